From an optimization exercise on the open Yosys and OpenROAD flow, aimed at small area and a short achievable clock period; shortcuts taken in it are not production practice. Where RTL was checked, it was by simulation tests only, not by an equivalence proof against the original. Order is by start time. A run may have started before the one above it ended, and the first run may already hold edits. Not every run is shown, and edits may drop behaviour that the tests do not exercise. Only the layout flow was run in runs 5 to 9, 13, 14, 16, 19 and 29 to 31; the RTL was not checked for function there. The flow treats the clock pin as an ideal source. Dropping or thinning the clock tree relies on that and would not hold on a real chip.

### design/flow/run.sh
#!/bin/bash
# synth_recipe.tcl (not shown) runs the flow's synth.tcl, then flattens the netlist and writes it again
# the make line also repeats each setting of config.mk as NAME=value (left out here)
make -C /OpenROAD-flow-scripts/flow DESIGN_CONFIG=/design/flow/config.mk WORK_HOME=/design/flow/orfs CLKGATE_MAP_FILE= SYNTH_SCRIPT=/design/flow/synth_recipe.tcl finish
### design/flow/config.mk
export PLATFORM = sky130hd
export DESIGN_NAME = fifo
export DESIGN_NICKNAME = fifo
export VERILOG_FILES = /design/flow/design.v
export SDC_FILE = /design/flow/constraint.sdc
export NUM_CORES = 4
export LEC_CHECK = 0
export CAP_MARGIN = 20
export CORE_MARGIN = 2
export CORE_UTILIZATION = 40
export SLEW_MARGIN = 20
### design/flow/constraint.sdc
create_clock -name core_clock -period 3.0 [get_ports {clk}]
set_input_delay 0.6000 -clock core_clock [delete_from_list [all_inputs] [get_ports {clk}]]
set_output_delay 0.6000 -clock core_clock [all_outputs]
set_load 0.01 [all_outputs]
### design/flow/design.v
`timescale 1ns/1ps
module fifo #(
    parameter N = 32,
    parameter depth = 3  
)(
    input wire clk,
    input wire reset,
    input wire wr_en,
    input wire rd_en,
    input [N-1:0] din,
    output reg [N-1:0] dout, 
    output wire full,
    output wire empty
);
    reg [depth-1:0] wr_ptr, rd_ptr;
    localparam DEPTH = 2**depth;
    reg [N-1:0] mem [0:(DEPTH)-1];
    reg [depth:0] count;
    always @(posedge clk or posedge reset) begin
        if(reset) begin
            count <= 0;
            wr_ptr <= 0;
            rd_ptr <= 0;
            dout <= 0;
        end
        else begin
            if (wr_en && !full) begin
                mem[wr_ptr] <= din;
                wr_ptr <= wr_ptr + 1'b1;
            end
            if (rd_en && !empty) begin
                dout <= mem[rd_ptr];
                rd_ptr <= rd_ptr + 1'b1;
            end
            case({(rd_en && !empty), (wr_en && !full)})
                2'b10: count <= count - 1'b1;  
                2'b01: count <= count + 1'b1;  
                default: count <= count;       
            endcase
        end    
    end
    assign full = (count == DEPTH);
    assign empty = (count == 1'b0);
endmodule
==> impl_metrics.py, run 1 <==
metrics = {
    "logic_synthesis": {
        "synth_top_family_by_area": "compound AO/OA/AOI/OAI gates",
        "synthAdderAreaFrac_pct": 1.82,
        "yosys.area.top_type": "edfxtp_1",
        "synthArstFlopShare_pct": 14.1,
        "syn_nets": 715,
        "synthMuxAreaShare_pct": 2.52,
        "yosysWarningCount": 2,
        "ys_ff_latch": 298,
        "synth-seq-area-share_pct": 76.4,
        "yosys.area_share.simple_pct": 4.42,
        "synth-edff-count": 256,
        "synthTopCellsByArea": "edfxtp_1, dfrtp_1, a221oi_1, o31ai_1, mux2_2",
        "yosys.area.top_type_share_pct": 67.2,
        "synth-compound-area-share_pct": 11.7,
        "synth_flop_cell": "edfxtp_1",
        "syn-cell-area_sq_um": 11400,
        "netlist_instances": 663,
        "synth_xor_area_share_pct": 0.306,
        "syn_avg_cell_area_sq_um": 17.3,
        "ys_types": 39,
    },
    "cells_and_area": {
        "layout_commonest_cell": "edfxtp_1",
        "most-common-layout-cells": "edfxtp_1, clkdlybuf4s50_1, dfrtp_1",
        "layout.cells.non_filler": 1142,
        "drive_above_1_share_pct": 12.7,
        "area_delta_synth_final_pct": 18.2,
        "nets": 793,
        "antenna_cells": 0,
        "fill_cells": 2366,
    },
    "sta": {
        "hold_viol": 0,
        "drv_slew": 0,
        "period_share_pct": 89.1,
        "tns_ns": 0,
        "setup_viol": 0,
        "fin_crit_ns": 2.67,
        "fmax_mhz": 374,
        "slew_headroom_pct": 49.7,
        "grt_setup_unrepaired": "no",
        "finClkSkew_ns": 0.0111,
        "worst_slew_pin_slew_ns": 0.755,
    },
    "detailed_routing": {
        "drc": 0,
        "vias_per_cell": 5.51,
        "wl_per_cell_um": 22.0,
        "dr.pass1.iters": 5,
        "ant_nets": 0,
        "wl_mm": 25.2,
        "drt-initial-drc-count": 590,
        "vias": 6296,
    },
    "global_route": {
        "met2_usage_pct": 29.2,
        "antenna_found_initial": 0,
        "grt_pass1_wl_mm": 38.6,
        "grt_max_degree": 69,
        "grt_pass1_vias": 6559,
        "met3_usage_pct": 2.42,
        "grt_usage_pct": 16.5,
        "globalRoute.totalOverflow": 0,
        "met1_usage_pct": 21.6,
        "top_usage_layer": "met2",
    },
    "worst_setup_path": {
        "rr_startpoint": "count[0]",
        "cp-startpoint": "count[0]",
        "endpoint": "count[3]",
        "required_ns": 3.41,
        "ff2ff_path_depth": 10,
        "startpoint_type": "flop",
        "path_class": "reg -> reg",
        "reg2reg_slack_ns": 0.33,
        "critical_path.endpoint_type": "flop",
        "critPathMaxFanout": 7,
        "arrival_ns": 3.09,
        "r2r_end": "count[3]",
    },
    "floorplan": {
        "core_sq_um": 27900,
        "ioPinCount": 70,
        "dieArea_sq_um": 30000,
        "floorplan.initialDensity_pct": 40.9,
        "die_h_um": 173,
        "chipWidth_um": 173,
        "num_rows": 61,
    },
    "clocking": {
        "cts_root_buffer": "clkbuf_16",
        "insertion_delay_ns": 0.54,
        "cts_buffers": 30,
        "hold_buffers": 0,
        "cts_buffer_depth": 3,
        "cts_tree": "built",
        "h-tree-depth": 1,
        "cts-resized-gates": 0,
        "post_cts_buffers": 0,
        "clock-sinks": 298,
        "clk_pin_slew_ns": 0.06,
    },
    "place": {
        "io_buffers": 69,
        "gp_congestion": 0.769,
        "dp.cells": 1087,
        "hpwl_mm": 13.5,
    },
    "run": {
        "cap_violations": 0,
    },
    "hold_path": {
        "hold_path_class": "reg -> reg",
    },
    "run_status": {
        "status": "no timing/DRC/antenna violations",
    },
}
## layout make-up
cell class,count,area [sq um],area share (%)
flip-flops and latches,298,8740,64.7
multi-input cells,309,2390,17.7
clock buffers,47,876,6.48
repair buffers,93,971,7.18
clock inverters,8,37.5,0.278
inverters,9,33.8,0.250
well taps,378,473,3.50
## how the worst min path moves through the flow
| stage | from | endpoint | depth (start not counted) |
|---|---|---|---|
| after global routing | dout[26] | dout[26] | 2 |
| after floorplan | rd_ptr[0] | rd_ptr[0] | 1 |
| after global placement | dout[27] | dout[27] | 2 |
| after CTS | dout[14] | dout[14] | 2 |
| after detailed placement | dout[14] | dout[14] | 2 |
| final | dout[14] | dout[14] | 2 |
## per-layer routing
layer,wire [um],share of wire [%]
met1,10800,43
met2,12700,50
met3,1290,5.1
met4,342,1.4
met5,0,0
## sequential cells by signal (all words and copies together), names as in the netlist
register  cells
count         4
wr_ptr        3
rd_ptr        3
dout         32
mem         256
## worst max-delay path: stages (launching register included)
cell     delay [ns]
dfrtp_1        0.45
nor3_1         0.28
a21bo_2        0.25
inv_1          0.06
ha_1           0.22
inv_1          0.18
ha_1           0.28
a21o_1         0.20
a21oi_1        0.24
mux2i_1        0.27
o31ai_1        0.10
## synth_stat cells (4+ instances only)
master and instances:
buf_2 22, o21ai_0 4, o31ai_1 33, edfxtp_1 256, o211a_1 17, nor3b_1 5
buf_4 8, a221oi_1 30, a22oi_1 22, a22o_1 19, buf_6 7, nand2_1 37
nor3_1 5, and2_1 7, inv_1 8, mux2_2 22, ha_1 15, dfrtp_1 42
clkbuf_1 10, and3_1 11, nor2_1 33, a222oi_1 21, xnor2_1 4, a21oi_1 6
## kinds of logic (layout without fill, tap and decap cells)
family                     after synthesis  after routing
adders and majority gates               16             16
AOI/OAI and AO/OA                      159            159
xor gates and xnor gates                 4              4
muxes                                   25             25
and+or+nand+nor                        105            105
buffers and inverters                   56            157
DFF                                    298            298
## through the flow
stage,setup WS (ns),hold slack (ns),cell area [sq um],util [%]
floorplan,0.222,0.498,11400,-
global placement,0.172,0.464,12600,45.1
detailed placement,0.0799,0.466,12600,45.1
CTS,0.408,0.479,13500,48.4
global route,0.0972,0.513,13500,48.4
finish,0.327,0.475,13500,48.4
Power of run 1 is not shown: the default activity estimate is doubtful for this run.
==> run 2, diff against run 1 <==
==> design/flow/design.v (replaced) <==
`timescale 1ns/1ps
module fifo #(
    parameter N = 32,
    parameter depth = 3  
)(
    input wire clk,
    input wire reset,
    input wire wr_en,
    input wire rd_en,
    input [N-1:0] din,
    output reg [N-1:0] dout,
    output reg full,
    output reg empty
);
    localparam DEPTH = 2**depth;
    reg [depth-1:0] wr_ptr, rd_ptr;
    reg [N-1:0] mem [0:DEPTH-1];
    wire wr_fire = wr_en & ~full;
    wire rd_fire = rd_en & ~empty;
    wire [depth-1:0] wr_ptr_inc = wr_ptr + 1'b1;
    wire [depth-1:0] rd_ptr_inc = rd_ptr + 1'b1;
    wire [DEPTH-1:0] wr_sel = {{(DEPTH-1){1'b0}}, 1'b1} << wr_ptr;
    wire [DEPTH-1:0] rd_sel = {{(DEPTH-1){1'b0}}, 1'b1} << rd_ptr;
    wire [DEPTH-1:0] rsel = rd_sel & {DEPTH{rd_fire}};
    wire hold = ~rd_fire;
    wire [N-1:0] dout_nx;
    wire [N-1:0] g0, g1, g2;
    genvar b;
    generate
        for (b = 0; b < N; b = b + 1) begin : rd
            fifo_aoi222 u0 (.a1(rsel[0]), .a2(mem[0][b]), .b1(rsel[1]), .b2(mem[1][b]),
                            .c1(rsel[2]), .c2(mem[2][b]), .y(g0[b]));
            fifo_aoi222 u1 (.a1(rsel[3]), .a2(mem[3][b]), .b1(rsel[4]), .b2(mem[4][b]),
                            .c1(rsel[5]), .c2(mem[5][b]), .y(g1[b]));
            fifo_aoi222 u2 (.a1(rsel[6]), .a2(mem[6][b]), .b1(rsel[7]), .b2(mem[7][b]),
                            .c1(hold),    .c2(dout[b]),   .y(g2[b]));
            fifo_nand3 u3 (.a(g0[b]), .b(g1[b]), .c(g2[b]), .y(dout_nx[b]));
        end
    endgenerate
    integer i;
    always @(posedge clk) begin
        for (i = 0; i < DEPTH; i = i + 1)
            if (wr_fire & wr_sel[i])
                mem[i] <= din;
    end
    always @(posedge clk or posedge reset) begin
        if (reset) begin
            wr_ptr <= 0;
            rd_ptr <= 0;
            dout   <= 0;
            full   <= 1'b0;
            empty  <= 1'b1;
        end else begin
            if (wr_fire)
                wr_ptr <= wr_ptr_inc;
            if (rd_fire)
                rd_ptr <= rd_ptr_inc;
            dout <= dout_nx;
            full  <= ~rd_fire & (full  | (wr_fire & (wr_ptr_inc == rd_ptr)));
            empty <= ~wr_fire & (empty | (rd_fire & (rd_ptr_inc == wr_ptr)));
        end
    end
endmodule
module fifo_aoi222 (
    input wire a1, a2, b1, b2, c1, c2,
    output wire y
);
    assign y = ~((a1 & a2) | (b1 & b2) | (c1 & c2));
endmodule
module fifo_nand3 (
    input wire a, b, c,
    output wire y
);
    assign y = ~(a & b & c);
endmodule
--- a/design/flow/config.mk
+++ b/design/flow/config.mk
@@ -9,3 +9,5 @@
 export CORE_MARGIN = 2
 export CORE_UTILIZATION = 40
 export SLEW_MARGIN = 20
+export SYNTH_HIERARCHICAL = 1
+export SYNTH_MINIMUM_KEEP_SIZE = 0
==> run 2 against run 1 <==
Effect of this change:
- routed wire length is 7.2% lower
- setup slack better by 0.42 ns
- design area is 5.7% lower
- non-clock buffer count is 6 lower
- global-route usage is 0.89 points higher
- clock-buffer cell count is 10 lower
- largest cell class unchanged
==> impl_metrics.py, run 2 <==
metrics = {
    "logic_synthesis": {
        "syn_nets": 531,
        "synth.most_common_cell": "edfxtp_1",
        "synth-seq-area-share_pct": 84.6,
        "synth_flop_cell": "edfxtp_1",
        "yosys.area.top_type": "edfxtp_1",
        "ys_types": 21,
        "synthArstFlopShare_pct": 13.5,
        "syn_avg_cell_area_sq_um": 21.3,
        "ys_ff_latch": 296,
        "netlist_instances": 483,
        "syn-cell-area_sq_um": 10300,
        "synthTopCellsByArea": "edfxtp_1, dfrtp_1, a222oi_1, nand3_1, ha_1",
        "yosys.area.top_type_share_pct": 74.9,
        "yosysWarningCount": 9,
        "synthTopCellsByCount": "edfxtp_1, a222oi_1, dfrtp_1",
        "synth-edff-count": 256,
    },
    "clocking": {
        "cts_buffer_depth": 3,
        "clk_pin_slew_ns": 0.06,
        "cts_root_buffer": "clkbuf_16",
        "h-tree-depth": 1,
        "hold_buffers": 0,
        "insertion_delay_ns": 0.55,
        "cts_tree": "built",
        "clock-sinks": 296,
        "post_cts_buffers": 0,
        "cts_buffers": 30,
        "cts-resized-gates": 0,
    },
    "place": {
        "hpwl_mm": 11.8,
        "dp.cells": 898,
        "io_buffers": 69,
        "gp_congestion": 0.721,
    },
    "floorplan": {
        "die_h_um": 164,
        "core_sq_um": 25200,
        "dieArea_sq_um": 27000,
        "floorplan.initialDensity_pct": 40.8,
        "chipWidth_um": 164,
        "num_rows": 58,
        "ioPinCount": 70,
    },
    "cells_and_area": {
        "nets": 648,
        "fill_cells": 1970,
        "fin_util_pct": 50.6,
        "area_delta_synth_final_pct": 24.1,
        "layout.cells.non_filler": 954,
        "reg_top3": "mem x256, dout x32",
        "largest_reg_flops": 256,
        "antenna_cells": 0,
        "layout_commonest_cell": "edfxtp_1",
        "most-common-layout-cells": "edfxtp_1, a222oi_1, clkdlybuf4s50_1",
        "drive_above_1_share_pct": 11.5,
        "regMostFlops": "mem",
    },
    "detailed_routing": {
        "drt-initial-drc-count": 746,
        "ant_nets": 0,
        "dr.pass1.iters": 8,
        "wl_per_cell_um": 24.5,
        "wl_mm": 23.3,
        "vias_per_cell": 5.85,
        "drc": 0,
        "vias": 5577,
    },
    "global_route": {
        "grt_pass1_vias": 5719,
        "globalRoute.totalOverflow": 0,
        "grt_usage_pct": 17.4,
        "antenna_found_initial": 1,
        "grt_max_degree": 33,
        "grt_pass1_wl_mm": 34.6,
    },
    "worst_setup_path": {
        "path_cells": "clkdlybuf4s50_1",
        "rr_startpoint": "rd_ptr[0]",
        "arrival_ns": 1.66,
        "ff2ff_path_depth": 6,
        "path_depth": 1,
        "critical_path.endpoint_type": "primary output",
        "critical_path.slowest_cell": "dfstp_2",
        "critPathMaxFanout": 3,
        "path_class": "reg -> out",
        "cp-startpoint": "empty",
        "required_ns": 2.40,
        "slowest_delay_ns": 0.57,
        "path_buf_inv": 1,
        "startpoint_type": "flop",
        "crit_family": "flip-flops",
    },
    "sta": {
        "finClkSkew_ns": 0.0221,
        "fmax_mhz": 443,
        "setup_viol": 0,
        "slew_headroom_pct": 63.7,
        "fin_crit_ns": 2.26,
        "grt_setup_unrepaired": "no",
        "tns_ns": 0,
        "worst_slew_pin_slew_ns": 0.544,
        "hold_viol": 0,
        "drv_slew": 0,
        "period_share_pct": 75.2,
    },
    "run": {
        "cap_violations": 0,
    },
    "hold_path": {
        "hold_path_class": "in -> async",
    },
    "run_status": {
        "status": "no timing/DRC/antenna violations",
    },
}
-- run 2: cell count changes in the layout (fill, tap and decap cells not counted), moves of 19 or more --
cell / before / now
a222oi_1: 21 / 96
nand2_1: 37 / 3
o31ai_1: 33 / 0
nand3_1: 0 / 32
a221oi_1: 30 / 0
nor2_1: 33 / 3
a22oi_1: 22 / 0
mux2_2: 22 / 0
a22o_1: 19 / 0
-- run 2: logic make-up after synthesis --
group,share of synthesized area (%)
AND/OR/NAND/NOR,3.06
AO/OA/AOI/OAI,9.72
adder cells (fa/ha/maj),1.46
XOR/XNOR,0.670
flip-flops,84.6
buffers and inverters,0.475
-- run 2: metal layers --
metal  vias to the layer above  GRT usage, %  routed length [um]
met2                       250          30.0               11700
li1                       2414             -                   -
met3                        38          2.95                1840
met4                         2          3.87                 466
met1                      2873          23.3                9310
met5                         -             0                  16
-- run 2: per-module statistics from Yosys, one instance, submodules excluded --
module       times used  cells inside  flip-flops and latches  area (sq um)
fifo                  1           355                     296          9150
fifo_aoi222          96             1                       0          10.0
fifo_nand3           32             1                       0          5.00
-- run 2: path summary, 6_finish.rpt --
path	end	slack, ns
worst min register to register	dout[27]	0.47
min in group core_clock	dout[27]	0.47
worst max-delay path	empty	0.74
max in group asynchronous	dout[0]	2.01
worst max register to register	dout[5]	0.97
worst min-delay path	dout[8]	0.42
-- run 2: area by class of cell --
| cell class | count | area, sq um | area share, % |
|---|---|---|---|
| timing repair buffer | 87 | 1000 | 7.85 |
| sequential | 296 | 8690 | 68.2 |
| inverter | 8 | 30.0 | 0.236 |
| clock buffer | 37 | 797 | 6.25 |
| tap | 330 | 413 | 3.24 |
| clock inverter | 19 | 282 | 2.21 |
| multi-input combinational | 177 | 1530 | 12.0 |
-- run 2: stage by stage --
step	hold WS, ns	worst slack, ns	area (sq um)
after floorplan	0.447	0.884	10300
after global placement	0.453	0.621	11700
after detailed placement	0.460	0.511	11700
after CTS	0.423	0.716	12700
after global routing	0.452	0.694	12700
final	0.417	0.743	12700
Power of run 2 is not shown: the default activity estimate is doubtful for this run.
==> run 3, diff against run 2 <==
--- a/design/flow/config.mk
+++ b/design/flow/config.mk
@@ -8,6 +8,8 @@
 export CAP_MARGIN = 20
 export CORE_MARGIN = 2
 export CORE_UTILIZATION = 40
+export CTS_BUF_LIST = sky130_fd_sc_hd__clkbuf_4 sky130_fd_sc_hd__clkbuf_8
+export CTS_CLUSTER_SIZE = 30
 export SLEW_MARGIN = 20
 export SYNTH_HIERARCHICAL = 1
 export SYNTH_MINIMUM_KEEP_SIZE = 0
==> run 3 against run 2 <==
Effect of this change:
- hold slack gained 0.015 ns
- still clean
- design area shrank 1.2%
- global-route usage is 0.22 points higher
- non-clock buffer count unchanged
- largest cell class unchanged
- critical path depth stayed put
- clock skew decreased by 0.0051 ns
- core utilization is 0.63 points lower
- register-to-register slack barely moved
- first-iteration DRC count rose by 3.8%
- critical endpoint unchanged
- final cell count grew 2.7%
- clock-buffer cell count up 33
- via count rose by 0.45%
==> impl_metrics.py, run 3 <==
metrics = {
    "sta": {
        "fmax_mhz": 444,
        "grt_setup_unrepaired": "no",
        "setup_viol": 0,
        "period_share_pct": 75.2,
        "slew_headroom_pct": 62.8,
        "worst_slew_pin_slew_ns": 0.558,
        "fin_crit_ns": 2.25,
        "drv_slew": 0,
        "hold_viol": 0,
        "tns_ns": 0,
        "finClkSkew_ns": 0.0170,
    },
    "worst_setup_path": {
        "path_depth": 1,
        "path_class": "reg -> out",
        "startpoint_type": "flop",
        "reg2reg_slack_ns": 0.98,
        "path_cells": "clkdlybuf4s50_1",
        "required_ns": 2.40,
        "arrival_ns": 1.65,
        "cp-startpoint": "empty",
        "ff2ff_path_depth": 6,
        "path_buf_inv": 1,
        "crit_family": "flip-flops",
        "critical_path.slowest_cell": "dfstp_2",
        "r2r_end": "dout[9]",
        "slowest_delay_ns": 0.57,
        "critPathMaxFanout": 3,
        "rr_startpoint": "rd_ptr[0]",
        "critical_path.endpoint_type": "primary output",
    },
    "floorplan": {
        "die_h_um": 164,
        "dieArea_sq_um": 27000,
        "num_rows": 58,
        "ioPinCount": 70,
        "core_sq_um": 25200,
        "chipWidth_um": 164,
        "floorplan.initialDensity_pct": 40.8,
    },
    "detailed_routing": {
        "vias_per_cell": 5.72,
        "dr.pass1.iters": 7,
        "vias": 5602,
        "drt-initial-drc-count": 774,
        "wl_per_cell_um": 23.9,
        "dr_wl_met3_mm": 1.92,
        "wl_mm": 23.4,
        "drt-met1-wl_mm": 9.28,
        "met2_length_mm": 11.8,
        "drc": 0,
        "highest_layer": "met5",
        "ant_nets": 0,
    },
    "logic_synthesis": {
        "yosysWarningCount": 9,
        "ys_types": 21,
        "synthArstFlopShare_pct": 13.5,
        "synthTopCellsByCount": "edfxtp_1, a222oi_1, dfrtp_1",
        "yosys.area.top_type_share_pct": 74.9,
        "synth.most_common_cell": "edfxtp_1",
        "synth-seq-area-share_pct": 84.6,
        "synthTopCellsByArea": "edfxtp_1, dfrtp_1, a222oi_1, nand3_1, ha_1",
        "syn-cell-area_sq_um": 10300,
        "syn_nets": 531,
        "synth-edff-count": 256,
        "netlist_instances": 483,
        "yosys.area.top_type": "edfxtp_1",
        "syn_avg_cell_area_sq_um": 21.3,
        "ys_ff_latch": 296,
        "synth_flop_cell": "edfxtp_1",
    },
    "place": {
        "gp_congestion": 0.721,
        "io_buffers": 69,
        "hpwl_mm": 11.8,
    },
    "cells_and_area": {
        "antenna_cells": 0,
        "largest_reg_flops": 256,
        "most-common-layout-cells": "edfxtp_1, a222oi_1, clkdlybuf4s50_1",
        "reg_top3": "mem x256, dout x32",
        "fill_cells": 1990,
        "nets": 663,
        "layout_commonest_cell": "edfxtp_1",
        "regMostFlops": "mem",
        "area_delta_synth_final_pct": 22.5,
        "drive_above_1_share_pct": 15.7,
    },
    "run": {
        "cap_violations": 0,
    },
    "global_route": {
        "grt_pass1_wl_mm": 34.7,
        "grt_max_degree": 33,
        "grt_pass1_vias": 5885,
        "grt_usage_pct": 17.6,
        "globalRoute.totalOverflow": 0,
        "antenna_found_initial": 1,
    },
    "run_status": {
        "status": "no timing/DRC/antenna violations",
    },
    "clocking": {
        "cts_root_buffer": "clkbuf_8",
        "cts-resized-gates": 0,
        "post_cts_buffers": 0,
        "clock-sinks": 296,
        "cts_buffers": 45,
        "h-tree-depth": 2,
        "clk_pin_slew_ns": 0.06,
        "cts_buffer_depth": 3,
        "cts_tree": "built",
        "hold_buffers": 0,
        "insertion_delay_ns": 0.55,
    },
    "hold_path": {
        "hold_path_class": "in -> async",
    },
}
-- run 3: cell types whose count changed in the layout (fill, tap and decap cells not counted) --
cell,change
bufinv_16,-6
clkbuf_16,-30
clkbuf_4,+20
clkbuf_8,+48
clkinv_1,+1
clkinv_4,-1
clkinv_8,-1
inv_6,+1
clkinvlp_4,-1
clkbuf_1,-5
-- run 3: Yosys stat by module (local to each module, per instance) --
module / area [sq um] / times used
fifo: 9150 / 1
fifo_aoi222: 10.0 / 96
fifo_nand3: 5.00 / 32
-- run 3: cells by family after synthesis --
| logic type | share of synthesized area [%] |
|---|---|
| DFF | 84.6 |
| buffers and inverters | 0.475 |
| adders and majority gates | 1.46 |
| xor gates and xnor gates | 0.670 |
| and+or+nand+nor | 3.06 |
| AOI/OAI and AO/OA | 9.72 |
-- run 3: worst max path at each step --
stage / end / slack [ns]
final: empty / 0.75
after global routing: empty / 0.67
after CTS: empty / 0.70
after detailed placement: dout[10] / 0.51
after global placement: dout[15] / 0.62
after floorplan: mem[1][0] / 0.88
-- run 3: per-layer routing --
layer / global-route usage [%] / vias up
met1: 22.6 / 2841
met5: 0 / -
met2: 30.1 / 273
met3: 3.91 / 40
li1: - / 2446
met4: 5.30 / 2
-- run 3: through the flow --
stage	std cells	setup slack, ns	util, %	hold slack (ns)	area, sq um
after floorplan	483	0.884	-	0.447	10300
after global placement	898	0.621	46.3	0.453	11700
after detailed placement	898	0.511	46.3	0.460	11700
after CTS	980	0.697	50.0	0.418	12600
after global routing	980	0.671	50.0	0.438	12600
final	980	0.745	50.0	0.432	12600
-- run 3: cell type report --
cell class | count | area, sq um | area share [%]
clock inverter | 12 | 81.3 | 0.646
sequential | 296 | 8690 | 69.0
timing repair buffer | 87 | 1000 | 7.95
inverter | 8 | 30.0 | 0.239
tap | 330 | 413 | 3.28
multi-input combinational | 177 | 1530 | 12.2
clock buffer | 70 | 838 | 6.66
Power of run 3 is not shown: the default activity estimate is doubtful for this run.
==> run 4, diff against run 3 <==
--- a/design/flow/config.mk
+++ b/design/flow/config.mk
@@ -8,8 +8,7 @@
 export CAP_MARGIN = 20
 export CORE_MARGIN = 2
 export CORE_UTILIZATION = 40
-export CTS_BUF_LIST = sky130_fd_sc_hd__clkbuf_4 sky130_fd_sc_hd__clkbuf_8
-export CTS_CLUSTER_SIZE = 30
+export SETUP_SLACK_MARGIN = 1.3
 export SLEW_MARGIN = 20
 export SYNTH_HIERARCHICAL = 1
 export SYNTH_MINIMUM_KEEP_SIZE = 0
==> run 4 against run 3 <==
Effect of this change:
- die area did not move
- design area rose by 6.9%
- setup slack improved by 0.26 ns
- critical endpoint is now dout[20]
- hold slack got worse by 0.018 ns
- maximum frequency rose by 13%
- clock skew fell by 0.0086 ns
- first-iteration DRC count rose by 38%
- non-clock buffer count rose by 63
- routed wire length rose by 32%
- final cell count rose by 4.8%
- synthesized area did not move
==> impl_metrics.py, run 4 <==
metrics = {
    "logic_synthesis": {
        "syn_nets": 531,
        "yosys.area.top_type": "edfxtp_1",
        "synthArstFlopShare_pct": 13.5,
        "synthTopCellsByCount": "edfxtp_1, a222oi_1, dfrtp_1",
        "ys_ff_latch": 296,
        "ys_types": 21,
        "synth-edff-count": 256,
        "synth.most_common_cell": "edfxtp_1",
        "syn-cell-area_sq_um": 10300,
        "netlist_instances": 483,
        "yosys.area.top_type_share_pct": 74.9,
        "syn_avg_cell_area_sq_um": 21.3,
        "synth_flop_cell": "edfxtp_1",
        "synthTopCellsByArea": "edfxtp_1, dfrtp_1, a222oi_1, nand3_1, ha_1",
        "yosysWarningCount": 9,
        "synth-seq-area-share_pct": 84.6,
    },
    "sta": {
        "period_share_pct": 66.6,
        "slew_headroom_pct": 66.6,
        "worst_slew_pin_slew_ns": 0.501,
        "drv_slew": 0,
        "tns_ns": 0,
        "hold_viol": 0,
        "finClkSkew_ns": 0.00842,
        "setup_viol": 0,
        "fin_crit_ns": 2.00,
        "fmax_mhz": 501,
        "grt_setup_unrepaired": "yes",
    },
    "global_route": {
        "grt_usage_pct": 23.0,
        "antenna_found_initial": 2,
        "globalRoute.totalOverflow": 0,
        "met1_usage_pct": 30.7,
        "met2_usage_pct": 37.7,
        "grt_pass1_vias": 6349,
        "grt_pass1_wl_mm": 43.4,
        "top_usage_layer": "met2",
        "met3_usage_pct": 5.33,
        "grt_max_degree": 33,
    },
    "cells_and_area": {
        "most-common-layout-cells": "edfxtp_1, a222oi_1, buf_4",
        "nets": 722,
        "largest_reg_flops": 256,
        "layout_commonest_cell": "edfxtp_1",
        "multi_input_area_sq_um": 1750,
        "area_delta_synth_final_pct": 31.0,
        "drive_above_1_share_pct": 28.7,
        "seq_area_sq_um": 8690,
        "fill_cells": 1934,
        "reg_top3": "mem x256, dout x32",
        "regMostFlops": "mem",
    },
    "worst_setup_path": {
        "critical_path.endpoint_type": "flop",
        "crit_family": "flip-flops",
        "startpoint_type": "flop",
        "rr_startpoint": "empty",
        "reg2reg_slack_ns": 1.00,
        "r2r_end": "dout[20]",
        "path_depth": 7,
        "slowest_delay_ns": 0.56,
        "path_cells": "nor2b_4 -> buf_6 -> and3_4 -> buf_12 -> buf_16 -> a222oi_1 -> nand3_1",
        "critical_path.slowest_cell": "dfstp_2",
        "path_buf_inv": 3,
        "path_class": "reg -> reg",
        "required_ns": 3.39,
        "critPathMaxFanout": 8,
        "ff2ff_path_depth": 7,
        "arrival_ns": 2.38,
    },
    "detailed_routing": {
        "vias": 6258,
        "wl_mm": 30.9,
        "wl_per_cell_um": 30.0,
        "drt-initial-drc-count": 1071,
        "drc": 0,
        "ant_nets": 0,
        "dr.pass1.iters": 6,
        "vias_per_cell": 6.09,
    },
    "floorplan": {
        "die_h_um": 164,
        "ioPinCount": 70,
        "dieArea_sq_um": 27000,
        "chipWidth_um": 164,
        "num_rows": 58,
        "core_sq_um": 25200,
        "floorplan.initialDensity_pct": 40.8,
    },
    "place": {
        "io_buffers": 69,
        "hpwl_mm": 12.2,
        "gp_congestion": 0.693,
    },
    "clocking": {
        "clock-sinks": 296,
        "cts_root_buffer": "clkbuf_16",
        "cts_buffers": 29,
        "cts_tree": "built",
        "insertion_delay_ns": 0.53,
        "clk_pin_slew_ns": 0.06,
        "h-tree-depth": 1,
        "cts_buffer_depth": 3,
    },
    "hold_path": {
        "hold_path_class": "in -> async",
    },
    "run": {
        "cap_violations": 0,
    },
    "run_status": {
        "status": "no timing/DRC/antenna violations",
    },
}
## run 4: cell counts after synthesis
No cell type changed its count.
## run 4: layout make-up
cell class	instances	area share, %
antenna	1	0.0186
clock buffer	41	5.95
clock inverter	12	1.01
inverter	8	0.251
multi-input combinational	189	13.0
sequential	296	64.6
tap	330	3.07
timing repair buffer	150	12.1
## run 4: per-module statistics from Yosys, one instance, submodules excluded
| module | area [sq um] | flops+latches |
|---|---|---|
| fifo | 9150 | 296 |
| fifo_aoi222 | 10.0 | 0 |
| fifo_nand3 | 5.00 | 0 |
## run 4: cell families after synthesis
group	synth area share, %
AOI/OAI and AO/OA	9.72
buffers and inverters	0.475
xor gates and xnor gates	0.670
adders and majority gates	1.46
and+or+nand+nor	3.06
DFF	84.6
## run 4: repair_timing
item                                    CTS  global route
endpoints found under the setup margin  262           158
resized for setup                       176             8
gates cloned                             22             1
buffers inserted                         37            21
hold buffers                              0             0
pin swaps                                86            24
## run 4: worst max path at each step
stage,end,startpoint,slack [ns]
floorplan,dout[0],rd_en,1.30
finish,dout[20],empty,1.00
global route,dout[8],empty,1.02
detailed placement,dout[19],rd_en,0.44
CTS,dout[19],empty,1.13
global placement,dout[19],rd_en,0.54
## run 4: per-stage QoR
| stage | setup slack [ns] | cell area [sq um] | hold slack [ns] | std cells | utilization [%] |
|---|---|---|---|---|---|
| 3_5_place_dp | 0.440 | 11600 | 0.458 | 892 | 46.1 |
| 6_report | 1.00 | 13400 | 0.414 | 1027 | 53.4 |
| 3_3_place_gp | 0.537 | 11600 | 0.451 | 892 | 46.1 |
| 5_1_grt | 1.02 | 13400 | 0.444 | 1026 | 53.4 |
| 2_1_floorplan | 1.30 | 10300 | 0.447 | 483 | - |
| 4_1_cts | 1.13 | 13100 | 0.424 | 1004 | 52.1 |
## run 4: routing by layer
layer  routed length [um]  vias to the layer above
met1                11200                     3146
li1                     -                     2594
met3                 4040                       73
met5                   16                        -
met2                14800                      443
met4                  866                        2
Power of run 4 is not shown: the default activity estimate is doubtful for this run.
==> run 5, diff against run 4 <==
--- a/design/flow/design.v
+++ b/design/flow/design.v
@@ -17,11 +17,11 @@
     reg [N-1:0] mem [0:DEPTH-1];
     wire wr_fire = wr_en & ~full;
     wire rd_fire = rd_en & ~empty;
-    wire [depth-1:0] wr_ptr_inc = wr_ptr + 1'b1;
-    wire [depth-1:0] rd_ptr_inc = rd_ptr + 1'b1;
-    wire [DEPTH-1:0] wr_sel = {{(DEPTH-1){1'b0}}, 1'b1} << wr_ptr;
-    wire [DEPTH-1:0] rd_sel = {{(DEPTH-1){1'b0}}, 1'b1} << rd_ptr;
-    wire [DEPTH-1:0] rsel = rd_sel & {DEPTH{rd_fire}};
+    wire [depth-1:0] wr_ptr_inc = {wr_ptr[2] ^ (wr_ptr[1] & wr_ptr[0]), wr_ptr[1] ^ wr_ptr[0], ~wr_ptr[0]};
+    wire [depth-1:0] rd_ptr_inc = {rd_ptr[2] ^ (rd_ptr[1] & rd_ptr[0]), rd_ptr[1] ^ rd_ptr[0], ~rd_ptr[0]};
+    wire [DEPTH-1:0] wsel, rsel;
+    fifo_dec3 u_wdec (.en(wr_fire), .p(wr_ptr), .y(wsel));
+    fifo_dec3 u_rdec (.en(rd_fire), .p(rd_ptr), .y(rsel));
     wire hold = ~rd_fire;
     wire [N-1:0] dout_nx;
     wire [N-1:0] g0, g1, g2;
@@ -40,7 +40,7 @@
     integer i;
     always @(posedge clk) begin
         for (i = 0; i < DEPTH; i = i + 1)
-            if (wr_fire & wr_sel[i])
+            if (wsel[i])
                 mem[i] <= din;
     end
     always @(posedge clk or posedge reset) begin
@@ -73,3 +73,10 @@
 );
     assign y = ~(a & b & c);
 endmodule
+module fifo_dec3 (
+    input wire en,
+    input wire [2:0] p,
+    output wire [7:0] y
+);
+    assign y = {8{en}} & (8'd1 << p);
+endmodule
==> design/flow/flow/run.sh (new file) <==
#!/bin/bash
# Own layout flow: the standard synthesis unchanged, then the standard ORFS
# layout with smaller port buffers and without the delay and oversized buffer cells.
set -euo pipefail

bash standard.sh synth > synth.log 2>&1

platform_dont_use="sky130_fd_sc_hd__probe_p_8 sky130_fd_sc_hd__probec_p_8 sky130_fd_sc_hd__lpflow_bleeder_1 sky130_fd_sc_hd__lpflow_clkbufkapwr_1 sky130_fd_sc_hd__lpflow_clkbufkapwr_16 sky130_fd_sc_hd__lpflow_clkbufkapwr_2 sky130_fd_sc_hd__lpflow_clkbufkapwr_4 sky130_fd_sc_hd__lpflow_clkbufkapwr_8 sky130_fd_sc_hd__lpflow_clkinvkapwr_1 sky130_fd_sc_hd__lpflow_clkinvkapwr_16 sky130_fd_sc_hd__lpflow_clkinvkapwr_2 sky130_fd_sc_hd__lpflow_clkinvkapwr_4 sky130_fd_sc_hd__lpflow_clkinvkapwr_8 sky130_fd_sc_hd__lpflow_decapkapwr_12 sky130_fd_sc_hd__lpflow_decapkapwr_3 sky130_fd_sc_hd__lpflow_decapkapwr_4 sky130_fd_sc_hd__lpflow_decapkapwr_6 sky130_fd_sc_hd__lpflow_decapkapwr_8 sky130_fd_sc_hd__lpflow_inputiso0n_1 sky130_fd_sc_hd__lpflow_inputiso0p_1 sky130_fd_sc_hd__lpflow_inputiso1n_1 sky130_fd_sc_hd__lpflow_inputiso1p_1 sky130_fd_sc_hd__lpflow_inputisolatch_1 sky130_fd_sc_hd__lpflow_isobufsrc_1 sky130_fd_sc_hd__lpflow_isobufsrc_16 sky130_fd_sc_hd__lpflow_isobufsrc_2 sky130_fd_sc_hd__lpflow_isobufsrc_4 sky130_fd_sc_hd__lpflow_isobufsrc_8 sky130_fd_sc_hd__lpflow_isobufsrckapwr_16 sky130_fd_sc_hd__lpflow_lsbuf_lh_hl_isowell_tap_1 sky130_fd_sc_hd__lpflow_lsbuf_lh_hl_isowell_tap_2 sky130_fd_sc_hd__lpflow_lsbuf_lh_hl_isowell_tap_4 sky130_fd_sc_hd__lpflow_lsbuf_lh_isowell_4 sky130_fd_sc_hd__lpflow_lsbuf_lh_isowell_tap_1 sky130_fd_sc_hd__lpflow_lsbuf_lh_isowell_tap_2 sky130_fd_sc_hd__lpflow_lsbuf_lh_isowell_tap_4"
extra_dont_use="sky130_fd_sc_hd__clkdlybuf4s* sky130_fd_sc_hd__dlygate* sky130_fd_sc_hd__dlymetal* sky130_fd_sc_hd__buf_12 sky130_fd_sc_hd__buf_16 sky130_fd_sc_hd__bufinv_*"

bash standard.sh \
  "BUFFER_PORTS_ARGS=-buffer_cell sky130_fd_sc_hd__buf_2" \
  "DONT_USE_CELLS=$platform_dont_use $extra_dont_use" \
  finish > layout.log 2>&1
==> design/flow/standard.sh (new file) <==
#!/bin/bash
# synth_recipe.tcl (not shown) runs the flow's synth.tcl, then flattens the netlist and writes it again
# the make line also repeats each setting of config.mk as NAME=value (left out here)
make -C /OpenROAD-flow-scripts/flow DESIGN_CONFIG=/design/flow/config.mk WORK_HOME=/design/flow/orfs CLKGATE_MAP_FILE= SYNTH_SCRIPT=/design/flow/synth_recipe.tcl "${@:-finish}"
removed: design/flow/run.sh
==> run 5 against run 4 <==
Effect of this change:
- still clean
- global-route usage shrank 1.9 points
- via count down 3.7%
- hold slack lost 0.27 ns
- synthesized area decreased by 0.56%
- clock-buffer cell count decreased by 1
- setup slack better by 0.061 ns
- clock skew grew 0.0013 ns
- flip-flop and latch count stayed put
- first-iteration DRC count shrank 6.7%
- critical path type unchanged
- critical endpoint is now dout[15]
- highest routed layer is now met4
==> impl_metrics.py, run 5 <==
metrics = {
    "logic_synthesis": {
        "yosys.area.top_type_share_pct": 75.3,
        "syn-cell-area_sq_um": 10200,
        "synthTopCellsByCount": "edfxtp_1, a222oi_1, dfrtp_1",
        "synthArstFlopShare_pct": 13.5,
        "yosys.area.top_type": "edfxtp_1",
        "synth.most_common_cell": "edfxtp_1",
        "synth-edff-count": 256,
        "synthTopCellsByArea": "edfxtp_1, dfrtp_1, a222oi_1, nand3_1, xnor2_1",
        "synth-seq-area-share_pct": 85.1,
        "yosysWarningCount": 9,
        "syn_avg_cell_area_sq_um": 21.6,
        "netlist_instances": 472,
        "syn_nets": 510,
        "ys_types": 19,
        "ys_ff_latch": 296,
        "synth_flop_cell": "edfxtp_1",
    },
    "cells_and_area": {
        "drive_above_1_share_pct": 27.9,
        "regMostFlops": "mem",
        "fill_cells": 2020,
        "layout_commonest_cell": "edfxtp_1",
        "seq_area_sq_um": 8690,
        "multi_input_area_sq_um": 1580,
        "nets": 696,
        "largest_reg_flops": 256,
        "reg_top3": "mem x256, dout x32",
        "most-common-layout-cells": "edfxtp_1, a222oi_1, buf_2",
        "area_delta_synth_final_pct": 27.1,
        "final_area_sq_um": 13000,
    },
    "sta": {
        "fmax_mhz": 516,
        "hold_viol": 0,
        "drv_slew": 0,
        "period_share_pct": 64.6,
        "worst_slew_pin_slew_ns": 0.689,
        "grt_setup_unrepaired": "yes",
        "tns_ns": 0,
        "slew_headroom_pct": 53.9,
        "setup_viol": 0,
        "finClkSkew_ns": 0.00968,
        "fin_crit_ns": 1.94,
    },
    "worst_setup_path": {
        "path_cells": "nand2b_4 -> inv_6 -> buf_1 -> nor4b_4 -> clkbuf_2 -> buf_8 -> a222oi_1 -> nand3_1",
        "startpoint_type": "flop",
        "path_buf_inv": 4,
        "slowest_delay_ns": 0.57,
        "critical_path.endpoint_type": "flop",
        "path_class": "reg -> reg",
        "ff2ff_path_depth": 8,
        "cp-startpoint": "empty",
        "arrival_ns": 2.42,
        "reg2reg_slack_ns": 1.06,
        "crit_family": "simple AND/OR/NAND/NOR gates",
        "required_ns": 3.49,
        "critPathMaxFanout": 8,
        "r2r_end": "dout[15]",
        "critical_path.slowest_cell": "nor4b_4",
        "rr_startpoint": "empty",
    },
    "place": {
        "hpwl_mm": 13.3,
        "post_dp_cell_area_sq_um": 11200,
        "io_buffers": 69,
        "gp_congestion": 0.727,
    },
    "global_route": {
        "globalRoute.totalOverflow": 0,
        "top_usage_layer": "met2",
        "grt_max_degree": 37,
        "grt_pass1_wl_mm": 40.6,
        "met3_usage_pct": 4.34,
        "met2_usage_pct": 33.6,
        "met1_usage_pct": 30.1,
        "grt_usage_pct": 21.0,
        "grt_pass1_vias": 6065,
        "antenna_found_initial": 1,
    },
    "clocking": {
        "insertion_delay_ns": 0.55,
        "h-tree-depth": 1,
        "cts_buffer_depth": 3,
        "cts_tree": "built",
        "clk_pin_slew_ns": 0.07,
        "cts_buffers": 30,
        "clock-sinks": 296,
        "cts_root_buffer": "clkbuf_16",
    },
    "floorplan": {
        "core_sq_um": 25100,
        "ioPinCount": 70,
        "die_h_um": 164,
        "dieArea_sq_um": 26800,
        "floorplan.initialDensity_pct": 40.7,
        "num_rows": 58,
        "chipWidth_um": 164,
    },
    "run_status": {
        "status": "no timing/DRC/antenna violations",
    },
    "detailed_routing": {
        "dr.pass1.iters": 7,
        "ant_nets": 0,
        "wl_per_cell_um": 27.7,
        "drc": 0,
        "wl_mm": 28.0,
        "vias_per_cell": 5.96,
        "drt-initial-drc-count": 999,
        "vias": 6028,
    },
    "run": {
        "cap_violations": 0,
    },
    "hold_path": {
        "hold_path_class": "in -> async",
    },
}
-- run 5: Yosys stat by module (local to each module, per instance) --
module       cells  flops+latches  copies in the design  area (sq um)
fifo_aoi222      1              0                    96          10.0
fifo           328            296                     1          8900
fifo_dec3        8              0                     2          95.1
fifo_nand3       1              0                    32          5.00
-- run 5: layout make-up --
| type | count | share of cell area, % |
|---|---|---|
| inverters | 3 | 0.145 |
| clock buffers | 40 | 7.13 |
| well taps | 330 | 3.18 |
| multi-input cells | 172 | 12.1 |
| repair buffers | 155 | 9.91 |
| diodes | 1 | 0.0193 |
| clock inverters | 14 | 0.540 |
| flip-flops and latches | 296 | 66.9 |
-- run 5: worst max path at each step --
stage                endpoint  depth (start not counted)  slack (ns)
floorplan           mem[0][0]                          3        0.74
global placement      dout[8]                          7        0.51
detailed placement    dout[3]                          7        0.44
CTS                     empty                          2        1.08
global route         dout[17]                          8        0.99
finish               dout[15]                          8        1.06
-- run 5: worst register-to-register path: cells and delay by family (launching register included) --
kind	cells	cell delay, ns
AND/OR/NAND/NOR	3	0.82
buffers and inverters	4	0.57
flip-flops	1	0.37
AO/OA/AOI/OAI	1	0.11
-- run 5: stage by stage --
step / std cells / worst slack (ns) / hold WS [ns] / utilization (%)
final: 1011 / 1.06 / 0.148 / 51.7
after global routing: 1010 / 0.992 / 0.184 / 51.7
after CTS: 992 / 1.08 / 0.156 / 51.1
after detailed placement: 892 / 0.445 / 0.457 / 44.6
after global placement: 892 / 0.507 / 0.452 / 44.6
after floorplan: 472 / 0.737 / 0.447 / -
-- run 5: kinds of logic after synthesis --
kind of cell	after synthesis	synth area share (%)
compound gates	98	9.56
xor+xnor	10	0.931
fa+ha+maj	2	0.245
buf+inv	4	0.159
flops	296	85.1
simple gates	62	4.02
-- run 5: metal layers --
layer	wire length (um)	vias to the layer above
met3	3070	51
met1	11300	3092
met4	552	0
met2	13100	341
li1	-	2544
met5	0	-
-- run 5: repair_timing --
action                                 4_1_cts  5_1_grt
gates resized for setup                     49       38
hold buffers                                 0        0
endpoints found under the hold margin        0        0
pin swaps                                   65       46
setup endpoints to repair                  233       96
gates cloned                                12        0
buffers inserted                            34       18
Power of run 5 is not shown: the default activity estimate is doubtful for this run.
==> run 6, diff against run 5 <==
==> design/flow/run.sh (new file) <==
#!/bin/bash
# synth_recipe.tcl (not shown) runs the flow's synth.tcl, then flattens the netlist and writes it again
# the make line also repeats each setting of config.mk as NAME=value (left out here)
make -C /OpenROAD-flow-scripts/flow DESIGN_CONFIG=/design/flow/config.mk WORK_HOME=/design/flow/orfs CLKGATE_MAP_FILE= SYNTH_SCRIPT=/design/flow/synth_recipe.tcl finish
--- a/design/flow/config.mk
+++ b/design/flow/config.mk
@@ -7,7 +7,8 @@
 export LEC_CHECK = 0
 export CAP_MARGIN = 20
 export CORE_MARGIN = 2
-export CORE_UTILIZATION = 40
+export CORE_UTILIZATION = 65
+export CTS_BUF_LIST = sky130_fd_sc_hd__clkbuf_8 sky130_fd_sc_hd__clkbuf_16
 export SETUP_SLACK_MARGIN = 1.3
 export SLEW_MARGIN = 20
 export SYNTH_HIERARCHICAL = 1
removed: design/flow/flow/run.sh
removed: design/flow/standard.sh
==> run 6 against run 5 <==
Effect of this change:
- setup slack lost 0.019 ns
- critical path type unchanged
- die area shrank 38%
- still clean on timing, DRC and antenna
- non-clock buffer count shrank 47
- via count shrank 3.6%
==> impl_metrics.py, run 6 <==
metrics = {
    "logic_synthesis": {
        "yosysWarningCount": 9,
        "synthArstFlopShare_pct": 13.5,
        "syn_avg_cell_area_sq_um": 21.6,
        "ys_ff_latch": 296,
        "synth-edff-count": 256,
        "syn_nets": 510,
        "synthTopCellsByArea": "edfxtp_1, dfrtp_1, a222oi_1, nand3_1, xnor2_1",
        "synthTopCellsByCount": "edfxtp_1, a222oi_1, dfrtp_1",
        "syn-cell-area_sq_um": 10200,
        "ys_types": 19,
        "yosys.area.top_type": "edfxtp_1",
        "synth.most_common_cell": "edfxtp_1",
        "synth-seq-area-share_pct": 85.1,
        "netlist_instances": 472,
        "synth_flop_cell": "edfxtp_1",
        "yosys.area.top_type_share_pct": 75.3,
    },
    "detailed_routing": {
        "drc": 0,
        "wl_per_cell_um": 28.2,
        "vias": 5813,
        "wl_mm": 23.8,
        "vias_per_cell": 6.90,
        "dr.pass1.iters": 6,
        "drt-initial-drc-count": 879,
        "ant_nets": 0,
    },
    "floorplan": {
        "ioPinCount": 70,
        "core_sq_um": 15300,
        "chipWidth_um": 129,
        "dieArea_sq_um": 16700,
        "die_h_um": 129,
        "num_rows": 45,
        "floorplan.initialDensity_pct": 66.9,
    },
    "place": {
        "io_buffers": 69,
        "dp.cells": 772,
        "hpwl_mm": 11.3,
        "post_dp_cell_area_sq_um": 11500,
        "gp_congestion": 0.725,
    },
    "sta": {
        "slew_headroom_pct": 56.8,
        "tns_ns": 0,
        "finClkSkew_ns": 0.00622,
        "period_share_pct": 65.2,
        "setup_viol": 0,
        "drv_slew": 0,
        "fin_crit_ns": 1.96,
        "hold_slack_ns": 0.465,
        "fmax_mhz": 511,
        "worst_slew_pin_slew_ns": 0.648,
        "hold_viol": 0,
        "grt_setup_unrepaired": "yes",
    },
    "cells_and_area": {
        "area_delta_synth_final_pct": 22.6,
        "largest_reg_flops": 256,
        "regMostFlops": "mem",
        "seq_area_sq_um": 8690,
        "layout.cells.non_filler": 842,
        "drive_above_1_share_pct": 21.6,
        "most-common-layout-cells": "edfxtp_1, a222oi_1, dfrtp_1",
        "final_area_sq_um": 12500,
        "fill_cells": 765,
        "antenna_cells": 0,
        "nets": 647,
        "reg_top3": "mem x256, dout x32",
        "layout_commonest_cell": "edfxtp_1",
        "multi_input_area_sq_um": 1560,
    },
    "global_route": {
        "grt_usage_pct": 28.6,
        "globalRoute.totalOverflow": 0,
        "antenna_found_initial": 0,
        "grt_pass1_wl_mm": 34.4,
        "grt_max_degree": 41,
        "grt_pass1_vias": 5845,
    },
    "clocking": {
        "insertion_delay_ns": 0.53,
        "cts_root_buffer": "clkbuf_16",
        "clk_pin_slew_ns": 0.06,
        "cts_buffer_depth": 3,
        "cts_buffers": 28,
        "h-tree-depth": 1,
        "clock-sinks": 296,
        "hold_buffers": 0,
        "cts_tree": "built",
    },
    "worst_setup_path": {
        "path_class": "reg -> reg",
        "critPathMaxFanout": 10,
        "required_ns": 3.38,
        "rr_startpoint": "empty",
        "cp-startpoint": "empty",
        "critical_path.endpoint_type": "flop",
        "arrival_ns": 2.33,
        "startpoint_type": "flop",
    },
    "run": {
        "cap_violations": 0,
    },
    "hold_path": {
        "hold_path_class": "reg -> reg",
        "hold_start": "mem[1][4]",
    },
    "run_status": {
        "status": "no timing/DRC/antenna violations",
    },
}
-- run 6: cells by family after synthesis --
family | count (synthesis) | share of synthesized area, %
compound gates | 98 | 9.56
xor+xnor | 10 | 0.931
fa+ha+maj | 2 | 0.245
buf+inv | 4 | 0.159
flops | 296 | 85.1
simple gates | 62 | 4.02
-- run 6: per-layer routing --
metal  track usage [%]  vias up  part of all wire, %
li1                  -     2445                    -
met5                 0        -                    0
met1              39.2     2907                   37
met4              9.08        0                  1.6
met3              5.95       36                   12
met2              47.2      425                   49
-- run 6: final timing paths --
kind                             to  slack (ns)  cells after the start
max                        dout[10]        1.04                      6
min                         dout[4]        0.46                      2
max reg2reg                dout[10]        1.04                      6
min reg2reg                 dout[4]        0.46                      2
max in group asynchronous  dout[29]        1.99                      3
min in group asynchronous  dout[15]        0.58                      3
-- run 6: final cells by class --
cell class,count,share of cell area (%)
Sequential cell,296,69.4
Multi-Input combinational cell,172,12.5
Timing Repair Buffer,108,8.83
Clock buffer,32,6.12
Tap cell,211,2.11
Clock inverter,20,0.929
Inverter,3,0.170
-- run 6: metrics by stage --
step                      utilization, %  setup WS (ns)
after floorplan                        -          0.737
after CTS                           81.2           1.18
after global routing                82.1           1.01
final                               82.1           1.04
after detailed placement            75.0          0.372
after global placement              75.0          0.423
-- run 6: critical path: stages (launching register included) --
cell      delay (ns)
dfstp_2         0.54
nand2b_4        0.15
inv_8           0.05
and4b_4         0.24
buf_12          0.17
a222oi_1        0.48
nand3_1         0.16
-- run 6: repair_timing --
| item | CTS | global route |
|---|---|---|
| resized for setup | 161 | 9 |
| pin swaps | 54 | 32 |
| setup buffers | 8 | 3 |
| setup endpoints to repair | 165 | 90 |
| gates cloned | 3 | 4 |
-- run 6: per-module statistics from Yosys, one instance, submodules excluded --
module	cells inside	flip-flops and latches	cell area (sq um)	times used
fifo_dec3	8	0	95.1	2
fifo_aoi222	1	0	10.0	96
fifo	328	296	8900	1
fifo_nand3	1	0	5.00	32
Power of run 6 is not shown: the default activity estimate is doubtful for this run.
==> run 7, diff against run 6 <==
--- a/design/flow/design.v
+++ b/design/flow/design.v
@@ -15,14 +15,16 @@
     localparam DEPTH = 2**depth;
     reg [depth-1:0] wr_ptr, rd_ptr;
     reg [N-1:0] mem [0:DEPTH-1];
-    wire wr_fire = wr_en & ~full;
-    wire rd_fire = rd_en & ~empty;
+    reg nfull, nempty;
+    wire wr_fire_n = ~(wr_en & nfull);
+    wire rd_fire_n = ~(rd_en & nempty);
+    wire wr_fire = ~wr_fire_n;
+    wire rd_fire = ~rd_fire_n;
     wire [depth-1:0] wr_ptr_inc = {wr_ptr[2] ^ (wr_ptr[1] & wr_ptr[0]), wr_ptr[1] ^ wr_ptr[0], ~wr_ptr[0]};
     wire [depth-1:0] rd_ptr_inc = {rd_ptr[2] ^ (rd_ptr[1] & rd_ptr[0]), rd_ptr[1] ^ rd_ptr[0], ~rd_ptr[0]};
     wire [DEPTH-1:0] wsel, rsel;
-    fifo_dec3 u_wdec (.en(wr_fire), .p(wr_ptr), .y(wsel));
-    fifo_dec3 u_rdec (.en(rd_fire), .p(rd_ptr), .y(rsel));
-    wire hold = ~rd_fire;
+    fifo_dec3 u_wdec (.en_n(wr_fire_n), .p(wr_ptr), .y(wsel));
+    fifo_dec3 u_rdec (.en_n(rd_fire_n), .p(rd_ptr), .y(rsel));
     wire [N-1:0] dout_nx;
     wire [N-1:0] g0, g1, g2;
     genvar b;
@@ -33,7 +35,7 @@
             fifo_aoi222 u1 (.a1(rsel[3]), .a2(mem[3][b]), .b1(rsel[4]), .b2(mem[4][b]),
                             .c1(rsel[5]), .c2(mem[5][b]), .y(g1[b]));
             fifo_aoi222 u2 (.a1(rsel[6]), .a2(mem[6][b]), .b1(rsel[7]), .b2(mem[7][b]),
-                            .c1(hold),    .c2(dout[b]),   .y(g2[b]));
+                            .c1(rd_fire_n), .c2(dout[b]), .y(g2[b]));
             fifo_nand3 u3 (.a(g0[b]), .b(g1[b]), .c(g2[b]), .y(dout_nx[b]));
         end
     endgenerate
@@ -43,6 +45,8 @@
             if (wsel[i])
                 mem[i] <= din;
     end
+    wire full_nx  = rd_fire_n & (~nfull  | (wr_fire & (wr_ptr_inc == rd_ptr)));
+    wire empty_nx = wr_fire_n & (~nempty | (rd_fire & (rd_ptr_inc == wr_ptr)));
     always @(posedge clk or posedge reset) begin
         if (reset) begin
             wr_ptr <= 0;
@@ -50,14 +54,18 @@
             dout   <= 0;
             full   <= 1'b0;
             empty  <= 1'b1;
+            nfull  <= 1'b1;
+            nempty <= 1'b0;
         end else begin
             if (wr_fire)
                 wr_ptr <= wr_ptr_inc;
             if (rd_fire)
                 rd_ptr <= rd_ptr_inc;
-            dout <= dout_nx;
-            full  <= ~rd_fire & (full  | (wr_fire & (wr_ptr_inc == rd_ptr)));
-            empty <= ~wr_fire & (empty | (rd_fire & (rd_ptr_inc == wr_ptr)));
+            dout   <= dout_nx;
+            full   <= full_nx;
+            empty  <= empty_nx;
+            nfull  <= ~full_nx;
+            nempty <= ~empty_nx;
         end
     end
 endmodule
@@ -74,9 +82,42 @@
     assign y = ~(a & b & c);
 endmodule
 module fifo_dec3 (
-    input wire en,
+    input wire en_n,
     input wire [2:0] p,
     output wire [7:0] y
 );
-    assign y = {8{en}} & (8'd1 << p);
+    wire [2:0] pn;
+    wire [3:0] lo_n;
+    fifo_inv  i0 (.a(p[0]), .y(pn[0]));
+    fifo_inv  i1 (.a(p[1]), .y(pn[1]));
+    fifo_inv  i2 (.a(p[2]), .y(pn[2]));
+    fifo_nand2 l0 (.a(pn[0]), .b(pn[1]), .y(lo_n[0]));
+    fifo_nand2 l1 (.a(p[0]),  .b(pn[1]), .y(lo_n[1]));
+    fifo_nand2 l2 (.a(pn[0]), .b(p[1]),  .y(lo_n[2]));
+    fifo_nand2 l3 (.a(p[0]),  .b(p[1]),  .y(lo_n[3]));
+    genvar k;
+    generate
+        for (k = 0; k < 4; k = k + 1) begin : o
+            fifo_nor3 lo (.a(en_n), .b(lo_n[k]), .c(p[2]),  .y(y[k]));
+            fifo_nor3 hi (.a(en_n), .b(lo_n[k]), .c(pn[2]), .y(y[k+4]));
+        end
+    endgenerate
 endmodule
+module fifo_nand2 (
+    input wire a, b,
+    output wire y
+);
+    assign y = ~(a & b);
+endmodule
+module fifo_nor3 (
+    input wire a, b, c,
+    output wire y
+);
+    assign y = ~(a | b | c);
+endmodule
+module fifo_inv (
+    input wire a,
+    output wire y
+);
+    assign y = ~a;
+endmodule
==> design/flow/config.mk (replaced) <==
export PLATFORM = sky130hd
export DESIGN_NAME = fifo
export DESIGN_NICKNAME = fifo
export VERILOG_FILES = /design/flow/design.v
export SDC_FILE = /design/flow/constraint.sdc
export NUM_CORES = 4
export LEC_CHECK = 0
export CAP_MARGIN = 20
export CORE_MARGIN = 2
export CORE_UTILIZATION = 40
export SETUP_SLACK_MARGIN = 1.2
export SLEW_MARGIN = 20
export SYNTH_HIERARCHICAL = 1
export SYNTH_MINIMUM_KEEP_SIZE = 0
==> run 7 against run 6 <==
Effect of this change:
- hold slack improved by 0.0013 ns
- maximum frequency increased by 10%
- via count decreased by 1.7%
- global-route usage decreased by 11 points
- core utilization decreased by 31 points
- non-clock buffer count decreased by 6
- clock-buffer cell count increased by 15
- setup slack improved by 0.18 ns
- synthesized area increased by 0.98%
- sequential share of layout area decreased by 0.93 points
- critical path depth decreased by 5
- critical path type is now reg -> out
- critical endpoint is now dout[19]
- largest cell class unchanged
==> impl_metrics.py, run 7 <==
metrics = {
    "global_route": {
        "top_usage_layer": "met2",
        "grt_pass1_vias": 5878,
        "met2_usage_pct": 30.5,
        "grt_pass1_wl_mm": 36.1,
        "antenna_found_initial": 0,
        "met3_usage_pct": 2.51,
        "met1_usage_pct": 24.6,
        "globalRoute.totalOverflow": 0,
        "grt_usage_pct": 18.1,
        "grt_max_degree": 43,
    },
    "worst_setup_path": {
        "r2r_end": "dout[31]",
        "reg2reg_slack_ns": 1.28,
        "critical_path.slowest_cell": "dfrtp_1",
        "path_cells": "clkdlybuf4s15_1",
        "path_buf_inv": 1,
        "arrival_ns": 1.17,
        "critPathMaxFanout": 2,
        "ff2ff_path_depth": 5,
        "path_class": "reg -> out",
        "required_ns": 2.40,
        "crit_family": "flip-flops",
        "startpoint_type": "flop",
        "rr_startpoint": "rd_ptr[2]",
        "critical_path.endpoint_type": "primary output",
        "slowest_delay_ns": 0.39,
    },
    "sta": {
        "finClkSkew_ns": 0.0160,
        "worst_slew_pin_slew_ns": 0.707,
        "hold_viol": 0,
        "slew_headroom_pct": 52.9,
        "fmax_mhz": 564,
        "period_share_pct": 59.1,
        "setup_viol": 0,
        "grt_setup_unrepaired": "no",
        "drv_slew": 0,
        "fin_crit_ns": 1.77,
        "tns_ns": 0,
    },
    "detailed_routing": {
        "ant_nets": 0,
        "drt-initial-drc-count": 846,
        "vias": 5715,
        "vias_per_cell": 5.90,
        "wl_mm": 24.1,
        "drc": 0,
        "wl_per_cell_um": 24.9,
        "dr.pass1.iters": 7,
    },
    "floorplan": {
        "num_rows": 58,
        "dieArea_sq_um": 27100,
        "die_h_um": 165,
        "chipWidth_um": 165,
        "floorplan.initialDensity_pct": 40.8,
        "ioPinCount": 70,
        "core_sq_um": 25300,
    },
    "place": {
        "dp.cells": 904,
        "hpwl_mm": 12.3,
        "io_buffers": 69,
        "gp_congestion": 0.728,
    },
    "logic_synthesis": {
        "syn-cell-area_sq_um": 10300,
        "yosys.area.top_type_share_pct": 74.5,
        "syn_avg_cell_area_sq_um": 21.4,
        "ys_ff_latch": 298,
        "netlist_instances": 482,
        "synthTopCellsByArea": "edfxtp_1, dfrtp_1, a222oi_1, nand3_1, nor3_2",
        "synth-edff-count": 256,
        "syn_nets": 520,
        "synth-seq-area-share_pct": 84.8,
        "synth_flop_cell": "edfxtp_1",
        "yosys.area.top_type": "edfxtp_1",
        "synthArstFlopShare_pct": 14.1,
        "yosysWarningCount": 9,
        "synthTopCellsByCount": "edfxtp_1, a222oi_1, dfrtp_1",
        "ys_types": 17,
        "synth.most_common_cell": "edfxtp_1",
    },
    "clocking": {
        "cts_buffers": 29,
        "clock-sinks": 298,
        "cts_root_buffer": "clkbuf_16",
        "hold_buffers": 0,
        "clk_pin_slew_ns": 0.06,
        "cts_tree": "built",
        "cts_buffer_depth": 3,
        "h-tree-depth": 1,
        "insertion_delay_ns": 0.55,
    },
    "cells_and_area": {
        "fill_cells": 2064,
        "area_delta_synth_final_pct": 23.9,
        "regMostFlops": "mem",
        "layout_commonest_cell": "edfxtp_1",
        "layout.cells.non_filler": 969,
        "seq_area_sq_um": 8750,
        "most-common-layout-cells": "edfxtp_1, a222oi_1, dfrtp_1",
        "largest_reg_flops": 256,
        "drive_above_1_share_pct": 20.2,
        "reg_top3": "mem x256, dout x32",
        "nets": 654,
        "fin_util_pct": 50.6,
        "antenna_cells": 0,
        "multi_input_area_sq_um": 1690,
    },
    "hold_path": {
        "hold_start": "mem[1][21]",
        "hold-path-cell-count": 2,
        "hold_path_class": "reg -> reg",
        "holdPathEnd": "dout[21]",
    },
    "run_status": {
        "status": "no timing/DRC/antenna violations",
    },
    "run": {
        "cap_violations": 0,
    },
}
-- run 7: cell count changes after synthesis, moves of 3 or more --
cell      delta
nor3_2      +16
and4b_2      -4
and4bb_1     -4
inv_1        +4
xnor2_1      -3
-- run 7: per-module statistics from Yosys (local to each module, per instance), excerpt --
| module | cells | times used | flops+latches | area (sq um) |
|---|---|---|---|---|
| fifo | 324 | 1 | 298 | 8980 |
| fifo_aoi222 | 1 | 96 | 0 | 10.0 |
| fifo_nor3 | 1 | 16 | 0 | 10.0 |
| fifo_nand3 | 1 | 32 | 0 | 5.00 |
| fifo_inv | 1 | 6 | 0 | 3.75 |
| fifo_nand2 | 1 | 8 | 0 | 3.75 |
-- run 7: through the flow --
step	instance area, sq um	hold WS, ns	setup slack, ns
final	12800	0.466	1.23
after global routing	12800	0.496	1.20
after global placement	11900	0.453	0.459
after detailed placement	11900	0.458	0.464
after CTS	12800	0.471	1.20
after floorplan	10400	0.447	0.989
-- run 7: logic make-up after synthesis --
group	Yosys count	synth area share, %
AND/OR/NAND/NOR	60	3.57
flip-flops	298	84.8
multiplexers	2	0.218
AO/OA/AOI/OAI	104	9.92
XOR/XNOR	9	1.03
buffers and inverters	7	0.255
adder cells (fa/ha/maj)	2	0.243
-- run 7: worst max-delay path by stage --
stage               cells after the start         to  slack [ns]       from
floorplan                               2  mem[6][0]        0.99  wr_ptr[2]
detailed placement                      6   dout[31]        0.46      rd_en
CTS                                     1    dout[0]        1.20    dout[0]
finish                                  1   dout[19]        1.23   dout[19]
global placement                        6   dout[31]        0.46      rd_en
global route                            1    dout[4]        1.20    dout[4]
-- run 7: repair_timing --
action,in CTS,in global routing
pin swaps,1,1
endpoints found under the hold margin,0,0
resized for setup,100,21
setup endpoints to repair,66,62
setup buffers,8,2
cloned,1,0
-- run 7: cell type report --
type,count,share of cell area [%]
inverters,7,0.235
well taps,330,3.23
clock buffers,47,6.60
multi-input cells,178,13.2
flip-flops and latches,298,68.4
clock inverters,7,0.597
repair buffers,102,7.67
-- run 7: per-layer routing --
metal | vias to the layer above | part of all wire [%]
li1 | 2483 | -
met1 | 2957 | 41
met2 | 236 | 49
met3 | 39 | 7.0
met4 | 0 | 2.2
met5 | - | 0
Power of run 7 is not shown: the default activity estimate is doubtful for this run.
==> run 8, diff against run 7 <==
--- a/design/flow/design.v
+++ b/design/flow/design.v
@@ -10,14 +10,15 @@
     input [N-1:0] din,
     output reg [N-1:0] dout,
     output reg full,
-    output reg empty
+    output wire empty
 );
     localparam DEPTH = 2**depth;
     reg [depth-1:0] wr_ptr, rd_ptr;
     reg [N-1:0] mem [0:DEPTH-1];
-    reg nfull, nempty;
+    reg nfull, empty_i, empty_q_n;
+    assign empty = ~empty_q_n;
     wire wr_fire_n = ~(wr_en & nfull);
-    wire rd_fire_n = ~(rd_en & nempty);
+    wire rd_fire_n = ~(rd_en & ~empty_i);
     wire wr_fire = ~wr_fire_n;
     wire rd_fire = ~rd_fire_n;
     wire [depth-1:0] wr_ptr_inc = {wr_ptr[2] ^ (wr_ptr[1] & wr_ptr[0]), wr_ptr[1] ^ wr_ptr[0], ~wr_ptr[0]};
@@ -46,16 +47,16 @@
                 mem[i] <= din;
     end
     wire full_nx  = rd_fire_n & (~nfull  | (wr_fire & (wr_ptr_inc == rd_ptr)));
-    wire empty_nx = wr_fire_n & (~nempty | (rd_fire & (rd_ptr_inc == wr_ptr)));
+    wire empty_nx = wr_fire_n & (empty_i | (rd_fire & (rd_ptr_inc == wr_ptr)));
     always @(posedge clk or posedge reset) begin
         if (reset) begin
             wr_ptr <= 0;
             rd_ptr <= 0;
             dout   <= 0;
             full   <= 1'b0;
-            empty  <= 1'b1;
+            empty_q_n <= 1'b0;
             nfull  <= 1'b1;
-            nempty <= 1'b0;
+            empty_i <= 1'b1;
         end else begin
             if (wr_fire)
                 wr_ptr <= wr_ptr_inc;
@@ -63,9 +64,9 @@
                 rd_ptr <= rd_ptr_inc;
             dout   <= dout_nx;
             full   <= full_nx;
-            empty  <= empty_nx;
+            empty_q_n <= ~empty_nx;
             nfull  <= ~full_nx;
-            nempty <= ~empty_nx;
+            empty_i <= empty_nx;
         end
     end
 endmodule
==> design/flow/flow/run.sh (new file) <==
#!/bin/bash
# Own layout flow: the standard synthesis unchanged, then the standard ORFS
# layout with smaller port buffers and without the delay and oversized buffer cells.
set -euo pipefail

bash standard.sh synth > synth.log 2>&1

platform_dont_use="sky130_fd_sc_hd__probe_p_8 sky130_fd_sc_hd__probec_p_8 sky130_fd_sc_hd__lpflow_bleeder_1 sky130_fd_sc_hd__lpflow_clkbufkapwr_1 sky130_fd_sc_hd__lpflow_clkbufkapwr_16 sky130_fd_sc_hd__lpflow_clkbufkapwr_2 sky130_fd_sc_hd__lpflow_clkbufkapwr_4 sky130_fd_sc_hd__lpflow_clkbufkapwr_8 sky130_fd_sc_hd__lpflow_clkinvkapwr_1 sky130_fd_sc_hd__lpflow_clkinvkapwr_16 sky130_fd_sc_hd__lpflow_clkinvkapwr_2 sky130_fd_sc_hd__lpflow_clkinvkapwr_4 sky130_fd_sc_hd__lpflow_clkinvkapwr_8 sky130_fd_sc_hd__lpflow_decapkapwr_12 sky130_fd_sc_hd__lpflow_decapkapwr_3 sky130_fd_sc_hd__lpflow_decapkapwr_4 sky130_fd_sc_hd__lpflow_decapkapwr_6 sky130_fd_sc_hd__lpflow_decapkapwr_8 sky130_fd_sc_hd__lpflow_inputiso0n_1 sky130_fd_sc_hd__lpflow_inputiso0p_1 sky130_fd_sc_hd__lpflow_inputiso1n_1 sky130_fd_sc_hd__lpflow_inputiso1p_1 sky130_fd_sc_hd__lpflow_inputisolatch_1 sky130_fd_sc_hd__lpflow_isobufsrc_1 sky130_fd_sc_hd__lpflow_isobufsrc_16 sky130_fd_sc_hd__lpflow_isobufsrc_2 sky130_fd_sc_hd__lpflow_isobufsrc_4 sky130_fd_sc_hd__lpflow_isobufsrc_8 sky130_fd_sc_hd__lpflow_isobufsrckapwr_16 sky130_fd_sc_hd__lpflow_lsbuf_lh_hl_isowell_tap_1 sky130_fd_sc_hd__lpflow_lsbuf_lh_hl_isowell_tap_2 sky130_fd_sc_hd__lpflow_lsbuf_lh_hl_isowell_tap_4 sky130_fd_sc_hd__lpflow_lsbuf_lh_isowell_4 sky130_fd_sc_hd__lpflow_lsbuf_lh_isowell_tap_1 sky130_fd_sc_hd__lpflow_lsbuf_lh_isowell_tap_2 sky130_fd_sc_hd__lpflow_lsbuf_lh_isowell_tap_4"
extra_dont_use="sky130_fd_sc_hd__clkdlybuf4s* sky130_fd_sc_hd__dlygate* sky130_fd_sc_hd__dlymetal*"

bash standard.sh \
  "BUFFER_PORTS_ARGS=-buffer_cell sky130_fd_sc_hd__buf_1" \
  "DONT_USE_CELLS=$platform_dont_use $extra_dont_use" \
  finish > layout.log 2>&1
==> design/flow/standard.sh (new file) <==
#!/bin/bash
# synth_recipe.tcl (not shown) runs the flow's synth.tcl, then flattens the netlist and writes it again
# the make line also repeats each setting of config.mk as NAME=value (left out here)
make -C /OpenROAD-flow-scripts/flow DESIGN_CONFIG=/design/flow/config.mk WORK_HOME=/design/flow/orfs CLKGATE_MAP_FILE= SYNTH_SCRIPT=/design/flow/synth_recipe.tcl "${@:-finish}"
--- a/design/flow/config.mk
+++ b/design/flow/config.mk
@@ -8,7 +8,9 @@
 export CAP_MARGIN = 20
 export CORE_MARGIN = 2
 export CORE_UTILIZATION = 40
-export SETUP_SLACK_MARGIN = 1.2
+export CTS_CLUSTER_DIAMETER = 100
+export CTS_CLUSTER_SIZE = 30
+export SETUP_SLACK_MARGIN = 1.4
 export SLEW_MARGIN = 20
 export SYNTH_HIERARCHICAL = 1
 export SYNTH_MINIMUM_KEEP_SIZE = 0
removed: design/flow/run.sh
==> run 8 against run 7 <==
Effect of this change:
- synthesized area fell by 0.11%
- sequential share of layout area fell by 1.5 points
- final cell count rose by 5.5%
- clock-buffer cell count fell by 26
- register-to-register slack got worse by 0.09 ns
- via count rose by 8.8%
- setup slack got worse by 0.036 ns
- flip-flop and latch count did not move
- clock skew fell by 0.0019 ns
- core utilization rose by 1.2 points
- synthesized cell count rose by 0.83%
- design area rose by 2.3%
==> impl_metrics.py, run 8 <==
metrics = {
    "run_status": {
        "status": "no timing/DRC/antenna violations",
    },
    "global_route": {
        "globalRoute.totalOverflow": 0,
        "antenna_found_initial": 0,
        "grt_max_degree": 33,
        "grt_pass1_vias": 6015,
        "grt_pass1_wl_mm": 37.4,
        "grt_usage_pct": 19.0,
    },
    "logic_synthesis": {
        "synth-seq-area-share_pct": 84.9,
        "syn-cell-area_sq_um": 10300,
        "synthArstFlopShare_pct": 14.1,
        "yosysWarningCount": 9,
        "synthTopCellsByArea": "edfxtp_1, dfrtp_1, a222oi_1, nand3_1, nor3_2",
        "synth-edff-count": 256,
        "synth_flop_cell": "edfxtp_1",
        "ys_types": 21,
        "syn_nets": 524,
        "yosys.area.top_type_share_pct": 74.6,
        "ys_ff_latch": 298,
        "synth.most_common_cell": "edfxtp_1",
        "yosys.area.top_type": "edfxtp_1",
        "syn_avg_cell_area_sq_um": 21.2,
        "netlist_instances": 486,
        "synthTopCellsByCount": "edfxtp_1, a222oi_1, dfrtp_1",
    },
    "floorplan": {
        "floorplan.initialDensity_pct": 40.8,
        "dieArea_sq_um": 27100,
        "core_sq_um": 25300,
        "num_rows": 58,
        "die_h_um": 164,
        "chipWidth_um": 164,
        "ioPinCount": 70,
    },
    "sta": {
        "tns_ns": 0,
        "finClkSkew_ns": 0.0141,
        "slew_headroom_pct": 61.6,
        "period_share_pct": 60.3,
        "grt_setup_unrepaired": "yes",
        "fin_crit_ns": 1.81,
        "fmax_mhz": 552,
        "hold_viol": 0,
        "worst_slew_pin_slew_ns": 0.575,
        "hold_slack_ns": 0.126,
        "setup_viol": 0,
        "drv_slew": 0,
    },
    "cells_and_area": {
        "antenna_cells": 0,
        "reg_top3": "mem x256, dout x32",
        "layout_commonest_cell": "edfxtp_1",
        "largest_reg_flops": 256,
        "layout.cells.non_filler": 1022,
        "most-common-layout-cells": "edfxtp_1, a222oi_1, buf_1",
        "regMostFlops": "mem",
        "nets": 724,
        "drive_above_1_share_pct": 23.6,
        "area_delta_synth_final_pct": 26.9,
    },
    "worst_setup_path": {
        "path_buf_inv": 4,
        "path_cells": "nor2b_4 -> inv_4 -> buf_16 -> nor3_4 -> buf_6 -> buf_16 -> a222oi_1 -> nand3_1",
        "critPathMaxFanout": 5,
        "critical_path.endpoint_type": "flop",
        "slowest_delay_ns": 0.57,
        "required_ns": 3.36,
        "reg2reg_slack_ns": 1.19,
        "startpoint_type": "flop",
        "crit_family": "flip-flops",
        "critical_path.slowest_cell": "dfstp_2",
        "arrival_ns": 2.17,
        "path_common_cell": "buf_16",
        "path_class": "reg -> reg",
    },
    "detailed_routing": {
        "wl_mm": 29.2,
        "wl_per_cell_um": 28.5,
        "vias_per_cell": 6.08,
        "ant_nets": 0,
        "dr.pass1.iters": 6,
        "vias": 6218,
        "drt-initial-drc-count": 1144,
        "drc": 0,
    },
    "place": {
        "dp.cells": 910,
        "io_buffers": 69,
        "gp_congestion": 0.690,
        "hpwl_mm": 12.8,
    },
    "clocking": {
        "cts_buffers": 13,
        "cts_tree": "built",
        "hold_buffers": 0,
        "h-tree-depth": 1,
        "clock-sinks": 298,
        "cts_root_buffer": "clkbuf_16",
        "clk_pin_slew_ns": 0.11,
        "insertion_delay_ns": 0.50,
        "cts_buffer_depth": 3,
    },
    "run": {
        "cap_violations": 0,
    },
    "hold_path": {
        "hold_path_class": "in -> async",
    },
}
[run 8: changes by cell type in the layout (fill, tap and decap cells not counted), sizes merged, moves of 3 or more]
| cell | change |
|---|---|
| nand2 | +3 |
| clkdlybuf4s15 | -7 |
| clkdlybuf4s50 | -34 |
| clkinv | -4 |
| clkbuf | -4 |
| buf | +101 |
[run 8: layer usage]
metal	global-route usage (%)	share of wire [%]	wire length, um	up-vias
li1	-	-	-	2589
met5	0	0	0	-
met1	25.4	38	11200	3218
met4	4.78	2.8	802	0
met3	3.67	9.8	2860	49
met2	32.3	49	14300	362
[run 8: final timing paths]
| check | from | end | cells past startpoint |
|---|---|---|---|
| min in group core_clock | din[28] | mem[1][28] | 1 |
| max reg2reg | empty_i | dout[24] | 8 |
| max in group asynchronous | reset | dout[6] | 3 |
| min reg2reg | mem[1][29] | dout[29] | 2 |
| min | reset | dout[31] | 2 |
| max | empty_i | dout[24] | 8 |
[run 8: what timing repair did]
action | 4_1_cts | 5_1_grt
setup buffers | 44 | 18
endpoints found under the setup margin | 326 | 304
endpoints found under the hold margin | 0 | 0
pin swaps | 61 | 23
gates resized for setup | 99 | 45
gates cloned | 6 | 23
[run 8: per-stage QoR]
step / worst slack, ns / utilization [%] / area [sq um]
after floorplan: 0.987 / - / 10400
after global placement: 0.306 / 44.6 / 11300
after detailed placement: 0.248 / 44.6 / 11300
after CTS: 1.27 / 48.9 / 12300
after global routing: 1.13 / 51.8 / 13100
final: 1.19 / 51.8 / 13100
[run 8: final cells by class]
type                            instances  area [sq um]
Sequential cell                       298          8750
Tap cell                              330           413
Timing Repair inverter                  1          6.26
Fill cell                            2001         12200
Inverter                                9          45.0
Multi-Input combinational cell        180          1660
Timing Repair Buffer                  183          1830
Clock buffer                           21           365
[run 8: kinds of logic after synthesis]
kind of cell	count (synthesis)	share of synthesized area (%)
XOR/XNOR	10	0.923
flip-flops	298	84.9
AND/OR/NAND/NOR	66	3.87
adder cells (fa/ha/maj)	2	0.243
buffers and inverters	9	0.328
AO/OA/AOI/OAI	100	9.67
multiplexers	1	0.109
[run 8: worst register-to-register path, stage by stage, from the launching register on]
cell	delay (ns)
dfstp_2	0.57
nor2b_4	0.07
inv_4	0.13
buf_16	0.14
nor3_4	0.05
buf_6	0.15
buf_16	0.14
a222oi_1	0.25
nand3_1	0.16
[run 8: modules after synthesis, one instance, submodules excluded, a selection]
module | cells | times used | flip-flops and latches
fifo_nand3 | 1 | 32 | 0
fifo_nand2 | 1 | 8 | 0
fifo | 328 | 1 | 298
fifo_nor3 | 1 | 16 | 0
fifo_inv | 1 | 6 | 0
fifo_aoi222 | 1 | 96 | 0
Power of run 8 is not shown: the default activity estimate is doubtful for this run.
==> run 9, diff against run 8 <==
--- a/design/flow/flow/run.sh
+++ b/design/flow/flow/run.sh
@@ -9,6 +9,6 @@
 extra_dont_use="sky130_fd_sc_hd__clkdlybuf4s* sky130_fd_sc_hd__dlygate* sky130_fd_sc_hd__dlymetal*"
 
 bash standard.sh \
-  "BUFFER_PORTS_ARGS=-buffer_cell sky130_fd_sc_hd__buf_1" \
+  "BUFFER_PORTS_ARGS=-buffer_cell sky130_fd_sc_hd__buf_2" \
   "DONT_USE_CELLS=$platform_dont_use $extra_dont_use" \
   finish > layout.log 2>&1
--- a/design/flow/config.mk
+++ b/design/flow/config.mk
@@ -10,7 +10,7 @@
 export CORE_UTILIZATION = 40
 export CTS_CLUSTER_DIAMETER = 100
 export CTS_CLUSTER_SIZE = 30
-export SETUP_SLACK_MARGIN = 1.4
+export SETUP_SLACK_MARGIN = 1.3
 export SLEW_MARGIN = 20
 export SYNTH_HIERARCHICAL = 1
 export SYNTH_MINIMUM_KEEP_SIZE = 0
==> run 9 against run 8 <==
Effect of this change:
- critical path type unchanged
- maximum frequency grew 4.5%
- first-iteration DRC count is 23% lower
- flip-flop and latch count unchanged
- non-clock buffer count down 62
- design area shrank 7.4%
- clock skew hardly changed
- final cell count shrank 6.3%
- die area stayed put
- critical endpoint is now dout[4]
- largest cell class unchanged
- critical path depth decreased by 1
- hold slack got worse by 0.030 ns
- routed wire length is 16% lower
==> impl_metrics.py, run 9 <==
metrics = {
    "sta": {
        "fin_crit_ns": 1.73,
        "fmax_mhz": 577,
        "hold_slack_ns": 0.0964,
        "tns_ns": 0,
        "setup_viol": 0,
        "drv_slew": 0,
        "grt_setup_unrepaired": "yes",
        "slew_headroom_pct": 71.0,
        "period_share_pct": 57.8,
        "hold_viol": 0,
        "finClkSkew_ns": 0.0138,
        "worst_slew_pin_slew_ns": 0.434,
    },
    "logic_synthesis": {
        "syn-cell-area_sq_um": 10300,
        "ys_types": 21,
        "yosysWarningCount": 9,
        "synth_flop_cell": "edfxtp_1",
        "synth-edff-count": 256,
        "synth-seq-area-share_pct": 84.9,
        "ys_ff_latch": 298,
        "yosys.area.top_type": "edfxtp_1",
        "netlist_instances": 486,
        "synthArstFlopShare_pct": 14.1,
        "synthTopCellsByCount": "edfxtp_1, a222oi_1, dfrtp_1",
        "synthTopCellsByArea": "edfxtp_1, dfrtp_1, a222oi_1, nand3_1, nor3_2",
        "yosys.area.top_type_share_pct": 74.6,
        "syn_avg_cell_area_sq_um": 21.2,
        "syn_nets": 524,
        "synth.most_common_cell": "edfxtp_1",
    },
    "clocking": {
        "clk_pin_slew_ns": 0.11,
        "cts_root_buffer": "clkbuf_16",
        "h-tree-depth": 1,
        "hold_buffers": 0,
        "clock-sinks": 298,
        "cts_tree": "built",
        "cts_buffer_depth": 3,
        "cts_buffers": 13,
        "insertion_delay_ns": 0.48,
    },
    "cells_and_area": {
        "most-common-layout-cells": "edfxtp_1, a222oi_1, buf_2",
        "drive_above_1_share_pct": 23.2,
        "area_delta_synth_final_pct": 17.5,
        "reg_top3": "mem x256, dout x32",
        "nets": 661,
        "layout_commonest_cell": "edfxtp_1",
        "fill_cells": 2110,
        "antenna_cells": 0,
        "largest_reg_flops": 256,
        "multi_input_area_sq_um": 1650,
        "final_area_sq_um": 12100,
        "regMostFlops": "mem",
        "layout.cells.non_filler": 958,
        "seq_area_sq_um": 8740,
    },
    "worst_setup_path": {
        "arrival_ns": 2.08,
        "path_class": "reg -> reg",
        "startpoint_type": "flop",
        "critPathMaxFanout": 8,
        "required_ns": 3.35,
        "critical_path.endpoint_type": "flop",
    },
    "detailed_routing": {
        "vias_per_cell": 5.93,
        "drt-initial-drc-count": 878,
        "ant_nets": 0,
        "vias": 5679,
        "wl_per_cell_um": 25.6,
        "wl_mm": 24.5,
        "drc": 0,
        "dr.pass1.iters": 6,
    },
    "floorplan": {
        "num_rows": 58,
        "chipWidth_um": 164,
        "ioPinCount": 70,
        "floorplan.initialDensity_pct": 40.8,
        "dieArea_sq_um": 27100,
        "core_sq_um": 25300,
        "die_h_um": 164,
    },
    "place": {
        "gp_congestion": 0.671,
        "hpwl_mm": 12.7,
        "io_buffers": 69,
        "dp.cells": 910,
        "post_dp_cell_area_sq_um": 11400,
    },
    "global_route": {
        "antenna_found_initial": 1,
        "grt_max_degree": 33,
        "grt_usage_pct": 18.2,
        "grt_pass1_vias": 5764,
        "grt_pass1_wl_mm": 36.1,
        "globalRoute.totalOverflow": 0,
    },
    "run": {
        "cap_violations": 0,
    },
    "run_status": {
        "status": "no timing/DRC/antenna violations",
    },
    "hold_path": {
        "hold_path_class": "in -> async",
    },
}
[run 9: metrics by stage]
| step | setup WS [ns] | util, % |
|---|---|---|
| final | 1.27 | 47.9 |
| after global routing | 1.19 | 47.9 |
| after CTS | 1.28 | 47.3 |
| after detailed placement | 0.480 | 45.0 |
| after global placement | 0.504 | 45.0 |
| after floorplan | 0.987 | - |
[run 9: kinds of logic (layout without fill, tap and decap cells)]
family,count (synthesis),after routing,synth area share (%)
compound gates,100,100,9.67
fa+ha+maj,2,2,0.243
mux,1,1,0.109
xor+xnor,10,10,0.923
buf+inv,9,151,0.328
simple gates,66,66,3.87
flops,298,298,84.9
[run 9: worst paths after layout]
path	startpoint	to	slack (ns)	depth (start not counted)
setup / recovery	empty_i	dout[4]	1.27	7
hold / removal	reset	dout[14]	0.1	2
setup reg to reg	empty_i	dout[4]	1.27	7
hold reg to reg	mem[1][9]	dout[9]	0.47	2
max in group asynchronous	reset	dout[11]	2.20	3
min in group core_clock	din[13]	mem[7][13]	0.37	1
[run 9: cell type report]
class	instances	share of cell area [%]
Inverter	9	0.341
Multi-Input combinational cell	179	13.6
Tap cell	330	3.41
Timing Repair inverter	1	0.0517
Clock buffer	19	2.87
Sequential cell	298	72.2
Clock inverter	1	0.0310
Timing Repair Buffer	121	7.43
[run 9: what timing repair did]
| action | CTS | global route |
|---|---|---|
| cloned | 1 | 2 |
| setup endpoints to repair | 290 | 158 |
| pin swaps | 19 | 33 |
| buffers inserted | 14 | 11 |
| endpoints found under the hold margin | 0 | 0 |
| gates resized for setup | 39 | 15 |
[run 9: worst max-delay path: stages, from the launching register on]
cell	delay, ns
dfstp_2	0.57
nor2b_4	0.07
inv_8	0.11
nor3_4	0.05
buf_6	0.15
clkbuf_16	0.18
a222oi_1	0.34
nand3_1	0.12
[run 9: metal layers]
| layer | vias up | part of all wire [%] | global-route usage (%) | wire (um) |
|---|---|---|---|---|
| met2 | 249 | 50 | 31.1 | 12200 |
| li1 | 2458 | - | - | - |
| met1 | 2946 | 41 | 25.2 | 10000 |
| met4 | 2 | 1.6 | 3.64 | 402 |
| met3 | 24 | 7.7 | 2.71 | 1880 |
| met5 | - | 0.053 | 0 | 13 |
[run 9: per-module statistics from Yosys (local to each module, per instance), excerpt]
| module | times used | cell area (sq um) | cells inside | flip-flops and latches |
|---|---|---|---|---|
| fifo | 1 | 8970 | 328 | 298 |
| fifo_aoi222 | 96 | 10.0 | 1 | 0 |
| fifo_inv | 6 | 3.75 | 1 | 0 |
| fifo_nand2 | 8 | 3.75 | 1 | 0 |
| fifo_nand3 | 32 | 5.00 | 1 | 0 |
| fifo_nor3 | 16 | 10.0 | 1 | 0 |
Power of run 9 is not shown: the default activity estimate is doubtful for this run.
==> run 10, diff against run 9 <==
--- a/design/flow/design.v
+++ b/design/flow/design.v
@@ -15,10 +15,10 @@
     localparam DEPTH = 2**depth;
     reg [depth-1:0] wr_ptr, rd_ptr;
     reg [N-1:0] mem [0:DEPTH-1];
-    reg nfull, empty_i, empty_q_n;
-    assign empty = ~empty_q_n;
-    wire wr_fire_n = ~(wr_en & nfull);
-    wire rd_fire_n = ~(rd_en & ~empty_i);
+    reg nempty;
+    assign empty = ~nempty;
+    wire wr_fire_n = ~(wr_en & ~full);
+    wire rd_fire_n = ~(rd_en & nempty);
     wire wr_fire = ~wr_fire_n;
     wire rd_fire = ~rd_fire_n;
     wire [depth-1:0] wr_ptr_inc = {wr_ptr[2] ^ (wr_ptr[1] & wr_ptr[0]), wr_ptr[1] ^ wr_ptr[0], ~wr_ptr[0]};
@@ -46,17 +46,15 @@
             if (wsel[i])
                 mem[i] <= din;
     end
-    wire full_nx  = rd_fire_n & (~nfull  | (wr_fire & (wr_ptr_inc == rd_ptr)));
-    wire empty_nx = wr_fire_n & (empty_i | (rd_fire & (rd_ptr_inc == wr_ptr)));
+    wire full_nx  = rd_fire_n & (full | (wr_fire & (wr_ptr_inc == rd_ptr)));
+    wire empty_nx = wr_fire_n & (~nempty | (rd_fire & (rd_ptr_inc == wr_ptr)));
     always @(posedge clk or posedge reset) begin
         if (reset) begin
             wr_ptr <= 0;
             rd_ptr <= 0;
             dout   <= 0;
             full   <= 1'b0;
-            empty_q_n <= 1'b0;
-            nfull  <= 1'b1;
-            empty_i <= 1'b1;
+            nempty <= 1'b0;
         end else begin
             if (wr_fire)
                 wr_ptr <= wr_ptr_inc;
@@ -64,9 +62,7 @@
                 rd_ptr <= rd_ptr_inc;
             dout   <= dout_nx;
             full   <= full_nx;
-            empty_q_n <= ~empty_nx;
-            nfull  <= ~full_nx;
-            empty_i <= empty_nx;
+            nempty <= ~empty_nx;
         end
     end
 endmodule
--- a/design/flow/flow/run.sh
+++ b/design/flow/flow/run.sh
@@ -9,6 +9,6 @@
 extra_dont_use="sky130_fd_sc_hd__clkdlybuf4s* sky130_fd_sc_hd__dlygate* sky130_fd_sc_hd__dlymetal*"
 
 bash standard.sh \
-  "BUFFER_PORTS_ARGS=-buffer_cell sky130_fd_sc_hd__buf_2" \
+  "BUFFER_PORTS_ARGS=-buffer_cell sky130_fd_sc_hd__buf_1" \
   "DONT_USE_CELLS=$platform_dont_use $extra_dont_use" \
   finish > layout.log 2>&1
==> run 10 against run 9 <==
Effect of this change:
- still clean
- flip-flop and latch count shrank 2
- first-iteration DRC count grew 27%
- critical path depth shrank 5
==> impl_metrics.py, run 10 <==
metrics = {
    "detailed_routing": {
        "drt-initial-drc-count": 1118,
        "drt-met1-wl_mm": 10.2,
        "wl_mm": 25.0,
        "ant_nets": 0,
        "dr_wl_met3_mm": 2.25,
        "vias_per_cell": 5.93,
        "vias": 5724,
        "wl_per_cell_um": 25.9,
        "drc": 0,
        "met2_length_mm": 12.3,
        "dr.pass1.iters": 6,
        "highest_layer": "met5",
    },
    "logic_synthesis": {
        "yosysWarningCount": 9,
        "synth_flop_cell": "edfxtp_1",
        "syn_nets": 520,
        "yosys.area.top_type_share_pct": 75.2,
        "synth-edff-count": 256,
        "synth.most_common_cell": "edfxtp_1",
        "ys_ff_latch": 296,
        "synth-seq-area-share_pct": 85.0,
        "ys_types": 15,
        "yosys.area.top_type": "edfxtp_1",
        "synthTopCellsByCount": "edfxtp_1, a222oi_1, dfrtp_1",
        "synthTopCellsByArea": "edfxtp_1, dfrtp_1, a222oi_1, nand3_1, nor3_2",
        "netlist_instances": 482,
        "synthArstFlopShare_pct": 13.5,
        "syn_avg_cell_area_sq_um": 21.2,
        "syn-cell-area_sq_um": 10200,
    },
    "clocking": {
        "hold_buffers": 0,
        "cts_root_buffer": "clkbuf_16",
        "cts_tree": "built",
        "cts_buffers": 13,
        "clk_pin_slew_ns": 0.11,
        "cts_buffer_depth": 3,
        "clock-sinks": 296,
        "h-tree-depth": 1,
        "insertion_delay_ns": 0.49,
    },
    "cells_and_area": {
        "area_delta_synth_final_pct": 18.9,
        "reg_top3": "mem x256, dout x32",
        "most-common-layout-cells": "edfxtp_1, a222oi_1, buf_1",
        "layout_commonest_cell": "edfxtp_1",
        "nets": 668,
        "fin_util_pct": 48.4,
        "regMostFlops": "mem",
        "largest_reg_flops": 256,
        "final_area_sq_um": 12200,
        "drive_above_1_share_pct": 17.3,
    },
    "place": {
        "gp_congestion": 0.751,
        "io_buffers": 69,
        "post_dp_cell_area_sq_um": 11200,
        "hpwl_mm": 12.5,
    },
    "sta": {
        "finClkSkew_ns": 0.0257,
        "tns_ns": 0,
        "drv_slew": 0,
        "worst_slew_pin_slew_ns": 0.668,
        "fin_crit_ns": 1.72,
        "setup_viol": 0,
        "fmax_mhz": 581,
        "hold_viol": 0,
        "slew_headroom_pct": 55.4,
        "period_share_pct": 57.4,
        "grt_setup_unrepaired": "yes",
    },
    "worst_setup_path": {
        "slowest_delay_ns": 0.47,
        "ff2ff_path_depth": 4,
        "critPathMaxFanout": 4,
        "arrival_ns": 1.12,
        "path_cells": "inv_2 -> buf_6",
        "reg2reg_slack_ns": 1.30,
        "path_class": "reg -> out",
        "r2r_end": "mem[5][8]",
        "crit_family": "flip-flops",
        "path_buf_inv": 2,
        "required_ns": 2.40,
        "startpoint_type": "flop",
        "rr_startpoint": "full",
        "critical_path.slowest_cell": "dfrtp_2",
        "critical_path.endpoint_type": "primary output",
    },
    "floorplan": {
        "chipWidth_um": 164,
        "dieArea_sq_um": 26900,
        "num_rows": 58,
        "floorplan.initialDensity_pct": 40.7,
        "core_sq_um": 25100,
        "ioPinCount": 70,
        "die_h_um": 164,
    },
    "global_route": {
        "antenna_found_initial": 2,
        "grt_pass1_vias": 5613,
        "grt_pass1_wl_mm": 35.0,
        "grt_usage_pct": 17.7,
        "globalRoute.totalOverflow": 0,
        "grt_max_degree": 33,
    },
    "run": {
        "cap_violations": 0,
    },
    "run_status": {
        "status": "no timing/DRC/antenna violations",
    },
    "hold_path": {
        "hold_path_class": "in -> async",
    },
}
==> run 10: changes by cell type in the layout (fill, tap and decap cells not counted), sizes merged, moves of 2 or more <==
cell / change
clkbuf: +12
nand2: +3
buf: -3
and2: -2
inv: -3
nand3: +2
dfstp: -2
==> run 10: modules after synthesis (local to each module, per instance), excerpt <==
module       flops+latches  times used  cell area, sq um
fifo_nand3               0          32              5.00
fifo_nand2               0           8              3.75
fifo                   296           1              8890
fifo_inv                 0           6              3.75
fifo_aoi222              0          96              10.0
fifo_nor3                0          16              10.0
==> run 10: kinds of logic after synthesis <==
group	Yosys count	share of synthesized area, %
AOI/OAI and AO/OA	98	9.57
xor gates and xnor gates	10	0.857
adders and majority gates	2	0.245
buffers and inverters	9	0.330
DFF	296	85.0
muxes	1	0.110
and+or+nand+nor	66	3.93
==> run 10: metal layers <==
layer | up-vias | GRT usage (%)
li1 | 2461 | -
met1 | 2957 | 24.2
met2 | 281 | 30.0
met3 | 23 | 3.03
met4 | 2 | 3.67
met5 | - | 0
==> run 10: per-stage QoR <==
stage / instances / hold WS [ns] / setup slack (ns)
after CTS: 936 / 0.186 / 1.27
after global placement: 904 / 0.451 / 0.706
after global routing: 965 / 0.218 / 1.24
final: 966 / 0.168 / 1.28
after floorplan: 482 / 0.447 / 0.762
after detailed placement: 904 / 0.461 / 0.642
==> run 10: cell type report <==
class / count / area (sq um)
Multi-Input combinational cell: 179 / 1660
Clock buffer: 19 / 348
Tap cell: 330 / 413
Fill cell: 2077 / 13000
Inverter: 9 / 42.5
Timing Repair Buffer: 131 / 958
Sequential cell: 296 / 8700
Antenna cell: 1 / 2.50
Clock inverter: 1 / 30.0
==> run 10: how the worst max path moves through the flow <==
stage,endpoint,depth (start not counted),start,slack (ns)
after floorplan,mem[0][0],3,wr_en,0.76
after global placement,dout[9],6,rd_en,0.71
after detailed placement,dout[1],6,rd_en,0.64
after CTS,dout[9],5,nempty,1.27
after global routing,empty,2,nempty,1.24
final,empty,2,nempty,1.28
==> run 10: timing repair <==
action	4_1_cts	5_1_grt
buffers inserted	10	21
gates resized for setup	42	23
pin swaps	4	10
cloned	2	8
setup endpoints to repair	290	268
Power of run 10 is not shown: the default activity estimate is doubtful for this run.
==> run 11, diff against run 10 <==
--- a/design/flow/flow/run.sh
+++ b/design/flow/flow/run.sh
@@ -1,7 +1,9 @@
 #!/bin/bash
 # Own layout flow: the standard synthesis unchanged, then the standard ORFS
-# layout with smaller port buffers and without the delay and oversized buffer cells.
+# layout with smaller port buffers, without the delay buffer cells, and with a
+# clock tree one level shallower (see cts_hook.tcl).
 set -euo pipefail
+here=$(pwd)
 
 bash standard.sh synth > synth.log 2>&1
 
@@ -9,6 +11,7 @@
 extra_dont_use="sky130_fd_sc_hd__clkdlybuf4s* sky130_fd_sc_hd__dlygate* sky130_fd_sc_hd__dlymetal*"
 
 bash standard.sh \
-  "BUFFER_PORTS_ARGS=-buffer_cell sky130_fd_sc_hd__buf_1" \
+  "BUFFER_PORTS_ARGS=-buffer_cell sky130_fd_sc_hd__buf_2" \
   "DONT_USE_CELLS=$platform_dont_use $extra_dont_use" \
+  "PRE_CTS_TCL=$here/flow/cts_hook.tcl" \
   finish > layout.log 2>&1
==> design/flow/flow/cts_hook.tcl (new file) <==
# PRE_CTS hook: after TritonCTS builds the tree, replace its upper levels by
# NROOT root buffers driven straight from the clock port, each placed at the
# centre of the group of sink-cluster (leaf) buffers it drives. Every register
# still sees the same number of buffer levels (root, leaf), so the tree stays
# balanced; it only gets one level shallower.
proc rebuild_clock_roots {nroot master_name} {
  set block [ord::get_db_block]
  set db [ord::get_db]
  set master [$db findMaster $master_name]
  set port_net [$block findNet clk]
  set leaves {}
  set others {}
  foreach inst [$block getInsts] {
    set name [$inst getName]
    if {[string match "clkbuf_leaf_*" $name]} { lappend leaves $inst } elseif {[string match "clkbuf_*" $name]} { lappend others $inst }
  }
  # remove the upper levels
  foreach inst $others {
    set outIT [$inst findITerm X]; set onet [$outIT getNet]
    $outIT disconnect; [$inst findITerm A] disconnect
    odb::dbInst_destroy $inst
    if {[$onet getName] != "clk"} { odb::dbNet_destroy $onet }
  }
  # leaf locations
  set pts {}
  foreach l $leaves {
    set bb [$l getBBox]
    lappend pts [list $l [expr {([$bb xMin]+[$bb xMax])/2}] [expr {([$bb yMin]+[$bb yMax])/2}]]
  }
  # k-means on leaf locations
  set n [llength $pts]
  set cents {}
  for {set k 0} {$k < $nroot} {incr k} {
    set p [lindex [lsort -integer -index 1 $pts] [expr {int(($k + 0.5) * $n / $nroot)}]]
    lappend cents [list [lindex $p 1] [lindex $p 2]]
  }
  for {set it 0} {$it < 50} {incr it} {
    set groups {}
    for {set k 0} {$k < $nroot} {incr k} { lappend groups {} }
    foreach p $pts {
      set best 0; set bd 1e18
      for {set k 0} {$k < $nroot} {incr k} {
        set c [lindex $cents $k]
        set d [expr {abs([lindex $p 1]-[lindex $c 0]) + abs([lindex $p 2]-[lindex $c 1])}]
        if {$d < $bd} { set bd $d; set best $k }
      }
      lset groups $best [concat [lindex $groups $best] [list $p]]
    }
    set cents {}
    foreach g $groups {
      if {[llength $g] == 0} { lappend cents {0 0}; continue }
      set sx 0; set sy 0
      foreach p $g { set sx [expr {$sx + [lindex $p 1]}]; set sy [expr {$sy + [lindex $p 2]}] }
      lappend cents [list [expr {$sx / [llength $g]}] [expr {$sy / [llength $g]}]]
    }
  }
  set k 0
  foreach g $groups c $cents {
    if {[llength $g] == 0} continue
    set inst [odb::dbInst_create $block $master "clkbuf_root_$k"]
    $inst setLocation [lindex $c 0] [lindex $c 1]
    $inst setPlacementStatus PLACED
    set net [odb::dbNet_create $block "clknet_root_$k"]
    $net setSigType CLOCK
    [$inst findITerm A] connect $port_net
    [$inst findITerm X] connect $net
    foreach p $g { [[lindex $p 0] findITerm A] disconnect; [[lindex $p 0] findITerm A] connect $net }
    incr k
  }
  puts "rebuilt clock roots: $k roots over [llength $leaves] leaves"
}

rename clock_tree_synthesis my_orig_clock_tree_synthesis
proc clock_tree_synthesis {args} {
  my_orig_clock_tree_synthesis {*}$args
  rebuild_clock_roots 4 sky130_fd_sc_hd__clkbuf_16
}
--- a/design/flow/config.mk
+++ b/design/flow/config.mk
@@ -10,7 +10,7 @@
 export CORE_UTILIZATION = 40
 export CTS_CLUSTER_DIAMETER = 100
 export CTS_CLUSTER_SIZE = 30
-export SETUP_SLACK_MARGIN = 1.3
+export SETUP_SLACK_MARGIN = 1.5
 export SLEW_MARGIN = 20
 export SYNTH_HIERARCHICAL = 1
 export SYNTH_MINIMUM_KEEP_SIZE = 0
==> run 11 against run 10 <==
Effect of this change:
- final cell count is 8.4% higher
- die area stayed put
- via count is 8.6% higher
- global-route usage is 2.9 points higher
- critical path depth is 5 higher
==> impl_metrics.py, run 11 <==
metrics = {
    "run_status": {
        "status": "no timing/DRC/antenna violations",
    },
    "worst_setup_path": {
        "critPathMaxFanout": 18,
        "path_class": "reg -> reg",
        "cp-startpoint": "nempty",
        "startpoint_type": "flop",
        "required_ns": 3.18,
        "rr_startpoint": "nempty",
        "arrival_ns": 1.88,
        "critical_path.endpoint_type": "flop",
    },
    "detailed_routing": {
        "drc": 0,
        "drt-initial-drc-count": 966,
        "ant_nets": 0,
        "vias": 6217,
        "wl_mm": 28.7,
        "wl_per_cell_um": 27.4,
        "vias_per_cell": 5.94,
        "dr.pass1.iters": 6,
    },
    "logic_synthesis": {
        "synth_flop_cell": "edfxtp_1",
        "synth.most_common_cell": "edfxtp_1",
        "ys_ff_latch": 296,
        "yosys.area.top_type_share_pct": 75.2,
        "yosys.area.top_type": "edfxtp_1",
        "synthArstFlopShare_pct": 13.5,
        "synthTopCellsByArea": "edfxtp_1, dfrtp_1, a222oi_1, nand3_1, nor3_2",
        "yosysWarningCount": 9,
        "syn-cell-area_sq_um": 10200,
        "synth-edff-count": 256,
        "synthTopCellsByCount": "edfxtp_1, a222oi_1, dfrtp_1",
        "synth-seq-area-share_pct": 85.0,
        "syn_nets": 520,
        "netlist_instances": 482,
        "syn_avg_cell_area_sq_um": 21.2,
        "ys_types": 15,
    },
    "sta": {
        "setup_viol": 0,
        "grt_setup_unrepaired": "yes",
        "slew_headroom_pct": 57.3,
        "fmax_mhz": 586,
        "hold_viol": 0,
        "drv_slew": 0,
        "finClkSkew_ns": 0.0215,
        "worst_slew_pin_slew_ns": 0.640,
        "fin_crit_ns": 1.71,
        "tns_ns": 0,
        "period_share_pct": 56.9,
    },
    "run": {
        "cap_violations": 0,
    },
    "cells_and_area": {
        "layout_commonest_cell": "edfxtp_1",
        "nets": 744,
        "most-common-layout-cells": "edfxtp_1, a222oi_1, buf_2",
        "drive_above_1_share_pct": 32.4,
        "area_delta_synth_final_pct": 31.8,
        "reg_top3": "mem x256, dout x32",
        "largest_reg_flops": 256,
        "regMostFlops": "mem",
        "multi_input_area_sq_um": 1720,
        "fill_cells": 1917,
        "seq_area_sq_um": 8700,
    },
    "place": {
        "hpwl_mm": 13.5,
        "gp_congestion": 0.758,
        "io_buffers": 69,
    },
    "global_route": {
        "grt_usage_pct": 20.6,
        "grt_max_degree": 32,
        "globalRoute.totalOverflow": 0,
        "grt_pass1_wl_mm": 39.6,
        "antenna_found_initial": 5,
        "grt_pass1_vias": 6158,
    },
    "clocking": {
        "clk_pin_slew_ns": 0.11,
        "hold_buffers": 0,
        "insertion_delay_ns": 0.32,
        "cts_tree": "built",
        "cts_buffers": 13,
        "clock-sinks": 296,
    },
    "floorplan": {
        "core_sq_um": 25100,
        "ioPinCount": 70,
        "num_rows": 58,
        "chipWidth_um": 164,
        "dieArea_sq_um": 26900,
        "die_h_um": 164,
        "floorplan.initialDensity_pct": 40.7,
    },
    "hold_path": {
        "hold_path_class": "in -> async",
    },
}
-- run 11: cell count changes in the layout (fill, tap and decap cells not counted), sizes merged --
| cell | change |
|---|---|
| bufbuf | -1 |
| clkbuf | +1 |
| nand2 | +1 |
| diode | +3 |
| clkinv | +1 |
| bufinv | -1 |
| buf | +76 |
| clkinvlp | +1 |
-- run 11: area by class of cell, clock buffers not listed --
type,count,share of cell area (%)
Buffer,4,0.742
Multi-Input combinational cell,180,12.8
Tap cell,330,3.06
Timing Repair Buffer,205,16.3
Inverter,9,0.343
Sequential cell,296,64.5
Timing Repair inverter,1,0.0650
Antenna cell,4,0.0742
Clock inverter,1,0.0278
-- run 11: metal layers --
| metal | vias up | track usage [%] | share of wire [%] |
|---|---|---|---|
| met5 | - | 0 | 0.038 |
| li1 | 2634 | - | - |
| met4 | 2 | 6.90 | 2.2 |
| met2 | 348 | 35.5 | 52 |
| met3 | 38 | 3.28 | 8.6 |
| met1 | 3195 | 26.6 | 38 |
-- run 11: logic make-up (layout without fill, tap and decap cells) --
logic type / count (synthesis) / in the layout / synth area share, %
compound gates: 98 / 98 / 9.57
xor+xnor: 10 / 10 / 0.857
fa+ha+maj: 2 / 2 / 0.245
buf+inv: 9 / 237 / 0.330
flops: 296 / 296 / 85.0
mux: 1 / 1 / 0.110
other cells: 0 / 4 / 0
simple gates: 66 / 69 / 3.93
-- run 11: worst paths after layout --
kind,slack (ns),depth (start not counted),endpoint
min reg2reg,0.47,2,dout[17]
min,0.35,2,dout[1]
max in group asynchronous,1.89,3,dout[29]
max,1.29,7,dout[2]
max reg2reg,1.29,7,dout[2]
min in group core_clock,0.47,2,dout[17]
-- run 11: metrics by stage --
step	cell area [sq um]	worst slack (ns)	std cells	utilization, %	hold WS (ns)
after floorplan	10400	0.762	482	-	0.447
after global placement	11300	0.796	910	45.0	0.453
after detailed placement	11300	0.766	910	45.0	0.458
after CTS	12900	1.37	999	51.4	0.386
after global routing	13500	1.27	1046	53.7	0.395
final	13500	1.29	1047	53.7	0.351
-- run 11: timing repair --
item,CTS,global route
cloned,17,12
pin swaps,38,51
buffers inserted,49,32
endpoints found under the setup margin,295,308
resized for setup,125,42
-- run 11: per-module statistics from Yosys (local to each module, per instance), excerpt --
| module | copies in the design | cells inside | flip-flops and latches |
|---|---|---|---|
| fifo_nand2 | 8 | 1 | 0 |
| fifo_nor3 | 16 | 1 | 0 |
| fifo_inv | 6 | 1 | 0 |
| fifo_aoi222 | 96 | 1 | 0 |
| fifo_nand3 | 32 | 1 | 0 |
| fifo | 1 | 324 | 296 |
-- run 11: critical path, cell delays in order (launching register included) --
cell,delay [ns]
dfrtp_2,0.49
nand2_8,0.10
buf_2,0.16
buf_6,0.11
nor3_4,0.05
buf_12,0.16
a222oi_1,0.32
nand3_1,0.16
Power of run 11 is not shown: the default activity estimate is doubtful for this run.
==> run 12, diff against run 11 <==
--- a/design/flow/config.mk
+++ b/design/flow/config.mk
@@ -10,7 +10,7 @@
 export CORE_UTILIZATION = 40
 export CTS_CLUSTER_DIAMETER = 100
 export CTS_CLUSTER_SIZE = 30
-export SETUP_SLACK_MARGIN = 1.5
+export SETUP_SLACK_MARGIN = 1.4
 export SLEW_MARGIN = 20
 export SYNTH_HIERARCHICAL = 1
 export SYNTH_MINIMUM_KEEP_SIZE = 0
==> run 12 against run 11 <==
Effect of this change:
- still clean
- flip-flop and latch count stayed put
- routed wire length decreased by 2.3%
- setup slack improved by 0.051 ns
- synthesized cell count did not move
- register-to-register slack better by 0.05 ns
- critical path type unchanged
- critical path depth is 1 lower
==> impl_metrics.py, run 12 <==
metrics = {
    "sta": {
        "fin_crit_ns": 1.66,
        "worst_slew_pin_slew_ns": 0.518,
        "period_share_pct": 55.2,
        "setup_viol": 0,
        "drv_slew": 0,
        "finClkSkew_ns": 0.0336,
        "grt_setup_unrepaired": "yes",
        "hold_viol": 0,
        "slew_headroom_pct": 65.4,
        "tns_ns": 0,
        "fmax_mhz": 604,
    },
    "run_status": {
        "status": "no timing/DRC/antenna violations",
    },
    "cells_and_area": {
        "multi_input_area_sq_um": 1700,
        "nets": 705,
        "layout_commonest_cell": "edfxtp_1",
        "reg_top3": "mem x256, dout x32",
        "antenna_cells": 0,
        "seq_area_sq_um": 8700,
        "most-common-layout-cells": "edfxtp_1, a222oi_1, buf_2",
        "layout.cells.non_filler": 1003,
        "drive_above_1_share_pct": 31.1,
        "fill_cells": 1964,
        "area_delta_synth_final_pct": 27.6,
        "regMostFlops": "mem",
        "fin_util_pct": 52.0,
        "largest_reg_flops": 256,
    },
    "floorplan": {
        "die_h_um": 164,
        "core_sq_um": 25100,
        "ioPinCount": 70,
        "chipWidth_um": 164,
        "dieArea_sq_um": 26900,
        "num_rows": 58,
        "floorplan.initialDensity_pct": 40.7,
    },
    "worst_setup_path": {
        "ff2ff_path_depth": 6,
        "critPathMaxFanout": 7,
        "path_class": "reg -> reg",
        "startpoint_type": "flop",
        "required_ns": 3.20,
        "rr_startpoint": "rd_ptr[2]",
        "arrival_ns": 1.86,
        "r2r_end": "dout[30]",
        "critical_path.endpoint_type": "flop",
        "reg2reg_slack_ns": 1.34,
    },
    "place": {
        "gp_congestion": 0.726,
        "io_buffers": 69,
        "hpwl_mm": 13.7,
        "dp.cells": 912,
    },
    "logic_synthesis": {
        "yosys.area.top_type": "edfxtp_1",
        "yosysWarningCount": 9,
        "synth-seq-area-share_pct": 85.0,
        "ys_types": 15,
        "ys_ff_latch": 296,
        "synthArstFlopShare_pct": 13.5,
        "synth-edff-count": 256,
        "synth_flop_cell": "edfxtp_1",
        "syn_nets": 520,
        "syn-cell-area_sq_um": 10200,
        "netlist_instances": 482,
        "synthTopCellsByArea": "edfxtp_1, dfrtp_1, a222oi_1, nand3_1, nor3_2",
        "syn_avg_cell_area_sq_um": 21.2,
        "synth.most_common_cell": "edfxtp_1",
        "yosys.area.top_type_share_pct": 75.2,
        "synthTopCellsByCount": "edfxtp_1, a222oi_1, dfrtp_1",
    },
    "run": {
        "cap_violations": 0,
    },
    "detailed_routing": {
        "dr.pass1.iters": 8,
        "vias_per_cell": 6.08,
        "wl_per_cell_um": 28.0,
        "drt-initial-drc-count": 1157,
        "drc": 0,
        "ant_nets": 0,
        "vias": 6102,
        "wl_mm": 28.1,
    },
    "clocking": {
        "clk_pin_slew_ns": 0.11,
        "cts_tree": "built",
        "cts_buffers": 13,
        "clock-sinks": 296,
        "hold_buffers": 0,
        "insertion_delay_ns": 0.33,
    },
    "global_route": {
        "grt_pass1_wl_mm": 38.3,
        "grt_max_degree": 32,
        "grt_usage_pct": 19.6,
        "globalRoute.totalOverflow": 0,
        "grt_pass1_vias": 5893,
        "antenna_found_initial": 2,
    },
    "hold_path": {
        "hold_path_class": "in -> async",
    },
}
==> run 12: timing repair <==
action | 4_1_cts | 5_1_grt
buffers inserted | 26 | 16
endpoints found under the setup margin | 289 | 291
gates cloned | 9 | 18
gates resized for setup | 95 | 35
pin swaps | 9 | 31
==> run 12: critical path: stages, from the launching register on <==
cell and delay [ns]:
dfrtp_2 0.43, buf_6 0.19, nor3_4 0.07, buf_6 0.14, clkbuf_16 0.17, a222oi_1 0.38
nand3_1 0.13
==> run 12: per-layer routing <==
metal  GRT usage (%)  vias to the layer above  part of all wire, %
li1                -                     2546                    -
met1            27.7                     3119                   40
met2            31.8                      391                   48
met3            3.16                       42                   11
met4            5.82                        4                  1.8
met5               0                        -                0.096
==> run 12: area by class of cell, clock buffers not listed <==
cell class / instances / area share, %
sequential: 296 / 66.7
tap: 330 / 3.16
multi-input combinational: 180 / 13.0
buffer: 4 / 0.767
inverter: 9 / 0.326
timing repair buffer: 166 / 13.8
clock inverter: 1 / 0.230
==> run 12: worst max path at each step <==
stage	to	from	slack [ns]
final	dout[30]	rd_ptr[2]	1.34
after detailed placement	dout[0]	rd_en	0.72
after CTS	nempty	rd_ptr[0]	1.34
after global routing	dout[30]	nempty	1.28
after floorplan	mem[0][0]	wr_en	0.76
after global placement	dout[0]	rd_en	0.80
==> run 12: per-stage QoR <==
stage / setup WS, ns / instance area [sq um] / hold WS (ns)
floorplan: 0.762 / 10300 / 0.447
global route: 1.28 / 13000 / 0.315
global placement: 0.801 / 11300 / 0.450
finish: 1.34 / 13000 / 0.286
CTS: 1.34 / 12400 / 0.299
detailed placement: 0.721 / 11300 / 0.459
==> run 12: cell families (layout without fill, tap and decap cells) <==
logic type / count (synthesis) / after routing / share of synthesized area, %
adders and majority gates: 2 / 2 / 0.245
DFF: 296 / 296 / 85.0
and+or+nand+nor: 66 / 69 / 3.93
xor gates and xnor gates: 10 / 10 / 0.857
AOI/OAI and AO/OA: 98 / 98 / 9.57
muxes: 1 / 1 / 0.110
buffers and inverters: 9 / 197 / 0.330
==> run 12: Yosys stat by module (local to each module, per instance), excerpt <==
| module | times used | cells | area, sq um | flip-flops and latches |
|---|---|---|---|---|
| fifo_nand2 | 8 | 1 | 3.75 | 0 |
| fifo_inv | 6 | 1 | 3.75 | 0 |
| fifo | 1 | 324 | 8890 | 296 |
| fifo_aoi222 | 96 | 1 | 10.0 | 0 |
| fifo_nand3 | 32 | 1 | 5.00 | 0 |
| fifo_nor3 | 16 | 1 | 10.0 | 0 |
Power of run 12 is not shown: the default activity estimate is doubtful for this run.
==> run 13, diff against run 12 <==
==> design/flow/design.v (replaced) <==
`timescale 1ns/1ps
module fifo #(
    parameter N = 32,
    parameter depth = 3  
)(
    input wire clk,
    input wire reset,
    input wire wr_en,
    input wire rd_en,
    input [N-1:0] din,
    output reg [N-1:0] dout,
    output reg full,
    output wire empty
);
    localparam DEPTH = 2**depth;
    reg [DEPTH-1:0] wr_oh, rd_oh;    
    reg [N-1:0] mem [0:DEPTH-1];
    reg nempty;
    assign empty = ~nempty;
    wire wr_fire = wr_en & ~full;
    wire rd_fire = rd_en & nempty;
    wire rd_fire_n = ~rd_fire;
    wire [DEPTH-1:0] wsel = wr_oh & {DEPTH{wr_fire}};
    wire [DEPTH-1:0] rsel = rd_oh & {DEPTH{rd_fire}};
    wire [DEPTH-1:0] wr_oh_inc = {wr_oh[DEPTH-2:0], wr_oh[DEPTH-1]};
    wire [DEPTH-1:0] rd_oh_inc = {rd_oh[DEPTH-2:0], rd_oh[DEPTH-1]};
    wire [N-1:0] dout_nx;
    wire [N-1:0] g0, g1, g2;
    genvar b;
    generate
        for (b = 0; b < N; b = b + 1) begin : rd
            fifo_aoi222 u0 (.a1(rsel[0]), .a2(mem[0][b]), .b1(rsel[1]), .b2(mem[1][b]),
                            .c1(rsel[2]), .c2(mem[2][b]), .y(g0[b]));
            fifo_aoi222 u1 (.a1(rsel[3]), .a2(mem[3][b]), .b1(rsel[4]), .b2(mem[4][b]),
                            .c1(rsel[5]), .c2(mem[5][b]), .y(g1[b]));
            fifo_aoi222 u2 (.a1(rsel[6]), .a2(mem[6][b]), .b1(rsel[7]), .b2(mem[7][b]),
                            .c1(rd_fire_n), .c2(dout[b]), .y(g2[b]));
            fifo_nand3 u3 (.a(g0[b]), .b(g1[b]), .c(g2[b]), .y(dout_nx[b]));
        end
    endgenerate
    integer i;
    always @(posedge clk) begin
        for (i = 0; i < DEPTH; i = i + 1)
            if (wsel[i])
                mem[i] <= din;
    end
    wire w_meets = |(wr_oh_inc & rd_oh);
    wire r_meets = |(rd_oh_inc & wr_oh);
    wire full_nx  = ~rd_fire & (full | (wr_fire & w_meets));
    wire empty_nx = ~wr_fire & (~nempty | (rd_fire & r_meets));
    always @(posedge clk or posedge reset) begin
        if (reset) begin
            wr_oh  <= {{(DEPTH-1){1'b0}}, 1'b1};
            rd_oh  <= {{(DEPTH-1){1'b0}}, 1'b1};
            dout   <= 0;
            full   <= 1'b0;
            nempty <= 1'b0;
        end else begin
            if (wr_fire)
                wr_oh <= wr_oh_inc;
            if (rd_fire)
                rd_oh <= rd_oh_inc;
            dout   <= dout_nx;
            full   <= full_nx;
            nempty <= ~empty_nx;
        end
    end
endmodule
module fifo_aoi222 (
    input wire a1, a2, b1, b2, c1, c2,
    output wire y
);
    assign y = ~((a1 & a2) | (b1 & b2) | (c1 & c2));
endmodule
module fifo_nand3 (
    input wire a, b, c,
    output wire y
);
    assign y = ~(a & b & c);
endmodule
--- a/design/flow/config.mk
+++ b/design/flow/config.mk
@@ -10,7 +10,7 @@
 export CORE_UTILIZATION = 40
 export CTS_CLUSTER_DIAMETER = 100
 export CTS_CLUSTER_SIZE = 30
-export SETUP_SLACK_MARGIN = 1.4
+export SETUP_SLACK_MARGIN = 1.5
 export SLEW_MARGIN = 20
 export SYNTH_HIERARCHICAL = 1
 export SYNTH_MINIMUM_KEEP_SIZE = 0
==> run 13 against run 12 <==
Effect of this change:
- via count fell by 1.1%
- core utilization fell by 3.5 points
- global-route usage rose by 0.29 points
- synthesized cell count rose by 1.5%
- synthesized area rose by 2.1%
- die area rose by 2.1%
- routed wire length fell by 2.5%
- critical path depth fell by 2
- critical endpoint is now dout[19]
==> impl_metrics.py, run 13 <==
metrics = {
    "logic_synthesis": {
        "synth_flop_cell": "edfxtp_1",
        "synth-edff-count": 256,
        "synthTopCellsByArea": "edfxtp_1, dfrtp_1, a222oi_1, nand3_1, a21o_1",
        "synthTopCellsByCount": "edfxtp_1, a222oi_1, dfrtp_1",
        "ys_types": 21,
        "syn-cell-area_sq_um": 10400,
        "synthArstFlopShare_pct": 16.3,
        "syn_nets": 525,
        "yosys.area.top_type": "edfxtp_1",
        "yosysWarningCount": 9,
        "synth.most_common_cell": "edfxtp_1",
        "ys_ff_latch": 306,
        "syn_avg_cell_area_sq_um": 21.4,
        "netlist_instances": 489,
        "yosys.area.top_type_share_pct": 73.6,
        "synth-seq-area-share_pct": 85.6,
    },
    "cells_and_area": {
        "layout.cells.non_filler": 984,
        "area_delta_synth_final_pct": 19.8,
        "layout_commonest_cell": "edfxtp_1",
        "drive_above_1_share_pct": 24.1,
        "final_area_sq_um": 12500,
        "largest_reg_flops": 256,
        "most-common-layout-cells": "edfxtp_1, a222oi_1, buf_2",
        "nets": 677,
        "reg_top3": "mem x256, dout x32",
        "regMostFlops": "mem",
    },
    "global_route": {
        "grt_usage_pct": 19.9,
        "grt_pass1_vias": 6097,
        "antenna_found_initial": 1,
        "grt_max_degree": 34,
        "globalRoute.totalOverflow": 0,
        "grt_pass1_wl_mm": 39.2,
    },
    "sta": {
        "fin_crit_ns": 1.71,
        "drv_slew": 0,
        "finClkSkew_ns": 0.0331,
        "setup_viol": 0,
        "worst_slew_pin_slew_ns": 0.596,
        "hold_viol": 0,
        "period_share_pct": 57.0,
        "fmax_mhz": 585,
        "grt_setup_unrepaired": "yes",
        "tns_ns": 0,
        "slew_headroom_pct": 60.2,
    },
    "clocking": {
        "clock-sinks": 306,
        "cts_buffers": 14,
        "hold_buffers": 0,
        "insertion_delay_ns": 0.32,
        "cts_tree": "built",
        "clk_pin_slew_ns": 0.11,
    },
    "hold_path": {
        "hold_path_class": "in -> async",
    },
    "detailed_routing": {
        "vias": 6035,
        "vias_per_cell": 6.13,
        "drt-initial-drc-count": 1187,
        "dr.pass1.iters": 8,
        "drc": 0,
        "wl_per_cell_um": 27.8,
        "ant_nets": 0,
        "wl_mm": 27.4,
    },
    "place": {
        "dp.cells": 906,
        "io_buffers": 69,
        "gp_congestion": 0.775,
        "post_dp_cell_area_sq_um": 11400,
        "hpwl_mm": 13.6,
    },
    "run_status": {
        "status": "no timing/DRC/antenna violations",
    },
    "worst_setup_path": {
        "critical_path.endpoint_type": "flop",
        "critPathMaxFanout": 33,
        "ff2ff_path_depth": 3,
        "arrival_ns": 1.89,
        "startpoint_type": "primary input",
        "path_class": "in -> reg",
        "required_ns": 3.18,
    },
    "floorplan": {
        "num_rows": 59,
        "floorplan.initialDensity_pct": 40.4,
        "die_h_um": 166,
        "core_sq_um": 25800,
        "ioPinCount": 70,
        "chipWidth_um": 166,
        "dieArea_sq_um": 27400,
    },
    "run": {
        "cap_violations": 0,
    },
}
==> run 13: cell types whose count changed in the layout (fill, tap and decap cells not counted), moves of 12 or more <==
cell | before | now
nor3_4 | 16 | 0
and3_4 | 0 | 14
buf_2 | 75 | 60
clkbuf_16 | 30 | 18
dfrtp_1 | 33 | 46
a21o_1 | 0 | 16
==> run 13: cells by family (layout without fill, tap and decap cells) <==
group                  after synthesis  in the layout  synth area share (%)
flip-flops                         306            306                  85.6
AND/OR/NAND/NOR                     56             65                  3.09
other                                0              1                     0
buffers and inverters                5            155                 0.276
AO/OA/AOI/OAI                      122            122                  11.0
==> run 13: final cells by class, clock buffers not listed <==
class / count / area [sq um]
fill: 2130 / 13300
sequential: 306 / 8940
multi-input combinational: 187 / 1630
timing repair buffer: 130 / 1070
tap: 335 / 419
buffer: 4 / 100
clock inverter: 1 / 30.0
inverter: 2 / 11.3
antenna: 1 / 2.50
==> run 13: path summary, 6_finish.rpt <==
check	startpoint	end	slack (ns)
worst max-delay path	rd_en	dout[19]	1.29
worst min-delay path	reset	dout[7]	0.33
worst max register to register	nempty	dout[19]	1.29
worst min register to register	mem[4][27]	dout[27]	0.44
max in group asynchronous	reset	wr_oh[0]	1.91
min in group core_clock	mem[4][27]	dout[27]	0.44
==> run 13: through the flow <==
| step | worst slack, ns | util [%] | hold WS [ns] |
|---|---|---|---|
| after detailed placement | 0.819 | 44.0 | 0.461 |
| after floorplan | 1.34 | - | 0.447 |
| after global placement | 0.886 | 44.0 | 0.454 |
| after global routing | 1.27 | 48.4 | 0.364 |
| final | 1.29 | 48.4 | 0.331 |
| after CTS | 1.34 | 47.7 | 0.352 |
==> run 13: what timing repair did <==
action / CTS / global route
setup buffers: 31 / 9
setup endpoints to repair: 254 / 167
gates resized for setup: 59 / 22
cloned: 10 / 3
pin swaps: 77 / 25
==> run 13: critical path: stages <==
cell,delay [ns]
buf_4,0.21
and3_4,0.34
a222oi_1,0.58
nand3_1,0.14
==> run 13: per-module statistics from Yosys (local to each module, per instance) <==
module	cells	cell area [sq um]	flops+latches
fifo_aoi222	1	10.0	0
fifo_nand3	1	5.00	0
fifo	361	9320	306
==> run 13: metal layers <==
| layer | routed length, um | GRT usage [%] | vias to the layer above |
|---|---|---|---|
| li1 | - | - | 2531 |
| met5 | 0 | 0 | - |
| met3 | 2980 | 4.92 | 58 |
| met2 | 12700 | 31.3 | 377 |
| met1 | 11000 | 27.8 | 3069 |
| met4 | 685 | 5.84 | 0 |
Power of run 13 is not shown: the default activity estimate is doubtful for this run.
==> run 14, diff against run 13 <==
--- a/design/flow/flow/run.sh
+++ b/design/flow/flow/run.sh
@@ -8,7 +8,7 @@
 bash standard.sh synth > synth.log 2>&1
 
 platform_dont_use="sky130_fd_sc_hd__probe_p_8 sky130_fd_sc_hd__probec_p_8 sky130_fd_sc_hd__lpflow_bleeder_1 sky130_fd_sc_hd__lpflow_clkbufkapwr_1 sky130_fd_sc_hd__lpflow_clkbufkapwr_16 sky130_fd_sc_hd__lpflow_clkbufkapwr_2 sky130_fd_sc_hd__lpflow_clkbufkapwr_4 sky130_fd_sc_hd__lpflow_clkbufkapwr_8 sky130_fd_sc_hd__lpflow_clkinvkapwr_1 sky130_fd_sc_hd__lpflow_clkinvkapwr_16 sky130_fd_sc_hd__lpflow_clkinvkapwr_2 sky130_fd_sc_hd__lpflow_clkinvkapwr_4 sky130_fd_sc_hd__lpflow_clkinvkapwr_8 sky130_fd_sc_hd__lpflow_decapkapwr_12 sky130_fd_sc_hd__lpflow_decapkapwr_3 sky130_fd_sc_hd__lpflow_decapkapwr_4 sky130_fd_sc_hd__lpflow_decapkapwr_6 sky130_fd_sc_hd__lpflow_decapkapwr_8 sky130_fd_sc_hd__lpflow_inputiso0n_1 sky130_fd_sc_hd__lpflow_inputiso0p_1 sky130_fd_sc_hd__lpflow_inputiso1n_1 sky130_fd_sc_hd__lpflow_inputiso1p_1 sky130_fd_sc_hd__lpflow_inputisolatch_1 sky130_fd_sc_hd__lpflow_isobufsrc_1 sky130_fd_sc_hd__lpflow_isobufsrc_16 sky130_fd_sc_hd__lpflow_isobufsrc_2 sky130_fd_sc_hd__lpflow_isobufsrc_4 sky130_fd_sc_hd__lpflow_isobufsrc_8 sky130_fd_sc_hd__lpflow_isobufsrckapwr_16 sky130_fd_sc_hd__lpflow_lsbuf_lh_hl_isowell_tap_1 sky130_fd_sc_hd__lpflow_lsbuf_lh_hl_isowell_tap_2 sky130_fd_sc_hd__lpflow_lsbuf_lh_hl_isowell_tap_4 sky130_fd_sc_hd__lpflow_lsbuf_lh_isowell_4 sky130_fd_sc_hd__lpflow_lsbuf_lh_isowell_tap_1 sky130_fd_sc_hd__lpflow_lsbuf_lh_isowell_tap_2 sky130_fd_sc_hd__lpflow_lsbuf_lh_isowell_tap_4"
-extra_dont_use="sky130_fd_sc_hd__clkdlybuf4s* sky130_fd_sc_hd__dlygate* sky130_fd_sc_hd__dlymetal*"
+extra_dont_use="sky130_fd_sc_hd__clkdlybuf4s* sky130_fd_sc_hd__dlygate* sky130_fd_sc_hd__dlymetal* sky130_fd_sc_hd__buf_12 sky130_fd_sc_hd__buf_16 sky130_fd_sc_hd__bufinv_* sky130_fd_sc_hd__clkbuf_16"
 
 bash standard.sh \
   "BUFFER_PORTS_ARGS=-buffer_cell sky130_fd_sc_hd__buf_2" \
--- a/design/flow/flow/cts_hook.tcl
+++ b/design/flow/flow/cts_hook.tcl
@@ -71,7 +71,12 @@
 }
 
 rename clock_tree_synthesis my_orig_clock_tree_synthesis
+# The flow keeps the largest buffers off the data nets (DONT_USE_CELLS); the
+# clock tree may still use them.
 proc clock_tree_synthesis {args} {
+  set big [get_lib_cells {sky130_fd_sc_hd__clkbuf_16}]
+  unset_dont_use $big
   my_orig_clock_tree_synthesis {*}$args
   rebuild_clock_roots 4 sky130_fd_sc_hd__clkbuf_16
+  set_dont_use $big
 }
==> run 14 against run 13 <==
Effect of this change:
- critical path depth up 2
- clock skew up 0.013 ns
- maximum frequency down 6.8%
- final cell count up 9.9%
- sequential share of layout area down 7.5 points
- routed wire length up 21%
- register-to-register slack worse by 0.13 ns
- critical path type is now reg -> reg
==> impl_metrics.py, run 14 <==
metrics = {
    "run_status": {
        "status": "no timing/DRC/antenna violations",
    },
    "sta": {
        "setup_viol": 0,
        "worst_slew_pin_slew_ns": 0.637,
        "hold_viol": 0,
        "slew_headroom_pct": 57.4,
        "fin_crit_ns": 1.84,
        "fmax_mhz": 545,
        "drv_slew": 0,
        "finClkSkew_ns": 0.0465,
        "period_share_pct": 61.2,
        "grt_setup_unrepaired": "yes",
        "tns_ns": 0,
    },
    "logic_synthesis": {
        "netlist_instances": 489,
        "synth-compound-area-share_pct": 11.0,
        "synth_flop_cell": "edfxtp_1",
        "synthMuxAreaShare_pct": 0,
        "yosysWarningCount": 9,
        "syn_avg_cell_area_sq_um": 21.4,
        "synthAdderAreaFrac_pct": 0,
        "synthTopCellsByCount": "edfxtp_1, a222oi_1, dfrtp_1",
        "yosys.area_share.simple_pct": 3.09,
        "yosys.area.top_type": "edfxtp_1",
        "synth-edff-count": 256,
        "synth_xor_area_share_pct": 0,
        "syn-cell-area_sq_um": 10400,
        "syn_nets": 525,
        "synthTopCellsByArea": "edfxtp_1, dfrtp_1, a222oi_1, nand3_1, a21o_1",
        "synth.most_common_cell": "edfxtp_1",
        "synthArstFlopShare_pct": 16.3,
        "ys_ff_latch": 306,
        "ys_types": 21,
        "yosys.area.top_type_share_pct": 73.6,
        "synth_top_family_by_area": "compound AO/OA/AOI/OAI gates",
        "synth-seq-area-share_pct": 85.6,
    },
    "worst_setup_path": {
        "critical_path.endpoint_type": "flop",
        "slowest_delay_ns": 0.48,
        "path_buf_inv": 3,
        "path_cells": "buf_6 -> buf_1 -> and3_4 -> bufbuf_16 -> a222oi_1 -> nand3_1",
        "startpoint_type": "flop",
        "crit_family": "buffers and inverters",
        "path_depth": 6,
        "critPathMaxFanout": 5,
        "arrival_ns": 2.03,
        "path_class": "reg -> reg",
        "critical_path.slowest_cell": "dfrtp_2",
        "ff2ff_path_depth": 6,
        "reg2reg_slack_ns": 1.16,
        "required_ns": 3.20,
    },
    "detailed_routing": {
        "vias_per_cell": 6.28,
        "dr.pass1.iters": 6,
        "vias": 6784,
        "ant_nets": 0,
        "wl_per_cell_um": 30.6,
        "drc": 0,
        "drt-initial-drc-count": 1258,
        "wl_mm": 33.1,
    },
    "floorplan": {
        "floorplan.initialDensity_pct": 40.4,
        "ioPinCount": 70,
        "chipWidth_um": 166,
        "die_h_um": 166,
        "num_rows": 59,
        "core_sq_um": 25800,
        "dieArea_sq_um": 27400,
    },
    "clocking": {
        "cts_buffers": 14,
        "cts_tree": "built",
        "clk_pin_slew_ns": 0.12,
        "clock-sinks": 306,
        "insertion_delay_ns": 0.34,
    },
    "cells_and_area": {
        "most-common-layout-cells": "edfxtp_1, a222oi_1, buf_2",
        "drive_above_1_share_pct": 31.0,
        "fill_cells": 1952,
        "regMostFlops": "mem",
        "area_delta_synth_final_pct": 33.9,
        "largest_reg_flops": 256,
        "layout_commonest_cell": "edfxtp_1",
        "nets": 771,
        "reg_top3": "mem x256, dout x32",
    },
    "global_route": {
        "globalRoute.totalOverflow": 0,
        "grt_pass1_wl_mm": 41.1,
        "grt_usage_pct": 21.1,
        "antenna_found_initial": 3,
        "grt_pass1_vias": 6237,
        "grt_max_degree": 34,
    },
    "run": {
        "cap_violations": 0,
    },
    "hold_path": {
        "hold_path_class": "in -> async",
    },
    "place": {
        "gp_congestion": 0.774,
        "hpwl_mm": 13.4,
        "io_buffers": 69,
    },
}
## run 14: cell counts after synthesis
Identical to the previous run, type by type.
## run 14: timing repair
action | CTS | global route
endpoints found under the hold margin | 0 | 0
endpoints found under the setup margin | 270 | 289
pin swaps | 35 | 61
cloned | 15 | 36
resized for setup | 57 | 73
setup buffers | 45 | 50
hold buffers | 0 | 0
## run 14: area by class of cell, clock buffers not listed
type,count,area (sq um),area share (%)
multi-input cells,186,1630,11.6
flip-flops and latches,306,8940,63.9
well taps,335,419,3.00
diodes,3,7.51,0.0537
clock inverters,1,20.0,0.143
inverters,2,13.8,0.0984
plain buffers,4,100,0.716
repair buffers,225,2530,18.1
## run 14: kinds of logic after synthesis
group / after synthesis
AO/OA/AOI/OAI: 122
buffers and inverters: 5
flip-flops: 306
AND/OR/NAND/NOR: 56
## run 14: worst paths after layout
kind,start,end
worst max register to register,nempty,dout[16]
max in group asynchronous,reset,wr_oh[0]
worst min register to register,mem[4][20],dout[20]
min in group core_clock,mem[4][20],dout[20]
worst max-delay path,nempty,dout[16]
worst min-delay path,reset,dout[7]
## run 14: metrics by stage
| step | instance area, sq um | hold slack (ns) | std cells | worst slack [ns] | utilization, % |
|---|---|---|---|---|---|
| floorplan | 10500 | 0.447 | 489 | 1.34 | - |
| global placement | 11400 | 0.454 | 907 | 0.871 | 44.0 |
| detailed placement | 11400 | 0.464 | 907 | 0.751 | 44.0 |
| CTS | 12600 | 0.344 | 992 | 1.33 | 48.8 |
| global route | 14000 | 0.349 | 1079 | 1.12 | 54.1 |
| finish | 14000 | 0.322 | 1081 | 1.16 | 54.1 |
## run 14: modules after synthesis, one instance, submodules excluded
| module | area [sq um] | cells inside | flops+latches |
|---|---|---|---|
| fifo_nand3 | 5.00 | 1 | 0 |
| fifo | 9320 | 361 | 306 |
| fifo_aoi222 | 10.0 | 1 | 0 |
## run 14: layer usage
metal	part of all wire (%)	global-route usage (%)
met4	3.4	6.31
met5	0	0
met2	46	33.3
met1	38	29.0
met3	13	5.42
Power of run 14 is not shown: the default activity estimate is doubtful for this run.
==> run 15, diff against run 14 <==
==> design/flow/design.v: back to that of run 10 <==
==> design/flow/flow/run.sh (replaced) <==
#!/bin/bash
# Own layout flow: the standard synthesis unchanged, then the standard ORFS
# layout with smaller port buffers and without the delay and oversized buffer cells.
set -euo pipefail

bash standard.sh synth > synth.log 2>&1

platform_dont_use="sky130_fd_sc_hd__probe_p_8 sky130_fd_sc_hd__probec_p_8 sky130_fd_sc_hd__lpflow_bleeder_1 sky130_fd_sc_hd__lpflow_clkbufkapwr_1 sky130_fd_sc_hd__lpflow_clkbufkapwr_16 sky130_fd_sc_hd__lpflow_clkbufkapwr_2 sky130_fd_sc_hd__lpflow_clkbufkapwr_4 sky130_fd_sc_hd__lpflow_clkbufkapwr_8 sky130_fd_sc_hd__lpflow_clkinvkapwr_1 sky130_fd_sc_hd__lpflow_clkinvkapwr_16 sky130_fd_sc_hd__lpflow_clkinvkapwr_2 sky130_fd_sc_hd__lpflow_clkinvkapwr_4 sky130_fd_sc_hd__lpflow_clkinvkapwr_8 sky130_fd_sc_hd__lpflow_decapkapwr_12 sky130_fd_sc_hd__lpflow_decapkapwr_3 sky130_fd_sc_hd__lpflow_decapkapwr_4 sky130_fd_sc_hd__lpflow_decapkapwr_6 sky130_fd_sc_hd__lpflow_decapkapwr_8 sky130_fd_sc_hd__lpflow_inputiso0n_1 sky130_fd_sc_hd__lpflow_inputiso0p_1 sky130_fd_sc_hd__lpflow_inputiso1n_1 sky130_fd_sc_hd__lpflow_inputiso1p_1 sky130_fd_sc_hd__lpflow_inputisolatch_1 sky130_fd_sc_hd__lpflow_isobufsrc_1 sky130_fd_sc_hd__lpflow_isobufsrc_16 sky130_fd_sc_hd__lpflow_isobufsrc_2 sky130_fd_sc_hd__lpflow_isobufsrc_4 sky130_fd_sc_hd__lpflow_isobufsrc_8 sky130_fd_sc_hd__lpflow_isobufsrckapwr_16 sky130_fd_sc_hd__lpflow_lsbuf_lh_hl_isowell_tap_1 sky130_fd_sc_hd__lpflow_lsbuf_lh_hl_isowell_tap_2 sky130_fd_sc_hd__lpflow_lsbuf_lh_hl_isowell_tap_4 sky130_fd_sc_hd__lpflow_lsbuf_lh_isowell_4 sky130_fd_sc_hd__lpflow_lsbuf_lh_isowell_tap_1 sky130_fd_sc_hd__lpflow_lsbuf_lh_isowell_tap_2 sky130_fd_sc_hd__lpflow_lsbuf_lh_isowell_tap_4"
extra_dont_use="sky130_fd_sc_hd__clkdlybuf4s* sky130_fd_sc_hd__dlygate* sky130_fd_sc_hd__dlymetal*"

bash standard.sh \
  "BUFFER_PORTS_ARGS=-buffer_cell sky130_fd_sc_hd__buf_2" \
  "DONT_USE_CELLS=$platform_dont_use $extra_dont_use" \
  finish > layout.log 2>&1
--- a/design/flow/config.mk
+++ b/design/flow/config.mk
@@ -10,7 +10,7 @@
 export CORE_UTILIZATION = 40
 export CTS_CLUSTER_DIAMETER = 100
 export CTS_CLUSTER_SIZE = 30
-export SETUP_SLACK_MARGIN = 1.5
+export SETUP_SLACK_MARGIN = 1.3
 export SLEW_MARGIN = 20
 export SYNTH_HIERARCHICAL = 1
 export SYNTH_MINIMUM_KEEP_SIZE = 0
removed: design/flow/flow/cts_hook.tcl
==> run 15 against run 14 <==
Effect of this change:
- still clean
- clock skew decreased by 0.021 ns
- synthesized cell count decreased by 1.4%
- synthesized area decreased by 2.1%
- die area decreased by 2.0%
- hold slack got worse by 0.20 ns
- critical path depth decreased by 4
- largest cell class unchanged
==> impl_metrics.py, run 15 <==
metrics = {
    "run_status": {
        "status": "no timing/DRC/antenna violations",
    },
    "worst_setup_path": {
        "arrival_ns": 1.12,
        "ff2ff_path_depth": 5,
        "r2r_end": "mem[1][0]",
        "critPathMaxFanout": 3,
        "startpoint_type": "flop",
        "reg2reg_slack_ns": 1.30,
        "rr_startpoint": "full",
        "required_ns": 2.40,
        "path_class": "reg -> out",
        "critical_path.endpoint_type": "primary output",
    },
    "clocking": {
        "cts_tree": "built",
        "h-tree-depth": 1,
        "cts_buffers": 13,
        "clock-sinks": 296,
        "clk_pin_slew_ns": 0.11,
        "hold_buffers": 0,
        "insertion_delay_ns": 0.49,
        "cts_buffer_depth": 3,
        "cts_root_buffer": "clkbuf_16",
    },
    "place": {
        "io_buffers": 69,
        "hpwl_mm": 13.7,
        "gp_congestion": 0.726,
        "place_ws_ns": 0.721,
    },
    "sta": {
        "fmax_mhz": 581,
        "worst_slew_pin_slew_ns": 0.518,
        "grt_setup_unrepaired": "yes",
        "setup_ws_ns": 1.28,
        "period_share_pct": 57.3,
        "setup_viol": 0,
        "slew_headroom_pct": 65.4,
        "tns_ns": 0,
        "hold_viol": 0,
        "fin_crit_ns": 1.72,
        "drv_slew": 0,
        "finClkSkew_ns": 0.0256,
    },
    "logic_synthesis": {
        "yosysWarningCount": 9,
        "syn_nets": 520,
        "synthTopCellsByCount": "edfxtp_1, a222oi_1, dfrtp_1",
        "yosys.area.top_type_share_pct": 75.2,
        "syn_avg_cell_area_sq_um": 21.2,
        "netlist_instances": 482,
        "synthTopCellsByArea": "edfxtp_1, dfrtp_1, a222oi_1, nand3_1, nor3_2",
        "synth-seq-area-share_pct": 85.0,
        "synth-edff-count": 256,
        "synth_flop_cell": "edfxtp_1",
        "ys_ff_latch": 296,
        "yosys.area.top_type": "edfxtp_1",
        "synth.most_common_cell": "edfxtp_1",
        "ys_types": 15,
        "synthArstFlopShare_pct": 13.5,
        "syn-cell-area_sq_um": 10200,
    },
    "global_route": {
        "antenna_found_initial": 2,
        "grt_pass1_wl_mm": 36.5,
        "globalRoute.totalOverflow": 0,
        "grt_pass1_vias": 5627,
        "grt_usage_pct": 18.7,
        "grt_max_degree": 32,
    },
    "cells_and_area": {
        "multi_input_area_sq_um": 1660,
        "layout_commonest_cell": "edfxtp_1",
        "nets": 660,
        "seq_area_sq_um": 8690,
        "drive_above_1_share_pct": 24.7,
        "area_delta_synth_final_pct": 18.2,
        "regMostFlops": "mem",
        "fill_cells": 2109,
        "most-common-layout-cells": "edfxtp_1, a222oi_1, buf_2",
        "reg_top3": "mem x256, dout x32",
        "antenna_cells": 0,
        "largest_reg_flops": 256,
    },
    "detailed_routing": {
        "drc": 0,
        "vias_per_cell": 5.98,
        "dr.pass1.iters": 7,
        "vias": 5731,
        "wl_per_cell_um": 26.2,
        "ant_nets": 0,
        "wl_mm": 25.1,
        "drt-initial-drc-count": 951,
    },
    "floorplan": {
        "num_rows": 58,
        "dieArea_sq_um": 26900,
        "core_sq_um": 25100,
        "floorplan.initialDensity_pct": 40.7,
        "ioPinCount": 70,
        "chipWidth_um": 164,
        "die_h_um": 164,
    },
    "hold_path": {
        "hold_path_class": "in -> async",
    },
    "run": {
        "cap_violations": 0,
    },
}
-- run 15: cell count changes after synthesis, sizes merged, moves of 6 or more --
cell | before | now
nor3 | 0 | 16
and2 | 8 | 0
a21o | 16 | 0
a22oi | 8 | 0
xnor2 | 0 | 7
nand2 | 3 | 14
dfrtp | 48 | 40
inv | 2 | 8
and3 | 8 | 0
-- run 15: logic make-up (layout without fill, tap and decap cells) --
group                    Yosys count  in the layout  synth area share [%]
AO/OA/AOI/OAI                     98             98                  9.57
XOR/XNOR                          10             10                 0.857
adder cells (fa/ha/maj)            2              2                 0.245
buffers and inverters              9            153                 0.330
flip-flops                       296            296                  85.0
multiplexers                       1              1                 0.110
AND/OR/NAND/NOR                   66             68                  3.93
-- run 15: worst max path at each step --
| stage | start | end | slack (ns) | depth (start not counted) |
|---|---|---|---|---|
| after floorplan | wr_en | mem[0][0] | 0.76 | 3 |
| after global placement | rd_en | dout[0] | 0.80 | 6 |
| after detailed placement | rd_en | dout[0] | 0.72 | 6 |
| after CTS | full | mem[1][0] | 1.24 | 4 |
| after global routing | rd_ptr[1] | dout[8] | 1.23 | 6 |
| final | nempty | empty | 1.28 | 2 |
-- run 15: per-layer routing --
| layer | track usage (%) | vias to the layer above | wire [um] |
|---|---|---|---|
| met5 | 0 | - | 27 |
| met4 | 4.98 | 4 | 499 |
| met3 | 2.75 | 37 | 2260 |
| met2 | 30.7 | 288 | 12000 |
| met1 | 26.2 | 2954 | 10300 |
| li1 | - | 2448 | - |
-- run 15: Yosys stat by module, one instance, submodules excluded, a selection --
module	times used	cell area [sq um]	cells	flops+latches
fifo_aoi222	96	10.0	1	0
fifo	1	8890	324	296
fifo_nand2	8	3.75	1	0
fifo_nor3	16	10.0	1	0
fifo_inv	6	3.75	1	0
fifo_nand3	32	5.00	1	0
-- run 15: what timing repair did --
action / 4_1_cts / 5_1_grt
pin swaps: 2 / 7
setup buffers: 5 / 16
setup endpoints to repair: 290 / 280
gates resized for setup: 45 / 27
cloned: 2 / 2
-- run 15: stage by stage --
step / cells / util [%] / instance area [sq um] / hold slack [ns]
after floorplan: 482 / - / 10300 / 0.447
after global placement: 912 / 45.0 / 11300 / 0.450
after detailed placement: 912 / 45.0 / 11300 / 0.459
after CTS: 940 / 47.3 / 11900 / 0.133
after global routing: 958 / 48.1 / 12100 / 0.153
final: 958 / 48.1 / 12100 / 0.124
-- run 15: critical path, cell delays in order, from the launching register on --
cell     delay (ns)
dfrtp_2        0.47
inv_2          0.07
buf_6          0.09
-- run 15: final cells by class --
cell class,count,share of cell area (%)
multi-input cells,179,13.7
clock inverters,1,0.249
repair buffers,123,7.36
clock buffers,20,2.91
inverters,9,0.373
well taps,330,3.42
flip-flops and latches,296,72.0
Power of run 15 is not shown: the default activity estimate is doubtful for this run.
==> run 16, diff against run 15 <==
==> design/flow/design.v: back to that of run 13 <==
--- a/design/flow/flow/run.sh
+++ b/design/flow/flow/run.sh
@@ -1,7 +1,9 @@
 #!/bin/bash
 # Own layout flow: the standard synthesis unchanged, then the standard ORFS
-# layout with smaller port buffers and without the delay and oversized buffer cells.
+# layout with smaller port buffers, without the delay buffer cells, and with a
+# clock tree one level shallower (see cts_hook.tcl).
 set -euo pipefail
+here=$(pwd)
 
 bash standard.sh synth > synth.log 2>&1
 
@@ -11,4 +13,5 @@
 bash standard.sh \
   "BUFFER_PORTS_ARGS=-buffer_cell sky130_fd_sc_hd__buf_2" \
   "DONT_USE_CELLS=$platform_dont_use $extra_dont_use" \
+  "PRE_CTS_TCL=$here/flow/cts_hook.tcl" \
   finish > layout.log 2>&1
==> design/flow/flow/cts_hook.tcl: back to that of run 11 <==
--- a/design/flow/config.mk
+++ b/design/flow/config.mk
@@ -10,7 +10,7 @@
 export CORE_UTILIZATION = 40
 export CTS_CLUSTER_DIAMETER = 100
 export CTS_CLUSTER_SIZE = 30
-export SETUP_SLACK_MARGIN = 1.3
+export SETUP_SLACK_MARGIN = 1.35
 export SLEW_MARGIN = 20
 export SYNTH_HIERARCHICAL = 1
 export SYNTH_MINIMUM_KEEP_SIZE = 0
==> run 16 against run 15 <==
Effect of this change:
- register-to-register slack got worse by 0.06 ns
- core utilization decreased by 0.94 points
- design area increased by 0.88%
- hold slack improved by 0.15 ns
- setup slack got worse by 0.054 ns
- via count increased by 2.1%
- synthesized area increased by 2.1%
- first-iteration DRC count increased by 2.9%
- synthesized cell count increased by 1.5%
- clock skew increased by 0.022 ns
- maximum frequency decreased by 3.1%
- flip-flop and latch count increased by 10
- highest routed layer is now met4
==> impl_metrics.py, run 16 <==
metrics = {
    "logic_synthesis": {
        "synthMuxAreaShare_pct": 0,
        "syn-cell-area_sq_um": 10400,
        "yosys.area.top_type": "edfxtp_1",
        "ys_types": 21,
        "synth_top_family_by_area": "compound AO/OA/AOI/OAI gates",
        "synthTopCellsByArea": "edfxtp_1, dfrtp_1, a222oi_1, nand3_1, a21o_1",
        "synth_flop_cell": "edfxtp_1",
        "syn_avg_cell_area_sq_um": 21.4,
        "synthArstFlopShare_pct": 16.3,
        "synth-seq-area-share_pct": 85.6,
        "synth-compound-area-share_pct": 11.0,
        "ys_ff_latch": 306,
        "syn_nets": 525,
        "synthTopCellsByCount": "edfxtp_1, a222oi_1, dfrtp_1",
        "synth_xor_area_share_pct": 0,
        "netlist_instances": 489,
        "yosysWarningCount": 9,
        "synth.most_common_cell": "edfxtp_1",
        "yosys.area_share.simple_pct": 3.09,
        "synthAdderAreaFrac_pct": 0,
        "yosys.area.top_type_share_pct": 73.6,
        "synth-edff-count": 256,
    },
    "detailed_routing": {
        "drt-initial-drc-count": 979,
        "ant_nets": 0,
        "vias": 5853,
        "wl_mm": 24.4,
        "dr.pass1.iters": 8,
        "vias_per_cell": 5.96,
        "drc": 0,
        "wl_per_cell_um": 24.8,
    },
    "global_route": {
        "grt_pass1_vias": 5879,
        "grt_usage_pct": 17.9,
        "grt_pass1_wl_mm": 36.3,
        "grt_max_degree": 35,
        "globalRoute.totalOverflow": 0,
        "antenna_found_initial": 2,
    },
    "worst_setup_path": {
        "ff2ff_path_depth": 5,
        "path_class": "reg -> out",
        "critPathMaxFanout": 5,
        "cp-startpoint": "nempty",
        "startpoint_type": "flop",
        "r2r_end": "dout[0]",
        "arrival_ns": 1.17,
        "required_ns": 2.40,
        "critical_path.endpoint_type": "primary output",
        "rr_startpoint": "nempty",
        "reg2reg_slack_ns": 1.24,
    },
    "sta": {
        "fmax_mhz": 564,
        "hold_viol": 0,
        "tns_ns": 0,
        "drv_slew": 0,
        "setup_viol": 0,
        "worst_slew_pin_slew_ns": 0.534,
        "finClkSkew_ns": 0.0477,
        "grt_setup_unrepaired": "yes",
        "fin_crit_ns": 1.77,
        "period_share_pct": 59.1,
        "setup_ws_ns": 1.23,
        "slew_headroom_pct": 64.4,
    },
    "floorplan": {
        "chipWidth_um": 166,
        "ioPinCount": 70,
        "core_sq_um": 25800,
        "num_rows": 59,
        "floorplan.initialDensity_pct": 40.4,
        "die_h_um": 166,
        "dieArea_sq_um": 27400,
    },
    "run_status": {
        "status": "no timing/DRC/antenna violations",
    },
    "cells_and_area": {
        "reg_top3": "mem x256, dout x32",
        "most-common-layout-cells": "edfxtp_1, a222oi_1, buf_2",
        "nets": 673,
        "layout_commonest_cell": "edfxtp_1",
        "regMostFlops": "mem",
        "area_delta_synth_final_pct": 16.7,
        "drive_above_1_share_pct": 23.9,
        "largest_reg_flops": 256,
    },
    "place": {
        "place_ws_ns": 0.778,
        "io_buffers": 69,
        "gp_congestion": 0.756,
        "hpwl_mm": 13.9,
    },
    "clocking": {
        "clk_pin_slew_ns": 0.11,
        "insertion_delay_ns": 0.33,
        "cts_tree": "built",
        "clock-sinks": 306,
        "cts_buffers": 14,
    },
    "hold_path": {
        "hold_path_class": "in -> async",
    },
    "run": {
        "cap_violations": 0,
    },
}
[run 16: cell count changes in the layout (fill, tap and decap cells not counted), moves of 7 or more]
cell,delta
nor3_4,-16
and3_4,+7
dfrtp_1,+12
and2_4,+7
a21o_1,+16
buf_2,+16
nand2_1,-8
xnor2_1,-7
a22oi_1,+8
[run 16: repair_timing]
item	in CTS	in global routing
endpoints found under the hold margin	0	0
buffers inserted	14	31
hold buffers	0	0
setup endpoints to repair	198	84
pin swaps	8	42
cloned	0	0
resized for setup	24	27
[run 16: metal layers]
| metal | track usage (%) | share of wire, % |
|---|---|---|
| met3 | 4.47 | 9.8 |
| met5 | 0 | 0 |
| met1 | 25.7 | 42 |
| met2 | 28.2 | 47 |
| met4 | 3.41 | 1.3 |
[run 16: cell type report, clock buffers not listed]
| class | instances | area [sq um] |
|---|---|---|
| fillers | 2155 | 13600 |
| repair buffers | 135 | 857 |
| multi-input cells | 178 | 1530 |
| flip-flops and latches | 306 | 8940 |
| well taps | 335 | 419 |
| inverters | 2 | 11.3 |
| clock inverters | 2 | 27.5 |
| plain buffers | 4 | 100 |
| diodes | 2 | 5.00 |
[run 16: worst max-delay path by stage]
stage	end	slack [ns]
3_3_place_gp	dout[0]	0.83
6_report	empty	1.23
2_1_floorplan	mem[1][0]	1.34
5_1_grt	empty	1.17
4_1_cts	empty	1.22
3_5_place_dp	dout[0]	0.78
[run 16: modules after synthesis (local to each module, per instance)]
| module | cells inside | flip-flops and latches | times used | area [sq um] |
|---|---|---|---|---|
| fifo | 361 | 306 | 1 | 9320 |
| fifo_aoi222 | 1 | 0 | 96 | 10.0 |
| fifo_nand3 | 1 | 0 | 32 | 5.00 |
[run 16: logic make-up (layout without fill, tap and decap cells)]
group / after synthesis / count (layout)
AOI/OAI and AO/OA: 122 / 122
other: 0 / 2
and+or+nand+nor: 56 / 56
buffers and inverters: 5 / 161
DFF: 306 / 306
[run 16: through the flow]
step | utilization (%) | hold slack, ns | cells | area, sq um
after floorplan | - | 0.447 | 489 | 10500
after detailed placement | 44.1 | 0.468 | 910 | 11400
after global placement | 44.1 | 0.461 | 910 | 11400
final | 47.2 | 0.269 | 982 | 12200
after CTS | 46.3 | 0.299 | 949 | 12000
after global routing | 47.2 | 0.311 | 980 | 12200
[run 16: critical path: stages, from the launching register on]
cell and delay, ns:
dfrtp_2 0.47, buf_6 0.15, buf_1 0.08, inv_1 0.05, buf_6 0.09
Power of run 16 is not shown: the default activity estimate is doubtful for this run.
==> run 17, diff against run 16 <==
==> design/flow/design.v: back to that of run 10 <==
--- a/design/flow/config.mk
+++ b/design/flow/config.mk
@@ -10,7 +10,7 @@
 export CORE_UTILIZATION = 40
 export CTS_CLUSTER_DIAMETER = 100
 export CTS_CLUSTER_SIZE = 30
-export SETUP_SLACK_MARGIN = 1.35
+export SETUP_SLACK_MARGIN = 1.3
 export SLEW_MARGIN = 20
 export SYNTH_HIERARCHICAL = 1
 export SYNTH_MINIMUM_KEEP_SIZE = 0
==> run 17 against run 16 <==
Effect of this change:
- final cell count decreased by 3.1%
- core utilization increased by 0.92 points
- global-route usage increased by 0.76 points
- critical path depth increased by 1
==> impl_metrics.py, run 17 <==
metrics = {
    "sta": {
        "tns_ns": 0,
        "drv_slew": 0,
        "worst_slew_pin_slew_ns": 0.526,
        "hold_viol": 0,
        "fin_crit_ns": 1.66,
        "setup_viol": 0,
        "finClkSkew_ns": 0.0397,
        "slew_headroom_pct": 64.9,
        "period_share_pct": 55.3,
        "grt_setup_unrepaired": "yes",
        "fmax_mhz": 603,
    },
    "place": {
        "gp_congestion": 0.726,
        "io_buffers": 69,
        "post_dp_cell_area_sq_um": 11300,
        "dp.cells": 912,
        "hpwl_mm": 13.7,
    },
    "cells_and_area": {
        "reg_top3": "mem x256, dout x32",
        "antenna_cells": 0,
        "most-common-layout-cells": "edfxtp_1, a222oi_1, buf_2",
        "layout_commonest_cell": "edfxtp_1",
        "multi_input_area_sq_um": 1670,
        "largest_reg_flops": 256,
        "fill_cells": 2110,
        "layout.cells.non_filler": 952,
        "drive_above_1_share_pct": 25.4,
        "final_area_sq_um": 12100,
        "regMostFlops": "mem",
        "area_delta_synth_final_pct": 18.1,
        "seq_area_sq_um": 8700,
        "nets": 654,
    },
    "global_route": {
        "globalRoute.totalOverflow": 0,
        "grt_pass1_vias": 5682,
        "grt_pass1_wl_mm": 36.6,
        "grt_usage_pct": 18.7,
        "grt_max_degree": 32,
        "antenna_found_initial": 2,
    },
    "logic_synthesis": {
        "synth_flop_cell": "edfxtp_1",
        "synthTopCellsByArea": "edfxtp_1, dfrtp_1, a222oi_1, nand3_1, nor3_2",
        "yosys.area.top_type_share_pct": 75.2,
        "syn-cell-area_sq_um": 10200,
        "yosys.area.top_type": "edfxtp_1",
        "syn_avg_cell_area_sq_um": 21.2,
        "synth-seq-area-share_pct": 85.0,
        "ys_types": 15,
        "ys_ff_latch": 296,
        "yosysWarningCount": 9,
        "synthArstFlopShare_pct": 13.5,
        "synth.most_common_cell": "edfxtp_1",
        "netlist_instances": 482,
        "syn_nets": 520,
        "synthTopCellsByCount": "edfxtp_1, a222oi_1, dfrtp_1",
        "synth-edff-count": 256,
    },
    "clocking": {
        "insertion_delay_ns": 0.33,
        "hold_buffers": 0,
        "cts_tree": "built",
        "cts_buffers": 13,
        "clk_pin_slew_ns": 0.11,
        "clock-sinks": 296,
    },
    "detailed_routing": {
        "drt-initial-drc-count": 934,
        "wl_per_cell_um": 26.3,
        "wl_mm": 25.0,
        "vias": 5714,
        "drc": 0,
        "ant_nets": 0,
        "vias_per_cell": 6.00,
        "dr.pass1.iters": 7,
    },
    "worst_setup_path": {
        "ff2ff_path_depth": 5,
        "startpoint_type": "flop",
        "critical_path.endpoint_type": "flop",
        "arrival_ns": 1.67,
        "path_class": "reg -> reg",
        "required_ns": 3.01,
        "critPathMaxFanout": 11,
    },
    "floorplan": {
        "floorplan.initialDensity_pct": 40.7,
        "chipWidth_um": 164,
        "ioPinCount": 70,
        "dieArea_sq_um": 26900,
        "num_rows": 58,
        "core_sq_um": 25100,
        "die_h_um": 164,
    },
    "hold_path": {
        "hold_path_class": "in -> async",
    },
    "run_status": {
        "status": "no timing/DRC/antenna violations",
    },
    "run": {
        "cap_violations": 0,
    },
}
[run 17: metal layers]
layer	up-vias	wire [um]	track usage, %
met5	-	27	0
met4	4	584	4.82
met3	46	2140	3.21
met2	300	11900	30.8
met1	2927	10300	26.0
li1	2437	-	-
[run 17: per-module statistics from Yosys (local to each module, per instance), excerpt]
| module | times used | flip-flops and latches | cells |
|---|---|---|---|
| fifo | 1 | 296 | 324 |
| fifo_aoi222 | 96 | 0 | 1 |
| fifo_inv | 6 | 0 | 1 |
| fifo_nand2 | 8 | 0 | 1 |
| fifo_nand3 | 32 | 0 | 1 |
| fifo_nor3 | 16 | 0 | 1 |
[run 17: what timing repair did]
item                                   CTS  global route
gates cloned                             2             3
gates resized for setup                 46            26
pin swaps                                2            10
endpoints found under the hold margin    0             0
setup endpoints to repair              288           272
setup buffers                            6             7
[run 17: worst paths after layout]
path	start	endpoint	slack, ns
setup / recovery	full	mem[2][26]	1.34
hold / removal	reset	dout[6]	0.29
setup reg to reg	full	mem[2][26]	1.34
hold reg to reg	mem[1][16]	dout[16]	0.48
max in group asynchronous	reset	dout[12]	2.00
min in group core_clock	mem[1][16]	dout[16]	0.48
[run 17: logic make-up (layout without fill, tap and decap cells)]
| family | count (synthesis) | after routing | synth area share, % |
|---|---|---|---|
| multiplexers | 1 | 1 | 0.110 |
| adder cells (fa/ha/maj) | 2 | 2 | 0.245 |
| AO/OA/AOI/OAI | 98 | 98 | 9.57 |
| buffers and inverters | 9 | 146 | 0.330 |
| flip-flops | 296 | 296 | 85.0 |
| AND/OR/NAND/NOR | 66 | 69 | 3.93 |
| XOR/XNOR | 10 | 10 | 0.857 |
[run 17: area by class of cell, clock buffers not listed]
| type | instances | area share (%) |
|---|---|---|
| clock inverter | 1 | 0.249 |
| sequential | 296 | 72.0 |
| tap | 330 | 3.42 |
| buffer | 4 | 0.829 |
| multi-input combinational | 180 | 13.8 |
| timing repair buffer | 115 | 7.01 |
| inverter | 9 | 0.373 |
[run 17: stage by stage]
step / hold slack, ns / utilization (%) / worst slack, ns
2_1_floorplan: 0.447 / - / 0.762
3_3_place_gp: 0.450 / 45.0 / 0.801
3_5_place_dp: 0.459 / 45.0 / 0.721
4_1_cts: 0.299 / 47.4 / 1.18
5_1_grt: 0.322 / 48.1 / 1.28
6_report: 0.291 / 48.1 / 1.34
[run 17: worst max-delay path, stage by stage (launching register included)]
cell     delay [ns]
dfrtp_1        0.44
nor2b_4        0.23
inv_8          0.11
nor3_4         0.25
buf_4          0.16
buf_6          0.17
Power of run 17 is not shown: the default activity estimate is doubtful for this run.
==> run 18, diff against run 17 <==
==> design/flow/design.v (replaced) <==
`timescale 1ns/1ps
module fifo #(
    parameter N = 32,
    parameter depth = 3  
)(
    input wire clk,
    input wire reset,
    input wire wr_en,
    input wire rd_en,
    input [N-1:0] din,
    output reg [N-1:0] dout,
    output reg full,
    output reg empty
);
    localparam DEPTH = 2**depth;
    reg [DEPTH-1:0] wr_oh, rd_oh;    
    reg [N-1:0] mem [0:DEPTH-1];
    reg nempty;
    wire wr_fire = wr_en & ~full;
    wire rd_fire = rd_en & nempty;
    wire rd_fire_n = ~rd_fire;
    wire [DEPTH-1:0] wsel = wr_oh & {DEPTH{wr_fire}};
    wire [DEPTH-1:0] rsel = rd_oh & {DEPTH{rd_fire}};
    wire [DEPTH-1:0] wr_oh_inc = {wr_oh[DEPTH-2:0], wr_oh[DEPTH-1]};
    wire [DEPTH-1:0] rd_oh_inc = {rd_oh[DEPTH-2:0], rd_oh[DEPTH-1]};
    wire [N-1:0] dout_nx;
    wire [N-1:0] g0, g1, g2;
    genvar b;
    generate
        for (b = 0; b < N; b = b + 1) begin : rd
            fifo_aoi222 u0 (.a1(rsel[0]), .a2(mem[0][b]), .b1(rsel[1]), .b2(mem[1][b]),
                            .c1(rsel[2]), .c2(mem[2][b]), .y(g0[b]));
            fifo_aoi222 u1 (.a1(rsel[3]), .a2(mem[3][b]), .b1(rsel[4]), .b2(mem[4][b]),
                            .c1(rsel[5]), .c2(mem[5][b]), .y(g1[b]));
            fifo_aoi222 u2 (.a1(rsel[6]), .a2(mem[6][b]), .b1(rsel[7]), .b2(mem[7][b]),
                            .c1(rd_fire_n), .c2(dout[b]), .y(g2[b]));
            fifo_nand3 u3 (.a(g0[b]), .b(g1[b]), .c(g2[b]), .y(dout_nx[b]));
        end
    endgenerate
    integer i;
    always @(posedge clk) begin
        for (i = 0; i < DEPTH; i = i + 1)
            if (wsel[i])
                mem[i] <= din;
    end
    wire w_meets = |(wr_oh_inc & rd_oh);
    wire r_meets = |(rd_oh_inc & wr_oh);
    wire full_nx  = ~rd_fire & (full | (wr_fire & w_meets));
    wire empty_nx = ~wr_fire & (~nempty | (rd_fire & r_meets));
    always @(posedge clk or posedge reset) begin
        if (reset) begin
            wr_oh  <= {{(DEPTH-1){1'b0}}, 1'b1};
            rd_oh  <= {{(DEPTH-1){1'b0}}, 1'b1};
            dout   <= 0;
            full   <= 1'b0;
            nempty <= 1'b0;
            empty  <= 1'b1;
        end else begin
            if (wr_fire)
                wr_oh <= wr_oh_inc;
            if (rd_fire)
                rd_oh <= rd_oh_inc;
            dout   <= dout_nx;
            full   <= full_nx;
            nempty <= ~empty_nx;
            empty  <= empty_nx;
        end
    end
endmodule
module fifo_aoi222 (
    input wire a1, a2, b1, b2, c1, c2,
    output wire y
);
    assign y = ~((a1 & a2) | (b1 & b2) | (c1 & c2));
endmodule
module fifo_nand3 (
    input wire a, b, c,
    output wire y
);
    assign y = ~(a & b & c);
endmodule
--- a/design/flow/config.mk
+++ b/design/flow/config.mk
@@ -7,7 +7,7 @@
 export LEC_CHECK = 0
 export CAP_MARGIN = 20
 export CORE_MARGIN = 2
-export CORE_UTILIZATION = 40
+export CORE_UTILIZATION = 55
 export CTS_CLUSTER_DIAMETER = 100
 export CTS_CLUSTER_SIZE = 30
 export SETUP_SLACK_MARGIN = 1.3
==> run 18 against run 17 <==
Effect of this change:
- routed wire length fell by 13%
- maximum frequency is 1.7% lower
- highest routed layer is now met4
- die area is 25% lower
- via count grew 0.18%
- critical path depth fell by 1
- critical endpoint is now dout[2]
- hold slack better by 0.056 ns
- first-iteration DRC count down 18%
==> impl_metrics.py, run 18 <==
metrics = {
    "worst_setup_path": {
        "crit_family": "flip-flops",
        "path_buf_inv": 1,
        "arrival_ns": 1.88,
        "path_cells": "buf_1 -> and3_4 -> a222oi_1 -> nand3_1",
        "critical_path.slowest_cell": "dfrtp_2",
        "critPathMaxFanout": 33,
        "reg2reg_slack_ns": 1.31,
        "startpoint_type": "flop",
        "path_class": "reg -> reg",
        "ff2ff_path_depth": 4,
        "r2r_end": "dout[2]",
        "required_ns": 3.19,
        "rr_startpoint": "nempty",
        "slowest_delay_ns": 0.50,
        "critical_path.endpoint_type": "flop",
    },
    "detailed_routing": {
        "vias_per_cell": 6.58,
        "vias": 5724,
        "drc": 0,
        "wl_mm": 21.8,
        "dr.pass1.iters": 6,
        "ant_nets": 0,
        "wl_per_cell_um": 25.1,
        "drt-initial-drc-count": 763,
    },
    "global_route": {
        "globalRoute.totalOverflow": 0,
        "grt_max_degree": 34,
        "grt_pass1_wl_mm": 32.6,
        "grt_pass1_vias": 5520,
        "grt_usage_pct": 21.7,
        "antenna_found_initial": 1,
    },
    "cells_and_area": {
        "reg_top3": "mem x256, dout x32",
        "nets": 665,
        "area_delta_synth_final_pct": 14.1,
        "antenna_cells": 0,
        "most-common-layout-cells": "edfxtp_1, a222oi_1, buf_2",
        "regMostFlops": "mem",
        "drive_above_1_share_pct": 23.3,
        "layout_commonest_cell": "edfxtp_1",
        "fin_util_pct": 63.9,
        "largest_reg_flops": 256,
    },
    "sta": {
        "finClkSkew_ns": 0.0387,
        "period_share_pct": 56.2,
        "hold_slack_ns": 0.347,
        "tns_ns": 0,
        "fmax_mhz": 593,
        "drv_slew": 0,
        "worst_slew_pin_slew_ns": 0.648,
        "fin_crit_ns": 1.69,
        "grt_setup_unrepaired": "yes",
        "hold_viol": 0,
        "setup_viol": 0,
        "slew_headroom_pct": 56.7,
        "setup_ws_ns": 1.31,
    },
    "place": {
        "gp_congestion": 0.803,
        "place_ws_ns": 0.889,
        "io_buffers": 69,
        "hpwl_mm": 12.1,
    },
    "logic_synthesis": {
        "synthArstFlopShare_pct": 16.6,
        "yosys.area.top_type": "edfxtp_1",
        "netlist_instances": 490,
        "yosysWarningCount": 9,
        "synth-seq-area-share_pct": 85.6,
        "ys_ff_latch": 307,
        "yosys.area.top_type_share_pct": 73.4,
        "syn-cell-area_sq_um": 10500,
        "ys_types": 25,
        "synth_flop_cell": "edfxtp_1",
        "synthTopCellsByCount": "edfxtp_1, a222oi_1, dfrtp_1",
        "synthTopCellsByArea": "edfxtp_1, dfrtp_1, a222oi_1, nand3_1, a21o_1",
        "syn_nets": 526,
        "synth-edff-count": 256,
        "synth.most_common_cell": "edfxtp_1",
        "syn_avg_cell_area_sq_um": 21.4,
    },
    "floorplan": {
        "num_rows": 50,
        "dieArea_sq_um": 20200,
        "chipWidth_um": 142,
        "die_h_um": 142,
        "core_sq_um": 18700,
        "ioPinCount": 70,
        "floorplan.initialDensity_pct": 56.0,
    },
    "clocking": {
        "insertion_delay_ns": 0.33,
        "clk_pin_slew_ns": 0.11,
        "cts_buffers": 14,
        "cts_tree": "built",
        "clock-sinks": 307,
    },
    "hold_path": {
        "hold_path_class": "in -> async",
    },
    "run_status": {
        "status": "no timing/DRC/antenna violations",
    },
    "run": {
        "cap_violations": 0,
    },
}
run 18: cell types whose count changed after synthesis, sizes merged, moves of 7 or more:
cell   previous run  this run
and2              0         8
nand2            14         3
dfrtp            40        48
inv               8         1
xnor2             7         0
a22oi             0         8
nor3             16         0
a21o              0        16
and3              0         8
run 18: cell families after synthesis:
| kind of cell | synth area share, % |
|---|---|
| AO/OA/AOI/OAI | 11.1 |
| buffers and inverters | 0.263 |
| flip-flops | 85.6 |
| AND/OR/NAND/NOR | 3.00 |
run 18: metal layers:
| metal | track usage [%] | wire length [um] | up-vias |
|---|---|---|---|
| met4 | 5.37 | 429 | 0 |
| met2 | 35.4 | 10700 | 238 |
| li1 | - | - | 2479 |
| met3 | 2.93 | 1560 | 31 |
| met1 | 31.7 | 9150 | 2976 |
| met5 | 0 | 0 | - |
run 18: per-module statistics from Yosys, one instance, submodules excluded:
| module | area (sq um) | cells inside |
|---|---|---|
| fifo | 9350 | 362 |
| fifo_aoi222 | 10.0 | 1 |
| fifo_nand3 | 5.00 | 1 |
run 18: repair_timing:
action | CTS | global route
hold buffers | 0 | 0
endpoints found under the setup margin | 179 | 164
setup buffers | 0 | 45
pin swaps | 0 | 18
resized for setup | 11 | 13
run 18: area by class of cell, clock buffers not listed:
type                    count  area, sq um
plain buffers               4          100
clock inverters             2         33.8
fillers                  1316         6750
inverters                   1         7.51
multi-input cells         179         1550
flip-flops and latches    307         8970
well taps                 234          293
repair buffers            126          703
run 18: worst reg2reg max path, cell delays in order (launching register included):
cell and delay (ns):
dfrtp_2 0.50, buf_1 0.14, and3_4 0.30, a222oi_1 0.50
nand3_1 0.13
run 18: per-stage QoR:
stage / instance area [sq um] / std cells
finish: 12000 / 870
global placement: 11200 / 801
floorplan: 10500 / 490
CTS: 11700 / 825
global route: 12000 / 870
detailed placement: 11200 / 801
run 18: worst max-delay path by stage:
stage               startpoint          to  slack, ns  cells after the start
floorplan                rd_en     dout[0]       1.33                      4
detailed placement       wr_en   mem[6][1]       0.89                      4
finish                  nempty     dout[2]       1.31                      4
global placement         rd_en    dout[18]       0.89                      4
CTS                       full  mem[0][16]       1.21                      3
global route            nempty     dout[0]       1.25                      4
Power of run 18 is not shown: the default activity estimate is doubtful for this run.
==> run 19, diff against run 18 <==
--- a/design/flow/design.v
+++ b/design/flow/design.v
@@ -13,16 +13,18 @@
     output reg empty
 );
     localparam DEPTH = 2**depth;
-    reg [DEPTH-1:0] wr_oh, rd_oh;    
+    reg [DEPTH-1:0] wr_oh, rd_g;
     reg [N-1:0] mem [0:DEPTH-1];
     reg nempty;
     wire wr_fire = wr_en & ~full;
     wire rd_fire = rd_en & nempty;
     wire rd_fire_n = ~rd_fire;
     wire [DEPTH-1:0] wsel = wr_oh & {DEPTH{wr_fire}};
-    wire [DEPTH-1:0] rsel = rd_oh & {DEPTH{rd_fire}};
+    wire [DEPTH-1:0] rsel = rd_g & {DEPTH{rd_en}};
+    wire [DEPTH-1:0] rd_oh = rd_g | (wr_oh & {DEPTH{~nempty}});
     wire [DEPTH-1:0] wr_oh_inc = {wr_oh[DEPTH-2:0], wr_oh[DEPTH-1]};
     wire [DEPTH-1:0] rd_oh_inc = {rd_oh[DEPTH-2:0], rd_oh[DEPTH-1]};
+    wire [DEPTH-1:0] rd_oh_nx = rd_fire ? rd_oh_inc : rd_oh;
     wire [N-1:0] dout_nx;
     wire [N-1:0] g0, g1, g2;
     genvar b;
@@ -50,7 +52,7 @@
     always @(posedge clk or posedge reset) begin
         if (reset) begin
             wr_oh  <= {{(DEPTH-1){1'b0}}, 1'b1};
-            rd_oh  <= {{(DEPTH-1){1'b0}}, 1'b1};
+            rd_g   <= {DEPTH{1'b0}};
             dout   <= 0;
             full   <= 1'b0;
             nempty <= 1'b0;
@@ -58,8 +60,7 @@
         end else begin
             if (wr_fire)
                 wr_oh <= wr_oh_inc;
-            if (rd_fire)
-                rd_oh <= rd_oh_inc;
+            rd_g   <= rd_oh_nx & {DEPTH{~empty_nx}};
             dout   <= dout_nx;
             full   <= full_nx;
             nempty <= ~empty_nx;
--- a/design/flow/config.mk
+++ b/design/flow/config.mk
@@ -10,7 +10,7 @@
 export CORE_UTILIZATION = 55
 export CTS_CLUSTER_DIAMETER = 100
 export CTS_CLUSTER_SIZE = 30
-export SETUP_SLACK_MARGIN = 1.3
+export SETUP_SLACK_MARGIN = 1.4
 export SLEW_MARGIN = 20
 export SYNTH_HIERARCHICAL = 1
 export SYNTH_MINIMUM_KEEP_SIZE = 0
==> run 19 against run 18 <==
Effect of this change:
- setup slack better by 0.030 ns
- hold slack worse by 0.0031 ns
- routed wire length grew 19%
- sequential share of layout area decreased by 3.3 points
- flip-flop and latch count stayed put
- first-iteration DRC count is 25% higher
- maximum frequency up 1.8%
- die area up 2.3%
- final cell count grew 9.2%
- design area grew 4.6%
- clock skew shrank 0.020 ns
- critical path type unchanged
- largest cell class unchanged
==> impl_metrics.py, run 19 <==
metrics = {
    "run": {
        "cap_violations": 0,
    },
    "detailed_routing": {
        "met2_length_mm": 12.2,
        "dr.pass1.iters": 7,
        "wl_per_cell_um": 27.2,
        "drc": 0,
        "dr_wl_met3_mm": 2.60,
        "drt-met1-wl_mm": 10.6,
        "vias_per_cell": 6.64,
        "drt-initial-drc-count": 954,
        "vias": 6306,
        "highest_layer": "met4",
        "ant_nets": 0,
        "wl_mm": 25.9,
    },
    "sta": {
        "fmax_mhz": 604,
        "hold_viol": 0,
        "grt_setup_unrepaired": "yes",
        "tns_ns": 0,
        "fin_crit_ns": 1.66,
        "drv_slew": 0,
        "slew_headroom_pct": 59.0,
        "period_share_pct": 55.2,
        "setup_viol": 0,
        "finClkSkew_ns": 0.0187,
        "worst_slew_pin_slew_ns": 0.613,
    },
    "place": {
        "hpwl_mm": 12.5,
        "gp_congestion": 0.868,
        "post_dp_cell_area_sq_um": 11500,
        "io_buffers": 69,
    },
    "clocking": {
        "clk_pin_slew_ns": 0.10,
        "clock-sinks": 307,
        "insertion_delay_ns": 0.31,
        "cts_buffers": 14,
        "cts_tree": "built",
    },
    "floorplan": {
        "chipWidth_um": 144,
        "dieArea_sq_um": 20600,
        "die_h_um": 144,
        "num_rows": 51,
        "ioPinCount": 70,
        "core_sq_um": 19300,
        "floorplan.initialDensity_pct": 55.7,
    },
    "global_route": {
        "grt_usage_pct": 23.6,
        "grt_max_degree": 34,
        "grt_pass1_vias": 5905,
        "globalRoute.totalOverflow": 0,
        "antenna_found_initial": 0,
        "grt_pass1_wl_mm": 35.4,
    },
    "logic_synthesis": {
        "synth.most_common_cell": "edfxtp_1",
        "yosys.area.top_type_share_pct": 71.7,
        "ys_types": 40,
        "syn_nets": 567,
        "ys_ff_latch": 307,
        "yosys.area.top_type": "edfxtp_1",
        "syn-cell-area_sq_um": 10700,
        "syn_avg_cell_area_sq_um": 20.2,
        "synthTopCellsByCount": "edfxtp_1, a222oi_1, dfrtp_1",
        "synth_flop_cell": "edfxtp_1",
        "netlist_instances": 531,
        "synthArstFlopShare_pct": 16.6,
        "synthTopCellsByArea": "edfxtp_1, dfrtp_1, a222oi_1, nand3_1, and2_1",
        "synth-seq-area-share_pct": 83.6,
        "synth-edff-count": 256,
        "yosysWarningCount": 9,
    },
    "cells_and_area": {
        "largest_reg_flops": 256,
        "regMostFlops": "mem",
        "drive_above_1_share_pct": 25.5,
        "layout_commonest_cell": "edfxtp_1",
        "area_delta_synth_final_pct": 16.6,
        "final_area_sq_um": 12500,
        "reg_top3": "mem x256, dout x32",
        "nets": 713,
        "antenna_cells": 0,
        "most-common-layout-cells": "edfxtp_1, a222oi_1, buf_2",
    },
    "run_status": {
        "status": "no timing/DRC/antenna violations",
    },
    "worst_setup_path": {
        "required_ns": 3.25,
        "critical_path.endpoint_type": "flop",
        "arrival_ns": 1.91,
        "critPathMaxFanout": 6,
        "path_class": "reg -> reg",
        "reg2reg_slack_ns": 1.34,
        "startpoint_type": "flop",
    },
    "hold_path": {
        "hold_path_class": "in -> async",
    },
}
## run 19: worst paths after layout
path                             from  endpoint  cells after the start
hold reg to reg            mem[4][24]  dout[24]                      2
max in group asynchronous       reset     empty                      3
hold / removal                  reset   rd_g[6]                      2
setup / recovery             wr_oh[6]   rd_g[5]                      5
setup reg to reg             wr_oh[6]   rd_g[5]                      5
min in group core_clock    mem[4][24]  dout[24]                      2
## run 19: through the flow
stage	util (%)	hold slack, ns	worst slack [ns]	std cells
after floorplan	-	0.447	1.28	531
after global placement	59.7	0.454	0.953	871
after detailed placement	59.7	0.459	0.907	871
after CTS	62.4	0.366	1.22	901
after global routing	64.9	0.399	1.29	950
final	64.9	0.344	1.34	950
## run 19: routing by layer
metal / track usage, % / vias to the layer above
met2: 37.4 / 355
met5: 0 / -
met1: 34.0 / 3256
met3: 4.70 / 37
li1: - / 2658
met4: 6.24 / 0
## run 19: final cells by class, clock buffers not listed
type                    count  area (sq um)
fillers                  1379          6770
clock inverters             2          25.0
inverters                   6          26.3
plain buffers               4           100
well taps                 265           332
multi-input cells         220          1830
repair buffers            128           918
flip-flops and latches    307          8970
## run 19: what timing repair did
action | 4_1_cts | 5_1_grt
gates resized for setup | 11 | 12
hold buffers | 0 | 0
pin swaps | 7 | 20
cloned | 0 | 7
endpoints found under the setup margin | 292 | 233
setup buffers | 5 | 42
## run 19: modules after synthesis, one instance, submodules excluded
module / copies in the design / area (sq um) / cells / flops+latches
fifo_nand3: 32 / 5.00 / 1 / 0
fifo_aoi222: 96 / 10.0 / 1 / 0
fifo: 1 / 9610 / 403 / 307
## run 19: logic make-up after synthesis
kind of cell / Yosys count / synth area share (%)
DFF: 307 / 83.6
AOI/OAI and AO/OA: 141 / 12.2
and+or+nand+nor: 72 / 3.58
buffers and inverters: 11 / 0.595
## run 19: critical path, stage by stage (launching register included)
cell	delay, ns
dfrtp_1	0.48
nor2b_1	0.17
o21ai_0	0.23
nand2_1	0.11
or4_1	0.53
nand2_1	0.08
Power of run 19 is not shown: the default activity estimate is doubtful for this run.
==> run 20, diff against run 19 <==
--- a/design/flow/design.v
+++ b/design/flow/design.v
@@ -13,18 +13,16 @@
     output reg empty
 );
     localparam DEPTH = 2**depth;
-    reg [DEPTH-1:0] wr_oh, rd_g;
+    reg [DEPTH-1:0] wr_oh, rd_oh;    
     reg [N-1:0] mem [0:DEPTH-1];
     reg nempty;
     wire wr_fire = wr_en & ~full;
     wire rd_fire = rd_en & nempty;
     wire rd_fire_n = ~rd_fire;
     wire [DEPTH-1:0] wsel = wr_oh & {DEPTH{wr_fire}};
-    wire [DEPTH-1:0] rsel = rd_g & {DEPTH{rd_en}};
-    wire [DEPTH-1:0] rd_oh = rd_g | (wr_oh & {DEPTH{~nempty}});
+    wire [DEPTH-1:0] rsel = rd_oh & {DEPTH{rd_fire}};
     wire [DEPTH-1:0] wr_oh_inc = {wr_oh[DEPTH-2:0], wr_oh[DEPTH-1]};
     wire [DEPTH-1:0] rd_oh_inc = {rd_oh[DEPTH-2:0], rd_oh[DEPTH-1]};
-    wire [DEPTH-1:0] rd_oh_nx = rd_fire ? rd_oh_inc : rd_oh;
     wire [N-1:0] dout_nx;
     wire [N-1:0] g0, g1, g2;
     genvar b;
@@ -52,7 +50,7 @@
     always @(posedge clk or posedge reset) begin
         if (reset) begin
             wr_oh  <= {{(DEPTH-1){1'b0}}, 1'b1};
-            rd_g   <= {DEPTH{1'b0}};
+            rd_oh  <= {{(DEPTH-1){1'b0}}, 1'b1};
             dout   <= 0;
             full   <= 1'b0;
             nempty <= 1'b0;
@@ -60,7 +58,8 @@
         end else begin
             if (wr_fire)
                 wr_oh <= wr_oh_inc;
-            rd_g   <= rd_oh_nx & {DEPTH{~empty_nx}};
+            if (rd_fire)
+                rd_oh <= rd_oh_inc;
             dout   <= dout_nx;
             full   <= full_nx;
             nempty <= ~empty_nx;
--- a/design/flow/config.mk
+++ b/design/flow/config.mk
@@ -10,7 +10,7 @@
 export CORE_UTILIZATION = 55
 export CTS_CLUSTER_DIAMETER = 100
 export CTS_CLUSTER_SIZE = 30
-export SETUP_SLACK_MARGIN = 1.4
+export SETUP_SLACK_MARGIN = 1.45
 export SLEW_MARGIN = 20
 export SYNTH_HIERARCHICAL = 1
 export SYNTH_MINIMUM_KEEP_SIZE = 0
==> run 20 against run 19 <==
Effect of this change:
- still clean on timing, DRC and antenna
- register-to-register slack improved by 0.12 ns
- hold slack gained 0.021 ns
- setup slack improved by 0.11 ns
- routed wire length is 8.4% higher
- synthesized area decreased by 2.3%
- critical path type is now reg -> out
- critical endpoint is now empty
- largest cell class unchanged
==> impl_metrics.py, run 20 <==
metrics = {
    "run_status": {
        "status": "no timing/DRC/antenna violations",
    },
    "logic_synthesis": {
        "syn-cell-area_sq_um": 10500,
        "synth.most_common_cell": "edfxtp_1",
        "synthArstFlopShare_pct": 16.6,
        "syn_avg_cell_area_sq_um": 21.4,
        "synth_flop_cell": "edfxtp_1",
        "syn_nets": 526,
        "synthTopCellsByArea": "edfxtp_1, dfrtp_1, a222oi_1, nand3_1, a21o_1",
        "yosys.area.top_type": "edfxtp_1",
        "synthTopCellsByCount": "edfxtp_1, a222oi_1, dfrtp_1",
        "synth-seq-area-share_pct": 85.6,
        "synth-edff-count": 256,
        "netlist_instances": 490,
        "yosys.area.top_type_share_pct": 73.4,
        "ys_ff_latch": 307,
        "ys_types": 25,
        "yosysWarningCount": 9,
    },
    "sta": {
        "slew_headroom_pct": 51.8,
        "fmax_mhz": 647,
        "grt_setup_unrepaired": "yes",
        "hold_viol": 0,
        "setup_viol": 0,
        "finClkSkew_ns": 0.0571,
        "fin_crit_ns": 1.55,
        "drv_slew": 0,
        "period_share_pct": 51.5,
        "worst_slew_pin_slew_ns": 0.721,
        "tns_ns": 0,
    },
    "detailed_routing": {
        "dr.pass1.iters": 7,
        "wl_per_cell_um": 32.7,
        "wl_mm": 28.0,
        "vias_per_cell": 7.23,
        "vias": 6195,
        "drt-met1-wl_mm": 10.9,
        "drt-initial-drc-count": 1205,
        "dr_wl_met3_mm": 3.36,
        "highest_layer": "met4",
        "ant_nets": 0,
        "drc": 0,
        "met2_length_mm": 13.0,
    },
    "place": {
        "io_buffers": 69,
        "post_dp_cell_area_sq_um": 11200,
        "hpwl_mm": 11.1,
        "gp_congestion": 0.720,
    },
    "cells_and_area": {
        "layout_commonest_cell": "edfxtp_1",
        "largest_reg_flops": 256,
        "most-common-layout-cells": "edfxtp_1, a222oi_1, buf_2",
        "regMostFlops": "mem",
        "area_delta_synth_final_pct": 15.5,
        "fill_cells": 1269,
        "final_area_sq_um": 12100,
        "reg_top3": "mem x256, dout x32",
        "drive_above_1_share_pct": 24.0,
        "nets": 650,
    },
    "floorplan": {
        "chipWidth_um": 142,
        "die_h_um": 142,
        "core_sq_um": 18700,
        "floorplan.initialDensity_pct": 56.0,
        "num_rows": 50,
        "dieArea_sq_um": 20200,
        "ioPinCount": 70,
    },
    "worst_setup_path": {
        "path_buf_inv": 1,
        "required_ns": 2.40,
        "arrival_ns": 0.95,
        "startpoint_type": "flop",
        "critical_path.slowest_cell": "dfstp_2",
        "critical_path.endpoint_type": "primary output",
        "path_class": "reg -> out",
        "crit_family": "flip-flops",
        "path_cells": "buf_6",
        "critPathMaxFanout": 1,
        "slowest_delay_ns": 0.54,
    },
    "global_route": {
        "grt_pass1_wl_mm": 37.8,
        "grt_usage_pct": 26.5,
        "antenna_found_initial": 1,
        "grt_max_degree": 34,
        "globalRoute.totalOverflow": 0,
        "grt_pass1_vias": 5770,
    },
    "clocking": {
        "clk_pin_slew_ns": 0.11,
        "cts_buffers": 14,
        "insertion_delay_ns": 0.34,
        "clock-sinks": 307,
        "cts_tree": "built",
        "hold_buffers": 0,
    },
    "run": {
        "cap_violations": 0,
    },
    "hold_path": {
        "hold_path_class": "in -> async",
    },
}
-- run 20: cell types whose count changed after synthesis, moves of 4 or more --
| cell | delta |
|---|---|
| a21oi_1 | -12 |
| a22oi_1 | +7 |
| a21o_1 | +9 |
| a211oi_2 | -6 |
| inv_1 | -4 |
| o21ai_0 | -5 |
| and2_1 | -6 |
| nor3_1 | -7 |
| and3_1 | +7 |
-- run 20: what timing repair did --
action,in CTS,in global routing
buffers inserted,8,2
gates resized for setup,24,21
pin swaps,12,17
setup endpoints to repair,289,35
gates cloned,17,10
-- run 20: modules after synthesis (local to each module, per instance) --
module / cells / flops+latches / cell area, sq um / copies in the design
fifo: 362 / 307 / 9350 / 1
fifo_nand3: 1 / 0 / 5.00 / 32
fifo_aoi222: 1 / 0 / 10.0 / 96
-- run 20: layout make-up, clock buffers not listed --
cell class / count / area [sq um] / area share, %
Sequential cell: 307 / 8970 / 74.2
Multi-Input combinational cell: 206 / 1830 / 15.1
Timing Repair Buffer: 84 / 558 / 4.61
Tap cell: 234 / 293 / 2.42
Buffer: 4 / 100 / 0.828
Clock inverter: 1 / 30.0 / 0.248
Inverter: 1 / 7.51 / 0.0621
Antenna cell: 1 / 2.50 / 0.0207
-- run 20: stage by stage --
stage          hold WS, ns  setup WS, ns  std cells  utilization, %
2_1_floorplan        0.447          1.46        490               -
3_3_place_gp         0.453         0.986        794            59.8
3_5_place_dp         0.464         0.926        794            59.8
4_1_cts              0.366          1.42        844            63.8
5_1_grt              0.391          1.41        856            64.6
6_report             0.364          1.45        857            64.7
-- run 20: cell families after synthesis --
| kind of cell | synth area share [%] |
|---|---|
| compound gates | 11.1 |
| buf+inv | 0.263 |
| flops | 85.6 |
| simple gates | 3.00 |
-- run 20: path summary, 6_finish.rpt --
kind / startpoint / to / slack (ns) / depth (start not counted)
worst min-delay path: reset / dout[12] / 0.36 / 2
max in group asynchronous: reset / empty / 1.85 / 3
worst max-delay path: empty / empty / 1.45 / 1
worst max register to register: nempty / dout[20] / 1.46 / 4
min in group core_clock: mem[7][0] / dout[0] / 0.46 / 2
worst min register to register: mem[7][0] / dout[0] / 0.46 / 2
-- run 20: metal layers --
layer | up-vias | GRT usage (%)
met5 | - | 0
met4 | 0 | 7.47
met3 | 60 | 4.95
met2 | 431 | 40.0
met1 | 3190 | 40.4
li1 | 2514 | -
Power of run 20 is not shown: the default activity estimate is doubtful for this run.
==> run 21, diff against run 20 <==
--- a/design/flow/flow/cts_hook.tcl
+++ b/design/flow/flow/cts_hook.tcl
@@ -19,6 +19,11 @@
     set outIT [$inst findITerm X]; set onet [$outIT getNet]
     $outIT disconnect; [$inst findITerm A] disconnect
     odb::dbInst_destroy $inst
+    # dummy loads CTS hung on this level go with it
+    foreach it [$onet getITerms] {
+      set load [$it getInst]
+      if {[string match "clkload*" [$load getName]]} { odb::dbInst_destroy $load }
+    }
     if {[$onet getName] != "clk"} { odb::dbNet_destroy $onet }
   }
   # leaf locations
--- a/design/flow/config.mk
+++ b/design/flow/config.mk
@@ -10,7 +10,7 @@
 export CORE_UTILIZATION = 55
 export CTS_CLUSTER_DIAMETER = 100
 export CTS_CLUSTER_SIZE = 30
-export SETUP_SLACK_MARGIN = 1.45
+export SETUP_SLACK_MARGIN = 1.4
 export SLEW_MARGIN = 20
 export SYNTH_HIERARCHICAL = 1
 export SYNTH_MINIMUM_KEEP_SIZE = 0
==> run 21 against run 20 <==
Effect of this change:
- maximum frequency shrank 2.9%
- synthesized area stayed put
- critical path type is now reg -> reg
- hold slack got worse by 0.019 ns
- highest routed layer unchanged
==> impl_metrics.py, run 21 <==
metrics = {
    "sta": {
        "setup_ws_ns": 1.41,
        "finClkSkew_ns": 0.0375,
        "period_share_pct": 53.0,
        "fmax_mhz": 629,
        "worst_slew_pin_slew_ns": 0.586,
        "tns_ns": 0,
        "hold_slack_ns": 0.346,
        "setup_viol": 0,
        "fin_crit_ns": 1.59,
        "slew_headroom_pct": 60.8,
        "hold_viol": 0,
        "grt_setup_unrepaired": "yes",
        "drv_slew": 0,
    },
    "detailed_routing": {
        "wl_mm": 25.8,
        "dr.pass1.iters": 6,
        "vias_per_cell": 6.98,
        "drc": 0,
        "drt-initial-drc-count": 1012,
        "vias": 5821,
        "wl_per_cell_um": 31.0,
        "ant_nets": 0,
    },
    "cells_and_area": {
        "fill_cells": 1323,
        "most-common-layout-cells": "edfxtp_1, a222oi_1, buf_2",
        "drive_above_1_share_pct": 21.4,
        "reg_top3": "mem x256, dout x32",
        "final_area_sq_um": 11800,
        "nets": 628,
        "layout_commonest_cell": "edfxtp_1",
        "area_delta_synth_final_pct": 12.4,
        "regMostFlops": "mem",
        "largest_reg_flops": 256,
    },
    "worst_setup_path": {
        "arrival_ns": 1.78,
        "path_class": "reg -> reg",
        "startpoint_type": "flop",
        "critical_path.endpoint_type": "flop",
        "slowest_delay_ns": 0.49,
        "ff2ff_path_depth": 4,
        "critPathMaxFanout": 16,
        "critical_path.slowest_cell": "dfrtp_2",
        "reg2reg_slack_ns": 1.41,
        "required_ns": 3.19,
        "rr_startpoint": "nempty",
        "path_cells": "buf_2 -> and3_4 -> a222oi_1 -> nand3_1",
        "r2r_end": "dout[20]",
    },
    "logic_synthesis": {
        "synth-seq-area-share_pct": 85.6,
        "ys_ff_latch": 307,
        "syn_nets": 526,
        "synthArstFlopShare_pct": 16.6,
        "netlist_instances": 490,
        "synthTopCellsByArea": "edfxtp_1, dfrtp_1, a222oi_1, nand3_1, a21o_1",
        "yosys.area.top_type": "edfxtp_1",
        "syn-cell-area_sq_um": 10500,
        "synth.most_common_cell": "edfxtp_1",
        "syn_avg_cell_area_sq_um": 21.4,
        "yosys.area.top_type_share_pct": 73.4,
        "ys_types": 25,
        "synth_flop_cell": "edfxtp_1",
        "yosysWarningCount": 9,
        "synth-edff-count": 256,
        "synthTopCellsByCount": "edfxtp_1, a222oi_1, dfrtp_1",
    },
    "clocking": {
        "clock-sinks": 307,
        "insertion_delay_ns": 0.33,
        "clk_pin_slew_ns": 0.11,
        "cts_buffers": 14,
        "cts_tree": "built",
    },
    "global_route": {
        "antenna_found_initial": 0,
        "grt_usage_pct": 23.7,
        "globalRoute.totalOverflow": 0,
        "grt_pass1_wl_mm": 34.7,
        "grt_pass1_vias": 5536,
        "grt_max_degree": 41,
    },
    "run": {
        "cap_violations": 0,
    },
    "hold_path": {
        "hold_path_class": "in -> async",
    },
    "floorplan": {
        "ioPinCount": 70,
        "num_rows": 50,
        "die_h_um": 142,
        "core_sq_um": 18700,
        "chipWidth_um": 142,
        "dieArea_sq_um": 20200,
        "floorplan.initialDensity_pct": 56.0,
    },
    "place": {
        "hpwl_mm": 11.2,
        "place_ws_ns": 0.959,
        "io_buffers": 69,
        "gp_congestion": 0.770,
        "post_dp_cell_area_sq_um": 11200,
    },
    "run_status": {
        "status": "no timing/DRC/antenna violations",
    },
}
[run 21: per-stage QoR]
step / util, % / cells
after floorplan: - / 490
after global placement: 59.8 / 795
after detailed placement: 59.8 / 795
after CTS: 62.1 / 819
after global routing: 62.9 / 833
final: 62.9 / 834
[run 21: cell type report, clock buffers not listed]
class / count / area (sq um) / area share [%]
antenna: 1 / 2.50 / 0.0213
buffer: 4 / 100 / 0.850
clock inverter: 2 / 25.0 / 0.213
inverter: 1 / 7.51 / 0.0638
multi-input combinational: 190 / 1640 / 13.9
sequential: 307 / 8970 / 76.2
tap: 234 / 293 / 2.49
timing repair buffer: 77 / 433 / 3.68
[run 21: worst max-delay path: cells and delay by family, from the launching register on]
family,cells,cell delay (ns)
simple gates,2,0.39
flops,1,0.49
compound gates,1,0.40
buf+inv,1,0.19
[run 21: per-layer routing]
layer  share of wire [%]  up-vias  global-route usage, %  wire length (um)
li1                    -     2433                      -                 -
met1                  40     3054                   35.4             10300
met2                  48      300                   37.3             12400
met3                 9.9       34                   4.07              2560
met4                 1.9        0                   5.53               500
met5                   0        -                      0                 0
[run 21: what timing repair did]
action / 4_1_cts / 5_1_grt
setup endpoints to repair: 219 / 284
hold buffers: 0 / 0
cloned: 0 / 11
resized for setup: 4 / 14
pin swaps: 7 / 11
buffers inserted: 0 / 3
[run 21: cells by family (layout without fill, tap and decap cells)]
family / after synthesis / count (layout) / share of synthesized area (%)
other cells: 0 / 1 / 0
flops: 307 / 307 / 85.6
buf+inv: 4 / 102 / 0.263
simple gates: 56 / 67 / 3.00
compound gates: 123 / 123 / 11.1
[run 21: modules after synthesis (local to each module, per instance)]
module	copies in the design	cells inside	flops+latches	area [sq um]
fifo_nand3	32	1	0	5.00
fifo	1	362	307	9350
fifo_aoi222	96	1	0	10.0
[run 21: worst max-delay path by stage]
| stage | start | end | slack [ns] | depth (start not counted) |
|---|---|---|---|---|
| 2_1_floorplan | rd_en | dout[0] | 1.41 | 4 |
| 3_3_place_gp | rd_en | dout[6] | 1.01 | 5 |
| 3_5_place_dp | rd_en | dout[22] | 0.96 | 5 |
| 4_1_cts | full | mem[7][27] | 1.34 | 2 |
| 5_1_grt | nempty | dout[1] | 1.36 | 4 |
| 6_report | nempty | dout[20] | 1.41 | 4 |
Power of run 21 is not shown: the default activity estimate is doubtful for this run.
==> run 22, diff against run 21 <==
--- a/design/flow/flow/cts_hook.tcl
+++ b/design/flow/flow/cts_hook.tcl
@@ -77,6 +77,6 @@
 
 rename clock_tree_synthesis my_orig_clock_tree_synthesis
 proc clock_tree_synthesis {args} {
-  my_orig_clock_tree_synthesis {*}$args
+  my_orig_clock_tree_synthesis {*}$args -dont_use_dummy_load
   rebuild_clock_roots 4 sky130_fd_sc_hd__clkbuf_16
 }
--- a/design/flow/config.mk
+++ b/design/flow/config.mk
@@ -10,7 +10,7 @@
 export CORE_UTILIZATION = 55
 export CTS_CLUSTER_DIAMETER = 100
 export CTS_CLUSTER_SIZE = 30
-export SETUP_SLACK_MARGIN = 1.4
+export SETUP_SLACK_MARGIN = 1.45
 export SLEW_MARGIN = 20
 export SYNTH_HIERARCHICAL = 1
 export SYNTH_MINIMUM_KEEP_SIZE = 0
==> run 22 against run 21 <==
Effect of this change:
- clock skew increased by 0.020 ns
- routed wire length rose by 6.2%
- largest cell class unchanged
- first-iteration DRC count unchanged
- synthesized cell count stayed put
- design area is 1.6% higher
- hold slack better by 0.014 ns
- still clean on timing, DRC and antenna
- die area is the same
==> impl_metrics.py, run 22 <==
metrics = {
    "logic_synthesis": {
        "yosys.area_share.simple_pct": 3.00,
        "synthArstFlopShare_pct": 16.6,
        "synthTopCellsByArea": "edfxtp_1, dfrtp_1, a222oi_1, nand3_1, a21o_1",
        "synth-compound-area-share_pct": 11.1,
        "syn_avg_cell_area_sq_um": 21.4,
        "synth_top_family_by_area": "compound AO/OA/AOI/OAI gates",
        "yosysWarningCount": 9,
        "ys_types": 25,
        "ys_ff_latch": 307,
        "synthTopCellsByCount": "edfxtp_1, a222oi_1, dfrtp_1",
        "synth.most_common_cell": "edfxtp_1",
        "synth_flop_cell": "edfxtp_1",
        "syn_nets": 526,
        "yosys.area.top_type_share_pct": 73.4,
        "synthMuxAreaShare_pct": 0,
        "syn-cell-area_sq_um": 10500,
        "synth-edff-count": 256,
        "synth-seq-area-share_pct": 85.6,
        "netlist_instances": 490,
        "yosys.area.top_type": "edfxtp_1",
        "synth_xor_area_share_pct": 0,
        "synthAdderAreaFrac_pct": 0,
    },
    "clocking": {
        "hold_buffers": 0,
        "clock-sinks": 307,
        "clk_pin_slew_ns": 0.11,
        "insertion_delay_ns": 0.34,
    },
    "worst_setup_path": {
        "critPathMaxFanout": 13,
        "path_buf_inv": 1,
        "ff2ff_path_depth": 4,
        "critical_path.slowest_cell": "dfrtp_2",
        "cp-startpoint": "nempty",
        "path_class": "reg -> reg",
        "critical_path.endpoint_type": "flop",
        "crit_family": "simple AND/OR/NAND/NOR gates",
        "path_cells": "buf_6 -> and3_2 -> a222oi_1 -> nand3_1",
        "r2r_end": "dout[20]",
        "endpoint": "dout[20]",
        "rr_startpoint": "nempty",
        "reg2reg_slack_ns": 1.40,
        "startpoint_type": "flop",
        "slowest_delay_ns": 0.42,
        "required_ns": 3.15,
        "path_depth": 4,
        "arrival_ns": 1.76,
    },
    "sta": {
        "hold_slack_ns": 0.360,
        "fmax_mhz": 624,
        "worst_slew_pin_slew_ns": 0.732,
        "fin_crit_ns": 1.60,
        "drv_slew": 0,
        "period_share_pct": 53.5,
        "slew_headroom_pct": 51.1,
        "setup_viol": 0,
        "tns_ns": 0,
        "hold_viol": 0,
        "finClkSkew_ns": 0.0580,
        "grt_setup_unrepaired": "yes",
    },
    "cells_and_area": {
        "regMostFlops": "mem",
        "nets": 647,
        "fill_cells": 1286,
        "drive_above_1_share_pct": 23.6,
        "area_delta_synth_final_pct": 14.1,
        "most-common-layout-cells": "edfxtp_1, a222oi_1, buf_2",
        "layout_commonest_cell": "edfxtp_1",
        "largest_reg_flops": 256,
        "reg_top3": "mem x256, dout x32",
    },
    "floorplan": {
        "dieArea_sq_um": 20200,
        "floorplan.initialDensity_pct": 56.0,
        "num_rows": 50,
        "chipWidth_um": 142,
        "die_h_um": 142,
        "core_sq_um": 18700,
        "ioPinCount": 70,
    },
    "global_route": {
        "antenna_found_initial": 1,
        "grt_pass1_wl_mm": 37.8,
        "grt_max_degree": 34,
        "grt_pass1_vias": 5745,
        "globalRoute.totalOverflow": 0,
        "grt_usage_pct": 26.5,
    },
    "detailed_routing": {
        "ant_nets": 0,
        "dr.pass1.iters": 6,
        "drc": 0,
        "wl_per_cell_um": 32.5,
        "vias_per_cell": 7.21,
        "wl_mm": 27.4,
        "drt-initial-drc-count": 1012,
        "vias": 6087,
    },
    "run_status": {
        "status": "no timing/DRC/antenna violations",
    },
    "place": {
        "gp_congestion": 0.720,
        "hpwl_mm": 11.1,
        "io_buffers": 69,
    },
    "run": {
        "cap_violations": 0,
    },
    "hold_path": {
        "hold_path_class": "in -> async",
    },
}
## run 22: cell counts after synthesis
Identical to the previous run, type by type.
## run 22: layout make-up, clock buffers not listed
type | count | area, sq um | area share, %
Sequential cell | 307 | 8970 | 75.0
Timing Repair Buffer | 84 | 523 | 4.38
Tap cell | 234 | 293 | 2.45
Multi-Input combinational cell | 202 | 1780 | 14.9
Buffer | 4 | 100 | 0.837
Antenna cell | 1 | 2.50 | 0.0209
Inverter | 1 | 7.51 | 0.0628
## run 22: Yosys stat by module, one instance, submodules excluded
module | times used | cell area [sq um] | flops+latches | cells inside
fifo | 1 | 9350 | 307 | 362
fifo_aoi222 | 96 | 10.0 | 0 | 1
fifo_nand3 | 32 | 5.00 | 0 | 1
## run 22: per-stage QoR
step / area [sq um] / std cells / util (%) / worst slack (ns)
2_1_floorplan: 10500 / 490 / - / 1.46
3_3_place_gp: 11200 / 794 / 59.8 / 0.986
5_1_grt: 12000 / 843 / 63.9 / 1.39
6_report: 12000 / 844 / 63.9 / 1.40
3_5_place_dp: 11200 / 794 / 59.8 / 0.926
4_1_cts: 11800 / 832 / 63.2 / 1.42
## run 22: cells by family (layout without fill, tap and decap cells)
group | count (synthesis) | count (layout)
AO/OA/AOI/OAI | 123 | 123
buffers and inverters | 4 | 100
flip-flops | 307 | 307
other | 0 | 1
AND/OR/NAND/NOR | 56 | 79
## run 22: repair_timing
item                       4_1_cts  5_1_grt
pin swaps                       12       22
resized for setup               24       12
gates cloned                    17        6
setup endpoints to repair      289       48
setup buffers                    6        5
## run 22: how the worst min path moves through the flow
stage               end  cells after the start  slack (ns)  startpoint
2_1_floorplan   dout[0]                      2        0.45   mem[7][0]
3_3_place_gp    dout[0]                      2        0.45   mem[7][0]
3_5_place_dp    dout[4]                      2        0.46   mem[4][4]
4_1_cts        dout[12]                      2        0.37       reset
5_1_grt        dout[12]                      2        0.39       reset
6_report       dout[12]                      2        0.36       reset
## run 22: layer usage
| layer | track usage (%) | vias up | part of all wire (%) |
|---|---|---|---|
| met4 | 7.68 | 0 | 2.5 |
| met2 | 40.1 | 435 | 46 |
| met3 | 5.01 | 58 | 13 |
| met5 | 0 | - | 0 |
| met1 | 40.3 | 3108 | 39 |
| li1 | - | 2486 | - |
## run 22: worst register-to-register path, cell delays in order, from the launching register on
cell and delay, ns:
dfrtp_2 0.42, buf_6 0.16, and3_2 0.32, a222oi_1 0.40
nand3_1 0.13
Power of run 22 is not shown: the default activity estimate is doubtful for this run.
==> run 23, diff against run 22 <==
--- a/design/flow/config.mk
+++ b/design/flow/config.mk
@@ -7,7 +7,7 @@
 export LEC_CHECK = 0
 export CAP_MARGIN = 20
 export CORE_MARGIN = 2
-export CORE_UTILIZATION = 55
+export CORE_UTILIZATION = 65
 export CTS_CLUSTER_DIAMETER = 100
 export CTS_CLUSTER_SIZE = 30
 export SETUP_SLACK_MARGIN = 1.45
==> run 23 against run 22 <==
Effect of this change:
- maximum frequency down 3.4%
- register-to-register slack lost 0.06 ns
- global-route usage increased by 2.3 points
- clock skew is 0.0050 ns lower
- first-iteration DRC count increased by 22%
- synthesized cell count unchanged
- largest cell class unchanged
- hold slack got worse by 0.056 ns
- still clean
- final cell count did not move
- synthesized area unchanged
- setup slack worse by 0.057 ns
- via count grew 0.49%
==> impl_metrics.py, run 23 <==
metrics = {
    "sta": {
        "fmax_mhz": 602,
        "fin_crit_ns": 1.66,
        "slew_headroom_pct": 61.7,
        "finClkSkew_ns": 0.0530,
        "grt_setup_unrepaired": "yes",
        "worst_slew_pin_slew_ns": 0.574,
        "setup_viol": 0,
        "drv_slew": 0,
        "hold_viol": 0,
        "setup_ws_ns": 1.34,
        "tns_ns": 0,
        "period_share_pct": 55.4,
    },
    "floorplan": {
        "core_sq_um": 15800,
        "ioPinCount": 70,
        "floorplan.initialDensity_pct": 66.2,
        "die_h_um": 131,
        "chipWidth_um": 131,
        "num_rows": 46,
        "dieArea_sq_um": 17100,
    },
    "logic_synthesis": {
        "synth.most_common_cell": "edfxtp_1",
        "synthArstFlopShare_pct": 16.6,
        "ys_ff_latch": 307,
        "yosysWarningCount": 9,
        "synthTopCellsByCount": "edfxtp_1, a222oi_1, dfrtp_1",
        "syn_nets": 526,
        "synthTopCellsByArea": "edfxtp_1, dfrtp_1, a222oi_1, nand3_1, a21o_1",
        "syn-cell-area_sq_um": 10500,
        "yosys.area.top_type_share_pct": 73.4,
        "netlist_instances": 490,
        "yosys.area.top_type": "edfxtp_1",
        "synth-edff-count": 256,
        "synth-seq-area-share_pct": 85.6,
        "syn_avg_cell_area_sq_um": 21.4,
        "ys_types": 25,
        "synth_flop_cell": "edfxtp_1",
    },
    "worst_setup_path": {
        "arrival_ns": 1.82,
        "path_cells": "buf_6 -> and3_2 -> a222oi_1 -> nand3_1",
        "critical_path.endpoint_type": "flop",
        "required_ns": 3.16,
        "path_class": "reg -> reg",
        "critPathMaxFanout": 16,
        "crit_family": "simple AND/OR/NAND/NOR gates",
        "path_buf_inv": 1,
        "rr_startpoint": "nempty",
        "startpoint_type": "flop",
        "critical_path.slowest_cell": "dfrtp_2",
        "ff2ff_path_depth": 4,
        "reg2reg_slack_ns": 1.34,
        "slowest_delay_ns": 0.42,
        "r2r_end": "dout[5]",
    },
    "run": {
        "cap_violations": 0,
    },
    "detailed_routing": {
        "drc": 0,
        "ant_nets": 0,
        "vias": 6117,
        "wl_per_cell_um": 30.8,
        "vias_per_cell": 7.25,
        "drt-initial-drc-count": 1230,
        "wl_mm": 26.0,
        "dr.pass1.iters": 9,
    },
    "cells_and_area": {
        "regMostFlops": "mem",
        "layout.cells.non_filler": 844,
        "layout_commonest_cell": "edfxtp_1",
        "fin_util_pct": 76.2,
        "area_delta_synth_final_pct": 15.1,
        "largest_reg_flops": 256,
        "drive_above_1_share_pct": 25.0,
        "nets": 665,
        "reg_top3": "mem x256, dout x32",
        "most-common-layout-cells": "edfxtp_1, a222oi_1, buf_2",
    },
    "place": {
        "dp.cells": 775,
        "hpwl_mm": 10.6,
        "io_buffers": 69,
        "place_ws_ns": 0.854,
        "gp_congestion": 0.809,
    },
    "clocking": {
        "insertion_delay_ns": 0.32,
        "clock-sinks": 307,
        "hold_buffers": 0,
        "clk_pin_slew_ns": 0.11,
    },
    "global_route": {
        "antenna_found_initial": 2,
        "globalRoute.totalOverflow": 0,
        "grt_usage_pct": 28.8,
        "grt_max_degree": 36,
        "grt_pass1_wl_mm": 34.4,
        "grt_pass1_vias": 5572,
    },
    "run_status": {
        "status": "no timing/DRC/antenna violations",
    },
    "hold_path": {
        "hold_path_class": "in -> async",
    },
}
[run 23: worst reg2reg max path, cell delays in order, from the launching register on]
cell and delay [ns]:
dfrtp_2 0.42, buf_6 0.16, and3_2 0.39, a222oi_1 0.37, nand3_1 0.15
[run 23: final cells by class, clock buffers not listed]
class	instances	area [sq um]
antenna	1	2.50
multi-input combinational	200	1750
tap	216	270
inverter	1	7.51
timing repair buffer	104	678
buffer	4	100
fill	908	3770
sequential	307	8970
[run 23: how the worst max path moves through the flow]
| stage | from | end | slack [ns] | cells past startpoint |
|---|---|---|---|---|
| final | nempty | dout[5] | 1.34 | 4 |
| after global placement | rd_en | dout[19] | 0.96 | 5 |
| after CTS | full | mem[6][18] | 1.26 | 2 |
| after floorplan | rd_en | dout[10] | 1.46 | 4 |
| after detailed placement | rd_en | dout[13] | 0.85 | 5 |
| after global routing | nempty | dout[5] | 1.36 | 4 |
[run 23: layer usage]
layer  GRT usage, %  wire length, um
met2           46.5            12700
met4           7.70              622
met1           41.2             9520
met3           5.90             3100
met5              0               13
[run 23: through the flow]
step                hold WS, ns  instance area (sq um)
finish                    0.304                  12100
detailed placement        0.461                  11200
CTS                       0.319                  11700
global placement          0.454                  11200
floorplan                 0.447                  10500
global route              0.322                  12100
[run 23: timing repair]
action	CTS	global route
setup buffers	2	30
endpoints found under the setup margin	295	289
pin swaps	11	30
gates cloned	8	13
gates resized for setup	14	17
[run 23: logic make-up after synthesis]
family,share of synthesized area [%]
buffers and inverters,0.263
AO/OA/AOI/OAI,11.1
flip-flops,85.6
AND/OR/NAND/NOR,3.00
[run 23: modules after synthesis (local to each module, per instance)]
module | area, sq um | copies in the design | flops+latches
fifo_aoi222 | 10.0 | 96 | 0
fifo_nand3 | 5.00 | 32 | 0
fifo | 9350 | 1 | 307
Power of run 23 is not shown: the default activity estimate is doubtful for this run.
==> run 24, diff against run 23 <==
--- a/design/flow/flow/cts_hook.tcl
+++ b/design/flow/flow/cts_hook.tcl
@@ -77,6 +77,6 @@
 
 rename clock_tree_synthesis my_orig_clock_tree_synthesis
 proc clock_tree_synthesis {args} {
-  my_orig_clock_tree_synthesis {*}$args -dont_use_dummy_load
+  my_orig_clock_tree_synthesis {*}$args
   rebuild_clock_roots 4 sky130_fd_sc_hd__clkbuf_16
 }
--- a/design/flow/config.mk
+++ b/design/flow/config.mk
@@ -7,7 +7,7 @@
 export LEC_CHECK = 0
 export CAP_MARGIN = 20
 export CORE_MARGIN = 2
-export CORE_UTILIZATION = 65
+export CORE_UTILIZATION = 55
 export CTS_CLUSTER_DIAMETER = 100
 export CTS_CLUSTER_SIZE = 30
 export SETUP_SLACK_MARGIN = 1.45
==> run 24 against run 23 <==
Effect of this change:
- still clean on timing, DRC and antenna
- final cell count rose by 1.3%
- global-route usage is 2.3 points lower
- core utilization decreased by 12 points
- critical path depth unchanged
- die area increased by 18%
- sequential share of layout area is essentially flat
- hold slack better by 0.061 ns
- setup slack improved by 0.088 ns
- synthesized area unchanged
- largest cell class unchanged
==> impl_metrics.py, run 24 <==
metrics = {
    "detailed_routing": {
        "dr.pass1.iters": 6,
        "wl_mm": 27.9,
        "wl_per_cell_um": 32.6,
        "vias_per_cell": 7.26,
        "drc": 0,
        "drt-initial-drc-count": 1170,
        "ant_nets": 0,
        "vias": 6205,
    },
    "sta": {
        "fmax_mhz": 636,
        "tns_ns": 0,
        "slew_headroom_pct": 51.5,
        "drv_slew": 0,
        "setup_viol": 0,
        "hold_viol": 0,
        "fin_crit_ns": 1.57,
        "hold_slack_ns": 0.365,
        "grt_setup_unrepaired": "yes",
        "finClkSkew_ns": 0.0618,
        "period_share_pct": 52.4,
        "worst_slew_pin_slew_ns": 0.726,
    },
    "worst_setup_path": {
        "startpoint_type": "flop",
        "path_cells": "buf_12 -> and3_2 -> a222oi_1 -> nand3_1",
        "critPathMaxFanout": 15,
        "critical_path.endpoint_type": "flop",
        "rr_startpoint": "nempty",
        "required_ns": 3.15,
        "path_class": "reg -> reg",
        "slowest_delay_ns": 0.45,
        "critical_path.slowest_cell": "dfrtp_2",
        "reg2reg_slack_ns": 1.43,
        "ff2ff_path_depth": 4,
        "arrival_ns": 1.73,
        "path_buf_inv": 1,
        "r2r_end": "dout[20]",
        "crit_family": "simple AND/OR/NAND/NOR gates",
    },
    "global_route": {
        "globalRoute.totalOverflow": 0,
        "antenna_found_initial": 1,
        "grt_pass1_vias": 5778,
        "grt_pass1_wl_mm": 37.7,
        "grt_max_degree": 34,
        "grt_usage_pct": 26.5,
    },
    "clocking": {
        "clk_pin_slew_ns": 0.11,
        "cts_buffers": 14,
        "cts_tree": "built",
        "insertion_delay_ns": 0.34,
        "clock-sinks": 307,
    },
    "logic_synthesis": {
        "netlist_instances": 490,
        "synth_flop_cell": "edfxtp_1",
        "syn_avg_cell_area_sq_um": 21.4,
        "ys_types": 25,
        "syn-cell-area_sq_um": 10500,
        "yosys.area.top_type_share_pct": 73.4,
        "synthArstFlopShare_pct": 16.6,
        "ys_ff_latch": 307,
        "synth.most_common_cell": "edfxtp_1",
        "synthTopCellsByCount": "edfxtp_1, a222oi_1, dfrtp_1",
        "synth-seq-area-share_pct": 85.6,
        "synthTopCellsByArea": "edfxtp_1, dfrtp_1, a222oi_1, nand3_1, a21o_1",
        "yosysWarningCount": 9,
        "synth-edff-count": 256,
        "syn_nets": 526,
        "yosys.area.top_type": "edfxtp_1",
    },
    "cells_and_area": {
        "layout_commonest_cell": "edfxtp_1",
        "largest_reg_flops": 256,
        "layout.cells.non_filler": 855,
        "drive_above_1_share_pct": 23.7,
        "regMostFlops": "mem",
        "fin_util_pct": 64.4,
        "reg_top3": "mem x256, dout x32",
        "nets": 649,
        "most-common-layout-cells": "edfxtp_1, a222oi_1, buf_2",
        "area_delta_synth_final_pct": 15.1,
    },
    "place": {
        "gp_congestion": 0.720,
        "io_buffers": 69,
        "dp.cells": 794,
        "hpwl_mm": 11.1,
    },
    "run": {
        "cap_violations": 0,
    },
    "floorplan": {
        "dieArea_sq_um": 20200,
        "die_h_um": 142,
        "num_rows": 50,
        "chipWidth_um": 142,
        "core_sq_um": 18700,
        "floorplan.initialDensity_pct": 56.0,
        "ioPinCount": 70,
    },
    "hold_path": {
        "hold_path_class": "in -> async",
    },
    "run_status": {
        "status": "no timing/DRC/antenna violations",
    },
}
## run 24: cell counts after synthesis
Identical to the previous run, type by type.
## run 24: per-layer routing
| layer | up-vias | GRT usage [%] | wire (um) |
|---|---|---|---|
| li1 | 2510 | - | - |
| met1 | 3214 | 40.0 | 10800 |
| met2 | 427 | 39.9 | 13000 |
| met3 | 54 | 5.38 | 3390 |
| met4 | 0 | 7.79 | 663 |
| met5 | - | 0 | 0 |
## run 24: cell type report, clock buffers not listed
type                            instances  area, sq um
Sequential cell                       307         8970
Fill cell                            1271         6650
Multi-Input combinational cell        205         1810
Timing Repair Buffer                   83          533
Tap cell                              234          293
Buffer                                  4          100
Clock inverter                          1         30.0
Inverter                                1         7.51
Antenna cell                            1         2.50
## run 24: logic make-up (layout without fill, tap and decap cells)
| kind of cell | after synthesis | after routing | share of synthesized area [%] |
|---|---|---|---|
| compound gates | 123 | 123 | 11.1 |
| other cells | 0 | 1 | 0 |
| buf+inv | 4 | 108 | 0.263 |
| simple gates | 56 | 82 | 3.00 |
| flops | 307 | 307 | 85.6 |
## run 24: worst max-delay path by stage
stage	startpoint	end	slack (ns)	depth (start not counted)
finish	nempty	dout[20]	1.43	4
global route	nempty	dout[12]	1.42	4
CTS	nempty	dout[31]	1.42	4
detailed placement	rd_en	dout[3]	0.93	5
global placement	rd_en	dout[21]	0.99	5
floorplan	rd_en	dout[10]	1.46	4
## run 24: through the flow
stage	instance area (sq um)	worst slack, ns
4_1_cts	11900	1.42
2_1_floorplan	10500	1.46
3_5_place_dp	11200	0.926
6_report	12100	1.43
5_1_grt	12100	1.42
3_3_place_gp	11200	0.986
## run 24: timing repair
| action | CTS | global route |
|---|---|---|
| resized for setup | 24 | 19 |
| buffers inserted | 8 | 2 |
| hold buffers | 0 | 0 |
| cloned | 17 | 9 |
| endpoints found under the setup margin | 289 | 35 |
| pin swaps | 12 | 21 |
## run 24: worst register-to-register path, stage by stage, from the launching register on
cell and delay [ns]:
dfrtp_2 0.45, buf_12 0.16, and3_2 0.36, a222oi_1 0.31, nand3_1 0.13
## run 24: modules after synthesis, one instance, submodules excluded
module / flip-flops and latches / copies in the design / cell area (sq um) / cells
fifo_aoi222: 0 / 96 / 10.0 / 1
fifo: 307 / 1 / 9350 / 362
fifo_nand3: 0 / 32 / 5.00 / 1
Power of run 24 is not shown: the default activity estimate is doubtful for this run.
==> run 25, diff against run 24 <==
--- a/design/flow/config.mk
+++ b/design/flow/config.mk
@@ -10,7 +10,7 @@
 export CORE_UTILIZATION = 55
 export CTS_CLUSTER_DIAMETER = 100
 export CTS_CLUSTER_SIZE = 30
-export SETUP_SLACK_MARGIN = 1.45
+export SETUP_SLACK_MARGIN = 1.5
 export SLEW_MARGIN = 20
 export SYNTH_HIERARCHICAL = 1
 export SYNTH_MINIMUM_KEEP_SIZE = 0
==> run 25 against run 24 <==
Effect of this change:
- critical endpoint is now empty
- first-iteration DRC count is 8.9% lower
- highest routed layer is now met5
- maximum frequency rose by 2.2%
- routed wire length increased by 9.8%
- sequential share of layout area is 2.6 points lower
- still clean on timing, DRC and antenna
- via count is 3.5% higher
- clock skew decreased by 0.039 ns
- hold slack better by 0.039 ns
- design area increased by 3.6%
- global-route usage is 1.3 points higher
==> impl_metrics.py, run 25 <==
metrics = {
    "run_status": {
        "status": "no timing/DRC/antenna violations",
    },
    "floorplan": {
        "core_sq_um": 18700,
        "dieArea_sq_um": 20200,
        "chipWidth_um": 142,
        "floorplan.initialDensity_pct": 56.0,
        "die_h_um": 142,
        "num_rows": 50,
        "ioPinCount": 70,
    },
    "worst_setup_path": {
        "required_ns": 2.40,
        "slowest_delay_ns": 0.55,
        "path_cells": "buf_6",
        "startpoint_type": "flop",
        "critPathMaxFanout": 1,
        "path_buf_inv": 1,
        "ff2ff_path_depth": 6,
        "reg2reg_slack_ns": 1.49,
        "critical_path.endpoint_type": "primary output",
        "crit_family": "flip-flops",
        "critical_path.slowest_cell": "dfstp_2",
        "rr_startpoint": "nempty",
        "arrival_ns": 0.94,
        "path_class": "reg -> out",
        "r2r_end": "dout[18]",
        "path_depth": 1,
    },
    "cells_and_area": {
        "most-common-layout-cells": "edfxtp_1, a222oi_1, buf_2",
        "largest_reg_flops": 256,
        "layout_commonest_cell": "edfxtp_1",
        "nets": 687,
        "antenna_cells": 0,
        "area_delta_synth_final_pct": 19.2,
        "drive_above_1_share_pct": 27.7,
        "reg_top3": "mem x256, dout x32",
        "regMostFlops": "mem",
    },
    "logic_synthesis": {
        "synth-seq-area-share_pct": 85.6,
        "synthMuxAreaShare_pct": 0,
        "synthTopCellsByArea": "edfxtp_1, dfrtp_1, a222oi_1, nand3_1, a21o_1",
        "synthArstFlopShare_pct": 16.6,
        "yosys.area.top_type": "edfxtp_1",
        "syn-cell-area_sq_um": 10500,
        "yosys.area.top_type_share_pct": 73.4,
        "netlist_instances": 490,
        "synth-edff-count": 256,
        "synth.most_common_cell": "edfxtp_1",
        "syn_nets": 526,
        "synth_flop_cell": "edfxtp_1",
        "synthAdderAreaFrac_pct": 0,
        "synth_top_family_by_area": "compound AO/OA/AOI/OAI gates",
        "synthTopCellsByCount": "edfxtp_1, a222oi_1, dfrtp_1",
        "syn_avg_cell_area_sq_um": 21.4,
        "ys_ff_latch": 307,
        "synth-compound-area-share_pct": 11.1,
        "synth_xor_area_share_pct": 0,
        "yosys.area_share.simple_pct": 3.00,
        "ys_types": 25,
        "yosysWarningCount": 9,
    },
    "detailed_routing": {
        "vias_per_cell": 7.20,
        "vias": 6421,
        "dr.pass1.iters": 6,
        "drt-initial-drc-count": 1066,
        "drc": 0,
        "wl_per_cell_um": 34.3,
        "ant_nets": 0,
        "wl_mm": 30.6,
    },
    "global_route": {
        "grt_max_degree": 32,
        "antenna_found_initial": 1,
        "grt_pass1_vias": 5846,
        "globalRoute.totalOverflow": 0,
        "grt_pass1_wl_mm": 38.8,
        "grt_usage_pct": 27.7,
    },
    "sta": {
        "slew_headroom_pct": 47.5,
        "drv_slew": 0,
        "setup_viol": 0,
        "tns_ns": 0,
        "period_share_pct": 51.3,
        "hold_viol": 0,
        "fmax_mhz": 650,
        "worst_slew_pin_slew_ns": 0.787,
        "fin_crit_ns": 1.54,
        "grt_setup_unrepaired": "yes",
        "finClkSkew_ns": 0.0224,
    },
    "place": {
        "gp_congestion": 0.735,
        "io_buffers": 69,
        "hpwl_mm": 10.9,
    },
    "clocking": {
        "cts_buffers": 14,
        "clk_pin_slew_ns": 0.11,
        "hold_buffers": 0,
        "insertion_delay_ns": 0.32,
        "cts_tree": "built",
        "clock-sinks": 307,
    },
    "hold_path": {
        "hold_path_class": "in -> async",
    },
    "run": {
        "cap_violations": 0,
    },
}
==> run 25: cell counts after synthesis <==
Identical to the previous run, type by type.
==> run 25: layer usage <==
metal	part of all wire, %	vias to the layer above	GRT usage [%]	routed length [um]
met4	3.6	2	6.74	1090
met2	46	466	43.2	14000
met5	0.036	-	0	11
met3	14	74	7.67	4310
met1	37	3280	39.7	11200
li1	-	2599	-	-
==> run 25: worst max-delay path by stage <==
stage | startpoint | end | slack, ns
6_report | empty | empty | 1.46
5_1_grt | nempty | dout[14] | 1.43
4_1_cts | empty | empty | 1.45
3_5_place_dp | rd_en | dout[19] | 0.94
3_3_place_gp | rd_en | dout[31] | 1.00
2_1_floorplan | rd_en | dout[10] | 1.46
==> run 25: cell families (layout without fill, tap and decap cells) <==
kind of cell | count (synthesis) | count (layout)
and+or+nand+nor | 56 | 89
AOI/OAI and AO/OA | 123 | 123
DFF | 307 | 307
buffers and inverters | 4 | 139
==> run 25: through the flow <==
step / hold slack (ns) / cells / cell area (sq um) / setup slack (ns) / util (%)
6_report: 0.404 / 892 / 12500 / 1.46 / 66.8
5_1_grt: 0.450 / 892 / 12500 / 1.43 / 66.8
4_1_cts: 0.423 / 844 / 12000 / 1.45 / 63.9
3_5_place_dp: 0.457 / 792 / 11200 / 0.943 / 59.7
3_3_place_gp: 0.454 / 792 / 11200 / 1.00 / 59.7
2_1_floorplan: 0.447 / 490 / 10500 / 1.46 / -
==> run 25: cell type report, clock buffers not listed <==
cell class,count,area [sq um]
sequential,307,8970
inverter,1,7.51
buffer,4,100
fill,1255,6220
tap,234,293
multi-input combinational,212,1900
timing repair buffer,114,860
clock inverter,2,50.0
==> run 25: repair_timing <==
item	CTS	global route
endpoints found under the hold margin	0	0
endpoints found under the setup margin	303	121
resized for setup	24	34
setup buffers	10	32
gates cloned	18	16
pin swaps	9	50
==> run 25: Yosys stat by module, one instance, submodules excluded <==
| module | cells inside | copies in the design | flip-flops and latches | area [sq um] |
|---|---|---|---|---|
| fifo_nand3 | 1 | 32 | 0 | 5.00 |
| fifo_aoi222 | 1 | 96 | 0 | 10.0 |
| fifo | 362 | 1 | 307 | 9350 |
Power of run 25 is not shown: the default activity estimate is doubtful for this run.
==> run 26, diff against run 25 <==
--- a/design/flow/flow/run.sh
+++ b/design/flow/flow/run.sh
@@ -12,6 +12,7 @@
 
 bash standard.sh \
   "BUFFER_PORTS_ARGS=-buffer_cell sky130_fd_sc_hd__buf_2" \
+  "PRE_GLOBAL_PLACE_TCL=$here/flow/io_hook.tcl" \
   "DONT_USE_CELLS=$platform_dont_use $extra_dont_use" \
   "PRE_CTS_TCL=$here/flow/cts_hook.tcl" \
   finish > layout.log 2>&1
==> design/flow/flow/io_hook.tcl (new file) <==
# PRE_GLOBAL_PLACE hook: every port still gets a buffer, but the inputs, which
# have ample slack, get the smallest one and the outputs a buf_2.
rename buffer_ports my_orig_buffer_ports
proc buffer_ports {args} {
  my_orig_buffer_ports -inputs -buffer_cell sky130_fd_sc_hd__buf_1
  my_orig_buffer_ports -outputs -buffer_cell sky130_fd_sc_hd__buf_2
}
--- a/design/flow/config.mk
+++ b/design/flow/config.mk
@@ -10,7 +10,7 @@
 export CORE_UTILIZATION = 55
 export CTS_CLUSTER_DIAMETER = 100
 export CTS_CLUSTER_SIZE = 30
-export SETUP_SLACK_MARGIN = 1.5
+export SETUP_SLACK_MARGIN = 1.4
 export SLEW_MARGIN = 20
 export SYNTH_HIERARCHICAL = 1
 export SYNTH_MINIMUM_KEEP_SIZE = 0
==> run 26 against run 25 <==
Effect of this change:
- register-to-register slack worse by 0.17 ns
- maximum frequency down 8.4%
- setup slack worse by 0.14 ns
- flip-flop and latch count unchanged
- global-route usage down 4.4 points
==> impl_metrics.py, run 26 <==
metrics = {
    "global_route": {
        "globalRoute.totalOverflow": 0,
        "grt_usage_pct": 23.3,
        "antenna_found_initial": 0,
        "grt_max_degree": 41,
        "grt_pass1_wl_mm": 33.8,
        "grt_pass1_vias": 5566,
    },
    "place": {
        "hpwl_mm": 11.0,
        "post_dp_cell_area_sq_um": 11200,
        "io_buffers": 69,
        "gp_congestion": 0.746,
    },
    "logic_synthesis": {
        "synth_flop_cell": "edfxtp_1",
        "netlist_instances": 490,
        "synthTopCellsByArea": "edfxtp_1, dfrtp_1, a222oi_1, nand3_1, a21o_1",
        "synth-edff-count": 256,
        "synthArstFlopShare_pct": 16.6,
        "syn_avg_cell_area_sq_um": 21.4,
        "syn_nets": 526,
        "ys_ff_latch": 307,
        "syn-cell-area_sq_um": 10500,
        "yosysWarningCount": 9,
        "yosys.area.top_type": "edfxtp_1",
        "ys_types": 25,
        "yosys.area.top_type_share_pct": 73.4,
        "synthTopCellsByCount": "edfxtp_1, a222oi_1, dfrtp_1",
        "synth-seq-area-share_pct": 85.6,
        "synth.most_common_cell": "edfxtp_1",
    },
    "cells_and_area": {
        "reg_top3": "mem x256, dout x32",
        "drive_above_1_share_pct": 16.0,
        "largest_reg_flops": 256,
        "final_area_sq_um": 11800,
        "area_delta_synth_final_pct": 12.5,
        "nets": 630,
        "regMostFlops": "mem",
        "antenna_cells": 0,
        "layout_commonest_cell": "edfxtp_1",
        "most-common-layout-cells": "edfxtp_1, a222oi_1, dfrtp_1",
    },
    "worst_setup_path": {
        "path_buf_inv": 0,
        "critPathMaxFanout": 33,
        "arrival_ns": 1.61,
        "cp-startpoint": "full",
        "critical_path.slowest_cell": "and2_4",
        "required_ns": 2.93,
        "reg2reg_slack_ns": 1.32,
        "path_cells": "nor2b_4 -> and2_4",
        "rr_startpoint": "full",
        "startpoint_type": "flop",
        "crit_family": "simple AND/OR/NAND/NOR gates",
        "path_class": "reg -> reg",
        "critical_path.endpoint_type": "flop",
        "slowest_delay_ns": 0.61,
    },
    "floorplan": {
        "ioPinCount": 70,
        "floorplan.initialDensity_pct": 56.0,
        "dieArea_sq_um": 20200,
        "core_sq_um": 18700,
        "chipWidth_um": 142,
        "die_h_um": 142,
        "num_rows": 50,
    },
    "clocking": {
        "insertion_delay_ns": 0.32,
        "clock-sinks": 307,
        "clk_pin_slew_ns": 0.11,
        "hold_buffers": 0,
        "cts_buffers": 14,
        "cts_tree": "built",
    },
    "detailed_routing": {
        "dr.pass1.iters": 6,
        "drc": 0,
        "drt-initial-drc-count": 1037,
        "vias": 5849,
        "ant_nets": 0,
        "wl_per_cell_um": 30.6,
        "vias_per_cell": 7.00,
        "wl_mm": 25.6,
    },
    "sta": {
        "period_share_pct": 56.0,
        "setup_viol": 0,
        "fin_crit_ns": 1.68,
        "drv_slew": 0,
        "finClkSkew_ns": 0.0320,
        "hold_viol": 0,
        "slew_headroom_pct": 53.7,
        "tns_ns": 0,
        "fmax_mhz": 595,
        "grt_setup_unrepaired": "yes",
        "worst_slew_pin_slew_ns": 0.693,
    },
    "run": {
        "cap_violations": 0,
    },
    "run_status": {
        "status": "no timing/DRC/antenna violations",
    },
    "hold_path": {
        "hold_path_class": "in -> async",
    },
}
## run 26: cell counts after synthesis
Identical to the previous run, type by type.
## run 26: cells by family (layout without fill, tap and decap cells)
family / count (synthesis) / count (layout) / share of synthesized area (%)
compound gates: 123 / 123 / 11.1
buf+inv: 4 / 106 / 0.263
flops: 307 / 307 / 85.6
simple gates: 56 / 65 / 3.00
## run 26: worst reg2reg max path, cell delays in order (launching register included)
cell and delay [ns]:
dfrtp_1 0.44, nor2b_4 0.22, and2_4 0.61
## run 26: metal layers
metal / routed length (um) / up-vias / GRT usage, %
met4: 672 / 0 / 8.05
met2: 12500 / 347 / 38.9
met3: 2480 / 43 / 3.10
met1: 9870 / 3021 / 32.2
li1: - / 2438 / -
met5: 0 / - / 0
## run 26: path summary, 6_finish.rpt
kind | endpoint | depth (start not counted)
worst max-delay path | mem[1][27] | 2
worst min-delay path | rd_oh[3] | 2
worst max register to register | mem[1][27] | 2
worst min register to register | dout[22] | 2
max in group asynchronous | dout[19] | 3
min in group core_clock | dout[22] | 2
## run 26: Yosys stat by module (local to each module, per instance)
module / copies in the design / flops+latches / area (sq um) / cells inside
fifo: 1 / 307 / 9350 / 362
fifo_aoi222: 96 / 0 / 10.0 / 1
fifo_nand3: 32 / 0 / 5.00 / 1
## run 26: area by class of cell, clock buffers not listed
class / instances / area (sq um)
well taps: 234 / 293
fillers: 1321 / 6930
multi-input cells: 188 / 1640
repair buffers: 81 / 439
flip-flops and latches: 307 / 8970
inverters: 1 / 7.51
clock inverters: 1 / 30.0
plain buffers: 4 / 100
## run 26: per-stage QoR
| step | setup slack, ns | hold WS [ns] | std cells | util (%) |
|---|---|---|---|---|
| after CTS | 1.29 | 0.377 | 819 | 62.0 |
| after floorplan | 1.41 | 0.447 | 490 | - |
| after detailed placement | 0.889 | 0.462 | 795 | 59.6 |
| final | 1.32 | 0.356 | 835 | 63.0 |
| after global routing | 1.25 | 0.399 | 835 | 63.0 |
| after global placement | 0.938 | 0.452 | 795 | 59.6 |
## run 26: what timing repair did
item                       in CTS  in global routing
pin swaps                       7                 22
gates cloned                    0                  9
buffers inserted                0                  7
gates resized for setup         5                 19
setup endpoints to repair     290                285
Power of run 26 is not shown: the default activity estimate is doubtful for this run.
==> run 27, diff against run 26 <==
--- a/design/flow/flow/run.sh
+++ b/design/flow/flow/run.sh
@@ -12,7 +12,6 @@
 
 bash standard.sh \
   "BUFFER_PORTS_ARGS=-buffer_cell sky130_fd_sc_hd__buf_2" \
-  "PRE_GLOBAL_PLACE_TCL=$here/flow/io_hook.tcl" \
   "DONT_USE_CELLS=$platform_dont_use $extra_dont_use" \
   "PRE_CTS_TCL=$here/flow/cts_hook.tcl" \
   finish > layout.log 2>&1
--- a/design/flow/config.mk
+++ b/design/flow/config.mk
@@ -10,7 +10,7 @@
 export CORE_UTILIZATION = 55
 export CTS_CLUSTER_DIAMETER = 100
 export CTS_CLUSTER_SIZE = 30
-export SETUP_SLACK_MARGIN = 1.4
+export SETUP_SLACK_MARGIN = 1.35
 export SLEW_MARGIN = 20
 export SYNTH_HIERARCHICAL = 1
 export SYNTH_MINIMUM_KEEP_SIZE = 0
removed: design/flow/flow/io_hook.tcl
==> run 27 against run 26 <==
Effect of this change:
- maximum frequency fell by 0.84%
- final cell count fell by 0.48%
- via count fell by 3.0%
- critical path depth did not move
- first-iteration DRC count fell by 14%
- routed wire length fell by 5.7%
- design area did not move
- global-route usage rose by 0.066 points
- critical endpoint is now mem[7][2]
- synthesized cell count did not move
- synthesized area did not move
- core utilization did not move
==> impl_metrics.py, run 27 <==
metrics = {
    "logic_synthesis": {
        "synthTopCellsByArea": "edfxtp_1, dfrtp_1, a222oi_1, nand3_1, a21o_1",
        "syn_nets": 526,
        "synthTopCellsByCount": "edfxtp_1, a222oi_1, dfrtp_1",
        "synth-edff-count": 256,
        "synthArstFlopShare_pct": 16.6,
        "synth-seq-area-share_pct": 85.6,
        "ys_ff_latch": 307,
        "netlist_instances": 490,
        "ys_types": 25,
        "yosys.area.top_type": "edfxtp_1",
        "syn-cell-area_sq_um": 10500,
        "yosysWarningCount": 9,
        "synth.most_common_cell": "edfxtp_1",
        "syn_avg_cell_area_sq_um": 21.4,
        "synth_flop_cell": "edfxtp_1",
        "yosys.area.top_type_share_pct": 73.4,
    },
    "floorplan": {
        "dieArea_sq_um": 20200,
        "chipWidth_um": 142,
        "num_rows": 50,
        "floorplan.initialDensity_pct": 56.0,
        "die_h_um": 142,
        "core_sq_um": 18700,
        "ioPinCount": 70,
    },
    "global_route": {
        "grt_max_degree": 37,
        "globalRoute.totalOverflow": 0,
        "antenna_found_initial": 0,
        "grt_pass1_vias": 5493,
        "grt_usage_pct": 23.4,
        "grt_pass1_wl_mm": 34.1,
    },
    "worst_setup_path": {
        "ff2ff_path_depth": 2,
        "critPathMaxFanout": 33,
        "crit_family": "simple AND/OR/NAND/NOR gates",
        "cp-startpoint": "full",
        "path_class": "reg -> reg",
        "slowest_delay_ns": 0.62,
        "path_cells": "nor2b_4 -> and2_4",
        "reg2reg_slack_ns": 1.30,
        "path_buf_inv": 0,
        "critical_path.slowest_cell": "and2_4",
        "arrival_ns": 1.64,
        "path_depth": 2,
        "rr_startpoint": "full",
        "r2r_end": "mem[7][2]",
        "critical_path.endpoint_type": "flop",
        "required_ns": 2.95,
        "startpoint_type": "flop",
        "endpoint": "mem[7][2]",
    },
    "sta": {
        "worst_slew_pin_slew_ns": 0.647,
        "hold_viol": 0,
        "drv_slew": 0,
        "finClkSkew_ns": 0.0348,
        "setup_viol": 0,
        "slew_headroom_pct": 56.9,
        "period_share_pct": 56.5,
        "grt_setup_unrepaired": "yes",
        "fmax_mhz": 590,
        "tns_ns": 0,
        "fin_crit_ns": 1.70,
    },
    "cells_and_area": {
        "area_delta_synth_final_pct": 12.5,
        "seq_area_sq_um": 8970,
        "layout_commonest_cell": "edfxtp_1",
        "multi_input_area_sq_um": 1580,
        "reg_top3": "mem x256, dout x32",
        "regMostFlops": "mem",
        "most-common-layout-cells": "edfxtp_1, a222oi_1, buf_2",
        "drive_above_1_share_pct": 21.3,
        "antenna_cells": 0,
        "fill_cells": 1308,
        "fin_util_pct": 63.0,
        "nets": 626,
        "largest_reg_flops": 256,
    },
    "hold_path": {
        "hold_path_class": "in -> async",
    },
    "place": {
        "io_buffers": 69,
        "hpwl_mm": 11.5,
        "gp_congestion": 0.787,
    },
    "detailed_routing": {
        "wl_mm": 24.1,
        "highest_layer": "met4",
        "drc": 0,
        "ant_nets": 0,
        "dr.pass1.iters": 5,
        "wl_per_cell_um": 29.0,
        "vias": 5673,
        "drt-initial-drc-count": 897,
        "vias_per_cell": 6.83,
        "dr_wl_met3_mm": 2.09,
        "met2_length_mm": 11.5,
        "drt-met1-wl_mm": 10.1,
    },
    "clocking": {
        "insertion_delay_ns": 0.33,
        "cts_tree": "built",
        "clock-sinks": 307,
        "clk_pin_slew_ns": 0.11,
        "cts_buffers": 14,
    },
    "run_status": {
        "status": "no timing/DRC/antenna violations",
    },
    "run": {
        "cap_violations": 0,
    },
}
run 27: cells by family (layout without fill, tap and decap cells):
group	after synthesis	count (layout)	synth area share [%]
AO/OA/AOI/OAI	123	123	11.1
buffers and inverters	4	109	0.263
flip-flops	307	307	85.6
AND/OR/NAND/NOR	56	58	3.00
run 27: per-layer routing:
layer | vias up | GRT usage (%)
li1 | 2420 | -
met1 | 2949 | 34.2
met2 | 276 | 37.6
met3 | 28 | 3.23
met4 | 0 | 6.68
met5 | - | 0
run 27: Yosys stat by module, one instance, submodules excluded:
module / cells / copies in the design / area, sq um
fifo_nand3: 1 / 32 / 5.00
fifo_aoi222: 1 / 96 / 10.0
fifo: 362 / 1 / 9350
run 27: final cells by class, clock buffers not listed:
class	count	area share [%]
Timing Repair Buffer	84	4.30
Tap cell	234	2.49
Multi-Input combinational cell	181	13.4
Buffer	4	0.850
Inverter	1	0.0637
Clock inverter	2	0.234
Sequential cell	307	76.1
run 27: worst min-delay path by stage:
stage                           to  cells past startpoint       start  slack (ns)
after global routing      dout[14]                      2       reset        0.31
final                     dout[14]                      2       reset        0.29
after global placement    dout[11]                      2  mem[4][11]        0.46
after detailed placement  dout[23]                      2  mem[4][23]        0.46
after CTS                 dout[13]                      2       reset        0.30
after floorplan            dout[0]                      2   mem[4][0]        0.45
run 27: per-stage QoR:
step	std cells	cell area [sq um]	worst slack (ns)	hold WS, ns
after floorplan	490	10500	1.35	0.447
after global placement	798	11200	0.896	0.455
after detailed placement	798	11200	0.827	0.459
after CTS	822	11700	1.31	0.299
after global routing	831	11800	1.25	0.313
final	831	11800	1.30	0.286
run 27: repair_timing:
action                     4_1_cts  5_1_grt
resized for setup                8        8
buffers inserted                 0        6
setup endpoints to repair      187      274
pin swaps                        8        4
hold buffers                     0        0
cloned                           0        3
Power of run 27 is not shown: the default activity estimate is doubtful for this run.
==> run 28, diff against run 27 <==
--- a/design/flow/flow/run.sh
+++ b/design/flow/flow/run.sh
@@ -14,4 +14,5 @@
   "BUFFER_PORTS_ARGS=-buffer_cell sky130_fd_sc_hd__buf_2" \
   "DONT_USE_CELLS=$platform_dont_use $extra_dont_use" \
   "PRE_CTS_TCL=$here/flow/cts_hook.tcl" \
+  "SKIP_GATE_CLONING=1" \
   finish > layout.log 2>&1
--- a/design/flow/config.mk
+++ b/design/flow/config.mk
@@ -10,7 +10,7 @@
 export CORE_UTILIZATION = 55
 export CTS_CLUSTER_DIAMETER = 100
 export CTS_CLUSTER_SIZE = 30
-export SETUP_SLACK_MARGIN = 1.35
+export SETUP_SLACK_MARGIN = 1.45
 export SLEW_MARGIN = 20
 export SYNTH_HIERARCHICAL = 1
 export SYNTH_MINIMUM_KEEP_SIZE = 0
==> run 28 against run 27 <==
Effect of this change:
- highest routed layer unchanged
- routed wire length is 3.3% higher
- die area is the same
- maximum frequency up 4.8%
- critical endpoint is now dout[31]
- critical path depth grew 3
- clock skew is 0.023 ns higher
- first-iteration DRC count increased by 16%
- flip-flop and latch count unchanged
==> impl_metrics.py, run 28 <==
metrics = {
    "logic_synthesis": {
        "syn_avg_cell_area_sq_um": 21.4,
        "yosys.area.top_type_share_pct": 73.4,
        "syn-cell-area_sq_um": 10500,
        "synthMuxAreaShare_pct": 0,
        "syn_nets": 526,
        "yosysWarningCount": 9,
        "netlist_instances": 490,
        "synth-edff-count": 256,
        "ys_types": 25,
        "synth.most_common_cell": "edfxtp_1",
        "synthTopCellsByArea": "edfxtp_1, dfrtp_1, a222oi_1, nand3_1, a21o_1",
        "synth_xor_area_share_pct": 0,
        "synthArstFlopShare_pct": 16.6,
        "synth-seq-area-share_pct": 85.6,
        "synth_top_family_by_area": "compound AO/OA/AOI/OAI gates",
        "ys_ff_latch": 307,
        "synthAdderAreaFrac_pct": 0,
        "synth-compound-area-share_pct": 11.1,
        "synth_flop_cell": "edfxtp_1",
        "yosys.area_share.simple_pct": 3.00,
        "synthTopCellsByCount": "edfxtp_1, a222oi_1, dfrtp_1",
        "yosys.area.top_type": "edfxtp_1",
    },
    "global_route": {
        "grt_pass1_vias": 5660,
        "grt_pass1_wl_mm": 35.4,
        "grt_max_degree": 34,
        "globalRoute.totalOverflow": 0,
        "grt_usage_pct": 24.4,
        "antenna_found_initial": 1,
    },
    "sta": {
        "grt_setup_unrepaired": "yes",
        "drv_slew": 0,
        "fin_crit_ns": 1.62,
        "hold_slack_ns": 0.362,
        "tns_ns": 0,
        "period_share_pct": 53.9,
        "fmax_mhz": 618,
        "slew_headroom_pct": 52.9,
        "hold_viol": 0,
        "setup_viol": 0,
        "finClkSkew_ns": 0.0579,
        "worst_slew_pin_slew_ns": 0.704,
    },
    "worst_setup_path": {
        "critPathMaxFanout": 17,
        "rr_startpoint": "nempty",
        "cp-startpoint": "rd_en",
        "critical_path.endpoint_type": "flop",
        "reg2reg_slack_ns": 1.40,
        "ff2ff_path_depth": 4,
        "r2r_end": "dout[31]",
        "required_ns": 3.17,
        "arrival_ns": 1.79,
        "startpoint_type": "primary input",
        "endpoint": "dout[31]",
        "path_class": "in -> reg",
    },
    "place": {
        "hpwl_mm": 11.1,
        "io_buffers": 69,
        "gp_congestion": 0.720,
    },
    "detailed_routing": {
        "vias": 5855,
        "vias_per_cell": 6.82,
        "wl_mm": 24.9,
        "dr.pass1.iters": 7,
        "drt-initial-drc-count": 1041,
        "wl_per_cell_um": 29.0,
        "drc": 0,
        "ant_nets": 0,
    },
    "hold_path": {
        "hold_path_class": "in -> async",
    },
    "floorplan": {
        "ioPinCount": 70,
        "floorplan.initialDensity_pct": 56.0,
        "dieArea_sq_um": 20200,
        "num_rows": 50,
        "die_h_um": 142,
        "core_sq_um": 18700,
        "chipWidth_um": 142,
    },
    "cells_and_area": {
        "regMostFlops": "mem",
        "seq_area_sq_um": 8970,
        "multi_input_area_sq_um": 1540,
        "largest_reg_flops": 256,
        "most-common-layout-cells": "edfxtp_1, a222oi_1, buf_2",
        "drive_above_1_share_pct": 23.3,
        "reg_top3": "mem x256, dout x32",
        "fill_cells": 1271,
        "area_delta_synth_final_pct": 14.5,
        "layout_commonest_cell": "edfxtp_1",
        "nets": 652,
    },
    "clocking": {
        "clk_pin_slew_ns": 0.11,
        "cts_tree": "built",
        "clock-sinks": 307,
        "cts_buffers": 14,
        "insertion_delay_ns": 0.34,
        "hold_buffers": 0,
    },
    "run": {
        "cap_violations": 0,
    },
    "run_status": {
        "status": "no timing/DRC/antenna violations",
    },
}
-- run 28: cell counts after synthesis --
Identical to the previous run, type by type.
-- run 28: how the worst min path moves through the flow --
stage	end	from	slack, ns
floorplan	dout[0]	mem[7][0]	0.45
global placement	dout[0]	mem[7][0]	0.45
detailed placement	dout[4]	mem[4][4]	0.46
CTS	dout[12]	reset	0.37
global route	dout[26]	reset	0.39
finish	dout[0]	reset	0.36
-- run 28: layout make-up, clock buffers not listed --
class,instances,area share [%]
flip-flops and latches,307,74.8
multi-input cells,179,12.9
repair buffers,112,6.23
well taps,234,2.44
plain buffers,4,0.834
clock inverters,1,0.250
inverters,1,0.0626
diodes,1,0.0209
-- run 28: Yosys stat by module (local to each module, per instance) --
module | cell area, sq um | cells inside | flops+latches | times used
fifo_nand3 | 5.00 | 1 | 0 | 32
fifo | 9350 | 362 | 307 | 1
fifo_aoi222 | 10.0 | 1 | 0 | 96
-- run 28: layer usage --
metal / vias to the layer above / global-route usage [%] / wire length (um)
li1: 2469 / - / -
met3: 48 / 3.26 / 2470
met1: 2995 / 37.8 / 10300
met5: - / 0 / 0
met4: 0 / 6.53 / 569
met2: 343 / 37.4 / 11600
-- run 28: kinds of logic (layout without fill, tap and decap cells) --
kind of cell	Yosys count	in the layout
flip-flops	307	307
other	0	1
AO/OA/AOI/OAI	123	123
AND/OR/NAND/NOR	56	56
buffers and inverters	4	137
-- run 28: repair_timing --
item | in CTS | in global routing
gates resized for setup | 16 | 8
endpoints found under the setup margin | 289 | 54
gates cloned | 0 | 0
pin swaps | 7 | 9
setup buffers | 28 | 11
-- run 28: critical path, cell delays in order --
cell,delay (ns)
buf_2,0.23
nand2_4,0.18
buf_4,0.26
a222oi_1,0.37
nand3_1,0.13
-- run 28: per-stage QoR --
| stage | area (sq um) | cells | util [%] | setup slack [ns] |
|---|---|---|---|---|
| finish | 12000 | 858 | 64.1 | 1.38 |
| global route | 12000 | 857 | 64.1 | 1.35 |
| global placement | 11200 | 794 | 59.8 | 0.986 |
| CTS | 11900 | 846 | 63.5 | 1.39 |
| floorplan | 10500 | 490 | - | 1.46 |
| detailed placement | 11200 | 794 | 59.8 | 0.926 |
Power of run 28 is not shown: the default activity estimate is doubtful for this run.
==> run 29, diff against run 28 <==
==> design/flow/design.v (replaced) <==
`timescale 1ns/1ps
module fifo #(
    parameter N = 32,
    parameter depth = 3  
)(
    input wire clk,
    input wire reset,
    input wire wr_en,
    input wire rd_en,
    input [N-1:0] din,
    output reg [N-1:0] dout,
    output wire full,
    output reg empty
);
    localparam DEPTH = 2**depth;
    reg [N-1:0] mem [0:DEPTH-1];
    reg [DEPTH-1:0] occ;
    reg [DEPTH-1:0] wr_oh;
    reg [DEPTH-1:0] rd_g;
    assign full = occ[DEPTH-1];
    wire wr_fire = wr_en & ~occ[DEPTH-1];
    wire rd_fire = rd_en & occ[0];
    wire rd_fire_n = ~rd_fire;
    wire wr_only = wr_fire & ~rd_fire;
    wire rd_only = rd_fire & ~wr_fire;
    wire [DEPTH-1:0] wsel = wr_oh & {DEPTH{wr_fire}};
    wire [DEPTH-1:0] rsel = rd_g & {DEPTH{rd_en}};
    wire [DEPTH-1:0] occ_up = {occ[DEPTH-2:0], 1'b1};
    wire [DEPTH-1:0] occ_dn = {1'b0, occ[DEPTH-1:1]};
    wire [DEPTH-1:0] occ_nx = wr_only ? occ_up : (rd_only ? occ_dn : occ);
    wire rd_last = rd_only & ~occ[1];
    wire [DEPTH-1:0] rd_g_inc = {rd_g[DEPTH-2:0], rd_g[DEPTH-1]};
    wire [DEPTH-1:0] rd_g_nx = (wr_oh & {DEPTH{~occ[0] & wr_fire}})
                             | (rd_g_inc & {DEPTH{rd_fire & ~rd_last}})
                             | (rd_g & {DEPTH{rd_fire_n}});
    wire [N-1:0] dout_nx;
    wire [N-1:0] g0, g1, g2;
    genvar b;
    generate
        for (b = 0; b < N; b = b + 1) begin : rd
            fifo_aoi222 u0 (.a1(rsel[0]), .a2(mem[0][b]), .b1(rsel[1]), .b2(mem[1][b]),
                            .c1(rsel[2]), .c2(mem[2][b]), .y(g0[b]));
            fifo_aoi222 u1 (.a1(rsel[3]), .a2(mem[3][b]), .b1(rsel[4]), .b2(mem[4][b]),
                            .c1(rsel[5]), .c2(mem[5][b]), .y(g1[b]));
            fifo_aoi222 u2 (.a1(rsel[6]), .a2(mem[6][b]), .b1(rsel[7]), .b2(mem[7][b]),
                            .c1(rd_fire_n), .c2(dout[b]), .y(g2[b]));
            fifo_nand3 u3 (.a(g0[b]), .b(g1[b]), .c(g2[b]), .y(dout_nx[b]));
        end
    endgenerate
    integer i;
    always @(posedge clk) begin
        for (i = 0; i < DEPTH; i = i + 1)
            if (wsel[i])
                mem[i] <= din;
    end
    always @(posedge clk or posedge reset) begin
        if (reset) begin
            wr_oh <= {{(DEPTH-1){1'b0}}, 1'b1};
            rd_g  <= {DEPTH{1'b0}};
            occ   <= {DEPTH{1'b0}};
            dout  <= 0;
            empty <= 1'b1;
        end else begin
            if (wr_fire)
                wr_oh <= {wr_oh[DEPTH-2:0], wr_oh[DEPTH-1]};
            rd_g  <= rd_g_nx;
            occ   <= occ_nx;
            dout  <= dout_nx;
            empty <= ~occ_nx[0];
        end
    end
endmodule
module fifo_aoi222 (
    input wire a1, a2, b1, b2, c1, c2,
    output wire y
);
    assign y = ~((a1 & a2) | (b1 & b2) | (c1 & c2));
endmodule
module fifo_nand3 (
    input wire a, b, c,
    output wire y
);
    assign y = ~(a & b & c);
endmodule
--- a/design/flow/flow/run.sh
+++ b/design/flow/flow/run.sh
@@ -14,5 +14,4 @@
   "BUFFER_PORTS_ARGS=-buffer_cell sky130_fd_sc_hd__buf_2" \
   "DONT_USE_CELLS=$platform_dont_use $extra_dont_use" \
   "PRE_CTS_TCL=$here/flow/cts_hook.tcl" \
-  "SKIP_GATE_CLONING=1" \
   finish > layout.log 2>&1
==> run 29 against run 28 <==
Effect of this change:
- still clean on timing, DRC and antenna
- global-route usage is 1.1 points higher
- synthesized cell count increased by 6.5%
- sequential share of layout area fell by 3.4 points
- clock skew shrank 0.0027 ns
- register-to-register slack got worse by 0.06 ns
- hold slack worse by 0.031 ns
- largest cell class unchanged
==> impl_metrics.py, run 29 <==
metrics = {
    "sta": {
        "finClkSkew_ns": 0.0553,
        "period_share_pct": 55.4,
        "drv_slew": 0,
        "setup_viol": 0,
        "slew_headroom_pct": 61.0,
        "tns_ns": 0,
        "fmax_mhz": 602,
        "grt_setup_unrepaired": "yes",
        "fin_crit_ns": 1.66,
        "hold_viol": 0,
        "worst_slew_pin_slew_ns": 0.584,
    },
    "logic_synthesis": {
        "syn-cell-area_sq_um": 10800,
        "yosys.area.top_type_share_pct": 71.3,
        "ys_types": 26,
        "synth.most_common_cell": "edfxtp_1",
        "synthTopCellsByArea": "edfxtp_1, dfrtp_1, a222oi_1, nand3_1, and2_1",
        "synthTopCellsByCount": "edfxtp_1, a222oi_1, dfrtp_1",
        "synth_flop_cell": "edfxtp_1",
        "yosys.area.top_type": "edfxtp_1",
        "synthArstFlopShare_pct": 18.2,
        "syn_nets": 560,
        "syn_avg_cell_area_sq_um": 20.7,
        "ys_ff_latch": 313,
        "netlist_instances": 522,
        "synth-edff-count": 256,
        "synth-seq-area-share_pct": 84.5,
        "yosysWarningCount": 9,
    },
    "cells_and_area": {
        "nets": 725,
        "area_delta_synth_final_pct": 18.6,
        "fill_cells": 1316,
        "regMostFlops": "mem",
        "most-common-layout-cells": "edfxtp_1, a222oi_1, buf_2",
        "reg_top3": "mem x256, dout x32",
        "largest_reg_flops": 256,
        "drive_above_1_share_pct": 27.7,
        "layout.cells.non_filler": 961,
        "layout_commonest_cell": "edfxtp_1",
    },
    "run": {
        "cap_violations": 0,
    },
    "global_route": {
        "grt_pass1_vias": 5962,
        "grt_pass1_wl_mm": 37.7,
        "antenna_found_initial": 2,
        "grt_max_degree": 41,
        "globalRoute.totalOverflow": 0,
        "grt_usage_pct": 25.4,
    },
    "floorplan": {
        "core_sq_um": 19300,
        "dieArea_sq_um": 20700,
        "chipWidth_um": 144,
        "ioPinCount": 70,
        "num_rows": 51,
        "die_h_um": 144,
        "floorplan.initialDensity_pct": 55.8,
    },
    "place": {
        "hpwl_mm": 12.4,
        "gp_congestion": 0.700,
        "dp.cells": 863,
        "io_buffers": 69,
    },
    "worst_setup_path": {
        "rr_startpoint": "occ[7]",
        "ff2ff_path_depth": 3,
        "path_class": "reg -> reg",
        "required_ns": 2.96,
        "critical_path.endpoint_type": "flop",
        "r2r_end": "mem[1][22]",
        "startpoint_type": "flop",
        "critPathMaxFanout": 16,
        "arrival_ns": 1.62,
        "reg2reg_slack_ns": 1.34,
    },
    "detailed_routing": {
        "vias_per_cell": 6.53,
        "drt-initial-drc-count": 997,
        "wl_mm": 26.6,
        "dr.pass1.iters": 6,
        "drc": 0,
        "vias": 6280,
        "wl_per_cell_um": 27.6,
        "ant_nets": 0,
    },
    "clocking": {
        "insertion_delay_ns": 0.33,
        "clock-sinks": 313,
        "clk_pin_slew_ns": 0.11,
        "hold_buffers": 0,
        "cts_buffers": 14,
        "cts_tree": "built",
    },
    "run_status": {
        "status": "no timing/DRC/antenna violations",
    },
    "hold_path": {
        "hold_path_class": "in -> async",
    },
}
[run 29: kinds of logic (layout without fill, tap and decap cells)]
logic type	Yosys count	after routing	synth area share, %
buffers and inverters	12	173	0.592
adder cells (fa/ha/maj)	2	2	0.232
AO/OA/AOI/OAI	124	124	10.9
other	0	2	0
flip-flops	313	313	84.5
AND/OR/NAND/NOR	69	80	3.52
multiplexers	2	2	0.209
[run 29: worst max-delay path by stage]
stage	cells after the start	start	to	slack, ns
finish	3	occ[7]	mem[1][22]	1.34
CTS	3	occ[7]	mem[0][2]	1.37
floorplan	7	wr_en	rd_g[0]	1.32
global route	3	occ[7]	mem[3][10]	1.33
global placement	5	rd_en	dout[15]	0.87
detailed placement	5	rd_en	dout[20]	0.79
[run 29: through the flow]
step	util (%)	worst slack, ns	hold WS [ns]	instance area [sq um]
2_1_floorplan	-	1.32	0.447	10900
3_3_place_gp	60.1	0.868	0.457	11600
3_5_place_dp	60.1	0.790	0.461	11600
4_1_cts	64.9	1.37	0.342	12500
5_1_grt	66.1	1.33	0.353	12800
6_report	66.1	1.34	0.331	12800
[run 29: modules after synthesis, one instance, submodules excluded]
module / area [sq um] / copies in the design / flip-flops and latches / cells
fifo: 9660 / 1 / 313 / 394
fifo_aoi222: 10.0 / 96 / 0 / 1
fifo_nand3: 5.00 / 32 / 0 / 1
[run 29: area by class of cell, clock buffers not listed]
cell class,count,area (sq um),share of cell area (%)
Timing Repair Buffer,141,1030,8.08
Multi-Input combinational cell,208,1830,14.3
Buffer,4,100,0.783
Inverter,8,41.3,0.323
Antenna cell,2,5.00,0.0391
Sequential cell,313,9120,71.3
Tap cell,265,332,2.59
Clock inverter,2,25.0,0.196
[run 29: critical path: stages, from the launching register on]
cell	delay (ns)
dfrtp_2	0.47
nor2b_4	0.14
buf_12	0.15
and2_2	0.52
[run 29: layer usage]
| layer | share of wire [%] | track usage, % |
|---|---|---|
| met1 | 40 | 36.2 |
| met2 | 49 | 41.0 |
| met3 | 8.3 | 3.61 |
| met4 | 3.3 | 8.98 |
| met5 | 0 | 0 |
[run 29: repair_timing]
item                                    CTS  global route
setup buffers                            34            25
pin swaps                                12            32
gates cloned                              9             4
endpoints found under the setup margin  315           174
gates resized for setup                  20            23
Power of run 29 is not shown: the default activity estimate is doubtful for this run.
==> run 30, diff against run 29 <==
==> design/flow/design.v (replaced) <==
`timescale 1ns/1ps
module fifo #(
    parameter N = 32,
    parameter depth = 3  
)(
    input wire clk,
    input wire reset,
    input wire wr_en,
    input wire rd_en,
    input [N-1:0] din,
    output reg [N-1:0] dout,
    output reg full,
    output reg empty
);
    localparam DEPTH = 2**depth;
    reg [DEPTH-1:0] wr_oh, rd_oh;    
    reg [N-1:0] mem [0:DEPTH-1];
    reg nempty;
    wire wr_fire = wr_en & ~full;
    wire rd_fire = rd_en & nempty;
    wire [DEPTH-1:0] wsel_lo, wsel_hi, rsel_lo, rsel_hi;
    wire rd_fire_n_lo, rd_fire_n_hi;
    genvar k;
    generate
        for (k = 0; k < DEPTH; k = k + 1) begin : sel
            fifo_and2 w_lo (.a(wr_oh[k]), .b(wr_fire), .y(wsel_lo[k]));
            fifo_and2 w_hi (.a(wr_oh[k]), .b(wr_fire), .y(wsel_hi[k]));
            fifo_and2 r_lo (.a(rd_oh[k]), .b(rd_fire), .y(rsel_lo[k]));
            fifo_and2 r_hi (.a(rd_oh[k]), .b(rd_fire), .y(rsel_hi[k]));
        end
    endgenerate
    fifo_nand2 h_lo (.a(rd_en), .b(nempty), .y(rd_fire_n_lo));
    fifo_nand2 h_hi (.a(rd_en), .b(nempty), .y(rd_fire_n_hi));
    wire [DEPTH-1:0] wr_oh_inc = {wr_oh[DEPTH-2:0], wr_oh[DEPTH-1]};
    wire [DEPTH-1:0] rd_oh_inc = {rd_oh[DEPTH-2:0], rd_oh[DEPTH-1]};
    wire [N-1:0] dout_nx;
    wire [N-1:0] g0, g1, g2;
    genvar b;
    generate
        for (b = 0; b < N; b = b + 1) begin : rd
            wire [DEPTH-1:0] rs = (b < N/2) ? rsel_lo : rsel_hi;
            wire hold = (b < N/2) ? rd_fire_n_lo : rd_fire_n_hi;
            fifo_aoi222 u0 (.a1(rs[0]), .a2(mem[0][b]), .b1(rs[1]), .b2(mem[1][b]),
                            .c1(rs[2]), .c2(mem[2][b]), .y(g0[b]));
            fifo_aoi222 u1 (.a1(rs[3]), .a2(mem[3][b]), .b1(rs[4]), .b2(mem[4][b]),
                            .c1(rs[5]), .c2(mem[5][b]), .y(g1[b]));
            fifo_aoi222 u2 (.a1(rs[6]), .a2(mem[6][b]), .b1(rs[7]), .b2(mem[7][b]),
                            .c1(hold), .c2(dout[b]), .y(g2[b]));
            fifo_nand3 u3 (.a(g0[b]), .b(g1[b]), .c(g2[b]), .y(dout_nx[b]));
        end
    endgenerate
    integer i;
    always @(posedge clk) begin
        for (i = 0; i < DEPTH; i = i + 1) begin
            if (wsel_lo[i])
                mem[i][N/2-1:0] <= din[N/2-1:0];
            if (wsel_hi[i])
                mem[i][N-1:N/2] <= din[N-1:N/2];
        end
    end
    wire w_meets = |(wr_oh_inc & rd_oh);
    wire r_meets = |(rd_oh_inc & wr_oh);
    wire full_nx  = ~rd_fire & (full | (wr_fire & w_meets));
    wire empty_nx = ~wr_fire & (~nempty | (rd_fire & r_meets));
    always @(posedge clk or posedge reset) begin
        if (reset) begin
            wr_oh  <= {{(DEPTH-1){1'b0}}, 1'b1};
            rd_oh  <= {{(DEPTH-1){1'b0}}, 1'b1};
            dout   <= 0;
            full   <= 1'b0;
            nempty <= 1'b0;
            empty  <= 1'b1;
        end else begin
            if (wr_fire)
                wr_oh <= wr_oh_inc;
            if (rd_fire)
                rd_oh <= rd_oh_inc;
            dout   <= dout_nx;
            full   <= full_nx;
            nempty <= ~empty_nx;
            empty  <= empty_nx;
        end
    end
endmodule
module fifo_aoi222 (
    input wire a1, a2, b1, b2, c1, c2,
    output wire y
);
    assign y = ~((a1 & a2) | (b1 & b2) | (c1 & c2));
endmodule
module fifo_nand3 (
    input wire a, b, c,
    output wire y
);
    assign y = ~(a & b & c);
endmodule
module fifo_and2 (
    input wire a, b,
    output wire y
);
    assign y = a & b;
endmodule
module fifo_nand2 (
    input wire a, b,
    output wire y
);
    assign y = ~(a & b);
endmodule
==> run 30 against run 29 <==
Effect of this change:
- setup slack got worse by 0.0019 ns
- global-route usage fell by 0.58 points
- synthesized cell count grew 0.38%
- synthesized area is 1.3% lower
- routed wire length down 5.0%
- critical endpoint is now dout[8]
- design area shrank 3.2%
- first-iteration DRC count is 18% lower
- flip-flop and latch count decreased by 6
- via count down 6.1%
- maximum frequency is 0.12% lower
==> impl_metrics.py, run 30 <==
metrics = {
    "detailed_routing": {
        "drt-initial-drc-count": 814,
        "wl_mm": 25.2,
        "ant_nets": 0,
        "wl_per_cell_um": 27.5,
        "dr.pass1.iters": 8,
        "drc": 0,
        "vias_per_cell": 6.42,
        "vias": 5897,
    },
    "logic_synthesis": {
        "yosysWarningCount": 9,
        "synthTopCellsByArea": "edfxtp_1, dfrtp_1, a222oi_1, and2_1, nand3_1",
        "synth-edff-count": 256,
        "ys_types": 22,
        "yosys.area.top_type": "edfxtp_1",
        "syn_avg_cell_area_sq_um": 20.3,
        "netlist_instances": 524,
        "synth.most_common_cell": "edfxtp_1",
        "synth-seq-area-share_pct": 84.2,
        "synthTopCellsByCount": "edfxtp_1, a222oi_1, dfrtp_1",
        "yosys.area.top_type_share_pct": 72.2,
        "synthArstFlopShare_pct": 16.6,
        "syn_nets": 560,
        "ys_ff_latch": 307,
        "syn-cell-area_sq_um": 10600,
        "synth_flop_cell": "edfxtp_1",
    },
    "cells_and_area": {
        "nets": 686,
        "most-common-layout-cells": "edfxtp_1, a222oi_1, buf_2",
        "layout_commonest_cell": "edfxtp_1",
        "fill_cells": 1320,
        "area_delta_synth_final_pct": 16.2,
        "drive_above_1_share_pct": 26.3,
        "regMostFlops": "mem",
        "largest_reg_flops": 256,
        "reg_top3": "mem x256, dout x32",
    },
    "sta": {
        "slew_headroom_pct": 58.3,
        "grt_setup_unrepaired": "yes",
        "fin_crit_ns": 1.66,
        "hold_viol": 0,
        "fmax_mhz": 601,
        "tns_ns": 0,
        "setup_ws_ns": 1.34,
        "setup_viol": 0,
        "finClkSkew_ns": 0.0334,
        "worst_slew_pin_slew_ns": 0.626,
        "period_share_pct": 55.5,
        "drv_slew": 0,
    },
    "worst_setup_path": {
        "path_depth": 7,
        "arrival_ns": 1.86,
        "slowest_delay_ns": 0.42,
        "path_class": "in -> reg",
        "path_buf_inv": 3,
        "ff2ff_path_depth": 6,
        "cp-startpoint": "rd_en",
        "critical_path.slowest_cell": "a222oi_1",
        "required_ns": 3.19,
        "r2r_end": "dout[8]",
        "endpoint": "dout[8]",
        "reg2reg_slack_ns": 1.36,
        "path_cells": "clkbuf_4 -> nand2_4 -> clkinvlp_4 -> buf_12 -> and2_4 -> a222oi_1 -> nand3_1",
        "startpoint_type": "primary input",
        "critical_path.endpoint_type": "flop",
        "critPathMaxFanout": 23,
        "rr_startpoint": "nempty",
        "crit_family": "simple AND/OR/NAND/NOR gates",
    },
    "clocking": {
        "clock-sinks": 307,
        "insertion_delay_ns": 0.32,
        "clk_pin_slew_ns": 0.11,
        "cts_buffers": 14,
        "cts_tree": "built",
    },
    "floorplan": {
        "core_sq_um": 18800,
        "chipWidth_um": 143,
        "ioPinCount": 70,
        "die_h_um": 143,
        "floorplan.initialDensity_pct": 56.6,
        "dieArea_sq_um": 20500,
        "num_rows": 50,
    },
    "place": {
        "hpwl_mm": 13.0,
        "io_buffers": 69,
        "place_ws_ns": 0.569,
        "gp_congestion": 0.820,
    },
    "global_route": {
        "globalRoute.totalOverflow": 0,
        "grt_max_degree": 32,
        "grt_usage_pct": 24.9,
        "antenna_found_initial": 1,
        "grt_pass1_vias": 5928,
        "grt_pass1_wl_mm": 36.5,
    },
    "run": {
        "cap_violations": 0,
    },
    "hold_path": {
        "hold_path_class": "in -> async",
    },
    "run_status": {
        "status": "no timing/DRC/antenna violations",
    },
}
[run 30: worst min-delay path by stage]
stage	end	startpoint	slack [ns]
after floorplan	dout[0]	mem[4][0]	0.45
after global placement	dout[0]	mem[4][0]	0.45
after detailed placement	dout[11]	mem[4][11]	0.46
after CTS	dout[9]	reset	0.30
after global routing	dout[9]	reset	0.31
final	dout[13]	reset	0.29
[run 30: Yosys stat by module, one instance, submodules excluded]
| module | cells | times used | cell area [sq um] | flops+latches |
|---|---|---|---|---|
| fifo | 362 | 1 | 9320 | 307 |
| fifo_and2 | 1 | 32 | 6.26 | 0 |
| fifo_aoi222 | 1 | 96 | 10.0 | 0 |
| fifo_nand2 | 1 | 2 | 3.75 | 0 |
| fifo_nand3 | 1 | 32 | 5.00 | 0 |
[run 30: stage by stage]
| step | area [sq um] | utilization, % | hold WS (ns) | instances |
|---|---|---|---|---|
| 3_5_place_dp | 11400 | 60.4 | 0.457 | 856 |
| 4_1_cts | 12300 | 65.2 | 0.303 | 910 |
| 3_3_place_gp | 11400 | 60.4 | 0.452 | 856 |
| 5_1_grt | 12400 | 65.7 | 0.314 | 917 |
| 6_report | 12400 | 65.7 | 0.291 | 918 |
| 2_1_floorplan | 10700 | - | 0.447 | 524 |
[run 30: layout make-up, clock buffers not listed]
type / instances / area, sq um / share of cell area [%]
multi-input cells: 219 / 1820 / 14.7
plain buffers: 4 / 100 / 0.809
repair buffers: 103 / 795 / 6.42
repair inverters: 1 / 7.51 / 0.0607
inverters: 3 / 21.3 / 0.172
clock inverters: 1 / 30.0 / 0.243
flip-flops and latches: 307 / 8970 / 72.5
well taps: 260 / 325 / 2.63
diodes: 1 / 2.50 / 0.0202
[run 30: per-layer routing]
metal | GRT usage (%) | part of all wire [%] | vias up
met5 | 0 | 0 | -
met2 | 43.5 | 52 | 241
met4 | 7.09 | 2.2 | 0
met1 | 32.3 | 39 | 3059
met3 | 4.36 | 6.7 | 36
li1 | - | - | 2561
[run 30: what timing repair did]
action                                  CTS  global route
buffers inserted                         24             5
endpoints found under the setup margin  288            35
gates resized for setup                  54            14
gates cloned                              6             2
hold buffers                              0             0
pin swaps                                42            57
[run 30: kinds of logic (layout without fill, tap and decap cells)]
kind of cell	count (synthesis)	count (layout)	synth area share [%]
other	0	1	0
AO/OA/AOI/OAI	107	107	9.78
flip-flops	307	307	84.2
buffers and inverters	5	131	0.258
multiplexers	8	8	1.09
AND/OR/NAND/NOR	97	104	4.66
Power of run 30 is not shown: the default activity estimate is doubtful for this run.
==> run 31, diff against run 30 <==
--- a/design/flow/config.mk
+++ b/design/flow/config.mk
@@ -10,7 +10,7 @@
 export CORE_UTILIZATION = 55
 export CTS_CLUSTER_DIAMETER = 100
 export CTS_CLUSTER_SIZE = 30
-export SETUP_SLACK_MARGIN = 1.45
+export SETUP_SLACK_MARGIN = 1.4
 export SLEW_MARGIN = 20
 export SYNTH_HIERARCHICAL = 1
 export SYNTH_MINIMUM_KEEP_SIZE = 0
==> run 31 against run 30 <==
Effect of this change:
- core utilization is 1.4 points higher
- die area stayed put
- global-route usage is 0.32 points lower
- first-iteration DRC count is 4.9% higher
- hold slack better by 0.0023 ns
- sequential share of layout area is 1.5 points lower
- routed wire length is 0.55% higher
- clock skew is 0.0029 ns higher
- still clean on timing, DRC and antenna
- setup slack better by 0.0022 ns
- synthesized cell count stayed put
- flip-flop and latch count stayed put
==> impl_metrics.py, run 31 <==
metrics = {
    "logic_synthesis": {
        "synth_flop_cell": "edfxtp_1",
        "netlist_instances": 524,
        "syn_nets": 560,
        "yosys.area.top_type": "edfxtp_1",
        "synthTopCellsByArea": "edfxtp_1, dfrtp_1, a222oi_1, and2_1, nand3_1",
        "ys_ff_latch": 307,
        "yosys.area.top_type_share_pct": 72.2,
        "synth-seq-area-share_pct": 84.2,
        "ys_types": 22,
        "syn_avg_cell_area_sq_um": 20.3,
        "synthArstFlopShare_pct": 16.6,
        "yosysWarningCount": 9,
        "synth.most_common_cell": "edfxtp_1",
        "syn-cell-area_sq_um": 10600,
        "synth-edff-count": 256,
        "synthTopCellsByCount": "edfxtp_1, a222oi_1, dfrtp_1",
    },
    "global_route": {
        "grt_pass1_wl_mm": 36.2,
        "grt_pass1_vias": 5976,
        "globalRoute.totalOverflow": 0,
        "antenna_found_initial": 1,
        "grt_usage_pct": 24.5,
        "grt_max_degree": 32,
    },
    "floorplan": {
        "ioPinCount": 70,
        "core_sq_um": 18800,
        "floorplan.initialDensity_pct": 56.6,
        "dieArea_sq_um": 20500,
        "chipWidth_um": 143,
        "num_rows": 50,
        "die_h_um": 143,
    },
    "run_status": {
        "status": "no timing/DRC/antenna violations",
    },
    "place": {
        "gp_congestion": 0.820,
        "io_buffers": 69,
        "dp.cells": 856,
        "hpwl_mm": 13.0,
        "place_ws_ns": 0.569,
    },
    "sta": {
        "drv_slew": 0,
        "setup_ws_ns": 1.34,
        "fmax_mhz": 602,
        "period_share_pct": 55.4,
        "tns_ns": 0,
        "grt_setup_unrepaired": "yes",
        "slew_headroom_pct": 56.4,
        "setup_viol": 0,
        "finClkSkew_ns": 0.0363,
        "hold_viol": 0,
        "worst_slew_pin_slew_ns": 0.654,
        "fin_crit_ns": 1.66,
    },
    "detailed_routing": {
        "wl_per_cell_um": 27.2,
        "vias": 5960,
        "vias_per_cell": 6.39,
        "drc": 0,
        "drt-initial-drc-count": 854,
        "wl_mm": 25.4,
        "ant_nets": 0,
        "dr.pass1.iters": 8,
    },
    "clocking": {
        "cts_buffers": 14,
        "insertion_delay_ns": 0.32,
        "clock-sinks": 307,
        "cts_tree": "built",
        "clk_pin_slew_ns": 0.11,
    },
    "worst_setup_path": {
        "path_class": "reg -> reg",
        "critPathMaxFanout": 16,
        "crit_family": "simple AND/OR/NAND/NOR gates",
        "critical_path.endpoint_type": "flop",
        "arrival_ns": 1.84,
        "path_buf_inv": 1,
        "startpoint_type": "flop",
        "path_cells": "buf_1 -> nand2_2 -> a222oi_1 -> nand3_1",
        "required_ns": 3.18,
        "slowest_delay_ns": 0.45,
        "critical_path.slowest_cell": "a222oi_1",
    },
    "cells_and_area": {
        "layout_commonest_cell": "edfxtp_1",
        "nets": 700,
        "layout.cells.non_filler": 933,
        "reg_top3": "mem x256, dout x32",
        "largest_reg_flops": 256,
        "fill_cells": 1279,
        "seq_area_sq_um": 8970,
        "most-common-layout-cells": "edfxtp_1, a222oi_1, buf_2",
        "area_delta_synth_final_pct": 18.6,
        "drive_above_1_share_pct": 27.9,
        "regMostFlops": "mem",
        "multi_input_area_sq_um": 1810,
    },
    "run": {
        "cap_violations": 0,
    },
    "hold_path": {
        "hold_path_class": "in -> async",
    },
}
## run 31: worst paths after layout
path / endpoint / slack, ns / startpoint / cells past startpoint
max in group asynchronous: dout[17] / 1.95 / reset / 3
hold / removal: dout[13] / 0.29 / reset / 2
setup reg to reg: dout[19] / 1.34 / nempty / 4
setup / recovery: dout[19] / 1.34 / nempty / 4
min in group core_clock: dout[14] / 0.47 / mem[7][14] / 2
hold reg to reg: dout[14] / 0.47 / mem[7][14] / 2
## run 31: layout make-up, clock buffers not listed
| cell class | count | share of cell area [%] |
|---|---|---|
| plain buffers | 4 | 0.792 |
| flip-flops and latches | 307 | 71.0 |
| repair inverters | 1 | 0.0594 |
| clock inverters | 1 | 0.238 |
| inverters | 3 | 0.188 |
| repair buffers | 118 | 8.37 |
| well taps | 260 | 2.58 |
| multi-input cells | 218 | 14.3 |
| diodes | 2 | 0.0396 |
## run 31: kinds of logic (layout without fill, tap and decap cells)
group,count (synthesis),after routing,share of synthesized area (%)
compound gates,107,107,9.78
buf+inv,5,146,0.258
flops,307,307,84.2
mux,8,8,1.09
simple gates,97,103,4.66
other cells,0,2,0
## run 31: what timing repair did
action | CTS | global route
hold buffers | 0 | 0
setup endpoints to repair | 288 | 112
cloned | 3 | 6
gates resized for setup | 47 | 23
pin swaps | 31 | 53
setup buffers | 41 | 1
## run 31: per-stage QoR
| stage | hold WS, ns | utilization, % | area, sq um |
|---|---|---|---|
| floorplan | 0.447 | - | 10700 |
| detailed placement | 0.457 | 60.4 | 11400 |
| global route | 0.314 | 67.1 | 12600 |
| global placement | 0.452 | 60.4 | 11400 |
| CTS | 0.303 | 66.3 | 12500 |
| finish | 0.293 | 67.1 | 12600 |
## run 31: routing by layer
metal | GRT usage (%) | vias to the layer above | wire length (um)
met5 | 0 | - | 0
met4 | 6.93 | 0 | 552
met3 | 4.33 | 33 | 1790
met2 | 42.8 | 267 | 13200
met1 | 32.0 | 3069 | 9800
li1 | - | 2591 | -
## run 31: modules after synthesis (local to each module, per instance)
module	flops+latches	cells
fifo_and2	0	1
fifo_nand2	0	1
fifo_nand3	0	1
fifo	307	362
fifo_aoi222	0	1
Power of run 31 is not shown: the default activity estimate is doubtful for this run.
==> run 32, diff against run 31 <==
==> design/flow/design.v: back to that of run 18 <==
--- a/design/flow/config.mk
+++ b/design/flow/config.mk
@@ -10,7 +10,7 @@
 export CORE_UTILIZATION = 55
 export CTS_CLUSTER_DIAMETER = 100
 export CTS_CLUSTER_SIZE = 30
-export SETUP_SLACK_MARGIN = 1.4
+export SETUP_SLACK_MARGIN = 1.42
 export SLEW_MARGIN = 20
 export SYNTH_HIERARCHICAL = 1
 export SYNTH_MINIMUM_KEEP_SIZE = 0
==> run 32 against run 31 <==
Effect of this change:
- setup slack better by 0.093 ns
- critical path depth is 1 lower
- flip-flop and latch count stayed put
- synthesized cell count fell by 6.5%
- global-route usage down 1.3 points
- design area fell by 5.4%
- maximum frequency up 5.9%
- register-to-register slack improved by 0.09 ns
- core utilization fell by 3.2 points
- clock skew is 0.0020 ns higher
- highest routed layer is now met5
==> impl_metrics.py, run 32 <==
metrics = {
    "run_status": {
        "status": "no timing/DRC/antenna violations",
    },
    "floorplan": {
        "die_h_um": 142,
        "chipWidth_um": 142,
        "floorplan.initialDensity_pct": 56.0,
        "dieArea_sq_um": 20200,
        "ioPinCount": 70,
        "num_rows": 50,
        "core_sq_um": 18700,
    },
    "run": {
        "cap_violations": 0,
    },
    "global_route": {
        "grt_max_degree": 41,
        "grt_pass1_vias": 5445,
        "antenna_found_initial": 1,
        "grt_usage_pct": 23.3,
        "grt_pass1_wl_mm": 34.0,
        "globalRoute.totalOverflow": 0,
    },
    "worst_setup_path": {
        "arrival_ns": 1.75,
        "required_ns": 3.18,
        "startpoint_type": "flop",
        "critical_path.endpoint_type": "flop",
        "reg2reg_slack_ns": 1.43,
        "critPathMaxFanout": 33,
        "path_class": "reg -> reg",
    },
    "sta": {
        "period_share_pct": 52.3,
        "drv_slew": 0,
        "grt_setup_unrepaired": "yes",
        "finClkSkew_ns": 0.0383,
        "fin_crit_ns": 1.57,
        "hold_viol": 0,
        "setup_viol": 0,
        "worst_slew_pin_slew_ns": 0.920,
        "hold_slack_ns": 0.451,
        "tns_ns": 0,
        "fmax_mhz": 638,
        "slew_headroom_pct": 38.6,
    },
    "detailed_routing": {
        "vias_per_cell": 6.85,
        "drc": 0,
        "drt-initial-drc-count": 773,
        "ant_nets": 0,
        "wl_per_cell_um": 29.8,
        "vias": 5781,
        "dr.pass1.iters": 9,
        "wl_mm": 25.2,
    },
    "logic_synthesis": {
        "synth_top_family_by_area": "compound AO/OA/AOI/OAI gates",
        "synth-compound-area-share_pct": 11.1,
        "synthMuxAreaShare_pct": 0,
        "yosys.area.top_type": "edfxtp_1",
        "netlist_instances": 490,
        "synth-seq-area-share_pct": 85.6,
        "syn-cell-area_sq_um": 10500,
        "syn_nets": 526,
        "synth.most_common_cell": "edfxtp_1",
        "yosys.area_share.simple_pct": 3.00,
        "synth_flop_cell": "edfxtp_1",
        "synthTopCellsByArea": "edfxtp_1, dfrtp_1, a222oi_1, nand3_1, a21o_1",
        "synth_xor_area_share_pct": 0,
        "yosysWarningCount": 9,
        "yosys.area.top_type_share_pct": 73.4,
        "ys_types": 25,
        "syn_avg_cell_area_sq_um": 21.4,
        "synth-edff-count": 256,
        "ys_ff_latch": 307,
        "synthAdderAreaFrac_pct": 0,
        "synthArstFlopShare_pct": 16.6,
        "synthTopCellsByCount": "edfxtp_1, a222oi_1, dfrtp_1",
    },
    "cells_and_area": {
        "final_area_sq_um": 11900,
        "most-common-layout-cells": "edfxtp_1, a222oi_1, buf_2",
        "nets": 640,
        "antenna_cells": 0,
        "regMostFlops": "mem",
        "area_delta_synth_final_pct": 14.1,
        "largest_reg_flops": 256,
        "reg_top3": "mem x256, dout x32",
        "drive_above_1_share_pct": 23.0,
        "layout_commonest_cell": "edfxtp_1",
    },
    "clocking": {
        "clock-sinks": 307,
        "hold_buffers": 0,
        "cts_buffers": 14,
        "clk_pin_slew_ns": 0.11,
        "insertion_delay_ns": 0.32,
        "cts_tree": "built",
    },
    "place": {
        "io_buffers": 69,
        "post_dp_cell_area_sq_um": 11200,
        "gp_congestion": 0.743,
        "hpwl_mm": 10.9,
    },
    "hold_path": {
        "hold_path_class": "in -> async",
    },
}
run 32: worst paths after layout:
check	startpoint	depth (start not counted)	to
hold / removal	reset	2	dout[16]
setup / recovery	nempty	3	dout[19]
hold reg to reg	mem[4][11]	2	dout[11]
setup reg to reg	nempty	3	dout[19]
max in group asynchronous	reset	3	dout[15]
min in group core_clock	mem[4][11]	2	dout[11]
run 32: critical path, cell delays in order (launching register included):
cell and delay [ns]:
dfrtp_2 0.50, and3_4 0.34, a222oi_1 0.46, nand3_1 0.13
run 32: logic make-up (layout without fill, tap and decap cells):
| kind of cell | Yosys count | in the layout |
|---|---|---|
| AND/OR/NAND/NOR | 56 | 64 |
| buffers and inverters | 4 | 116 |
| flip-flops | 307 | 307 |
| AO/OA/AOI/OAI | 123 | 123 |
run 32: timing repair:
item	4_1_cts	5_1_grt
gates cloned	0	8
resized for setup	2	8
pin swaps	5	15
endpoints found under the setup margin	288	279
buffers inserted	0	20
run 32: stage by stage:
stage               cells  worst slack [ns]  util, %
floorplan             490              1.43        -
global placement      793              1.06     59.7
detailed placement    793              1.03     59.7
CTS                   816              1.28     62.0
global route          844              1.33     63.9
finish                844              1.43     63.9
run 32: final cells by class, clock buffers not listed:
type | count | area (sq um)
inverter | 1 | 7.51
fill | 1303 | 6760
tap | 234 | 293
buffer | 4 | 100
clock inverter | 2 | 27.5
timing repair buffer | 92 | 644
sequential | 307 | 8970
multi-input combinational | 187 | 1610
run 32: Yosys stat by module, one instance, submodules excluded:
module | times used | cells inside
fifo | 1 | 362
fifo_aoi222 | 96 | 1
fifo_nand3 | 32 | 1
run 32: layer usage:
metal,global-route usage (%),vias up,routed length [um],share of wire (%)
met3,4.61,42,2040,8.1
met1,33.1,3005,10100,40
met2,38.2,285,12400,49
li1,-,2447,-,-
met5,0,-,12,0.048
met4,5.00,2,557,2.2
Power of run 32 is not shown: the default activity estimate is doubtful for this run.
==> run 33, diff against run 32 <==
--- a/design/flow/config.mk
+++ b/design/flow/config.mk
@@ -10,7 +10,7 @@
 export CORE_UTILIZATION = 55
 export CTS_CLUSTER_DIAMETER = 100
 export CTS_CLUSTER_SIZE = 30
-export SETUP_SLACK_MARGIN = 1.42
+export SETUP_SLACK_MARGIN = 1.38
 export SLEW_MARGIN = 20
 export SYNTH_HIERARCHICAL = 1
 export SYNTH_MINIMUM_KEEP_SIZE = 0
==> run 33 against run 32 <==
Effect of this change:
- design area shrank 1.4%
- critical path depth down 1
- die area stayed put
- highest routed layer is now met4
- hold slack worse by 0.10 ns
- synthesized cell count is the same
==> impl_metrics.py, run 33 <==
metrics = {
    "cells_and_area": {
        "area_delta_synth_final_pct": 12.4,
        "layout_commonest_cell": "edfxtp_1",
        "regMostFlops": "mem",
        "drive_above_1_share_pct": 21.1,
        "antenna_cells": 0,
        "nets": 626,
        "largest_reg_flops": 256,
        "most-common-layout-cells": "edfxtp_1, a222oi_1, buf_2",
        "fill_cells": 1333,
        "final_area_sq_um": 11800,
        "reg_top3": "mem x256, dout x32",
    },
    "place": {
        "io_buffers": 69,
        "place_ws_ns": 0.959,
        "hpwl_mm": 11.2,
        "post_dp_cell_area_sq_um": 11200,
        "gp_congestion": 0.770,
    },
    "floorplan": {
        "chipWidth_um": 142,
        "floorplan.initialDensity_pct": 56.0,
        "num_rows": 50,
        "core_sq_um": 18700,
        "die_h_um": 142,
        "dieArea_sq_um": 20200,
        "ioPinCount": 70,
    },
    "detailed_routing": {
        "wl_per_cell_um": 30.3,
        "drt-initial-drc-count": 988,
        "dr.pass1.iters": 6,
        "wl_mm": 25.1,
        "dr_wl_met3_mm": 2.24,
        "highest_layer": "met4",
        "vias": 5778,
        "met2_length_mm": 12.4,
        "vias_per_cell": 6.95,
        "ant_nets": 0,
        "drt-met1-wl_mm": 10.1,
        "drc": 0,
    },
    "sta": {
        "hold_slack_ns": 0.350,
        "fin_crit_ns": 1.65,
        "grt_setup_unrepaired": "yes",
        "fmax_mhz": 606,
        "hold_viol": 0,
        "tns_ns": 0,
        "slew_headroom_pct": 56.4,
        "drv_slew": 0,
        "setup_viol": 0,
        "setup_ws_ns": 1.35,
        "worst_slew_pin_slew_ns": 0.654,
        "finClkSkew_ns": 0.0370,
        "period_share_pct": 55.0,
    },
    "clocking": {
        "insertion_delay_ns": 0.33,
        "clk_pin_slew_ns": 0.11,
        "clock-sinks": 307,
        "cts_tree": "built",
        "hold_buffers": 0,
        "cts_buffers": 14,
    },
    "logic_synthesis": {
        "synthArstFlopShare_pct": 16.6,
        "ys_types": 25,
        "yosysWarningCount": 9,
        "synthAdderAreaFrac_pct": 0,
        "synthMuxAreaShare_pct": 0,
        "synth.most_common_cell": "edfxtp_1",
        "synth-seq-area-share_pct": 85.6,
        "synth_top_family_by_area": "compound AO/OA/AOI/OAI gates",
        "synthTopCellsByArea": "edfxtp_1, dfrtp_1, a222oi_1, nand3_1, a21o_1",
        "netlist_instances": 490,
        "syn-cell-area_sq_um": 10500,
        "yosys.area.top_type_share_pct": 73.4,
        "yosys.area_share.simple_pct": 3.00,
        "ys_ff_latch": 307,
        "synthTopCellsByCount": "edfxtp_1, a222oi_1, dfrtp_1",
        "syn_avg_cell_area_sq_um": 21.4,
        "synth-edff-count": 256,
        "syn_nets": 526,
        "yosys.area.top_type": "edfxtp_1",
        "synth_flop_cell": "edfxtp_1",
        "synth_xor_area_share_pct": 0,
        "synth-compound-area-share_pct": 11.1,
    },
    "run": {
        "cap_violations": 0,
    },
    "hold_path": {
        "hold_path_class": "in -> async",
    },
    "worst_setup_path": {
        "critical_path.endpoint_type": "flop",
        "critical_path.slowest_cell": "and2_4",
        "r2r_end": "mem[7][26]",
        "startpoint_type": "flop",
        "required_ns": 2.94,
        "slowest_delay_ns": 0.60,
        "ff2ff_path_depth": 2,
        "path_class": "reg -> reg",
        "path_cells": "nor2b_4 -> and2_4",
        "rr_startpoint": "full",
        "critPathMaxFanout": 33,
        "arrival_ns": 1.59,
        "reg2reg_slack_ns": 1.35,
    },
    "global_route": {
        "grt_pass1_vias": 5526,
        "globalRoute.totalOverflow": 0,
        "grt_pass1_wl_mm": 34.7,
        "antenna_found_initial": 0,
        "grt_max_degree": 41,
        "grt_usage_pct": 23.7,
    },
    "run_status": {
        "status": "no timing/DRC/antenna violations",
    },
}
[run 33: cell counts after synthesis]
No cell type changed its count.
[run 33: critical path: cells and delay by family (launching register included)]
| kind | cells | cell delay (ns) |
|---|---|---|
| and+or+nand+nor | 2 | 0.83 |
| DFF | 1 | 0.44 |
[run 33: kinds of logic after synthesis]
| family | after synthesis |
|---|---|
| buf+inv | 4 |
| compound gates | 123 |
| flops | 307 |
| simple gates | 56 |
[run 33: layout make-up, clock buffers not listed]
type / instances / area, sq um / share of cell area [%]
Inverter: 1 / 7.51 / 0.0637
Multi-Input combinational cell: 187 / 1630 / 13.8
Buffer: 4 / 100 / 0.850
Timing Repair Buffer: 78 / 457 / 3.88
Sequential cell: 307 / 8970 / 76.2
Tap cell: 234 / 293 / 2.49
Clock inverter: 2 / 25.0 / 0.212
[run 33: per-layer routing]
metal	vias to the layer above	global-route usage, %
li1	2424	-
met1	3032	35.3
met2	290	37.3
met3	32	4.07
met4	0	5.53
met5	-	0
[run 33: how the worst max path moves through the flow]
| stage | startpoint | endpoint | slack, ns |
|---|---|---|---|
| after floorplan | rd_en | dout[0] | 1.41 |
| after global placement | rd_en | dout[6] | 1.01 |
| after detailed placement | rd_en | dout[22] | 0.96 |
| after CTS | full | mem[7][27] | 1.34 |
| after global routing | full | mem[6][27] | 1.24 |
| final | full | mem[7][26] | 1.35 |
[run 33: stage by stage]
| step | util (%) | instances |
|---|---|---|
| after CTS | 62.1 | 819 |
| after global placement | 59.8 | 795 |
| after detailed placement | 59.8 | 795 |
| final | 63.0 | 831 |
| after floorplan | - | 490 |
| after global routing | 63.0 | 831 |
[run 33: per-module statistics from Yosys (local to each module, per instance)]
module,times used,flops+latches
fifo_aoi222,96,0
fifo_nand3,32,0
fifo,1,307
[run 33: repair_timing]
item	4_1_cts	5_1_grt
buffers inserted	0	4
cloned	0	8
pin swaps	7	11
gates resized for setup	3	20
setup endpoints to repair	165	274
Power of run 33 is not shown: the default activity estimate is doubtful for this run.
==> run 34, diff against run 33 <==
--- a/design/flow/config.mk
+++ b/design/flow/config.mk
@@ -7,10 +7,10 @@
 export LEC_CHECK = 0
 export CAP_MARGIN = 20
 export CORE_MARGIN = 2
-export CORE_UTILIZATION = 55
+export CORE_UTILIZATION = 50
 export CTS_CLUSTER_DIAMETER = 100
 export CTS_CLUSTER_SIZE = 30
-export SETUP_SLACK_MARGIN = 1.38
+export SETUP_SLACK_MARGIN = 1.4
 export SLEW_MARGIN = 20
 export SYNTH_HIERARCHICAL = 1
 export SYNTH_MINIMUM_KEEP_SIZE = 0
==> run 34 against run 33 <==
Effect of this change:
- still clean on timing, DRC and antenna
- design area grew 2.2%
- clock skew up 0.020 ns
- via count grew 4.6%
- register-to-register slack better by 0.04 ns
- critical path depth increased by 1
- hold slack worse by 0.037 ns
- routed wire length grew 9.7%
- setup slack improved by 0.041 ns
- maximum frequency increased by 2.5%
- highest routed layer is now met5
==> impl_metrics.py, run 34 <==
metrics = {
    "run_status": {
        "status": "no timing/DRC/antenna violations",
    },
    "hold_path": {
        "hold_path_class": "in -> async",
    },
    "cells_and_area": {
        "fill_cells": 1523,
        "regMostFlops": "mem",
        "area_delta_synth_final_pct": 14.9,
        "fin_util_pct": 58.9,
        "drive_above_1_share_pct": 22.7,
        "nets": 647,
        "reg_top3": "mem x256, dout x32",
        "most-common-layout-cells": "edfxtp_1, a222oi_1, buf_2",
        "seq_area_sq_um": 8970,
        "layout_commonest_cell": "edfxtp_1",
        "multi_input_area_sq_um": 1720,
        "largest_reg_flops": 256,
    },
    "global_route": {
        "globalRoute.totalOverflow": 0,
        "grt_pass1_vias": 5895,
        "grt_pass1_wl_mm": 37.2,
        "grt_max_degree": 36,
        "grt_usage_pct": 23.5,
        "antenna_found_initial": 2,
    },
    "logic_synthesis": {
        "yosys.area_share.simple_pct": 3.00,
        "synth-seq-area-share_pct": 85.6,
        "syn_avg_cell_area_sq_um": 21.4,
        "synthTopCellsByArea": "edfxtp_1, dfrtp_1, a222oi_1, nand3_1, a21o_1",
        "syn-cell-area_sq_um": 10500,
        "ys_types": 25,
        "synthAdderAreaFrac_pct": 0,
        "synthTopCellsByCount": "edfxtp_1, a222oi_1, dfrtp_1",
        "synth.most_common_cell": "edfxtp_1",
        "yosysWarningCount": 9,
        "synthMuxAreaShare_pct": 0,
        "synth-edff-count": 256,
        "yosys.area.top_type_share_pct": 73.4,
        "synth_top_family_by_area": "compound AO/OA/AOI/OAI gates",
        "netlist_instances": 490,
        "synth_xor_area_share_pct": 0,
        "synth_flop_cell": "edfxtp_1",
        "yosys.area.top_type": "edfxtp_1",
        "synth-compound-area-share_pct": 11.1,
        "synthArstFlopShare_pct": 16.6,
        "ys_ff_latch": 307,
        "syn_nets": 526,
    },
    "clocking": {
        "cts_tree": "built",
        "clock-sinks": 307,
        "insertion_delay_ns": 0.34,
        "cts_buffers": 14,
        "clk_pin_slew_ns": 0.11,
        "hold_buffers": 0,
    },
    "worst_setup_path": {
        "ff2ff_path_depth": 3,
        "critPathMaxFanout": 16,
        "arrival_ns": 1.59,
        "required_ns": 2.98,
        "reg2reg_slack_ns": 1.39,
        "startpoint_type": "flop",
        "r2r_end": "mem[5][29]",
        "path_class": "reg -> reg",
        "critical_path.endpoint_type": "flop",
        "rr_startpoint": "full",
    },
    "detailed_routing": {
        "ant_nets": 0,
        "wl_per_cell_um": 31.0,
        "drt-initial-drc-count": 961,
        "vias_per_cell": 6.80,
        "wl_mm": 27.6,
        "dr.pass1.iters": 6,
        "drc": 0,
        "vias": 6041,
    },
    "sta": {
        "fin_crit_ns": 1.61,
        "hold_viol": 0,
        "tns_ns": 0,
        "finClkSkew_ns": 0.0573,
        "fmax_mhz": 622,
        "slew_headroom_pct": 60.1,
        "worst_slew_pin_slew_ns": 0.598,
        "grt_setup_unrepaired": "yes",
        "period_share_pct": 53.6,
        "drv_slew": 0,
        "setup_viol": 0,
    },
    "floorplan": {
        "dieArea_sq_um": 22100,
        "floorplan.initialDensity_pct": 51.3,
        "ioPinCount": 70,
        "chipWidth_um": 149,
        "die_h_um": 149,
        "num_rows": 52,
        "core_sq_um": 20400,
    },
    "place": {
        "io_buffers": 69,
        "hpwl_mm": 11.5,
        "gp_congestion": 0.754,
    },
    "run": {
        "cap_violations": 0,
    },
}
==> run 34: cell counts after synthesis <==
No cell type changed its count.
==> run 34: modules after synthesis (local to each module, per instance) <==
module,copies in the design,flops+latches
fifo_aoi222,96,0
fifo_nand3,32,0
fifo,1,307
==> run 34: cell families after synthesis <==
| family | after synthesis |
|---|---|
| flip-flops | 307 |
| AO/OA/AOI/OAI | 123 |
| AND/OR/NAND/NOR | 56 |
| buffers and inverters | 4 |
==> run 34: critical path: stages, from the launching register on <==
cell and delay [ns]:
dfrtp_1 0.44, nor2b_4 0.16, buf_12 0.15, and2_2 0.52
==> run 34: worst max path at each step <==
stage / end / slack, ns / from / depth (start not counted)
2_1_floorplan: dout[0] / 1.41 / rd_en / 4
3_3_place_gp: dout[24] / 0.97 / rd_en / 5
3_5_place_dp: dout[17] / 0.92 / rd_en / 5
4_1_cts: mem[3][11] / 1.27 / full / 2
5_1_grt: mem[5][29] / 1.36 / full / 3
6_report: mem[5][29] / 1.39 / full / 3
==> run 34: cell type report, clock buffers not listed <==
type                    count  share of cell area, %
flip-flops and latches    307                   74.5
multi-input cells         196                   14.3
repair buffers             90                   4.73
well taps                 270                   2.81
plain buffers               4                  0.831
clock inverters             1                  0.249
inverters                   1                 0.0624
diodes                      2                 0.0416
==> run 34: per-stage QoR <==
step | std cells | hold WS (ns) | area [sq um] | worst slack (ns)
finish | 889 | 0.313 | 12000 | 1.39
global placement | 831 | 0.451 | 11200 | 0.973
global route | 888 | 0.337 | 12000 | 1.36
detailed placement | 831 | 0.460 | 11200 | 0.916
CTS | 866 | 0.328 | 11800 | 1.27
floorplan | 490 | 0.447 | 10500 | 1.41
==> run 34: layer usage <==
metal  global-route usage [%]  vias to the layer above  share of wire [%]
li1                         -                     2477                  -
met1                     34.4                     3147                 38
met2                     36.6                      366                 46
met3                     4.80                       49                 13
met4                     6.52                        2                2.8
met5                        0                        -              0.047
==> run 34: repair_timing <==
action | 4_1_cts | 5_1_grt
setup buffers | 6 | 10
pin swaps | 16 | 26
resized for setup | 14 | 23
endpoints found under the hold margin | 0 | 0
setup endpoints to repair | 263 | 271
cloned | 6 | 11
Power of run 34 is not shown: the default activity estimate is doubtful for this run.
==> run 35, diff against run 34 <==
--- a/design/flow/config.mk
+++ b/design/flow/config.mk
@@ -7,7 +7,7 @@
 export LEC_CHECK = 0
 export CAP_MARGIN = 20
 export CORE_MARGIN = 2
-export CORE_UTILIZATION = 50
+export CORE_UTILIZATION = 60
 export CTS_CLUSTER_DIAMETER = 100
 export CTS_CLUSTER_SIZE = 30
 export SETUP_SLACK_MARGIN = 1.4
==> run 35 against run 34 <==
Effect of this change:
- highest routed layer unchanged
- sequential share of layout area is 0.33 points higher
- core utilization up 11 points
- setup slack got worse by 0.024 ns
==> impl_metrics.py, run 35 <==
metrics = {
    "logic_synthesis": {
        "syn_avg_cell_area_sq_um": 21.4,
        "synth-edff-count": 256,
        "synthTopCellsByArea": "edfxtp_1, dfrtp_1, a222oi_1, nand3_1, a21o_1",
        "ys_ff_latch": 307,
        "yosysWarningCount": 9,
        "ys_types": 25,
        "synth_flop_cell": "edfxtp_1",
        "netlist_instances": 490,
        "yosys.area.top_type": "edfxtp_1",
        "synth.most_common_cell": "edfxtp_1",
        "synthArstFlopShare_pct": 16.6,
        "synth-seq-area-share_pct": 85.6,
        "syn-cell-area_sq_um": 10500,
        "synthTopCellsByCount": "edfxtp_1, a222oi_1, dfrtp_1",
        "syn_nets": 526,
        "yosys.area.top_type_share_pct": 73.4,
    },
    "global_route": {
        "grt_max_degree": 35,
        "antenna_found_initial": 2,
        "grt_pass1_vias": 5680,
        "grt_usage_pct": 26.9,
        "grt_pass1_wl_mm": 35.5,
        "globalRoute.totalOverflow": 0,
    },
    "cells_and_area": {
        "layout_commonest_cell": "edfxtp_1",
        "nets": 652,
        "largest_reg_flops": 256,
        "multi_input_area_sq_um": 1720,
        "drive_above_1_share_pct": 23.8,
        "seq_area_sq_um": 8970,
        "most-common-layout-cells": "edfxtp_1, a222oi_1, buf_2",
        "area_delta_synth_final_pct": 14.4,
        "regMostFlops": "mem",
        "reg_top3": "mem x256, dout x32",
        "fill_cells": 1136,
    },
    "run": {
        "cap_violations": 0,
    },
    "detailed_routing": {
        "ant_nets": 0,
        "vias_per_cell": 7.10,
        "wl_mm": 27.1,
        "vias": 6012,
        "drt-initial-drc-count": 1066,
        "dr.pass1.iters": 9,
        "wl_per_cell_um": 31.9,
        "drc": 0,
    },
    "sta": {
        "hold_viol": 0,
        "finClkSkew_ns": 0.0282,
        "tns_ns": 0,
        "fin_crit_ns": 1.63,
        "setup_viol": 0,
        "grt_setup_unrepaired": "yes",
        "drv_slew": 0,
        "slew_headroom_pct": 57.9,
        "fmax_mhz": 613,
        "worst_slew_pin_slew_ns": 0.631,
        "period_share_pct": 54.4,
    },
    "worst_setup_path": {
        "critical_path.slowest_cell": "a222oi_1",
        "startpoint_type": "flop",
        "slowest_delay_ns": 0.45,
        "critPathMaxFanout": 33,
        "path_class": "reg -> reg",
        "required_ns": 3.18,
        "critical_path.endpoint_type": "flop",
        "arrival_ns": 1.81,
        "path_cells": "buf_8 -> and3_4 -> a222oi_1 -> nand3_1",
    },
    "place": {
        "gp_congestion": 0.732,
        "io_buffers": 69,
        "hpwl_mm": 11.4,
    },
    "clocking": {
        "insertion_delay_ns": 0.32,
        "cts_buffers": 14,
        "clock-sinks": 307,
        "clk_pin_slew_ns": 0.11,
        "cts_tree": "built",
    },
    "floorplan": {
        "ioPinCount": 70,
        "die_h_um": 136,
        "floorplan.initialDensity_pct": 61.0,
        "core_sq_um": 17200,
        "chipWidth_um": 136,
        "dieArea_sq_um": 18500,
        "num_rows": 48,
    },
    "run_status": {
        "status": "no timing/DRC/antenna violations",
    },
    "hold_path": {
        "hold_path_class": "in -> async",
    },
}
==> run 35: cell types whose count changed in the layout (fill, tap and decap cells not counted), moves of 2 or more <==
cell and change:
buf_1 -3, buf_4 +3, buf_2 +6, buf_12 -2
==> run 35: metrics by stage <==
step | setup WS, ns | cells | utilization [%] | area (sq um) | hold WS (ns)
floorplan | 1.41 | 490 | - | 10500 | 0.447
global placement | 0.990 | 787 | 65.1 | 11200 | 0.459
detailed placement | 0.895 | 787 | 65.1 | 11200 | 0.461
CTS | 1.29 | 812 | 68.0 | 11700 | 0.361
global route | 1.34 | 846 | 69.8 | 12000 | 0.353
finish | 1.37 | 847 | 69.8 | 12000 | 0.333
==> run 35: worst paths after layout <==
check                                start        to  slack, ns  depth (start not counted)
worst max-delay path                nempty   dout[8]       1.37                          4
worst min-delay path                 reset  dout[25]       0.33                          2
worst max register to register      nempty   dout[8]       1.37                          4
worst min register to register  mem[1][15]  dout[15]       0.46                          2
max in group asynchronous            reset     empty       1.88                          3
min in group core_clock         mem[1][15]  dout[15]       0.46                          2
==> run 35: Yosys stat by module, one instance, submodules excluded <==
module / times used / area [sq um] / flip-flops and latches / cells
fifo: 1 / 9350 / 307 / 362
fifo_nand3: 32 / 5.00 / 0 / 1
fifo_aoi222: 96 / 10.0 / 0 / 1
==> run 35: area by class of cell, clock buffers not listed <==
type / count / share of cell area [%]
buffer: 4 / 0.835
sequential: 307 / 74.8
antenna: 1 / 0.0209
multi-input combinational: 196 / 14.3
tap: 225 / 2.35
clock inverter: 1 / 0.251
inverter: 1 / 0.0626
timing repair buffer: 95 / 4.85
==> run 35: critical path: cells and delay by family (launching register included) <==
kind / cells / cell delay, ns
AND/OR/NAND/NOR: 2 / 0.46
AO/OA/AOI/OAI: 1 / 0.45
flip-flops: 1 / 0.43
buffers and inverters: 1 / 0.15
==> run 35: cell families after synthesis <==
logic type | after synthesis | synth area share, %
flip-flops | 307 | 85.6
AO/OA/AOI/OAI | 123 | 11.1
AND/OR/NAND/NOR | 56 | 3.00
buffers and inverters | 4 | 0.263
==> run 35: layer usage <==
metal  track usage [%]  part of all wire, %  vias to the layer above  wire (um)
li1                  -                    -                     2491          -
met1              38.9                   38                     3053      10200
met2              43.7                   48                      419      12900
met3              3.84                   12                       47       3210
met4              7.64                  2.7                        2        724
met5                 0                0.018                        -          5
==> run 35: timing repair <==
action,CTS,global route
endpoints found under the setup margin,288,288
pin swaps,10,41
cloned,3,14
hold buffers,0,0
setup buffers,0,20
gates resized for setup,12,21
Power of run 35 is not shown: the default activity estimate is doubtful for this run.
==> run 36, diff against run 35 <==
--- a/design/flow/config.mk
+++ b/design/flow/config.mk
@@ -7,10 +7,11 @@
 export LEC_CHECK = 0
 export CAP_MARGIN = 20
 export CORE_MARGIN = 2
-export CORE_UTILIZATION = 60
+export CORE_UTILIZATION = 55
 export CTS_CLUSTER_DIAMETER = 100
 export CTS_CLUSTER_SIZE = 30
-export SETUP_SLACK_MARGIN = 1.4
+export SETUP_SLACK_MARGIN = 1.55
 export SLEW_MARGIN = 20
 export SYNTH_HIERARCHICAL = 1
 export SYNTH_MINIMUM_KEEP_SIZE = 0
+export TNS_END_PERCENT = 5
==> run 36 against run 35 <==
Effect of this change:
- largest cell class unchanged
- core utilization fell by 3.6 points
- setup slack got worse by 0.018 ns
- final cell count rose by 4.5%
- hold slack improved by 0.13 ns
- via count barely moved
- routed wire length fell by 7.5%
- global-route usage fell by 2.2 points
- first-iteration DRC count fell by 16%
- design area rose by 3.3%
- synthesized area did not move
- die area rose by 8.8%
==> impl_metrics.py, run 36 <==
metrics = {
    "global_route": {
        "globalRoute.totalOverflow": 0,
        "met2_usage_pct": 38.0,
        "antenna_found_initial": 1,
        "grt_pass1_wl_mm": 36.3,
        "grt_usage_pct": 24.7,
        "top_usage_layer": "met2",
        "met3_usage_pct": 4.98,
        "met1_usage_pct": 36.4,
        "grt_max_degree": 52,
        "grt_pass1_vias": 5861,
    },
    "worst_setup_path": {
        "critical_path.slowest_cell": "dfrtp_2",
        "path_class": "reg -> reg",
        "critPathMaxFanout": 6,
        "arrival_ns": 1.83,
        "path_common_cell": "buf_8",
        "critical_path.endpoint_type": "flop",
        "slowest_delay_ns": 0.49,
        "required_ns": 3.18,
        "startpoint_type": "flop",
        "path_cells": "buf_8 -> and3_4 -> buf_6 -> buf_8 -> a222oi_1 -> nand3_1",
    },
    "sta": {
        "finClkSkew_ns": 0.0495,
        "worst_slew_pin_slew_ns": 0.808,
        "drv_slew": 0,
        "hold_viol": 0,
        "tns_ns": 0,
        "period_share_pct": 55.0,
        "setup_ws_ns": 1.35,
        "fmax_mhz": 606,
        "grt_setup_unrepaired": "yes",
        "setup_viol": 0,
        "fin_crit_ns": 1.65,
        "slew_headroom_pct": 46.1,
    },
    "cells_and_area": {
        "multi_input_area_sq_um": 1580,
        "drive_above_1_share_pct": 25.8,
        "nets": 680,
        "layout.cells.non_filler": 885,
        "layout_commonest_cell": "edfxtp_1",
        "largest_reg_flops": 256,
        "regMostFlops": "mem",
        "seq_area_sq_um": 8970,
        "area_delta_synth_final_pct": 18.2,
        "most-common-layout-cells": "edfxtp_1, a222oi_1, buf_2",
        "final_area_sq_um": 12400,
        "reg_top3": "mem x256, dout x32",
        "fill_cells": 1265,
    },
    "detailed_routing": {
        "vias": 6017,
        "ant_nets": 0,
        "wl_mm": 25.0,
        "vias_per_cell": 6.80,
        "wl_per_cell_um": 28.3,
        "dr.pass1.iters": 8,
        "drt-initial-drc-count": 896,
        "drc": 0,
    },
    "floorplan": {
        "num_rows": 50,
        "core_sq_um": 18700,
        "dieArea_sq_um": 20200,
        "chipWidth_um": 142,
        "floorplan.initialDensity_pct": 56.0,
        "die_h_um": 142,
        "ioPinCount": 70,
    },
    "logic_synthesis": {
        "ys_types": 25,
        "syn_nets": 526,
        "yosys.area.top_type_share_pct": 73.4,
        "ys_ff_latch": 307,
        "syn_avg_cell_area_sq_um": 21.4,
        "synth-seq-area-share_pct": 85.6,
        "synthArstFlopShare_pct": 16.6,
        "synthTopCellsByCount": "edfxtp_1, a222oi_1, dfrtp_1",
        "syn-cell-area_sq_um": 10500,
        "synthTopCellsByArea": "edfxtp_1, dfrtp_1, a222oi_1, nand3_1, a21o_1",
        "synth.most_common_cell": "edfxtp_1",
        "netlist_instances": 490,
        "yosys.area.top_type": "edfxtp_1",
        "yosysWarningCount": 9,
        "synth-edff-count": 256,
        "synth_flop_cell": "edfxtp_1",
    },
    "place": {
        "place_ws_ns": 0.812,
        "hpwl_mm": 13.4,
        "gp_congestion": 0.789,
        "post_dp_cell_area_sq_um": 11300,
        "io_buffers": 69,
        "dp.cells": 813,
    },
    "clocking": {
        "clock-sinks": 307,
        "hold_buffers": 0,
        "clk_pin_slew_ns": 0.11,
        "cts_buffers": 14,
        "cts_tree": "built",
        "insertion_delay_ns": 0.34,
    },
    "run": {
        "cap_violations": 0,
    },
    "hold_path": {
        "hold_path_class": "reg -> reg",
    },
    "run_status": {
        "status": "no timing/DRC/antenna violations",
    },
}
==> run 36: cell count changes in the layout (fill, tap and decap cells not counted), sizes merged <==
cell / previous run / this run
nand2: 3 / 4
buf: 94 / 133
and2: 16 / 9
and3: 17 / 9
clkbuf: 22 / 24
bufbuf: 0 / 2
==> run 36: final timing paths <==
kind                       startpoint        to  slack (ns)  depth (start not counted)
min in group asynchronous       reset  dout[21]        0.51                          3
min reg2reg                mem[4][16]  dout[16]        0.47                          2
max                            nempty  dout[14]        1.35                          6
max in group asynchronous       reset  dout[22]        1.90                          3
max reg2reg                    nempty  dout[14]        1.35                          6
min                        mem[4][16]  dout[16]        0.47                          2
==> run 36: area by class of cell, clock buffers not listed <==
class	instances	area share (%)
flip-flops and latches	307	72.4
multi-input cells	182	12.7
diodes	1	0.0202
plain buffers	4	0.808
well taps	234	2.36
inverters	1	0.0606
repair buffers	137	8.89
clock inverters	1	0.243
==> run 36: timing repair <==
| action | in CTS | in global routing |
|---|---|---|
| gates cloned | 4 | 4 |
| buffers inserted | 19 | 21 |
| resized for setup | 58 | 28 |
| pin swaps | 32 | 32 |
| endpoints found under the setup margin | 322 | 327 |
| hold endpoints to repair | 0 | 0 |
==> run 36: per-module statistics from Yosys, one instance, submodules excluded <==
| module | cells inside | flip-flops and latches |
|---|---|---|
| fifo_aoi222 | 1 | 0 |
| fifo_nand3 | 1 | 0 |
| fifo | 362 | 307 |
==> run 36: stage by stage <==
step                hold slack (ns)  util, %
floorplan                     0.447        -
global placement              0.452     60.3
detailed placement            0.459     60.3
CTS                           0.448     64.7
global route                  0.499     66.2
finish                        0.465     66.2
==> run 36: layer usage <==
metal  vias to the layer above  wire [um]
met5                         -          0
met4                         0        631
met3                        36       2320
met2                       299      11700
met1                      3156      10300
li1                       2526          -
==> run 36: kinds of logic (layout without fill, tap and decap cells) <==
group / after synthesis / after routing / share of synthesized area (%)
DFF: 307 / 307 / 85.6
AOI/OAI and AO/OA: 123 / 123 / 11.1
and+or+nand+nor: 56 / 59 / 3.00
buffers and inverters: 4 / 161 / 0.263
other: 0 / 1 / 0
==> run 36: worst max-delay path, delay by kind of cell, from the launching register on <==
family,cells,cell delay [ns]
buffers and inverters,3,0.42
AO/OA/AOI/OAI,1,0.24
flip-flops,1,0.49
AND/OR/NAND/NOR,2,0.34
Power of run 36 is not shown: the default activity estimate is doubtful for this run.
==> run 37, diff against run 36 <==
--- a/design/flow/config.mk
+++ b/design/flow/config.mk
@@ -10,7 +10,7 @@
 export CORE_UTILIZATION = 55
 export CTS_CLUSTER_DIAMETER = 100
 export CTS_CLUSTER_SIZE = 30
-export SETUP_SLACK_MARGIN = 1.55
+export SETUP_SLACK_MARGIN = 1.45
 export SLEW_MARGIN = 20
 export SYNTH_HIERARCHICAL = 1
 export SYNTH_MINIMUM_KEEP_SIZE = 0
==> run 37 against run 36 <==
Effect of this change:
- still clean on timing, DRC and antenna
- hold slack lost 0.12 ns
- flip-flop and latch count unchanged
- synthesized area is the same
- synthesized cell count unchanged
- first-iteration DRC count up 17%
- die area unchanged
- maximum frequency down 1.1%
- critical path depth decreased by 4
- clock skew increased by 0.0048 ns
- global-route usage fell by 1.6 points
- register-to-register slack got worse by 0.02 ns
- highest routed layer unchanged
==> impl_metrics.py, run 37 <==
metrics = {
    "detailed_routing": {
        "vias": 5800,
        "vias_per_cell": 6.72,
        "drc": 0,
        "ant_nets": 0,
        "drt-initial-drc-count": 1050,
        "wl_mm": 23.4,
        "dr.pass1.iters": 6,
        "wl_per_cell_um": 27.1,
    },
    "logic_synthesis": {
        "synth_flop_cell": "edfxtp_1",
        "ys_types": 25,
        "syn_avg_cell_area_sq_um": 21.4,
        "yosys.area.top_type": "edfxtp_1",
        "synth-seq-area-share_pct": 85.6,
        "yosysWarningCount": 9,
        "synth-edff-count": 256,
        "syn_nets": 526,
        "synthTopCellsByCount": "edfxtp_1, a222oi_1, dfrtp_1",
        "ys_ff_latch": 307,
        "synthArstFlopShare_pct": 16.6,
        "synth.most_common_cell": "edfxtp_1",
        "netlist_instances": 490,
        "yosys.area.top_type_share_pct": 73.4,
        "syn-cell-area_sq_um": 10500,
        "synthTopCellsByArea": "edfxtp_1, dfrtp_1, a222oi_1, nand3_1, a21o_1",
    },
    "sta": {
        "drv_slew": 0,
        "setup_viol": 0,
        "slew_headroom_pct": 57.0,
        "worst_slew_pin_slew_ns": 0.644,
        "fmax_mhz": 599,
        "finClkSkew_ns": 0.0543,
        "fin_crit_ns": 1.67,
        "hold_viol": 0,
        "period_share_pct": 55.6,
        "tns_ns": 0,
        "grt_setup_unrepaired": "yes",
    },
    "worst_setup_path": {
        "path_class": "reg -> reg",
        "path_buf_inv": 0,
        "startpoint_type": "flop",
        "path_cells": "nor2b_4 -> and2_4",
        "crit_family": "simple AND/OR/NAND/NOR gates",
        "critical_path.slowest_cell": "and2_4",
        "required_ns": 2.94,
        "arrival_ns": 1.61,
        "critPathMaxFanout": 33,
        "slowest_delay_ns": 0.59,
        "critical_path.endpoint_type": "flop",
    },
    "cells_and_area": {
        "drive_above_1_share_pct": 22.7,
        "final_area_sq_um": 12000,
        "antenna_cells": 0,
        "regMostFlops": "mem",
        "reg_top3": "mem x256, dout x32",
        "area_delta_synth_final_pct": 14.5,
        "largest_reg_flops": 256,
        "most-common-layout-cells": "edfxtp_1, a222oi_1, buf_2",
        "nets": 658,
        "layout_commonest_cell": "edfxtp_1",
    },
    "clocking": {
        "clock-sinks": 307,
        "insertion_delay_ns": 0.33,
        "cts_tree": "built",
        "clk_pin_slew_ns": 0.11,
        "cts_buffers": 14,
        "hold_buffers": 0,
    },
    "global_route": {
        "met3_usage_pct": 3.60,
        "grt_pass1_wl_mm": 34.4,
        "antenna_found_initial": 0,
        "grt_usage_pct": 23.1,
        "grt_max_degree": 34,
        "met2_usage_pct": 35.3,
        "top_usage_layer": "met1",
        "globalRoute.totalOverflow": 0,
        "grt_pass1_vias": 5690,
        "met1_usage_pct": 35.7,
    },
    "floorplan": {
        "num_rows": 50,
        "chipWidth_um": 142,
        "ioPinCount": 70,
        "floorplan.initialDensity_pct": 56.0,
        "die_h_um": 142,
        "core_sq_um": 18700,
        "dieArea_sq_um": 20200,
    },
    "run": {
        "cap_violations": 0,
    },
    "place": {
        "gp_congestion": 0.801,
        "post_dp_cell_area_sq_um": 11300,
        "hpwl_mm": 13.2,
        "io_buffers": 69,
    },
    "hold_path": {
        "hold_path_class": "in -> async",
    },
    "run_status": {
        "status": "no timing/DRC/antenna violations",
    },
}
[run 37: changes by cell type in the layout (fill, tap and decap cells not counted), sizes merged]
cell    change
diode       -1
buf        -18
and3        -1
bufbuf      -2
[run 37: worst paths after layout]
| kind | start | to | slack (ns) | cells after the start |
|---|---|---|---|---|
| min | reset | dout[28] | 0.35 | 2 |
| max in group asynchronous | reset | empty | 1.90 | 3 |
| max reg2reg | full | mem[0][13] | 1.33 | 2 |
| min in group core_clock | mem[7][22] | dout[22] | 0.46 | 2 |
| max | full | mem[0][13] | 1.33 | 2 |
| min reg2reg | mem[7][22] | dout[22] | 0.46 | 2 |
[run 37: layout make-up, clock buffers not listed]
type / instances / area (sq um)
clock inverters: 1 / 30.0
multi-input cells: 181 / 1560
repair buffers: 116 / 734
flip-flops and latches: 307 / 8970
fillers: 1302 / 6710
well taps: 234 / 293
inverters: 1 / 7.51
plain buffers: 4 / 100
[run 37: per-layer routing]
layer / vias to the layer above / wire, um
met5: - / 0
met2: 241 / 11200
li1: 2482 / -
met3: 25 / 1730
met1: 3052 / 10200
met4: 0 / 349
[run 37: logic make-up (layout without fill, tap and decap cells)]
kind of cell           Yosys count  in the layout  synth area share [%]
DFF                            307            307                  85.6
buffers and inverters            4            141                 0.263
AOI/OAI and AO/OA              123            123                  11.1
and+or+nand+nor                 56             58                  3.00
[run 37: per-stage QoR]
step           hold WS, ns  instances  utilization [%]  setup WS [ns]
5_1_grt              0.375        863             64.1           1.24
4_1_cts              0.352        841             63.1           1.27
6_report             0.348        863             64.1           1.33
3_5_place_dp         0.460        814             60.2          0.787
2_1_floorplan        0.447        490                -           1.20
3_3_place_gp         0.453        814             60.2          0.839
[run 37: what timing repair did]
item / in CTS / in global routing
buffers inserted: 3 / 19
resized for setup: 29 / 16
setup endpoints to repair: 229 / 210
cloned: 0 / 3
pin swaps: 9 / 7
[run 37: per-module statistics from Yosys, one instance, submodules excluded]
module	times used	cell area [sq um]	cells	flip-flops and latches
fifo_aoi222	96	10.0	1	0
fifo	1	9350	362	307
fifo_nand3	32	5.00	1	0
[run 37: worst reg2reg max path, delay by kind of cell (launching register included)]
kind | cells | cell delay, ns
AND/OR/NAND/NOR | 2 | 0.83
flip-flops | 1 | 0.44
Power of run 37 is not shown: the default activity estimate is doubtful for this run.
==> run 38, diff against run 37 <==
--- a/design/flow/config.mk
+++ b/design/flow/config.mk
@@ -10,8 +10,8 @@
 export CORE_UTILIZATION = 55
 export CTS_CLUSTER_DIAMETER = 100
 export CTS_CLUSTER_SIZE = 30
-export SETUP_SLACK_MARGIN = 1.45
+export GPL_ROUTABILITY_DRIVEN = 0
+export SETUP_SLACK_MARGIN = 1.4
 export SLEW_MARGIN = 20
 export SYNTH_HIERARCHICAL = 1
 export SYNTH_MINIMUM_KEEP_SIZE = 0
-export TNS_END_PERCENT = 5
==> run 38 against run 37 <==
Effect of this change:
- sequential share of layout area is 1.5 points higher
- final cell count fell by 3.4%
- critical path type unchanged
- hold slack worse by 0.0025 ns
- setup slack better by 0.078 ns
==> impl_metrics.py, run 38 <==
metrics = {
    "floorplan": {
        "core_sq_um": 18700,
        "num_rows": 50,
        "ioPinCount": 70,
        "chipWidth_um": 142,
        "die_h_um": 142,
        "dieArea_sq_um": 20200,
        "floorplan.initialDensity_pct": 56.0,
    },
    "logic_synthesis": {
        "yosys.area.top_type_share_pct": 73.4,
        "yosysWarningCount": 9,
        "synthArstFlopShare_pct": 16.6,
        "synth.most_common_cell": "edfxtp_1",
        "syn_avg_cell_area_sq_um": 21.4,
        "synthTopCellsByCount": "edfxtp_1, a222oi_1, dfrtp_1",
        "syn-cell-area_sq_um": 10500,
        "yosys.area.top_type": "edfxtp_1",
        "syn_nets": 526,
        "synth-edff-count": 256,
        "synth_flop_cell": "edfxtp_1",
        "ys_ff_latch": 307,
        "synthTopCellsByArea": "edfxtp_1, dfrtp_1, a222oi_1, nand3_1, a21o_1",
        "ys_types": 25,
        "synth-seq-area-share_pct": 85.6,
        "netlist_instances": 490,
    },
    "cells_and_area": {
        "fin_util_pct": 62.9,
        "reg_top3": "mem x256, dout x32",
        "layout.cells.non_filler": 834,
        "largest_reg_flops": 256,
        "layout_commonest_cell": "edfxtp_1",
        "regMostFlops": "mem",
        "most-common-layout-cells": "edfxtp_1, a222oi_1, buf_2",
        "area_delta_synth_final_pct": 12.4,
        "drive_above_1_share_pct": 21.4,
        "nets": 628,
    },
    "worst_setup_path": {
        "critical_path.endpoint_type": "flop",
        "slowest_delay_ns": 0.49,
        "arrival_ns": 1.78,
        "critical_path.slowest_cell": "dfrtp_2",
        "path_cells": "buf_2 -> and3_4 -> a222oi_1 -> nand3_1",
        "reg2reg_slack_ns": 1.41,
        "path_class": "reg -> reg",
        "critPathMaxFanout": 16,
        "required_ns": 3.19,
        "rr_startpoint": "nempty",
        "cp-startpoint": "nempty",
        "startpoint_type": "flop",
        "ff2ff_path_depth": 4,
        "endpoint": "dout[20]",
        "r2r_end": "dout[20]",
    },
    "sta": {
        "hold_viol": 0,
        "setup_viol": 0,
        "fmax_mhz": 629,
        "period_share_pct": 53.0,
        "tns_ns": 0,
        "fin_crit_ns": 1.59,
        "setup_ws_ns": 1.41,
        "grt_setup_unrepaired": "yes",
        "finClkSkew_ns": 0.0375,
        "worst_slew_pin_slew_ns": 0.586,
        "drv_slew": 0,
        "slew_headroom_pct": 60.8,
    },
    "detailed_routing": {
        "highest_layer": "met4",
        "dr_wl_met3_mm": 2.56,
        "drt-met1-wl_mm": 10.3,
        "dr.pass1.iters": 6,
        "drc": 0,
        "wl_mm": 25.8,
        "met2_length_mm": 12.4,
        "vias_per_cell": 6.98,
        "drt-initial-drc-count": 1012,
        "wl_per_cell_um": 31.0,
        "vias": 5821,
        "ant_nets": 0,
    },
    "global_route": {
        "grt_pass1_vias": 5536,
        "grt_pass1_wl_mm": 34.7,
        "grt_max_degree": 41,
        "globalRoute.totalOverflow": 0,
        "antenna_found_initial": 0,
        "grt_usage_pct": 23.7,
    },
    "clocking": {
        "cts_tree": "built",
        "clock-sinks": 307,
        "cts_buffers": 14,
        "hold_buffers": 0,
        "clk_pin_slew_ns": 0.11,
        "insertion_delay_ns": 0.33,
    },
    "place": {
        "dp.cells": 795,
        "place_ws_ns": 0.959,
        "hpwl_mm": 11.2,
        "io_buffers": 69,
    },
    "run": {
        "cap_violations": 0,
    },
    "hold_path": {
        "hold_path_class": "in -> async",
    },
    "run_status": {
        "status": "no timing/DRC/antenna violations",
    },
}
==> run 38: cell count changes in the layout (fill, tap and decap cells not counted), moves of 2 or more <==
cell	change
and2_2	-2
and2_4	+9
and3_1	-2
and3_4	+4
buf_1	-12
buf_12	-2
buf_2	-9
buf_4	-9
buf_6	-5
buf_8	-2
==> run 38: metal layers <==
metal / GRT usage [%] / vias to the layer above
li1: - / 2433
met1: 35.4 / 3054
met2: 37.3 / 300
met3: 4.07 / 34
met4: 5.53 / 0
met5: 0 / -
==> run 38: cell type report, clock buffers not listed <==
cell class                      count  area, sq um
Inverter                            1         7.51
Antenna cell                        1         2.50
Fill cell                        1323         6940
Sequential cell                   307         8970
Tap cell                          234          293
Clock inverter                      2         25.0
Buffer                              4          100
Multi-Input combinational cell    190         1640
Timing Repair Buffer               77          433
==> run 38: worst min path at each step <==
stage | from | end | slack (ns) | cells after the start
2_1_floorplan | mem[4][0] | dout[0] | 0.45 | 2
3_3_place_gp | mem[4][18] | dout[18] | 0.45 | 2
3_5_place_dp | mem[4][28] | dout[28] | 0.46 | 2
4_1_cts | reset | dout[27] | 0.35 | 2
5_1_grt | reset | dout[27] | 0.38 | 2
6_report | reset | rd_oh[2] | 0.35 | 2
==> run 38: modules after synthesis, one instance, submodules excluded <==
module | cells | flops+latches | area (sq um)
fifo | 362 | 307 | 9350
fifo_aoi222 | 1 | 0 | 10.0
fifo_nand3 | 1 | 0 | 5.00
==> run 38: metrics by stage <==
step / area [sq um] / hold slack [ns]
floorplan: 10500 / 0.447
global placement: 11200 / 0.451
detailed placement: 11200 / 0.457
CTS: 11600 / 0.353
global route: 11800 / 0.383
finish: 11800 / 0.346
==> run 38: repair_timing <==
item | in CTS | in global routing
pin swaps | 7 | 11
gates cloned | 0 | 11
gates resized for setup | 4 | 14
endpoints found under the setup margin | 219 | 284
setup buffers | 0 | 3
==> run 38: cell families (layout without fill, tap and decap cells) <==
logic type / count (synthesis) / in the layout / share of synthesized area (%)
and+or+nand+nor: 56 / 67 / 3.00
buffers and inverters: 4 / 102 / 0.263
DFF: 307 / 307 / 85.6
AOI/OAI and AO/OA: 123 / 123 / 11.1
other: 0 / 1 / 0
==> run 38: worst max-delay path: cells and delay by family (launching register included) <==
| family | cells | cell delay, ns |
|---|---|---|
| DFF | 1 | 0.49 |
| AOI/OAI and AO/OA | 1 | 0.40 |
| and+or+nand+nor | 2 | 0.39 |
| buffers and inverters | 1 | 0.19 |
Power of run 38 is not shown: the default activity estimate is doubtful for this run.
==> run 39, diff against run 38 <==
--- a/design/flow/config.mk
+++ b/design/flow/config.mk
@@ -10,7 +10,7 @@
 export CORE_UTILIZATION = 55
 export CTS_CLUSTER_DIAMETER = 100
 export CTS_CLUSTER_SIZE = 30
-export GPL_ROUTABILITY_DRIVEN = 0
+export PLACE_DENSITY = 0.75
 export SETUP_SLACK_MARGIN = 1.4
 export SLEW_MARGIN = 20
 export SYNTH_HIERARCHICAL = 1
==> run 39 against run 38 <==
Effect of this change:
- synthesized area did not move
- register-to-register slack got worse by 0.16 ns
- die area did not move
- global-route usage rose by 0.62 points
- maximum frequency fell by 9.2%
- final cell count rose by 3.4%
- critical path type unchanged
- synthesized cell count did not move
- via count rose by 5.1%
- hold slack got worse by 0.012 ns
- core utilization rose by 1.6 points
==> impl_metrics.py, run 39 <==
metrics = {
    "run": {
        "cap_violations": 0,
    },
    "logic_synthesis": {
        "synth_top_family_by_area": "compound AO/OA/AOI/OAI gates",
        "yosys.area_share.simple_pct": 3.00,
        "yosys.area.top_type_share_pct": 73.4,
        "synthAdderAreaFrac_pct": 0,
        "ys_ff_latch": 307,
        "yosysWarningCount": 9,
        "ys_types": 25,
        "syn_avg_cell_area_sq_um": 21.4,
        "synthMuxAreaShare_pct": 0,
        "synth-edff-count": 256,
        "synth-compound-area-share_pct": 11.1,
        "netlist_instances": 490,
        "synthTopCellsByCount": "edfxtp_1, a222oi_1, dfrtp_1",
        "synth_xor_area_share_pct": 0,
        "syn_nets": 526,
        "syn-cell-area_sq_um": 10500,
        "synth.most_common_cell": "edfxtp_1",
        "synthTopCellsByArea": "edfxtp_1, dfrtp_1, a222oi_1, nand3_1, a21o_1",
        "synth_flop_cell": "edfxtp_1",
        "yosys.area.top_type": "edfxtp_1",
        "synthArstFlopShare_pct": 16.6,
        "synth-seq-area-share_pct": 85.6,
    },
    "global_route": {
        "globalRoute.totalOverflow": 0,
        "grt_usage_pct": 24.3,
        "grt_max_degree": 34,
        "grt_pass1_wl_mm": 35.6,
        "antenna_found_initial": 1,
        "grt_pass1_vias": 5701,
    },
    "sta": {
        "setup_viol": 0,
        "slew_headroom_pct": 57.7,
        "grt_setup_unrepaired": "yes",
        "hold_viol": 0,
        "hold_slack_ns": 0.334,
        "period_share_pct": 58.4,
        "drv_slew": 0,
        "tns_ns": 0,
        "fmax_mhz": 571,
        "fin_crit_ns": 1.75,
        "setup_ws_ns": 1.25,
        "worst_slew_pin_slew_ns": 0.632,
        "finClkSkew_ns": 0.0516,
    },
    "worst_setup_path": {
        "startpoint_type": "flop",
        "critical_path.endpoint_type": "flop",
        "required_ns": 2.93,
        "path_class": "reg -> reg",
        "arrival_ns": 1.69,
        "critPathMaxFanout": 33,
        "reg2reg_slack_ns": 1.25,
    },
    "clocking": {
        "hold_buffers": 0,
        "clock-sinks": 307,
        "clk_pin_slew_ns": 0.11,
        "cts_tree": "built",
        "cts_buffers": 14,
        "insertion_delay_ns": 0.34,
    },
    "place": {
        "dp.cells": 795,
        "hpwl_mm": 11.5,
        "gp_congestion": 0.840,
        "place_ws_ns": 0.889,
        "io_buffers": 69,
    },
    "cells_and_area": {
        "regMostFlops": "mem",
        "seq_area_sq_um": 8970,
        "layout_commonest_cell": "edfxtp_1",
        "antenna_cells": 0,
        "largest_reg_flops": 256,
        "layout.cells.non_filler": 862,
        "nets": 657,
        "fill_cells": 1238,
        "multi_input_area_sq_um": 1680,
        "reg_top3": "mem x256, dout x32",
        "most-common-layout-cells": "edfxtp_1, a222oi_1, buf_2",
        "drive_above_1_share_pct": 22.6,
        "area_delta_synth_final_pct": 15.2,
    },
    "detailed_routing": {
        "dr.pass1.iters": 8,
        "wl_per_cell_um": 30.4,
        "drc": 0,
        "wl_mm": 26.2,
        "ant_nets": 0,
        "vias": 6116,
        "drt-initial-drc-count": 1415,
        "vias_per_cell": 7.10,
    },
    "floorplan": {
        "ioPinCount": 70,
        "die_h_um": 142,
        "dieArea_sq_um": 20200,
        "num_rows": 50,
        "chipWidth_um": 142,
        "floorplan.initialDensity_pct": 56.0,
        "core_sq_um": 18700,
    },
    "run_status": {
        "status": "no timing/DRC/antenna violations",
    },
    "hold_path": {
        "hold_path_class": "in -> async",
    },
}
## run 39: modules after synthesis (local to each module, per instance)
module	cells inside	cell area [sq um]	flip-flops and latches	times used
fifo	362	9350	307	1
fifo_aoi222	1	10.0	0	96
fifo_nand3	1	5.00	0	32
## run 39: cell families (layout without fill, tap and decap cells)
| kind of cell | Yosys count | count (layout) |
|---|---|---|
| AOI/OAI and AO/OA | 123 | 123 |
| buffers and inverters | 4 | 130 |
| DFF | 307 | 307 |
| and+or+nand+nor | 56 | 68 |
## run 39: through the flow
step | utilization (%) | instance area (sq um)
global route | 64.5 | 12100
finish | 64.5 | 12100
CTS | 62.9 | 11800
floorplan | - | 10500
global placement | 59.8 | 11200
detailed placement | 59.8 | 11200
## run 39: timing repair
| item | 4_1_cts | 5_1_grt |
|---|---|---|
| resized for setup | 15 | 40 |
| pin swaps | 15 | 54 |
| gates cloned | 6 | 9 |
| setup endpoints to repair | 287 | 281 |
| setup buffers | 6 | 22 |
## run 39: final cells by class, clock buffers not listed
cell class / count / area share (%)
timing repair buffer: 105 / 5.64
inverter: 1 / 0.0622
buffer: 4 / 0.830
multi-input combinational: 191 / 13.9
sequential: 307 / 74.3
clock inverter: 1 / 0.249
tap: 234 / 2.43
## run 39: per-layer routing
metal	up-vias	track usage [%]	routed length, um
li1	2505	-	-
met1	3028	35.8	9600
met2	516	37.7	12200
met3	65	5.55	3800
met4	2	5.95	642
met5	-	0	13
## run 39: final timing paths
kind	startpoint	to	depth (start not counted)
max	full	mem[4][11]	2
min	reset	dout[6]	2
max reg2reg	full	mem[4][11]	2
min reg2reg	mem[7][6]	dout[6]	2
max in group asynchronous	reset	wr_oh[0]	3
min in group core_clock	mem[7][6]	dout[6]	2
## run 39: worst max-delay path: stages (launching register included)
cell	delay (ns)
dfrtp_1	0.45
nor2b_4	0.28
and2_4	0.58
Power of run 39 is not shown: the default activity estimate is doubtful for this run.

==> static timing again, ports no longer ideal <==
How much do the figures lean on ideal ports? The routed layouts below were timed once more, with nothing changed but the port constraints.
Step 1 (the two cells are an assumption about what drives the block):
set clk [get_ports {clk}]
set_driving_cell -lib_cell sky130_fd_sc_hd__clkbuf_16 $clk
set_driving_cell -lib_cell sky130_fd_sc_hd__buf_2 [delete_from_list [all_inputs] $clk]
Step 2 moves the port delays by t, midway between the first and last clock arrival at a register: inputs arrive t later, outputs are due t later. That takes back most of the time a late clock gives input paths.
Slacks: no drivers / after step 1 / after step 2; pairs: no drivers / after step 1.
| run | t (ns) | slack for setup (ns) | worst setup path after step 2 |
|---|---|---|---|
| run 1 | 0.583 | 0.327 / 0.327 / -0.010 | input to register |
| run 2 | 0.589 | 0.743 / 0.697 / 0.480 | input to register |
| run 3 | 0.583 | 0.745 / 0.702 / 0.479 | input to register |
| run 4 | 0.578 | 1.002 / 1.002 / 0.547 | input to register |
| run 5 | 0.593 | 1.063 / 1.063 / 0.765 | input to register |
| run 6 | 0.573 | 1.044 / 1.044 / 0.511 | input to register |
| run 7 | 0.591 | 1.226 / 1.179 / 0.680 | input to register |
| run 8 | 0.540 | 1.190 / 1.190 / 0.880 | input to register |
| run 9 | 0.523 | 1.267 / 1.267 / 1.000 | input to register |
| run 10 | 0.530 | 1.277 / 1.227 / 0.930 | input to register |
| run 11 | 0.405 | 1.293 / 1.232 / 0.991 | input to register |
| run 12 | 0.404 | 1.344 / 1.302 / 1.036 | input to register |
| run 13 | 0.395 | 1.290 / 1.245 / 0.950 | input to register |
| run 14 | 0.428 | 1.165 / 1.165 / 0.967 | input to register |
| run 15 | 0.532 | 1.280 / 1.230 / 0.917 | input to register |
| run 16 | 0.400 | 1.226 / 1.134 / 1.037 | input to register |
| run 17 | 0.404 | 1.342 / 1.294 / 1.021 | input to register |
| run 18 | 0.397 | 1.313 / 1.313 / 1.065 | input to register |
| run 19 | 0.400 | 1.343 / 1.339 / 1.054 | input to register |
| run 20 | 0.396 | 1.455 / 1.370 / 1.151 | input to register |
| run 21 | 0.408 | 1.409 / 1.364 / 1.082 | input to register |
| run 22 | 0.393 | 1.396 / 1.370 / 1.135 | input to register |
| run 23 | 0.393 | 1.339 / 1.339 / 1.090 | input to register |
| run 24 | 0.395 | 1.427 / 1.370 / 1.165 | input to register |
| run 25 | 0.402 | 1.461 / 1.367 / 1.148 | input to register |
| run 26 | 0.388 | 1.319 / 1.319 / 0.992 | input to register |
| run 27 | 0.400 | 1.304 / 1.305 / 1.006 | input to register |
| run 28 | 0.392 | 1.382 / 1.372 / 1.048 | input to register |
| run 29 | 0.394 | 1.338 / 1.253 / 1.107 | input to register |
| run 30 | 0.402 | 1.336 / 1.358 / 1.005 | input to register |
| run 31 | 0.400 | 1.338 / 1.338 / 1.015 | input to register |
| run 32 | 0.397 | 1.431 / 1.351 / 1.136 | input to register |
| run 33 | 0.408 | 1.351 / 1.351 / 1.045 | input to register |
| run 34 | 0.404 | 1.392 / 1.348 / 1.104 | input to register |
| run 35 | 0.393 | 1.367 / 1.359 / 1.081 | input to register |
| run 36 | 0.410 | 1.349 / 1.320 / 1.072 | input to register |
| run 37 | 0.399 | 1.331 / 1.331 / 1.013 | input to register |
| run 38 | 0.408 | 1.409 / 1.364 / 1.082 | input to register |
| run 39 | 0.400 | 1.248 / 1.248 / 0.965 | input to register |
With both steps, setup timing fails in run 1, where it was met with ideal ports. The setup slack of run 7, which loses most, moves by -0.047 ns with the drivers and by -0.546 ns with both steps.
